What follows belongs to an exercise in optimizing a design on an open flow for small area; a production flow would make more cautious choices.
At most, simulation tests tie the RTL to the original design; equivalence was not proved.
Order is by start time. A run may have started before the one above it ended, and the first run may already hold edits.
Some runs may be left out. An edit can pass the tests and still lose a function that they never use.
Only the layout flow was run in runs 3, 4 and 34; the RTL was not checked for function there.
No activity file was given, so power comes from the tool's default toggle rates.

**design/flow/design.v**
```verilog
module ROM_COS(clka, ena, addra, douta);
input clka, ena;
input [9:0] addra;
output reg [11:0] douta;
reg [11:0] mem [0:1023];
initial begin
	$readmemh("cos_rom.hex", mem);
end
always @(posedge clka) begin
	if (ena) douta <= mem[addra];
end
endmodule
module ROM_SINE(clka, ena, addra, douta);
input clka, ena;
input [9:0] addra;
output reg [11:0] douta;
reg [11:0] mem [0:1023];
initial begin
	$readmemh("sin_rom.hex", mem);
end
always @(posedge clka) begin
	if (ena) douta <= mem[addra];
end
endmodule
module NCO(clk, rst, en, ncos, nsin);
input clk, rst, en;
output [11:0] ncos, nsin;
reg [9:0] addr;
wire [11:0] cos_rom, sin_rom;
ROM_COS u_ROM_COS(.clka(clk),
	              .addra(addr),
	              .douta(cos_rom),
	              .ena(1)
	              );
ROM_SINE u_ROM_SINE(.clka(clk),
	               .addra(addr),
	               .douta(sin_rom),
	               .ena(1)
	               );
always @(posedge clk or posedge rst) begin
	if (rst) begin
	    addr <= 10'd0;
	end
	else if(en) begin
		addr <= addr + 10'd1;
	end
	else begin
		addr <= addr;
	end
end
assign ncos = cos_rom;
assign nsin = sin_rom;
endmodule
module CO(clk, rst, en, I, Q, I_ro, Q_ro);
input clk, rst, en;
input [1:0] I;
input [1:0] Q;
output reg signed [13:0] I_ro;
output reg signed [13:0] Q_ro; 
wire signed [11:0] ncos;
wire signed [11:0] nsin;
wire signed [13:0] I_temp0;
wire signed [13:0] Q_temp0;
reg signed [13:0] I_temp;
reg signed [13:0] Q_temp;
wire signed [13:0] cos_temp;
wire signed [13:0] sin_temp;
wire signed [13:0] sin_minus;
NCO u_NCO(.clk(clk),
	      .rst(rst),
	      .en(1),
	      .ncos(ncos),
	      .nsin(nsin)
	      );
assign I_temp0 ={I[1], I[1], I[1], I[1], I[1], I[1], I[1], I[1], I[1], I[1], I[1], I[1], I};
assign Q_temp0 ={Q[1], Q[1], Q[1], Q[1], Q[1], Q[1], Q[1], Q[1], Q[1], Q[1], Q[1], Q[1], Q};
always @(posedge clk or posedge rst) begin
	if (rst) begin
	    I_temp <= 0;
	    Q_temp <= 0;
	end
	else begin
		I_temp <= I_temp0;
		Q_temp <= Q_temp0;
	end
end
assign cos_temp = {ncos[11], ncos[11] ,ncos};
assign sin_temp = {nsin[11], nsin[11] ,nsin};
assign sin_minus = (~sin_temp) + 1;
always @(posedge clk or posedge rst) begin
	if (rst) begin
	    I_ro <= 13'd0;
	    Q_ro <= 13'd0;
	end
	else if (en) begin
		I_ro <= I_temp*cos_temp + Q_temp*sin_minus;
		Q_ro <= I_temp*sin_temp + Q_temp*cos_temp;
	end
	else begin
		I_ro <= I_ro;
		Q_ro <= Q_ro;
	end
end
endmodule
```
**design/flow/cos_rom.hex**
```
01c
01c
01c
01c
01c
01b
01b
01b
01b
01b
01a
01a
01a
01a
01a
01a
019
019
019
019
019
018
018
018
018
018
017
017
017
017
017
016
016
016
016
016
015
015
015
015
015
014
014
014
014
014
013
013
013
013
012
012
012
012
012
011
011
011
011
010
010
010
010
010
00f
00f
00f
00f
00e
00e
00e
00e
00d
00d
00d
00d
00d
00c
00c
00c
00c
00b
00b
00b
00b
00a
00a
00a
00a
009
009
009
009
009
008
008
008
008
007
007
007
007
006
006
006
006
005
005
005
005
004
004
004
004
003
003
003
003
002
002
002
002
001
001
001
001
000
000
000
000
000
fff
fff
fff
fff
ffe
ffe
ffe
ffe
ffd
ffd
ffd
ffd
ffc
ffc
ffc
ffc
ffb
ffb
ffb
ffb
ffa
ffa
ffa
ffa
ff9
ff9
ff9
ff9
ff8
ff8
ff8
ff8
ff7
ff7
ff7
ff7
ff7
ff6
ff6
ff6
ff6
ff5
ff5
ff5
ff5
ff4
ff4
ff4
ff4
ff3
ff3
ff3
ff3
ff3
ff2
ff2
ff2
ff2
ff1
ff1
ff1
ff1
ff0
ff0
ff0
ff0
ff0
fef
fef
fef
fef
fee
fee
fee
fee
fee
fed
fed
fed
fed
fec
fec
fec
fec
fec
feb
feb
feb
feb
feb
fea
fea
fea
fea
fea
fe9
fe9
fe9
fe9
fe9
fe8
fe8
fe8
fe8
fe8
fe7
fe7
fe7
fe7
fe7
fe6
fe6
fe6
fe6
fe6
fe6
fe5
fe5
fe5
fe5
fe5
fe4
fe4
fe4
fe4
fe4
fe4
fe3
fe3
fe3
fe3
fe3
fe3
fe2
fe2
fe2
fe2
fe2
fe2
fe1
fe1
fe1
fe1
fe1
fe1
fe0
fe0
fe0
fe0
fe0
fe0
fe0
fdf
fdf
fdf
fdf
fdf
fdf
fdf
fde
fde
fde
fde
fde
fde
fde
fde
fdd
fdd
fdd
fdd
fdd
fdd
fdd
fdd
fdc
fdc
fdc
fdc
fdc
fdc
fdc
fdc
fdc
fdc
fdb
fdb
fdb
fdb
fdb
fdb
fdb
fdb
fdb
fdb
fdb
fda
fda
fda
fda
fda
fda
fda
fda
fda
fda
fda
fda
fda
fd9
fd9
fd9
fd9
fd9
fd9
fd9
fd9
fd9
fd9
fd9
fd9
fd9
fd9
fd9
fd9
fd9
fd9
fd9
fd8
fd8
fd8
fd8
fd8
fd8
fd8
fd8
fd8
fd8
fd8
fd8
fd8
fd8
fd8
fd8
fd8
fd8
fd8
fd8
fd8
fd8
fd8
fd8
fd8
fd8
fd8
fd8
fd8
fd8
fd8
fd8
fd8
fd8
fd8
fd8
fd8
fd8
fd8
fd8
fd8
fd8
fd8
fd8
fd8
fd8
fd8
fd8
fd8
fd8
fd8
fd9
fd9
fd9
fd9
fd9
fd9
fd9
fd9
fd9
fd9
fd9
fd9
fd9
fd9
fd9
fd9
fd9
fd9
fd9
fda
fda
fda
fda
fda
fda
fda
fda
fda
fda
fda
fda
fda
fdb
fdb
fdb
fdb
fdb
fdb
fdb
fdb
fdb
fdb
fdb
fdc
fdc
fdc
fdc
fdc
fdc
fdc
fdc
fdc
fdc
fdd
fdd
fdd
fdd
fdd
fdd
fdd
fdd
fde
fde
fde
fde
fde
fde
fde
fde
fdf
fdf
fdf
fdf
fdf
fdf
fdf
fe0
fe0
fe0
fe0
fe0
fe0
fe0
fe1
fe1
fe1
fe1
fe1
fe1
fe2
fe2
fe2
fe2
fe2
fe2
fe3
fe3
fe3
fe3
fe3
fe3
fe4
fe4
fe4
fe4
fe4
fe4
fe5
fe5
fe5
fe5
fe5
fe6
fe6
fe6
fe6
fe6
fe6
fe7
fe7
fe7
fe7
fe7
fe8
fe8
fe8
fe8
fe8
fe9
fe9
fe9
fe9
fe9
fea
fea
fea
fea
fea
feb
feb
feb
feb
feb
fec
fec
fec
fec
fec
fed
fed
fed
fed
fee
fee
fee
fee
fee
fef
fef
fef
fef
ff0
ff0
ff0
ff0
ff0
ff1
ff1
ff1
ff1
ff2
ff2
ff2
ff2
ff3
ff3
ff3
ff3
ff3
ff4
ff4
ff4
ff4
ff5
ff5
ff5
ff5
ff6
ff6
ff6
ff6
ff7
ff7
ff7
ff7
ff7
ff8
ff8
ff8
ff8
ff9
ff9
ff9
ff9
ffa
ffa
ffa
ffa
ffb
ffb
ffb
ffb
ffc
ffc
ffc
ffc
ffd
ffd
ffd
ffd
ffe
ffe
ffe
ffe
fff
fff
fff
fff
000
000
000
000
000
001
001
001
001
002
002
002
002
003
003
003
003
004
004
004
004
005
005
005
005
006
006
006
006
007
007
007
007
008
008
008
008
009
009
009
009
009
00a
00a
00a
00a
00b
00b
00b
00b
00c
00c
00c
00c
00d
00d
00d
00d
00d
00e
00e
00e
00e
00f
00f
00f
00f
010
010
010
010
010
011
011
011
011
012
012
012
012
012
013
013
013
013
014
014
014
014
014
015
015
015
015
015
016
016
016
016
016
017
017
017
017
017
018
018
018
018
018
019
019
019
019
019
01a
01a
01a
01a
01a
01a
01b
01b
01b
01b
01b
01c
01c
01c
01c
01c
01c
01d
01d
01d
01d
01d
01d
01e
01e
01e
01e
01e
01e
01f
01f
01f
01f
01f
01f
020
020
020
020
020
020
020
021
021
021
021
021
021
021
022
022
022
022
022
022
022
022
023
023
023
023
023
023
023
023
024
024
024
024
024
024
024
024
024
024
025
025
025
025
025
025
025
025
025
025
025
026
026
026
026
026
026
026
026
026
026
026
026
026
027
027
027
027
027
027
027
027
027
027
027
027
027
027
027
027
027
027
027
028
028
028
028
028
028
028
028
028
028
028
028
028
028
028
028
028
028
028
028
028
028
028
028
028
028
028
028
028
028
028
028
028
028
028
028
028
028
028
028
028
028
028
028
028
028
028
028
028
028
028
027
027
027
027
027
027
027
027
027
027
027
027
027
027
027
027
027
027
027
026
026
026
026
026
026
026
026
026
026
026
026
026
025
025
025
025
025
025
025
025
025
025
025
024
024
024
024
024
024
024
024
024
024
023
023
023
023
023
023
023
023
022
022
022
022
022
022
022
022
021
021
021
021
021
021
021
020
020
020
020
020
020
020
01f
01f
01f
01f
01f
01f
01e
01e
01e
01e
01e
01e
01d
01d
01d
01d
01d
01d
01c
```
**design/flow/sin_rom.hex**
```
01c
01c
01d
01d
01d
01d
01d
01d
01e
01e
01e
01e
01e
01e
01f
01f
01f
01f
01f
01f
020
020
020
020
020
020
020
021
021
021
021
021
021
021
022
022
022
022
022
022
022
022
023
023
023
023
023
023
023
023
024
024
024
024
024
024
024
024
024
024
025
025
025
025
025
025
025
025
025
025
025
026
026
026
026
026
026
026
026
026
026
026
026
026
027
027
027
027
027
027
027
027
027
027
027
027
027
027
027
027
027
027
027
028
028
028
028
028
028
028
028
028
028
028
028
028
028
028
028
028
028
028
028
028
028
028
028
028
028
028
028
028
028
028
028
028
028
028
028
028
028
028
028
028
028
028
028
028
028
028
028
028
028
028
027
027
027
027
027
027
027
027
027
027
027
027
027
027
027
027
027
027
027
026
026
026
026
026
026
026
026
026
026
026
026
026
025
025
025
025
025
025
025
025
025
025
025
024
024
024
024
024
024
024
024
024
024
023
023
023
023
023
023
023
023
022
022
022
022
022
022
022
022
021
021
021
021
021
021
021
020
020
020
020
020
020
020
01f
01f
01f
01f
01f
01f
01e
01e
01e
01e
01e
01e
01d
01d
01d
01d
01d
01d
01c
01c
01c
01c
01c
01c
01b
01b
01b
01b
01b
01a
01a
01a
01a
01a
01a
019
019
019
019
019
018
018
018
018
018
017
017
017
017
017
016
016
016
016
016
015
015
015
015
015
014
014
014
014
014
013
013
013
013
012
012
012
012
012
011
011
011
011
010
010
010
010
010
00f
00f
00f
00f
00e
00e
00e
00e
00d
00d
00d
00d
00d
00c
00c
00c
00c
00b
00b
00b
00b
00a
00a
00a
00a
009
009
009
009
009
008
008
008
008
007
007
007
007
006
006
006
006
005
005
005
005
004
004
004
004
003
003
003
003
002
002
002
002
001
001
001
001
000
000
000
000
000
fff
fff
fff
fff
ffe
ffe
ffe
ffe
ffd
ffd
ffd
ffd
ffc
ffc
ffc
ffc
ffb
ffb
ffb
ffb
ffa
ffa
ffa
ffa
ff9
ff9
ff9
ff9
ff8
ff8
ff8
ff8
ff7
ff7
ff7
ff7
ff7
ff6
ff6
ff6
ff6
ff5
ff5
ff5
ff5
ff4
ff4
ff4
ff4
ff3
ff3
ff3
ff3
ff3
ff2
ff2
ff2
ff2
ff1
ff1
ff1
ff1
ff0
ff0
ff0
ff0
ff0
fef
fef
fef
fef
fee
fee
fee
fee
fee
fed
fed
fed
fed
fec
fec
fec
fec
fec
feb
feb
feb
feb
feb
fea
fea
fea
fea
fea
fe9
fe9
fe9
fe9
fe9
fe8
fe8
fe8
fe8
fe8
fe7
fe7
fe7
fe7
fe7
fe6
fe6
fe6
fe6
fe6
fe6
fe5
fe5
fe5
fe5
fe5
fe4
fe4
fe4
fe4
fe4
fe4
fe3
fe3
fe3
fe3
fe3
fe3
fe2
fe2
fe2
fe2
fe2
fe2
fe1
fe1
fe1
fe1
fe1
fe1
fe0
fe0
fe0
fe0
fe0
fe0
fe0
fdf
fdf
fdf
fdf
fdf
fdf
fdf
fde
fde
fde
fde
fde
fde
fde
fde
fdd
fdd
fdd
fdd
fdd
fdd
fdd
fdd
fdc
fdc
fdc
fdc
fdc
fdc
fdc
fdc
fdc
fdc
fdb
fdb
fdb
fdb
fdb
fdb
fdb
fdb
fdb
fdb
fdb
fda
fda
fda
fda
fda
fda
fda
fda
fda
fda
fda
fda
fda
fd9
fd9
fd9
fd9
fd9
fd9
fd9
fd9
fd9
fd9
fd9
fd9
fd9
fd9
fd9
fd9
fd9
fd9
fd9
fd8
fd8
fd8
fd8
fd8
fd8
fd8
fd8
fd8
fd8
fd8
fd8
fd8
fd8
fd8
fd8
fd8
fd8
fd8
fd8
fd8
fd8
fd8
fd8
fd8
fd8
fd8
fd8
fd8
fd8
fd8
fd8
fd8
fd8
fd8
fd8
fd8
fd8
fd8
fd8
fd8
fd8
fd8
fd8
fd8
fd8
fd8
fd8
fd8
fd8
fd8
fd9
fd9
fd9
fd9
fd9
fd9
fd9
fd9
fd9
fd9
fd9
fd9
fd9
fd9
fd9
fd9
fd9
fd9
fd9
fda
fda
fda
fda
fda
fda
fda
fda
fda
fda
fda
fda
fda
fdb
fdb
fdb
fdb
fdb
fdb
fdb
fdb
fdb
fdb
fdb
fdc
fdc
fdc
fdc
fdc
fdc
fdc
fdc
fdc
fdc
fdd
fdd
fdd
fdd
fdd
fdd
fdd
fdd
fde
fde
fde
fde
fde
fde
fde
fde
fdf
fdf
fdf
fdf
fdf
fdf
fdf
fe0
fe0
fe0
fe0
fe0
fe0
fe0
fe1
fe1
fe1
fe1
fe1
fe1
fe2
fe2
fe2
fe2
fe2
fe2
fe3
fe3
fe3
fe3
fe3
fe3
fe4
fe4
fe4
fe4
fe4
fe4
fe5
fe5
fe5
fe5
fe5
fe6
fe6
fe6
fe6
fe6
fe6
fe7
fe7
fe7
fe7
fe7
fe8
fe8
fe8
fe8
fe8
fe9
fe9
fe9
fe9
fe9
fea
fea
fea
fea
fea
feb
feb
feb
feb
feb
fec
fec
fec
fec
fec
fed
fed
fed
fed
fee
fee
fee
fee
fee
fef
fef
fef
fef
ff0
ff0
ff0
ff0
ff0
ff1
ff1
ff1
ff1
ff2
ff2
ff2
ff2
ff3
ff3
ff3
ff3
ff3
ff4
ff4
ff4
ff4
ff5
ff5
ff5
ff5
ff6
ff6
ff6
ff6
ff7
ff7
ff7
ff7
ff7
ff8
ff8
ff8
ff8
ff9
ff9
ff9
ff9
ffa
ffa
ffa
ffa
ffb
ffb
ffb
ffb
ffc
ffc
ffc
ffc
ffd
ffd
ffd
ffd
ffe
ffe
ffe
ffe
fff
fff
fff
fff
000
000
000
000
000
001
001
001
001
002
002
002
002
003
003
003
003
004
004
004
004
005
005
005
005
006
006
006
006
007
007
007
007
008
008
008
008
009
009
009
009
009
00a
00a
00a
00a
00b
00b
00b
00b
00c
00c
00c
00c
00d
00d
00d
00d
00d
00e
00e
00e
00e
00f
00f
00f
00f
010
010
010
010
010
011
011
011
011
012
012
012
012
012
013
013
013
013
014
014
014
014
014
015
015
015
015
015
016
016
016
016
016
017
017
017
017
017
018
018
018
018
018
019
019
019
019
019
01a
01a
01a
01a
01a
01a
01b
01b
01b
01b
01b
01c
01c
01c
01c
```
**design/flow/run.sh**
```bash
#!/bin/bash
# synth_recipe.tcl (not shown) runs the flow's synth.tcl, then flattens the netlist and writes it again
# the make line also repeats each setting of config.mk as NAME=value (left out here)
make -C /OpenROAD-flow-scripts/flow DESIGN_CONFIG=/design/flow/config.mk WORK_HOME=/design/flow/orfs CLKGATE_MAP_FILE= SYNTH_SCRIPT=/design/flow/synth_recipe.tcl finish
```
**design/flow/config.mk**
```make
export PLATFORM = sky130hd
export DESIGN_NAME = CO
export DESIGN_NICKNAME = CO
export VERILOG_FILES = /design/flow/design.v
export SDC_FILE = /design/flow/constraint.sdc
export NUM_CORES = 4
export LEC_CHECK = 0
export CAP_MARGIN = 20
export CORE_MARGIN = 2
export CORE_UTILIZATION = 40
export SLEW_MARGIN = 20
export SYNTH_MEMORY_MAX_BITS = 32768
```
**design/flow/constraint.sdc**
```tcl
create_clock -name core_clock -period 5.0 [get_ports {clk}]
set_input_delay 1.0000 -clock core_clock [delete_from_list [all_inputs] [get_ports {clk}]]
set_output_delay 1.0000 -clock core_clock [all_outputs]
set_load 0.01 [all_outputs]
```
==> results of run 1 <==
cell usage in the layout (no fill, tap or decap), types with 6 or more instances in the layout:
cell type	n
a221oi_1	6
xor2_1	8
o211ai_1	14
o21ai_0	30
xnor2_1	30
o311ai_0	7
nor2_1	60
nor2b_1	27
o21a_1	9
o22ai_1	8
nor3_1	18
buf_4	12
a31oi_1	16
clkdlybuf4s50_1	34
a211oi_1	14
nand2b_1	22
inv_1	56
nand2_1	58
dfrtp_1	39
a21oi_1	51
nand3_1	13
and2_1	21
mux2i_1	9
fa_1	42
ha_1	64
mux2_2	21
o31ai_1	7
dfxtp_1	14
worst max-delay path: cells and delay by family (launching register included):
kind / cells / cell delay (ps)
adder cells (fa/ha/maj): 5 / 1840
AND/OR/NAND/NOR: 4 / 900
AO/OA/AOI/OAI: 3 / 800
flip-flops: 1 / 360
multiplexers: 1 / 260
XOR/XNOR: 2 / 220
buffers and inverters: 1 / 120
stage by stage:
stage               setup slack [ps]  total power [µW]  hold WS (ps)
finish                           404              1410           483
global route                    29.3              1520           517
CTS                              330              1440           492
detailed placement               342              1070           473
global placement                 447              1060           467
floorplan                        703               868           502
registers in the layout, indices dropped and copies added (netlist names):
name,cells
Q_ro,14
I_ro,14
u_NCO.u_ROM_COS.douta,7
u_NCO.addr,10
Q_temp,2
u_NCO.u_ROM_SINE.douta,7
I_temp,2
power by group:
group          internal (µW)  switching, µW
Clock                    190            176
Combinational            271            225
Sequential               516           37.2
Total                    977            438
layer usage:
layer  vias up  share of wire  global-route usage
met5         -              0                   0
met4         0          0.025              0.0660
met3        39          0.047              0.0220
met2       184           0.47               0.332
met1      2878           0.46               0.268
li1       2908              -                   -
path summary, 6_finish.rpt:
kind / cells past startpoint / endpoint / slack [ps] / from
max in group asynchronous: 2 / u_NCO.addr[3] / 3220 / rst
worst min register to register: 1 / Q_ro[5] / 480 / Q_ro[5]
worst max-delay path: 16 / I_ro[13] / 400 / u_NCO.u_ROM_SINE.douta[0]
worst max register to register: 16 / I_ro[13] / 400 / u_NCO.u_ROM_SINE.douta[0]
worst min-delay path: 1 / Q_ro[5] / 480 / Q_ro[5]
min in group asynchronous: 2 / Q_ro[5] / 1200 / rst
final cells by class:
cell class	instances	share of cell area
timing repair buffer	46	0.0566
tap	225	0.0370
sequential	56	0.176
clock buffer	5	0.0165
multi-input combinational	649	0.681
inverter	60	0.0296
clock inverter	3	0.00346
timing repair:
action / CTS / global route
gates resized for setup: 0 / 1
endpoints found under the setup margin: 0 / 1
hold buffers: 0 / 0
hold endpoints to repair: 0 / 0
logic make-up after synthesis:
family | after synthesis | share of synthesized area
simple gates | 247 | 0.178
mux | 35 | 0.0629
xor+xnor | 38 | 0.0477
flops | 56 | 0.191
compound gates | 223 | 0.218
fa+ha+maj | 106 | 0.235
buf+inv | 115 | 0.0676
==> impl_metrics.tcl, run 1 <==
set metrics [dict create \
    tritoncts "built" \
    synth-async-reset-ratio 0.750 \
    grt_pass1_wl_um 29700 \
    setup_viol 0 \
    synth_nets 933 \
    multiInputGateArea_um2 5180 \
    avgViaCountPerCell 5.76 \
    clock_skew_ps 6.31 \
    tightestPinTransition_ps 862 \
    hpwl_um 13100 \
    relSlewSlack 0.424 \
    grt_pass1_vias 5835 \
    yosysTopAreaCell "dfrtp_1" \
    cap_violations 0 \
    yosysWarnings 7 \
    cpPeakStageDelay_ps 530 \
    p_per_area_nw_per_um2 186 \
    dpl-instance-area_um2 7450 \
    synth_flop_cell "dfrtp_1" \
    p_leak_uw 0.00324 \
    synth.most_common_cell "ha_1" \
    cp_common_cell "ha_1" \
    rsz0062_at_grt "no" \
    synth_top_cells_by_area "dfrtp_1 15%, fa_1 12%, ha_1 11%, dfxtp_1 4.0%, xnor2_1 3.8%" \
    irDropWorstVdd_mv 0.151 \
    hold_viol_final 0 \
    drive_gt1_frac 0.0720 \
    slowest_stage "fa_1" \
    synth-seq-cells 56 \
    cts_buffers 5 \
    ys_types 73 \
    setup_tns_ps 0 \
    drt-total-wl_um 17800 \
    synth.avg_cell_area_um2 8.51 \
    fin_nets 931 \
    dpl.cell_count 1036 \
    fin_area_um2 7600 \
    critPathKind "reg -> reg" \
    final_cells 1044 \
    slew_violations 0 \
    syn_area_um2 6980 \
    max_freq_ghz 0.218 \
    crit_arrival_ps 4780 \
    seq_area_um2 1340 \
    drt-initial-drc-count 467 \
    cts_max_path_buffers 2 \
    path_cells "inv_1, ha_1, nand2_1, nor3_1, xnor2_1, and2_1, fa_1, fa_1, ha_1, ha_1, or2_1, a21oi_1, a211oi_1, a221oi_1, xnor2_1, mux2_2" \
    vias 6009 \
    synth_edf_count 0 \
    final_util 0.443 \
    post_drt_wl_per_cell_um 17.0 \
    syn-instance-count 820 \
    port_buffers 34 \
    final_antenna_net_count 0 \
    grt_use_total 0.199 \
    hp-class "reg -> reg" \
    cts_setup_buffers 0 \
    num_io_pins 35 \
    dieWidth_um 136 \
    drtPass1Iterations 5 \
    yosysSeqAreaShare 0.191 \
    synth_commonest_cells "64 x ha_1, 61 x nor2_1, 58 x nand2_1, 57 x inv_1, 51 x a21oi_1" \
    period_minus_slack_ps 4600 \
    diodes 0 \
    initial_core_util 0.406 \
    path_max_fanout 5 \
    clock_latency_ps 300 \
    antenna_found_initial 0 \
    grt_max_degree 68 \
    htreeDepth 2 \
    drc 0 \
    dieArea_um2 18500 \
    period_share 0.919 \
    crit_path_end_kind "flip-flop" \
    nFillCells 1740 \
    syn2layout_area_growth_pct 8.92 \
    die_h_um 136 \
    core_area_um2 17200 \
    cp.required_ps 5190 \
    rows 48 \
    gr-total-overflow 0 \
    cts_sinks 56 \
    clockRootBuffer "clkbuf_16" \
    place.gp.congestion 0.887 \
    worst_setup_path_start_kind "flip-flop" \
    netlist.area_leader.share 0.151 \
    clk_pin_slew_worst_paths_ps 80 \
    status "finished clean" \
]
==> inputs of run 2 (changes only) <==
==> design/flow/design.v (replaced) <==
module ROM_COS(clka, ena, addra, douta);
input clka, ena;
input [9:0] addra;
output [11:0] douta;
assign douta = 12'd0;
endmodule
module ROM_SINE(clka, ena, addra, douta);
input clka, ena;
input [9:0] addra;
output [11:0] douta;
assign douta = 12'd0;
endmodule
module NCO(clk, rst, en, ncos, nsin);
input clk, rst, en;
output [11:0] ncos, nsin;
assign ncos = 12'd0;
assign nsin = 12'd0;
endmodule
module CO(clk, rst, en, I, Q, I_ro, Q_ro);
input clk, rst, en;
input [1:0] I;
input [1:0] Q;
output [13:0] I_ro;
output [13:0] Q_ro;
reg [9:0] m;
reg [1:0] It, Qt;
always @(posedge clk or posedge rst) begin
  if (rst) begin
    m <= 10'd127;
    It <= 2'd0;
    Qt <= 2'd0;
  end else begin
    m <= m + 10'd1;
    It <= I;
    Qt <= Q;
  end
end
reg [1:0] Ih, Qh;
reg [9:0] mh;
always @(posedge clk or posedge rst) begin
  if (rst) begin
    Ih <= 2'd0; Qh <= 2'd0; mh <= 10'd0;
  end else if (en) begin
    Ih <= It; Qh <= Qt; mh <= m;
  end
end
function [5:0] QT;
input [7:0] a;
begin
case (a)
  8'd0: QT = 6'd40;
  8'd1: QT = 6'd40;
  8'd2: QT = 6'd40;
  8'd3: QT = 6'd40;
  8'd4: QT = 6'd40;
  8'd5: QT = 6'd40;
  8'd6: QT = 6'd40;
  8'd7: QT = 6'd40;
  8'd8: QT = 6'd40;
  8'd9: QT = 6'd40;
  8'd10: QT = 6'd40;
  8'd11: QT = 6'd40;
  8'd12: QT = 6'd40;
  8'd13: QT = 6'd40;
  8'd14: QT = 6'd40;
  8'd15: QT = 6'd40;
  8'd16: QT = 6'd40;
  8'd17: QT = 6'd40;
  8'd18: QT = 6'd40;
  8'd19: QT = 6'd40;
  8'd20: QT = 6'd40;
  8'd21: QT = 6'd40;
  8'd22: QT = 6'd40;
  8'd23: QT = 6'd40;
  8'd24: QT = 6'd40;
  8'd25: QT = 6'd40;
  8'd26: QT = 6'd39;
  8'd27: QT = 6'd39;
  8'd28: QT = 6'd39;
  8'd29: QT = 6'd39;
  8'd30: QT = 6'd39;
  8'd31: QT = 6'd39;
  8'd32: QT = 6'd39;
  8'd33: QT = 6'd39;
  8'd34: QT = 6'd39;
  8'd35: QT = 6'd39;
  8'd36: QT = 6'd39;
  8'd37: QT = 6'd39;
  8'd38: QT = 6'd39;
  8'd39: QT = 6'd39;
  8'd40: QT = 6'd39;
  8'd41: QT = 6'd39;
  8'd42: QT = 6'd39;
  8'd43: QT = 6'd39;
  8'd44: QT = 6'd39;
  8'd45: QT = 6'd38;
  8'd46: QT = 6'd38;
  8'd47: QT = 6'd38;
  8'd48: QT = 6'd38;
  8'd49: QT = 6'd38;
  8'd50: QT = 6'd38;
  8'd51: QT = 6'd38;
  8'd52: QT = 6'd38;
  8'd53: QT = 6'd38;
  8'd54: QT = 6'd38;
  8'd55: QT = 6'd38;
  8'd56: QT = 6'd38;
  8'd57: QT = 6'd38;
  8'd58: QT = 6'd37;
  8'd59: QT = 6'd37;
  8'd60: QT = 6'd37;
  8'd61: QT = 6'd37;
  8'd62: QT = 6'd37;
  8'd63: QT = 6'd37;
  8'd64: QT = 6'd37;
  8'd65: QT = 6'd37;
  8'd66: QT = 6'd37;
  8'd67: QT = 6'd37;
  8'd68: QT = 6'd37;
  8'd69: QT = 6'd36;
  8'd70: QT = 6'd36;
  8'd71: QT = 6'd36;
  8'd72: QT = 6'd36;
  8'd73: QT = 6'd36;
  8'd74: QT = 6'd36;
  8'd75: QT = 6'd36;
  8'd76: QT = 6'd36;
  8'd77: QT = 6'd36;
  8'd78: QT = 6'd36;
  8'd79: QT = 6'd35;
  8'd80: QT = 6'd35;
  8'd81: QT = 6'd35;
  8'd82: QT = 6'd35;
  8'd83: QT = 6'd35;
  8'd84: QT = 6'd35;
  8'd85: QT = 6'd35;
  8'd86: QT = 6'd35;
  8'd87: QT = 6'd34;
  8'd88: QT = 6'd34;
  8'd89: QT = 6'd34;
  8'd90: QT = 6'd34;
  8'd91: QT = 6'd34;
  8'd92: QT = 6'd34;
  8'd93: QT = 6'd34;
  8'd94: QT = 6'd34;
  8'd95: QT = 6'd33;
  8'd96: QT = 6'd33;
  8'd97: QT = 6'd33;
  8'd98: QT = 6'd33;
  8'd99: QT = 6'd33;
  8'd100: QT = 6'd33;
  8'd101: QT = 6'd33;
  8'd102: QT = 6'd32;
  8'd103: QT = 6'd32;
  8'd104: QT = 6'd32;
  8'd105: QT = 6'd32;
  8'd106: QT = 6'd32;
  8'd107: QT = 6'd32;
  8'd108: QT = 6'd32;
  8'd109: QT = 6'd31;
  8'd110: QT = 6'd31;
  8'd111: QT = 6'd31;
  8'd112: QT = 6'd31;
  8'd113: QT = 6'd31;
  8'd114: QT = 6'd31;
  8'd115: QT = 6'd30;
  8'd116: QT = 6'd30;
  8'd117: QT = 6'd30;
  8'd118: QT = 6'd30;
  8'd119: QT = 6'd30;
  8'd120: QT = 6'd30;
  8'd121: QT = 6'd29;
  8'd122: QT = 6'd29;
  8'd123: QT = 6'd29;
  8'd124: QT = 6'd29;
  8'd125: QT = 6'd29;
  8'd126: QT = 6'd29;
  8'd127: QT = 6'd28;
  8'd128: QT = 6'd28;
  8'd129: QT = 6'd28;
  8'd130: QT = 6'd28;
  8'd131: QT = 6'd28;
  8'd132: QT = 6'd28;
  8'd133: QT = 6'd27;
  8'd134: QT = 6'd27;
  8'd135: QT = 6'd27;
  8'd136: QT = 6'd27;
  8'd137: QT = 6'd27;
  8'd138: QT = 6'd26;
  8'd139: QT = 6'd26;
  8'd140: QT = 6'd26;
  8'd141: QT = 6'd26;
  8'd142: QT = 6'd26;
  8'd143: QT = 6'd26;
  8'd144: QT = 6'd25;
  8'd145: QT = 6'd25;
  8'd146: QT = 6'd25;
  8'd147: QT = 6'd25;
  8'd148: QT = 6'd25;
  8'd149: QT = 6'd24;
  8'd150: QT = 6'd24;
  8'd151: QT = 6'd24;
  8'd152: QT = 6'd24;
  8'd153: QT = 6'd24;
  8'd154: QT = 6'd23;
  8'd155: QT = 6'd23;
  8'd156: QT = 6'd23;
  8'd157: QT = 6'd23;
  8'd158: QT = 6'd23;
  8'd159: QT = 6'd22;
  8'd160: QT = 6'd22;
  8'd161: QT = 6'd22;
  8'd162: QT = 6'd22;
  8'd163: QT = 6'd22;
  8'd164: QT = 6'd21;
  8'd165: QT = 6'd21;
  8'd166: QT = 6'd21;
  8'd167: QT = 6'd21;
  8'd168: QT = 6'd21;
  8'd169: QT = 6'd20;
  8'd170: QT = 6'd20;
  8'd171: QT = 6'd20;
  8'd172: QT = 6'd20;
  8'd173: QT = 6'd20;
  8'd174: QT = 6'd19;
  8'd175: QT = 6'd19;
  8'd176: QT = 6'd19;
  8'd177: QT = 6'd19;
  8'd178: QT = 6'd18;
  8'd179: QT = 6'd18;
  8'd180: QT = 6'd18;
  8'd181: QT = 6'd18;
  8'd182: QT = 6'd18;
  8'd183: QT = 6'd17;
  8'd184: QT = 6'd17;
  8'd185: QT = 6'd17;
  8'd186: QT = 6'd17;
  8'd187: QT = 6'd16;
  8'd188: QT = 6'd16;
  8'd189: QT = 6'd16;
  8'd190: QT = 6'd16;
  8'd191: QT = 6'd16;
  8'd192: QT = 6'd15;
  8'd193: QT = 6'd15;
  8'd194: QT = 6'd15;
  8'd195: QT = 6'd15;
  8'd196: QT = 6'd14;
  8'd197: QT = 6'd14;
  8'd198: QT = 6'd14;
  8'd199: QT = 6'd14;
  8'd200: QT = 6'd13;
  8'd201: QT = 6'd13;
  8'd202: QT = 6'd13;
  8'd203: QT = 6'd13;
  8'd204: QT = 6'd13;
  8'd205: QT = 6'd12;
  8'd206: QT = 6'd12;
  8'd207: QT = 6'd12;
  8'd208: QT = 6'd12;
  8'd209: QT = 6'd11;
  8'd210: QT = 6'd11;
  8'd211: QT = 6'd11;
  8'd212: QT = 6'd11;
  8'd213: QT = 6'd10;
  8'd214: QT = 6'd10;
  8'd215: QT = 6'd10;
  8'd216: QT = 6'd10;
  8'd217: QT = 6'd9;
  8'd218: QT = 6'd9;
  8'd219: QT = 6'd9;
  8'd220: QT = 6'd9;
  8'd221: QT = 6'd9;
  8'd222: QT = 6'd8;
  8'd223: QT = 6'd8;
  8'd224: QT = 6'd8;
  8'd225: QT = 6'd8;
  8'd226: QT = 6'd7;
  8'd227: QT = 6'd7;
  8'd228: QT = 6'd7;
  8'd229: QT = 6'd7;
  8'd230: QT = 6'd6;
  8'd231: QT = 6'd6;
  8'd232: QT = 6'd6;
  8'd233: QT = 6'd6;
  8'd234: QT = 6'd5;
  8'd235: QT = 6'd5;
  8'd236: QT = 6'd5;
  8'd237: QT = 6'd5;
  8'd238: QT = 6'd4;
  8'd239: QT = 6'd4;
  8'd240: QT = 6'd4;
  8'd241: QT = 6'd4;
  8'd242: QT = 6'd3;
  8'd243: QT = 6'd3;
  8'd244: QT = 6'd3;
  8'd245: QT = 6'd3;
  8'd246: QT = 6'd2;
  8'd247: QT = 6'd2;
  8'd248: QT = 6'd2;
  8'd249: QT = 6'd2;
  8'd250: QT = 6'd1;
  8'd251: QT = 6'd1;
  8'd252: QT = 6'd1;
  8'd253: QT = 6'd1;
  8'd254: QT = 6'd0;
  8'd255: QT = 6'd0;
  default: QT = 6'd0;
endcase
end
endfunction
function [5:0] RT;
input [7:0] a;
begin
case (a)
  8'd0: RT = 6'd0;
  8'd1: RT = 6'd0;
  8'd2: RT = 6'd0;
  8'd3: RT = 6'd1;
  8'd4: RT = 6'd1;
  8'd5: RT = 6'd1;
  8'd6: RT = 6'd1;
  8'd7: RT = 6'd2;
  8'd8: RT = 6'd2;
  8'd9: RT = 6'd2;
  8'd10: RT = 6'd2;
  8'd11: RT = 6'd3;
  8'd12: RT = 6'd3;
  8'd13: RT = 6'd3;
  8'd14: RT = 6'd3;
  8'd15: RT = 6'd4;
  8'd16: RT = 6'd4;
  8'd17: RT = 6'd4;
  8'd18: RT = 6'd4;
  8'd19: RT = 6'd5;
  8'd20: RT = 6'd5;
  8'd21: RT = 6'd5;
  8'd22: RT = 6'd5;
  8'd23: RT = 6'd6;
  8'd24: RT = 6'd6;
  8'd25: RT = 6'd6;
  8'd26: RT = 6'd6;
  8'd27: RT = 6'd7;
  8'd28: RT = 6'd7;
  8'd29: RT = 6'd7;
  8'd30: RT = 6'd7;
  8'd31: RT = 6'd8;
  8'd32: RT = 6'd8;
  8'd33: RT = 6'd8;
  8'd34: RT = 6'd8;
  8'd35: RT = 6'd9;
  8'd36: RT = 6'd9;
  8'd37: RT = 6'd9;
  8'd38: RT = 6'd9;
  8'd39: RT = 6'd9;
  8'd40: RT = 6'd10;
  8'd41: RT = 6'd10;
  8'd42: RT = 6'd10;
  8'd43: RT = 6'd10;
  8'd44: RT = 6'd11;
  8'd45: RT = 6'd11;
  8'd46: RT = 6'd11;
  8'd47: RT = 6'd11;
  8'd48: RT = 6'd12;
  8'd49: RT = 6'd12;
  8'd50: RT = 6'd12;
  8'd51: RT = 6'd12;
  8'd52: RT = 6'd13;
  8'd53: RT = 6'd13;
  8'd54: RT = 6'd13;
  8'd55: RT = 6'd13;
  8'd56: RT = 6'd13;
  8'd57: RT = 6'd14;
  8'd58: RT = 6'd14;
  8'd59: RT = 6'd14;
  8'd60: RT = 6'd14;
  8'd61: RT = 6'd15;
  8'd62: RT = 6'd15;
  8'd63: RT = 6'd15;
  8'd64: RT = 6'd15;
  8'd65: RT = 6'd16;
  8'd66: RT = 6'd16;
  8'd67: RT = 6'd16;
  8'd68: RT = 6'd16;
  8'd69: RT = 6'd16;
  8'd70: RT = 6'd17;
  8'd71: RT = 6'd17;
  8'd72: RT = 6'd17;
  8'd73: RT = 6'd17;
  8'd74: RT = 6'd18;
  8'd75: RT = 6'd18;
  8'd76: RT = 6'd18;
  8'd77: RT = 6'd18;
  8'd78: RT = 6'd18;
  8'd79: RT = 6'd19;
  8'd80: RT = 6'd19;
  8'd81: RT = 6'd19;
  8'd82: RT = 6'd19;
  8'd83: RT = 6'd20;
  8'd84: RT = 6'd20;
  8'd85: RT = 6'd20;
  8'd86: RT = 6'd20;
  8'd87: RT = 6'd20;
  8'd88: RT = 6'd21;
  8'd89: RT = 6'd21;
  8'd90: RT = 6'd21;
  8'd91: RT = 6'd21;
  8'd92: RT = 6'd21;
  8'd93: RT = 6'd22;
  8'd94: RT = 6'd22;
  8'd95: RT = 6'd22;
  8'd96: RT = 6'd22;
  8'd97: RT = 6'd22;
  8'd98: RT = 6'd23;
  8'd99: RT = 6'd23;
  8'd100: RT = 6'd23;
  8'd101: RT = 6'd23;
  8'd102: RT = 6'd23;
  8'd103: RT = 6'd24;
  8'd104: RT = 6'd24;
  8'd105: RT = 6'd24;
  8'd106: RT = 6'd24;
  8'd107: RT = 6'd24;
  8'd108: RT = 6'd25;
  8'd109: RT = 6'd25;
  8'd110: RT = 6'd25;
  8'd111: RT = 6'd25;
  8'd112: RT = 6'd25;
  8'd113: RT = 6'd26;
  8'd114: RT = 6'd26;
  8'd115: RT = 6'd26;
  8'd116: RT = 6'd26;
  8'd117: RT = 6'd26;
  8'd118: RT = 6'd26;
  8'd119: RT = 6'd27;
  8'd120: RT = 6'd27;
  8'd121: RT = 6'd27;
  8'd122: RT = 6'd27;
  8'd123: RT = 6'd27;
  8'd124: RT = 6'd28;
  8'd125: RT = 6'd28;
  8'd126: RT = 6'd28;
  8'd127: RT = 6'd28;
  8'd128: RT = 6'd28;
  8'd129: RT = 6'd28;
  8'd130: RT = 6'd29;
  8'd131: RT = 6'd29;
  8'd132: RT = 6'd29;
  8'd133: RT = 6'd29;
  8'd134: RT = 6'd29;
  8'd135: RT = 6'd29;
  8'd136: RT = 6'd30;
  8'd137: RT = 6'd30;
  8'd138: RT = 6'd30;
  8'd139: RT = 6'd30;
  8'd140: RT = 6'd30;
  8'd141: RT = 6'd30;
  8'd142: RT = 6'd31;
  8'd143: RT = 6'd31;
  8'd144: RT = 6'd31;
  8'd145: RT = 6'd31;
  8'd146: RT = 6'd31;
  8'd147: RT = 6'd31;
  8'd148: RT = 6'd32;
  8'd149: RT = 6'd32;
  8'd150: RT = 6'd32;
  8'd151: RT = 6'd32;
  8'd152: RT = 6'd32;
  8'd153: RT = 6'd32;
  8'd154: RT = 6'd32;
  8'd155: RT = 6'd33;
  8'd156: RT = 6'd33;
  8'd157: RT = 6'd33;
  8'd158: RT = 6'd33;
  8'd159: RT = 6'd33;
  8'd160: RT = 6'd33;
  8'd161: RT = 6'd33;
  8'd162: RT = 6'd34;
  8'd163: RT = 6'd34;
  8'd164: RT = 6'd34;
  8'd165: RT = 6'd34;
  8'd166: RT = 6'd34;
  8'd167: RT = 6'd34;
  8'd168: RT = 6'd34;
  8'd169: RT = 6'd34;
  8'd170: RT = 6'd35;
  8'd171: RT = 6'd35;
  8'd172: RT = 6'd35;
  8'd173: RT = 6'd35;
  8'd174: RT = 6'd35;
  8'd175: RT = 6'd35;
  8'd176: RT = 6'd35;
  8'd177: RT = 6'd35;
  8'd178: RT = 6'd36;
  8'd179: RT = 6'd36;
  8'd180: RT = 6'd36;
  8'd181: RT = 6'd36;
  8'd182: RT = 6'd36;
  8'd183: RT = 6'd36;
  8'd184: RT = 6'd36;
  8'd185: RT = 6'd36;
  8'd186: RT = 6'd36;
  8'd187: RT = 6'd36;
  8'd188: RT = 6'd37;
  8'd189: RT = 6'd37;
  8'd190: RT = 6'd37;
  8'd191: RT = 6'd37;
  8'd192: RT = 6'd37;
  8'd193: RT = 6'd37;
  8'd194: RT = 6'd37;
  8'd195: RT = 6'd37;
  8'd196: RT = 6'd37;
  8'd197: RT = 6'd37;
  8'd198: RT = 6'd37;
  8'd199: RT = 6'd38;
  8'd200: RT = 6'd38;
  8'd201: RT = 6'd38;
  8'd202: RT = 6'd38;
  8'd203: RT = 6'd38;
  8'd204: RT = 6'd38;
  8'd205: RT = 6'd38;
  8'd206: RT = 6'd38;
  8'd207: RT = 6'd38;
  8'd208: RT = 6'd38;
  8'd209: RT = 6'd38;
  8'd210: RT = 6'd38;
  8'd211: RT = 6'd38;
  8'd212: RT = 6'd39;
  8'd213: RT = 6'd39;
  8'd214: RT = 6'd39;
  8'd215: RT = 6'd39;
  8'd216: RT = 6'd39;
  8'd217: RT = 6'd39;
  8'd218: RT = 6'd39;
  8'd219: RT = 6'd39;
  8'd220: RT = 6'd39;
  8'd221: RT = 6'd39;
  8'd222: RT = 6'd39;
  8'd223: RT = 6'd39;
  8'd224: RT = 6'd39;
  8'd225: RT = 6'd39;
  8'd226: RT = 6'd39;
  8'd227: RT = 6'd39;
  8'd228: RT = 6'd39;
  8'd229: RT = 6'd39;
  8'd230: RT = 6'd39;
  8'd231: RT = 6'd40;
  8'd232: RT = 6'd40;
  8'd233: RT = 6'd40;
  8'd234: RT = 6'd40;
  8'd235: RT = 6'd40;
  8'd236: RT = 6'd40;
  8'd237: RT = 6'd40;
  8'd238: RT = 6'd40;
  8'd239: RT = 6'd40;
  8'd240: RT = 6'd40;
  8'd241: RT = 6'd40;
  8'd242: RT = 6'd40;
  8'd243: RT = 6'd40;
  8'd244: RT = 6'd40;
  8'd245: RT = 6'd40;
  8'd246: RT = 6'd40;
  8'd247: RT = 6'd40;
  8'd248: RT = 6'd40;
  8'd249: RT = 6'd40;
  8'd250: RT = 6'd40;
  8'd251: RT = 6'd40;
  8'd252: RT = 6'd40;
  8'd253: RT = 6'd40;
  8'd254: RT = 6'd40;
  8'd255: RT = 6'd40;
  default: RT = 6'd0;
endcase
end
endfunction
wire [7:0] v = mh[7:0];
wire [5:0] qa = QT(v);
wire [5:0] ra = RT(v);
wire [5:0] ca = mh[8] ? ra : qa;    
wire [5:0] sa = mh[8] ? qa : ra;    
wire cn = mh[9]^mh[8];              
wire sn = mh[9];                    
function [8:0] term; input [1:0] k; input [5:0] a; input neg;
  reg [7:0] mag;
  begin
    mag = (k == 2'd0) ? 8'd0 : (k == 2'd1) ? {2'b0,a} : {1'b0,a,1'b0};
    term = neg ? (~{1'b0,mag} + 9'd1) : {1'b0,mag};
  end
endfunction
wire [1:0] ki = Ih[1] ? (Ih[0] ? 2'd1 : 2'd2) : {1'b0,Ih[0]};
wire [1:0] kq = Qh[1] ? (Qh[0] ? 2'd1 : 2'd2) : {1'b0,Qh[0]};
wire [8:0] ri = term(ki, ca, Ih[1]^cn) + term(kq, sa, ~(Qh[1]^sn));
wire [8:0] rq = term(ki, sa, Ih[1]^sn) + term(kq, ca, Qh[1]^cn);
assign I_ro = {{5{ri[8]}}, ri};
assign Q_ro = {{5{rq[8]}}, rq};
endmodule
--- a/design/flow/config.mk
+++ b/design/flow/config.mk
@@ -7,2 +7,3 @@
 export LEC_CHECK = 0
+export ABC_AREA = 1
 export CAP_MARGIN = 20
removed: design/flow/cos_rom.hex
removed: design/flow/sin_rom.hex
==> impl_metrics.tcl, run 2 <==
set metrics [dict create \
    yosysSeqAreaShare 0.174 \
    synth_nets 717 \
    reg2reg_setup_slack_ps 3630 \
    clock_latency_ps 260 \
    syn-instance-count 679 \
    gr-total-overflow 0 \
    synth_flop_cell "dfrtp_1" \
    critPathKind "reg -> out" \
    initial_core_util 0.415 \
    dieWidth_um 105 \
    tightestPinTransition_ps 744 \
    synth_commonest_cells "213 x nand2_1, 66 x nand3_1, 63 x inv_1, 61 x nor2_1, 34 x o21ai_0" \
    p_per_area_nw_per_um2 253 \
    path_max_fanout 6 \
    hold_viol_final 0 \
    yosysWarnings 1 \
    drt-initial-drc-count 371 \
    grt_max_degree 29 \
    netlist.area_leader.share 0.196 \
    grt_use_total 0.260 \
    vias 5329 \
    seq_area_um2 714 \
    rows 36 \
    period_share 1.07 \
    synth-async-reset-ratio 1.00 \
    final_cells 1028 \
    clock_skew_ps 0.823 \
    final_antenna_net_count 0 \
    tritoncts "built" \
    reg_top3 "m: 10 flops, mh: 10 flops" \
    crit_path_end_kind "primary output" \
    core_area_um2 9820 \
    setup_viol 17 \
    multiInputGateArea_um2 3470 \
    dpl.cell_count 985 \
    cp.required_ps 4000 \
    syn2layout_area_growth_pct 64.9 \
    clk_pin_slew_worst_paths_ps 80 \
    fin_nets 934 \
    die_h_um 105 \
    slowest_stage "dfrtp_2" \
    synth-seq-cells 28 \
    irDropWorstVdd_mv 0.262 \
    rsz0062_at_grt "yes" \
    cts_buffers 3 \
    p_leak_uw 0.00348 \
    drtPass1Iterations 5 \
    diodes 0 \
    relSlewSlack 0.502 \
    htreeDepth 1 \
    period_minus_slack_ps 5360 \
    yosysTopAreaCell "nand2_1" \
    syn_area_um2 4070 \
    final_util 0.684 \
    ys_types 41 \
    port_buffers 34 \
    worst_setup_path_start_kind "flip-flop" \
    dieArea_um2 11000 \
    slew_violations 0 \
    layout_common_cells "191 x buf_4, 180 x nand2_1, 55 x nand3_1, 54 x inv_1, 48 x nor2_1" \
    drt-total-wl_um 14500 \
    avgViaCountPerCell 5.18 \
    drc 0 \
    hold_buffers 0 \
    cts_sinks 28 \
    synth_top_cells_by_area "nand2_1 20%, dfrtp_1 13%, ha_1 8.9%, nand3_1 8.1%, inv_1 5.8%" \
    post_drt_wl_per_cell_um 14.1 \
    cpPeakStageDelay_ps 450 \
    layout_setup_ws_ps -359 \
    hpwl_um 10700 \
    cts_max_path_buffers 2 \
    clockRootBuffer "clkbuf_8" \
    synth_edf_count 0 \
    setup_tns_ps -4860 \
    drive_gt1_frac 0.445 \
    nFillCells 869 \
    crit_arrival_ps 4360 \
    max_freq_ghz 0.187 \
    grt_pass1_wl_um 24000 \
    grt_pass1_vias 5207 \
    hp-class "reg -> reg" \
    antenna_found_initial 0 \
    cap_violations 0 \
    synth.avg_cell_area_um2 6.00 \
    final_common_cell "buf_4" \
    synth.most_common_cell "nand2_1" \
    violations "negative setup slack" \
    place.gp.congestion 0.997 \
    status "failed layout checks" \
    num_io_pins 35 \
]
run 2: cell count changes in the layout (fill, tap and decap cells not counted), moves of 23 or more:
cell	change
a21oi_1	-38
clkdlybuf4s50_1	-23
nor2b_1	-27
buf_6	+27
ha_1	-47
nand2_2	+40
nand3_1	+42
fa_1	-42
nand2_1	+122
buf_4	+179
run 2: routing by layer:
layer / part of all wire / global-route usage
met2: 0.48 / 0.450
met3: 0.063 / 0.0112
met1: 0.44 / 0.359
met4: 0.015 / 0.0562
met5: 0 / 0
run 2: final timing paths:
kind,start,to,depth (start not counted)
setup / recovery,mh[0],I_ro[12],33
max in group asynchronous,rst,m[2],3
min in group asynchronous,rst,Qh[1],2
setup reg to reg,m[2],m[9],6
hold reg to reg,Qt[0],Qh[0],2
hold / removal,Qt[0],Qh[0],2
run 2: report_power, final:
part	leakage (µW)	switching, µW	internal, µW
logic	0.00312	638	684
registers	0.000334	9.95	235
clock network	0.0000288	60.7	70.2
total	0.00348	708	989
run 2: area by class of cell:
cell class              instances  area share
multi-input cells             543       0.517
clock buffers                   4     0.00820
inverters                      77      0.0453
well taps                     133      0.0248
repair buffers                243       0.298
flip-flops and latches         28       0.106
run 2: worst max-delay path: cells and delay by family (launching register included):
family | cells | cell delay, ps
AOI/OAI and AO/OA | 4 | 540
adders and majority gates | 1 | 250
DFF | 1 | 450
buffers and inverters | 7 | 780
and+or+nand+nor | 20 | 1840
xor gates and xnor gates | 1 | 190
run 2: logic make-up after synthesis:
kind of cell               after synthesis  share of synthesized area
AOI/OAI and AO/OA                       92                      0.129
xor gates and xnor gates                31                     0.0667
adders and majority gates               31                     0.0989
buffers and inverters                  108                      0.119
DFF                                     28                      0.174
and+or+nand+nor                        389                      0.413
run 2: stage by stage:
step	hold slack, ps	area (µm²)	total power (µW)	worst slack (ps)
after detailed placement	447	5710	1330	-722
after CTS	468	6340	1570	-316
after global placement	444	5710	1310	-607
after floorplan	430	4100	809	3.09
after global routing	503	6710	1830	-701
final	463	6710	1700	-359
run 2: timing repair:
item	CTS	global route
endpoints found under the hold margin	0	0
pin swaps	44	43
gates resized for setup	183	71
buffers inserted	30	14
setup endpoints to repair	25	25
==> inputs of run 3 (changes only) <==
==> design/flow/design.v (replaced) <==
module ROM_COS(clka, ena, addra, douta);
input clka, ena;
input [9:0] addra;
output [11:0] douta;
assign douta = 12'd0;
endmodule
module ROM_SINE(clka, ena, addra, douta);
input clka, ena;
input [9:0] addra;
output [11:0] douta;
assign douta = 12'd0;
endmodule
module NCO(clk, rst, en, ncos, nsin);
input clk, rst, en;
output [11:0] ncos, nsin;
assign ncos = 12'd0;
assign nsin = 12'd0;
endmodule
module CO(clk, rst, en, I, Q, I_ro, Q_ro);
input clk, rst, en;
input [1:0] I;
input [1:0] Q;
output [13:0] I_ro;
output [13:0] Q_ro;
function [6:0] FRONT;
input [6:0] a;
begin
case (a)
  7'd0: FRONT = 7'd0;
  7'd1: FRONT = 7'd49;
  7'd2: FRONT = 7'd82;
  7'd3: FRONT = 7'd81;
  7'd4: FRONT = 7'd1;
  7'd5: FRONT = 7'd5;
  7'd6: FRONT = 7'd86;
  7'd7: FRONT = 7'd85;
  7'd8: FRONT = 7'd98;
  7'd9: FRONT = 7'd57;
  7'd10: FRONT = 7'd106;
  7'd11: FRONT = 7'd102;
  7'd12: FRONT = 7'd97;
  7'd13: FRONT = 7'd53;
  7'd14: FRONT = 7'd105;
  7'd15: FRONT = 7'd101;
  7'd16: FRONT = 7'd48;
  7'd17: FRONT = 7'd97;
  7'd18: FRONT = 7'd2;
  7'd19: FRONT = 7'd1;
  7'd20: FRONT = 7'd49;
  7'd21: FRONT = 7'd53;
  7'd22: FRONT = 7'd6;
  7'd23: FRONT = 7'd5;
  7'd24: FRONT = 7'd82;
  7'd25: FRONT = 7'd105;
  7'd26: FRONT = 7'd90;
  7'd27: FRONT = 7'd86;
  7'd28: FRONT = 7'd81;
  7'd29: FRONT = 7'd101;
  7'd30: FRONT = 7'd89;
  7'd31: FRONT = 7'd85;
  7'd32: FRONT = 7'd96;
  7'd33: FRONT = 7'd81;
  7'd34: FRONT = 7'd50;
  7'd35: FRONT = 7'd49;
  7'd36: FRONT = 7'd97;
  7'd37: FRONT = 7'd101;
  7'd38: FRONT = 7'd54;
  7'd39: FRONT = 7'd53;
  7'd40: FRONT = 7'd2;
  7'd41: FRONT = 7'd89;
  7'd42: FRONT = 7'd10;
  7'd43: FRONT = 7'd6;
  7'd44: FRONT = 7'd1;
  7'd45: FRONT = 7'd85;
  7'd46: FRONT = 7'd9;
  7'd47: FRONT = 7'd5;
  7'd48: FRONT = 7'd80;
  7'd49: FRONT = 7'd1;
  7'd50: FRONT = 7'd98;
  7'd51: FRONT = 7'd97;
  7'd52: FRONT = 7'd81;
  7'd53: FRONT = 7'd85;
  7'd54: FRONT = 7'd102;
  7'd55: FRONT = 7'd101;
  7'd56: FRONT = 7'd50;
  7'd57: FRONT = 7'd9;
  7'd58: FRONT = 7'd58;
  7'd59: FRONT = 7'd54;
  7'd60: FRONT = 7'd49;
  7'd61: FRONT = 7'd5;
  7'd62: FRONT = 7'd57;
  7'd63: FRONT = 7'd53;
  7'd64: FRONT = 7'd16;
  7'd65: FRONT = 7'd33;
  7'd66: FRONT = 7'd66;
  7'd67: FRONT = 7'd65;
  7'd68: FRONT = 7'd17;
  7'd69: FRONT = 7'd37;
  7'd70: FRONT = 7'd25;
  7'd71: FRONT = 7'd21;
  7'd72: FRONT = 7'd114;
  7'd73: FRONT = 7'd118;
  7'd74: FRONT = 7'd74;
  7'd75: FRONT = 7'd73;
  7'd76: FRONT = 7'd113;
  7'd77: FRONT = 7'd117;
  7'd78: FRONT = 7'd70;
  7'd79: FRONT = 7'd69;
  7'd80: FRONT = 7'd32;
  7'd81: FRONT = 7'd113;
  7'd82: FRONT = 7'd18;
  7'd83: FRONT = 7'd17;
  7'd84: FRONT = 7'd33;
  7'd85: FRONT = 7'd117;
  7'd86: FRONT = 7'd41;
  7'd87: FRONT = 7'd37;
  7'd88: FRONT = 7'd66;
  7'd89: FRONT = 7'd70;
  7'd90: FRONT = 7'd26;
  7'd91: FRONT = 7'd25;
  7'd92: FRONT = 7'd65;
  7'd93: FRONT = 7'd69;
  7'd94: FRONT = 7'd22;
  7'd95: FRONT = 7'd21;
  7'd96: FRONT = 7'd112;
  7'd97: FRONT = 7'd65;
  7'd98: FRONT = 7'd34;
  7'd99: FRONT = 7'd33;
  7'd100: FRONT = 7'd113;
  7'd101: FRONT = 7'd69;
  7'd102: FRONT = 7'd121;
  7'd103: FRONT = 7'd117;
  7'd104: FRONT = 7'd18;
  7'd105: FRONT = 7'd22;
  7'd106: FRONT = 7'd42;
  7'd107: FRONT = 7'd41;
  7'd108: FRONT = 7'd17;
  7'd109: FRONT = 7'd21;
  7'd110: FRONT = 7'd38;
  7'd111: FRONT = 7'd37;
  7'd112: FRONT = 7'd64;
  7'd113: FRONT = 7'd17;
  7'd114: FRONT = 7'd114;
  7'd115: FRONT = 7'd113;
  7'd116: FRONT = 7'd65;
  7'd117: FRONT = 7'd21;
  7'd118: FRONT = 7'd73;
  7'd119: FRONT = 7'd69;
  7'd120: FRONT = 7'd34;
  7'd121: FRONT = 7'd38;
  7'd122: FRONT = 7'd122;
  7'd123: FRONT = 7'd121;
  7'd124: FRONT = 7'd33;
  7'd125: FRONT = 7'd37;
  7'd126: FRONT = 7'd118;
  7'd127: FRONT = 7'd117;
  default: FRONT = 7'd0;
endcase
end
endfunction
function [7:0] CNEG; input [7:0] v; input n; CNEG = n ? (~v + 8'd1) : v; endfunction
reg [9:0] m;
reg [1:0] It, Qt;
always @(posedge clk or posedge rst) begin
  if (rst) begin
    m <= 10'd127;
    It <= 2'd0;
    Qt <= 2'd0;
  end else begin
    m <= m + 10'd1;
    It <= I;
    Qt <= Q;
  end
end
wire p = m[7];
wire [6:0] u = m[6:0];
wire [6:0] xf = p ? (~u + 7'd1) : u;
wire sf = p & (u == 7'd0);
wire [6:0] fr = FRONT({p, m[9:8], It, Qt});
reg [6:0] hf, hx;
reg hs;
always @(posedge clk or posedge rst) begin
  if (rst) begin
    hf <= 7'd0; hx <= 7'd0; hs <= 1'b0;
  end else if (en) begin
    hf <= fr; hx <= xf; hs <= sf;
  end
end
wire [1:0] a = hf[1:0], b = hf[3:2];
wire selI = hf[4], nI = hf[5], nQ = hf[6];
wire [6:0] tx = hx;
wire ts = hs;
wire [5:0] bt;
wire [4:0] st;
BIGT u_big(.a(tx), .y(bt));
SMALLT u_small(.a(tx), .y(st));
wire [5:0] TA = ts ? 6'd28 : bt;
wire [4:0] TB = ts ? 5'd28 : st;
wire [5:0] A = TA;
wire [4:0] B = TB;
wire [6:0] A2 = {1'b0, A};
wire [6:0] B2 = {2'b0, B};
wire [7:0] aA = a[1] ? {A2[6:0],1'b0} : a[0] ? {1'b0,A2} : 8'd0;
wire [7:0] bB = b[1] ? {B2[6:0],1'b0} : b[0] ? {1'b0,B2} : 8'd0;
wire [7:0] aB = a[1] ? {B2[6:0],1'b0} : a[0] ? {1'b0,B2} : 8'd0;
wire [7:0] bA = b[1] ? {A2[6:0],1'b0} : b[0] ? {1'b0,A2} : 8'd0;
wire [7:0] X = aA - bB;
wire [7:0] Y = aB + bA;
wire [7:0] ri = CNEG(selI ? Y : X, nI);
wire [7:0] rq = CNEG(selI ? X : Y, nQ);
assign I_ro = {{6{ri[7]}}, ri};
assign Q_ro = {{6{rq[7]}}, rq};
endmodule
module BIGT(a, y);
  input [6:0] a;
  output [5:0] y;
  wire new_n14, new_n15, new_n16, new_n17, new_n18, new_n19, new_n20,
    new_n21, new_n22, new_n23, new_n24, new_n25, new_n26, new_n27, new_n28,
    new_n29, new_n30, new_n31, new_n32, new_n33, new_n34, new_n35, new_n36,
    new_n37, new_n38, new_n39, new_n40, new_n42, new_n43, new_n44, new_n45,
    new_n46, new_n47, new_n48, new_n50, new_n51, new_n52;
  assign new_n14 = ~a[0] & ~a[1];
  assign new_n15 = a[2] & ~new_n14;
  assign new_n16 = a[0] & a[1];
  assign new_n17 = ~a[1] & a[5];
  assign new_n18 = ~a[4] & ~new_n17;
  assign new_n19 = ~new_n16 & ~new_n18;
  assign new_n20 = new_n15 & ~new_n19;
  assign new_n21 = ~a[3] & ~new_n20;
  assign new_n22 = ~a[5] & ~new_n16;
  assign new_n23 = a[3] & new_n15;
  assign new_n24 = ~new_n22 & new_n23;
  assign new_n25 = ~new_n21 & ~new_n24;
  assign new_n26 = a[6] & ~new_n25;
  assign new_n27 = a[0] & a[6];
  assign new_n28 = ~a[1] & ~a[2];
  assign new_n29 = ~new_n27 & new_n28;
  assign new_n30 = a[3] & a[4];
  assign new_n31 = ~new_n29 & new_n30;
  assign new_n32 = a[5] & new_n31;
  assign new_n33 = ~new_n26 & ~new_n32;
  assign new_n34 = ~a[4] & ~new_n24;
  assign new_n35 = a[5] & ~new_n34;
  assign new_n36 = ~a[5] & new_n34;
  assign new_n37 = ~new_n35 & ~new_n36;
  assign new_n38 = a[6] & new_n37;
  assign new_n39 = ~a[5] & ~a[6];
  assign new_n40 = ~new_n31 & new_n39;
  assign y[2] = ~new_n38 & ~new_n40;
  assign new_n42 = new_n37 & y[2];
  assign new_n43 = new_n33 & ~new_n42;
  assign new_n44 = a[2] & ~a[3];
  assign new_n45 = ~new_n16 & ~new_n44;
  assign new_n46 = a[4] & a[5];
  assign new_n47 = ~new_n45 & new_n46;
  assign new_n48 = new_n26 & new_n47;
  assign y[0] = ~new_n43 & ~new_n48;
  assign new_n50 = new_n31 & ~new_n33;
  assign new_n51 = a[6] & new_n34;
  assign new_n52 = ~new_n40 & ~new_n51;
  assign y[1] = ~new_n50 & new_n52;
  assign y[4] = a[6] & new_n35;
  assign y[3] = new_n40 | y[4];
  assign y[5] = ~y[4];
endmodule
module SMALLT(a, y);
  input [6:0] a;
  output [4:0] y;
  wire new_n13, new_n14, new_n15, new_n16, new_n17, new_n18, new_n19,
    new_n20, new_n21, new_n22, new_n23, new_n24, new_n25, new_n26, new_n27,
    new_n28, new_n29, new_n30, new_n31, new_n32, new_n33, new_n34, new_n35,
    new_n36, new_n37, new_n38, new_n39, new_n40, new_n41, new_n42, new_n43,
    new_n44, new_n45, new_n46, new_n47, new_n48, new_n49, new_n50, new_n52,
    new_n53, new_n54, new_n55, new_n56, new_n57, new_n58, new_n59, new_n60,
    new_n61, new_n62, new_n63, new_n64, new_n66, new_n68, new_n69, new_n70,
    new_n72;
  assign new_n13 = ~a[5] & a[6];
  assign new_n14 = ~a[3] & ~a[4];
  assign new_n15 = new_n13 & ~new_n14;
  assign new_n16 = a[0] & ~new_n15;
  assign new_n17 = ~a[4] & a[5];
  assign new_n18 = a[6] & ~new_n17;
  assign new_n19 = a[3] & a[4];
  assign new_n20 = a[5] & new_n19;
  assign new_n21 = ~new_n18 & ~new_n20;
  assign new_n22 = ~a[1] & ~new_n21;
  assign new_n23 = ~new_n16 & new_n22;
  assign new_n24 = ~a[0] & ~a[5];
  assign new_n25 = new_n19 & new_n24;
  assign new_n26 = a[2] & ~new_n25;
  assign new_n27 = new_n23 & ~new_n26;
  assign new_n28 = ~a[3] & ~new_n24;
  assign new_n29 = ~a[2] & a[4];
  assign new_n30 = a[6] & new_n29;
  assign new_n31 = ~new_n28 & new_n30;
  assign new_n32 = ~new_n27 & ~new_n31;
  assign new_n33 = a[6] & new_n14;
  assign new_n34 = a[5] & ~new_n33;
  assign new_n35 = a[0] & a[1];
  assign new_n36 = a[2] & new_n35;
  assign new_n37 = ~new_n13 & new_n36;
  assign new_n38 = ~new_n34 & new_n37;
  assign new_n39 = a[5] & a[6];
  assign new_n40 = new_n32 & ~new_n38;
  assign new_n41 = ~a[3] & ~new_n40;
  assign new_n42 = a[3] & new_n40;
  assign new_n43 = ~new_n41 & ~new_n42;
  assign new_n44 = ~new_n39 & new_n43;
  assign new_n45 = new_n32 & ~new_n43;
  assign new_n46 = ~new_n44 & ~new_n45;
  assign new_n47 = a[3] & new_n38;
  assign new_n48 = ~new_n46 & ~new_n47;
  assign new_n49 = a[4] & ~new_n48;
  assign new_n50 = ~a[4] & new_n48;
  assign y[2] = ~new_n49 & ~new_n50;
  assign new_n52 = new_n36 & ~y[2];
  assign new_n53 = a[2] & ~new_n18;
  assign new_n54 = ~new_n23 & new_n53;
  assign new_n55 = a[0] & ~a[6];
  assign new_n56 = ~a[2] & ~new_n39;
  assign new_n57 = ~new_n55 & new_n56;
  assign new_n58 = ~a[5] & ~a[6];
  assign new_n59 = ~new_n14 & ~new_n58;
  assign new_n60 = a[1] & ~new_n59;
  assign new_n61 = ~new_n57 & new_n60;
  assign new_n62 = ~new_n54 & ~new_n61;
  assign new_n63 = ~new_n52 & new_n62;
  assign new_n64 = ~new_n38 & ~new_n63;
  assign y[0] = ~new_n32 | new_n64;
  assign new_n66 = new_n39 & ~new_n43;
  assign y[1] = ~new_n44 & ~new_n66;
  assign new_n68 = ~a[6] & new_n19;
  assign new_n69 = ~new_n33 & ~new_n68;
  assign new_n70 = ~new_n40 & ~new_n69;
  assign y[3] = new_n34 | new_n70;
  assign new_n72 = ~a[5] & new_n70;
  assign y[4] = a[6] & ~new_n72;
endmodule
==> impl_metrics.tcl, run 3 <==
set metrics [dict create \
    synth.avg_cell_area_um2 6.97 \
    yosysWarnings 1 \
    clk_pin_slew_worst_paths_ps 60 \
    grt_use_total 0.207 \
    syn-instance-count 474 \
    cap_violations 0 \
    status "failed layout checks" \
    highest_layer "met4" \
    reg_top3 "m: 10 flops, hf: 7 flops, hx: 7 flops" \
    rsz0062_at_grt "yes" \
    period_share 1.06 \
    die_h_um 94.9 \
    path_max_fanout 7 \
    core_area_um2 8090 \
    avgViaCountPerCell 5.14 \
    slowest_stage "dfrtp_2" \
    cp.required_ps 4000 \
    grt_pass1_wl_um 15300 \
    cts_max_path_buffers 2 \
    largest_reg_flops 10 \
    met2_length_um 4480 \
    period_minus_slack_ps 5300 \
    setup_tns_ps -4310 \
    dpl.cell_count 645 \
    diodes 0 \
    drive_gt1_frac 0.362 \
    top_register "m" \
    grt_pass1_vias 3523 \
    gr-total-overflow 0 \
    hold_slack_ps 518 \
    final_antenna_net_count 0 \
    finalPower_uw 1370 \
    crit_path_end "I_ro[12]" \
    startpoint "hx[4]" \
    met1_length_um 3900 \
    reg2reg_from "m[2]" \
    drc 0 \
    dieArea_um2 9000 \
    rows 33 \
    max_freq_ghz 0.189 \
    hpwl_um 6510 \
    port_buffers 34 \
    layout_setup_ws_ps -301 \
    synth_flop_cell "dfrtp_1" \
    drt-initial-drc-count 198 \
    cts_buffers 5 \
    drt-total-wl_um 8940 \
    synth-async-reset-ratio 1.00 \
    clock_skew_ps 4.50 \
    critPathKind "reg -> out" \
    synth_top_cells_by_area "dfrtp_1 17%, nand2_1 9.2%, ha_1 8.7%, inv_1 7.4%, xor2_1 7.2%" \
    syn_area_um2 3300 \
    htreeDepth 2 \
    tightestPinTransition_ps 610 \
    p_leak_uw 0.00227 \
    hp-class "reg -> reg" \
    tritoncts "built" \
    yosysTopAreaCell "dfrtp_1" \
    final_cells 685 \
    post_drt_wl_per_cell_um 13.0 \
    p_per_area_nw_per_um2 298 \
    vias 3520 \
    fin_nets 611 \
    clockRootBuffer "clkbuf_8" \
    cts_sinks 29 \
    reg2reg_setup_slack_ps 3160 \
    r2r_end "m[9]" \
    antenna_found_initial 0 \
    violations "negative setup slack" \
    clock_latency_ps 280 \
    setup_viol 21 \
    yosysSeqAreaShare 0.222 \
    hold_viol_final 0 \
    crit_path_end_kind "primary output" \
    place.gp.congestion 0.876 \
    irDropWorstVdd_mv 0.209 \
    layout_common_cells "86 x buf_4, 71 x nand2_1, 59 x inv_1, 34 x o21ai_0" \
    num_io_pins 35 \
    synth_edf_count 0 \
    cpPeakStageDelay_ps 480 \
    relSlewSlack 0.593 \
    synth.most_common_cell "nand2_1" \
    reg2regPathDepth 7 \
    dieWidth_um 94.9 \
    synth-seq-cells 29 \
    worst_setup_path_start_kind "flip-flop" \
    syn2layout_area_growth_pct 39.4 \
    crit_arrival_ps 4300 \
    ys_types 46 \
    slew_violations 0 \
    drtPass1Iterations 5 \
    initial_core_util 0.408 \
    final_common_cell "buf_4" \
    synth_nets 506 \
    cp_common_cell "nand2_2" \
    synth_commonest_cells "81 x nand2_1, 65 x inv_1, 42 x o21ai_0, 29 x nor2_1, 27 x xor2_1" \
    netlist.area_leader.share 0.167 \
    grt_max_degree 30 \
    met3_wirelength_um 310 \
]
run 3: changes by cell type after synthesis, moves of 6 or more:
cell     delta
a21oi_1     -6
xor2_1      +6
o22ai_1    +10
nand2_1   -132
nand4_1    -11
nand3_1    -46
ha_1        -6
nor2_1     -32
buf_2       -8
inv_2       -6
o21ai_0     +8
run 3: worst min path at each step:
| stage | endpoint | startpoint | slack [ps] | depth (start not counted) |
|---|---|---|---|---|
| after detailed placement | m[0] | m[0] | 510 | 1 |
| after global placement | m[0] | m[0] | 500 | 1 |
| after floorplan | m[0] | m[0] | 470 | 1 |
| final | m[0] | m[0] | 520 | 1 |
| after global routing | m[0] | m[0] | 550 | 1 |
| after CTS | m[0] | m[0] | 520 | 1 |
run 3: area by class of cell:
cell class                 count  area, µm²
clock inverter                 2       10.0
tap                          105        131
clock buffer                   6       72.6
inverter                      71        267
fill                         757       3490
multi-input combinational    349       2380
sequential                    29        738
timing repair buffer         123       1000
run 3: what timing repair did:
| action | in CTS | in global routing |
|---|---|---|
| resized for setup | 138 | 37 |
| setup buffers | 25 | 7 |
| pin swaps | 25 | 24 |
| hold buffers | 0 | 0 |
| setup endpoints to repair | 26 | 26 |
run 3: per-layer routing:
layer / global-route usage / vias up
li1: - / 1785
met1: 0.251 / 1612
met2: 0.378 / 96
met3: 0.0255 / 27
met4: 0.0700 / 0
met5: 0 / -
run 3: logic make-up after synthesis:
kind of cell,Yosys count,share of synthesized area
and+or+nand+nor,167,0.236
AOI/OAI and AO/OA,120,0.214
buffers and inverters,96,0.130
xor gates and xnor gates,37,0.0981
DFF,29,0.222
adders and majority gates,25,0.0992
run 3: power breakdown:
group          total [µW]  switching (µW)  leakage [µW]  internal [µW]
logic                 924             454       0.00188            470
clock network         180            84.3     0.0000450           96.0
registers             268            22.1      0.000343            246
total                1370             560       0.00227            812
run 3: critical path: cells and delay by family (launching register included):
kind / cells / cell delay [ps]
AO/OA/AOI/OAI: 2 / 220
XOR/XNOR: 2 / 270
flip-flops: 1 / 480
AND/OR/NAND/NOR: 19 / 1580
adder cells (fa/ha/maj): 2 / 550
buffers and inverters: 8 / 920
run 3: through the flow:
stage	area, µm²	setup slack [ps]	util
after global placement	4040	-216	0.499
final	4610	-301	0.569
after floorplan	3300	90.6	-
after global routing	4610	-631	0.569
after detailed placement	4040	-372	0.499
after CTS	4460	-169	0.551
==> inputs of run 4 (changes only) <==
--- a/design/flow/design.v
+++ b/design/flow/design.v
@@ -179,15 +179,6 @@
 wire [6:0] fr = FRONT({p, m[9:8], It, Qt});
-reg [6:0] hf, hx;
-reg hs;
-always @(posedge clk or posedge rst) begin
-  if (rst) begin
-    hf <= 7'd0; hx <= 7'd0; hs <= 1'b0;
-  end else if (en) begin
-    hf <= fr; hx <= xf; hs <= sf;
-  end
-end
-wire [1:0] a = hf[1:0], b = hf[3:2];
-wire selI = hf[4], nI = hf[5], nQ = hf[6];
-wire [6:0] tx = hx;
-wire ts = hs;
+wire [1:0] a = fr[1:0], b = fr[3:2];
+wire selI = fr[4], nI = fr[5], nQ = fr[6];
+wire [6:0] tx = xf;
+wire ts = sf;
 wire [5:0] bt;
@@ -210,4 +201,12 @@
 wire [7:0] rq = CNEG(selI ? X : Y, nQ);
-assign I_ro = {{6{ri[7]}}, ri};
-assign Q_ro = {{6{rq[7]}}, rq};
+reg [7:0] ir, qr;
+always @(posedge clk or posedge rst) begin
+  if (rst) begin
+    ir <= 8'd0; qr <= 8'd0;
+  end else if (en) begin
+    ir <= ri; qr <= rq;
+  end
+end
+assign I_ro = {{6{ir[7]}}, ir};
+assign Q_ro = {{6{qr[7]}}, qr};
 endmodule
==> impl_metrics.tcl, run 4 <==
set metrics [dict create \
    setup_tns_ps 0 \
    die_h_um 96.9 \
    path_max_fanout 6 \
    startpoint "m[1]" \
    synth.most_common_cell "nand2_1" \
    cpPeakStageDelay_ps 590 \
    drt-total-wl_um 8400 \
    r2r_end "ir[6]" \
    diodes 0 \
    clock_skew_ps 6.77 \
    synth_flop_cell "dfrtp_1" \
    place_ws_ps 7.35 \
    synth.avg_cell_area_um2 6.78 \
    layout_common_cells "123 x nand2_1, 50 x inv_1, 37 x o21ai_0, 34 x clkdlybuf4s50_1, 26 x nor2_1" \
    final_common_cell "nand2_1" \
    largest_reg_flops 10 \
    crit_path_end_kind "flip-flop" \
    grt_max_degree 31 \
    crit_arrival_ps 4850 \
    ys_types 45 \
    synth-seq-cells 30 \
    period_share 0.943 \
    synth_edf_count 0 \
    reg_top3 "m: 10 flops, ir: 8 flops, qr: 8 flops" \
    port_buffers 34 \
    reg2regPathDepth 27 \
    drt-initial-drc-count 191 \
    num_io_pins 35 \
    syn2layout_area_growth_pct 18.4 \
    final_util 0.492 \
    synth_nets 541 \
    dieArea_um2 9390 \
    tritoncts "built" \
    grt_pass1_wl_um 13900 \
    relSlewSlack 0.509 \
    cts_max_path_buffers 2 \
    cp.depth 27 \
    vias 3298 \
    syn-instance-count 509 \
    worst_setup_path_start_kind "flip-flop" \
    p_leak_uw 0.00187 \
    yosysSeqAreaShare 0.220 \
    place.gp.congestion 0.958 \
    slew_violations 0 \
    period_minus_slack_ps 4720 \
    syn_area_um2 3450 \
    hold_slack_ps 468 \
    critPathKind "reg -> reg" \
    p_per_area_nw_per_um2 245 \
    avgViaCountPerCell 5.15 \
    drtPass1Iterations 5 \
    core_area_um2 8300 \
    irDropWorstVdd_mv 0.106 \
    cp_common_cell "nand2_1" \
    synth_top_cells_by_area "dfrtp_1 17%, nand2_1 14%, ha_1 8.3%, o21ai_0 6.8%, xor2_1 6.3%" \
    cap_violations 0 \
    yosysTopAreaCell "dfrtp_1" \
    drive_gt1_frac 0.178 \
    grt_use_total 0.175 \
    clk_pin_slew_worst_paths_ps 70 \
    hpwl_um 6520 \
    clockRootBuffer "clkbuf_8" \
    hp-class "reg -> reg" \
    hold_viol_final 0 \
    cp_top_family "adder cells" \
    antenna_found_initial 0 \
    cts_buffers 5 \
    slowest_stage "dfstp_2" \
    cp.required_ps 5140 \
    drc 0 \
    top_register "m" \
    max_freq_ghz 0.212 \
    synth_commonest_cells "125 x nand2_1, 51 x inv_1, 47 x o21ai_0, 30 x nor2_1" \
    reg2reg_setup_slack_ps 280 \
    yosysWarnings 1 \
    dieWidth_um 96.9 \
    synth-async-reset-ratio 1.00 \
    crit_path_end "ir[6]" \
    netlist.area_leader.share 0.167 \
    reg2reg_from "m[1]" \
    tightestPinTransition_ps 735 \
    htreeDepth 2 \
    path_buf_inv 4 \
    fin_nets 566 \
    setup_viol 0 \
    grt_pass1_vias 3078 \
    rows 33 \
    clock_latency_ps 280 \
    hold_buffers 0 \
    post_drt_wl_per_cell_um 13.1 \
    status "finished clean" \
    layout_setup_ws_ps 283 \
    final_antenna_net_count 0 \
    gr-total-overflow 0 \
    initial_core_util 0.416 \
    cts_sinks 30 \
]
[run 4: changes by cell type after synthesis, moves of 5 or more]
| cell | before | now |
|---|---|---|
| nand3_1 | 20 | 25 |
| o21ai_0 | 42 | 47 |
| nand2_1 | 81 | 125 |
| inv_2 | 5 | 10 |
| a31oi_1 | 8 | 3 |
| inv_1 | 65 | 51 |
[run 4: worst min path at each step]
stage,from,endpoint,depth (start not counted)
after floorplan,m[9],m[9],1
final,m[9],m[9],1
after detailed placement,m[9],m[9],1
after global placement,m[9],m[9],1
after global routing,qr[0],qr[0],2
after CTS,m[9],m[9],1
[run 4: cells by family after synthesis]
kind of cell | share of synthesized area
compound gates | 0.197
xor+xnor | 0.0812
fa+ha+maj | 0.0950
buf+inv | 0.120
flops | 0.220
mux | 0.00290
simple gates | 0.284
[run 4: report_power, final]
group / switching, µW / total [µW] / internal, µW
clock network: 93.2 / 242 / 149
logic: 232 / 453 / 221
registers: 27.4 / 307 / 280
total: 352 / 1000 / 650
[run 4: routing by layer]
metal  vias up  part of all wire  track usage
li1       1715                 -            -
met1      1497              0.46        0.213
met2        74              0.49        0.312
met3        12             0.035       0.0311
met4         0             0.013       0.0531
met5         -                 0            0
[run 4: area by class of cell]
type | instances | area, µm²
sequential | 30 | 759
tap | 105 | 131
fill | 871 | 4210
clock inverter | 1 | 30.0
clock buffer | 7 | 76.3
timing repair buffer | 44 | 415
inverter | 61 | 234
multi-input combinational | 392 | 2440
[run 4: through the flow]
stage | cell area (µm²) | power, µW | std cells
after detailed placement | 3780 | 735 | 628
final | 4090 | 1000 | 640
after CTS | 3890 | 979 | 636
after floorplan | 3450 | 594 | 509
after global routing | 4090 | 1080 | 640
after global placement | 3780 | 729 | 628
[run 4: timing repair]
item | in CTS | in global routing
buffers inserted | 0 | 4
hold endpoints to repair | 0 | 0
pin swaps | 0 | 13
setup endpoints to repair | 1 | 10
resized for setup | 1 | 46
==> inputs of run 5 (changes only) <==
--- a/design/flow/design.v
+++ b/design/flow/design.v
@@ -24,3 +24,3 @@
 output [13:0] Q_ro;
-function [6:0] FRONT;
+function [11:0] FRONTF;
 input [6:0] a;
@@ -28,131 +28,131 @@
 case (a)
-  7'd0: FRONT = 7'd0;
-  7'd1: FRONT = 7'd49;
-  7'd2: FRONT = 7'd82;
-  7'd3: FRONT = 7'd81;
-  7'd4: FRONT = 7'd1;
-  7'd5: FRONT = 7'd5;
-  7'd6: FRONT = 7'd86;
-  7'd7: FRONT = 7'd85;
-  7'd8: FRONT = 7'd98;
-  7'd9: FRONT = 7'd57;
-  7'd10: FRONT = 7'd106;
-  7'd11: FRONT = 7'd102;
-  7'd12: FRONT = 7'd97;
-  7'd13: FRONT = 7'd53;
-  7'd14: FRONT = 7'd105;
-  7'd15: FRONT = 7'd101;
-  7'd16: FRONT = 7'd48;
-  7'd17: FRONT = 7'd97;
-  7'd18: FRONT = 7'd2;
-  7'd19: FRONT = 7'd1;
-  7'd20: FRONT = 7'd49;
-  7'd21: FRONT = 7'd53;
-  7'd22: FRONT = 7'd6;
-  7'd23: FRONT = 7'd5;
-  7'd24: FRONT = 7'd82;
-  7'd25: FRONT = 7'd105;
-  7'd26: FRONT = 7'd90;
-  7'd27: FRONT = 7'd86;
-  7'd28: FRONT = 7'd81;
-  7'd29: FRONT = 7'd101;
-  7'd30: FRONT = 7'd89;
-  7'd31: FRONT = 7'd85;
-  7'd32: FRONT = 7'd96;
-  7'd33: FRONT = 7'd81;
-  7'd34: FRONT = 7'd50;
-  7'd35: FRONT = 7'd49;
-  7'd36: FRONT = 7'd97;
-  7'd37: FRONT = 7'd101;
-  7'd38: FRONT = 7'd54;
-  7'd39: FRONT = 7'd53;
-  7'd40: FRONT = 7'd2;
-  7'd41: FRONT = 7'd89;
-  7'd42: FRONT = 7'd10;
-  7'd43: FRONT = 7'd6;
-  7'd44: FRONT = 7'd1;
-  7'd45: FRONT = 7'd85;
-  7'd46: FRONT = 7'd9;
-  7'd47: FRONT = 7'd5;
-  7'd48: FRONT = 7'd80;
-  7'd49: FRONT = 7'd1;
-  7'd50: FRONT = 7'd98;
-  7'd51: FRONT = 7'd97;
-  7'd52: FRONT = 7'd81;
-  7'd53: FRONT = 7'd85;
-  7'd54: FRONT = 7'd102;
-  7'd55: FRONT = 7'd101;
-  7'd56: FRONT = 7'd50;
-  7'd57: FRONT = 7'd9;
-  7'd58: FRONT = 7'd58;
-  7'd59: FRONT = 7'd54;
-  7'd60: FRONT = 7'd49;
-  7'd61: FRONT = 7'd5;
-  7'd62: FRONT = 7'd57;
-  7'd63: FRONT = 7'd53;
-  7'd64: FRONT = 7'd16;
-  7'd65: FRONT = 7'd33;
-  7'd66: FRONT = 7'd66;
-  7'd67: FRONT = 7'd65;
-  7'd68: FRONT = 7'd17;
-  7'd69: FRONT = 7'd37;
-  7'd70: FRONT = 7'd25;
-  7'd71: FRONT = 7'd21;
-  7'd72: FRONT = 7'd114;
-  7'd73: FRONT = 7'd118;
-  7'd74: FRONT = 7'd74;
-  7'd75: FRONT = 7'd73;
-  7'd76: FRONT = 7'd113;
-  7'd77: FRONT = 7'd117;
-  7'd78: FRONT = 7'd70;
-  7'd79: FRONT = 7'd69;
-  7'd80: FRONT = 7'd32;
-  7'd81: FRONT = 7'd113;
-  7'd82: FRONT = 7'd18;
-  7'd83: FRONT = 7'd17;
-  7'd84: FRONT = 7'd33;
-  7'd85: FRONT = 7'd117;
-  7'd86: FRONT = 7'd41;
-  7'd87: FRONT = 7'd37;
-  7'd88: FRONT = 7'd66;
-  7'd89: FRONT = 7'd70;
-  7'd90: FRONT = 7'd26;
-  7'd91: FRONT = 7'd25;
-  7'd92: FRONT = 7'd65;
-  7'd93: FRONT = 7'd69;
-  7'd94: FRONT = 7'd22;
-  7'd95: FRONT = 7'd21;
-  7'd96: FRONT = 7'd112;
-  7'd97: FRONT = 7'd65;
-  7'd98: FRONT = 7'd34;
-  7'd99: FRONT = 7'd33;
-  7'd100: FRONT = 7'd113;
-  7'd101: FRONT = 7'd69;
-  7'd102: FRONT = 7'd121;
-  7'd103: FRONT = 7'd117;
-  7'd104: FRONT = 7'd18;
-  7'd105: FRONT = 7'd22;
-  7'd106: FRONT = 7'd42;
-  7'd107: FRONT = 7'd41;
-  7'd108: FRONT = 7'd17;
-  7'd109: FRONT = 7'd21;
-  7'd110: FRONT = 7'd38;
-  7'd111: FRONT = 7'd37;
-  7'd112: FRONT = 7'd64;
-  7'd113: FRONT = 7'd17;
-  7'd114: FRONT = 7'd114;
-  7'd115: FRONT = 7'd113;
-  7'd116: FRONT = 7'd65;
-  7'd117: FRONT = 7'd21;
-  7'd118: FRONT = 7'd73;
-  7'd119: FRONT = 7'd69;
-  7'd120: FRONT = 7'd34;
-  7'd121: FRONT = 7'd38;
-  7'd122: FRONT = 7'd122;
-  7'd123: FRONT = 7'd121;
-  7'd124: FRONT = 7'd33;
-  7'd125: FRONT = 7'd37;
-  7'd126: FRONT = 7'd118;
-  7'd127: FRONT = 7'd117;
-  default: FRONT = 7'd0;
+  7'd0: FRONTF = 12'd16;
+  7'd1: FRONTF = 12'd1124;
+  7'd2: FRONTF = 12'd3208;
+  7'd3: FRONTF = 12'd3140;
+  7'd4: FRONTF = 12'd273;
+  7'd5: FRONTF = 12'd341;
+  7'd6: FRONTF = 12'd3465;
+  7'd7: FRONTF = 12'd3397;
+  7'd8: FRONTF = 12'd2610;
+  7'd9: FRONTF = 12'd1638;
+  7'd10: FRONTF = 12'd2746;
+  7'd11: FRONTF = 12'd2678;
+  7'd12: FRONTF = 12'd2353;
+  7'd13: FRONTF = 12'd1381;
+  7'd14: FRONTF = 12'd2489;
+  7'd15: FRONTF = 12'd2421;
+  7'd16: FRONTF = 12'd1056;
+  7'd17: FRONTF = 12'd2353;
+  7'd18: FRONTF = 12'd530;
+  7'd19: FRONTF = 12'd273;
+  7'd20: FRONTF = 12'd1124;
+  7'd21: FRONTF = 12'd1381;
+  7'd22: FRONTF = 12'd598;
+  7'd23: FRONTF = 12'd341;
+  7'd24: FRONTF = 12'd3208;
+  7'd25: FRONTF = 12'd2489;
+  7'd26: FRONTF = 12'd3722;
+  7'd27: FRONTF = 12'd3465;
+  7'd28: FRONTF = 12'd3140;
+  7'd29: FRONTF = 12'd2421;
+  7'd30: FRONTF = 12'd3654;
+  7'd31: FRONTF = 12'd3397;
+  7'd32: FRONTF = 12'd2096;
+  7'd33: FRONTF = 12'd3140;
+  7'd34: FRONTF = 12'd1192;
+  7'd35: FRONTF = 12'd1124;
+  7'd36: FRONTF = 12'd2353;
+  7'd37: FRONTF = 12'd2421;
+  7'd38: FRONTF = 12'd1449;
+  7'd39: FRONTF = 12'd1381;
+  7'd40: FRONTF = 12'd530;
+  7'd41: FRONTF = 12'd3654;
+  7'd42: FRONTF = 12'd666;
+  7'd43: FRONTF = 12'd598;
+  7'd44: FRONTF = 12'd273;
+  7'd45: FRONTF = 12'd3397;
+  7'd46: FRONTF = 12'd409;
+  7'd47: FRONTF = 12'd341;
+  7'd48: FRONTF = 12'd3072;
+  7'd49: FRONTF = 12'd273;
+  7'd50: FRONTF = 12'd2610;
+  7'd51: FRONTF = 12'd2353;
+  7'd52: FRONTF = 12'd3140;
+  7'd53: FRONTF = 12'd3397;
+  7'd54: FRONTF = 12'd2678;
+  7'd55: FRONTF = 12'd2421;
+  7'd56: FRONTF = 12'd1192;
+  7'd57: FRONTF = 12'd409;
+  7'd58: FRONTF = 12'd1706;
+  7'd59: FRONTF = 12'd1449;
+  7'd60: FRONTF = 12'd1124;
+  7'd61: FRONTF = 12'd341;
+  7'd62: FRONTF = 12'd1638;
+  7'd63: FRONTF = 12'd1381;
+  7'd64: FRONTF = 12'd1024;
+  7'd65: FRONTF = 12'd305;
+  7'd66: FRONTF = 12'd2578;
+  7'd67: FRONTF = 12'd2321;
+  7'd68: FRONTF = 12'd1092;
+  7'd69: FRONTF = 12'd373;
+  7'd70: FRONTF = 12'd1606;
+  7'd71: FRONTF = 12'd1349;
+  7'd72: FRONTF = 12'd3240;
+  7'd73: FRONTF = 12'd3497;
+  7'd74: FRONTF = 12'd2714;
+  7'd75: FRONTF = 12'd2457;
+  7'd76: FRONTF = 12'd3172;
+  7'd77: FRONTF = 12'd3429;
+  7'd78: FRONTF = 12'd2646;
+  7'd79: FRONTF = 12'd2389;
+  7'd80: FRONTF = 12'd48;
+  7'd81: FRONTF = 12'd3172;
+  7'd82: FRONTF = 12'd1160;
+  7'd83: FRONTF = 12'd1092;
+  7'd84: FRONTF = 12'd305;
+  7'd85: FRONTF = 12'd3429;
+  7'd86: FRONTF = 12'd441;
+  7'd87: FRONTF = 12'd373;
+  7'd88: FRONTF = 12'd2578;
+  7'd89: FRONTF = 12'd2646;
+  7'd90: FRONTF = 12'd1674;
+  7'd91: FRONTF = 12'd1606;
+  7'd92: FRONTF = 12'd2321;
+  7'd93: FRONTF = 12'd2389;
+  7'd94: FRONTF = 12'd1417;
+  7'd95: FRONTF = 12'd1349;
+  7'd96: FRONTF = 12'd3104;
+  7'd97: FRONTF = 12'd2321;
+  7'd98: FRONTF = 12'd562;
+  7'd99: FRONTF = 12'd305;
+  7'd100: FRONTF = 12'd3172;
+  7'd101: FRONTF = 12'd2389;
+  7'd102: FRONTF = 12'd3686;
+  7'd103: FRONTF = 12'd3429;
+  7'd104: FRONTF = 12'd1160;
+  7'd105: FRONTF = 12'd1417;
+  7'd106: FRONTF = 12'd698;
+  7'd107: FRONTF = 12'd441;
+  7'd108: FRONTF = 12'd1092;
+  7'd109: FRONTF = 12'd1349;
+  7'd110: FRONTF = 12'd630;
+  7'd111: FRONTF = 12'd373;
+  7'd112: FRONTF = 12'd2064;
+  7'd113: FRONTF = 12'd1092;
+  7'd114: FRONTF = 12'd3240;
+  7'd115: FRONTF = 12'd3172;
+  7'd116: FRONTF = 12'd2321;
+  7'd117: FRONTF = 12'd1349;
+  7'd118: FRONTF = 12'd2457;
+  7'd119: FRONTF = 12'd2389;
+  7'd120: FRONTF = 12'd562;
+  7'd121: FRONTF = 12'd630;
+  7'd122: FRONTF = 12'd3754;
+  7'd123: FRONTF = 12'd3686;
+  7'd124: FRONTF = 12'd305;
+  7'd125: FRONTF = 12'd373;
+  7'd126: FRONTF = 12'd3497;
+  7'd127: FRONTF = 12'd3429;
+  default: FRONTF = 12'd0;
 endcase
@@ -160,5 +160,37 @@
 endfunction
-function [7:0] CNEG; input [7:0] v; input n; CNEG = n ? (~v + 8'd1) : v; endfunction
+function [7:0] ADD; input [7:0] x; input [7:0] y; input ci;
+  integer i; reg cy;
+  begin
+    cy = ci;
+    for (i = 0; i < 8; i = i + 1) begin
+      ADD[i] = x[i] ^ y[i] ^ cy;
+      cy = (x[i] & y[i]) | (cy & (x[i] ^ y[i]));
+    end
+  end
+endfunction
+function [7:0] CNEG; input [7:0] x; input n;
+  integer i; reg any;
+  begin
+    any = 1'b0;
+    for (i = 0; i < 8; i = i + 1) begin
+      CNEG[i] = x[i] ^ (n & any);
+      any = any | x[i];
+    end
+  end
+endfunction
+function [7:0] MUL; input [1:0] k; input [5:0] s;
+  MUL = ({8{k[1]}} & {1'b0, s, 1'b0}) | ({8{k[0]}} & {2'b0, s});
+endfunction
 reg [9:0] m;
 reg [1:0] It, Qt;
+reg [9:0] mi;
+integer j;
+reg cy;
+always @(*) begin
+  cy = 1'b1;
+  for (j = 0; j < 10; j = j + 1) begin
+    mi[j] = m[j] ^ cy;
+    cy = cy & m[j];
+  end
+end
 always @(posedge clk or posedge rst) begin
@@ -169,3 +201,3 @@
   end else begin
-    m <= m + 10'd1;
+    m <= mi;
     It <= I;
@@ -176,27 +208,24 @@
 wire [6:0] u = m[6:0];
-wire [6:0] xf = p ? (~u + 7'd1) : u;
-wire sf = p & (u == 7'd0);
-wire [6:0] fr = FRONT({p, m[9:8], It, Qt});
-wire [1:0] a = fr[1:0], b = fr[3:2];
-wire selI = fr[4], nI = fr[5], nQ = fr[6];
-wire [6:0] tx = xf;
-wire ts = sf;
+reg [6:0] x;
+reg anyu;
+always @(*) begin
+  anyu = 1'b0;
+  for (j = 0; j < 7; j = j + 1) begin
+    x[j] = u[j] ^ (p & anyu);
+    anyu = anyu | u[j];
+  end
+end
+wire s = p & ~anyu;
 wire [5:0] bt;
 wire [4:0] st;
-BIGT u_big(.a(tx), .y(bt));
-SMALLT u_small(.a(tx), .y(st));
-wire [5:0] TA = ts ? 6'd28 : bt;
-wire [4:0] TB = ts ? 5'd28 : st;
-wire [5:0] A = TA;
-wire [4:0] B = TB;
-wire [6:0] A2 = {1'b0, A};
-wire [6:0] B2 = {2'b0, B};
-wire [7:0] aA = a[1] ? {A2[6:0],1'b0} : a[0] ? {1'b0,A2} : 8'd0;
-wire [7:0] bB = b[1] ? {B2[6:0],1'b0} : b[0] ? {1'b0,B2} : 8'd0;
-wire [7:0] aB = a[1] ? {B2[6:0],1'b0} : a[0] ? {1'b0,B2} : 8'd0;
-wire [7:0] bA = b[1] ? {A2[6:0],1'b0} : b[0] ? {1'b0,A2} : 8'd0;
-wire [7:0] X = aA - bB;
-wire [7:0] Y = aB + bA;
-wire [7:0] ri = CNEG(selI ? Y : X, nI);
-wire [7:0] rq = CNEG(selI ? X : Y, nQ);
+BIGT u_big(.a(x), .y(bt));
+SMALLT u_small(.a(x), .y(st));
+wire [5:0] A = s ? 6'd28 : bt;
+wire [5:0] B = s ? 6'd28 : {1'b0, st};
+wire [11:0] fr;
+assign fr = FRONTF({p, m[9:8], It, Qt});
+wire [5:0] fi = fr[5:0];
+wire [5:0] fq = fr[11:6];
+wire [7:0] ri = CNEG(ADD(MUL(fi[1:0], A), MUL(fi[3:2], B) ^ {8{fi[4]}}, fi[4]), fi[5]);
+wire [7:0] rq = CNEG(ADD(MUL(fq[1:0], A), MUL(fq[3:2], B) ^ {8{fq[4]}}, fq[4]), fq[5]);
 reg [7:0] ir, qr;
@@ -204,5 +233,7 @@
   if (rst) begin
-    ir <= 8'd0; qr <= 8'd0;
+    ir <= 8'd0;
+    qr <= 8'd0;
   end else if (en) begin
-    ir <= ri; qr <= rq;
+    ir <= ri;
+    qr <= rq;
   end
==> impl_metrics.tcl, run 5 <==
set metrics [dict create \
    synth-async-reset-ratio 1.00 \
    post_drt_wl_per_cell_um 12.1 \
    yosysWarnings 1 \
    layout_common_cells "87 x nand2_1, 72 x buf_4, 37 x inv_1, 34 x clkdlybuf4s50_1, 25 x nand3_1" \
    p_leak_uw 0.00198 \
    hpwl_um 5800 \
    drc 0 \
    cp.required_ps 5180 \
    initial_core_util 0.415 \
    diodes 0 \
    multiInputGateArea_um2 2150 \
    cap_violations 0 \
    crit_arrival_ps 5630 \
    dieWidth_um 90.9 \
    critPathKind "reg -> reg" \
    violations "negative setup slack" \
    final_common_cell "nand2_1" \
    seq_area_um2 759 \
    clk_pin_slew_worst_paths_ps 70 \
    ys_types 37 \
    syn2layout_area_growth_pct 40.8 \
    yosysTopAreaCell "dfrtp_1" \
    p_per_area_nw_per_um2 227 \
    top_register "m" \
    hold_path.startpoint "ir[6]" \
    fin_nets 537 \
    netSwitchingPower_uw 325 \
    drtPass1Iterations 4 \
    status "failed layout checks" \
    cp_common_cell "nand2_1" \
    nFillCells 690 \
    grt_pass1_wl_um 13000 \
    syn_area_um2 3020 \
    cts_max_path_buffers 2 \
    tightestPinTransition_ps 793 \
    clock_latency_ps 290 \
    port_buffers 34 \
    synth_top_cells_by_area "dfrtp_1 19%, nand2_1 13%, fa_1 7.9%, dfstp_2 6.1%, xor2_1 5.8%" \
    worst_setup_path_start_kind "flip-flop" \
    synth_commonest_cells "101 x nand2_1, 39 x inv_1, 31 x nand3_1, 23 x dfrtp_1, 22 x o21ai_0" \
    reg2reg_from "m[0]" \
    period_minus_slack_ps 5450 \
    yosysSeqAreaShare 0.251 \
    htreeDepth 2 \
    num_io_pins 35 \
    synth_flop_cell "dfrtp_1" \
    clock_skew_ps 3.77 \
    syn-instance-count 410 \
    tritoncts "built" \
    synth.avg_cell_area_um2 7.37 \
    slew_violations 0 \
    netlist.area_leader.share 0.190 \
    cpPeakStageDelay_ps 560 \
    setup_viol 5 \
    power_frac_seq 0.316 \
    synth-seq-cells 30 \
    relSlewSlack 0.469 \
    layout_setup_ws_ps -449 \
    vias 3045 \
    p_sw_frac 0.337 \
    path_max_fanout 4 \
    drt-initial-drc-count 138 \
    final_antenna_net_count 0 \
    p_comb_frac 0.422 \
    place_ws_ps -456 \
    die_h_um 90.9 \
    cts_buffers 5 \
    crit_path_end_kind "flip-flop" \
    cts_sinks 30 \
    grt_use_total 0.189 \
    largest_reg_flops 10 \
    synth_edf_count 0 \
    drive_gt1_frac 0.348 \
    hp-class "reg -> reg" \
    antenna_found_initial 0 \
    synth.most_common_cell "nand2_1" \
    grt_pass1_vias 2961 \
    avgViaCountPerCell 5.01 \
    drt-total-wl_um 7350 \
    max_freq_ghz 0.184 \
    p_int_uw 639 \
    gr-total-overflow 0 \
    irDropWorstVdd_mv 0.111 \
    hold_slack_ps 479 \
    period_share 1.09 \
    core_area_um2 7290 \
    reg_top3 "m: 10 flops, ir: 8 flops, qr: 8 flops" \
    dieArea_um2 8270 \
    place.gp.congestion 0.927 \
    slowest_stage "dfstp_2" \
    hold_viol_final 0 \
    rsz0062_at_grt "yes" \
    pwr-share-clk 0.262 \
    rows 31 \
    startpoint "m[0]" \
    synth_nets 439 \
    clockRootBuffer "clkbuf_8" \
    grt_max_degree 31 \
]
-- run 5: cell types whose count changed in the layout (fill, tap and decap cells not counted), moves of 5 or more --
cell,change
buf_4,+62
nand2_1,-36
o21ai_0,-15
inv_1,-13
ha_1,-10
nand2_2,+10
fa_2,+8
nor2_1,-7
o21ai_1,-7
a21oi_1,-6
nand4_1,+6
o21ai_2,-6
xor2_1,-5
-- run 5: through the flow --
step                      TNS (ps)  total power (µW)  instance area, µm²  std cells  utilization
after floorplan               -744               566                3090        410            -
after global placement       -1380               699                3930        591        0.539
after detailed placement     -1750               709                3930        591        0.539
after CTS                    -1620               976                4210        607        0.578
after global routing         -3420              1030                4260        608        0.584
final                        -1670               964                4260        608        0.584
-- run 5: repair_timing --
action,in CTS,in global routing
endpoints found under the hold margin,0,0
hold buffers,0,0
pin swaps,23,13
setup buffers,8,1
gates resized for setup,29,8
endpoints found under the setup margin,6,7
gates cloned,0,0
-- run 5: power groups by stage --
| stage | Clock (µW) | Sequential, µW | Combinational, µW |
|---|---|---|---|
| finish | 252 | 305 | 407 |
| global route | 272 | 311 | 449 |
| CTS | 259 | 306 | 411 |
| detailed placement | 0 | 310 | 399 |
| global placement | 0 | 308 | 392 |
| floorplan | 0 | 326 | 240 |
-- run 5: worst paths after layout --
kind	to	slack [ps]	cells past startpoint
worst max-delay path	ir[7]	-450	34
worst min-delay path	ir[6]	480	2
worst max register to register	ir[7]	-450	34
worst min register to register	ir[6]	480	2
max in group asynchronous	m[0]	3590	3
min in group asynchronous	Qt[0]	1100	3
-- run 5: layout make-up --
class	count	share of cell area
clock inverter	3	0.0106
timing repair buffer	110	0.218
multi-input combinational	313	0.505
tap	99	0.0291
clock buffer	5	0.0162
sequential	30	0.178
inverter	48	0.0435
-- run 5: worst max-delay path: cells and delay by family (launching register included) --
| kind | cells | cell delay, ps |
|---|---|---|
| simple gates | 19 | 1430 |
| compound gates | 1 | 150 |
| buf+inv | 7 | 720 |
| fa+ha+maj | 7 | 2460 |
| flops | 1 | 560 |
-- run 5: logic make-up (layout without fill, tap and decap cells) --
kind of cell	count (synthesis)	in the layout	share of synthesized area
DFF	30	30	0.251
and+or+nand+nor	197	197	0.325
xor gates and xnor gates	23	23	0.0666
buffers and inverters	67	166	0.101
AOI/OAI and AO/OA	71	71	0.135
adders and majority gates	22	22	0.121
-- run 5: layer usage --
metal	vias to the layer above	wire length, µm	GRT usage
met2	71	3640	0.339
met4	0	212	0.0783
met3	16	283	0.0282
li1	1545	-	-
met5	-	0	0
met1	1413	3220	0.226
==> inputs of run 6 (changes only) <==
--- a/design/flow/design.v
+++ b/design/flow/design.v
@@ -183,6 +183,8 @@
 endfunction
-reg [9:0] m;
+reg [1:0] q;
+reg p;
+reg [6:0] x;
 reg [1:0] It, Qt;
-reg [9:0] mi;
 integer j;
+reg [6:0] xn;
 reg cy;
@@ -190,10 +192,13 @@
   cy = 1'b1;
-  for (j = 0; j < 10; j = j + 1) begin
-    mi[j] = m[j] ^ cy;
-    cy = cy & m[j];
+  for (j = 0; j < 7; j = j + 1) begin
+    xn[j] = x[j] ^ cy;
+    cy = cy & (x[j] ^ p);
   end
 end
+wire w = x[0] & (&(x[6:1] ^ {6{p}}));
 always @(posedge clk or posedge rst) begin
   if (rst) begin
-    m <= 10'd127;
+    q <= 2'd0;
+    p <= 1'b0;
+    x <= 7'd127;
     It <= 2'd0;
@@ -201,3 +206,5 @@
   end else begin
-    m <= mi;
+    q <= {q[1] ^ (q[0] & p & w), q[0] ^ (p & w)};
+    p <= p ^ w;
+    x <= xn;
     It <= I;
@@ -206,14 +213,3 @@
 end
-wire p = m[7];
-wire [6:0] u = m[6:0];
-reg [6:0] x;
-reg anyu;
-always @(*) begin
-  anyu = 1'b0;
-  for (j = 0; j < 7; j = j + 1) begin
-    x[j] = u[j] ^ (p & anyu);
-    anyu = anyu | u[j];
-  end
-end
-wire s = p & ~anyu;
+wire s = p & ~(|x);
 wire [5:0] bt;
@@ -225,8 +221,9 @@
 wire [11:0] fr;
-assign fr = FRONTF({p, m[9:8], It, Qt});
+assign fr = FRONTF({p, q, It, Qt});
 wire [5:0] fi = fr[5:0];
 wire [5:0] fq = fr[11:6];
-wire [7:0] ri = CNEG(ADD(MUL(fi[1:0], A), MUL(fi[3:2], B) ^ {8{fi[4]}}, fi[4]), fi[5]);
-wire [7:0] rq = CNEG(ADD(MUL(fq[1:0], A), MUL(fq[3:2], B) ^ {8{fq[4]}}, fq[4]), fq[5]);
+wire [7:0] wi = ADD(MUL(fi[1:0], A), MUL(fi[3:2], B) ^ {8{fi[4]}}, fi[4]);
+wire [7:0] wq = ADD(MUL(fq[1:0], A), MUL(fq[3:2], B) ^ {8{fq[4]}}, fq[4]);
 reg [7:0] ir, qr;
+reg ineg, qneg;
 always @(posedge clk or posedge rst) begin
@@ -235,9 +232,15 @@
     qr <= 8'd0;
+    ineg <= 1'b0;
+    qneg <= 1'b0;
   end else if (en) begin
-    ir <= ri;
-    qr <= rq;
+    ir <= wi;
+    qr <= wq;
+    ineg <= fi[5];
+    qneg <= fq[5];
   end
 end
-assign I_ro = {{6{ir[7]}}, ir};
-assign Q_ro = {{6{qr[7]}}, qr};
+wire [7:0] ri = CNEG(ir, ineg);
+wire [7:0] rq = CNEG(qr, qneg);
+assign I_ro = {{6{ri[7]}}, ri};
+assign Q_ro = {{6{rq[7]}}, rq};
 endmodule
@@ -302,67 +305,63 @@
     new_n36, new_n37, new_n38, new_n39, new_n40, new_n41, new_n42, new_n43,
-    new_n44, new_n45, new_n46, new_n47, new_n48, new_n49, new_n50, new_n52,
-    new_n53, new_n54, new_n55, new_n56, new_n57, new_n58, new_n59, new_n60,
-    new_n61, new_n62, new_n63, new_n64, new_n66, new_n68, new_n69, new_n70,
-    new_n72;
-  assign new_n13 = ~a[5] & a[6];
-  assign new_n14 = ~a[3] & ~a[4];
-  assign new_n15 = new_n13 & ~new_n14;
-  assign new_n16 = a[0] & ~new_n15;
-  assign new_n17 = ~a[4] & a[5];
-  assign new_n18 = a[6] & ~new_n17;
-  assign new_n19 = a[3] & a[4];
-  assign new_n20 = a[5] & new_n19;
-  assign new_n21 = ~new_n18 & ~new_n20;
-  assign new_n22 = ~a[1] & ~new_n21;
-  assign new_n23 = ~new_n16 & new_n22;
-  assign new_n24 = ~a[0] & ~a[5];
-  assign new_n25 = new_n19 & new_n24;
-  assign new_n26 = a[2] & ~new_n25;
-  assign new_n27 = new_n23 & ~new_n26;
-  assign new_n28 = ~a[3] & ~new_n24;
-  assign new_n29 = ~a[2] & a[4];
-  assign new_n30 = a[6] & new_n29;
-  assign new_n31 = ~new_n28 & new_n30;
-  assign new_n32 = ~new_n27 & ~new_n31;
-  assign new_n33 = a[6] & new_n14;
-  assign new_n34 = a[5] & ~new_n33;
-  assign new_n35 = a[0] & a[1];
-  assign new_n36 = a[2] & new_n35;
-  assign new_n37 = ~new_n13 & new_n36;
-  assign new_n38 = ~new_n34 & new_n37;
-  assign new_n39 = a[5] & a[6];
-  assign new_n40 = new_n32 & ~new_n38;
-  assign new_n41 = ~a[3] & ~new_n40;
-  assign new_n42 = a[3] & new_n40;
-  assign new_n43 = ~new_n41 & ~new_n42;
-  assign new_n44 = ~new_n39 & new_n43;
-  assign new_n45 = new_n32 & ~new_n43;
-  assign new_n46 = ~new_n44 & ~new_n45;
-  assign new_n47 = a[3] & new_n38;
-  assign new_n48 = ~new_n46 & ~new_n47;
-  assign new_n49 = a[4] & ~new_n48;
-  assign new_n50 = ~a[4] & new_n48;
-  assign y[2] = ~new_n49 & ~new_n50;
-  assign new_n52 = new_n36 & ~y[2];
-  assign new_n53 = a[2] & ~new_n18;
-  assign new_n54 = ~new_n23 & new_n53;
-  assign new_n55 = a[0] & ~a[6];
-  assign new_n56 = ~a[2] & ~new_n39;
-  assign new_n57 = ~new_n55 & new_n56;
-  assign new_n58 = ~a[5] & ~a[6];
-  assign new_n59 = ~new_n14 & ~new_n58;
-  assign new_n60 = a[1] & ~new_n59;
-  assign new_n61 = ~new_n57 & new_n60;
-  assign new_n62 = ~new_n54 & ~new_n61;
-  assign new_n63 = ~new_n52 & new_n62;
-  assign new_n64 = ~new_n38 & ~new_n63;
-  assign y[0] = ~new_n32 | new_n64;
-  assign new_n66 = new_n39 & ~new_n43;
-  assign y[1] = ~new_n44 & ~new_n66;
-  assign new_n68 = ~a[6] & new_n19;
-  assign new_n69 = ~new_n33 & ~new_n68;
-  assign new_n70 = ~new_n40 & ~new_n69;
-  assign y[3] = new_n34 | new_n70;
-  assign new_n72 = ~a[5] & new_n70;
-  assign y[4] = a[6] & ~new_n72;
+    new_n44, new_n45, new_n46, new_n47, new_n49, new_n50, new_n51, new_n52,
+    new_n53, new_n54, new_n55, new_n57, new_n58, new_n59, new_n60, new_n61,
+    new_n62, new_n63, new_n65, new_n66, new_n67, new_n69;
+  assign new_n13 = ~a[1] & a[4];
+  assign new_n14 = ~a[0] & new_n13;
+  assign new_n15 = a[3] & a[5];
+  assign new_n16 = new_n14 & new_n15;
+  assign new_n17 = a[0] & ~a[3];
+  assign new_n18 = ~new_n13 & new_n17;
+  assign new_n19 = ~a[1] & ~a[5];
+  assign new_n20 = ~a[4] & ~new_n19;
+  assign new_n21 = a[6] & ~new_n20;
+  assign new_n22 = ~new_n18 & new_n21;
+  assign new_n23 = ~new_n16 & ~new_n22;
+  assign new_n24 = a[3] & ~a[5];
+  assign new_n25 = a[2] & ~new_n24;
+  assign new_n26 = new_n14 & ~new_n25;
+  assign new_n27 = ~a[3] & a[5];
+  assign new_n28 = ~a[2] & ~new_n27;
+  assign new_n29 = ~new_n26 & ~new_n28;
+  assign new_n30 = ~new_n23 & ~new_n29;
+  assign new_n31 = ~a[5] & a[6];
+  assign new_n32 = a[2] & ~new_n31;
+  assign new_n33 = ~a[5] & ~a[6];
+  assign new_n34 = ~a[4] & ~new_n28;
+  assign new_n35 = ~new_n33 & ~new_n34;
+  assign new_n36 = ~a[3] & a[6];
+  assign new_n37 = ~a[0] & ~new_n36;
+  assign new_n38 = a[1] & ~new_n37;
+  assign new_n39 = ~new_n35 & new_n38;
+  assign new_n40 = ~new_n32 & ~new_n39;
+  assign new_n41 = ~a[4] & new_n36;
+  assign new_n42 = a[5] & ~new_n41;
+  assign new_n43 = a[0] & a[1];
+  assign new_n44 = new_n32 & new_n43;
+  assign new_n45 = ~new_n42 & new_n44;
+  assign new_n46 = new_n23 & ~new_n45;
+  assign new_n47 = ~new_n40 & new_n46;
+  assign y[0] = new_n30 | new_n47;
+  assign new_n49 = ~new_n30 & ~new_n45;
+  assign new_n50 = a[5] & a[6];
+  assign new_n51 = new_n49 & ~new_n50;
+  assign new_n52 = ~new_n49 & new_n50;
+  assign new_n53 = ~new_n51 & ~new_n52;
+  assign new_n54 = ~a[3] & ~new_n53;
+  assign new_n55 = a[3] & new_n53;
+  assign y[1] = ~new_n54 & ~new_n55;
+  assign new_n57 = a[3] & ~a[6];
+  assign new_n58 = ~new_n36 & ~new_n57;
+  assign new_n59 = ~new_n51 & ~new_n58;
+  assign new_n60 = ~a[4] & ~new_n59;
+  assign new_n61 = a[4] & ~new_n15;
+  assign new_n62 = new_n59 & new_n61;
+  assign new_n63 = ~new_n52 & ~new_n62;
+  assign y[2] = ~new_n60 & new_n63;
+  assign new_n65 = a[4] & new_n57;
+  assign new_n66 = ~new_n41 & ~new_n65;
+  assign new_n67 = ~new_n49 & ~new_n66;
+  assign y[3] = new_n42 | new_n67;
+  assign new_n69 = ~a[5] & new_n67;
+  assign y[4] = a[6] & ~new_n69;
 endmodule
==> impl_metrics.tcl, run 6 <==
set metrics [dict create \
    max_freq_ghz 0.212 \
    cap_violations 0 \
    cpPeakStageDelay_ps 600 \
    avgViaCountPerCell 4.87 \
    initial_core_util 0.414 \
    drt-total-wl_um 6710 \
    drtPass1Iterations 4 \
    tightestPinTransition_ps 710 \
    worst_setup_path_start_kind "flip-flop" \
    synth-async-reset-ratio 1.00 \
    dieWidth_um 90.9 \
    layout_common_cells "129 x nand2_1, 41 x inv_1, 34 x clkdlybuf4s50_1, 31 x xor2_1, 28 x o21ai_0" \
    grt_pass1_wl_um 11900 \
    rsz0062_at_grt "no" \
    yosysWarnings 1 \
    die_h_um 90.9 \
    final_cells 542 \
    clock_skew_ps 3.51 \
    relSlewSlack 0.525 \
    cts_max_path_buffers 2 \
    cp_top_family "adder cells" \
    num_io_pins 35 \
    setup_tns_ps 0 \
    cp.required_ps 5210 \
    grt_pass1_vias 2554 \
    p_leak_uw 0.00173 \
    fin_nets 467 \
    reg2reg_setup_slack_ps 280 \
    synth.most_common_cell "nand2_1" \
    yosysSeqAreaShare 0.268 \
    yosysTopAreaCell "dfrtp_1" \
    synth.avg_cell_area_um2 7.24 \
    ys_types 34 \
    synth_nets 442 \
    final_antenna_net_count 0 \
    clockRootBuffer "clkbuf_8" \
    antenna_found_initial 0 \
    reg2regPathDepth 22 \
    critPathKind "reg -> reg" \
    slew_violations 0 \
    clock_latency_ps 290 \
    dieArea_um2 8260 \
    cp.depth 22 \
    synth_top_cells_by_area "dfrtp_1 21%, nand2_1 16%, xor2_1 9.0%, fa_1 8.0%, dfstp_2 6.1%" \
    reg_top3 "ir: 8 flops, qr: 8 flops, x: 7 flops" \
    cts_sinks 32 \
    path_buf_inv 4 \
    synth_commonest_cells "129 x nand2_1, 41 x inv_1, 31 x xor2_1, 30 x o21ai_0, 27 x nand3_1" \
    irDropWorstVdd_mv 0.117 \
    holdPathStages 2 \
    clk_pin_slew_worst_paths_ps 70 \
    hp-class "reg -> reg" \
    synth_flop_cell "dfrtp_1" \
    syn_area_um2 3020 \
    dpl.cell_count 530 \
    period_minus_slack_ps 4720 \
    slowest_stage "dfstp_2" \
    synth_edf_count 0 \
    post_drt_wl_per_cell_um 12.4 \
    synth-seq-cells 32 \
    core_area_um2 7290 \
    status "finished clean" \
    drc 0 \
    gr-total-overflow 0 \
    cp_common_cell "nand2_1" \
    path_cells "inv_2, ha_1, nand2_1, nand2_1, nand2_1, nand2_2, inv_1, ha_1, xor2_1, nand2_1, inv_1, nand2_1, nand2_1, xor2_1, fa_2, fa_1, fa_1, fa_2, fa_1, inv_1, fa_1, o21ai_2" \
    grt_max_degree 33 \
    drive_gt1_frac 0.135 \
    port_buffers 34 \
    setup_viol 0 \
    syn-instance-count 417 \
    cts_buffers 5 \
    htreeDepth 2 \
    final_common_cell "nand2_1" \
    drt-initial-drc-count 155 \
    hpwl_um 5310 \
    tritoncts "built" \
    rows 31 \
    vias 2642 \
    place.gp.congestion 0.883 \
    crit_arrival_ps 4940 \
    period_share 0.944 \
    netlist.area_leader.share 0.207 \
    path_max_fanout 7 \
    syn2layout_area_growth_pct 15.3 \
    diodes 0 \
    p_per_area_nw_per_um2 278 \
    grt_use_total 0.173 \
    crit_path_end_kind "flip-flop" \
    hold_viol_final 0 \
]
-- run 6: worst reg2reg max path: stages (launching register included) --
cell and delay [ps]:
dfstp_2 600, inv_2 80, ha_1 220, nand2_1 90
nand2_1 70, nand2_1 100, nand2_2 70, inv_1 50
ha_1 230, xor2_1 140, nand2_1 100, inv_1 60
nand2_1 60, nand2_1 60, xor2_1 150, fa_2 350
fa_1 390, fa_1 390, fa_2 360, fa_1 420
inv_1 80, fa_1 420, o21ai_2 140
-- run 6: final timing paths --
path	start	end
max	x[3]	ir[6]
min	qr[6]	qr[6]
max reg2reg	x[3]	ir[6]
min reg2reg	qr[6]	qr[6]
max in group asynchronous	rst	x[1]
min in group asynchronous	rst	ir[7]
-- run 6: final cells by class --
cell class	count	area (µm²)
repair buffers	44	415
inverters	53	204
clock buffers	5	68.8
flip-flops and latches	32	810
clock inverters	3	42.5
multi-input cells	306	1820
well taps	99	124
fillers	771	3810
-- run 6: logic make-up after synthesis --
logic type,after synthesis,share of synthesized area
AOI/OAI and AO/OA,69,0.133
xor gates and xnor gates,35,0.104
adders and majority gates,18,0.104
buffers and inverters,79,0.134
DFF,32,0.268
and+or+nand+nor,184,0.256
-- run 6: power by group --
group | switching [µW] | leakage [µW] | internal (µW)
clock | 105 | 0.0000541 | 147
sequential | 21.5 | 0.000380 | 288
combinational | 191 | 0.00130 | 216
-- run 6: stage by stage --
stage | hold slack (ps) | util | instance area [µm²] | setup slack, ps | total power [µW]
after global routing | 539 | 0.477 | 3480 | 6.94 | 1030
final | 512 | 0.477 | 3480 | 278 | 968
after global placement | 471 | 0.456 | 3330 | 170 | 715
after floorplan | 453 | - | 3020 | 335 | 569
after CTS | 511 | 0.472 | 3440 | 42.5 | 978
after detailed placement | 493 | 0.456 | 3330 | 51.9 | 723
-- run 6: what timing repair did --
action,CTS,global route
hold buffers,0,0
buffers inserted,0,4
endpoints found under the setup margin,0,4
gates resized for setup,0,6
-- run 6: layer usage --
layer  up-vias  track usage  share of wire
li1       1359            -              -
met1      1220        0.225           0.47
met2        55        0.304           0.48
met3         8       0.0234          0.038
met4         0       0.0429          0.012
met5         -            0              0
==> inputs of run 7 (changes only) <==
==> design/flow/flow/run.sh (new file) <==
#!/bin/bash
# Own layout flow: the standard layout (standard.sh), with two changes:
#  - synthesis maps with an area-only ABC script (flow/abc_area.script) instead of
#    ORFS's, which sizes and buffers for speed; everything else in synthesis is
#    the standard script (synth_recipe.tcl), so the registers are the same;
#  - port buffering uses the smallest buffer cell.
# Each step's full output goes to logs under orfs/logs (ORFS's own logs) and to
# flow_*.log in the work folder.
set -euo pipefail
W=$PWD
rm -rf "$W/myscripts"
cp -r "$FLOW_HOME/scripts" "$W/myscripts"
cp "$W/flow/abc_area.script" "$W/myscripts/abc_area.script"
export SCRIPTS_DIR="$W/myscripts"
export BUFFER_PORTS_ARGS="-buffer_cell sky130_fd_sc_hd__buf_1"
bash "$W/standard.sh" synth > "$W/flow_synth.log" 2>&1
bash "$W/standard.sh" finish > "$W/flow_finish.log" 2>&1
test -f "$W/out/final.def"
==> design/flow/flow/abc_area.script (new file) <==
strash
dch
map -a
topo
==> design/flow/standard.sh (new file) <==
#!/bin/bash
# synth_recipe.tcl (not shown) runs the flow's synth.tcl, then flattens the netlist and writes it again
# the make line also repeats each setting of config.mk as NAME=value (left out here)
make -C /OpenROAD-flow-scripts/flow DESIGN_CONFIG=/design/flow/config.mk WORK_HOME=/design/flow/orfs CLKGATE_MAP_FILE= SYNTH_SCRIPT=/design/flow/synth_recipe.tcl "${@:-finish}"
removed: design/flow/run.sh
==> impl_metrics.tcl, run 7 <==
set metrics [dict create \
    status "finished clean" \
    initial_core_util 0.407 \
    clockRootBuffer "clkbuf_8" \
    rsz0062_at_grt "yes" \
    rows 30 \
    finalPower_uw 785 \
    seq_area_um2 810 \
    yosysWarnings 1 \
    dieArea_um2 7520 \
    die_h_um 86.7 \
    slowest_stage "dfstp_2" \
    netlist.area_leader.share 0.229 \
    clock_latency_ps 290 \
    hold-path-endpoint "qr[7]" \
    cts_buffers 5 \
    holdPathStages 2 \
    final_util 0.473 \
    vias 2512 \
    synth_commonest_cells "60 x nand2_1, 47 x nor2_1, 46 x clkinv_1, 38 x o21ai_0, 35 x xor2_1" \
    synth-async-reset-ratio 1.00 \
    reg2reg_from "x[3]" \
    place.gp.congestion 0.929 \
    grt_use_total 0.172 \
    cts_max_path_buffers 2 \
    antenna_found_initial 0 \
    synth_top_cells_by_area "dfrtp_1 23%, xor2_1 11%, fa_1 8.8%, nand2_1 8.2%, o21ai_0 6.9%" \
    yosysSeqAreaShare 0.296 \
    synth_flop_cell "dfrtp_1" \
    final_common_cell "nand2_1" \
    grt_pass1_wl_um 10200 \
    drive_gt1_frac 0.135 \
    syn2layout_area_growth_pct 16.1 \
    avgViaCountPerCell 5.15 \
    p_per_area_nw_per_um2 247 \
    tightestPinTransition_ps 612 \
    syn_area_um2 2740 \
    drc 0 \
    setup_tns_ps 0 \
    relSlewSlack 0.592 \
    period_share 0.974 \
    path_cells "clkinvlp_4, ha_1, clkinv_1, nor2_1, nor2_1, nor3_2, nor2_1, ha_1, xor2_1, nand2_2, o22ai_2, xor2_1, fa_2, fa_1, fa_1, fa_2, fa_1, clkinv_1, fa_1, a21oi_1" \
    path_buf_inv 3 \
    cpPeakStageDelay_ps 560 \
    ys_types 27 \
    hpwl_um 4780 \
    cp_common_cell "fa_1" \
    r2r_end "qr[6]" \
    yosysTopAreaCell "dfrtp_1" \
    worst_setup_path_start_kind "flip-flop" \
    p_leak_uw 0.00131 \
    cp_top_family "adder cells" \
    synth_edf_count 0 \
    hold_viol_final 0 \
    crit_arrival_ps 5090 \
    path_max_fanout 6 \
    core_area_um2 6720 \
    clk_pin_slew_worst_paths_ps 70 \
    cp.required_ps 5220 \
    htreeDepth 2 \
    critPathKind "reg -> reg" \
    port_buffers 34 \
    reg_top3 "ir: 8 flops, qr: 8 flops, x: 7 flops" \
    post_drt_wl_per_cell_um 12.8 \
    irDropWorstVdd_mv 0.0837 \
    nFillCells 679 \
    slew_violations 0 \
    dpl.cell_count 478 \
    grt_max_degree 33 \
    hold_buffers 0 \
    synth.most_common_cell "nand2_1" \
    crit_path_end_kind "flip-flop" \
    gr-total-overflow 0 \
    max_freq_ghz 0.205 \
    hp-class "reg -> reg" \
    synth.avg_cell_area_um2 7.69 \
    tritoncts "built" \
    diodes 0 \
    reg2regPathDepth 20 \
    fin_nets 432 \
    period_minus_slack_ps 4870 \
    hold_path.startpoint "qr[7]" \
    final_antenna_net_count 0 \
    clock_skew_ps 3.42 \
    drtPass1Iterations 4 \
    synth-seq-cells 32 \
    final_cells 488 \
    drt-initial-drc-count 96 \
    num_io_pins 35 \
    setup_viol 0 \
    grt_pass1_vias 2281 \
    dieWidth_um 86.7 \
    syn-instance-count 356 \
    synth_nets 381 \
    layout_common_cells "59 x nand2_1, 46 x nor2_1, 42 x clkinv_1, 37 x o21ai_0, 35 x xor2_1" \
    multiInputGateArea_um2 1700 \
    drt-total-wl_um 6230 \
    cts_sinks 32 \
    reg2reg_setup_slack_ps 130 \
    cap_violations 0 \
]
==> run 7: changes by cell type in the layout (fill, tap and decap cells not counted), sizes merged, moves of 9 or more <==
cell | before | now
clkinv | 1 | 44
clkdlybuf4s50 | 34 | 0
nand3 | 28 | 4
inv | 53 | 2
o22ai | 8 | 17
nor2 | 16 | 47
buf | 10 | 58
nand2 | 135 | 60
==> run 7: worst max path at each step <==
stage,from,to,slack (ps),depth (start not counted)
after global routing,x[1],ir[6],-70,22
after global placement,x[6],ir[6],40,19
final,x[3],qr[6],130,20
after CTS,x[3],ir[6],20,20
after detailed placement,x[1],ir[6],-60,22
after floorplan,x[0],ir[6],110,22
==> run 7: report_power, final <==
group          total, µW  leakage [µW]  switching [µW]  internal [µW]
combinational        278      0.000890             175            103
sequential           315      0.000380            24.6            290
clock                193     0.0000422            95.3           97.6
total                785       0.00131             294            491
==> run 7: through the flow <==
| step | hold WS (ps) | instance area, µm² | setup WS [ps] |
|---|---|---|---|
| detailed placement | 517 | 3030 | -63.4 |
| floorplan | 472 | 2740 | 112 |
| global placement | 498 | 3030 | 43.3 |
| CTS | 534 | 3120 | 16.8 |
| finish | 522 | 3180 | 131 |
| global route | 548 | 3180 | -67.0 |
==> run 7: worst reg2reg max path: stages (launching register included) <==
cell        delay [ps]
dfstp_2            560
clkinvlp_4         150
ha_1               250
clkinv_1            60
nor2_1              50
nor2_1             150
nor3_2              80
nor2_1             170
ha_1               270
xor2_1             170
nand2_2            120
o22ai_2            160
xor2_1             110
fa_2               380
fa_1               380
fa_1               400
fa_2               350
fa_1               380
clkinv_1            70
fa_1               400
a21oi_1            140
==> run 7: cell families (layout without fill, tap and decap cells) <==
| kind of cell | Yosys count | count (layout) | share of synthesized area |
|---|---|---|---|
| and+or+nand+nor | 117 | 117 | 0.166 |
| AOI/OAI and AO/OA | 86 | 86 | 0.184 |
| buffers and inverters | 60 | 112 | 0.101 |
| xor gates and xnor gates | 43 | 43 | 0.138 |
| DFF | 32 | 32 | 0.296 |
| adders and majority gates | 18 | 18 | 0.115 |
==> run 7: area by class of cell <==
class	count	area share
multi-input cells	264	0.535
flip-flops and latches	32	0.255
repair buffers	58	0.0969
inverters	46	0.0559
well taps	80	0.0315
clock buffers	7	0.0240
clock inverters	1	0.00157
==> run 7: what timing repair did <==
| item | 4_1_cts | 5_1_grt |
|---|---|---|
| setup endpoints to repair | 2 | 4 |
| setup buffers | 0 | 2 |
| gates resized for setup | 5 | 13 |
| pin swaps | 0 | 3 |
==> run 7: routing by layer <==
layer | vias to the layer above | routed length, µm | GRT usage
met3 | 16 | 227 | 0.0314
met1 | 1157 | 2920 | 0.224
met5 | - | 0 | 0
met4 | 0 | 141 | 0.0582
li1 | 1270 | - | -
met2 | 69 | 2940 | 0.287
==> inputs of run 8 (changes only) <==
--- a/design/flow/config.mk
+++ b/design/flow/config.mk
@@ -11,2 +11,3 @@
 export CORE_UTILIZATION = 40
+export GPL_TIMING_DRIVEN = 0
 export SLEW_MARGIN = 20
==> impl_metrics.tcl, run 8 <==
set metrics [dict create \
    period_share 0.977 \
    core_area_um2 6720 \
    synth_top_cells_by_area "dfrtp_1 23%, xor2_1 11%, fa_1 8.8%, nand2_1 8.2%, o21ai_0 6.9%" \
    die_h_um 86.7 \
    synth.avg_cell_area_um2 7.69 \
    place.gp.congestion 0.815 \
    yosysWarnings 1 \
    ys_types 27 \
    clockRootBuffer "clkbuf_8" \
    num_io_pins 35 \
    vias 2517 \
    dieWidth_um 86.7 \
    layout_setup_ws_ps 116 \
    path_buf_inv 5 \
    p_per_area_nw_per_um2 278 \
    layout_common_cells "59 x nand2_1, 39 x nor2_1, 37 x o21ai_0, 36 x clkinv_1, 35 x xor2_1" \
    clock_latency_ps 290 \
    htreeDepth 2 \
    tritoncts "built" \
    post_drt_wl_per_cell_um 12.4 \
    drtPass1Iterations 4 \
    crit_path_end_kind "flip-flop" \
    hold_viol_final 0 \
    cp_top_family "adder cells" \
    cap_violations 0 \
    tightestPinTransition_ps 914 \
    hold_buffers 0 \
    slowest_stage "dfstp_2" \
    clk_pin_slew_worst_paths_ps 70 \
    period_minus_slack_ps 4880 \
    cts_sinks 32 \
    yosysSeqAreaShare 0.296 \
    setup_viol 0 \
    slew_violations 0 \
    finalPower_uw 926 \
    synth-async-reset-ratio 1.00 \
    hp-class "reg -> reg" \
    nFillCells 653 \
    drt-total-wl_um 6120 \
    reg2reg_from "x[1]" \
    grt_use_total 0.174 \
    drc 0 \
    grt_pass1_wl_um 10500 \
    synth_flop_cell "dfrtp_1" \
    dieArea_um2 7520 \
    synth_edf_count 0 \
    rows 30 \
    synth.most_common_cell "nand2_1" \
    final_common_cell "nand2_1" \
    syn-instance-count 356 \
    syn_area_um2 2740 \
    cts_max_path_buffers 2 \
    diodes 0 \
    startpoint "x[1]" \
    reg_top3 "ir: 8 flops, qr: 8 flops, x: 7 flops" \
    hpwl_um 4440 \
    synth_nets 381 \
    synth-seq-cells 32 \
    clock_skew_ps 10.1 \
    worst_setup_path_start_kind "flip-flop" \
    port_buffers 34 \
    syn2layout_area_growth_pct 21.5 \
    cts_buffers 5 \
    yosysTopAreaCell "dfrtp_1" \
    status "finished clean" \
    critPathKind "reg -> reg" \
    drt-initial-drc-count 130 \
    path_cells "inv_2, nor2_4, buf_4, o221ai_1, a21oi_1, nor2_1, a221o_2, o41ai_4, nor2_1, clkinv_1, nor2_1, clkinv_1, o21ai_0, fa_2, fa_1, fa_2, fa_2, fa_1, clkinv_1, fa_1, a21oi_2" \
    crit_arrival_ps 5090 \
    final_antenna_net_count 0 \
    place_ws_ps -396 \
    final_util 0.495 \
    grt_pass1_vias 2321 \
    gr-total-overflow 0 \
    fin_nets 436 \
    relSlewSlack 0.391 \
    antenna_found_initial 0 \
    initial_core_util 0.407 \
    p_leak_uw 0.00136 \
    max_freq_ghz 0.205 \
    path_max_fanout 4 \
    avgViaCountPerCell 5.12 \
    drive_gt1_frac 0.194 \
    cpPeakStageDelay_ps 600 \
    grt_max_degree 33 \
    cp.required_ps 5210 \
    netlist.area_leader.share 0.229 \
    irDropWorstVdd_mv 0.103 \
    hold_path.startpoint "ir[7]" \
    synth_commonest_cells "60 x nand2_1, 47 x nor2_1, 46 x clkinv_1, 38 x o21ai_0, 35 x xor2_1" \
]
[run 8: power by group]
part,switching (µW),internal (µW)
Combinational,186,146
Sequential,24.0,290
Clock,104,176
[run 8: kinds of logic after synthesis]
logic type / count (synthesis) / share of synthesized area
xor+xnor: 43 / 0.138
fa+ha+maj: 18 / 0.115
flops: 32 / 0.296
buf+inv: 60 / 0.101
simple gates: 117 / 0.166
compound gates: 86 / 0.184
[run 8: metal layers]
metal | GRT usage | vias up | wire, µm
met1 | 0.227 | 1145 | 2780
li1 | - | 1287 | -
met3 | 0.0267 | 13 | 242
met4 | 0.0540 | 0 | 114
met2 | 0.298 | 72 | 2980
met5 | 0 | - | 0
[run 8: metrics by stage]
step           std cells  hold WS (ps)  TNS (ps)  area [µm²]
2_1_floorplan        356           472         0        2740
3_3_place_gp         470           490     -1360        2970
3_5_place_dp         470           495     -1490        2970
4_1_cts              483           508         0        3170
5_1_grt              492           528     -42.6        3330
6_report             492           508         0        3330
[run 8: worst min-delay path, stage by stage (launching register included)]
cell	delay (ps)
dfrtp_1	360
nand2_1	60
o21ai_0	60
[run 8: cell type report]
type / count / area [µm²] / area share
Buffer: 14 / 105 / 0.0316
Clock buffer: 7 / 96.3 / 0.0290
Clock inverter: 1 / 30.0 / 0.00903
Inverter: 46 / 191 / 0.0575
Multi-Input combinational cell: 264 / 1760 / 0.529
Sequential cell: 32 / 811 / 0.244
Tap cell: 80 / 100 / 0.0301
Timing Repair Buffer: 48 / 233 / 0.0700
[run 8: final timing paths]
path | endpoint | slack (ps) | depth (start not counted)
max | ir[6] | 120 | 21
min | ir[7] | 510 | 2
max reg2reg | ir[6] | 120 | 21
min reg2reg | ir[7] | 510 | 2
max in group asynchronous | p | 3900 | 2
min in group asynchronous | qneg | 720 | 2
[run 8: timing repair]
action | 4_1_cts | 5_1_grt
cloned | 0 | 0
pin swaps | 1 | 7
resized for setup | 13 | 29
setup buffers | 5 | 9
endpoints found under the hold margin | 0 | 0
endpoints found under the setup margin | 6 | 4
==> inputs of run 9 (changes only) <==
--- a/design/flow/config.mk
+++ b/design/flow/config.mk
@@ -11,3 +11,3 @@
 export CORE_UTILIZATION = 40
-export GPL_TIMING_DRIVEN = 0
+export CTS_BUF_LIST = sky130_fd_sc_hd__clkbuf_4
 export SLEW_MARGIN = 20
==> impl_metrics.tcl, run 9 <==
set metrics [dict create \
    port_buffers 34 \
    tritoncts "built" \
    grt_use_total 0.172 \
    slew_violations 0 \
    grt_pass1_vias 2296 \
    diodes 0 \
    path_cells "clkinvlp_4, ha_1, clkinv_1, nor2_1, nor2_1, nor3_2, nor2_1, ha_1, xor2_1, nand2_2, o22ai_2, xor2_1, fa_2, fa_1, fa_1, fa_2, fa_1, clkinv_1, fa_1, a21oi_1" \
    cts_max_path_buffers 2 \
    hold_path.startpoint "qr[7]" \
    layout_common_cells "59 x nand2_1, 46 x nor2_1, 43 x clkinv_1, 37 x o21ai_0, 35 x xor2_1" \
    p_per_area_nw_per_um2 235 \
    path_buf_inv 3 \
    netlist.area_leader.share 0.229 \
    drtPass1Iterations 4 \
    max_freq_ghz 0.207 \
    drc 0 \
    cp.required_ps 5270 \
    reg2reg_setup_slack_ps 180 \
    reg_top3 "ir: 8 flops, qr: 8 flops, x: 7 flops" \
    place.gp.congestion 0.929 \
    hold_buffers 0 \
    ys_types 27 \
    core_area_um2 6720 \
    synth_top_cells_by_area "dfrtp_1 23%, xor2_1 11%, fa_1 8.8%, nand2_1 8.2%, o21ai_0 6.9%" \
    globalRouteMet3Util 0.0324 \
    num_io_pins 35 \
    pwr-share-clk 0.207 \
    netSwitchingPower_uw 288 \
    syn-instance-count 356 \
    syn2layout_area_growth_pct 15.8 \
    irDropWorstVdd_mv 0.0811 \
    antenna_found_initial 0 \
    dieArea_um2 7520 \
    finalPower_uw 747 \
    drive_gt1_frac 0.144 \
    cap_violations 0 \
    clk_pin_slew_worst_paths_ps 100 \
    synth-async-reset-ratio 1.00 \
    top_usage_layer "met2" \
    fin_nets 435 \
    period_share 0.964 \
    hold-path-endpoint "qr[7]" \
    avgViaCountPerCell 5.07 \
    hp-class "reg -> reg" \
    p_leak_uw 0.00131 \
    cp_common_cell "fa_1" \
    synth_nets 381 \
    grt_pass1_wl_um 10300 \
    vias 2491 \
    status "finished clean" \
    clock_latency_ps 330 \
    relSlewSlack 0.593 \
    cp_top_family "adder cells" \
    cts_buffers 5 \
    period_minus_slack_ps 4820 \
    htreeDepth 2 \
    setup_viol 0 \
    die_h_um 86.7 \
    reg2regPathDepth 20 \
    synth_edf_count 0 \
    hpwl_um 4780 \
    hold_viol_final 0 \
    worst_setup_path_start_kind "flip-flop" \
    grt_max_degree 33 \
    rows 30 \
    cts_sinks 32 \
    clockRootBuffer "clkbuf_4" \
    p_int_uw 459 \
    synth_flop_cell "dfrtp_1" \
    synth-seq-cells 32 \
    clock_skew_ps 4.76 \
    final_common_cell "nand2_1" \
    path_max_fanout 6 \
    initial_core_util 0.407 \
    drt-initial-drc-count 100 \
    yosysSeqAreaShare 0.296 \
    holdPathStages 2 \
    crit_path_end_kind "flip-flop" \
    final_antenna_net_count 0 \
    reg2reg_from "x[3]" \
    p_sw_frac 0.386 \
    tightestPinTransition_ps 611 \
    drt-total-wl_um 6120 \
    power_frac_seq 0.421 \
    yosysWarnings 1 \
    met1_usage 0.221 \
    syn_area_um2 2740 \
    use_met2 0.286 \
    setup_tns_ps 0 \
    critPathKind "reg -> reg" \
    synth.avg_cell_area_um2 7.69 \
    crit_arrival_ps 5090 \
    dieWidth_um 86.7 \
    r2r_end "qr[6]" \
    gr-total-overflow 0 \
    post_drt_wl_per_cell_um 12.5 \
    slowest_stage "dfstp_2" \
    p_comb_frac 0.372 \
    synth.most_common_cell "nand2_1" \
    yosysTopAreaCell "dfrtp_1" \
    synth_commonest_cells "60 x nand2_1, 47 x nor2_1, 46 x clkinv_1, 38 x o21ai_0, 35 x xor2_1" \
    cpPeakStageDelay_ps 570 \
    nFillCells 679 \
]
==> run 9: final cells by class <==
| type | count | area, µm² | share of cell area |
|---|---|---|---|
| Multi-Input combinational cell | 264 | 1700 | 0.535 |
| Sequential cell | 32 | 810 | 0.255 |
| Timing Repair Buffer | 61 | 330 | 0.104 |
| Inverter | 46 | 176 | 0.0556 |
| Tap cell | 80 | 100 | 0.0316 |
| Clock buffer | 7 | 52.6 | 0.0166 |
| Clock inverter | 1 | 5.00 | 0.00158 |
==> run 9: cells by family after synthesis <==
logic type,count (synthesis),share of synthesized area
adder cells (fa/ha/maj),18,0.115
XOR/XNOR,43,0.138
buffers and inverters,60,0.101
AO/OA/AOI/OAI,86,0.184
AND/OR/NAND/NOR,117,0.166
flip-flops,32,0.296
==> run 9: worst register-to-register path, cell delays in order, from the launching register on <==
cell	delay, ps
dfstp_2	570
clkinvlp_4	140
ha_1	250
clkinv_1	60
nor2_1	50
nor2_1	120
nor3_2	70
nor2_1	170
ha_1	270
xor2_1	170
nand2_2	120
o22ai_2	160
xor2_1	110
fa_2	380
fa_1	380
fa_1	400
fa_2	350
fa_1	380
clkinv_1	70
fa_1	400
a21oi_1	140
==> run 9: stage by stage <==
step / setup slack [ps] / util / hold slack (ps) / cells / instance area (µm²)
finish: 179 / 0.472 / 530 / 491 / 3170
CTS: 20.7 / 0.463 / 541 / 489 / 3110
global placement: 43.3 / 0.450 / 498 / 478 / 3030
global route: -16.1 / 0.472 / 558 / 491 / 3170
detailed placement: -63.4 / 0.450 / 517 / 478 / 3030
floorplan: 112 / - / 472 / 356 / 2740
==> run 9: layer usage <==
metal | vias up | part of all wire
li1 | 1275 | -
met1 | 1128 | 0.47
met2 | 72 | 0.46
met3 | 16 | 0.042
met4 | 0 | 0.028
met5 | - | 0
==> run 9: how the worst max path moves through the flow <==
stage          from    end  cells after the start
6_report       x[3]  qr[6]                     20
2_1_floorplan  x[0]  ir[6]                     22
3_3_place_gp   x[6]  ir[6]                     19
4_1_cts        x[1]  ir[6]                     22
5_1_grt        x[3]  ir[6]                     21
3_5_place_dp   x[1]  ir[6]                     22
==> run 9: power by group through the flow <==
stage | logic, µW | registers (µW) | clock network [µW]
after floorplan | 246 | 314 | 0
after global placement | 278 | 318 | 0
after detailed placement | 282 | 319 | 0
after CTS | 282 | 314 | 163
after global routing | 324 | 318 | 173
final | 278 | 314 | 155
==> run 9: repair_timing <==
item,4_1_cts,5_1_grt
gates resized for setup,2,14
gates cloned,0,0
buffers inserted,3,2
pin swaps,0,3
endpoints found under the setup margin,2,4
==> inputs of run 10 (changes only) <==
--- a/design/flow/design.v
+++ b/design/flow/design.v
@@ -24,138 +24,2 @@
 output [13:0] Q_ro;
-function [11:0] FRONTF;
-input [6:0] a;
-begin
-case (a)
-  7'd0: FRONTF = 12'd16;
-  7'd1: FRONTF = 12'd1124;
-  7'd2: FRONTF = 12'd3208;
-  7'd3: FRONTF = 12'd3140;
-  7'd4: FRONTF = 12'd273;
-  7'd5: FRONTF = 12'd341;
-  7'd6: FRONTF = 12'd3465;
-  7'd7: FRONTF = 12'd3397;
-  7'd8: FRONTF = 12'd2610;
-  7'd9: FRONTF = 12'd1638;
-  7'd10: FRONTF = 12'd2746;
-  7'd11: FRONTF = 12'd2678;
-  7'd12: FRONTF = 12'd2353;
-  7'd13: FRONTF = 12'd1381;
-  7'd14: FRONTF = 12'd2489;
-  7'd15: FRONTF = 12'd2421;
-  7'd16: FRONTF = 12'd1056;
-  7'd17: FRONTF = 12'd2353;
-  7'd18: FRONTF = 12'd530;
-  7'd19: FRONTF = 12'd273;
-  7'd20: FRONTF = 12'd1124;
-  7'd21: FRONTF = 12'd1381;
-  7'd22: FRONTF = 12'd598;
-  7'd23: FRONTF = 12'd341;
-  7'd24: FRONTF = 12'd3208;
-  7'd25: FRONTF = 12'd2489;
-  7'd26: FRONTF = 12'd3722;
-  7'd27: FRONTF = 12'd3465;
-  7'd28: FRONTF = 12'd3140;
-  7'd29: FRONTF = 12'd2421;
-  7'd30: FRONTF = 12'd3654;
-  7'd31: FRONTF = 12'd3397;
-  7'd32: FRONTF = 12'd2096;
-  7'd33: FRONTF = 12'd3140;
-  7'd34: FRONTF = 12'd1192;
-  7'd35: FRONTF = 12'd1124;
-  7'd36: FRONTF = 12'd2353;
-  7'd37: FRONTF = 12'd2421;
-  7'd38: FRONTF = 12'd1449;
-  7'd39: FRONTF = 12'd1381;
-  7'd40: FRONTF = 12'd530;
-  7'd41: FRONTF = 12'd3654;
-  7'd42: FRONTF = 12'd666;
-  7'd43: FRONTF = 12'd598;
-  7'd44: FRONTF = 12'd273;
-  7'd45: FRONTF = 12'd3397;
-  7'd46: FRONTF = 12'd409;
-  7'd47: FRONTF = 12'd341;
-  7'd48: FRONTF = 12'd3072;
-  7'd49: FRONTF = 12'd273;
-  7'd50: FRONTF = 12'd2610;
-  7'd51: FRONTF = 12'd2353;
-  7'd52: FRONTF = 12'd3140;
-  7'd53: FRONTF = 12'd3397;
-  7'd54: FRONTF = 12'd2678;
-  7'd55: FRONTF = 12'd2421;
-  7'd56: FRONTF = 12'd1192;
-  7'd57: FRONTF = 12'd409;
-  7'd58: FRONTF = 12'd1706;
-  7'd59: FRONTF = 12'd1449;
-  7'd60: FRONTF = 12'd1124;
-  7'd61: FRONTF = 12'd341;
-  7'd62: FRONTF = 12'd1638;
-  7'd63: FRONTF = 12'd1381;
-  7'd64: FRONTF = 12'd1024;
-  7'd65: FRONTF = 12'd305;
-  7'd66: FRONTF = 12'd2578;
-  7'd67: FRONTF = 12'd2321;
-  7'd68: FRONTF = 12'd1092;
-  7'd69: FRONTF = 12'd373;
-  7'd70: FRONTF = 12'd1606;
-  7'd71: FRONTF = 12'd1349;
-  7'd72: FRONTF = 12'd3240;
-  7'd73: FRONTF = 12'd3497;
-  7'd74: FRONTF = 12'd2714;
-  7'd75: FRONTF = 12'd2457;
-  7'd76: FRONTF = 12'd3172;
-  7'd77: FRONTF = 12'd3429;
-  7'd78: FRONTF = 12'd2646;
-  7'd79: FRONTF = 12'd2389;
-  7'd80: FRONTF = 12'd48;
-  7'd81: FRONTF = 12'd3172;
-  7'd82: FRONTF = 12'd1160;
-  7'd83: FRONTF = 12'd1092;
-  7'd84: FRONTF = 12'd305;
-  7'd85: FRONTF = 12'd3429;
-  7'd86: FRONTF = 12'd441;
-  7'd87: FRONTF = 12'd373;
-  7'd88: FRONTF = 12'd2578;
-  7'd89: FRONTF = 12'd2646;
-  7'd90: FRONTF = 12'd1674;
-  7'd91: FRONTF = 12'd1606;
-  7'd92: FRONTF = 12'd2321;
-  7'd93: FRONTF = 12'd2389;
-  7'd94: FRONTF = 12'd1417;
-  7'd95: FRONTF = 12'd1349;
-  7'd96: FRONTF = 12'd3104;
-  7'd97: FRONTF = 12'd2321;
-  7'd98: FRONTF = 12'd562;
-  7'd99: FRONTF = 12'd305;
-  7'd100: FRONTF = 12'd3172;
-  7'd101: FRONTF = 12'd2389;
-  7'd102: FRONTF = 12'd3686;
-  7'd103: FRONTF = 12'd3429;
-  7'd104: FRONTF = 12'd1160;
-  7'd105: FRONTF = 12'd1417;
-  7'd106: FRONTF = 12'd698;
-  7'd107: FRONTF = 12'd441;
-  7'd108: FRONTF = 12'd1092;
-  7'd109: FRONTF = 12'd1349;
-  7'd110: FRONTF = 12'd630;
-  7'd111: FRONTF = 12'd373;
-  7'd112: FRONTF = 12'd2064;
-  7'd113: FRONTF = 12'd1092;
-  7'd114: FRONTF = 12'd3240;
-  7'd115: FRONTF = 12'd3172;
-  7'd116: FRONTF = 12'd2321;
-  7'd117: FRONTF = 12'd1349;
-  7'd118: FRONTF = 12'd2457;
-  7'd119: FRONTF = 12'd2389;
-  7'd120: FRONTF = 12'd562;
-  7'd121: FRONTF = 12'd630;
-  7'd122: FRONTF = 12'd3754;
-  7'd123: FRONTF = 12'd3686;
-  7'd124: FRONTF = 12'd305;
-  7'd125: FRONTF = 12'd373;
-  7'd126: FRONTF = 12'd3497;
-  7'd127: FRONTF = 12'd3429;
-  default: FRONTF = 12'd0;
-endcase
-end
-endfunction
 function [7:0] ADD; input [7:0] x; input [7:0] y; input ci;
@@ -185,3 +49,4 @@
 reg p;
-reg [6:0] x;
+reg [6:0] xb;                
+wire [6:0] x = ~xb;
 reg [1:0] It, Qt;
@@ -202,3 +67,3 @@
     p <= 1'b0;
-    x <= 7'd127;
+    xb <= 7'd0;
     It <= 2'd0;
@@ -208,3 +73,3 @@
     p <= p ^ w;
-    x <= xn;
+    xb <= ~xn;
     It <= I;
@@ -220,6 +85,17 @@
 wire [5:0] B = s ? 6'd28 : {1'b0, st};
-wire [11:0] fr;
-assign fr = FRONTF({p, q, It, Qt});
-wire [5:0] fi = fr[5:0];
-wire [5:0] fq = fr[11:6];
+wire sw = p ^ q[0];
+wire cneg = q[1] ^ q[0];
+wire sneg = q[1];
+wire [1:0] mi = {It[1] & ~It[0], It[0]};    
+wire [1:0] mq = {Qt[1] & ~Qt[0], Qt[0]};    
+wire ic = It[1] ^ cneg, is = It[1] ^ sneg;   
+wire qc = Qt[1] ^ cneg, qs = Qt[1] ^ sneg;   
+wire [1:0] ia = sw ? mq : mi;
+wire [1:0] ib = sw ? mi : mq;
+wire isa = sw ? ~qs : ic;
+wire isb = sw ? ic : ~qs;
+wire qsa = sw ? is : qc;
+wire qsb = sw ? qc : is;
+wire [5:0] fi = {isa, isa ^ isb, ib, ia};
+wire [5:0] fq = {qsa, qsa ^ qsb, ia, ib};
 wire [7:0] wi = ADD(MUL(fi[1:0], A), MUL(fi[3:2], B) ^ {8{fi[4]}}, fi[4]);
==> design/flow/flow/abc_area.script (replaced) <==
strash
dch
map -a
topo
stime -c
upsize -c
dnsize -c
==> impl_metrics.tcl, run 10 <==
set metrics [dict create \
    status "finished clean" \
    dieWidth_um 85.9 \
    cts_max_path_buffers 2 \
    crit_arrival_ps 4990 \
    pwr-share-clk 0.248 \
    power_frac_seq 0.411 \
    yosysSeqAreaShare 0.299 \
    p_per_area_nw_per_um2 255 \
    holdPathStages 1 \
    fin_nets 394 \
    place_ws_ps 224 \
    synth.avg_cell_area_um2 8.15 \
    hold_slack_ps 460 \
    crit_path_end_kind "flip-flop" \
    grt_use_total 0.162 \
    drtPass1Iterations 20 \
    clock_skew_ps 4.83 \
    synth-seq-cells 32 \
    multiInputGateArea_um2 1630 \
    htreeDepth 2 \
    seq_area_um2 805 \
    clock_latency_ps 330 \
    cts_setup_buffers 0 \
    hp-class "reg -> reg" \
    period_minus_slack_ps 4720 \
    rows 29 \
    worst_setup_path_start_kind "flip-flop" \
    clk_pin_slew_worst_paths_ps 100 \
    cts_sinks 32 \
    num_io_pins 35 \
    initial_core_util 0.417 \
    die_h_um 85.9 \
    cp.required_ps 5270 \
    diodes 0 \
    syn-instance-count 329 \
    synth_edf_count 0 \
    drt-initial-drc-count 82 \
    synth_nets 355 \
    grt_max_degree 33 \
    gr-total-overflow 0 \
    drive_gt1_frac 0.130 \
    r2r_end "ir[6]" \
    post_drt_wl_per_cell_um 12.0 \
    relSlewSlack 0.638 \
    drc 0 \
    vias 2255 \
    netSwitchingPower_uw 273 \
    layout_setup_ws_ps 275 \
    port_buffers 34 \
    hpwl_um 4330 \
    synth_top_cells_by_area "dfrtp_1 30%, xor2_1 10%, fa_1 9.0%, nand2_1 6.2%, o21ai_0 5.8%" \
    synth-async-reset-ratio 1.00 \
    clockRootBuffer "clkbuf_4" \
    reg2reg_setup_slack_ps 280 \
    netlist.area_leader.share 0.299 \
    dpl.cell_count 438 \
    syn_area_um2 2680 \
    nFillCells 670 \
    yosysTopAreaCell "dfrtp_1" \
    antenna_found_initial 0 \
    place.gp.congestion 0.869 \
    avgViaCountPerCell 5.06 \
    hold_viol_final 0 \
    cap_violations 0 \
    layout_common_cells "44 x nand2_1, 34 x buf_1" \
    reg_top3 "ir: 8 flops, qr: 8 flops, xb: 7 flops" \
    final_common_cell "nand2_1" \
    hold_path.startpoint "xb[0]" \
    p_int_uw 488 \
    syn2layout_area_growth_pct 11.3 \
    grt_pass1_wl_um 9710 \
    ys_types 34 \
    core_area_um2 6420 \
    irDropWorstVdd_mv 0.0910 \
    grt_pass1_vias 2121 \
    cts_buffers 5 \
    period_share 0.945 \
    yosysWarnings 1 \
    p_leak_uw 0.00124 \
    p_comb_frac 0.341 \
    tightestPinTransition_ps 543 \
    synth_commonest_cells "44 x nand2_1, 32 x dfrtp_1, 32 x nor2_1, 31 x o21ai_0, 31 x xor2_1" \
    synth.most_common_cell "nand2_1" \
    reg2reg_from "xb[3]" \
    final_antenna_net_count 0 \
    tritoncts "built" \
    path_max_fanout 7 \
    final_cells 446 \
    setup_viol 0 \
    critPathKind "reg -> reg" \
    reg2regPathDepth 19 \
    slew_violations 0 \
    dieArea_um2 7370 \
    synth_flop_cell "dfrtp_1" \
    max_freq_ghz 0.212 \
    p_sw_frac 0.359 \
    hold-path-endpoint "xb[0]" \
    drt-total-wl_um 5370 \
]
[run 10: cell types whose count changed in the layout (fill, tap and decap cells not counted), moves of 7 or more]
cell | before | now
a21oi_1 | 13 | 20
dfstp_2 | 7 | 0
nand2_1 | 59 | 44
buf_4 | 27 | 12
clkinv_1 | 43 | 31
nor2_1 | 46 | 31
[run 10: power by group through the flow]
stage	Clock [µW]	Sequential (µW)	Combinational, µW
final	189	313	259
after global routing	212	317	301
after CTS	198	313	265
after detailed placement	0	318	265
after global placement	0	317	263
after floorplan	0	313	233
[run 10: worst max path at each step]
stage / start / to / slack [ps]
global route: xb[6] / ir[6] / -8
global placement: xb[1] / ir[6] / 290
CTS: xb[3] / ir[6] / 200
floorplan: xb[6] / ir[6] / 330
detailed placement: xb[3] / ir[6] / 220
finish: xb[3] / ir[6] / 280
[run 10: final cells by class]
cell class                 instances  area share
tap                               77      0.0323
clock inverter                     3      0.0126
inverter                          41      0.0525
multi-input combinational        242       0.547
sequential                        32       0.270
clock buffer                       5      0.0126
timing repair buffer              46      0.0730
[run 10: logic make-up after synthesis]
family          after synthesis  share of synthesized area
compound gates               84                      0.189
fa+ha+maj                    19                      0.122
simple gates                 98                      0.158
buf+inv                      55                     0.0976
flops                        32                      0.299
xor+xnor                     41                      0.134
[run 10: timing repair]
action                                  CTS  global route
gates resized for setup                   0             6
endpoints found under the setup margin    0             3
hold buffers                              0             0
[run 10: metrics by stage]
step	util	TNS [ps]	power, µW	instance area [µm²]
floorplan	-	0	546	2680
detailed placement	0.450	0	584	2890
global placement	0.450	0	580	2890
finish	0.464	0	761	2980
global route	0.464	-8.42	830	2980
CTS	0.462	0	777	2960
[run 10: worst max-delay path, stage by stage, from the launching register on]
cell	delay (ps)
dfrtp_2	480
ha_1	220
clkinv_1	50
nor2_1	40
nor2_1	190
nor2_2	90
nor2_4	160
ha_1	270
xnor2_2	150
o21ai_2	110
o22ai_1	190
xor2_1	120
fa_1	440
fa_1	390
fa_1	390
fa_1	390
fa_1	370
clkinv_1	70
fa_1	400
a21oi_1	140
[run 10: routing by layer]
metal	global-route usage	wire length, µm	vias to the layer above
li1	-	-	1167
met4	0.0361	53	0
met2	0.268	2560	53
met5	0	0	-
met3	0.0327	213	6
met1	0.220	2540	1029
==> inputs of run 11 (changes only) <==
==> design/flow/flow/abc_area.script (replaced) <==
strash
dch
map -a
topo
==> impl_metrics.tcl, run 11 <==
set metrics [dict create \
    tritoncts "built" \
    final_util 0.469 \
    max_freq_ghz 0.212 \
    layout_common_cells "47 x nand2_1, 41 x clkinv_1, 35 x nor2_1, 34 x buf_1, 33 x o21ai_0" \
    r2r_end "ir[6]" \
    hpwl_um 4580 \
    synth-seq-cells 32 \
    grt_pass1_vias 2247 \
    synth_commonest_cells "47 x nand2_1, 41 x clkinv_1, 37 x nor2_1, 36 x o21ai_0, 32 x dfrtp_1" \
    irDropWorstVdd_mv 0.152 \
    status "finished clean" \
    synth_nets 355 \
    crit_arrival_ps 4980 \
    final_common_cell "nand2_1" \
    layout_setup_ws_ps 290 \
    drt-initial-drc-count 74 \
    slowest_stage "dfrtp_1" \
    synth.avg_cell_area_um2 7.94 \
    p_int_uw 488 \
    place_ws_ps 73.7 \
    p_per_area_nw_per_um2 260 \
    hold-path-endpoint "xb[0]" \
    cp_common_cell "fa_1" \
    synth-async-reset-ratio 1.00 \
    drc 0 \
    reg2reg_setup_slack_ps 290 \
    path_max_fanout 6 \
    syn-instance-count 329 \
    core_area_um2 6350 \
    cap_violations 0 \
    place.gp.congestion 0.971 \
    reg2reg_from "xb[1]" \
    vias 2329 \
    p_leak_uw 0.00124 \
    dieWidth_um 84.8 \
    cts_max_path_buffers 2 \
    port_buffers 34 \
    grt_use_total 0.177 \
    hp-class "reg -> reg" \
    antenna_found_initial 0 \
    synth_flop_cell "dfrtp_1" \
    yosysSeqAreaShare 0.307 \
    yosysTopAreaCell "dfrtp_1" \
    cts_sinks 32 \
    path_cells "inv_2, nor2_2, nor2_1, nand2_1, a21oi_1, or2_2, ha_1, a21oi_1, a21oi_1, a41o_2, nor2_1, nand2_1, o21ai_0, fa_1, fa_1, fa_1, fa_1, fa_1, clkinv_1, fa_1, a21oi_1" \
    power_frac_seq 0.404 \
    period_share 0.942 \
    rsz0062_at_grt "no" \
    reg2regPathDepth 21 \
    critPathKind "reg -> reg" \
    netSwitchingPower_uw 285 \
    synth_edf_count 0 \
    netlist.area_leader.share 0.307 \
    reg_top3 "ir: 8 flops, qr: 8 flops, xb: 7 flops" \
    crit_path_end_kind "flip-flop" \
    nFillCells 653 \
    period_minus_slack_ps 4710 \
    synth.most_common_cell "nand2_1" \
    holdPathStages 1 \
    drtPass1Iterations 4 \
    p_sw_frac 0.369 \
    diodes 0 \
    final_cells 453 \
    clock_skew_ps 2.55 \
    pwr-share-clk 0.258 \
    hold_viol_final 0 \
    cp.required_ps 5270 \
    setup_tns_ps 0 \
    initial_core_util 0.411 \
    synth_top_cells_by_area "dfrtp_1 31%, xor2_1 10%, fa_1 9.2%, o21ai_0 6.9%, nand2_1 6.8%" \
    clockRootBuffer "clkbuf_4" \
    die_h_um 84.8 \
    clock_latency_ps 340 \
    dieArea_um2 7190 \
    worst_setup_path_start_kind "flip-flop" \
    p_comb_frac 0.338 \
    post_drt_wl_per_cell_um 12.8 \
    fin_nets 401 \
    cts_buffers 5 \
    slew_violations 0 \
    ys_types 23 \
    grt_pass1_wl_um 10300 \
    rows 29 \
    relSlewSlack 0.627 \
    syn2layout_area_growth_pct 14.0 \
    gr-total-overflow 0 \
    yosysWarnings 1 \
    cpPeakStageDelay_ps 440 \
    drt-total-wl_um 5790 \
    hold_path.startpoint "xb[0]" \
    clk_pin_slew_worst_paths_ps 110 \
    setup_viol 0 \
    syn_area_um2 2610 \
    grt_max_degree 33 \
    num_io_pins 35 \
    drive_gt1_frac 0.0984 \
    htreeDepth 2 \
    final_antenna_net_count 0 \
    dpl.cell_count 443 \
    avgViaCountPerCell 5.14 \
    tightestPinTransition_ps 559 \
]
run 11: cell types whose count changed after synthesis, moves of 2 or more:
cell,change
inv_1,-3
clkinv_1,+12
nor2_4,-2
nor2_1,+5
nor2_2,-3
o21ai_1,-4
nand2_1,+3
inv_2,-8
nand2_2,-3
o21ai_0,+5
run 11: area by class of cell:
cell class              count  area, µm²  area share
flip-flops and latches     32        801       0.269
clock buffers               5       37.5      0.0126
repair buffers             53        270      0.0907
well taps                  77       96.3      0.0323
inverters                  41        154      0.0517
clock inverters             3       37.5      0.0126
multi-input cells         242       1580       0.531
run 11: how the worst max path moves through the flow:
stage | startpoint | to | cells after the start
after floorplan | xb[5] | ir[6] | 19
final | xb[1] | ir[6] | 21
after detailed placement | xb[0] | qr[6] | 19
after global routing | xb[3] | ir[6] | 19
after CTS | xb[0] | qr[6] | 19
after global placement | xb[0] | ir[6] | 19
run 11: kinds of logic (layout without fill, tap and decap cells):
family          Yosys count  after routing  synth area share
fa+ha+maj                19             19             0.125
buf+inv                  55            102            0.0991
compound gates           84             84             0.182
flops                    32             32             0.307
simple gates             98             98             0.149
xor+xnor                 41             41             0.137
run 11: timing repair:
item                                    CTS  global route
endpoints found under the setup margin    0             5
gates resized for setup                   0            13
hold buffers                              0             0
buffers inserted                          0             2
run 11: stage by stage:
stage | total power, µW | hold WS (ps) | area, µm²
final | 774 | 474 | 2980
after global routing | 837 | 512 | 2980
after CTS | 788 | 522 | 2930
after detailed placement | 585 | 495 | 2860
after global placement | 579 | 491 | 2860
after floorplan | 545 | 472 | 2610
run 11: critical path: cells and delay by family, from the launching register on:
family / cells / cell delay [ps]
AOI/OAI and AO/OA: 6 / 720
adders and majority gates: 7 / 2640
buffers and inverters: 2 / 170
DFF: 1 / 440
and+or+nand+nor: 6 / 670
run 11: metal layers:
metal | vias up | routed length (µm) | part of all wire | GRT usage
met1 | 1066 | 2640 | 0.46 | 0.228
met2 | 71 | 2720 | 0.47 | 0.290
met4 | 0 | 153 | 0.026 | 0.0693
met3 | 15 | 275 | 0.047 | 0.0379
met5 | - | 0 | 0 | 0
li1 | 1177 | - | - | -
run 11: power groups by stage:
| stage | clock, µW | combinational (µW) | sequential (µW) |
|---|---|---|---|
| after floorplan | 0 | 232 | 313 |
| after global placement | 0 | 262 | 317 |
| after detailed placement | 0 | 267 | 318 |
| after CTS | 208 | 268 | 313 |
| after global routing | 219 | 300 | 318 |
| final | 200 | 262 | 312 |
==> inputs of run 12 (changes only) <==
==> design/flow/flow/run.sh (replaced) <==
#!/bin/bash
# Own layout flow: the standard layout (standard.sh), with these changes:
#  - synthesis maps with an area-only ABC script (flow/abc_area.script) instead of
#    ORFS's, which sizes and buffers for speed; everything else in synthesis is
#    the standard script (synth_recipe.tcl), so the registers are the same;
#  - port buffering uses the smallest buffer cell (every port still gets one);
#  - clock tree synthesis takes its arguments from flow/cts_args.txt (no dummy
#    loads, small clock buffers).
# ORFS writes each step's full log under orfs/logs; the make output of each
# standard.sh call goes to flow_synth.log and flow_finish.log here.
set -euo pipefail
W=$PWD
rm -rf "$W/myscripts"
cp -r "$FLOW_HOME/scripts" "$W/myscripts"
cp "$W/flow/abc_area.script" "$W/myscripts/abc_area.script"
export SCRIPTS_DIR="$W/myscripts"
export BUFFER_PORTS_ARGS="-buffer_cell sky130_fd_sc_hd__buf_1"
if [[ -f "$W/flow/cts_args.txt" ]]; then
  CTS_ARGS="$(tr '\n' ' ' < "$W/flow/cts_args.txt")"
  export CTS_ARGS
fi
bash "$W/standard.sh" synth > "$W/flow_synth.log" 2>&1
bash "$W/standard.sh" finish > "$W/flow_finish.log" 2>&1
test -f "$W/out/final.def"
==> design/flow/flow/cts_args.txt (new file) <==
-sink_clustering_enable -repair_clock_nets -buf_list sky130_fd_sc_hd__clkbuf_8 -dont_use_dummy_load -sink_clustering_size 40 -sink_clustering_max_diameter 300
--- a/design/flow/config.mk
+++ b/design/flow/config.mk
@@ -11,3 +11,2 @@
 export CORE_UTILIZATION = 40
-export CTS_BUF_LIST = sky130_fd_sc_hd__clkbuf_4
 export SLEW_MARGIN = 20
==> impl_metrics.tcl, run 12 <==
set metrics [dict create \
    status "finished clean" \
    clock_skew_ps 9.61 \
    drc 0 \
    synth_top_cells_by_area "dfrtp_1 31%, xor2_1 10%, fa_1 9.2%, o21ai_0 6.9%, nand2_1 6.8%" \
    drive_gt1_frac 0.0943 \
    avgViaCountPerCell 5.11 \
    synth_edf_count 0 \
    dieArea_um2 7190 \
    syn-instance-count 329 \
    die_h_um 84.8 \
    synth_nets 355 \
    slowest_stage "fa_1" \
    cts_max_path_buffers 2 \
    final_common_cell "nand2_1" \
    synth-seq-cells 32 \
    cts_resized 0 \
    cts_buffers 5 \
    setup_tns_ps 0 \
    cts_sinks 32 \
    diodes 0 \
    post_drt_wl_per_cell_um 12.8 \
    syn2layout_area_growth_pct 13.3 \
    hp-class "reg -> reg" \
    hold_viol_final 0 \
    rows 29 \
    syn_area_um2 2610 \
    core_area_um2 6350 \
    cpPeakStageDelay_ps 440 \
    synth.most_common_cell "nand2_1" \
    synth_commonest_cells "47 x nand2_1, 41 x clkinv_1, 37 x nor2_1, 36 x o21ai_0, 32 x dfrtp_1" \
    vias 2289 \
    synth.avg_cell_area_um2 7.94 \
    grt_pass1_wl_um 10200 \
    htreeDepth 2 \
    max_freq_ghz 0.213 \
    num_io_pins 35 \
    clockRootBuffer "clkbuf_8" \
    hpwl_um 4580 \
    final_antenna_net_count 0 \
    tritoncts "built" \
    yosysTopAreaCell "dfrtp_1" \
    path_cells "clkinv_1, buf_4, o21ai_0, o211a_1, nor2_1, ha_1, xnor2_2, o21ai_2, o22ai_1, xor2_1, fa_1, fa_1, fa_1, fa_1, fa_1, clkinv_1, fa_1, a21oi_1" \
    yosysWarnings 1 \
    place.gp.congestion 0.971 \
    seq_area_um2 802 \
    gr-total-overflow 0 \
    relSlewSlack 0.626 \
    cap_violations 0 \
    dpl-instance-area_um2 2860 \
    drt-total-wl_um 5730 \
    tightestPinTransition_ps 561 \
    grt_pass1_vias 2229 \
    clock_latency_ps 290 \
    grt_max_degree 33 \
    setup_viol 0 \
    fin_nets 399 \
    hold_buffers 0 \
    cp.required_ps 5210 \
    port_buffers 34 \
    cts_setup_buffers 0 \
    period_share 0.937 \
    period_minus_slack_ps 4690 \
    dieWidth_um 84.8 \
    cp_common_cell "fa_1" \
    nFillCells 653 \
    crit_arrival_ps 4900 \
    initial_core_util 0.411 \
    layout_common_cells "47 x nand2_1, 39 x clkinv_1, 35 x nor2_1, 34 x buf_1, 33 x o21ai_0" \
    slew_violations 0 \
    antenna_found_initial 0 \
    yosysSeqAreaShare 0.307 \
    synth_flop_cell "dfrtp_1" \
    crit_path_end_kind "flip-flop" \
    critPathKind "reg -> reg" \
    p_per_area_nw_per_um2 256 \
    p_leak_uw 0.00123 \
    drt-initial-drc-count 54 \
    clk_pin_slew_worst_paths_ps 70 \
    rsz0062_at_grt "no" \
    irDropWorstVdd_mv 0.153 \
    drtPass1Iterations 5 \
    reg_top3 "ir: 8 flops, qr: 8 flops, xb: 7 flops" \
    netlist.area_leader.share 0.307 \
    ys_types 23 \
    fin_area_um2 2960 \
    path_max_fanout 5 \
    grt_use_total 0.175 \
    worst_setup_path_start_kind "flip-flop" \
    multiInputGateArea_um2 1580 \
    synth-async-reset-ratio 1.00 \
]
[run 12: worst paths after layout]
check / start / end / slack [ps] / depth (start not counted)
worst max-delay path: xb[5] / ir[6] / 310 / 18
worst min-delay path: xb[0] / xb[0] / 470 / 1
worst max register to register: xb[5] / ir[6] / 310 / 18
worst min register to register: xb[0] / xb[0] / 470 / 1
max in group asynchronous: rst / qr[6] / 3920 / 3
min in group asynchronous: rst / p / 750 / 3
[run 12: logic make-up (layout without fill, tap and decap cells)]
logic type | Yosys count | in the layout | synth area share
compound gates | 84 | 84 | 0.182
xor+xnor | 41 | 41 | 0.137
fa+ha+maj | 19 | 19 | 0.125
buf+inv | 55 | 97 | 0.0991
flops | 32 | 32 | 0.307
simple gates | 98 | 98 | 0.149
[run 12: layout make-up]
cell class | instances | share of cell area
multi-input cells | 242 | 0.535
flip-flops and latches | 32 | 0.271
inverters | 41 | 0.0520
repair buffers | 51 | 0.0863
clock buffers | 5 | 0.0233
well taps | 77 | 0.0326
[run 12: where the power goes]
part           leakage (µW)  total, µW  switching (µW)  internal (µW)
registers          0.000373        313            23.6            289
clock network     0.0000359        182            92.6           89.6
logic              0.000820        261             164           97.6
total               0.00123        756             280            476
[run 12: per-stage QoR]
stage          utilization  std cells  worst slack [ps]  total power [µW]  hold WS (ps)
3_3_place_gp         0.450        443               244               579           491
4_1_cts              0.461        448              57.7               771           512
2_1_floorplan            -        329               258               545           472
5_1_grt              0.466        448              20.4               818           504
6_report             0.466        448               313               756           467
3_5_place_dp         0.450        443              73.7               585           495
[run 12: worst max-delay path, delay by kind of cell, from the launching register on]
kind / cells / cell delay, ps
XOR/XNOR: 2 / 260
adder cells (fa/ha/maj): 7 / 2700
flip-flops: 1 / 350
AO/OA/AOI/OAI: 5 / 860
buffers and inverters: 3 / 380
AND/OR/NAND/NOR: 1 / 60
[run 12: per-layer routing]
layer	vias up	wire (µm)	track usage
met3	17	267	0.0340
met5	-	0	0
met2	59	2700	0.293
met1	1046	2610	0.225
met4	0	148	0.0635
li1	1167	-	-
==> inputs of run 13 (changes only) <==
==> design/flow/flow/cts_args.txt (replaced) <==
-sink_clustering_enable -repair_clock_nets -buf_list sky130_fd_sc_hd__clkbuf_4 -dont_use_dummy_load
==> impl_metrics.tcl, run 13 <==
set metrics [dict create \
    status "finished clean" \
    gr-total-overflow 0 \
    clock_skew_ps 17.3 \
    synth_flop_cell "dfrtp_1" \
    cts_max_path_buffers 2 \
    synth_top_cells_by_area "dfrtp_1 31%, xor2_1 10%, fa_1 9.2%, o21ai_0 6.9%, nand2_1 6.8%" \
    dieArea_um2 7190 \
    num_io_pins 35 \
    layout_setup_ws_ps 293 \
    drt-initial-drc-count 87 \
    drive_gt1_frac 0.0965 \
    irDropWorstVdd_mv 0.152 \
    finalPower_uw 707 \
    layout_common_cells "47 x nand2_1, 39 x clkinv_1, 35 x nor2_1, 34 x buf_1, 33 x o21ai_0" \
    die_h_um 84.8 \
    place_ws_ps 73.7 \
    path_cells "inv_2, nor2_2, nor2_1, nand2_1, a21oi_1, or2_2, ha_1, a21oi_1, a21oi_1, a41o_2, nor2_1, nand2_1, o21ai_0, fa_1, fa_1, fa_1, fa_1, fa_1, clkinv_1, fa_1, a21oi_1" \
    path_max_fanout 6 \
    hold_viol_final 0 \
    drc 0 \
    critPathKind "reg -> reg" \
    period_minus_slack_ps 4710 \
    cts_sinks 32 \
    initial_core_util 0.411 \
    period_share 0.941 \
    tritoncts "built" \
    tightestPinTransition_ps 560 \
    synth_edf_count 0 \
    startpoint "xb[1]" \
    yosysWarnings 1 \
    synth_nets 355 \
    max_freq_ghz 0.212 \
    multiInputGateArea_um2 1580 \
    port_buffers 34 \
    reg2regPathDepth 21 \
    setup_tns_ps 0 \
    yosysSeqAreaShare 0.307 \
    r2r_end "ir[6]" \
    grt_pass1_vias 2242 \
    antenna_found_initial 0 \
    synth.most_common_cell "nand2_1" \
    grt_max_degree 33 \
    grt_pass1_wl_um 10200 \
    p_leak_uw 0.00123 \
    cp.required_ps 5270 \
    reg_top3 "ir: 8 flops, qr: 8 flops, xb: 7 flops" \
    core_area_um2 6350 \
    drt-total-wl_um 5780 \
    slowest_stage "dfrtp_1" \
    slew_violations 0 \
    syn_area_um2 2610 \
    hpwl_um 4580 \
    clockRootBuffer "clkbuf_4" \
    synth.avg_cell_area_um2 7.94 \
    diodes 0 \
    ys_types 23 \
    p_per_area_nw_per_um2 241 \
    syn2layout_area_growth_pct 12.5 \
    synth-async-reset-ratio 1.00 \
    hold_path.startpoint "xb[0]" \
    avgViaCountPerCell 5.15 \
    syn-instance-count 329 \
    seq_area_um2 801 \
    hp-class "reg -> reg" \
    final_common_cell "nand2_1" \
    cts_buffers 5 \
    cap_violations 0 \
    post_drt_wl_per_cell_um 12.8 \
    nFillCells 660 \
    dieWidth_um 84.8 \
    synth-seq-cells 32 \
    clock_latency_ps 340 \
    grt_use_total 0.175 \
    cpPeakStageDelay_ps 430 \
    crit_path_end "ir[6]" \
    clk_pin_slew_worst_paths_ps 110 \
    crit_path_end_kind "flip-flop" \
    reg2reg_setup_slack_ps 290 \
    rows 29 \
    rsz0062_at_grt "no" \
    netlist.area_leader.share 0.307 \
    setup_viol 0 \
    cp_common_cell "fa_1" \
    hold_buffers 0 \
    reg2reg_from "xb[1]" \
    yosysTopAreaCell "dfrtp_1" \
    htreeDepth 2 \
    worst_setup_path_start_kind "flip-flop" \
    relSlewSlack 0.627 \
    hold_slack_ps 471 \
    final_antenna_net_count 0 \
    drtPass1Iterations 4 \
    crit_arrival_ps 4970 \
    synth_commonest_cells "47 x nand2_1, 41 x clkinv_1, 37 x nor2_1, 36 x o21ai_0, 32 x dfrtp_1" \
    fin_nets 401 \
    vias 2318 \
    place.gp.congestion 0.971 \
]
run 13: critical path: cells and delay by family, from the launching register on:
| kind | cells | cell delay [ps] |
|---|---|---|
| DFF | 1 | 430 |
| and+or+nand+nor | 6 | 670 |
| buffers and inverters | 2 | 170 |
| AOI/OAI and AO/OA | 6 | 710 |
| adders and majority gates | 7 | 2650 |
run 13: through the flow:
stage | std cells | instance area (µm²) | util
CTS | 448 | 2900 | 0.456
detailed placement | 443 | 2860 | 0.450
floorplan | 329 | 2610 | -
global route | 450 | 2940 | 0.463
finish | 450 | 2940 | 0.463
global placement | 443 | 2860 | 0.450
run 13: cell families after synthesis:
| kind of cell | Yosys count | synth area share |
|---|---|---|
| AO/OA/AOI/OAI | 84 | 0.182 |
| buffers and inverters | 55 | 0.0991 |
| adder cells (fa/ha/maj) | 19 | 0.125 |
| XOR/XNOR | 41 | 0.137 |
| AND/OR/NAND/NOR | 98 | 0.149 |
| flip-flops | 32 | 0.307 |
run 13: timing repair:
action	CTS	global route
setup buffers	0	2
resized for setup	0	13
setup endpoints to repair	0	6
run 13: per-layer routing:
layer | vias up | part of all wire | track usage
met4 | 0 | 0.025 | 0.0678
met3 | 15 | 0.050 | 0.0379
li1 | 1173 | - | -
met2 | 65 | 0.47 | 0.291
met5 | - | 0 | 0
met1 | 1065 | 0.46 | 0.225
run 13: power breakdown:
group	internal [µW]	total (µW)	leakage (µW)	switching (µW)
clock network	47.0	133	0.0000230	86.1
logic	97.9	262	0.000832	164
registers	289	312	0.000373	23.7
total	433	707	0.00123	274
run 13: cell type report:
cell class	count	share of cell area
multi-input cells	242	0.538
flip-flops and latches	32	0.272
clock buffers	5	0.0128
well taps	77	0.0328
inverters	41	0.0523
repair buffers	53	0.0919
run 13: how the worst min path moves through the flow:
stage                       end  depth (start not counted)
after floorplan           ir[7]                          2
after global placement    xb[0]                          1
after detailed placement  xb[0]                          1
after CTS                 qr[7]                          2
after global routing      xb[0]                          1
final                     xb[0]                          1
==> inputs of run 14 (changes only) <==
--- a/design/flow/design.v
+++ b/design/flow/design.v
@@ -103,3 +103,2 @@
 reg [7:0] ir, qr;
-reg ineg, qneg;
 always @(posedge clk or posedge rst) begin
@@ -108,15 +107,9 @@
     qr <= 8'd0;
-    ineg <= 1'b0;
-    qneg <= 1'b0;
   end else if (en) begin
-    ir <= wi;
-    qr <= wq;
-    ineg <= fi[5];
-    qneg <= fq[5];
+    ir <= CNEG(wi, fi[5]);
+    qr <= CNEG(wq, fq[5]);
   end
 end
-wire [7:0] ri = CNEG(ir, ineg);
-wire [7:0] rq = CNEG(qr, qneg);
-assign I_ro = {{6{ri[7]}}, ri};
-assign Q_ro = {{6{rq[7]}}, rq};
+assign I_ro = {{6{ir[7]}}, ir};
+assign Q_ro = {{6{qr[7]}}, qr};
 endmodule
==> impl_metrics.tcl, run 14 <==
set metrics [dict create \
    status "failed layout checks" \
    violations "negative setup slack" \
    finalPower_uw 698 \
    synth-async-reset-ratio 1.00 \
    diodes 0 \
    synth.most_common_cell "nor2_1" \
    hp-class "reg -> reg" \
    initial_core_util 0.408 \
    path_buf_inv 2 \
    yosysTopAreaCell "dfrtp_1" \
    synth.avg_cell_area_um2 7.71 \
    cp.depth 23 \
    crit_path_end_kind "flip-flop" \
    max_freq_ghz 0.199 \
    syn2layout_area_growth_pct 30.7 \
    slowest_stage "fa_1" \
    drtPass1Iterations 4 \
    clk_pin_slew_worst_paths_ps 100 \
    rows 29 \
    synth-simple-area-share 0.180 \
    synth-seq-cells 30 \
    synth-xor-area-share 0.124 \
    crit_arrival_ps 5210 \
    slew_violations 0 \
    yosysSeqAreaShare 0.295 \
    synth_mux_area_frac 0 \
    cap_violations 0 \
    hpwl_um 4500 \
    cts_max_path_buffers 2 \
    use_met2 0.313 \
    hold_viol_final 0 \
    netlist.area_leader.share 0.295 \
    vias 2456 \
    layout_common_cells "54 x buf_4, 53 x nor2_1, 34 x nand2_1, 33 x buf_1, 31 x clkinv_1" \
    p_leak_uw 0.00142 \
    cp_top_family "adder cells" \
    die_h_um 83.7 \
    synth-compound-area-share 0.180 \
    reg2regPathDepth 23 \
    drt-initial-drc-count 167 \
    setup_tns_ps -29.1 \
    htreeDepth 2 \
    irDropWorstVdd_mv 0.135 \
    synth_flop_cell "dfrtp_1" \
    clock_skew_ps 17.7 \
    critPathKind "reg -> reg" \
    path_max_fanout 6 \
    place.gp.congestion 0.921 \
    synth_edf_count 0 \
    period_share 1.01 \
    cpPeakStageDelay_ps 560 \
    place_ws_ps -232 \
    synth_adder_area_share 0.129 \
    syn-instance-count 330 \
    cp_common_cell "fa_2" \
    synth_commonest_cells "61 x nor2_1, 39 x clkinv_1, 36 x nand2_1, 30 x dfrtp_1, 29 x xor2_1" \
    cts_buffers 5 \
    grt_pass1_wl_um 10300 \
    setup_viol 1 \
    syn_area_um2 2540 \
    core_area_um2 6240 \
    p_per_area_nw_per_um2 210 \
    fin_nets 440 \
    avgViaCountPerCell 5.02 \
    drc 0 \
    grt_use_total 0.180 \
    drive_gt1_frac 0.279 \
    gr-total-overflow 0 \
    dieWidth_um 83.7 \
    synth_nets 356 \
    synth_top_cells_by_area "dfrtp_1 30%, xor2_1 10%, fa_1 9.4%, nor2_1 9.0%, clkinv_1 5.8%" \
    met1_usage 0.231 \
    cts_sinks 30 \
    relSlewSlack 0.632 \
    antenna_found_initial 0 \
    holdPathStages 2 \
    grt_max_degree 33 \
    ys_types 24 \
    rsz0062_at_grt "yes" \
    period_minus_slack_ps 5030 \
    globalRouteMet3Util 0.0277 \
    drt-total-wl_um 6280 \
    final_common_cell "buf_4" \
    layout_setup_ws_ps -29.1 \
    port_buffers 34 \
    clock_latency_ps 330 \
    synth_top_family_by_area "simple AND/OR/NAND/NOR gates" \
    num_io_pins 35 \
    path_cells "inv_4, nor2_4, nor2_4, inv_2, nor3_2, or2_4, ha_4, a21oi_2, a221o_2, o21ai_4, nor2_4, nand2_2, o21ai_2, fa_2, fa_2, fa_2, fa_2, fa_2, fa_1, nand2_1, nand2_1, xor2_1, a21oi_1" \
    yosysWarnings 1 \
    top_usage_layer "met2" \
    post_drt_wl_per_cell_um 12.8 \
    tightestPinTransition_ps 551 \
    dieArea_um2 7010 \
    grt_pass1_vias 2279 \
    clockRootBuffer "clkbuf_4" \
    tritoncts "built" \
    reg_top3 "ir: 8 flops, qr: 8 flops, xb: 7 flops" \
    final_antenna_net_count 0 \
    worst_setup_path_start_kind "flip-flop" \
    cp.required_ps 5190 \
]
[run 14: changes by cell type after synthesis, sizes merged, moves of 3 or more]
cell,previous run,this run
nor2,37,61
o21ai,36,23
nand2,47,36
a21oi,21,28
a31oi,0,4
or2,2,5
xnor2,10,7
[run 14: layout make-up]
class,instances,area (µm²)
fillers,593,2920
multi-input cells,249,1730
flip-flops and latches,30,756
repair buffers,89,546
inverters,39,158
well taps,77,96.3
clock buffers,5,37.5
[run 14: kinds of logic after synthesis]
logic type,after synthesis
simple gates,114
compound gates,80
fa+ha+maj,19
buf+inv,51
xor+xnor,36
flops,30
[run 14: final timing paths]
check / start / to / slack [ps]
setup / recovery: xb[0] / ir[7] / -30
hold / removal: qr[2] / qr[2] / 520
setup reg to reg: xb[0] / ir[7] / -30
hold reg to reg: qr[2] / qr[2] / 520
max in group asynchronous: rst / xb[5] / 3960
min in group asynchronous: rst / qr[0] / 660
[run 14: power by group]
part / switching (µW) / internal (µW) / total, µW / leakage (µW)
logic: 154 / 110 / 264 / 0.00106
registers: 24.1 / 278 / 302 / 0.000334
clock network: 85.2 / 47.0 / 132 / 0.0000230
[run 14: worst min-delay path, cell delays in order (launching register included)]
cell,delay (ps)
dfrtp_1,350
nor2_1,40
a21oi_1,100
[run 14: layer usage]
metal / routed length (µm) / vias up
met5: 0 / -
met4: 102 / 0
met3: 232 / 9
met2: 3140 / 55
met1: 2810 / 1142
li1: - / 1250
[run 14: through the flow]
| step | instances | area (µm²) | utilization | hold WS [ps] |
|---|---|---|---|---|
| floorplan | 330 | 2560 | - | 487 |
| global placement | 475 | 3040 | 0.488 | 500 |
| detailed placement | 475 | 3040 | 0.488 | 510 |
| CTS | 483 | 3150 | 0.505 | 534 |
| global route | 489 | 3320 | 0.533 | 557 |
| finish | 489 | 3320 | 0.533 | 525 |
[run 14: repair_timing]
item / in CTS / in global routing
hold buffers: 0 / 0
endpoints found under the hold margin: 0 / 0
gates resized for setup: 16 / 34
pin swaps: 4 / 17
endpoints found under the setup margin: 4 / 4
buffers inserted: 3 / 6
==> inputs of run 15 (changes only) <==
--- a/design/flow/design.v
+++ b/design/flow/design.v
@@ -103,2 +103,3 @@
 reg [7:0] ir, qr;
+reg ineg, qneg;
 always @(posedge clk or posedge rst) begin
@@ -107,9 +108,15 @@
     qr <= 8'd0;
+    ineg <= 1'b0;
+    qneg <= 1'b0;
   end else if (en) begin
-    ir <= CNEG(wi, fi[5]);
-    qr <= CNEG(wq, fq[5]);
+    ir <= wi;
+    qr <= wq;
+    ineg <= fi[5];
+    qneg <= fq[5];
   end
 end
-assign I_ro = {{6{ir[7]}}, ir};
-assign Q_ro = {{6{qr[7]}}, qr};
+wire [7:0] ri = CNEG(ir, ineg);
+wire [7:0] rq = CNEG(qr, qneg);
+assign I_ro = {{6{ri[7]}}, ri};
+assign Q_ro = {{6{rq[7]}}, rq};
 endmodule
==> design/flow/flow/abc_area.script (replaced) <==
strash
&get -n
&deepsyn -T 120
&put
dch
map -a
topo
--- a/design/flow/config.mk
+++ b/design/flow/config.mk
@@ -10,3 +10,4 @@
 export CORE_MARGIN = 2
-export CORE_UTILIZATION = 40
+export CORE_UTILIZATION = 65
+export PLACE_DENSITY = 0.75
 export SLEW_MARGIN = 20
==> impl_metrics.tcl, run 15 <==
set metrics [dict create \
    status "finished clean" \
    period_share 0.963 \
    max_freq_ghz 0.208 \
    path_buf_inv 4 \
    dieWidth_um 67.1 \
    p_comb_frac 0.391 \
    critPathKind "reg -> reg" \
    hp-class "reg -> reg" \
    grt_use_total 0.315 \
    nFillCells 281 \
    final_common_cell "nand2_1" \
    cpPeakStageDelay_ps 430 \
    hold_viol_final 0 \
    diodes 0 \
    worst_setup_path_start_kind "flip-flop" \
    cts_sinks 32 \
    slew_violations 0 \
    hold_slack_ps 523 \
    avgViaCountPerCell 5.62 \
    vias 2456 \
    synth.most_common_cell "nand2_1" \
    gr-total-overflow 0 \
    hpwl_um 4780 \
    grt_pass1_vias 2291 \
    slowest_stage "fa_1" \
    syn-instance-count 336 \
    crit_path_end_kind "flip-flop" \
    syn2layout_area_growth_pct 16.6 \
    final_util 0.805 \
    ys_types 18 \
    crit_path_end "qr[6]" \
    place.gp.congestion 0.961 \
    netlist.area_leader.share 0.310 \
    met1_usage 0.376 \
    p_sw_frac 0.390 \
    power_frac_seq 0.430 \
    hold_buffers 0 \
    drc 0 \
    netSwitchingPower_uw 281 \
    cap_violations 0 \
    drt-initial-drc-count 196 \
    dpl.cell_count 428 \
    period_minus_slack_ps 4810 \
    cp.depth 20 \
    die_h_um 67.1 \
    layout_common_cells "53 x nand2_1, 44 x nor2_1, 38 x clkinv_1, 34 x buf_1, 32 x dfrtp_1" \
    dieArea_um2 4500 \
    num_io_pins 35 \
    core_area_um2 3740 \
    layout_setup_ws_ps 186 \
    cts_max_path_buffers 2 \
    synth-seq-cells 32 \
    relSlewSlack 0.618 \
    initial_core_util 0.691 \
    use_met2 0.527 \
    final_cells 437 \
    rows 22 \
    yosysTopAreaCell "dfrtp_1" \
    synth.avg_cell_area_um2 7.69 \
    synth_top_cells_by_area "dfrtp_1 31%, xor2_1 11%, fa_1 9.3%, nand2_1 7.8%, nor2_1 6.8%" \
    irDropWorstVdd_mv 0.151 \
    synth_nets 362 \
    cts_buffers 5 \
    globalRouteMet3Util 0.0693 \
    synth_edf_count 0 \
    cp_top_family "adder cells" \
    p_leak_uw 0.00134 \
    drt-total-wl_um 6370 \
    cp_common_cell "fa_1" \
    p_int_uw 441 \
    drive_gt1_frac 0.152 \
    tritoncts "built" \
    clk_pin_slew_worst_paths_ps 90 \
    grt_max_degree 33 \
    pwr-share-clk 0.178 \
    yosysWarnings 1 \
    antenna_found_initial 0 \
    p_per_area_nw_per_um2 240 \
    cp.required_ps 5270 \
    yosysSeqAreaShare 0.310 \
    synth-async-reset-ratio 1.00 \
    path_cells "clkinv_1, ha_1, clkinv_1, o21ai_0, nand3_1, nand2_1, inv_2, ha_1, xnor2_1, nand2_2, o22ai_2, xor2_1, fa_1, fa_2, fa_2, fa_1, fa_1, clkinv_1, fa_1, a21oi_2" \
    clock_skew_ps 4.11 \
    tightestPinTransition_ps 573 \
    port_buffers 34 \
    setup_viol 0 \
    reg_top3 "ir: 8 flops, qr: 8 flops, xb: 7 flops" \
    path_max_fanout 4 \
    clock_latency_ps 330 \
    reg2reg_from "xb[6]" \
    top_usage_layer "met2" \
    post_drt_wl_per_cell_um 14.6 \
    r2r_end "qr[6]" \
    final_antenna_net_count 0 \
    startpoint "xb[6]" \
    place_ws_ps -191 \
    reg2regPathDepth 20 \
    drtPass1Iterations 5 \
    grt_pass1_wl_um 10400 \
    clockRootBuffer "clkbuf_4" \
    synth_flop_cell "dfrtp_1" \
    reg2reg_setup_slack_ps 190 \
    fin_nets 417 \
    synth_commonest_cells "54 x nand2_1, 47 x nor2_1, 44 x clkinv_1, 32 x dfrtp_1, 31 x xor2_1" \
    crit_arrival_ps 5080 \
    htreeDepth 2 \
    syn_area_um2 2580 \
]
[run 15: cell families (layout without fill, tap and decap cells)]
logic type | Yosys count | in the layout | share of synthesized area
buf+inv | 58 | 111 | 0.105
fa+ha+maj | 19 | 19 | 0.127
xor+xnor | 37 | 37 | 0.125
compound gates | 83 | 83 | 0.174
simple gates | 107 | 107 | 0.159
flops | 32 | 32 | 0.310
[run 15: worst register-to-register path, cell delays in order, from the launching register on]
cell and delay (ps):
dfrtp_1 400, clkinv_1 70, ha_1 140, clkinv_1 90
o21ai_0 260, nand3_1 160, nand2_1 130, inv_2 50
ha_1 290, xnor2_1 190, nand2_2 140, o22ai_2 190
xor2_1 110, fa_1 430, fa_2 360, fa_2 350
fa_1 390, fa_1 370, clkinv_1 70, fa_1 420
a21oi_2 150
[run 15: worst min-delay path by stage]
| stage | from | cells after the start | to | slack [ps] |
|---|---|---|---|---|
| CTS | q[0] | 1 | q[0] | 520 |
| global placement | qr[1] | 2 | qr[1] | 490 |
| global route | q[0] | 1 | q[0] | 550 |
| finish | q[0] | 1 | q[0] | 520 |
| floorplan | qr[1] | 2 | qr[1] | 480 |
| detailed placement | q[0] | 1 | q[0] | 510 |
[run 15: stage by stage]
step / TNS, ps / total power, µW / cell area [µm²]
2_1_floorplan: 0 / 544 / 2580
3_3_place_gp: 0 / 576 / 2850
3_5_place_dp: -327 / 590 / 2850
4_1_cts: 0 / 717 / 2930
5_1_grt: -16.2 / 779 / 3010
6_report: 0 / 722 / 3010
[run 15: area by class of cell]
type	count	area, µm²	area share
flip-flops and latches	32	801	0.266
repair buffers	62	338	0.112
inverters	44	165	0.0548
well taps	48	60.1	0.0199
multi-input cells	246	1610	0.535
clock buffers	5	37.5	0.0125
[run 15: power groups by stage]
stage                     sequential (µW)  clock [µW]  combinational [µW]
after floorplan                       310           0                 233
after global placement                314           0                 262
after detailed placement              316           0                 275
after CTS                             310         130                 276
after global routing                  315         142                 322
final                                 311         129                 282
[run 15: what timing repair did]
action                                  in CTS  in global routing
gates resized for setup                      6                 24
setup buffers                                3                  1
endpoints found under the setup margin       4                  4
pin swaps                                    1                 12
[run 15: layer usage]
| layer | vias up | wire length, µm |
|---|---|---|
| met2 | 116 | 3260 |
| met1 | 1120 | 2570 |
| met5 | - | 0 |
| met3 | 25 | 338 |
| met4 | 0 | 196 |
| li1 | 1195 | - |
==> inputs of run 16 (changes only) <==
--- a/design/flow/config.mk
+++ b/design/flow/config.mk
@@ -10,4 +10,3 @@
 export CORE_MARGIN = 2
-export CORE_UTILIZATION = 65
-export PLACE_DENSITY = 0.75
+export CORE_UTILIZATION = 40
 export SLEW_MARGIN = 20
==> impl_metrics.tcl, run 16 <==
set metrics [dict create \
    clk_pin_slew_worst_paths_ps 100 \
    syn2layout_area_growth_pct 17.9 \
    reg_top3 "ir: 8 flops, qr: 8 flops, xb: 7 flops" \
    diodes 0 \
    grt_pass1_wl_um 9600 \
    htreeDepth 2 \
    drive_gt1_frac 0.142 \
    num_io_pins 35 \
    dieWidth_um 84.4 \
    core_area_um2 6310 \
    clock_skew_ps 22.7 \
    tritoncts "built" \
    grt_pass1_vias 2194 \
    cp_common_cell "fa_1" \
    drtPass1Iterations 4 \
    synth-seq-cells 32 \
    gr-total-overflow 0 \
    setup_viol 0 \
    hold_viol_final 0 \
    antenna_found_initial 0 \
    drt-initial-drc-count 99 \
    crit_path_end "ir[6]" \
    port_buffers 34 \
    grt_use_total 0.163 \
    startpoint "xb[5]" \
    clockRootBuffer "clkbuf_4" \
    grt_max_degree 33 \
    synth.most_common_cell "nand2_1" \
    synth_commonest_cells "54 x nand2_1, 47 x nor2_1, 44 x clkinv_1, 32 x dfrtp_1, 31 x xor2_1" \
    relSlewSlack 0.598 \
    dieArea_um2 7120 \
    cpPeakStageDelay_ps 420 \
    period_minus_slack_ps 4810 \
    place.gp.congestion 1.05 \
    post_drt_wl_per_cell_um 12.0 \
    hp-class "reg -> reg" \
    cts_buffers 5 \
    slew_violations 0 \
    ys_types 18 \
    cap_violations 0 \
    initial_core_util 0.409 \
    status "finished clean" \
    fin_nets 421 \
    multiInputGateArea_um2 1570 \
    p_leak_uw 0.00133 \
    cts_sinks 32 \
    slowest_stage "dfrtp_1" \
    reg2reg_from "xb[5]" \
    layout_setup_ws_ps 188 \
    tightestPinTransition_ps 602 \
    reg2regPathDepth 20 \
    p_per_area_nw_per_um2 230 \
    final_common_cell "nand2_1" \
    critPathKind "reg -> reg" \
    netlist.area_leader.share 0.310 \
    synth.avg_cell_area_um2 7.69 \
    avgViaCountPerCell 5.00 \
    finalPower_uw 700 \
    synth_top_cells_by_area "dfrtp_1 31%, xor2_1 11%, fa_1 9.3%, nand2_1 7.8%, nor2_1 6.8%" \
    cts_max_path_buffers 2 \
    place_ws_ps -4.13 \
    seq_area_um2 803 \
    r2r_end "ir[6]" \
    reg2reg_setup_slack_ps 190 \
    period_share 0.962 \
    worst_setup_path_start_kind "flip-flop" \
    hpwl_um 4330 \
    die_h_um 84.4 \
    synth-async-reset-ratio 1.00 \
    final_antenna_net_count 0 \
    hold_path.startpoint "ir[4]" \
    max_freq_ghz 0.208 \
    rows 29 \
    layout_common_cells "54 x nand2_1, 42 x nor2_1, 40 x clkinv_1, 34 x buf_1, 32 x buf_4" \
    synth_edf_count 0 \
    drc 0 \
    path_cells "clkinv_1, buf_4, o22ai_1, a21oi_2, o211ai_1, nand2_1, inv_2, ha_4, xnor2_2, nand2_1, o22ai_1, xor2_1, fa_2, fa_1, fa_1, fa_1, fa_1, clkinv_1, fa_1, a21oi_1" \
    irDropWorstVdd_mv 0.134 \
    clock_latency_ps 330 \
    crit_arrival_ps 5050 \
    yosysSeqAreaShare 0.310 \
    yosysWarnings 1 \
    syn_area_um2 2580 \
    synth_nets 362 \
    path_max_fanout 7 \
    vias 2350 \
    synth_flop_cell "dfrtp_1" \
    drt-total-wl_um 5640 \
    syn-instance-count 336 \
    cp.required_ps 5240 \
    hold_buffers 0 \
    yosysTopAreaCell "dfrtp_1" \
    crit_path_end_kind "flip-flop" \
    nFillCells 675 \
]
## run 16: cell count changes in the layout (fill, tap and decap cells not counted), moves of 2 or more
| cell | delta |
|---|---|
| a21oi_1 | +2 |
| buf_4 | +4 |
| clkinv_1 | +2 |
| dfrtp_1 | -2 |
| dfrtp_2 | +2 |
| fa_1 | +5 |
| fa_2 | -5 |
| inv_2 | -3 |
| nor2_1 | -2 |
| o21ai_0 | -2 |
| o21ai_1 | +2 |
| o22ai_1 | +2 |
## run 16: how the worst min path moves through the flow
stage	end	slack, ps	depth (start not counted)
after CTS	qr[1]	530	2
after detailed placement	qr[1]	500	2
final	ir[4]	530	2
after global routing	q[0]	550	1
after floorplan	qr[1]	480	2
after global placement	qr[1]	500	2
## run 16: per-stage QoR
stage | util | TNS (ps) | instance area [µm²] | cells | hold slack, ps
after global placement | 0.457 | 0 | 2880 | 457 | 496
after detailed placement | 0.457 | -4.13 | 2880 | 457 | 504
after CTS | 0.463 | 0 | 2920 | 462 | 529
after global routing | 0.483 | -110 | 3050 | 470 | 552
after floorplan | - | 0 | 2580 | 336 | 479
final | 0.483 | 0 | 3050 | 470 | 528
## run 16: logic make-up (layout without fill, tap and decap cells)
logic type      count (synthesis)  count (layout)  share of synthesized area
buf+inv                        58             115                      0.105
compound gates                 83              83                      0.174
flops                          32              32                      0.310
xor+xnor                       37              37                      0.125
simple gates                  107             107                      0.159
fa+ha+maj                      19              19                      0.127
## run 16: routing by layer
metal | GRT usage | up-vias | share of wire
met1 | 0.211 | 1084 | 0.47
met4 | 0.0592 | 0 | 0.022
met3 | 0.0324 | 10 | 0.036
met5 | 0 | - | 0
met2 | 0.273 | 51 | 0.47
li1 | - | 1205 | -
## run 16: timing repair
action                     CTS  global route
buffers inserted             0             8
gates resized for setup      2            21
pin swaps                    0             4
setup endpoints to repair    2             4
## run 16: report_power, final
group	total, µW	internal, µW	switching [µW]
logic	265	99.5	165
registers	309	288	20.9
clock network	127	46.9	79.8
total	700	435	266
## run 16: worst max-delay path: cells and delay by family (launching register included)
kind,cells,cell delay (ps)
buf+inv,4,530
fa+ha+maj,7,2530
compound gates,5,780
flops,1,420
xor+xnor,2,230
simple gates,2,250
## run 16: layout make-up
class,instances,share of cell area
Multi-Input combinational cell,246,0.516
Tap cell,77,0.0316
Inverter,44,0.0554
Timing Repair Buffer,66,0.121
Clock buffer,5,0.0123
Sequential cell,32,0.264
==> inputs of run 17 (changes only) <==
--- a/design/flow/design.v
+++ b/design/flow/design.v
@@ -103,3 +103,2 @@
 reg [7:0] ir, qr;
-reg ineg, qneg;
 always @(posedge clk or posedge rst) begin
@@ -108,15 +107,9 @@
     qr <= 8'd0;
-    ineg <= 1'b0;
-    qneg <= 1'b0;
   end else if (en) begin
-    ir <= wi;
-    qr <= wq;
-    ineg <= fi[5];
-    qneg <= fq[5];
+    ir <= CNEG(wi, fi[5]);
+    qr <= CNEG(wq, fq[5]);
   end
 end
-wire [7:0] ri = CNEG(ir, ineg);
-wire [7:0] rq = CNEG(qr, qneg);
-assign I_ro = {{6{ri[7]}}, ri};
-assign Q_ro = {{6{rq[7]}}, rq};
+assign I_ro = {{6{ir[7]}}, ir};
+assign Q_ro = {{6{qr[7]}}, qr};
 endmodule
--- a/design/flow/flow/run.sh
+++ b/design/flow/flow/run.sh
@@ -5,2 +5,4 @@
 #    the standard script (synth_recipe.tcl), so the registers are the same;
+#  - synthesis extracts no full-adder cells (ADDER_MAP_FILE empty): ABC maps the
+#    adders as gates, whose carry chain is faster than the full-adder cell's;
 #  - port buffering uses the smallest buffer cell (every port still gets one);
@@ -16,2 +18,3 @@
 export SCRIPTS_DIR="$W/myscripts"
+export ADDER_MAP_FILE=
 export BUFFER_PORTS_ARGS="-buffer_cell sky130_fd_sc_hd__buf_1"
==> design/flow/flow/abc_area.script (replaced) <==
strash
dch
map -a
topo
==> impl_metrics.tcl, run 17 <==
set metrics [dict create \
    relSlewSlack 0.423 \
    reg2reg_setup_slack_ps 320 \
    r2r_end "ir[7]" \
    drtPass1Iterations 5 \
    tightestPinTransition_ps 857 \
    final_antenna_net_count 0 \
    seq_area_um2 753 \
    p_per_area_nw_per_um2 221 \
    syn-instance-count 378 \
    synth_top_cells_by_area "dfrtp_1 29%, xor2_1 14%, nand2_1 11%, nor2_1 9.1%, o21ai_0 6.9%" \
    hpwl_um 4720 \
    place.gp.congestion 0.954 \
    slew_violations 0 \
    die_h_um 84.6 \
    synth_edf_count 0 \
    yosysTopAreaCell "dfrtp_1" \
    synth.avg_cell_area_um2 6.87 \
    drc 0 \
    post_drt_wl_per_cell_um 11.6 \
    yosysSeqAreaShare 0.289 \
    crit_arrival_ps 4860 \
    critPathKind "reg -> reg" \
    path_max_fanout 5 \
    period_minus_slack_ps 4680 \
    cap_violations 0 \
    max_freq_ghz 0.214 \
    layout_common_cells "73 x nand2_1, 61 x nor2_1, 41 x xor2_1, 40 x clkinv_1" \
    drt-initial-drc-count 117 \
    grt_pass1_wl_um 10400 \
    synth_commonest_cells "73 x nand2_1, 63 x nor2_1, 43 x clkinv_1, 42 x xor2_1, 36 x o21ai_0" \
    clock_latency_ps 330 \
    p_leak_uw 0.00130 \
    hold-path-endpoint "ir[4]" \
    dieArea_um2 7150 \
    initial_core_util 0.411 \
    rows 29 \
    yosysWarnings 1 \
    cts_max_path_buffers 2 \
    syn2layout_area_growth_pct 16.6 \
    grt_use_total 0.175 \
    reg2reg_from "xb[0]" \
    fin_nets 437 \
    grt_pass1_vias 2378 \
    antenna_found_initial 0 \
    period_share 0.935 \
    cts_sinks 30 \
    path_cells "nor2_2, inv_2, a2111oi_4, nor2_2, xor2_1, a21oi_1, nand2_1, nand2_1, o41ai_4, o22ai_1, clkinv_1, xor2_1, clkinv_1, or2_2, o21ai_0, maj3_1, maj3_1, maj3_1, maj3_1, xnor2_1, nand2_1, nand2_1, xor2_1, o21ai_0" \
    nFillCells 651 \
    synth_flop_cell "dfrtp_1" \
    path_buf_inv 3 \
    crit_path_end_kind "flip-flop" \
    num_io_pins 35 \
    htreeDepth 2 \
    diodes 0 \
    finalPower_uw 669 \
    hold_path.startpoint "ir[4]" \
    core_area_um2 6310 \
    synth-seq-cells 30 \
    clock_skew_ps 28.6 \
    gr-total-overflow 0 \
    slowest_stage "dfrtp_1" \
    reg2regPathDepth 24 \
    grt_max_degree 31 \
    hold_slack_ps 485 \
    vias 2510 \
    clk_pin_slew_worst_paths_ps 100 \
    holdPathStages 2 \
    synth_nets 385 \
    worst_setup_path_start_kind "flip-flop" \
    synth.most_common_cell "nand2_1" \
    drt-total-wl_um 5860 \
    dieWidth_um 84.6 \
    status "finished clean" \
    cp_top_family "adder cells" \
    port_buffers 34 \
    syn_area_um2 2600 \
    cts_buffers 5 \
    avgViaCountPerCell 4.97 \
    netlist.area_leader.share 0.289 \
    hp-class "reg -> reg" \
    multiInputGateArea_um2 1660 \
    ys_types 26 \
    irDropWorstVdd_mv 0.119 \
    hold_viol_final 0 \
    drive_gt1_frac 0.114 \
    reg_top3 "ir: 8 flops, qr: 8 flops, xb: 7 flops" \
    cpPeakStageDelay_ps 430 \
    synth-async-reset-ratio 1.00 \
    cp.required_ps 5190 \
    tritoncts "built" \
    setup_viol 0 \
    clockRootBuffer "clkbuf_4" \
    final_common_cell "nand2_1" \
]
run 17: cell count changes in the layout (fill, tap and decap cells not counted), moves of 9 or more:
| cell | change |
|---|---|
| o22ai_1 | -9 |
| xor2_1 | +10 |
| buf_4 | -10 |
| a21oi_1 | -10 |
| nand2_1 | +19 |
| nor2_1 | +19 |
| fa_1 | -10 |
| xnor2_1 | +9 |
run 17: final cells by class:
class,instances,area share
clock buffers,5,0.0124
well taps,77,0.0318
inverters,43,0.0533
repair buffers,57,0.106
multi-input cells,293,0.548
flip-flops and latches,30,0.249
run 17: worst reg2reg max path, cell delays in order (launching register included):
cell and delay, ps:
dfrtp_1 430, nor2_2 160, inv_2 80, a2111oi_4 380
nor2_2 90, xor2_1 160, a21oi_1 190, nand2_1 70
nand2_1 100, o41ai_4 110, o22ai_1 150, clkinv_1 110
xor2_1 170, clkinv_1 60, or2_2 100, o21ai_0 100
maj3_1 380, maj3_1 380, maj3_1 370, maj3_1 380
xnor2_1 180, nand2_1 100, nand2_1 80, xor2_1 130
o21ai_0 80
run 17: report_power, final:
part,switching (µW),internal [µW],total (µW)
Clock,80.0,47.0,127
Combinational,148,98.4,247
Sequential,19.6,275,295
Total,248,421,669
run 17: through the flow:
step | TNS (ps) | setup WS [ps] | util | area [µm²] | std cells
4_1_cts | 0 | 27.2 | 0.468 | 2950 | 504
2_1_floorplan | 0 | 304 | - | 2600 | 378
6_report | 0 | 325 | 0.479 | 3030 | 505
3_5_place_dp | 0 | 70.5 | 0.462 | 2920 | 499
3_3_place_gp | 0 | 199 | 0.457 | 2890 | 498
5_1_grt | -10.9 | -5.83 | 0.479 | 3030 | 505
run 17: cell families (layout without fill, tap and decap cells):
group                      Yosys count  in the layout  share of synthesized area
AOI/OAI and AO/OA                   75             75                      0.161
xor gates and xnor gates            56             56                      0.189
adders and majority gates            5              5                     0.0193
buffers and inverters               55            105                     0.0969
DFF                                 30             30                      0.289
and+or+nand+nor                    157            157                      0.245
run 17: worst max-delay path by stage:
stage                       end  cells past startpoint  start
after floorplan           ir[7]                     19   q[1]
after global placement    ir[7]                     18  xb[0]
after detailed placement  ir[7]                     24  xb[0]
after CTS                 ir[7]                     24  xb[0]
after global routing      ir[7]                     24  xb[0]
final                     ir[7]                     24  xb[0]
run 17: repair_timing:
item	4_1_cts	5_1_grt
hold buffers	0	0
endpoints found under the setup margin	0	5
buffers inserted	0	1
resized for setup	0	19
run 17: layer usage:
metal / GRT usage / wire (µm) / vias up
li1: - / - / 1318
met1: 0.219 / 2730 / 1117
met2: 0.304 / 2780 / 63
met3: 0.0275 / 231 / 12
met4: 0.0649 / 125 / 0
met5: 0 / 0 / -
==> inputs of run 18 (changes only) <==
--- a/design/flow/design.v
+++ b/design/flow/design.v
@@ -103,2 +103,3 @@
 reg [7:0] ir, qr;
+reg ineg, qneg;
 always @(posedge clk or posedge rst) begin
@@ -107,9 +108,15 @@
     qr <= 8'd0;
+    ineg <= 1'b0;
+    qneg <= 1'b0;
   end else if (en) begin
-    ir <= CNEG(wi, fi[5]);
-    qr <= CNEG(wq, fq[5]);
+    ir <= wi;
+    qr <= wq;
+    ineg <= fi[5];
+    qneg <= fq[5];
   end
 end
-assign I_ro = {{6{ir[7]}}, ir};
-assign Q_ro = {{6{qr[7]}}, qr};
+wire [7:0] ri = CNEG(ir, ineg);
+wire [7:0] rq = CNEG(qr, qneg);
+assign I_ro = {{6{ri[7]}}, ri};
+assign Q_ro = {{6{rq[7]}}, rq};
 endmodule
==> impl_metrics.tcl, run 18 <==
set metrics [dict create \
    syn-instance-count 377 \
    crit_path_end_kind "flip-flop" \
    grt_max_degree 33 \
    finalPower_uw 719 \
    yosysTopAreaCell "dfrtp_1" \
    synth-seq-cells 32 \
    dpl-instance-area_um2 2800 \
    fin_nets 415 \
    clock_latency_ps 340 \
    syn2layout_area_growth_pct 7.03 \
    clk_pin_slew_worst_paths_ps 90 \
    synth_commonest_cells "59 x nand2_1, 59 x nor2_1, 45 x clkinv_1, 36 x o21ai_0, 36 x xor2_1" \
    final_antenna_net_count 0 \
    drt-total-wl_um 5870 \
    synth_flop_cell "dfrtp_1" \
    p_sw_frac 0.384 \
    cp.required_ps 5220 \
    grt_pass1_vias 2254 \
    num_io_pins 35 \
    netSwitchingPower_uw 276 \
    drive_gt1_frac 0.0271 \
    synth_edf_count 0 \
    clock_skew_ps 34.0 \
    vias 2469 \
    final_util 0.444 \
    avgViaCountPerCell 5.11 \
    hold_buffers 0 \
    cts_buffers 5 \
    hold_viol_final 0 \
    setup_viol 0 \
    cts_max_path_buffers 2 \
    cts_setup_buffers 0 \
    diodes 0 \
    period_share 0.840 \
    max_freq_ghz 0.238 \
    layout_common_cells "59 x nor2_1, 59 x nand2_1, 45 x clkinv_1, 36 x o21ai_0, 36 x xor2_1" \
    irDropWorstVdd_mv 0.170 \
    htreeDepth 2 \
    cap_violations 0 \
    dieArea_um2 7290 \
    slew_violations 0 \
    reg_top3 "ir: 8 flops, qr: 8 flops, xb: 7 flops" \
    post_drt_wl_per_cell_um 12.2 \
    initial_core_util 0.415 \
    port_buffers 34 \
    cts_resized 0 \
    drtPass1Iterations 4 \
    synth_nets 384 \
    netlist.area_leader.share 0.302 \
    grt_use_total 0.171 \
    nFillCells 676 \
    die_h_um 85.4 \
    p_int_uw 443 \
    rsz0062_at_grt "no" \
    worst_setup_path_start_kind "flip-flop" \
    syn_area_um2 2650 \
    synth.avg_cell_area_um2 7.03 \
    seq_area_um2 801 \
    tightestPinTransition_ps 717 \
    pwr-share-clk 0.180 \
    crit_arrival_ps 4420 \
    path_max_fanout 11 \
    status "finished clean" \
    hpwl_um 4660 \
    antenna_found_initial 0 \
    cts_sinks 32 \
    ys_types 22 \
    holdPathStages 2 \
    hp-class "reg -> reg" \
    rows 29 \
    reg2regPathDepth 22 \
    p_per_area_nw_per_um2 254 \
    power_frac_seq 0.435 \
    critPathKind "reg -> reg" \
    period_minus_slack_ps 4200 \
    hold_slack_ps 497 \
    gr-total-overflow 0 \
    yosysSeqAreaShare 0.302 \
    synth_top_cells_by_area "dfrtp_1 30%, xor2_1 12%, nand2_1 8.4%, nor2_1 8.4%, xnor2_1 7.6%" \
    place.gp.congestion 0.943 \
    synth-async-reset-ratio 1.00 \
    drc 0 \
    relSlewSlack 0.522 \
    p_comb_frac 0.384 \
    yosysWarnings 1 \
    clockRootBuffer "clkbuf_4" \
    grt_pass1_wl_um 10100 \
    p_leak_uw 0.00118 \
    core_area_um2 6390 \
    setup_tns_ps 0 \
    tritoncts "built" \
    reg2reg_setup_slack_ps 800 \
    multiInputGateArea_um2 1580 \
    dieWidth_um 85.4 \
    fin_area_um2 2840 \
    drt-initial-drc-count 89 \
]
==> run 18: cell types whose count changed after synthesis, moves of 4 or more <==
cell / change
nand2_1: -14
xnor2_1: +9
nand3_1: +8
a21oi_1: +6
xor2_1: -6
or2_2: -5
nor2_1: -4
==> run 18: final cells by class <==
class	count	area share
multi-input combinational	286	0.555
sequential	32	0.282
inverter	45	0.0596
timing repair buffer	38	0.0556
tap	77	0.0340
clock buffer	5	0.0132
==> run 18: per-stage QoR <==
step                      instances  worst slack, ps
after floorplan                 377             1290
after global placement          478              944
after detailed placement        478              846
after CTS                       483              802
after global routing            483             99.0
final                           483              801
==> run 18: per-layer routing <==
metal	part of all wire	GRT usage	wire length, µm	vias to the layer above
li1	-	-	-	1283
met1	0.48	0.225	2810	1132
met2	0.47	0.285	2770	46
met3	0.033	0.0282	196	8
met4	0.015	0.0577	87	0
met5	0	0	0	-
==> run 18: cells by family (layout without fill, tap and decap cells) <==
logic type,Yosys count,count (layout),share of synthesized area
adders and majority gates,4,4,0.0151
xor gates and xnor gates,59,59,0.195
DFF,32,32,0.302
AOI/OAI and AO/OA,81,81,0.168
buffers and inverters,59,88,0.103
and+or+nand+nor,142,142,0.216
==> run 18: path summary, 6_finish.rpt <==
check | from | to
setup reg to reg | xb[5] | ir[6]
min in group asynchronous | rst | p
hold / removal | ir[6] | ir[6]
hold reg to reg | ir[6] | ir[6]
max in group asynchronous | rst | ir[6]
setup / recovery | xb[5] | ir[6]
==> run 18: power groups by stage <==
stage | clock [µW] | sequential, µW | combinational (µW)
finish | 130 | 313 | 276
global route | 148 | 318 | 314
CTS | 136 | 314 | 281
detailed placement | 0 | 319 | 280
global placement | 0 | 317 | 278
floorplan | 0 | 312 | 249
==> run 18: worst max-delay path, stage by stage (launching register included) <==
cell and delay [ps]:
dfrtp_1 470, clkinv_1 300, nor2_1 210, nor2_1 80
nand3_1 110, clkinv_1 60, nor2_1 130, clkinv_1 100
nor2_1 190, clkinv_1 90, nand2_1 70, xor2_1 270
o22ai_1 140, xor2_1 250, clkinv_1 100, maj3_1 370
maj3_1 370, nand2_1 100, a21oi_1 90, o21ai_0 200
nand2_1 120, xor2_1 150, o21ai_0 130
==> inputs of run 19 (changes only) <==
==> design/flow/flow/abc_area.script (replaced) <==
strash
dch
amap
topo
==> impl_metrics.tcl, run 19 <==
set metrics [dict create \
    status "finished clean" \
    tightestPinTransition_ps 939 \
    vias 2669 \
    hold_viol_final 0 \
    pwr-share-clk 0.198 \
    slew_violations 0 \
    drive_gt1_frac 0.0389 \
    reg2regPathDepth 28 \
    cts_setup_buffers 0 \
    p_per_area_nw_per_um2 235 \
    slowest_stage "dfrtp_2" \
    period_minus_slack_ps 4420 \
    hp-class "reg -> reg" \
    power_frac_seq 0.467 \
    grt_pass1_vias 2346 \
    p_sw_frac 0.370 \
    clock_skew_ps 32.6 \
    synth-async-reset-ratio 1.00 \
    layout_setup_ws_ps 585 \
    hold_path.startpoint "ir[7]" \
    p_leak_uw 0.000960 \
    reg2reg_from "xb[4]" \
    clockRootBuffer "clkbuf_4" \
    cp_top_family "compound AO/OA/AOI/OAI gates" \
    cts_buffers 5 \
    gr-total-overflow 0 \
    dieArea_um2 6880 \
    synth_edf_count 0 \
    cap_violations 0 \
    p_int_uw 403 \
    place.gp.congestion 0.903 \
    relSlewSlack 0.366 \
    cts_max_path_buffers 2 \
    path_buf_inv 1 \
    cp.required_ps 5240 \
    port_buffers 34 \
    cpPeakStageDelay_ps 480 \
    p_comb_frac 0.335 \
    tritoncts "built" \
    irDropWorstVdd_mv 0.125 \
    final_antenna_net_count 0 \
    holdPathStages 1 \
    netSwitchingPower_uw 236 \
    clock_latency_ps 340 \
    layout_common_cells "70 x nor2_1, 55 x a21oi_1, 51 x o21ai_0, 46 x clkinv_1, 43 x o22ai_1" \
    hold-path-endpoint "ir[7]" \
    synth_nets 384 \
    period_share 0.883 \
    diodes 0 \
    syn_area_um2 2490 \
    yosysTopAreaCell "dfrtp_1" \
    critPathKind "reg -> reg" \
    r2r_end "ir[6]" \
    hold_buffers 0 \
    drt-initial-drc-count 123 \
    drc 0 \
    die_h_um 83.0 \
    synth.avg_cell_area_um2 6.62 \
    setup_tns_ps 0 \
    antenna_found_initial 0 \
    cts_sinks 32 \
    crit_arrival_ps 4650 \
    core_area_um2 5990 \
    avgViaCountPerCell 5.49 \
    synth-seq-cells 32 \
    num_io_pins 35 \
    initial_core_util 0.416 \
    synth_top_cells_by_area "dfrtp_1 32%, a21oi_1 11%, o22ai_1 11%, o21ai_0 11%, nor2_1 11%" \
    yosysWarnings 1 \
    worst_setup_path_start_kind "flip-flop" \
    cp_common_cell "nor2_1" \
    cts_resized 0 \
    place_ws_ps 505 \
    max_freq_ghz 0.226 \
    grt_use_total 0.181 \
    htreeDepth 2 \
    grt_pass1_wl_um 10600 \
    synth_flop_cell "dfrtp_1" \
    clk_pin_slew_worst_paths_ps 110 \
    synth_commonest_cells "70 x nor2_1, 55 x a21oi_1, 53 x o21ai_0, 46 x clkinv_1, 43 x o22ai_1" \
    reg2reg_setup_slack_ps 580 \
    final_common_cell "nor2_1" \
    rows 28 \
    dieWidth_um 83.0 \
    post_drt_wl_per_cell_um 12.5 \
    synth.most_common_cell "nor2_1" \
    netlist.area_leader.share 0.321 \
    ys_types 23 \
    drt-total-wl_um 6060 \
    fin_nets 420 \
    nFillCells 662 \
    syn2layout_area_growth_pct 8.98 \
    crit_path_end_kind "flip-flop" \
    reg_top3 "ir: 8 flops, qr: 8 flops, xb: 7 flops" \
    hpwl_um 4570 \
    yosysSeqAreaShare 0.321 \
    syn-instance-count 377 \
    setup_viol 0 \
    drtPass1Iterations 5 \
    rsz0062_at_grt "no" \
    grt_max_degree 33 \
    path_max_fanout 10 \
]
-- run 19: cell families after synthesis --
logic type / count (synthesis) / synth area share
buffers and inverters: 60 / 0.111
AOI/OAI and AO/OA: 168 / 0.381
and+or+nand+nor: 117 / 0.187
DFF: 32 / 0.321
-- run 19: area by class of cell --
type	instances	area, µm²	share of cell area
Multi-Input combinational cell	285	1420	0.521
Sequential cell	32	803	0.295
Timing Repair Buffer	43	195	0.0718
Inverter	46	173	0.0635
Tap cell	75	93.8	0.0345
Clock buffer	5	37.5	0.0138
-- run 19: how the worst max path moves through the flow --
stage | slack [ps] | end | from | cells past startpoint
2_1_floorplan | 970 | ir[7] | q[1] | 22
3_3_place_gp | 700 | qr[6] | xb[4] | 26
3_5_place_dp | 510 | qr[6] | xb[3] | 26
4_1_cts | 440 | qr[6] | xb[4] | 26
5_1_grt | 20 | qr[6] | xb[6] | 24
6_report | 580 | ir[6] | xb[4] | 28
-- run 19: routing by layer --
metal,global-route usage,part of all wire,up-vias
met2,0.305,0.45,82
li1,-,-,1412
met4,0.0656,0.029,0
met5,0,0,-
met3,0.0318,0.047,12
met1,0.233,0.47,1163
-- run 19: stage by stage --
stage | std cells | area, µm² | hold slack (ps) | power (µW) | utilization
floorplan | 377 | 2490 | 488 | 485 | -
global placement | 481 | 2680 | 506 | 514 | 0.447
detailed placement | 481 | 2680 | 510 | 519 | 0.447
CTS | 486 | 2720 | 531 | 651 | 0.453
global route | 486 | 2720 | 561 | 689 | 0.454
finish | 486 | 2720 | 528 | 639 | 0.454
-- run 19: power groups by stage --
stage	Sequential, µW	Clock, µW	Combinational [µW]
final	298	127	214
after global routing	302	144	243
after CTS	298	136	216
after detailed placement	304	0	215
after global placement	302	0	212
after floorplan	300	0	186
==> inputs of run 20 (changes only) <==
==> design/flow/flow/abc_area.script (replaced) <==
strash
dch
amap
topo
strash
dch
amap
topo
==> impl_metrics.tcl, run 20 <==
set metrics [dict create \
    synth_edf_count 0 \
    drc 0 \
    multiInputGateArea_um2 1410 \
    synth-async-reset-ratio 1.00 \
    diodes 0 \
    netlist.area_leader.share 0.322 \
    period_share 0.876 \
    tritoncts "built" \
    crit_arrival_ps 4620 \
    grt_use_total 0.190 \
    p_leak_uw 0.000994 \
    final_common_cell "nor2_1" \
    syn_area_um2 2480 \
    clock_latency_ps 330 \
    gr-total-overflow 0 \
    antenna_found_initial 0 \
    port_buffers 34 \
    relSlewSlack 0.462 \
    clock_skew_ps 15.5 \
    dieWidth_um 82.8 \
    cap_violations 0 \
    layout_common_cells "68 x nor2_1, 48 x o22ai_1, 46 x clkinv_1, 44 x o21ai_0, 38 x a21oi_1" \
    p_per_area_nw_per_um2 243 \
    hold_buffers 0 \
    clk_pin_slew_worst_paths_ps 90 \
    grt_max_degree 33 \
    place.gp.congestion 0.925 \
    vias 2571 \
    clockRootBuffer "clkbuf_4" \
    cts_max_path_buffers 2 \
    globalRouteMet3Util 0.0357 \
    status "finished clean" \
    ys_types 24 \
    yosysTopAreaCell "dfrtp_1" \
    drt-total-wl_um 5860 \
    synth_commonest_cells "69 x nor2_1, 49 x o22ai_1, 46 x clkinv_1, 45 x o21ai_0, 38 x a21oi_1" \
    core_area_um2 5960 \
    tightestPinTransition_ps 797 \
    hold_slack_ps 523 \
    cts_resized 0 \
    critPathKind "reg -> reg" \
    syn2layout_area_growth_pct 7.86 \
    synth_top_cells_by_area "dfrtp_1 32%, o22ai_1 12%, nor2_1 10%, o21ai_0 9.1%, a21oi_1 7.7%" \
    period_minus_slack_ps 4380 \
    use_met2 0.319 \
    synth_nets 374 \
    post_drt_wl_per_cell_um 12.4 \
    synth.most_common_cell "nor2_1" \
    die_h_um 82.8 \
    setup_viol 0 \
    syn-instance-count 367 \
    rsz0062_at_grt "no" \
    slew_violations 0 \
    drtPass1Iterations 4 \
    synth-seq-cells 32 \
    path_max_fanout 9 \
    cts_setup_buffers 0 \
    htreeDepth 2 \
    seq_area_um2 803 \
    max_freq_ghz 0.228 \
    cp.required_ps 5240 \
    crit_path_end_kind "flip-flop" \
    hp-class "reg -> reg" \
    drt-initial-drc-count 158 \
    fin_nets 405 \
    cts_buffers 5 \
    hpwl_um 4500 \
    synth.avg_cell_area_um2 6.77 \
    yosysWarnings 1 \
    irDropWorstVdd_mv 0.138 \
    num_io_pins 35 \
    avgViaCountPerCell 5.46 \
    drive_gt1_frac 0.0328 \
    hold_viol_final 0 \
    nFillCells 625 \
    rows 28 \
    cts_sinks 32 \
    reg_top3 "ir: 8 flops, qr: 8 flops, xb: 7 flops" \
    setup_tns_ps 0 \
    grt_pass1_wl_um 10200 \
    grt_pass1_vias 2276 \
    finalPower_uw 650 \
    top_usage_layer "met2" \
    synth_flop_cell "dfrtp_1" \
    dieArea_um2 6860 \
    yosysSeqAreaShare 0.322 \
    met1_usage 0.252 \
    worst_setup_path_start_kind "flip-flop" \
    initial_core_util 0.417 \
    final_antenna_net_count 0 \
]
run 20: changes by cell type in the layout (fill, tap and decap cells not counted), sizes merged, moves of 3 or more:
cell	delta
o21ai	-8
buf	-5
a21o	+6
o22ai	+6
a21oi	-17
or2	+3
nand2	-3
run 20: area by class of cell:
cell class | count | share of cell area
well taps | 75 | 0.0350
inverters | 46 | 0.0645
flip-flops and latches | 32 | 0.300
repair buffers | 38 | 0.0589
multi-input cells | 275 | 0.528
clock buffers | 5 | 0.0140
run 20: through the flow:
step | std cells | setup slack, ps | area (µm²) | utilization
6_report | 471 | 621 | 2680 | 0.450
5_1_grt | 471 | 9.28 | 2680 | 0.450
4_1_cts | 471 | 421 | 2670 | 0.448
3_5_place_dp | 466 | 452 | 2630 | 0.442
3_3_place_gp | 466 | 498 | 2630 | 0.442
2_1_floorplan | 367 | 941 | 2480 | -
run 20: kinds of logic after synthesis:
logic type	synth area share
AO/OA/AOI/OAI	0.376
flip-flops	0.322
AND/OR/NAND/NOR	0.190
buffers and inverters	0.112
run 20: critical path, stage by stage, from the launching register on:
cell and delay [ps]:
dfrtp_1 490, clkinv_1 270, a211oi_1 270, nor3_1 80, a21oi_1 170, nor2_1 80
nor2_1 180, nor3_1 90, nor2_1 160, nor2_1 50, a21oi_1 240, o22ai_1 130
o21ai_0 230, nor2_1 90, a21oi_1 160, and2_0 190, nor2_1 70, nor2_1 140
a21oi_1 70, nor2_1 160, a21oi_1 70, nor2_1 150, a21oi_1 80, o21ai_0 300
nor2_1 80, a21oi_1 120, nor2_1 50, a21oi_1 120
run 20: layer usage:
metal	up-vias	wire length, µm
met5	-	0
met4	0	75
met2	66	2690
met3	10	247
met1	1113	2850
li1	1382	-
run 20: worst paths after layout:
path	start	endpoint	slack, ps	depth (start not counted)
setup / recovery	xb[4]	ir[6]	620	27
hold / removal	ir[7]	ir[7]	520	2
setup reg to reg	xb[4]	ir[6]	620	27
hold reg to reg	ir[7]	ir[7]	520	2
max in group asynchronous	rst	xb[3]	3960	3
min in group asynchronous	rst	q[1]	700	3
run 20: power by group:
group          switching (µW)  total (µW)  internal, µW
combinational             143         221          77.9
clock                    85.8         133          47.0
sequential               14.8         296           281
==> inputs of run 21 (changes only) <==
--- a/design/flow/design.v
+++ b/design/flow/design.v
@@ -103,3 +103,2 @@
 reg [7:0] ir, qr;
-reg ineg, qneg;
 always @(posedge clk or posedge rst) begin
@@ -108,15 +107,9 @@
     qr <= 8'd0;
-    ineg <= 1'b0;
-    qneg <= 1'b0;
   end else if (en) begin
-    ir <= wi;
-    qr <= wq;
-    ineg <= fi[5];
-    qneg <= fq[5];
+    ir <= CNEG(wi, fi[5]);
+    qr <= CNEG(wq, fq[5]);
   end
 end
-wire [7:0] ri = CNEG(ir, ineg);
-wire [7:0] rq = CNEG(qr, qneg);
-assign I_ro = {{6{ri[7]}}, ri};
-assign Q_ro = {{6{rq[7]}}, rq};
+assign I_ro = {{6{ir[7]}}, ir};
+assign Q_ro = {{6{qr[7]}}, qr};
 endmodule
==> design/flow/flow/abc_area.script (replaced) <==
strash
dch
amap
topo
==> impl_metrics.tcl, run 21 <==
set metrics [dict create \
    status "finished clean" \
    cts_setup_buffers 0 \
    grt_max_degree 31 \
    p_leak_uw 0.00100 \
    clock_skew_ps 25.1 \
    synth_commonest_cells "67 x nand2_1, 57 x o21ai_0, 55 x nor2_1, 35 x o22ai_1" \
    max_freq_ghz 0.226 \
    cts_sinks 30 \
    worst_setup_path_start_kind "flip-flop" \
    crit_arrival_ps 4670 \
    critPathKind "reg -> reg" \
    num_io_pins 35 \
    synth.most_common_cell "nand2_1" \
    dieWidth_um 81.6 \
    hold_slack_ps 483 \
    layout_setup_ws_ps 574 \
    tritoncts "built" \
    syn-instance-count 363 \
    synth.avg_cell_area_um2 6.63 \
    fin_area_um2 2660 \
    path_max_fanout 12 \
    synth-async-reset-ratio 1.00 \
    yosysSeqAreaShare 0.312 \
    die_h_um 81.6 \
    cp_top_family "compound AO/OA/AOI/OAI gates" \
    diodes 0 \
    cts_buffers 5 \
    slowest_stage "dfrtp_2" \
    cp.required_ps 5240 \
    clockRootBuffer "clkbuf_4" \
    drc 0 \
    syn2layout_area_growth_pct 10.7 \
    final_common_cell "nand2_1" \
    yosysTopAreaCell "dfrtp_1" \
    cap_violations 0 \
    core_area_um2 5850 \
    post_drt_wl_per_cell_um 12.5 \
    synth-seq-cells 30 \
    synth_edf_count 0 \
    synth_top_cells_by_area "dfrtp_1 31%, o21ai_0 12%, nand2_1 10%, o22ai_1 9.1%, nor2_1 8.6%" \
    vias 2583 \
    yosysWarnings 1 \
    irDropWorstVdd_mv 0.132 \
    cts_max_path_buffers 2 \
    antenna_found_initial 0 \
    slew_violations 0 \
    cp_common_cell "nand2_1" \
    p_per_area_nw_per_um2 223 \
    htreeDepth 2 \
    hp-class "reg -> reg" \
    synth_nets 370 \
    relSlewSlack 0.407 \
    syn_area_um2 2410 \
    ys_types 27 \
    dieArea_um2 6650 \
    crit_path_end_kind "flip-flop" \
    hold_path.startpoint "ir[6]" \
    rows 28 \
    reg2regPathDepth 28 \
    port_buffers 34 \
    avgViaCountPerCell 5.46 \
    path_buf_inv 2 \
    reg2reg_setup_slack_ps 570 \
    hpwl_um 4510 \
    layout_common_cells "67 x nand2_1, 53 x nor2_1, 53 x o21ai_0, 34 x o22ai_1, 34 x buf_1" \
    grt_pass1_wl_um 10100 \
    grt_use_total 0.194 \
    drtPass1Iterations 5 \
    final_cells 473 \
    reg2reg_from "xb[3]" \
    drive_gt1_frac 0.0528 \
    fin_nets 407 \
    period_share 0.885 \
    grt_pass1_vias 2277 \
    drt-total-wl_um 5930 \
    clk_pin_slew_worst_paths_ps 100 \
    period_minus_slack_ps 4430 \
    tightestPinTransition_ps 881 \
    drt-initial-drc-count 127 \
    final_antenna_net_count 0 \
    synth_flop_cell "dfrtp_1" \
    dpl.cell_count 468 \
    setup_viol 0 \
    reg_top3 "ir: 8 flops, qr: 8 flops, xb: 7 flops" \
    gr-total-overflow 0 \
    place_ws_ps 399 \
    holdPathStages 2 \
    r2r_end "qr[7]" \
    dpl-instance-area_um2 2600 \
    hold-path-endpoint "ir[6]" \
    clock_latency_ps 340 \
    netlist.area_leader.share 0.312 \
    cpPeakStageDelay_ps 510 \
    hold_viol_final 0 \
    place.gp.congestion 0.998 \
    initial_core_util 0.411 \
]
-- run 21: logic make-up after synthesis --
family | share of synthesized area
DFF | 0.312
AOI/OAI and AO/OA | 0.372
buffers and inverters | 0.0842
and+or+nand+nor | 0.231
-- run 21: power by group --
group	switching (µW)	leakage (µW)	internal [µW]
logic	117	0.000629	66.6
registers	15.2	0.000349	266
clock network	82.7	0.0000230	46.9
-- run 21: cell type report --
cell class,instances,area [µm²]
fillers,639,3190
flip-flops and latches,30,752
well taps,75,93.8
inverters,30,118
clock buffers,5,37.5
multi-input cells,291,1480
repair buffers,42,188
-- run 21: worst max-delay path by stage --
stage               slack (ps)    end  startpoint  cells after the start
floorplan                  890  qr[7]        q[1]                     23
global placement           570  qr[7]       xb[3]                     24
detailed placement         400  qr[7]       xb[3]                     24
CTS                        360  ir[7]       xb[3]                     25
global route              -0.4  ir[7]       xb[3]                     30
finish                     570  qr[7]       xb[3]                     28
-- run 21: per-layer routing --
layer | GRT usage | vias to the layer above | part of all wire
li1 | - | 1367 | -
met1 | 0.253 | 1134 | 0.47
met2 | 0.322 | 76 | 0.47
met3 | 0.0385 | 6 | 0.044
met4 | 0.0627 | 0 | 0.014
met5 | 0 | - | 0
-- run 21: timing repair --
| action | in CTS | in global routing |
|---|---|---|
| hold buffers | 0 | 0 |
| endpoints found under the setup margin | 0 | 4 |
| resized for setup | 0 | 11 |
-- run 21: worst reg2reg max path: cells and delay by family (launching register included) --
family,cells,cell delay (ps)
compound gates,12,2050
simple gates,14,1400
flops,1,510
buf+inv,2,380
-- run 21: stage by stage --
step / setup TNS [ps] / power [µW] / utilization
finish: 0 / 594 / 0.455
global placement: 0 / 467 / 0.444
floorplan: 0 / 434 / -
global route: -0.356 / 642 / 0.455
detailed placement: 0 / 470 / 0.444
CTS: 0 / 601 / 0.451
==> inputs of run 22 (changes only) <==
==> design/flow/flow/abc_area.script (replaced) <==
strash
dch
amap
topo
strash
dch
amap
topo
==> impl_metrics.tcl, run 22 <==
set metrics [dict create \
    setup_tns_ps 0 \
    yosysTopAreaCell "dfrtp_1" \
    synth-seq-cells 30 \
    p_per_area_nw_per_um2 224 \
    synth.avg_cell_area_um2 6.68 \
    fin_nets 404 \
    synth_nets 361 \
    tritoncts "built" \
    antenna_found_initial 0 \
    cpPeakStageDelay_ps 440 \
    synth-async-reset-ratio 1.00 \
    final_cells 470 \
    slew_violations 0 \
    rows 28 \
    max_freq_ghz 0.221 \
    gr-total-overflow 0 \
    slowest_stage "dfrtp_1" \
    drt-total-wl_um 5800 \
    dpl.cell_count 461 \
    cts_max_path_buffers 2 \
    grt_pass1_wl_um 9480 \
    yosysSeqAreaShare 0.317 \
    syn_area_um2 2370 \
    cap_violations 0 \
    critPathKind "reg -> reg" \
    grt_max_degree 25 \
    syn-instance-count 354 \
    period_share 0.906 \
    final_util 0.464 \
    dieArea_um2 6550 \
    ys_types 27 \
    irDropWorstVdd_mv 0.134 \
    layout_common_cells "74 x nor2_1, 48 x a21oi_1, 38 x o21ai_0, 34 x nand2_1, 34 x buf_1" \
    clockRootBuffer "clkbuf_4" \
    cts_buffers 5 \
    rsz0062_at_grt "no" \
    hold_buffers 0 \
    yosysWarnings 1 \
    final_common_cell "nor2_1" \
    holdPathStages 2 \
    crit_path_end_kind "flip-flop" \
    reg2reg_from "xb[1]" \
    num_io_pins 35 \
    drc 0 \
    grt_pass1_vias 2156 \
    hold-path-endpoint "qr[0]" \
    dieWidth_um 80.9 \
    hold_viol_final 0 \
    final_antenna_net_count 0 \
    clock_skew_ps 10.1 \
    path_buf_inv 1 \
    reg2regPathDepth 27 \
    hp-class "reg -> reg" \
    synth_commonest_cells "79 x nor2_1, 53 x a21oi_1, 43 x o21ai_0, 34 x nand2_1, 31 x o22ai_1" \
    seq_area_um2 752 \
    relSlewSlack 0.403 \
    post_drt_wl_per_cell_um 12.3 \
    hpwl_um 4450 \
    avgViaCountPerCell 5.50 \
    vias 2585 \
    period_minus_slack_ps 4530 \
    die_h_um 80.9 \
    clk_pin_slew_worst_paths_ps 90 \
    multiInputGateArea_um2 1470 \
    finalPower_uw 603 \
    cp_common_cell "nor2_1" \
    reg_top3 "ir: 8 flops, qr: 8 flops, xb: 7 flops" \
    hold_path.startpoint "qr[0]" \
    r2r_end "ir[7]" \
    hold_slack_ps 489 \
    synth_flop_cell "dfrtp_1" \
    synth.most_common_cell "nor2_1" \
    cp_top_family "simple AND/OR/NAND/NOR gates" \
    synth_top_cells_by_area "dfrtp_1 32%, nor2_1 13%, a21oi_1 11%, o21ai_0 9.1%, o22ai_1 8.2%" \
    drive_gt1_frac 0.0835 \
    p_leak_uw 0.00100 \
    setup_viol 0 \
    nFillCells 675 \
    crit_arrival_ps 4720 \
    path_max_fanout 5 \
    initial_core_util 0.407 \
    htreeDepth 2 \
    port_buffers 34 \
    place.gp.congestion 0.892 \
    status "finished clean" \
    drtPass1Iterations 5 \
    syn2layout_area_growth_pct 14.1 \
    grt_use_total 0.182 \
    diodes 0 \
    cp.required_ps 5190 \
    netlist.area_leader.share 0.317 \
    cts_sinks 30 \
    synth_edf_count 0 \
    drt-initial-drc-count 233 \
    worst_setup_path_start_kind "flip-flop" \
    clock_latency_ps 320 \
    reg2reg_setup_slack_ps 470 \
    tightestPinTransition_ps 884 \
    core_area_um2 5820 \
]
## run 22: worst register-to-register path: stages (launching register included)
cell and delay, ps:
dfrtp_1 440, nor2_1 290, clkinv_1 140, nor3_1 320
nor2_2 110, nand2_1 70, o21ai_0 90, or3_1 400
a31oi_4 220, o22ai_1 160, a21oi_2 220, nand2_1 70
o21ai_1 100, nor2_1 70, a21oi_1 160, nor2_1 80
a21oi_1 160, nor2_1 80, a21oi_1 160, nor2_1 80
a21oi_1 160, nor2_1 80, or2_0 210, and2_0 160
nor2_1 120, nor2_1 50, a21oi_1 100, o21ai_0 80
## run 22: stage by stage
step	instance area [µm²]	setup slack [ps]
final	2700	469
after global routing	2700	3.75
after CTS	2620	245
after detailed placement	2580	261
after global placement	2560	310
after floorplan	2370	521
## run 22: power breakdown
| group | total, µW | internal (µW) | leakage (µW) | switching [µW] |
|---|---|---|---|---|
| clock | 125 | 46.9 | 0.0000230 | 78.3 |
| combinational | 195 | 73.2 | 0.000634 | 122 |
| sequential | 283 | 267 | 0.000343 | 15.5 |
| total | 603 | 387 | 0.00100 | 216 |
## run 22: cell type report
class | count | area share
sequential | 30 | 0.279
timing repair buffer | 48 | 0.0890
clock buffer | 5 | 0.0139
tap | 75 | 0.0348
inverter | 27 | 0.0389
multi-input combinational | 285 | 0.545
## run 22: kinds of logic (layout without fill, tap and decap cells)
family,Yosys count,in the layout,synth area share
AND/OR/NAND/NOR,131,131,0.224
AO/OA/AOI/OAI,154,154,0.378
flip-flops,30,30,0.317
buffers and inverters,39,80,0.0809
## run 22: how the worst max path moves through the flow
| stage | from | to | slack (ps) | cells past startpoint |
|---|---|---|---|---|
| after global placement | xb[3] | ir[7] | 310 | 28 |
| after CTS | xb[3] | ir[7] | 240 | 28 |
| after detailed placement | xb[3] | ir[7] | 260 | 28 |
| final | xb[1] | ir[7] | 470 | 27 |
| after global routing | xb[0] | ir[7] | 4 | 30 |
| after floorplan | q[1] | qr[7] | 520 | 23 |
## run 22: timing repair
item,in CTS,in global routing
gates resized for setup,0,20
setup endpoints to repair,0,4
buffers inserted,0,4
## run 22: per-layer routing
metal,GRT usage,vias up,wire length (µm)
met5,0,-,0
met4,0.0475,0,93
met3,0.0300,12,329
met2,0.309,81,2690
met1,0.239,1137,2690
li1,-,1355,-
==> inputs of run 23 (changes only) <==
==> design/flow/flow/abc_area.script (replaced) <==
strash
dch
amap
topo
--- a/design/flow/config.mk
+++ b/design/flow/config.mk
@@ -10,3 +10,3 @@
 export CORE_MARGIN = 2
-export CORE_UTILIZATION = 40
+export CORE_UTILIZATION = 55
 export SLEW_MARGIN = 20
==> impl_metrics.tcl, run 23 <==
set metrics [dict create \
    status "finished clean" \
    netSwitchingPower_uw 209 \
    initial_core_util 0.560 \
    reg2reg_setup_slack_ps 630 \
    drt-total-wl_um 5460 \
    clk_pin_slew_worst_paths_ps 80 \
    htreeDepth 2 \
    tightestPinTransition_ps 837 \
    post_drt_wl_per_cell_um 12.1 \
    layout_common_cells "67 x nand2_1, 53 x nor2_1, 52 x o21ai_0, 35 x o22ai_1, 34 x buf_1" \
    dieArea_um2 4920 \
    hpwl_um 4190 \
    clock_skew_ps 20.0 \
    gr-total-overflow 0 \
    drive_gt1_frac 0.0500 \
    netlist.area_leader.share 0.312 \
    p_per_area_nw_per_um2 224 \
    cp.required_ps 5200 \
    slowest_stage "dfrtp_2" \
    synth_mux_area_frac 0 \
    synth_adder_area_share 0 \
    synth-simple-area-share 0.231 \
    core_area_um2 4290 \
    port_buffers 34 \
    crit_path_end_kind "flip-flop" \
    diodes 0 \
    yosysTopAreaCell "dfrtp_1" \
    max_freq_ghz 0.229 \
    setup_tns_ps 0 \
    avgViaCountPerCell 5.53 \
    final_common_cell "nand2_1" \
    r2r_end "qr[7]" \
    synth-xor-area-share 0 \
    yosysWarnings 1 \
    antenna_found_initial 0 \
    crit_arrival_ps 4570 \
    p_int_uw 381 \
    path_max_fanout 12 \
    num_io_pins 35 \
    grt_use_total 0.238 \
    cts_sinks 30 \
    yosysSeqAreaShare 0.312 \
    syn2layout_area_growth_pct 9.46 \
    use_met2 0.390 \
    pwr-share-clk 0.211 \
    irDropWorstVdd_mv 0.147 \
    vias 2500 \
    grt_max_degree 31 \
    period_minus_slack_ps 4370 \
    nFillCells 417 \
    p_leak_uw 0.00101 \
    relSlewSlack 0.437 \
    synth_nets 370 \
    hp-class "reg -> reg" \
    dieWidth_um 70.1 \
    syn_area_um2 2410 \
    drc 0 \
    slew_violations 0 \
    synth_flop_cell "dfrtp_1" \
    final_antenna_net_count 0 \
    synth_edf_count 0 \
    top_usage_layer "met2" \
    synth_commonest_cells "67 x nand2_1, 57 x o21ai_0, 55 x nor2_1, 35 x o22ai_1" \
    hold_buffers 0 \
    synth_top_family_by_area "compound AO/OA/AOI/OAI gates" \
    setup_viol 0 \
    hold_viol_final 0 \
    drtPass1Iterations 4 \
    reg_top3 "ir: 8 flops, qr: 8 flops, xb: 7 flops" \
    rows 24 \
    p_sw_frac 0.354 \
    cts_buffers 5 \
    tritoncts "built" \
    p_comb_frac 0.313 \
    period_share 0.874 \
    synth-seq-cells 30 \
    startpoint "xb[3]" \
    drt-initial-drc-count 191 \
    reg2regPathDepth 23 \
    ys_types 27 \
    clock_latency_ps 340 \
    globalRouteMet3Util 0.0433 \
    power_frac_seq 0.477 \
    reg2reg_from "xb[3]" \
    critPathKind "reg -> reg" \
    synth-async-reset-ratio 1.00 \
    cp_common_cell "o21ai_0" \
    die_h_um 70.1 \
    layout_setup_ws_ps 631 \
    cts_max_path_buffers 2 \
    worst_setup_path_start_kind "flip-flop" \
    synth.most_common_cell "nand2_1" \
    finalPower_uw 590 \
    cap_violations 0 \
    place_ws_ps 426 \
    clockRootBuffer "clkbuf_4" \
    final_cells 452 \
    crit_path_end "qr[7]" \
    grt_pass1_vias 2128 \
    met1_usage 0.320 \
    fin_nets 409 \
    hold_slack_ps 479 \
    syn-instance-count 363 \
    grt_pass1_wl_um 9520 \
    synth-compound-area-share 0.372 \
    synth_top_cells_by_area "dfrtp_1 31%, o21ai_0 12%, nand2_1 10%, o22ai_1 9.1%, nor2_1 8.6%" \
    synth.avg_cell_area_um2 6.63 \
    place.gp.congestion 0.901 \
    cpPeakStageDelay_ps 490 \
    path_cells "clkinv_1, nor2_2, a21oi_1, nor3_1, nor2_2, nand2_1, o21ai_0, or3_1, a31oi_2, o22ai_1, o21ai_0, nand2_1, o21a_1, nand2_1, nand2_1, o21ai_1, a41oi_1, nor2_1, o21ai_0, nor2_1, nor2_1, o21ai_0, o21ai_0" \
    dpl.cell_count 447 \
]
==> run 23: worst min-delay path by stage <==
stage               startpoint  endpoint  slack, ps  cells past startpoint
detailed placement       ir[5]     ir[5]        470                      2
finish                   ir[5]     ir[5]        480                      2
global placement         ir[4]     ir[4]        460                      2
CTS                      ir[5]     ir[5]        490                      2
floorplan                xb[2]     xb[2]        510                      1
global route             ir[4]     ir[4]        510                      2
==> run 23: final cells by class <==
class | instances | area, µm² | share of cell area
multi-input cells | 291 | 1460 | 0.556
flip-flops and latches | 30 | 752 | 0.286
repair buffers | 44 | 203 | 0.0770
inverters | 30 | 113 | 0.0428
well taps | 52 | 65.1 | 0.0247
clock buffers | 5 | 37.5 | 0.0143
==> run 23: what timing repair did <==
action | in CTS | in global routing
setup endpoints to repair | 0 | 4
gates resized for setup | 0 | 9
buffers inserted | 0 | 0
==> run 23: layer usage <==
| metal | share of wire | routed length [µm] |
|---|---|---|
| met5 | 0 | 0 |
| met4 | 0.020 | 107 |
| met3 | 0.040 | 221 |
| met2 | 0.44 | 2390 |
| met1 | 0.50 | 2750 |
==> run 23: cell families (layout without fill, tap and decap cells) <==
group | after synthesis | after routing
buffers and inverters | 42 | 79
AO/OA/AOI/OAI | 152 | 152
AND/OR/NAND/NOR | 139 | 139
flip-flops | 30 | 30
==> run 23: per-stage QoR <==
step	instance area (µm²)	utilization
floorplan	2410	-
global placement	2580	0.602
detailed placement	2580	0.602
CTS	2620	0.610
global route	2630	0.613
finish	2630	0.613
==> run 23: critical path, delay by kind of cell (launching register included) <==
kind | cells | cell delay, ps
DFF | 1 | 490
AOI/OAI and AO/OA | 11 | 1820
and+or+nand+nor | 11 | 1740
buffers and inverters | 1 | 200
==> run 23: power by group through the flow <==
stage / clock network [µW] / logic, µW / registers, µW
2_1_floorplan: 0 / 137 / 297
3_3_place_gp: 0 / 182 / 285
3_5_place_dp: 0 / 184 / 286
4_1_cts: 129 / 185 / 282
5_1_grt: 137 / 214 / 286
6_report: 124 / 184 / 281
==> inputs of run 24 (changes only) <==
==> design/flow/flow/cts_args.txt (replaced) <==
-sink_clustering_enable -sink_clustering_size 16 -sink_clustering_max_diameter 200 -repair_clock_nets -buf_list sky130_fd_sc_hd__clkbuf_4 -dont_use_dummy_load
--- a/design/flow/config.mk
+++ b/design/flow/config.mk
@@ -10,3 +10,3 @@
 export CORE_MARGIN = 2
-export CORE_UTILIZATION = 55
+export CORE_UTILIZATION = 40
 export SLEW_MARGIN = 20
==> impl_metrics.tcl, run 24 <==
set metrics [dict create \
    dieArea_um2 6650 \
    p_int_uw 380 \
    pwr-share-clk 0.218 \
    synth_commonest_cells "67 x nand2_1, 57 x o21ai_0, 55 x nor2_1, 35 x o22ai_1" \
    max_freq_ghz 0.226 \
    dieWidth_um 81.6 \
    cpPeakStageDelay_ps 510 \
    drtPass1Iterations 5 \
    tightestPinTransition_ps 881 \
    grt_use_total 0.194 \
    hpwl_um 4510 \
    setup_tns_ps 0 \
    gr-total-overflow 0 \
    yosysTopAreaCell "dfrtp_1" \
    p_comb_frac 0.308 \
    syn_area_um2 2410 \
    yosysSeqAreaShare 0.312 \
    p_sw_frac 0.361 \
    clockRootBuffer "clkbuf_4" \
    synth_flop_cell "dfrtp_1" \
    clock_latency_ps 340 \
    path_max_fanout 12 \
    rows 28 \
    r2r_end "qr[7]" \
    drt-total-wl_um 5930 \
    synth_edf_count 0 \
    antenna_found_initial 0 \
    num_io_pins 35 \
    period_share 0.885 \
    initial_core_util 0.411 \
    synth_top_family_by_area "compound AO/OA/AOI/OAI gates" \
    dpl.cell_count 468 \
    reg_top3 "ir: 8 flops, qr: 8 flops, xb: 7 flops" \
    synth_mux_area_frac 0 \
    ys_types 27 \
    cts_max_path_buffers 2 \
    layout_common_cells "67 x nand2_1, 53 x nor2_1, 53 x o21ai_0, 34 x o22ai_1, 34 x buf_1" \
    avgViaCountPerCell 5.46 \
    drive_gt1_frac 0.0528 \
    synth_nets 370 \
    diodes 0 \
    vias 2583 \
    netSwitchingPower_uw 215 \
    p_leak_uw 0.00100 \
    relSlewSlack 0.407 \
    final_cells 473 \
    irDropWorstVdd_mv 0.132 \
    cp.required_ps 5240 \
    cts_buffers 5 \
    synth-xor-area-share 0 \
    critPathKind "reg -> reg" \
    synth_adder_area_share 0 \
    place.gp.congestion 0.998 \
    syn-instance-count 363 \
    fin_area_um2 2660 \
    cap_violations 0 \
    slew_violations 0 \
    post_drt_wl_per_cell_um 12.5 \
    port_buffers 34 \
    p_per_area_nw_per_um2 223 \
    synth-async-reset-ratio 1.00 \
    clk_pin_slew_worst_paths_ps 100 \
    period_minus_slack_ps 4430 \
    drc 0 \
    synth.most_common_cell "nand2_1" \
    startpoint "xb[3]" \
    synth-simple-area-share 0.231 \
    syn2layout_area_growth_pct 10.7 \
    synth-seq-cells 30 \
    cts_setup_buffers 0 \
    synth-compound-area-share 0.372 \
    final_common_cell "nand2_1" \
    status "finished clean" \
    synth.avg_cell_area_um2 6.63 \
    die_h_um 81.6 \
    crit_arrival_ps 4670 \
    hold_slack_ps 483 \
    crit_path_end "qr[7]" \
    dpl-instance-area_um2 2600 \
    synth_top_cells_by_area "dfrtp_1 31%, o21ai_0 12%, nand2_1 10%, o22ai_1 9.1%, nor2_1 8.6%" \
    reg2regPathDepth 28 \
    crit_path_end_kind "flip-flop" \
    hold_viol_final 0 \
    slowest_stage "dfrtp_2" \
    reg2reg_from "xb[3]" \
    hp-class "reg -> reg" \
    finalPower_uw 594 \
    worst_setup_path_start_kind "flip-flop" \
    cp_common_cell "nand2_1" \
    grt_pass1_wl_um 10100 \
    netlist.area_leader.share 0.312 \
    power_frac_seq 0.473 \
    drt-initial-drc-count 127 \
    fin_nets 407 \
    grt_max_degree 31 \
    reg2reg_setup_slack_ps 570 \
    grt_pass1_vias 2277 \
    setup_viol 0 \
    htreeDepth 2 \
    clock_skew_ps 25.1 \
    nFillCells 639 \
    core_area_um2 5850 \
    tritoncts "built" \
    cts_sinks 30 \
    final_antenna_net_count 0 \
    yosysWarnings 1 \
]
run 24: logic make-up (layout without fill, tap and decap cells):
kind of cell    after synthesis  in the layout
buf+inv                      42             77
simple gates                139            139
flops                        30             30
compound gates              152            152
run 24: power groups by stage:
stage	clock, µW	sequential (µW)	combinational, µW
floorplan	0	297	137
global placement	0	286	182
detailed placement	0	286	184
CTS	135	282	184
global route	142	285	214
finish	130	281	183
run 24: worst max-delay path: cells and delay by family, from the launching register on:
| kind | cells | cell delay, ps |
|---|---|---|
| and+or+nand+nor | 14 | 1390 |
| AOI/OAI and AO/OA | 12 | 2050 |
| DFF | 1 | 510 |
| buffers and inverters | 2 | 380 |
run 24: metal layers:
layer | vias to the layer above | global-route usage | part of all wire
met1 | 1134 | 0.253 | 0.47
li1 | 1367 | - | -
met2 | 76 | 0.322 | 0.47
met3 | 6 | 0.0385 | 0.044
met5 | - | 0 | 0
met4 | 0 | 0.0627 | 0.014
run 24: worst min-delay path by stage:
stage          startpoint  endpoint  slack, ps  cells after the start
6_report            ir[6]     ir[6]        480                      2
5_1_grt             ir[4]     ir[4]        510                      2
2_1_floorplan       xb[2]     xb[2]        510                      1
3_3_place_gp        ir[2]     ir[2]        470                      2
3_5_place_dp        ir[4]     ir[4]        470                      2
4_1_cts             ir[4]     ir[4]        490                      2
run 24: per-stage QoR:
step                      utilization  setup slack, ps
after floorplan                     -              889
after global placement          0.444              573
after detailed placement        0.444              399
after CTS                       0.451              356
after global routing            0.455           -0.356
final                           0.455              574
run 24: layout make-up:
type	count	area (µm²)	share of cell area
Tap cell	75	93.8	0.0352
Inverter	30	118	0.0442
Clock buffer	5	37.5	0.0141
Timing Repair Buffer	42	188	0.0705
Sequential cell	30	752	0.282
Multi-Input combinational cell	291	1480	0.554
run 24: timing repair:
item                                   in CTS  in global routing
hold buffers                                0                  0
endpoints found under the hold margin       0                  0
resized for setup                           0                 11
setup endpoints to repair                   0                  4
==> inputs of run 25 (changes only) <==
==> design/flow/flow/abc_area.script (replaced) <==
strash
&get -n
&deepsyn -T 120
&put
dch
amap
topo
==> design/flow/flow/cts_args.txt (replaced) <==
-sink_clustering_enable -repair_clock_nets -buf_list sky130_fd_sc_hd__clkbuf_4 -dont_use_dummy_load
==> impl_metrics.tcl, run 25 <==
set metrics [dict create \
    status "finished clean" \
    die_h_um 80.2 \
    yosysTopAreaCell "dfrtp_1" \
    netlist.area_leader.share 0.323 \
    dieWidth_um 80.2 \
    cp.required_ps 5210 \
    hold_viol_final 0 \
    clock_latency_ps 340 \
    num_io_pins 35 \
    synth_edf_count 0 \
    synth-seq-cells 30 \
    grt_pass1_vias 2219 \
    synth_commonest_cells "79 x nor2_1, 44 x a21oi_1, 39 x nand2_1, 37 x o21ai_0, 33 x o22ai_1" \
    hp-class "reg -> reg" \
    dieArea_um2 6430 \
    layout_setup_ws_ps 309 \
    p_per_area_nw_per_um2 224 \
    hpwl_um 4470 \
    path_max_fanout 5 \
    clockRootBuffer "clkbuf_4" \
    gr-total-overflow 0 \
    rows 27 \
    tightestPinTransition_ps 614 \
    worst_setup_path_start_kind "flip-flop" \
    syn2layout_area_growth_pct 29.4 \
    final_common_cell "nor2_1" \
    synth_top_cells_by_area "dfrtp_1 32%, nor2_1 13%, a21oi_1 9.5%, o22ai_1 8.9%, o21ai_0 8.0%" \
    grt_use_total 0.199 \
    syn-instance-count 348 \
    port_buffers 34 \
    yosysSeqAreaShare 0.323 \
    setup_viol 0 \
    drtPass1Iterations 4 \
    grt_pass1_wl_um 10200 \
    reg_top3 "ir: 8 flops, qr: 8 flops, xb: 7 flops" \
    grt_max_degree 31 \
    clk_pin_slew_worst_paths_ps 100 \
    rsz0062_at_grt "yes" \
    vias 2613 \
    clock_skew_ps 23.9 \
    cts_sinks 30 \
    layout_common_cells "62 x nor2_1, 34 x buf_1, 34 x buf_4, 33 x a21oi_1, 30 x nand2_1" \
    initial_core_util 0.419 \
    synth_nets 355 \
    place.gp.congestion 0.916 \
    relSlewSlack 0.588 \
    dpl-instance-area_um2 2620 \
    place_ws_ps 98.2 \
    fin_nets 419 \
    cts_buffers 5 \
    critPathKind "reg -> reg" \
    p_leak_uw 0.00116 \
    htreeDepth 2 \
    crit_path_end_kind "flip-flop" \
    synth.avg_cell_area_um2 6.67 \
    antenna_found_initial 0 \
    synth-async-reset-ratio 1.00 \
    tritoncts "built" \
    fin_area_um2 3000 \
    cap_violations 0 \
    cpPeakStageDelay_ps 480 \
    ys_types 21 \
    yosysWarnings 1 \
    final_antenna_net_count 0 \
    synth.most_common_cell "nor2_1" \
    slew_violations 0 \
    core_area_um2 5540 \
    drive_gt1_frac 0.256 \
    max_freq_ghz 0.213 \
    drt-total-wl_um 6250 \
    cts_max_path_buffers 2 \
    slowest_stage "dfrtp_2" \
    syn_area_um2 2320 \
    nFillCells 578 \
    post_drt_wl_per_cell_um 13.0 \
    period_minus_slack_ps 4690 \
    period_share 0.938 \
    synth_flop_cell "dfrtp_1" \
    diodes 0 \
    drt-initial-drc-count 138 \
    crit_arrival_ps 4900 \
    avgViaCountPerCell 5.42 \
    drc 0 \
    irDropWorstVdd_mv 0.154 \
]
## run 25: critical path, delay by kind of cell, from the launching register on
family,cells,cell delay (ps)
flops,1,480
simple gates,19,1920
compound gates,16,1770
buf+inv,3,350
## run 25: path summary, 6_finish.rpt
path | slack (ps) | startpoint | cells after the start | to
hold / removal | 490 | qr[0] | 2 | qr[0]
min in group asynchronous | 650 | rst | 2 | q[0]
max in group asynchronous | 3980 | rst | 2 | xb[2]
setup / recovery | 310 | xb[1] | 38 | ir[7]
setup reg to reg | 310 | xb[1] | 38 | ir[7]
hold reg to reg | 490 | qr[0] | 2 | qr[0]
## run 25: kinds of logic (layout without fill, tap and decap cells)
kind of cell | after synthesis | after routing | share of synthesized area
AOI/OAI and AO/OA | 144 | 144 | 0.365
buffers and inverters | 40 | 102 | 0.0841
DFF | 30 | 30 | 0.323
and+or+nand+nor | 134 | 134 | 0.227
## run 25: metrics by stage
stage	hold slack (ps)	instances	total power [µW]	utilization	TNS, ps
global placement	464	464	505	0.472	0
finish	485	482	673	0.542	0
CTS	490	469	641	0.480	0
global route	503	482	729	0.542	-500
detailed placement	467	464	508	0.472	0
floorplan	487	348	469	-	0
## run 25: timing repair
item,CTS,global route
pin swaps,0,34
hold buffers,0,0
resized for setup,1,88
buffers inserted,0,13
endpoints found under the setup margin,1,7
## run 25: power by group
part	switching (µW)	internal [µW]	leakage (µW)	total, µW
combinational	155	104	0.000797	260
sequential	17.4	269	0.000341	287
clock	79.4	46.9	0.0000230	126
total	252	420	0.00116	673
## run 25: cell type report
| type | instances | area, µm² | area share |
|---|---|---|---|
| sequential | 30 | 753 | 0.251 |
| tap | 72 | 90.1 | 0.0300 |
| multi-input combinational | 278 | 1620 | 0.539 |
| clock buffer | 5 | 37.5 | 0.0125 |
| timing repair buffer | 69 | 394 | 0.131 |
| inverter | 28 | 109 | 0.0362 |
## run 25: layer usage
layer / wire, µm / global-route usage
met1: 3180 / 0.292
met5: 0 / 0
met2: 2790 / 0.300
met3: 217 / 0.0348
met4: 68 / 0.0508
==> inputs of run 26 (changes only) <==
==> design/flow/flow/abc_area.script (replaced) <==
strash
dch
amap -F 4 -A 10
topo
==> impl_metrics.tcl, run 26 <==
set metrics [dict create \
    synth.avg_cell_area_um2 6.67 \
    setup_tns_ps 0 \
    grt_pass1_vias 2194 \
    cap_violations 0 \
    synth_commonest_cells "81 x nor2_1, 47 x a21oi_1, 42 x o21ai_0, 37 x nand2_1" \
    cts_buffers 5 \
    setup_viol 0 \
    period_share 0.908 \
    dpl-instance-area_um2 2620 \
    crit_path_end_kind "flip-flop" \
    antenna_found_initial 0 \
    synth-async-reset-ratio 1.00 \
    synth_top_cells_by_area "dfrtp_1 31%, nor2_1 13%, a21oi_1 9.7%, o21ai_0 8.7%, o22ai_1 8.0%" \
    drive_gt1_frac 0.0720 \
    syn2layout_area_growth_pct 12.6 \
    die_h_um 81.9 \
    p_leak_uw 0.00103 \
    htreeDepth 2 \
    core_area_um2 5890 \
    r2r_end "ir[7]" \
    path_cells "clkinvlp_4, a211oi_1, nor3_1, a31oi_1, nor2_1, nor3_1, nor2_1, o21ai_1, o22ai_1, a21oi_1, nand2_1, o21ai_1, o22ai_2, a21oi_1, o22ai_1, o21ai_1, o21ai_0, nor2_1, nor2_1, nor2_1, nor2_1, nor2_1, a21oi_1, a22o_1" \
    grt_use_total 0.190 \
    place.gp.congestion 0.913 \
    cp.required_ps 5230 \
    grt_max_degree 31 \
    synth-seq-cells 30 \
    final_common_cell "nor2_1" \
    tightestPinTransition_ps 720 \
    cts_sinks 30 \
    reg2reg_setup_slack_ps 460 \
    synth.most_common_cell "nor2_1" \
    netlist.area_leader.share 0.309 \
    tritoncts "built" \
    syn-instance-count 364 \
    reg_top3 "ir: 8 flops, qr: 8 flops, xb: 7 flops" \
    p_per_area_nw_per_um2 220 \
    hold_path.startpoint "ir[2]" \
    avgViaCountPerCell 5.51 \
    initial_core_util 0.413 \
    drt-initial-drc-count 233 \
    worst_setup_path_start_kind "flip-flop" \
    final_antenna_net_count 0 \
    nFillCells 640 \
    hp-class "reg -> reg" \
    clock_skew_ps 20.6 \
    relSlewSlack 0.514 \
    critPathKind "reg -> reg" \
    max_freq_ghz 0.220 \
    dieArea_um2 6710 \
    port_buffers 34 \
    grt_pass1_wl_um 10100 \
    crit_path_end "ir[7]" \
    hpwl_um 4430 \
    cp_common_cell "nor2_1" \
    synth_flop_cell "dfrtp_1" \
    drc 0 \
    yosysWarnings 1 \
    fin_area_um2 2730 \
    path_max_fanout 7 \
    post_drt_wl_per_cell_um 12.8 \
    drtPass1Iterations 5 \
    cts_max_path_buffers 2 \
    multiInputGateArea_um2 1510 \
    startpoint "xb[3]" \
    cpPeakStageDelay_ps 440 \
    clockRootBuffer "clkbuf_4" \
    drt-total-wl_um 6120 \
    layout_common_cells "80 x nor2_1, 46 x a21oi_1, 37 x nand2_1, 36 x o21ai_0, 34 x buf_1" \
    slowest_stage "dfrtp_2" \
    fin_nets 412 \
    rows 28 \
    synth_edf_count 0 \
    num_io_pins 35 \
    reg2reg_from "xb[3]" \
    period_minus_slack_ps 4540 \
    dpl.cell_count 469 \
    syn_area_um2 2430 \
    hold_viol_final 0 \
    synth_nets 371 \
    ys_types 26 \
    vias 2634 \
    crit_arrival_ps 4770 \
    diodes 0 \
    clk_pin_slew_worst_paths_ps 100 \
    slew_violations 0 \
    seq_area_um2 754 \
    status "finished clean" \
    yosysSeqAreaShare 0.309 \
    dieWidth_um 81.9 \
    final_cells 478 \
    irDropWorstVdd_mv 0.143 \
    reg2regPathDepth 24 \
    yosysTopAreaCell "dfrtp_1" \
    gr-total-overflow 0 \
    clock_latency_ps 330 \
]
==> run 26: cell types whose count changed in the layout (fill, tap and decap cells not counted), sizes merged, moves of 3 or more <==
cell | previous run | this run
a211oi | 1 | 4
a21oi | 44 | 47
buf | 69 | 46
clkinv | 23 | 29
inv | 5 | 0
nor2b | 0 | 3
nor3 | 12 | 8
o21a | 9 | 2
o21ai | 37 | 42
o22a | 8 | 14
o31ai | 5 | 0
==> run 26: logic make-up (layout without fill, tap and decap cells) <==
kind of cell / Yosys count / after routing / share of synthesized area
compound gates: 156 / 156 / 0.385
simple gates: 135 / 135 / 0.221
buf+inv: 43 / 82 / 0.0850
flops: 30 / 30 / 0.309
==> run 26: what timing repair did <==
action,4_1_cts,5_1_grt
hold buffers,0,0
buffers inserted,0,4
resized for setup,0,18
setup endpoints to repair,0,6
hold endpoints to repair,0,0
==> run 26: worst min-delay path by stage <==
stage / end / cells past startpoint
global placement: ir[2] / 2
CTS: qr[6] / 2
global route: ir[4] / 2
finish: ir[2] / 2
floorplan: ir[2] / 2
detailed placement: qr[2] / 2
==> run 26: through the flow <==
stage	total power, µW	util	hold slack [ps]	worst slack [ps]
6_report	602	0.464	492	460
5_1_grt	650	0.464	530	-61.5
4_1_cts	609	0.452	498	12.6
3_5_place_dp	476	0.445	479	28.8
3_3_place_gp	471	0.445	461	234
2_1_floorplan	441	-	516	661
==> run 26: power by group <==
group,leakage (µW),internal (µW),switching [µW]
Sequential,0.000345,266,14.9
Clock,0.0000230,47.0,82.5
Combinational,0.000660,68.9,123
Total,0.00103,382,220
==> run 26: layout make-up <==
class,instances,share of cell area
Inverter,31,0.0453
Multi-Input combinational cell,291,0.551
Sequential cell,30,0.276
Timing Repair Buffer,46,0.0796
Tap cell,75,0.0343
Clock buffer,5,0.0137
==> run 26: critical path, delay by kind of cell, from the launching register on <==
kind	cells	cell delay, ps
AOI/OAI and AO/OA	13	2570
DFF	1	440
and+or+nand+nor	10	1250
buffers and inverters	1	180
==> run 26: metal layers <==
| layer | global-route usage | up-vias | wire length (µm) |
|---|---|---|---|
| met2 | 0.307 | 78 | 2770 |
| met5 | 0 | - | 0 |
| met3 | 0.0297 | 7 | 273 |
| met4 | 0.0467 | 0 | 63 |
| li1 | - | 1389 | - |
| met1 | 0.266 | 1160 | 3010 |
==> inputs of run 27 (changes only) <==
==> design/flow/flow/abc_area.script (replaced) <==
strash
dch
amap
topo
--- a/design/flow/config.mk
+++ b/design/flow/config.mk
@@ -8,6 +8,7 @@
 export ABC_AREA = 1
-export CAP_MARGIN = 20
+export CAP_MARGIN = 0
 export CORE_MARGIN = 2
 export CORE_UTILIZATION = 40
-export SLEW_MARGIN = 20
+export SETUP_SLACK_MARGIN = -0.2
+export SLEW_MARGIN = 0
 export SYNTH_MEMORY_MAX_BITS = 32768
==> impl_metrics.tcl, run 27 <==
set metrics [dict create \
    cap_violations 0 \
    yosysSeqAreaShare 0.312 \
    drtPass1Iterations 4 \
    hold_viol_final 0 \
    synth_flop_cell "dfrtp_1" \
    finalPower_uw 592 \
    synth-async-reset-ratio 1.00 \
    cpPeakStageDelay_ps 520 \
    drc 0 \
    syn2layout_area_growth_pct 9.83 \
    netlist.area_leader.share 0.312 \
    final_antenna_net_count 0 \
    ys_types 27 \
    p_per_area_nw_per_um2 224 \
    rows 28 \
    dieArea_um2 6650 \
    grt_pass1_vias 2277 \
    final_util 0.452 \
    met1_length_um 2760 \
    layout_common_cells "67 x nand2_1, 56 x o21ai_0, 55 x nor2_1, 35 x o22ai_1, 34 x buf_1" \
    worst_setup_path_start_kind "flip-flop" \
    tritoncts "built" \
    period_minus_slack_ps 4560 \
    reg_top3 "ir: 8 flops, qr: 8 flops, xb: 7 flops" \
    cts_sinks 30 \
    cts_setup_buffers 0 \
    highest_layer "met4" \
    slew_violations 0 \
    hold_buffers 0 \
    met2_length_um 2790 \
    synth_edf_count 0 \
    num_io_pins 35 \
    synth_commonest_cells "67 x nand2_1, 57 x o21ai_0, 55 x nor2_1, 35 x o22ai_1" \
    synth_top_cells_by_area "dfrtp_1 31%, o21ai_0 12%, nand2_1 10%, o22ai_1 9.1%, nor2_1 8.6%" \
    slowest_stage "dfrtp_1" \
    period_share 0.911 \
    synth.avg_cell_area_um2 6.63 \
    setup_viol 0 \
    irDropWorstVdd_mv 0.132 \
    syn-instance-count 363 \
    p_leak_uw 0.000998 \
    post_drt_wl_per_cell_um 12.4 \
    hold_slack_ps 483 \
    dieWidth_um 81.6 \
    crit_path_end_kind "flip-flop" \
    critPathKind "reg -> reg" \
    clock_skew_ps 24.1 \
    cts_max_path_buffers 2 \
    fin_nets 407 \
    place.gp.congestion 0.998 \
    cts_buffers 5 \
    cts_resized 0 \
    syn_area_um2 2410 \
    clk_pin_slew_worst_paths_ps 100 \
    max_freq_ghz 0.220 \
    port_buffers 34 \
    synth.most_common_cell "nand2_1" \
    yosysTopAreaCell "dfrtp_1" \
    hp-class "reg -> reg" \
    final_common_cell "nand2_1" \
    fin_area_um2 2640 \
    drive_gt1_frac 0.0377 \
    status "finished clean" \
    grt_pass1_wl_um 10100 \
    initial_core_util 0.411 \
    core_area_um2 5850 \
    synth_nets 370 \
    drt-total-wl_um 5870 \
    htreeDepth 2 \
    path_buf_inv 2 \
    die_h_um 81.6 \
    grt_max_degree 31 \
    path_cells "clkinv_1, o22ai_1, clkinv_1, o22a_1, o22ai_1, nand2_1, o21ai_0, nand2_1, o21a_1, nand2_1, nand2_1, nand2_1, nand2_1, o21ai_0, a31oi_1, nor2_1, and2_0, nor2_1, nor2_1, nor2_1, nand2_1, o21ai_0, o21ai_0" \
    crit_arrival_ps 4780 \
    relSlewSlack 0.265 \
    antenna_found_initial 0 \
    tightestPinTransition_ps 1100 \
    synth-seq-cells 30 \
    yosysWarnings 1 \
    grt_use_total 0.194 \
    nFillCells 643 \
    clock_latency_ps 340 \
    avgViaCountPerCell 5.41 \
    hpwl_um 4510 \
    setup_tns_ps 0 \
    path_max_fanout 11 \
    vias 2559 \
    met3_wirelength_um 248 \
    clockRootBuffer "clkbuf_4" \
    gr-total-overflow 0 \
    drt-initial-drc-count 135 \
    cp_top_family "compound AO/OA/AOI/OAI gates" \
    diodes 0 \
    dpl-instance-area_um2 2600 \
    cp.required_ps 5230 \
    cp_common_cell "nand2_1" \
]
-- run 27: changes by cell type in the layout (fill, tap and decap cells not counted), sizes merged, moves of 3 or more --
cell,before,now
a21oi,47,26
o22ai,31,35
o22a,14,3
buf,46,42
o21ai,42,57
nand2,37,67
o21a,2,13
nor3,8,5
and2,0,3
nor2,81,55
-- run 27: per-layer routing --
metal,vias to the layer above,GRT usage
met3,6,0.0385
met1,1117,0.253
met5,-,0
met4,0,0.0627
li1,1367,-
met2,69,0.322
-- run 27: final cells by class --
class,instances,area (µm²),area share
Multi-Input combinational cell,291,1460,0.552
Timing Repair Buffer,42,188,0.0710
Sequential cell,30,752,0.285
Tap cell,75,93.8,0.0355
Clock buffer,5,37.5,0.0142
Inverter,30,113,0.0426
-- run 27: stage by stage --
stage                     instances  setup WS, ps
after detailed placement        468           399
after global placement          468           573
final                           473           445
after global routing            473          -187
after CTS                       473           356
after floorplan                 363           889
-- run 27: worst paths after layout --
path	startpoint	endpoint	slack (ps)	depth (start not counted)
setup / recovery	p	ir[7]	440	23
hold / removal	ir[6]	ir[6]	480	2
setup reg to reg	p	ir[7]	440	23
hold reg to reg	ir[6]	ir[6]	480	2
max in group asynchronous	rst	xb[3]	3690	2
min in group asynchronous	rst	qr[0]	760	2
-- run 27: cell families after synthesis --
family / count (synthesis) / synth area share
AO/OA/AOI/OAI: 152 / 0.372
AND/OR/NAND/NOR: 139 / 0.231
buffers and inverters: 42 / 0.0842
flip-flops: 30 / 0.312
-- run 27: power by group --
part,internal (µW),total (µW),switching (µW)
clock,46.9,129,82.0
sequential,266,281,15.1
combinational,66.0,182,116
-- run 27: worst reg2reg max path: cells and delay by family (launching register included) --
family | cells | cell delay (ps)
simple gates | 12 | 1200
flops | 1 | 520
compound gates | 9 | 2080
buf+inv | 2 | 640
==> inputs of run 28 (changes only) <==
--- a/design/flow/config.mk
+++ b/design/flow/config.mk
@@ -8,7 +8,7 @@
 export ABC_AREA = 1
-export CAP_MARGIN = 0
+export CAP_MARGIN = 20
 export CORE_MARGIN = 2
 export CORE_UTILIZATION = 40
-export SETUP_SLACK_MARGIN = -0.2
-export SLEW_MARGIN = 0
+export SETUP_SLACK_MARGIN = -0.3
+export SLEW_MARGIN = 20
 export SYNTH_MEMORY_MAX_BITS = 32768
==> impl_metrics.tcl, run 28 <==
set metrics [dict create \
    status "finished clean" \
    port_buffers 34 \
    setup_tns_ps 0 \
    synth_edf_count 0 \
    cap_violations 0 \
    core_area_um2 5850 \
    irDropWorstVdd_mv 0.132 \
    grt_max_degree 31 \
    avgViaCountPerCell 5.50 \
    startpoint "xb[3]" \
    drc 0 \
    hold_buffers 0 \
    final_antenna_net_count 0 \
    synth.most_common_cell "nand2_1" \
    power_frac_seq 0.474 \
    p_sw_frac 0.361 \
    die_h_um 81.6 \
    period_share 0.912 \
    dieArea_um2 6650 \
    synth_commonest_cells "67 x nand2_1, 57 x o21ai_0, 55 x nor2_1, 35 x o22ai_1" \
    post_drt_wl_per_cell_um 12.4 \
    clockRootBuffer "clkbuf_4" \
    crit_arrival_ps 4790 \
    drtPass1Iterations 4 \
    synth_flop_cell "dfrtp_1" \
    num_io_pins 35 \
    vias 2603 \
    synth-seq-cells 30 \
    syn_area_um2 2410 \
    reg2reg_from "xb[3]" \
    cts_buffers 5 \
    diodes 0 \
    hp-class "reg -> reg" \
    p_comb_frac 0.306 \
    initial_core_util 0.411 \
    p_int_uw 379 \
    critPathKind "reg -> reg" \
    dpl-instance-area_um2 2600 \
    synth-async-reset-ratio 1.00 \
    cp.required_ps 5230 \
    antenna_found_initial 0 \
    tightestPinTransition_ps 805 \
    drt-total-wl_um 5890 \
    grt_use_total 0.194 \
    relSlewSlack 0.456 \
    path_max_fanout 12 \
    rows 28 \
    syn2layout_area_growth_pct 9.62 \
    hold_viol_final 0 \
    crit_path_end_kind "flip-flop" \
    syn-instance-count 363 \
    ys_types 27 \
    setup_viol 0 \
    yosysTopAreaCell "dfrtp_1" \
    clock_latency_ps 340 \
    cts_sinks 30 \
    yosysWarnings 1 \
    max_freq_ghz 0.219 \
    htreeDepth 2 \
    grt_pass1_vias 2277 \
    synth_nets 370 \
    cts_max_path_buffers 2 \
    finalPower_uw 593 \
    r2r_end "ir[7]" \
    drive_gt1_frac 0.0377 \
    fin_area_um2 2640 \
    tritoncts "built" \
    hold-path-endpoint "ir[6]" \
    yosysSeqAreaShare 0.312 \
    grt_pass1_wl_um 10100 \
    synth_top_cells_by_area "dfrtp_1 31%, o21ai_0 12%, nand2_1 10%, o22ai_1 9.1%, nor2_1 8.6%" \
    pwr-share-clk 0.219 \
    period_minus_slack_ps 4560 \
    clock_skew_ps 25.0 \
    reg_top3 "ir: 8 flops, qr: 8 flops, xb: 7 flops" \
    drt-initial-drc-count 153 \
    netSwitchingPower_uw 214 \
    gr-total-overflow 0 \
    p_leak_uw 0.000999 \
    clk_pin_slew_worst_paths_ps 100 \
    layout_common_cells "67 x nand2_1, 57 x o21ai_0, 55 x nor2_1, 35 x o22ai_1, 34 x buf_1" \
    slew_violations 0 \
    synth.avg_cell_area_um2 6.63 \
    final_common_cell "nand2_1" \
    cts_setup_buffers 0 \
    fin_nets 407 \
    holdPathStages 2 \
    hold_path.startpoint "ir[6]" \
    p_per_area_nw_per_um2 225 \
    netlist.area_leader.share 0.312 \
    final_util 0.451 \
    worst_setup_path_start_kind "flip-flop" \
    reg2regPathDepth 27 \
    dieWidth_um 81.6 \
    hpwl_um 4510 \
    reg2reg_setup_slack_ps 440 \
    place.gp.congestion 0.998 \
]
==> run 28: cells by family (layout without fill, tap and decap cells) <==
logic type      after synthesis  after routing  synth area share
compound gates              152            152             0.372
buf+inv                      42             77            0.0842
flops                        30             30             0.312
simple gates                139            139             0.231
==> run 28: cell type report <==
type | count | area, µm²
Tap cell | 75 | 93.8
Inverter | 30 | 114
Multi-Input combinational cell | 291 | 1450
Sequential cell | 30 | 752
Clock buffer | 5 | 37.5
Fill cell | 641 | 3210
Timing Repair Buffer | 42 | 188
==> run 28: layer usage <==
layer  vias to the layer above  track usage  wire, µm
met4                         0       0.0627        91
met2                        75        0.322      2770
met1                      1151        0.253      2770
li1                       1371            -         -
met3                         6       0.0385       260
met5                         -            0         0
==> run 28: worst max-delay path, stage by stage, from the launching register on <==
cell and delay [ps]:
dfrtp_2 480, clkinv_1 210, nor2_1 260, a21oi_1 120, nor3_1 260, nor2_1 130
nand2_1 80, o21ai_0 90, or3_1 360, a31oi_1 330, o22ai_1 160, o21ai_0 260
nand2_1 110, o21a_1 120, nand2_1 70, nand2_1 60, nand2_1 70, nand2_1 60
o21ai_0 270, nor2_1 70, nor2_1 130, and2_0 160, nor2_1 60, nor2_1 170
nor2_1 60, nand2_1 90, o21ai_0 60, o21ai_0 140
==> run 28: metrics by stage <==
| stage | std cells | hold WS (ps) | setup slack (ps) |
|---|---|---|---|
| 3_5_place_dp | 468 | 472 | 399 |
| 2_1_floorplan | 363 | 513 | 889 |
| 4_1_cts | 473 | 491 | 356 |
| 6_report | 473 | 483 | 438 |
| 5_1_grt | 473 | 509 | -207 |
| 3_3_place_gp | 468 | 467 | 573 |
==> run 28: power groups by stage <==
| stage | Sequential (µW) | Clock, µW | Combinational (µW) |
|---|---|---|---|
| 2_1_floorplan | 297 | 0 | 137 |
| 3_3_place_gp | 286 | 0 | 182 |
| 3_5_place_dp | 286 | 0 | 184 |
| 4_1_cts | 282 | 135 | 184 |
| 5_1_grt | 285 | 142 | 213 |
| 6_report | 281 | 130 | 182 |
==> run 28: what timing repair did <==
action | in CTS | in global routing
hold endpoints to repair | 0 | 0
gates resized for setup | 0 | 1
endpoints found under the setup margin | 0 | 2
==> run 28: worst max path at each step <==
stage,endpoint,slack [ps],cells after the start
2_1_floorplan,qr[7],890,23
3_3_place_gp,qr[7],570,24
3_5_place_dp,qr[7],400,24
4_1_cts,ir[7],360,25
5_1_grt,ir[7],-210,27
6_report,ir[7],440,27
==> inputs of run 29 (changes only) <==
--- a/design/flow/flow/run.sh
+++ b/design/flow/flow/run.sh
@@ -9,3 +9,5 @@
 #  - clock tree synthesis takes its arguments from flow/cts_args.txt (no dummy
-#    loads, small clock buffers).
+#    loads, small clock buffers);
+#  - global placement removes synthesis's buffers also when it is not timing
+#    driven (GPL_TIMING_DRIVEN 0 in config.mk).
 # ORFS writes each step's full log under orfs/logs; the make output of each
@@ -17,2 +19,3 @@
 cp "$W/flow/abc_area.script" "$W/myscripts/abc_area.script"
+sed -i '0,/^if { $::env(GPL_TIMING_DRIVEN) } {$/s//if { 1 } {/' "$W/myscripts/global_place.tcl"
 export SCRIPTS_DIR="$W/myscripts"
--- a/design/flow/config.mk
+++ b/design/flow/config.mk
@@ -11,3 +11,3 @@
 export CORE_UTILIZATION = 40
-export SETUP_SLACK_MARGIN = -0.3
+export GPL_TIMING_DRIVEN = 0
 export SLEW_MARGIN = 20
==> impl_metrics.tcl, run 29 <==
set metrics [dict create \
    status "finished clean" \
    syn-instance-count 363 \
    irDropWorstVdd_mv 0.130 \
    synth_nets 370 \
    final_common_cell "nand2_1" \
    finalPower_uw 592 \
    cts_buffers 5 \
    synth_flop_cell "dfrtp_1" \
    synth.most_common_cell "nand2_1" \
    fin_nets 408 \
    place.gp.congestion 0.921 \
    die_h_um 81.6 \
    tritoncts "built" \
    hold_viol_final 0 \
    cpPeakStageDelay_ps 520 \
    yosysTopAreaCell "dfrtp_1" \
    path_cells "clkinv_1, a21oi_1, o21ai_0, nor2_1, nor2_1, nand2_1, o21ai_0, or3_1, a31oi_2, o22ai_1, o21ai_0, nand2_1, o21a_1, nand2_1, nand2_1, o21ai_1, a41oi_1, nor2_1, o21ai_0, nor2_1, nor2_1, nand2_1, o21ai_0, o21ai_0" \
    path_max_fanout 14 \
    drive_gt1_frac 0.0677 \
    reg_top3 "ir: 8 flops, qr: 8 flops, xb: 7 flops" \
    layout_setup_ws_ps 632 \
    cts_max_path_buffers 2 \
    synth-async-reset-ratio 1.00 \
    crit_arrival_ps 4590 \
    dieWidth_um 81.6 \
    hold-path-endpoint "ir[3]" \
    period_share 0.874 \
    cp_common_cell "o21ai_0" \
    post_drt_wl_per_cell_um 12.0 \
    p_per_area_nw_per_um2 217 \
    layout_common_cells "67 x nand2_1, 54 x nor2_1, 50 x o21ai_0, 34 x buf_1, 31 x o22ai_1" \
    rows 28 \
    period_minus_slack_ps 4370 \
    core_area_um2 5850 \
    reg2regPathDepth 24 \
    hpwl_um 4280 \
    cts_sinks 30 \
    syn_area_um2 2410 \
    yosysSeqAreaShare 0.312 \
    dieArea_um2 6650 \
    initial_core_util 0.411 \
    synth-seq-cells 30 \
    cap_violations 0 \
    crit_path_end_kind "flip-flop" \
    vias 2528 \
    synth_edf_count 0 \
    grt_use_total 0.176 \
    grt_max_degree 28 \
    max_freq_ghz 0.229 \
    slowest_stage "dfrtp_2" \
    clk_pin_slew_worst_paths_ps 110 \
    hp-class "reg -> reg" \
    dpl.cell_count 461 \
    reg2reg_setup_slack_ps 630 \
    setup_viol 0 \
    port_buffers 34 \
    p_leak_uw 0.00101 \
    cp.required_ps 5230 \
    syn2layout_area_growth_pct 13.2 \
    relSlewSlack 0.368 \
    fin_area_um2 2720 \
    place_ws_ps -16.9 \
    worst_setup_path_start_kind "flip-flop" \
    grt_pass1_vias 2122 \
    clock_skew_ps 34.4 \
    drc 0 \
    r2r_end "qr[7]" \
    synth_commonest_cells "67 x nand2_1, 57 x o21ai_0, 55 x nor2_1, 35 x o22ai_1" \
    clockRootBuffer "clkbuf_4" \
    antenna_found_initial 0 \
    drtPass1Iterations 4 \
    final_antenna_net_count 0 \
    avgViaCountPerCell 5.33 \
    num_io_pins 35 \
    reg2reg_from "xb[5]" \
    gr-total-overflow 0 \
    drt-initial-drc-count 114 \
    synth_top_cells_by_area "dfrtp_1 31%, o21ai_0 12%, nand2_1 10%, o22ai_1 9.1%, nor2_1 8.6%" \
    clock_latency_ps 340 \
    ys_types 27 \
    hold_path.startpoint "ir[3]" \
    synth.avg_cell_area_um2 6.63 \
    yosysWarnings 1 \
    grt_pass1_wl_um 9340 \
    slew_violations 0 \
    htreeDepth 2 \
    final_cells 474 \
    holdPathStages 2 \
    drt-total-wl_um 5690 \
    diodes 0 \
    critPathKind "reg -> reg" \
    tightestPinTransition_ps 940 \
    dpl-instance-area_um2 2560 \
    rsz0062_at_grt "no" \
    netlist.area_leader.share 0.312 \
]
run 29: cell types whose count changed in the layout (fill, tap and decap cells not counted), moves of 2 or more:
cell | before | now
dfrtp_1 | 29 | 27
dfrtp_2 | 1 | 3
o21ai_0 | 57 | 50
o21ai_1 | 0 | 7
clkinvlp_4 | 0 | 3
o22ai_2 | 0 | 3
clkinv_1 | 29 | 27
o22ai_1 | 35 | 31
run 29: worst max path at each step:
stage                      from  endpoint  slack, ps  cells after the start
after detailed placement   q[1]     qr[7]        -20                     22
after global placement     q[1]     qr[7]         10                     23
after CTS                 xb[3]     qr[7]        150                     23
after global routing       q[1]     qr[7]          3                     23
final                     xb[5]     qr[7]        630                     24
after floorplan            q[1]     qr[7]        890                     23
run 29: cells by family after synthesis:
family,count (synthesis),synth area share
and+or+nand+nor,139,0.231
AOI/OAI and AO/OA,152,0.372
DFF,30,0.312
buffers and inverters,42,0.0842
run 29: worst max-delay path, delay by kind of cell (launching register included):
kind / cells / cell delay, ps
DFF: 1 / 520
and+or+nand+nor: 11 / 1480
AOI/OAI and AO/OA: 12 / 2010
buffers and inverters: 1 / 230
run 29: metal layers:
metal / up-vias / track usage / wire length [µm]
met5: - / 0 / 0
met4: 0 / 0.0729 / 142
met3: 10 / 0.0297 / 262
met2: 61 / 0.278 / 2510
met1: 1084 / 0.238 / 2770
li1: 1373 / - / -
run 29: timing repair:
item	CTS	global route
buffers inserted	0	8
setup endpoints to repair	1	6
pin swaps	0	0
resized for setup	1	20
hold buffers	0	0
run 29: power breakdown:
part | internal, µW | switching, µW | total, µW | leakage (µW)
clock | 46.9 | 77.7 | 125 | 0.0000230
combinational | 68.8 | 117 | 186 | 0.000645
sequential | 266 | 15.2 | 281 | 0.000347
run 29: layout make-up:
class | count | area [µm²]
repair buffers | 43 | 215
inverters | 30 | 124
well taps | 75 | 93.8
fillers | 604 | 3130
clock buffers | 5 | 37.5
multi-input cells | 291 | 1500
flip-flops and latches | 30 | 754
run 29: stage by stage:
stage	hold WS (ps)	setup TNS (ps)	util
6_report	482	0	0.466
5_1_grt	516	0	0.466
4_1_cts	489	0	0.446
3_5_place_dp	472	-16.9	0.438
3_3_place_gp	467	0	0.434
2_1_floorplan	513	0	-
==> inputs of run 30 (changes only) <==
--- a/design/flow/flow/run.sh
+++ b/design/flow/flow/run.sh
@@ -9,5 +9,3 @@
 #  - clock tree synthesis takes its arguments from flow/cts_args.txt (no dummy
-#    loads, small clock buffers);
-#  - global placement removes synthesis's buffers also when it is not timing
-#    driven (GPL_TIMING_DRIVEN 0 in config.mk).
+#    loads, small clock buffers).
 # ORFS writes each step's full log under orfs/logs; the make output of each
@@ -19,3 +17,2 @@
 cp "$W/flow/abc_area.script" "$W/myscripts/abc_area.script"
-sed -i '0,/^if { $::env(GPL_TIMING_DRIVEN) } {$/s//if { 1 } {/' "$W/myscripts/global_place.tcl"
 export SCRIPTS_DIR="$W/myscripts"
--- a/design/flow/config.mk
+++ b/design/flow/config.mk
@@ -11,3 +11,3 @@
 export CORE_UTILIZATION = 40
-export GPL_TIMING_DRIVEN = 0
+export SETUP_SLACK_MARGIN = -1.0
 export SLEW_MARGIN = 20
==> impl_metrics.tcl, run 30 <==
set metrics [dict create \
    status "finished clean" \
    clock_latency_ps 340 \
    max_freq_ghz 0.213 \
    cp.required_ps 5230 \
    grt_pass1_vias 2277 \
    cts_setup_buffers 0 \
    synth.most_common_cell "nand2_1" \
    p_leak_uw 0.000999 \
    grt_max_degree 31 \
    cts_resized 0 \
    syn2layout_area_growth_pct 9.57 \
    syn-instance-count 363 \
    synth_flop_cell "dfrtp_1" \
    nFillCells 642 \
    die_h_um 81.6 \
    reg2reg_from "xb[3]" \
    final_cells 473 \
    netlist.area_leader.share 0.312 \
    slowest_stage "dfrtp_1" \
    fin_nets 407 \
    cts_sinks 30 \
    clock_skew_ps 25.0 \
    setup_viol 0 \
    path_max_fanout 12 \
    diodes 0 \
    period_minus_slack_ps 4700 \
    clockRootBuffer "clkbuf_4" \
    dpl.cell_count 468 \
    grt_use_total 0.194 \
    dieWidth_um 81.6 \
    reg2regPathDepth 27 \
    drtPass1Iterations 5 \
    tightestPinTransition_ps 819 \
    htreeDepth 2 \
    startpoint "xb[3]" \
    dieArea_um2 6650 \
    cp_top_family "simple AND/OR/NAND/NOR gates" \
    relSlewSlack 0.447 \
    synth.avg_cell_area_um2 6.63 \
    clk_pin_slew_worst_paths_ps 90 \
    yosysSeqAreaShare 0.312 \
    place.gp.congestion 0.998 \
    synth-seq-cells 30 \
    ys_types 27 \
    slew_violations 0 \
    initial_core_util 0.411 \
    num_io_pins 35 \
    yosysWarnings 1 \
    crit_path_end "ir[7]" \
    drc 0 \
    drt-total-wl_um 5890 \
    hold_viol_final 0 \
    tritoncts "built" \
    antenna_found_initial 0 \
    critPathKind "reg -> reg" \
    post_drt_wl_per_cell_um 12.4 \
    worst_setup_path_start_kind "flip-flop" \
    path_buf_inv 1 \
    p_per_area_nw_per_um2 225 \
    reg2reg_setup_slack_ps 300 \
    cpPeakStageDelay_ps 570 \
    gr-total-overflow 0 \
    synth_commonest_cells "67 x nand2_1, 57 x o21ai_0, 55 x nor2_1, 35 x o22ai_1" \
    rows 28 \
    hold_buffers 0 \
    synth-async-reset-ratio 1.00 \
    crit_path_end_kind "flip-flop" \
    irDropWorstVdd_mv 0.132 \
    yosysTopAreaCell "dfrtp_1" \
    final_common_cell "nand2_1" \
    synth_edf_count 0 \
    vias 2591 \
    drive_gt1_frac 0.0352 \
    fin_area_um2 2640 \
    avgViaCountPerCell 5.48 \
    cp.depth 27 \
    hold_slack_ps 483 \
    port_buffers 34 \
    core_area_um2 5850 \
    dpl-instance-area_um2 2600 \
    drt-initial-drc-count 160 \
    grt_pass1_wl_um 10100 \
    reg_top3 "ir: 8 flops, qr: 8 flops, xb: 7 flops" \
    layout_common_cells "67 x nand2_1, 57 x o21ai_0, 55 x nor2_1, 35 x o22ai_1, 34 x buf_1" \
    synth_top_cells_by_area "dfrtp_1 31%, o21ai_0 12%, nand2_1 10%, o22ai_1 9.1%, nor2_1 8.6%" \
    synth_nets 370 \
    syn_area_um2 2410 \
    final_antenna_net_count 0 \
    setup_tns_ps 0 \
    hpwl_um 4510 \
    finalPower_uw 592 \
    cap_violations 0 \
    r2r_end "ir[7]" \
    crit_arrival_ps 4930 \
    cts_buffers 5 \
    cts_max_path_buffers 2 \
    hp-class "reg -> reg" \
    period_share 0.941 \
]
run 30: cell counts after synthesis:
No cell type changed its count.
run 30: worst min-delay path by stage:
stage / end / cells past startpoint / startpoint / slack [ps]
after floorplan: xb[2] / 1 / xb[2] / 510
after global placement: ir[2] / 2 / ir[2] / 470
after detailed placement: ir[4] / 2 / ir[4] / 470
after CTS: ir[4] / 2 / ir[4] / 490
after global routing: ir[4] / 2 / ir[4] / 510
final: ir[6] / 2 / ir[6] / 480
run 30: through the flow:
step	utilization	setup WS, ps
after global placement	0.444	573
after detailed placement	0.444	399
after floorplan	-	889
after CTS	0.451	356
after global routing	0.451	-360
final	0.451	297
run 30: per-layer routing:
metal	routed length (µm)	global-route usage	vias up
li1	-	-	1365
met1	2780	0.253	1145
met2	2770	0.322	73
met3	248	0.0385	8
met4	94	0.0627	0
met5	0	0	-
run 30: logic make-up (layout without fill, tap and decap cells):
logic type	after synthesis	after routing	share of synthesized area
and+or+nand+nor	139	139	0.231
AOI/OAI and AO/OA	152	152	0.372
DFF	30	30	0.312
buffers and inverters	42	77	0.0842
run 30: worst reg2reg max path, stage by stage, from the launching register on:
cell      delay [ps]
dfrtp_1          570
clkinv_1         260
nor2_1           270
a21oi_1          130
nor3_1           260
nor2_1           130
nand2_1           90
o21ai_0           90
or3_1            360
a31oi_1          330
o22ai_1          160
o21ai_0          260
nand2_1          110
o21a_1           120
nand2_1           70
nand2_1           60
nand2_1           70
nand2_1           60
o21ai_0          270
nor2_1            70
nor2_1           130
and2_0           160
nor2_1            60
nor2_1           170
nor2_1            60
nand2_1           90
o21ai_0           60
o21ai_0          140
run 30: final cells by class:
class / instances / area, µm² / share of cell area
clock buffers: 5 / 37.5 / 0.0142
inverters: 30 / 114 / 0.0432
multi-input cells: 291 / 1450 / 0.551
flip-flops and latches: 30 / 751 / 0.285
well taps: 75 / 93.8 / 0.0356
repair buffers: 42 / 188 / 0.0712
run 30: power breakdown:
| part | leakage (µW) | switching (µW) | internal (µW) |
|---|---|---|---|
| clock network | 0.0000230 | 82.6 | 46.9 |
| registers | 0.000349 | 15.2 | 266 |
| logic | 0.000628 | 116 | 65.9 |
==> inputs of run 31 (changes only) <==
--- a/design/flow/config.mk
+++ b/design/flow/config.mk
@@ -11,3 +11,3 @@
 export CORE_UTILIZATION = 40
-export SETUP_SLACK_MARGIN = -1.0
+export SETUP_SLACK_MARGIN = -0.6
 export SLEW_MARGIN = 20
==> impl_metrics.tcl, run 31 <==
set metrics [dict create \
    fin_nets 407 \
    setup_tns_ps 0 \
    holdPathStages 2 \
    vias 2591 \
    cts_setup_buffers 0 \
    num_io_pins 35 \
    clockRootBuffer "clkbuf_4" \
    htreeDepth 2 \
    hold_buffers 0 \
    netSwitchingPower_uw 214 \
    multiInputGateArea_um2 1450 \
    cts_resized 0 \
    synth-seq-cells 30 \
    reg_top3 "ir: 8 flops, qr: 8 flops, xb: 7 flops" \
    dpl-instance-area_um2 2600 \
    rows 28 \
    post_drt_wl_per_cell_um 12.4 \
    gr-total-overflow 0 \
    r2r_end "ir[7]" \
    grt_use_total 0.194 \
    clock_skew_ps 25.0 \
    reg2reg_from "xb[3]" \
    dpl.cell_count 468 \
    hold-path-endpoint "ir[6]" \
    pwr-share-clk 0.219 \
    grt_pass1_vias 2277 \
    syn-instance-count 363 \
    port_buffers 34 \
    power_frac_seq 0.475 \
    layout_common_cells "67 x nand2_1, 57 x o21ai_0, 55 x nor2_1, 35 x o22ai_1, 34 x buf_1" \
    clock_latency_ps 340 \
    hold_path.startpoint "ir[6]" \
    fin_area_um2 2640 \
    nFillCells 642 \
    irDropWorstVdd_mv 0.132 \
    place.gp.congestion 0.998 \
    final_common_cell "nand2_1" \
    cap_violations 0 \
    hold_slack_ps 483 \
    clk_pin_slew_worst_paths_ps 90 \
    diodes 0 \
    p_comb_frac 0.307 \
    antenna_found_initial 0 \
    yosysTopAreaCell "dfrtp_1" \
    p_per_area_nw_per_um2 225 \
    synth_nets 370 \
    final_util 0.451 \
    grt_max_degree 31 \
    relSlewSlack 0.447 \
    cts_max_path_buffers 2 \
    seq_area_um2 751 \
    synth.avg_cell_area_um2 6.63 \
    cts_buffers 5 \
    yosysSeqAreaShare 0.312 \
    ys_types 27 \
    critPathKind "reg -> reg" \
    synth.most_common_cell "nand2_1" \
    worst_setup_path_start_kind "flip-flop" \
    core_area_um2 5850 \
    yosysWarnings 1 \
    period_share 0.941 \
    cts_sinks 30 \
    synth-async-reset-ratio 1.00 \
    setup_viol 0 \
    dieWidth_um 81.6 \
    netlist.area_leader.share 0.312 \
    drive_gt1_frac 0.0352 \
    cp.required_ps 5230 \
    drt-initial-drc-count 160 \
    crit_arrival_ps 4930 \
    grt_pass1_wl_um 10100 \
    reg2regPathDepth 27 \
    hold_viol_final 0 \
    status "finished clean" \
    max_freq_ghz 0.213 \
    final_cells 473 \
    tightestPinTransition_ps 819 \
    p_int_uw 379 \
    path_max_fanout 12 \
    drc 0 \
    final_antenna_net_count 0 \
    synth_top_cells_by_area "dfrtp_1 31%, o21ai_0 12%, nand2_1 10%, o22ai_1 9.1%, nor2_1 8.6%" \
    drt-total-wl_um 5890 \
    slew_violations 0 \
    synth_commonest_cells "67 x nand2_1, 57 x o21ai_0, 55 x nor2_1, 35 x o22ai_1" \
    crit_path_end_kind "flip-flop" \
    synth_edf_count 0 \
    syn2layout_area_growth_pct 9.57 \
    die_h_um 81.6 \
    hp-class "reg -> reg" \
    p_leak_uw 0.000999 \
    p_sw_frac 0.360 \
    period_minus_slack_ps 4700 \
    avgViaCountPerCell 5.48 \
    tritoncts "built" \
    drtPass1Iterations 5 \
    synth_flop_cell "dfrtp_1" \
    dieArea_um2 6650 \
    hpwl_um 4510 \
    reg2reg_setup_slack_ps 300 \
    initial_core_util 0.411 \
    syn_area_um2 2410 \
]
==> run 31: power groups by stage <==
stage	Sequential, µW	Clock, µW	Combinational (µW)
6_report	281	130	182
5_1_grt	285	142	213
4_1_cts	282	135	184
3_5_place_dp	286	0	184
3_3_place_gp	286	0	182
2_1_floorplan	297	0	137
==> run 31: critical path, cell delays in order (launching register included) <==
cell,delay (ps)
dfrtp_1,570
clkinv_1,260
nor2_1,270
a21oi_1,120
nor3_1,260
nor2_1,130
nand2_1,80
o21ai_0,90
or3_1,360
a31oi_1,330
o22ai_1,160
o21ai_0,260
nand2_1,110
o21a_1,120
nand2_1,70
nand2_1,60
nand2_1,70
nand2_1,60
o21ai_0,270
nor2_1,70
nor2_1,130
and2_0,160
nor2_1,60
nor2_1,170
nor2_1,60
nand2_1,90
o21ai_0,60
o21ai_0,140
==> run 31: cell families (layout without fill, tap and decap cells) <==
family / after synthesis / in the layout / share of synthesized area
flops: 30 / 30 / 0.312
simple gates: 139 / 139 / 0.231
buf+inv: 42 / 77 / 0.0842
compound gates: 152 / 152 / 0.372
==> run 31: through the flow <==
step / power [µW] / setup slack, ps
6_report: 592 / 297
5_1_grt: 641 / -360
4_1_cts: 601 / 356
3_5_place_dp: 470 / 399
3_3_place_gp: 467 / 573
2_1_floorplan: 434 / 889
==> run 31: how the worst max path moves through the flow <==
stage / slack, ps / to / start
2_1_floorplan: 890 / qr[7] / q[1]
3_3_place_gp: 570 / qr[7] / xb[3]
3_5_place_dp: 400 / qr[7] / xb[3]
4_1_cts: 360 / ir[7] / xb[3]
5_1_grt: -360 / ir[7] / xb[3]
6_report: 300 / ir[7] / xb[3]
==> run 31: layer usage <==
layer | wire, µm | track usage
met1 | 2780 | 0.253
met3 | 248 | 0.0385
met4 | 94 | 0.0627
met2 | 2770 | 0.322
met5 | 0 | 0
==> run 31: layout make-up <==
class | count | share of cell area
timing repair buffer | 42 | 0.0712
multi-input combinational | 291 | 0.551
tap | 75 | 0.0356
clock buffer | 5 | 0.0142
sequential | 30 | 0.285
inverter | 30 | 0.0432
==> inputs of run 32 (changes only) <==
--- a/design/flow/flow/run.sh
+++ b/design/flow/flow/run.sh
@@ -9,3 +9,5 @@
 #  - clock tree synthesis takes its arguments from flow/cts_args.txt (no dummy
-#    loads, small clock buffers).
+#    loads, small clock buffers);
+#  - timing-driven global placement does not keep the buffers of its virtual
+#    repair (GPL_KEEP_OVERFLOW 0); the later repair steps still run.
 # ORFS writes each step's full log under orfs/logs; the make output of each
@@ -19,2 +21,3 @@
 export ADDER_MAP_FILE=
+export GPL_KEEP_OVERFLOW=0
 export BUFFER_PORTS_ARGS="-buffer_cell sky130_fd_sc_hd__buf_1"
--- a/design/flow/config.mk
+++ b/design/flow/config.mk
@@ -11,3 +11,2 @@
 export CORE_UTILIZATION = 40
-export SETUP_SLACK_MARGIN = -0.6
 export SLEW_MARGIN = 20
==> impl_metrics.tcl, run 32 <==
set metrics [dict create \
    fin_nets 406 \
    hp-class "reg -> reg" \
    met2_length_um 2800 \
    final_cells 472 \
    p_per_area_nw_per_um2 219 \
    met3_wirelength_um 265 \
    critPathKind "reg -> reg" \
    syn-instance-count 363 \
    reg2reg_from "xb[3]" \
    period_share 0.889 \
    netlist.area_leader.share 0.312 \
    post_drt_wl_per_cell_um 12.5 \
    drive_gt1_frac 0.0630 \
    core_area_um2 5850 \
    p_leak_uw 0.000997 \
    rsz0062_at_grt "no" \
    layout_common_cells "67 x nand2_1, 54 x nor2_1, 51 x o21ai_0, 34 x buf_1, 31 x o22ai_1" \
    hold_viol_final 0 \
    hold_path.startpoint "ir[6]" \
    reg2reg_setup_slack_ps 550 \
    num_io_pins 35 \
    drt-initial-drc-count 204 \
    initial_core_util 0.411 \
    drtPass1Iterations 4 \
    period_minus_slack_ps 4450 \
    holdPathStages 2 \
    max_freq_ghz 0.225 \
    dieWidth_um 81.6 \
    grt_pass1_vias 2128 \
    synth-async-reset-ratio 1.00 \
    place_ws_ps -98.3 \
    relSlewSlack 0.392 \
    r2r_end "qr[7]" \
    place.gp.congestion 0.958 \
    drc 0 \
    clk_pin_slew_worst_paths_ps 100 \
    layout_setup_ws_ps 554 \
    diodes 0 \
    htreeDepth 2 \
    yosysTopAreaCell "dfrtp_1" \
    avgViaCountPerCell 5.35 \
    cap_violations 0 \
    crit_path_end_kind "flip-flop" \
    synth_flop_cell "dfrtp_1" \
    synth_top_cells_by_area "dfrtp_1 31%, o21ai_0 12%, nand2_1 10%, o22ai_1 9.1%, nor2_1 8.6%" \
    final_antenna_net_count 0 \
    cp.required_ps 5230 \
    synth_commonest_cells "67 x nand2_1, 57 x o21ai_0, 55 x nor2_1, 35 x o22ai_1" \
    cts_sinks 30 \
    dieArea_um2 6650 \
    tightestPinTransition_ps 903 \
    synth.avg_cell_area_um2 6.63 \
    yosysSeqAreaShare 0.312 \
    grt_pass1_wl_um 9670 \
    met1_length_um 2760 \
    cts_buffers 5 \
    reg2regPathDepth 25 \
    synth-seq-cells 30 \
    setup_viol 0 \
    grt_use_total 0.186 \
    yosysWarnings 1 \
    final_common_cell "nand2_1" \
    slew_violations 0 \
    synth.most_common_cell "nand2_1" \
    gr-total-overflow 0 \
    hpwl_um 4340 \
    worst_setup_path_start_kind "flip-flop" \
    irDropWorstVdd_mv 0.145 \
    die_h_um 81.6 \
    clockRootBuffer "clkbuf_4" \
    grt_max_degree 31 \
    dpl.cell_count 460 \
    status "finished clean" \
    clock_skew_ps 26.5 \
    reg_top3 "ir: 8 flops, qr: 8 flops, xb: 7 flops" \
    port_buffers 34 \
    highest_layer "met4" \
    tritoncts "built" \
    clock_latency_ps 340 \
    drt-total-wl_um 5890 \
    syn2layout_area_growth_pct 11.6 \
    ys_types 27 \
    antenna_found_initial 0 \
    vias 2526 \
    path_max_fanout 7 \
    crit_arrival_ps 4670 \
    hold-path-endpoint "ir[6]" \
    syn_area_um2 2410 \
    cts_max_path_buffers 2 \
    rows 28 \
    synth_nets 370 \
    hold_buffers 0 \
    synth_edf_count 0 \
]
==> run 32: how the worst max path moves through the flow <==
stage | start | to | depth (start not counted)
after global placement | q[1] | qr[7] | 23
final | xb[3] | qr[7] | 25
after global routing | xb[5] | qr[7] | 22
after CTS | p | ir[7] | 22
after detailed placement | q[1] | qr[7] | 23
after floorplan | q[1] | qr[7] | 23
==> run 32: worst max-delay path, stage by stage, from the launching register on <==
cell,delay [ps]
dfrtp_2,450
clkinvlp_4,170
a211oi_1,280
nor3_1,90
a21oi_1,170
nor2_1,80
nor2_1,230
nor2_1,100
a21oi_1,180
nand2_1,70
o21ai_1,190
o22ai_1,130
o21ai_0,250
nand2_1,100
o21a_1,120
nand2_1,70
nand2_1,60
o21ai_0,380
a41oi_1,250
nor2_1,230
o21ai_0,140
nor2_1,180
nor2_1,70
nand2_1,90
o21ai_0,70
o21ai_0,160
==> run 32: metal layers <==
layer,GRT usage,vias to the layer above
met5,0,-
met4,0.0559,0
met3,0.0352,5
met2,0.298,55
met1,0.253,1100
li1,-,1366
==> run 32: where the power goes <==
group          total (µW)  internal, µW  switching (µW)
Sequential            282           266            16.0
Combinational         181          65.1             116
Clock                 126          46.9            78.9
==> run 32: repair_timing <==
item / in CTS / in global routing
endpoints found under the hold margin: 0 / 0
setup buffers: 0 / 7
endpoints found under the setup margin: 2 / 5
pin swaps: 0 / 0
resized for setup: 1 / 18
==> run 32: cell families after synthesis <==
kind of cell / after synthesis / synth area share
AOI/OAI and AO/OA: 152 / 0.372
and+or+nand+nor: 139 / 0.231
buffers and inverters: 42 / 0.0842
DFF: 30 / 0.312
==> run 32: layout make-up <==
class                   instances  area [µm²]
multi-input cells             291        1490
clock buffers                   5        37.5
flip-flops and latches         30         754
well taps                      75        93.8
fillers                       601        3170
inverters                      30         125
repair buffers                 41         180
==> run 32: through the flow <==
step / total power [µW] / setup TNS, ps / util / instance area, µm² / hold slack (ps)
2_1_floorplan: 434 / 0 / - / 2410 / 513
3_3_place_gp: 462 / -13.3 / 0.434 / 2540 / 467
3_5_place_dp: 464 / -98.3 / 0.434 / 2540 / 471
4_1_cts: 596 / 0 / 0.441 / 2580 / 490
5_1_grt: 644 / 0 / 0.459 / 2690 / 517
6_report: 589 / 0 / 0.459 / 2690 / 483
==> inputs of run 33 (changes only) <==
--- a/design/flow/config.mk
+++ b/design/flow/config.mk
@@ -11,2 +11,3 @@
 export CORE_UTILIZATION = 40
+export SETUP_SLACK_MARGIN = -0.3
 export SLEW_MARGIN = 20
==> impl_metrics.tcl, run 33 <==
set metrics [dict create \
    synth-async-reset-ratio 1.00 \
    cp.required_ps 5230 \
    fin_nets 399 \
    met1_usage 0.251 \
    netlist.area_leader.share 0.312 \
    irDropWorstVdd_mv 0.145 \
    status "finished clean" \
    initial_core_util 0.411 \
    netSwitchingPower_uw 208 \
    path_max_fanout 16 \
    final_util 0.446 \
    syn-instance-count 363 \
    crit_arrival_ps 4940 \
    grt_pass1_wl_um 9650 \
    slew_violations 0 \
    vias 2491 \
    period_share 0.942 \
    cap_violations 0 \
    die_h_um 81.6 \
    final_antenna_net_count 0 \
    p_int_uw 376 \
    setup_tns_ps 0 \
    pwr-share-clk 0.215 \
    yosysWarnings 1 \
    critPathKind "reg -> reg" \
    layout_common_cells "67 x nand2_1, 56 x o21ai_0, 55 x nor2_1, 34 x buf_1, 31 x o22ai_1" \
    multiInputGateArea_um2 1480 \
    p_comb_frac 0.302 \
    place.gp.congestion 0.958 \
    gr-total-overflow 0 \
    holdPathStages 2 \
    clock_skew_ps 30.0 \
    use_met2 0.299 \
    synth-seq-cells 30 \
    cts_buffers 5 \
    clk_pin_slew_worst_paths_ps 110 \
    hp-class "reg -> reg" \
    cts_max_path_buffers 2 \
    htreeDepth 2 \
    p_leak_uw 0.000967 \
    num_io_pins 35 \
    synth.avg_cell_area_um2 6.63 \
    max_freq_ghz 0.212 \
    cts_sinks 30 \
    seq_area_um2 754 \
    synth_top_cells_by_area "dfrtp_1 31%, o21ai_0 12%, nand2_1 10%, o22ai_1 9.1%, nor2_1 8.6%" \
    syn_area_um2 2410 \
    setup_viol 0 \
    synth_edf_count 0 \
    clock_latency_ps 340 \
    top_usage_layer "met2" \
    rows 28 \
    drive_gt1_frac 0.0359 \
    period_minus_slack_ps 4710 \
    grt_use_total 0.185 \
    hpwl_um 4340 \
    dieWidth_um 81.6 \
    p_per_area_nw_per_um2 224 \
    final_common_cell "nand2_1" \
    nFillCells 610 \
    grt_pass1_vias 2119 \
    grt_max_degree 31 \
    place_ws_ps -98.3 \
    worst_setup_path_start_kind "flip-flop" \
    yosysSeqAreaShare 0.312 \
    ys_types 27 \
    synth_nets 370 \
    diodes 0 \
    tightestPinTransition_ps 805 \
    core_area_um2 5850 \
    drt-total-wl_um 5770 \
    syn2layout_area_growth_pct 8.42 \
    hold_viol_final 0 \
    drc 0 \
    globalRouteMet3Util 0.0352 \
    post_drt_wl_per_cell_um 12.4 \
    synth_flop_cell "dfrtp_1" \
    dieArea_um2 6650 \
    crit_path_end_kind "flip-flop" \
    synth.most_common_cell "nand2_1" \
    avgViaCountPerCell 5.36 \
    antenna_found_initial 0 \
    tritoncts "built" \
    synth_commonest_cells "67 x nand2_1, 57 x o21ai_0, 55 x nor2_1, 35 x o22ai_1" \
    p_sw_frac 0.357 \
    yosysTopAreaCell "dfrtp_1" \
    relSlewSlack 0.457 \
    drt-initial-drc-count 176 \
    reg_top3 "ir: 8 flops, qr: 8 flops, xb: 7 flops" \
    reg2regPathDepth 23 \
    port_buffers 34 \
    layout_setup_ws_ps 288 \
    drtPass1Iterations 5 \
    clockRootBuffer "clkbuf_4" \
    power_frac_seq 0.483 \
]
run 33: cell counts after synthesis:
Identical to the previous run, type by type.
run 33: logic make-up (layout without fill, tap and decap cells):
kind of cell    count (synthesis)  in the layout  synth area share
compound gates                152            152             0.372
simple gates                  139            139             0.231
buf+inv                        42             69            0.0842
flops                          30             30             0.312
run 33: final timing paths:
path / startpoint / to / slack, ps
min in group asynchronous: rst / q[0] / 660
worst max register to register: q[1] / qr[7] / 290
worst max-delay path: q[1] / qr[7] / 290
worst min-delay path: ir[6] / ir[6] / 480
worst min register to register: ir[6] / ir[6] / 480
max in group asynchronous: rst / ir[7] / 3960
run 33: power groups by stage:
stage	clock network (µW)	registers [µW]	logic, µW
final	125	282	177
after detailed placement	0	287	177
after CTS	135	282	178
after global routing	146	286	208
after floorplan	0	297	137
after global placement	0	286	177
run 33: metal layers:
layer	share of wire	vias to the layer above
li1	-	1355
met1	0.48	1086
met2	0.47	43
met3	0.038	7
met4	0.013	0
met5	0	-
run 33: critical path: stages (launching register included):
cell and delay, ps:
dfrtp_1 410, clkinv_1 120, o22ai_1 230, clkinv_1 110, o22ai_1 250, clkinv_1 140, o22ai_2 510, clkinv_1 530
o21ai_0 360, nand2_1 110, o21a_1 120, nand2_1 70, nand2_1 70, nand2_1 70, nand2_1 60, o21ai_0 290
a41oi_1 220, nor2_1 230, o21ai_0 140, nor2_1 180, nor2_1 70, nand2_1 90, o21ai_0 70, o21ai_0 160
run 33: cell type report:
type / instances / share of cell area
clock buffer: 5 / 0.0144
inverter: 30 / 0.0451
multi-input combinational: 291 / 0.566
sequential: 30 / 0.289
tap: 75 / 0.0360
timing repair buffer: 34 / 0.0489
run 33: per-stage QoR:
step                hold WS [ps]  power (µW)  instance area, µm²  cells
floorplan                    513         434                2410    363
global placement             467         462                2540    460
detailed placement           471         464                2540    460
CTS                          490         595                2580    465
global route                 517         640                2610    465
finish                       482         584                2610    465
run 33: timing repair:
| action | in CTS | in global routing |
|---|---|---|
| buffers inserted | 0 | 0 |
| resized for setup | 0 | 8 |
| setup endpoints to repair | 0 | 3 |
| hold buffers | 0 | 0 |
| endpoints found under the hold margin | 0 | 0 |
==> inputs of run 34 (changes only) <==
==> design/flow/design.v (replaced) <==
module ROM_COS(clka, ena, addra, douta);
input clka, ena;
input [9:0] addra;
output [11:0] douta;
assign douta = 12'd0;
endmodule
module ROM_SINE(clka, ena, addra, douta);
input clka, ena;
input [9:0] addra;
output [11:0] douta;
assign douta = 12'd0;
endmodule
module NCO(clk, rst, en, ncos, nsin);
input clk, rst, en;
output [11:0] ncos, nsin;
assign ncos = 12'd0;
assign nsin = 12'd0;
endmodule
module CO(clk, rst, en, I, Q, I_ro, Q_ro);
input clk, rst, en;
input [1:0] I;
input [1:0] Q;
output [13:0] I_ro;
output [13:0] Q_ro;
function [7:0] ADD; input [7:0] x; input [7:0] y; input ci;
  integer i; reg cy;
  begin
    cy = ci;
    for (i = 0; i < 8; i = i + 1) begin
      ADD[i] = x[i] ^ y[i] ^ cy;
      cy = (x[i] & y[i]) | (cy & (x[i] ^ y[i]));
    end
  end
endfunction
function [7:0] CNEG; input [7:0] x; input n;
  integer i; reg any;
  begin
    any = 1'b0;
    for (i = 0; i < 8; i = i + 1) begin
      CNEG[i] = x[i] ^ (n & any);
      any = any | x[i];
    end
  end
endfunction
function [7:0] MUL; input [1:0] k; input [5:0] s;
  MUL = ({8{k[1]}} & {1'b0, s, 1'b0}) | ({8{k[0]}} & {2'b0, s});
endfunction
reg [1:0] q;
reg p;
reg [6:0] xb;                
wire [6:0] x = ~xb;
reg [1:0] It, Qt;
integer j;
reg [6:0] xn;
reg cy;
always @(*) begin
  cy = 1'b1;
  for (j = 0; j < 7; j = j + 1) begin
    xn[j] = x[j] ^ cy;
    cy = cy & (x[j] ^ p);
  end
end
wire w = x[0] & (&(x[6:1] ^ {6{p}}));
always @(posedge clk or posedge rst) begin
  if (rst) begin
    q <= 2'd0;
    p <= 1'b0;
    xb <= 7'd0;
    It <= 2'd0;
    Qt <= 2'd0;
  end else begin
    q <= {q[1] ^ (q[0] & p & w), q[0] ^ (p & w)};
    p <= p ^ w;
    xb <= ~xn;
    It <= I;
    Qt <= Q;
  end
end
wire [5:0] A;
wire [4:0] st;
BIGS u_big(.a({p, x}), .y(A));
SMALLS u_small(.a({p, x}), .y(st));
wire [5:0] B = {1'b0, st};
wire sw = p ^ q[0];
wire cneg = q[1] ^ q[0];
wire sneg = q[1];
wire [1:0] mi = {It[1] & ~It[0], It[0]};    
wire [1:0] mq = {Qt[1] & ~Qt[0], Qt[0]};    
wire ic = It[1] ^ cneg, is = It[1] ^ sneg;   
wire qc = Qt[1] ^ cneg, qs = Qt[1] ^ sneg;   
wire [1:0] ia = sw ? mq : mi;
wire [1:0] ib = sw ? mi : mq;
wire isa = sw ? ~qs : ic;
wire isb = sw ? ic : ~qs;
wire qsa = sw ? is : qc;
wire qsb = sw ? qc : is;
wire [5:0] fi = {isa, isa ^ isb, ib, ia};
wire [5:0] fq = {qsa, qsa ^ qsb, ia, ib};
wire [7:0] wi = ADD(MUL(fi[1:0], A), MUL(fi[3:2], B) ^ {8{fi[4]}}, fi[4]);
wire [7:0] wq = ADD(MUL(fq[1:0], A), MUL(fq[3:2], B) ^ {8{fq[4]}}, fq[4]);
reg [7:0] ir, qr;
always @(posedge clk or posedge rst) begin
  if (rst) begin
    ir <= 8'd0;
    qr <= 8'd0;
  end else if (en) begin
    ir <= CNEG(wi, fi[5]);
    qr <= CNEG(wq, fq[5]);
  end
end
assign I_ro = {{6{ir[7]}}, ir};
assign Q_ro = {{6{qr[7]}}, qr};
endmodule
module BIGS(a, y);
  input [7:0] a;
  output [5:0] y;
  wire new_n15, new_n16, new_n17, new_n18, new_n19, new_n20, new_n21,
    new_n22, new_n23, new_n24, new_n25, new_n26, new_n27, new_n28, new_n29,
    new_n30, new_n31, new_n32, new_n33, new_n34, new_n35, new_n36, new_n37,
    new_n38, new_n39, new_n40, new_n41, new_n42, new_n43, new_n45, new_n46,
    new_n47, new_n48, new_n49, new_n50, new_n52, new_n54, new_n55, new_n56,
    new_n57, new_n58, new_n60;
  assign new_n15 = ~a[0] & ~a[1];
  assign new_n16 = a[2] & ~new_n15;
  assign new_n17 = a[0] & a[1];
  assign new_n18 = a[4] & ~new_n17;
  assign new_n19 = new_n16 & ~new_n18;
  assign new_n20 = ~a[5] & ~new_n17;
  assign new_n21 = a[3] & ~new_n20;
  assign new_n22 = new_n19 & new_n21;
  assign new_n23 = ~a[3] & ~new_n19;
  assign new_n24 = ~new_n22 & ~new_n23;
  assign new_n25 = a[6] & ~new_n24;
  assign new_n26 = ~a[5] & a[6];
  assign new_n27 = a[0] & a[6];
  assign new_n28 = ~a[1] & ~a[2];
  assign new_n29 = ~new_n27 & new_n28;
  assign new_n30 = a[3] & a[4];
  assign new_n31 = ~new_n29 & new_n30;
  assign new_n32 = ~new_n26 & new_n31;
  assign new_n33 = ~new_n25 & new_n32;
  assign new_n34 = ~a[1] & new_n16;
  assign new_n35 = a[6] & ~new_n34;
  assign new_n36 = ~a[4] & ~new_n22;
  assign new_n37 = a[5] & new_n36;
  assign new_n38 = ~new_n35 & new_n37;
  assign new_n39 = ~a[2] & ~new_n17;
  assign new_n40 = a[4] & a[5];
  assign new_n41 = ~new_n39 & new_n40;
  assign new_n42 = new_n25 & ~new_n41;
  assign new_n43 = ~new_n38 & ~new_n42;
  assign y[0] = new_n33 | ~new_n43;
  assign new_n45 = ~a[5] & ~new_n25;
  assign new_n46 = new_n31 & ~new_n45;
  assign new_n47 = a[6] & ~new_n36;
  assign new_n48 = ~a[5] & ~new_n31;
  assign new_n49 = ~a[6] & ~new_n48;
  assign new_n50 = ~new_n47 & ~new_n49;
  assign y[1] = ~new_n46 & ~new_n50;
  assign new_n52 = ~new_n26 & ~new_n49;
  assign y[3] = ~new_n37 & new_n52;
  assign new_n54 = ~a[0] & ~a[3];
  assign new_n55 = ~a[4] & a[7];
  assign new_n56 = new_n54 & new_n55;
  assign new_n57 = new_n28 & new_n56;
  assign new_n58 = ~a[5] & ~new_n57;
  assign y[4] = y[3] & ~new_n58;
  assign new_n60 = ~new_n47 & ~new_n52;
  assign y[2] = y[4] | new_n60;
  assign y[5] = ~y[4];
endmodule
module SMALLS(a, y);
  input [7:0] a;
  output [4:0] y;
  wire new_n14, new_n15, new_n16, new_n17, new_n18, new_n19, new_n20,
    new_n21, new_n22, new_n23, new_n24, new_n25, new_n26, new_n27, new_n28,
    new_n29, new_n30, new_n31, new_n32, new_n33, new_n34, new_n35, new_n36,
    new_n37, new_n38, new_n39, new_n40, new_n41, new_n42, new_n43, new_n44,
    new_n45, new_n46, new_n47, new_n48, new_n49, new_n51, new_n52, new_n53,
    new_n54, new_n55, new_n56, new_n57, new_n58, new_n60, new_n61, new_n62,
    new_n63, new_n64, new_n65, new_n66, new_n67, new_n68, new_n70, new_n71,
    new_n72, new_n74, new_n75;
  assign new_n14 = a[0] & a[1];
  assign new_n15 = a[2] & new_n14;
  assign new_n16 = ~a[3] & a[5];
  assign new_n17 = new_n15 & new_n16;
  assign new_n18 = ~a[2] & ~a[5];
  assign new_n19 = ~a[4] & ~new_n18;
  assign new_n20 = ~new_n17 & new_n19;
  assign new_n21 = ~a[0] & ~a[1];
  assign new_n22 = a[3] & new_n21;
  assign new_n23 = a[5] & new_n22;
  assign new_n24 = ~a[6] & ~new_n23;
  assign new_n25 = ~new_n20 & ~new_n24;
  assign new_n26 = ~a[3] & ~a[4];
  assign new_n27 = a[5] & ~new_n26;
  assign new_n28 = new_n14 & ~new_n27;
  assign new_n29 = a[4] & new_n18;
  assign new_n30 = ~new_n17 & ~new_n29;
  assign new_n31 = ~new_n28 & ~new_n30;
  assign new_n32 = ~a[5] & new_n22;
  assign new_n33 = a[2] & ~new_n32;
  assign new_n34 = a[1] & ~a[4];
  assign new_n35 = ~a[3] & ~new_n21;
  assign new_n36 = ~new_n34 & ~new_n35;
  assign new_n37 = ~new_n33 & new_n36;
  assign new_n38 = ~new_n31 & ~new_n37;
  assign new_n39 = new_n25 & ~new_n38;
  assign new_n40 = ~a[5] & ~a[6];
  assign new_n41 = new_n15 & new_n40;
  assign new_n42 = ~a[5] & a[6];
  assign new_n43 = a[2] & ~new_n42;
  assign new_n44 = a[1] & ~a[3];
  assign new_n45 = a[6] & new_n44;
  assign new_n46 = ~new_n43 & ~new_n45;
  assign new_n47 = ~new_n28 & new_n46;
  assign new_n48 = ~new_n41 & ~new_n47;
  assign new_n49 = ~new_n25 & new_n48;
  assign y[0] = new_n39 | new_n49;
  assign new_n51 = a[5] & a[6];
  assign new_n52 = a[3] & ~new_n51;
  assign new_n53 = a[6] & new_n16;
  assign new_n54 = ~new_n15 & new_n53;
  assign new_n55 = ~new_n52 & ~new_n54;
  assign new_n56 = ~new_n39 & ~new_n41;
  assign new_n57 = ~new_n55 & ~new_n56;
  assign new_n58 = new_n55 & new_n56;
  assign y[1] = ~new_n57 & ~new_n58;
  assign new_n60 = new_n18 & new_n21;
  assign new_n61 = new_n26 & new_n60;
  assign new_n62 = a[7] & new_n61;
  assign new_n63 = ~new_n39 & new_n55;
  assign new_n64 = ~new_n41 & new_n52;
  assign new_n65 = ~new_n63 & ~new_n64;
  assign new_n66 = ~new_n62 & ~new_n65;
  assign new_n67 = a[4] & new_n66;
  assign new_n68 = ~a[4] & ~new_n66;
  assign y[2] = new_n67 | new_n68;
  assign new_n70 = ~a[5] & new_n66;
  assign new_n71 = new_n19 & ~new_n66;
  assign new_n72 = ~new_n29 & ~new_n71;
  assign y[3] = ~new_n70 & new_n72;
  assign new_n74 = ~a[6] & ~new_n62;
  assign new_n75 = a[6] & new_n61;
  assign y[4] = ~new_n74 & ~new_n75;
endmodule
==> impl_metrics.tcl, run 34 <==
set metrics [dict create \
    post_drt_wl_per_cell_um 12.5 \
    synth_commonest_cells "64 x nor2_1, 61 x o21ai_0, 53 x nand2_1, 39 x o22ai_1, 37 x a21oi_1" \
    grt_use_total 0.185 \
    cp.required_ps 5180 \
    initial_core_util 0.409 \
    hpwl_um 4460 \
    hp-class "reg -> reg" \
    p_per_area_nw_per_um2 222 \
    yosysWarnings 1 \
    clk_pin_slew_worst_paths_ps 100 \
    dieArea_um2 6620 \
    drt-initial-drc-count 172 \
    cts_sinks 30 \
    synth_top_cells_by_area "dfrtp_1 31%, o21ai_0 13%, o22ai_1 10%, nor2_1 10%, nand2_1 8.3%" \
    status "finished clean" \
    period_share 0.938 \
    htreeDepth 2 \
    worst_setup_path_start_kind "flip-flop" \
    vias 2547 \
    dpl-instance-area_um2 2530 \
    synth_edf_count 0 \
    die_h_um 81.4 \
    drt-total-wl_um 5930 \
    synth_flop_cell "dfrtp_1" \
    synth-xor-area-share 0 \
    max_freq_ghz 0.213 \
    synth_nets 372 \
    core_area_um2 5850 \
    cap_violations 0 \
    place.gp.congestion 0.890 \
    period_minus_slack_ps 4690 \
    gr-total-overflow 0 \
    fin_nets 408 \
    relSlewSlack 0.518 \
    crit_path_end_kind "flip-flop" \
    grt_max_degree 31 \
    path_max_fanout 12 \
    layout_common_cells "64 x nor2_1, 55 x o21ai_0, 53 x nand2_1, 37 x a21oi_1, 35 x o22ai_1" \
    syn-instance-count 365 \
    irDropWorstVdd_mv 0.133 \
    synth_top_family_by_area "compound AO/OA/AOI/OAI gates" \
    drive_gt1_frac 0.0501 \
    final_antenna_net_count 0 \
    avgViaCountPerCell 5.37 \
    synth-async-reset-ratio 1.00 \
    nFillCells 624 \
    synth_mux_area_frac 0 \
    seq_area_um2 752 \
    clock_latency_ps 330 \
    drc 0 \
    grt_pass1_vias 2094 \
    syn2layout_area_growth_pct 11.7 \
    multiInputGateArea_um2 1490 \
    cts_buffers 5 \
    ys_types 23 \
    synth-seq-cells 30 \
    reg_top3 "ir: 8 flops, qr: 8 flops, xb: 7 flops" \
    num_io_pins 35 \
    path_buf_inv 3 \
    yosysSeqAreaShare 0.313 \
    reg2reg_from "p" \
    antenna_found_initial 0 \
    fin_area_um2 2670 \
    startpoint "p" \
    tightestPinTransition_ps 723 \
    cp_top_family "compound AO/OA/AOI/OAI gates" \
    crit_arrival_ps 4870 \
    cts_max_path_buffers 2 \
    synth.avg_cell_area_um2 6.56 \
    slew_violations 0 \
    clock_skew_ps 17.0 \
    rows 28 \
    clockRootBuffer "clkbuf_4" \
    synth_adder_area_share 0 \
    netlist.area_leader.share 0.313 \
    setup_tns_ps 0 \
    final_common_cell "nor2_1" \
    synth-compound-area-share 0.376 \
    port_buffers 34 \
    critPathKind "reg -> reg" \
    p_leak_uw 0.000999 \
    dieWidth_um 81.4 \
    cpPeakStageDelay_ps 530 \
    path_cells "clkinv_1, o22ai_4, clkinv_1, o22ai_2, o22ai_1, nand2_1, o21ai_1, o21ai_0, nor2_1, a21oi_1, nor2_1, a21oi_1, nor2_1, a21oi_1, nor2_1, a21oi_1, clkinv_1, o21ai_1, nor2_1, a21oi_1, nor2_1, a21oi_1, o21ai_0" \
    slowest_stage "dfrtp_1" \
    synth-simple-area-share 0.228 \
    hold_buffers 0 \
    drtPass1Iterations 4 \
    grt_pass1_wl_um 9690 \
    yosysTopAreaCell "dfrtp_1" \
    tritoncts "built" \
    synth.most_common_cell "nor2_1" \
    hold_viol_final 0 \
    hold_slack_ps 482 \
    setup_viol 0 \
    hold_path.startpoint "qr[6]" \
    diodes 0 \
    syn_area_um2 2390 \
]
-- run 34: kinds of logic after synthesis --
group / Yosys count
AO/OA/AOI/OAI: 158
AND/OR/NAND/NOR: 136
flip-flops: 30
buffers and inverters: 41
-- run 34: what timing repair did --
action | in CTS | in global routing
resized for setup | 1 | 15
setup endpoints to repair | 1 | 6
buffers inserted | 0 | 7
-- run 34: per-stage QoR --
step / util / worst slack (ps) / std cells / total power [µW]
finish: 0.457 / 310 / 474 / 594
CTS: 0.439 / -136 / 467 / 598
global placement: 0.432 / -216 / 462 / 464
floorplan: - / 625 / 365 / 436
global route: 0.457 / -285 / 474 / 644
detailed placement: 0.432 / -360 / 462 / 467
-- run 34: final cells by class --
cell class,count,share of cell area
Multi-Input combinational cell,294,0.558
Sequential cell,30,0.281
Timing Repair Buffer,41,0.0674
Inverter,29,0.0440
Tap cell,75,0.0351
Clock buffer,5,0.0140
-- run 34: where the power goes --
| part | switching (µW) | internal [µW] |
|---|---|---|
| clock network | 79.8 | 46.9 |
| registers | 15.5 | 266 |
| logic | 121 | 64.7 |
-- run 34: tightest hold or removal path, delay by kind of cell (launching register included) --
| family | cells | cell delay (ps) |
|---|---|---|
| AND/OR/NAND/NOR | 1 | 50 |
| flip-flops | 1 | 350 |
| AO/OA/AOI/OAI | 1 | 50 |
-- run 34: metal layers --
metal | up-vias | part of all wire | GRT usage
li1 | 1384 | - | -
met1 | 1088 | 0.49 | 0.261
met2 | 65 | 0.44 | 0.284
met3 | 10 | 0.046 | 0.0300
met4 | 0 | 0.021 | 0.0627
met5 | - | 0 | 0
-- run 34: final timing paths --
path | to | slack [ps] | depth (start not counted)
max | qr[7] | 310 | 23
min | qr[6] | 480 | 2
max reg2reg | qr[7] | 310 | 23
max in group asynchronous | qr[5] | 3960 | 2
min reg2reg | qr[6] | 480 | 2
min in group asynchronous | q[1] | 660 | 2

[re-timing with driven ports]
In the flow no input, the clock included, has a driving cell. The finished layouts below were timed again as built, in two steps.
Step 1 (the two cells are an assumption about what drives the block):
set clk [get_ports {clk}]
set_driving_cell -lib_cell sky130_fd_sc_hd__clkbuf_16 $clk
set_driving_cell -lib_cell sky130_fd_sc_hd__buf_2 [delete_from_list [all_inputs] $clk]
Step 2 times the ports against the registers' clock, not the clock port: input delays grow and output delays shrink by t, the midpoint of the rising clock arrivals with the driver on.
Slacks: ideal ports / drivers / drivers and shift; pairs: ideal ports / drivers.
| run | t, ns | setup slack, ns | worst setup path at the end | latest minus earliest clock arrival (ns) | worst data-port slew with drivers (ns) |
|---|---|---|---|---|---|
| run 1 | 0.335 | 0.404 / 0.404 / 0.404 | register to register | 0.007 / 0.007 | 0.03 |
| run 2 | 0.283 | -0.359 / -0.382 / -0.099 | register to output | 0.001 / 0.002 | 0.03 |
| run 3 | 0.302 | -0.301 / -0.327 / -0.025 | register to output | 0.005 / 0.006 | 0.03 |
| run 4 | 0.310 | 0.283 / 0.283 / 0.283 | register to register | 0.007 / 0.006 | 0.03 |
| run 5 | 0.317 | -0.449 / -0.449 / -0.449 | register to register | 0.004 / 0.004 | 0.03 |
| run 6 | 0.315 | 0.278 / 0.278 / 0.278 | register to register | 0.003 / 0.004 | 0.03 |
| run 7 | 0.312 | 0.131 / 0.131 / 0.131 | register to register | 0.004 / 0.004 | 0.03 |
| run 8 | 0.316 | 0.116 / 0.116 / 0.116 | register to register | 0.010 / 0.011 | 0.03 |
| run 9 | 0.357 | 0.179 / 0.179 / 0.179 | register to register | 0.004 / 0.004 | 0.03 |
| run 10 | 0.353 | 0.275 / 0.275 / 0.275 | register to register | 0.004 / 0.005 | 0.03 |
| run 11 | 0.361 | 0.290 / 0.290 / 0.290 | register to register | 0.003 / 0.002 | 0.03 |
| run 12 | 0.310 | 0.313 / 0.313 / 0.313 | register to register | 0.010 / 0.010 | 0.03 |
| run 13 | 0.354 | 0.293 / 0.293 / 0.293 | register to register | 0.017 / 0.018 | 0.03 |
| run 14 | 0.354 | -0.029 / -0.029 / -0.029 | register to register | 0.018 / 0.018 | 0.03 |
| run 15 | 0.352 | 0.186 / 0.186 / 0.186 | register to register | 0.004 / 0.005 | 0.03 |
| run 16 | 0.343 | 0.188 / 0.188 / 0.188 | register to register | 0.023 / 0.022 | 0.03 |
| run 17 | 0.342 | 0.325 / 0.325 / 0.325 | register to register | 0.029 / 0.029 | 0.03 |
| run 18 | 0.353 | 0.801 / 0.801 / 0.801 | register to register | 0.034 / 0.034 | 0.03 |
| run 19 | 0.346 | 0.585 / 0.585 / 0.585 | register to register | 0.033 / 0.032 | 0.03 |
| run 20 | 0.350 | 0.621 / 0.621 / 0.621 | register to register | 0.015 / 0.016 | 0.03 |
| run 21 | 0.354 | 0.574 / 0.574 / 0.574 | register to register | 0.025 / 0.025 | 0.03 |
| run 22 | 0.345 | 0.469 / 0.469 / 0.469 | register to register | 0.010 / 0.010 | 0.03 |
| run 23 | 0.351 | 0.631 / 0.631 / 0.631 | register to register | 0.020 / 0.020 | 0.03 |
| run 24 | 0.354 | 0.574 / 0.574 / 0.574 | register to register | 0.025 / 0.025 | 0.03 |
| run 25 | 0.350 | 0.309 / 0.309 / 0.309 | register to register | 0.024 / 0.024 | 0.03 |
| run 26 | 0.347 | 0.460 / 0.460 / 0.460 | register to register | 0.021 / 0.021 | 0.03 |
| run 27 | 0.350 | 0.445 / 0.445 / 0.445 | register to register | 0.024 / 0.024 | 0.03 |
| run 28 | 0.353 | 0.438 / 0.438 / 0.438 | register to register | 0.025 / 0.025 | 0.03 |
| run 29 | 0.350 | 0.632 / 0.632 / 0.632 | register to register | 0.035 / 0.035 | 0.03 |
| run 30 | 0.353 | 0.297 / 0.297 / 0.297 | register to register | 0.025 / 0.025 | 0.03 |
| run 31 | 0.353 | 0.297 / 0.297 / 0.297 | register to register | 0.025 / 0.025 | 0.03 |
| run 32 | 0.349 | 0.554 / 0.554 / 0.554 | register to register | 0.026 / 0.027 | 0.03 |
| run 33 | 0.348 | 0.288 / 0.288 / 0.288 | register to register | 0.030 / 0.030 | 0.03 |
| run 34 | 0.348 | 0.310 / 0.310 / 0.310 | register to register | 0.017 / 0.017 | 0.03 |
